Source: an optimization exercise on an open RTL-to-GDS flow (aim: small area). Production flows keep margins and buffers that such runs may drop.
At most, simulation tests tie the RTL to the original design; equivalence was not proved.
The runs stand in the order in which they began. Some may have run side by side, so a run need not build on the results above it, and the first need not be the original design.
The series may have gaps, and a smaller design here may also do less where the tests do not look.
Function not checked in runs 1 to 4, 6, 7 and 14 to 16: the RTL went through the layout flow alone.

<file path="flow/config.mk">
export PLATFORM = sky130hd
export DESIGN_NAME = complex_sinusoid_ddfs
export DESIGN_NICKNAME = complex_sinusoid_ddfs
export VERILOG_FILES = /design/flow/design.v
export SDC_FILE = /design/flow/constraint.sdc
export NUM_CORES = 4
export LEC_CHECK = 0
export ABC_AREA = 1
export CAP_MARGIN = 20
export CELL_PAD_IN_SITES_DETAIL_PLACEMENT = 2
export CELL_PAD_IN_SITES_GLOBAL_PLACEMENT = 4
export CORE_MARGIN = 2
export CORE_UTILIZATION = 20
export PLACE_DENSITY = 0.25
export SLEW_MARGIN = 20
export SYNTH_MEMORY_MAX_BITS = 1048576
</file>
<file path="flow/constraint.sdc">
create_clock -name core_clock -period 10.0 [get_ports {i_clk}]
set_input_delay 2.0000 -clock core_clock [delete_from_list [all_inputs] [get_ports {i_clk}]]
set_output_delay 2.0000 -clock core_clock [all_outputs]
set_load 0.01 [all_outputs]
</file>
<file path="flow/design.v">
`timescale 1ns / 1ps
module complex_sinusoid_ddfs#(parameter ROM_DEPTH = 2048, ROM_WIDTH = 16)
(
        input wire                           i_clk,
        input wire                           i_rst,
        input wire        [31:0]             i_freq_control,  
        input wire        [1:0]              i_invert_out,
        output reg signed [ROM_WIDTH-1:0]    o_real,
        output reg signed [ROM_WIDTH-1:0]    o_imag
);
    reg signed [ROM_WIDTH-1:0] rom_memory [ROM_DEPTH-1:0];
    initial begin
        $readmemh("16x2048_sine_lut_quarter.mem", rom_memory);
    end
    reg  [31:0] accumulator;
    wire [10:0] lut_index_sin;
    wire [10:0] lut_index_cos;
    wire [12:0] index;
    wire [ROM_WIDTH-1:0] sin_out;
    wire [ROM_WIDTH-1:0] cos_out;
    wire [1:0] sin_quadrant;
    wire [1:0] cos_quadrant;
    assign sin_quadrant = (i_invert_out[0]) ?  (index[12:11] + 2'd2) : index[12:11];
    assign cos_quadrant = (i_invert_out[1]) ?  (index[12:11] + 2'd3) : (index[12:11] + 1'b1);
    assign index = accumulator[31:19];
    assign lut_index_sin = (sin_quadrant[0]) ? ((ROM_DEPTH-1) - index[10:0]) : index[10:0];
    assign lut_index_cos = (cos_quadrant[0]) ? ((ROM_DEPTH-1) - index[10:0]) : index[10:0];
    assign sin_out  =  (sin_quadrant[1]) ? -rom_memory[lut_index_sin] : rom_memory[lut_index_sin];
    assign cos_out  =  (cos_quadrant[1]) ? -rom_memory[lut_index_cos] : rom_memory[lut_index_cos];
    always@(posedge i_clk) begin
        if(i_rst)begin
            o_real <= 0;
            o_imag <= 0;
            accumulator <= 0;
        end         
        else begin
            accumulator <= accumulator + i_freq_control;
            o_real <= cos_out;
            o_imag <= sin_out;
        end
    end
endmodule
</file>
<file path="flow/16x2048_sine_lut_quarter.mem">
0
19
32
4B
64
7D
96
AF
C9
E2
FB
114
12D
146
15F
178
192
1AB
1C4
1DD
1F6
20F
228
242
25B
274
28D
2A6
2BF
2D8
2F1
30B
324
33D
356
36F
388
3A1
3BA
3D4
3ED
406
41F
438
451
46A
483
49C
4B6
4CF
4E8
501
51A
533
54C
565
57E
598
5B1
5CA
5E3
5FC
615
62E
647
660
67A
693
6AC
6C5
6DE
6F7
710
729
742
75B
774
78E
7A7
7C0
7D9
7F2
80B
824
83D
856
86F
888
8A1
8BB
8D4
8ED
906
91F
938
951
96A
983
99C
9B5
9CE
9E7
A00
A19
A32
A4C
A65
A7E
A97
AB0
AC9
AE2
AFB
B14
B2D
B46
B5F
B78
B91
BAA
BC3
BDC
BF5
C0E
C27
C40
C59
C72
C8B
CA4
CBD
CD6
CEF
D08
D21
D3A
D53
D6C
D85
D9E
DB7
DD0
DE9
E02
E1B
E34
E4D
E66
E7F
E98
EB1
ECA
EE3
EFC
F15
F2E
F47
F60
F79
F92
FAB
FC3
FDC
FF5
100E
1027
1040
1059
1072
108B
10A4
10BD
10D6
10EF
1107
1120
1139
1152
116B
1184
119D
11B6
11CF
11E8
1200
1219
1232
124B
1264
127D
1296
12AF
12C7
12E0
12F9
1312
132B
1344
135D
1375
138E
13A7
13C0
13D9
13F2
140A
1423
143C
1455
146E
1486
149F
14B8
14D1
14EA
1502
151B
1534
154D
1566
157E
1597
15B0
15C9
15E1
15FA
1613
162C
1644
165D
1676
168F
16A7
16C0
16D9
16F2
170A
1723
173C
1754
176D
1786
179F
17B7
17D0
17E9
1801
181A
1833
184B
1864
187D
1895
18AE
18C7
18DF
18F8
1911
1929
1942
195B
1973
198C
19A4
19BD
19D6
19EE
1A07
1A20
1A38
1A51
1A69
1A82
1A9B
1AB3
1ACC
1AE4
1AFD
1B15
1B2E
1B46
1B5F
1B78
1B90
1BA9
1BC1
1BDA
1BF2
1C0B
1C23
1C3C
1C54
1C6D
1C85
1C9E
1CB6
1CCF
1CE7
1D00
1D18
1D31
1D49
1D62
1D7A
1D93
1DAB
1DC3
1DDC
1DF4
1E0D
1E25
1E3E
1E56
1E6E
1E87
1E9F
1EB8
1ED0
1EE8
1F01
1F19
1F32
1F4A
1F62
1F7B
1F93
1FAB
1FC4
1FDC
1FF4
200D
2025
203D
2056
206E
2086
209F
20B7
20CF
20E8
2100
2118
2130
2149
2161
2179
2191
21AA
21C2
21DA
21F2
220B
2223
223B
2253
226C
2284
229C
22B4
22CC
22E4
22FD
2315
232D
2345
235D
2375
238E
23A6
23BE
23D6
23EE
2406
241E
2436
244F
2467
247F
2497
24AF
24C7
24DF
24F7
250F
2527
253F
2557
256F
2587
259F
25B7
25CF
25E7
25FF
2617
262F
2647
265F
2677
268F
26A7
26BF
26D7
26EF
2707
271F
2737
274F
2767
277F
2797
27AF
27C6
27DE
27F6
280E
2826
283E
2856
286D
2885
289D
28B5
28CD
28E5
28FC
2914
292C
2944
295C
2973
298B
29A3
29BB
29D2
29EA
2A02
2A1A
2A31
2A49
2A61
2A79
2A90
2AA8
2AC0
2AD7
2AEF
2B07
2B1E
2B36
2B4E
2B65
2B7D
2B95
2BAC
2BC4
2BDB
2BF3
2C0B
2C22
2C3A
2C51
2C69
2C81
2C98
2CB0
2CC7
2CDF
2CF6
2D0E
2D25
2D3D
2D54
2D6C
2D83
2D9B
2DB2
2DCA
2DE1
2DF9
2E10
2E28
2E3F
2E56
2E6E
2E85
2E9D
2EB4
2ECC
2EE3
2EFA
2F12
2F29
2F40
2F58
2F6F
2F86
2F9E
2FB5
2FCC
2FE4
2FFB
3012
302A
3041
3058
306F
3087
309E
30B5
30CC
30E4
30FB
3112
3129
3141
3158
316F
3186
319D
31B4
31CC
31E3
31FA
3211
3228
323F
3256
326D
3285
329C
32B3
32CA
32E1
32F8
330F
3326
333D
3354
336B
3382
3399
33B0
33C7
33DE
33F5
340C
3423
343A
3451
3468
347F
3496
34AD
34C3
34DA
34F1
3508
351F
3536
354D
3563
357A
3591
35A8
35BF
35D6
35EC
3603
361A
3631
3647
365E
3675
368C
36A2
36B9
36D0
36E7
36FD
3714
372B
3741
3758
376F
3785
379C
37B3
37C9
37E0
37F6
380D
3824
383A
3851
3867
387E
3894
38AB
38C2
38D8
38EF
3905
391C
3932
3949
395F
3975
398C
39A2
39B9
39CF
39E6
39FC
3A12
3A29
3A3F
3A56
3A6C
3A82
3A99
3AAF
3AC5
3ADC
3AF2
3B08
3B1F
3B35
3B4B
3B61
3B78
3B8E
3BA4
3BBA
3BD1
3BE7
3BFD
3C13
3C29
3C40
3C56
3C6C
3C82
3C98
3CAE
3CC4
3CDB
3CF1
3D07
3D1D
3D33
3D49
3D5F
3D75
3D8B
3DA1
3DB7
3DCD
3DE3
3DF9
3E0F
3E25
3E3B
3E51
3E67
3E7D
3E93
3EA9
3EBF
3ED5
3EEB
3F00
3F16
3F2C
3F42
3F58
3F6E
3F84
3F99
3FAF
3FC5
3FDB
3FF0
4006
401C
4032
4047
405D
4073
4089
409E
40B4
40CA
40DF
40F5
410B
4120
4136
414C
4161
4177
418C
41A2
41B8
41CD
41E3
41F8
420E
4223
4239
424E
4264
4279
428F
42A4
42BA
42CF
42E4
42FA
430F
4325
433A
4350
4365
437A
4390
43A5
43BA
43D0
43E5
43FA
440F
4425
443A
444F
4465
447A
448F
44A4
44B9
44CF
44E4
44F9
450E
4523
4538
454E
4563
4578
458D
45A2
45B7
45CC
45E1
45F6
460B
4620
4635
464A
465F
4674
4689
469E
46B3
46C8
46DD
46F2
4707
471C
4731
4746
475B
476F
4784
4799
47AE
47C3
47D8
47EC
4801
4816
482B
483F
4854
4869
487E
4892
48A7
48BC
48D0
48E5
48FA
490E
4923
4938
494C
4961
4975
498A
499E
49B3
49C8
49DC
49F1
4A05
4A1A
4A2E
4A43
4A57
4A6B
4A80
4A94
4AA9
4ABD
4AD2
4AE6
4AFA
4B0F
4B23
4B37
4B4C
4B60
4B74
4B89
4B9D
4BB1
4BC5
4BDA
4BEE
4C02
4C16
4C2B
4C3F
4C53
4C67
4C7B
4C8F
4CA4
4CB8
4CCC
4CE0
4CF4
4D08
4D1C
4D30
4D44
4D58
4D6C
4D80
4D94
4DA8
4DBC
4DD0
4DE4
4DF8
4E0C
4E20
4E34
4E48
4E5C
4E6F
4E83
4E97
4EAB
4EBF
4ED3
4EE6
4EFA
4F0E
4F22
4F35
4F49
4F5D
4F71
4F84
4F98
4FAC
4FBF
4FD3
4FE7
4FFA
500E
5021
5035
5049
505C
5070
5083
5097
50AA
50BE
50D1
50E5
50F8
510C
511F
5133
5146
5159
516D
5180
5194
51A7
51BA
51CE
51E1
51F4
5208
521B
522E
5241
5255
5268
527B
528E
52A2
52B5
52C8
52DB
52EE
5301
5314
5328
533B
534E
5361
5374
5387
539A
53AD
53C0
53D3
53E6
53F9
540C
541F
5432
5445
5458
546B
547D
5490
54A3
54B6
54C9
54DC
54EF
5501
5514
5527
553A
554C
555F
5572
5585
5597
55AA
55BD
55CF
55E2
55F4
5607
561A
562C
563F
5651
5664
5677
5689
569C
56AE
56C1
56D3
56E5
56F8
570A
571D
572F
5742
5754
5766
5779
578B
579D
57B0
57C2
57D4
57E7
57F9
580B
581D
582F
5842
5854
5866
5878
588A
589D
58AF
58C1
58D3
58E5
58F7
5909
591B
592D
593F
5951
5963
5975
5987
5999
59AB
59BD
59CF
59E1
59F3
5A05
5A16
5A28
5A3A
5A4C
5A5E
5A6F
5A81
5A93
5AA5
5AB7
5AC8
5ADA
5AEC
5AFD
5B0F
5B21
5B32
5B44
5B56
5B67
5B79
5B8A
5B9C
5BAD
5BBF
5BD0
5BE2
5BF3
5C05
5C16
5C28
5C39
5C4B
5C5C
5C6D
5C7F
5C90
5CA2
5CB3
5CC4
5CD6
5CE7
5CF8
5D09
5D1B
5D2C
5D3D
5D4E
5D5F
5D71
5D82
5D93
5DA4
5DB5
5DC6
5DD7
5DE9
5DFA
5E0B
5E1C
5E2D
5E3E
5E4F
5E60
5E71
5E82
5E93
5EA4
5EB4
5EC5
5ED6
5EE7
5EF8
5F09
5F1A
5F2A
5F3B
5F4C
5F5D
5F6E
5F7E
5F8F
5FA0
5FB0
5FC1
5FD2
5FE2
5FF3
6004
6014
6025
6036
6046
6057
6067
6078
6088
6099
60A9
60BA
60CA
60DB
60EB
60FB
610C
611C
612D
613D
614D
615E
616E
617E
618E
619F
61AF
61BF
61CF
61E0
61F0
6200
6210
6220
6230
6240
6251
6261
6271
6281
6291
62A1
62B1
62C1
62D1
62E1
62F1
6301
6311
6320
6330
6340
6350
6360
6370
6380
638F
639F
63AF
63BF
63CE
63DE
63EE
63FE
640D
641D
642D
643C
644C
645B
646B
647B
648A
649A
64A9
64B9
64C8
64D8
64E7
64F7
6506
6516
6525
6534
6544
6553
6562
6572
6581
6590
65A0
65AF
65BE
65CD
65DD
65EC
65FB
660A
6619
6629
6638
6647
6656
6665
6674
6683
6692
66A1
66B0
66BF
66CE
66DD
66EC
66FB
670A
6719
6728
6737
6745
6754
6763
6772
6781
6790
679E
67AD
67BC
67CA
67D9
67E8
67F7
6805
6814
6822
6831
6840
684E
685D
686B
687A
6888
6897
68A5
68B4
68C2
68D1
68DF
68ED
68FC
690A
6919
6927
6935
6944
6952
6960
696E
697D
698B
6999
69A7
69B5
69C4
69D2
69E0
69EE
69FC
6A0A
6A18
6A26
6A34
6A42
6A50
6A5E
6A6C
6A7A
6A88
6A96
6AA4
6AB2
6AC0
6ACE
6ADB
6AE9
6AF7
6B05
6B13
6B20
6B2E
6B3C
6B4A
6B57
6B65
6B73
6B80
6B8E
6B9C
6BA9
6BB7
6BC4
6BD2
6BDF
6BED
6BFA
6C08
6C15
6C23
6C30
6C3E
6C4B
6C58
6C66
6C73
6C81
6C8E
6C9B
6CA8
6CB6
6CC3
6CD0
6CDD
6CEB
6CF8
6D05
6D12
6D1F
6D2C
6D3A
6D47
6D54
6D61
6D6E
6D7B
6D88
6D95
6DA2
6DAF
6DBC
6DC9
6DD6
6DE3
6DEF
6DFC
6E09
6E16
6E23
6E30
6E3C
6E49
6E56
6E63
6E6F
6E7C
6E89
6E95
6EA2
6EAF
6EBB
6EC8
6ED4
6EE1
6EED
6EFA
6F07
6F13
6F1F
6F2C
6F38
6F45
6F51
6F5E
6F6A
6F76
6F83
6F8F
6F9B
6FA8
6FB4
6FC0
6FCC
6FD9
6FE5
6FF1
6FFD
7009
7016
7022
702E
703A
7046
7052
705E
706A
7076
7082
708E
709A
70A6
70B2
70BE
70CA
70D6
70E1
70ED
70F9
7105
7111
711C
7128
7134
7140
714B
7157
7163
716E
717A
7186
7191
719D
71A8
71B4
71BF
71CB
71D6
71E2
71ED
71F9
7204
7210
721B
7226
7232
723D
7248
7254
725F
726A
7276
7281
728C
7297
72A2
72AE
72B9
72C4
72CF
72DA
72E5
72F0
72FB
7306
7311
731C
7327
7332
733D
7348
7353
735E
7369
7374
737F
7389
7394
739F
73AA
73B5
73BF
73CA
73D5
73DF
73EA
73F5
73FF
740A
7415
741F
742A
7434
743F
7449
7454
745E
7469
7473
747E
7488
7492
749D
74A7
74B1
74BC
74C6
74D0
74DB
74E5
74EF
74F9
7503
750E
7518
7522
752C
7536
7540
754A
7554
755E
7568
7572
757C
7586
7590
759A
75A4
75AE
75B8
75C2
75CC
75D5
75DF
75E9
75F3
75FD
7606
7610
761A
7623
762D
7637
7640
764A
7653
765D
7667
7670
767A
7683
768D
7696
76A0
76A9
76B2
76BC
76C5
76CF
76D8
76E1
76EA
76F4
76FD
7706
7710
7719
7722
772B
7734
773D
7747
7750
7759
7762
776B
7774
777D
7786
778F
7798
77A1
77AA
77B3
77BC
77C4
77CD
77D6
77DF
77E8
77F1
77F9
7802
780B
7813
781C
7825
782E
7836
783F
7847
7850
7859
7861
786A
7872
787B
7883
788C
7894
789C
78A5
78AD
78B6
78BE
78C6
78CF
78D7
78DF
78E7
78F0
78F8
7900
7908
7910
7919
7921
7929
7931
7939
7941
7949
7951
7959
7961
7969
7971
7979
7981
7989
7991
7998
79A0
79A8
79B0
79B8
79BF
79C7
79CF
79D7
79DE
79E6
79EE
79F5
79FD
7A04
7A0C
7A14
7A1B
7A23
7A2A
7A32
7A39
7A41
7A48
7A4F
7A57
7A5E
7A66
7A6D
7A74
7A7C
7A83
7A8A
7A91
7A99
7AA0
7AA7
7AAE
7AB5
7ABC
7AC4
7ACB
7AD2
7AD9
7AE0
7AE7
7AEE
7AF5
7AFC
7B03
7B0A
7B11
7B18
7B1E
7B25
7B2C
7B33
7B3A
7B41
7B47
7B4E
7B55
7B5C
7B62
7B69
7B70
7B76
7B7D
7B83
7B8A
7B91
7B97
7B9E
7BA4
7BAB
7BB1
7BB8
7BBE
7BC4
7BCB
7BD1
7BD8
7BDE
7BE4
7BEB
7BF1
7BF7
7BFD
7C04
7C0A
7C10
7C16
7C1C
7C22
7C29
7C2F
7C35
7C3B
7C41
7C47
7C4D
7C53
7C59
7C5F
7C65
7C6B
7C70
7C76
7C7C
7C82
7C88
7C8E
7C93
7C99
7C9F
7CA5
7CAA
7CB0
7CB6
7CBB
7CC1
7CC7
7CCC
7CD2
7CD7
7CDD
7CE2
7CE8
7CED
7CF3
7CF8
7CFE
7D03
7D08
7D0E
7D13
7D18
7D1E
7D23
7D28
7D2E
7D33
7D38
7D3D
7D42
7D48
7D4D
7D52
7D57
7D5C
7D61
7D66
7D6B
7D70
7D75
7D7A
7D7F
7D84
7D89
7D8E
7D93
7D98
7D9C
7DA1
7DA6
7DAB
7DB0
7DB4
7DB9
7DBE
7DC2
7DC7
7DCC
7DD0
7DD5
7DDA
7DDE
7DE3
7DE7
7DEC
7DF0
7DF5
7DF9
7DFE
7E02
7E06
7E0B
7E0F
7E13
7E18
7E1C
7E20
7E25
7E29
7E2D
7E31
7E36
7E3A
7E3E
7E42
7E46
7E4A
7E4E
7E52
7E56
7E5A
7E5E
7E62
7E66
7E6A
7E6E
7E72
7E76
7E7A
7E7E
7E82
7E85
7E89
7E8D
7E91
7E94
7E98
7E9C
7EA0
7EA3
7EA7
7EAA
7EAE
7EB2
7EB5
7EB9
7EBC
7EC0
7EC3
7EC7
7ECA
7ECE
7ED1
7ED4
7ED8
7EDB
7EDE
7EE2
7EE5
7EE8
7EEC
7EEF
7EF2
7EF5
7EF8
7EFC
7EFF
7F02
7F05
7F08
7F0B
7F0E
7F11
7F14
7F17
7F1A
7F1D
7F20
7F23
7F26
7F29
7F2C
7F2E
7F31
7F34
7F37
7F3A
7F3C
7F3F
7F42
7F44
7F47
7F4A
7F4C
7F4F
7F52
7F54
7F57
7F59
7F5C
7F5E
7F61
7F63
7F66
7F68
7F6A
7F6D
7F6F
7F71
7F74
7F76
7F78
7F7B
7F7D
7F7F
7F81
7F84
7F86
7F88
7F8A
7F8C
7F8E
7F90
7F92
7F94
7F96
7F98
7F9A
7F9C
7F9E
7FA0
7FA2
7FA4
7FA6
7FA8
7FA9
7FAB
7FAD
7FAF
7FB0
7FB2
7FB4
7FB6
7FB7
7FB9
7FBB
7FBC
7FBE
7FBF
7FC1
7FC2
7FC4
7FC5
7FC7
7FC8
7FCA
7FCB
7FCD
7FCE
7FCF
7FD1
7FD2
7FD3
7FD5
7FD6
7FD7
7FD8
7FD9
7FDB
7FDC
7FDD
7FDE
7FDF
7FE0
7FE1
7FE2
7FE3
7FE4
7FE5
7FE6
7FE7
7FE8
7FE9
7FEA
7FEB
7FEC
7FED
7FEE
7FEE
7FEF
7FF0
7FF1
7FF1
7FF2
7FF3
7FF3
7FF4
7FF5
7FF5
7FF6
7FF6
7FF7
7FF7
7FF8
7FF8
7FF9
7FF9
7FFA
7FFA
7FFB
7FFB
7FFB
7FFC
7FFC
7FFC
7FFD
7FFD
7FFD
7FFD
7FFE
7FFE
7FFE
7FFE
7FFE
7FFE
7FFE
7FFE
7FFE
7FFE
</file>
<file path="flow/run.sh">
#!/bin/bash
# synth_recipe.tcl (not shown) runs the flow's synth.tcl, then flattens the netlist and writes it again
# the make line also repeats each setting of config.mk as NAME=value (left out here)
make -C /OpenROAD-flow-scripts/flow DESIGN_CONFIG=/design/flow/config.mk WORK_HOME=/design/flow/orfs CLKGATE_MAP_FILE= SYNTH_SCRIPT=/design/flow/synth_recipe.tcl finish
</file>
==> results of run 1 <==
==> worst max-delay path by stage <==
stage | start | endpoint | slack [ns]
finish | accumulator[30] | o_real[10] | 3.16
CTS | accumulator[30] | o_imag[12] | 3.45
global placement | accumulator[30] | o_real[14] | 3.23
global route | accumulator[30] | o_imag[12] | 3.03
floorplan | i_freq_control[0] | accumulator[26] | 5.58
detailed placement | accumulator[30] | o_imag[12] | 3.47
==> placed cells by master (no fill, tap or decap), types with 6 or more instances in the layout <==
cell type and n:
and2_1 7, a31oi_1 29, a21oi_1 459, o211ai_1 53
inv_1 316, nor2_1 497, nand3_1 847, nand2_2 45
nand2_4 15, o2111ai_1 6, diode_2 11, buf_4 133
o21a_1 17, nor3_1 31, a22oi_1 13, o21ai_1 86
nand2_1 3041, nand2_8 7, inv_2 23, o31ai_1 9
o21ai_0 371, dfxtp_1 63, nand3_2 22, nand4_1 110
ha_1 73, o221ai_1 9, clkbuf_16 9, buf_12 7
nor2_2 22, nand3b_1 8, o22ai_1 10, nor2_4 13
clkdlybuf4s50_1 67
==> sequential cells by signal, indices dropped and copies added, names as in the netlist <==
register,flops
accumulator,32
o_imag,16
o_real,16
==> area by class of cell <==
cell class / instances / area, um2 / share of cell area [%]
repair buffers: 208 / 1824 / 5.368
well taps: 2058 / 2575 / 7.578
flip-flops and latches: 64 / 1282 / 3.774
clock buffers: 10 / 239.0 / 0.7033
inverters: 350 / 1336 / 3.932
clock inverters: 6 / 42.54 / 0.1252
diodes: 11 / 27.53 / 0.08100
multi-input cells: 5852 / 26650 / 78.44
==> per-layer routing <==
metal  vias to the layer above  track usage [%]
li1                      21540                -
met1                     26570            57.30
met2                      3126            64.55
met3                       966            9.162
met4                        16            27.19
met5                         -                0
==> logic make-up after synthesis <==
group | count (synthesis)
XOR/XNOR | 9
AO/OA/AOI/OAI | 1092
buffers and inverters | 775
AND/OR/NAND/NOR | 4677
flip-flops | 64
adder cells (fa/ha/maj) | 74
==> per-stage QoR <==
step	std cells	worst slack, ns	util (%)	area, um2
3_5_place_dp	8532	3.471	21.58	33670
6_report	8559	3.157	21.78	33980
2_1_floorplan	6691	5.583	-	31390
5_1_grt	8551	3.028	21.77	33960
3_3_place_gp	8531	3.234	21.56	33640
4_1_cts	8548	3.449	21.76	33950
==> critical path, stage by stage (launching register included) <==
cell and delay (ns):
dfxtp_2 0.62, buf_4 0.41, inv_6 0.16, nand2_2 0.14, nand2_1 0.31, ha_1 0.44
inv_1 0.13, nand3_2 0.66, nand2_1 0.78, nand2_1 0.27, nand3_1 0.13, nand3_1 0.08
nor2_1 0.43, nor2_1 0.10, nand2_1 0.09, nand2_1 0.05, nand3_1 0.10, nand3_1 0.10
nand2_1 0.54, ha_1 0.28, nand3_1 0.15, nor3_2 0.33, a21oi_1 0.14, nand2_1 0.09
nand2_1 0.06, nor2_1 0.11
==> metrics.cfg, run 1 <==
[sta]
tightest_slew_ns=1.218
fin_hold_ws_ns=0.5541
hold_violations=0
fmax_mhz=146.1
fin_skew_ns=0.01283
setup_tns_ns=0
slew_violations=0
period_share_pct=68.43
maxSlewHeadroom_pct=18.62
final-setup-viol-count=0
period_minus_slack_ns=6.843
rsz0062_at_grt=false

[setup_path]
crit_path_end_kind=flip-flop
worstPathArrival_ns=7.17
r2r-start=accumulator[30]
cp_data_required_time_ns=10.33
r2r_end=o_real[10]
reg2reg_depth=25
worstSetupPathType=reg -> reg
crit_fanout=14
worst-r2r-setup-slack_ns=3.16
start_kind=flip-flop

[cts]
clk_path_buf_depth=2
cts-resized-gates=0
clock_latency_ns=0.40
cts_num_sinks=64
numCtsBuffers=9
clk_pin_slew_ns=0.07
clk_root_buffer_cell=clkbuf_16
cts_tree=done
ctsHtreeMaxLevel=3
cts_setup_buffers=0
hold_buffers=0

[floorplan]
die_h_um=400.2
start_util_pct=20.12
dieArea_um2=160100
die_x_um=400.2
rows=145
ioPinCount=68
core_um2=156000

[synthesis]
yosysMostFrequentCell=nand2_1
synth_top_family_by_area=simple AND/OR/NAND/NOR gates
netlist_instances=6691
synth_compound_area_share_pct=18.78
netlist_area_um2=31390
synth-main-ff-cell=dfxtp_1
yosysSeqAreaShare_pct=4.082
synthSimpleGateAreaFrac_pct=62.13
synth_edf_count=0
synthTopCellsByCount=nand2_1, nand3_1, nor2_1
ys_ff_latch=64
synthAdderAreaFrac_pct=2.974
yosysWarnings=1
yosys.area.top_type_share_pct=36.40
synthArstFlopShare_pct=0
ys_types=64
yosys-top-cells-area=nand2_1, nand3_1, a21oi_1
synth_mux_area_share_pct=0
yosysTopAreaCell=nand2_1
syn_area_per_cell_um2=4.691
synth_xor_xnor_area_share_pct=0.4185

[route]
dr_total_vias=52210
drt_iter0_markers=6484
top_layer=met5
drc=0
wl_met3_um=31970
ant_nets=0
wl_per_cell_um=42.04
first_pass_iters=6
finalWirelength_um=359900
wirelength_met1_um=151300
vias_per_cell=6.100
dr_wl_met2_um=149800

[flow_run]
maxCapViolCount=0

[finish]
areaGrowthSynthToFinish_pct=8.255
drive_gt1_share_pct=5.054
nFillCells=20320
fin_nets=6595

[global_route]
grt_pass1_vias=52590
gr-usage-all-layers_pct=43.61
antenna_found_initial=17
grt_pass1_wl_um=480600
grt_max_degree=115
grt_overflow_total=0

[worst_hold_path]
hold_path_end=accumulator[0]
hold_path_depth=3
hp-class=reg -> reg
hp-start=accumulator[0]

[run_status]
status=finished clean

[placement]
place_congestion=1.006
port_buffers=67
dp_hpwl_um=260600

Power of run 1 is left out: the tool's default activity adds up to more than one toggle a clock period on the data nets, which glitch-free logic cannot reach.
==> run 2, diff against run 1 <==
==> flow/design.v (replaced) <==
`timescale 1ns / 1ps
module complex_sinusoid_ddfs#(parameter ROM_DEPTH = 2048, ROM_WIDTH = 16)
(
        input wire                           i_clk,
        input wire                           i_rst,
        input wire        [31:0]             i_freq_control,
        input wire        [1:0]              i_invert_out,
        output reg signed [ROM_WIDTH-1:0]    o_real,
        output reg signed [ROM_WIDTH-1:0]    o_imag
);
    reg  [31:0] accumulator;
    wire [31:0] acc_sum;
    wire [31:0] acc_c;
    ddfs_fa u_acc0 (.a(accumulator[0]), .b(i_freq_control[0]), .c(1'b0), .s(acc_sum[0]), .co(acc_c[0]));
    ddfs_fa u_acc1 (.a(accumulator[1]), .b(i_freq_control[1]), .c(acc_c[0]), .s(acc_sum[1]), .co(acc_c[1]));
    ddfs_fa u_acc2 (.a(accumulator[2]), .b(i_freq_control[2]), .c(acc_c[1]), .s(acc_sum[2]), .co(acc_c[2]));
    ddfs_fa u_acc3 (.a(accumulator[3]), .b(i_freq_control[3]), .c(acc_c[2]), .s(acc_sum[3]), .co(acc_c[3]));
    ddfs_fa u_acc4 (.a(accumulator[4]), .b(i_freq_control[4]), .c(acc_c[3]), .s(acc_sum[4]), .co(acc_c[4]));
    ddfs_fa u_acc5 (.a(accumulator[5]), .b(i_freq_control[5]), .c(acc_c[4]), .s(acc_sum[5]), .co(acc_c[5]));
    ddfs_fa u_acc6 (.a(accumulator[6]), .b(i_freq_control[6]), .c(acc_c[5]), .s(acc_sum[6]), .co(acc_c[6]));
    ddfs_fa u_acc7 (.a(accumulator[7]), .b(i_freq_control[7]), .c(acc_c[6]), .s(acc_sum[7]), .co(acc_c[7]));
    ddfs_fa u_acc8 (.a(accumulator[8]), .b(i_freq_control[8]), .c(acc_c[7]), .s(acc_sum[8]), .co(acc_c[8]));
    ddfs_fa u_acc9 (.a(accumulator[9]), .b(i_freq_control[9]), .c(acc_c[8]), .s(acc_sum[9]), .co(acc_c[9]));
    ddfs_fa u_acc10 (.a(accumulator[10]), .b(i_freq_control[10]), .c(acc_c[9]), .s(acc_sum[10]), .co(acc_c[10]));
    ddfs_fa u_acc11 (.a(accumulator[11]), .b(i_freq_control[11]), .c(acc_c[10]), .s(acc_sum[11]), .co(acc_c[11]));
    ddfs_fa u_acc12 (.a(accumulator[12]), .b(i_freq_control[12]), .c(acc_c[11]), .s(acc_sum[12]), .co(acc_c[12]));
    ddfs_fa u_acc13 (.a(accumulator[13]), .b(i_freq_control[13]), .c(acc_c[12]), .s(acc_sum[13]), .co(acc_c[13]));
    ddfs_fa u_acc14 (.a(accumulator[14]), .b(i_freq_control[14]), .c(acc_c[13]), .s(acc_sum[14]), .co(acc_c[14]));
    ddfs_fa u_acc15 (.a(accumulator[15]), .b(i_freq_control[15]), .c(acc_c[14]), .s(acc_sum[15]), .co(acc_c[15]));
    ddfs_fa u_acc16 (.a(accumulator[16]), .b(i_freq_control[16]), .c(acc_c[15]), .s(acc_sum[16]), .co(acc_c[16]));
    ddfs_fa u_acc17 (.a(accumulator[17]), .b(i_freq_control[17]), .c(acc_c[16]), .s(acc_sum[17]), .co(acc_c[17]));
    ddfs_fa u_acc18 (.a(accumulator[18]), .b(i_freq_control[18]), .c(acc_c[17]), .s(acc_sum[18]), .co(acc_c[18]));
    ddfs_fa u_acc19 (.a(accumulator[19]), .b(i_freq_control[19]), .c(acc_c[18]), .s(acc_sum[19]), .co(acc_c[19]));
    ddfs_fa u_acc20 (.a(accumulator[20]), .b(i_freq_control[20]), .c(acc_c[19]), .s(acc_sum[20]), .co(acc_c[20]));
    ddfs_fa u_acc21 (.a(accumulator[21]), .b(i_freq_control[21]), .c(acc_c[20]), .s(acc_sum[21]), .co(acc_c[21]));
    ddfs_fa u_acc22 (.a(accumulator[22]), .b(i_freq_control[22]), .c(acc_c[21]), .s(acc_sum[22]), .co(acc_c[22]));
    ddfs_fa u_acc23 (.a(accumulator[23]), .b(i_freq_control[23]), .c(acc_c[22]), .s(acc_sum[23]), .co(acc_c[23]));
    ddfs_fa u_acc24 (.a(accumulator[24]), .b(i_freq_control[24]), .c(acc_c[23]), .s(acc_sum[24]), .co(acc_c[24]));
    ddfs_fa u_acc25 (.a(accumulator[25]), .b(i_freq_control[25]), .c(acc_c[24]), .s(acc_sum[25]), .co(acc_c[25]));
    ddfs_fa u_acc26 (.a(accumulator[26]), .b(i_freq_control[26]), .c(acc_c[25]), .s(acc_sum[26]), .co(acc_c[26]));
    ddfs_fa u_acc27 (.a(accumulator[27]), .b(i_freq_control[27]), .c(acc_c[26]), .s(acc_sum[27]), .co(acc_c[27]));
    ddfs_fa u_acc28 (.a(accumulator[28]), .b(i_freq_control[28]), .c(acc_c[27]), .s(acc_sum[28]), .co(acc_c[28]));
    ddfs_fa u_acc29 (.a(accumulator[29]), .b(i_freq_control[29]), .c(acc_c[28]), .s(acc_sum[29]), .co(acc_c[29]));
    ddfs_fa u_acc30 (.a(accumulator[30]), .b(i_freq_control[30]), .c(acc_c[29]), .s(acc_sum[30]), .co(acc_c[30]));
    ddfs_fa u_acc31 (.a(accumulator[31]), .b(i_freq_control[31]), .c(acc_c[30]), .s(acc_sum[31]), .co(acc_c[31]));
    wire [10:0] sin_addr = accumulator[29:19] ^ {11{accumulator[30]}};
    wire [10:0] cos_addr = ~sin_addr;
    wire [7:0]  g;                        
    ddfs_g u_g (.t(sin_addr[4:0]), .g(g));
    wire [19:0] s_c0n, c_c0n;
    wire [11:0] s_c1, c_c1;
    wire [4:0]  s_c2, c_c2;
    ddfs_rom u_rom_s (.s(sin_addr[10:5]), .c0n(s_c0n), .c1(s_c1), .c2(s_c2));
    ddfs_rom u_rom_c (.s(cos_addr[10:5]), .c0n(c_c0n), .c1(c_c1), .c2(c_c2));
    wire [14:0] sin_mag_n, cos_mag_n;    
    ddfs_poly u_poly_s (.c0n(s_c0n), .c1(s_c1), .c2(s_c2), .t(sin_addr[4:0]), .g(g), .v_n(sin_mag_n));
    ddfs_poly u_poly_c (.c0n(c_c0n), .c1(c_c1), .c2(c_c2), .t(cos_addr[4:0]), .g(g), .v_n(cos_mag_n));
    wire sin_neg = accumulator[31] ^ i_invert_out[0];
    wire cos_neg = accumulator[31] ^ accumulator[30] ^ i_invert_out[1];
    wire [15:0] sin_out = {sin_neg, sin_mag_n ^ {15{~sin_neg}}} + {15'd0, sin_neg};
    wire [15:0] cos_out = {cos_neg, cos_mag_n ^ {15{~cos_neg}}} + {15'd0, cos_neg};
    always @(posedge i_clk) begin
        if (i_rst) begin
            o_real <= 0;
            o_imag <= 0;
            accumulator <= 0;
        end else begin
            accumulator <= acc_sum;
            o_real <= cos_out;
            o_imag <= sin_out;
        end
    end
endmodule
module ddfs_rom(input [5:0] s, output reg [19:0] c0n, output reg [11:0] c1, output reg [4:0] c2);
  always @* begin
    case (s)
      6'd0: begin c0n = ~20'd0; c1 = 12'd3217; c2 = 5'd0; end
      6'd1: begin c0n = ~20'd25737; c1 = 12'd3214; c2 = 5'd0; end
      6'd2: begin c0n = ~20'd51453; c1 = 12'd3211; c2 = 5'd0; end
      6'd3: begin c0n = ~20'd77141; c1 = 12'd3205; c2 = 5'd0; end
      6'd4: begin c0n = ~20'd102752; c1 = 12'd3200; c2 = 5'd0; end
      6'd5: begin c0n = ~20'd128352; c1 = 12'd3188; c2 = 5'd2; end
      6'd6: begin c0n = ~20'd153854; c1 = 12'd3177; c2 = 5'd2; end
      6'd7: begin c0n = ~20'd179262; c1 = 12'd3163; c2 = 5'd3; end
      6'd8: begin c0n = ~20'd204559; c1 = 12'd3147; c2 = 5'd5; end
      6'd9: begin c0n = ~20'd229737; c1 = 12'd3130; c2 = 5'd4; end
      6'd10: begin c0n = ~20'd254777; c1 = 12'd3111; c2 = 5'd4; end
      6'd11: begin c0n = ~20'd279667; c1 = 12'd3090; c2 = 5'd3; end
      6'd12: begin c0n = ~20'd304379; c1 = 12'd3068; c2 = 5'd0; end
      6'd13: begin c0n = ~20'd328909; c1 = 12'd3043; c2 = 5'd5; end
      6'd14: begin c0n = ~20'd353241; c1 = 12'd3017; c2 = 5'd6; end
      6'd15: begin c0n = ~20'd377366; c1 = 12'd2987; c2 = 5'd7; end
      6'd16: begin c0n = ~20'd401267; c1 = 12'd2958; c2 = 5'd5; end
      6'd17: begin c0n = ~20'd424922; c1 = 12'd2924; c2 = 5'd7; end
      6'd18: begin c0n = ~20'd448314; c1 = 12'd2891; c2 = 5'd8; end
      6'd19: begin c0n = ~20'd471440; c1 = 12'd2856; c2 = 5'd8; end
      6'd20: begin c0n = ~20'd494296; c1 = 12'd2817; c2 = 5'd3; end
      6'd21: begin c0n = ~20'd516829; c1 = 12'd2780; c2 = 5'd8; end
      6'd22: begin c0n = ~20'd539054; c1 = 12'd2740; c2 = 5'd11; end
      6'd23: begin c0n = ~20'd560973; c1 = 12'd2698; c2 = 5'd8; end
      6'd24: begin c0n = ~20'd582543; c1 = 12'd2653; c2 = 5'd11; end
      6'd25: begin c0n = ~20'd603767; c1 = 12'd2607; c2 = 5'd10; end
      6'd26: begin c0n = ~20'd624621; c1 = 12'd2561; c2 = 5'd9; end
      6'd27: begin c0n = ~20'd645099; c1 = 12'd2513; c2 = 5'd10; end
      6'd28: begin c0n = ~20'd665186; c1 = 12'd2463; c2 = 5'd12; end
      6'd29: begin c0n = ~20'd684887; c1 = 12'd2411; c2 = 5'd11; end
      6'd30: begin c0n = ~20'd704157; c1 = 12'd2358; c2 = 5'd14; end
      6'd31: begin c0n = ~20'd723015; c1 = 12'd2303; c2 = 5'd14; end
      6'd32: begin c0n = ~20'd741437; c1 = 12'd2247; c2 = 5'd13; end
      6'd33: begin c0n = ~20'd759407; c1 = 12'd2190; c2 = 5'd14; end
      6'd34: begin c0n = ~20'd776924; c1 = 12'd2133; c2 = 5'd12; end
      6'd35: begin c0n = ~20'd793970; c1 = 12'd2072; c2 = 5'd14; end
      6'd36: begin c0n = ~20'd810534; c1 = 12'd2012; c2 = 5'd14; end
      6'd37: begin c0n = ~20'd826623; c1 = 12'd1949; c2 = 5'd13; end
      6'd38: begin c0n = ~20'd842196; c1 = 12'd1886; c2 = 5'd16; end
      6'd39: begin c0n = ~20'd857277; c1 = 12'd1821; c2 = 5'd15; end
      6'd40: begin c0n = ~20'd871838; c1 = 12'd1755; c2 = 5'd15; end
      6'd41: begin c0n = ~20'd885869; c1 = 12'd1689; c2 = 5'd15; end
      6'd42: begin c0n = ~20'd899369; c1 = 12'd1620; c2 = 5'd18; end
      6'd43: begin c0n = ~20'd912328; c1 = 12'd1555; c2 = 5'd13; end
      6'd44: begin c0n = ~20'd924735; c1 = 12'd1482; c2 = 5'd17; end
      6'd45: begin c0n = ~20'd936593; c1 = 12'd1412; c2 = 5'd14; end
      6'd46: begin c0n = ~20'd947879; c1 = 12'd1341; c2 = 5'd16; end
      6'd47: begin c0n = ~20'd958591; c1 = 12'd1269; c2 = 5'd17; end
      6'd48: begin c0n = ~20'd968728; c1 = 12'd1196; c2 = 5'd18; end
      6'd49: begin c0n = ~20'd978293; c1 = 12'd1122; c2 = 5'd16; end
      6'd50: begin c0n = ~20'd987256; c1 = 12'd1049; c2 = 5'd16; end
      6'd51: begin c0n = ~20'd995624; c1 = 12'd973; c2 = 5'd17; end
      6'd52: begin c0n = ~20'd1003402; c1 = 12'd897; c2 = 5'd16; end
      6'd53: begin c0n = ~20'd1010565; c1 = 12'd821; c2 = 5'd18; end
      6'd54: begin c0n = ~20'd1017148; c1 = 12'd742; c2 = 5'd14; end
      6'd55: begin c0n = ~20'd1023070; c1 = 12'd669; c2 = 5'd17; end
      6'd56: begin c0n = ~20'd1028398; c1 = 12'd590; c2 = 5'd19; end
      6'd57: begin c0n = ~20'd1033111; c1 = 12'd512; c2 = 5'd18; end
      6'd58: begin c0n = ~20'd1037199; c1 = 12'd434; c2 = 5'd18; end
      6'd59: begin c0n = ~20'd1040671; c1 = 12'd355; c2 = 5'd17; end
      6'd60: begin c0n = ~20'd1043498; c1 = 12'd278; c2 = 5'd18; end
      6'd61: begin c0n = ~20'd1045707; c1 = 12'd199; c2 = 5'd18; end
      6'd62: begin c0n = ~20'd1047282; c1 = 12'd120; c2 = 5'd19; end
      6'd63: begin c0n = ~20'd1048226; c1 = 12'd41; c2 = 5'd20; end
      default: begin c0n = {20{1'b1}}; c1 = 12'd0; c2 = 5'd0; end
    endcase
  end
endmodule
module ddfs_g(input [4:0] t, output reg [7:0] g);
  always @* begin
    case (t)
      5'd0: g = 8'd0;
      5'd1: g = 8'd30;
      5'd2: g = 8'd58;
      5'd3: g = 8'd84;
      5'd4: g = 8'd108;
      5'd5: g = 8'd130;
      5'd6: g = 8'd150;
      5'd7: g = 8'd168;
      5'd8: g = 8'd184;
      5'd9: g = 8'd198;
      5'd10: g = 8'd210;
      5'd11: g = 8'd220;
      5'd12: g = 8'd228;
      5'd13: g = 8'd234;
      5'd14: g = 8'd238;
      5'd15: g = 8'd240;
      5'd16: g = 8'd240;
      5'd17: g = 8'd238;
      5'd18: g = 8'd234;
      5'd19: g = 8'd228;
      5'd20: g = 8'd220;
      5'd21: g = 8'd210;
      5'd22: g = 8'd198;
      5'd23: g = 8'd184;
      5'd24: g = 8'd168;
      5'd25: g = 8'd150;
      5'd26: g = 8'd130;
      5'd27: g = 8'd108;
      5'd28: g = 8'd84;
      5'd29: g = 8'd58;
      5'd30: g = 8'd30;
      5'd31: g = 8'd0;
      default: g = 8'd0;
    endcase
  end
endmodule
module ddfs_poly(input [19:0] c0n, input [11:0] c1, input [4:0] c2, input [4:0] t, input [7:0] g, output [14:0] v_n);
  wire n1;
  wire n2;
  wire n3;
  wire n4;
  wire n5;
  wire n6;
  wire n7;
  wire n8;
  wire n9;
  wire n10;
  wire n11;
  wire n12;
  wire n13;
  wire n14;
  wire n15;
  wire n16;
  wire n17;
  wire n18;
  wire n19;
  wire n20;
  wire n21;
  wire n22;
  wire n23;
  wire n24;
  wire n25;
  wire n26;
  wire n27;
  wire n28;
  wire n29;
  wire n30;
  wire n31;
  wire n32;
  wire n33;
  wire n34;
  wire n35;
  wire n36;
  wire n37;
  wire n38;
  wire n39;
  wire n40;
  wire n41;
  wire n42;
  wire n43;
  wire n44;
  wire n45;
  wire n46;
  wire n47;
  wire n48;
  wire n49;
  wire n50;
  wire n51;
  wire n52;
  wire n53;
  wire n54;
  wire n55;
  wire n56;
  wire n57;
  wire n58;
  wire n59;
  wire n60;
  wire n61;
  wire n62;
  wire n63;
  wire n64;
  wire n65;
  wire n66;
  wire n67;
  wire n68;
  wire n69;
  wire n70;
  wire n71;
  wire n72;
  wire n73;
  wire n74;
  wire n75;
  wire n76;
  wire n77;
  wire n78;
  wire n79;
  wire n80;
  wire n81;
  wire n82;
  wire n83;
  wire n84;
  wire n85;
  wire n86;
  wire n87;
  wire n88;
  wire n89;
  wire n90;
  wire n91;
  wire n92;
  wire n93;
  wire n94;
  wire n95;
  wire n96;
  wire n97;
  wire n98;
  wire n99;
  wire n100;
  wire n101;
  wire n102;
  wire n103;
  wire n104;
  wire n105;
  wire n106;
  wire n107;
  wire n108;
  wire n109;
  wire n110;
  wire n111;
  wire n112;
  wire n113;
  wire n114;
  wire n115;
  wire n116;
  wire n117;
  wire n118;
  wire n119;
  wire n120;
  wire n121;
  wire n122;
  wire n123;
  wire n124;
  wire n125;
  wire n126;
  wire n127;
  wire n128;
  wire n129;
  wire n130;
  wire n131;
  wire n132;
  wire n133;
  wire n134;
  wire n135;
  wire n136;
  wire n137;
  wire n138;
  wire n139;
  wire n140;
  wire n141;
  wire n142;
  wire n143;
  wire n144;
  wire n145;
  wire n146;
  wire n147;
  wire n148;
  wire n149;
  wire n150;
  wire n151;
  wire n152;
  wire n153;
  wire n154;
  wire n155;
  wire n156;
  wire n157;
  wire n158;
  wire n159;
  wire n160;
  wire n161;
  wire n162;
  wire n163;
  wire n164;
  wire n165;
  wire n166;
  wire n167;
  wire n168;
  wire n169;
  wire n170;
  wire n171;
  wire n172;
  wire n173;
  wire n174;
  wire n175;
  wire n176;
  wire n177;
  wire n178;
  wire n179;
  wire n180;
  wire n181;
  wire n182;
  wire n183;
  wire n184;
  wire n185;
  wire n186;
  wire n187;
  wire n188;
  wire n189;
  wire n190;
  wire n191;
  wire n192;
  wire n193;
  wire n194;
  wire n195;
  wire n196;
  wire n197;
  wire n198;
  wire n199;
  wire n200;
  wire n201;
  wire n202;
  wire n203;
  wire n204;
  wire n205;
  wire n206;
  wire n207;
  wire n208;
  wire n209;
  wire n210;
  wire n211;
  wire n212;
  wire n213;
  wire n214;
  wire n215;
  wire n216;
  wire n217;
  wire n218;
  ddfs_han nha2 (.a(c0n[1]), .b(~(c1[3]&t[0])), .s(n1), .co(n2));
  ddfs_fa nfa4 (.a(c0n[2]), .b(~(c1[4]&t[0])), .c(~(c1[3]&t[1])), .s(n3), .co(n4));
  ddfs_han nha6 (.a(c0n[3]), .b(~(c1[5]&t[0])), .s(n5), .co(n6));
  ddfs_han nha8 (.a(~(c1[1]&t[0])), .b(~(c1[0]&t[1])), .s(n7), .co(n8));
  ddfs_fa nfa10 (.a(c0n[0]), .b(~(c1[2]&t[0])), .c(~(c1[1]&t[1])), .s(n9), .co(n10));
  ddfs_fa nfa12 (.a(~(c1[0]&t[2])), .b(~(c2[4]&g[2])), .c(~(c2[3]&g[3])), .s(n11), .co(n12));
  ddfs_fa nfa14 (.a(~(c1[2]&t[1])), .b(~(c1[1]&t[2])), .c(~(c1[0]&t[3])), .s(n13), .co(n14));
  ddfs_fa nfa16 (.a(~(c2[4]&g[3])), .b(~(c2[3]&g[4])), .c(~(c2[2]&g[5])), .s(n15), .co(n16));
  ddfs_han nha18 (.a(~(c2[1]&g[6])), .b(~(c2[0]&g[7])), .s(n17), .co(n18));
  ddfs_fa nfa20 (.a(~(c1[2]&t[2])), .b(~(c1[1]&t[3])), .c(~(c1[0]&t[4])), .s(n19), .co(n20));
  ddfs_fa nfa22 (.a(~(c2[4]&g[4])), .b(~(c2[3]&g[5])), .c(~(c2[2]&g[6])), .s(n21), .co(n22));
  ddfs_fa nfa24 (.a(~(c2[1]&g[7])), .b(n2), .c(n3), .s(n23), .co(n24));
  ddfs_fa nfa26 (.a(~(c1[4]&t[1])), .b(~(c1[3]&t[2])), .c(~(c1[2]&t[3])), .s(n25), .co(n26));
  ddfs_fa nfa28 (.a(~(c1[1]&t[4])), .b(~(c2[4]&g[5])), .c(~(c2[3]&g[6])), .s(n27), .co(n28));
  ddfs_fa nfa30 (.a(~(c2[2]&g[7])), .b(n4), .c(n5), .s(n29), .co(n30));
  ddfs_fa nfa32 (.a(c0n[4]), .b(~(c1[6]&t[0])), .c(~(c1[5]&t[1])), .s(n31), .co(n32));
  ddfs_fa nfa34 (.a(~(c1[4]&t[2])), .b(~(c1[3]&t[3])), .c(~(c1[2]&t[4])), .s(n33), .co(n34));
  ddfs_fa nfa36 (.a(~(c2[4]&g[6])), .b(~(c2[3]&g[7])), .c(n6), .s(n35), .co(n36));
  ddfs_fa nfa38 (.a(c0n[5]), .b(~(c1[7]&t[0])), .c(~(c1[6]&t[1])), .s(n37), .co(n38));
  ddfs_fa nfa40 (.a(~(c1[5]&t[2])), .b(~(c1[4]&t[3])), .c(~(c1[3]&t[4])), .s(n39), .co(n40));
  ddfs_fa nfa42 (.a(c0n[6]), .b(~(c1[8]&t[0])), .c(~(c1[7]&t[1])), .s(n41), .co(n42));
  ddfs_han nha44 (.a(c0n[7]), .b(~(c1[9]&t[0])), .s(n43), .co(n44));
  ddfs_han nha46 (.a(c0n[8]), .b(~(c1[10]&t[0])), .s(n45), .co(n46));
  ddfs_han nha48 (.a(c0n[9]), .b(~(c1[11]&t[0])), .s(n47), .co(n48));
  ddfs_fa nfa50 (.a(~(c1[0]&t[0])), .b(~(c2[4]&g[0])), .c(~(c2[3]&g[1])), .s(n49), .co(n50));
  ddfs_fa nfa52 (.a(~(c2[4]&g[1])), .b(~(c2[3]&g[2])), .c(~(c2[2]&g[3])), .s(n51), .co(n52));
  ddfs_han nha54 (.a(~(c2[1]&g[4])), .b(~(c2[0]&g[5])), .s(n53), .co(n54));
  ddfs_fa nfa56 (.a(~(c2[2]&g[4])), .b(~(c2[1]&g[5])), .c(~(c2[0]&g[6])), .s(n55), .co(n56));
  ddfs_fa nfa58 (.a(n8), .b(n9), .c(n11), .s(n57), .co(n58));
  ddfs_fa nfa60 (.a(n1), .b(n10), .c(n12), .s(n59), .co(n60));
  ddfs_fa nfa62 (.a(n13), .b(n15), .c(n17), .s(n61), .co(n62));
  ddfs_fa nfa64 (.a(n14), .b(n16), .c(n18), .s(n63), .co(n64));
  ddfs_fa nfa66 (.a(n19), .b(n21), .c(n23), .s(n65), .co(n66));
  ddfs_fa nfa68 (.a(n20), .b(n22), .c(n24), .s(n67), .co(n68));
  ddfs_fa nfa70 (.a(n25), .b(n27), .c(n29), .s(n69), .co(n70));
  ddfs_fa nfa72 (.a(n26), .b(n28), .c(n30), .s(n71), .co(n72));
  ddfs_fa nfa74 (.a(n31), .b(n33), .c(n35), .s(n73), .co(n74));
  ddfs_fa nfa76 (.a(~(c2[4]&g[7])), .b(n32), .c(n34), .s(n75), .co(n76));
  ddfs_fa nfa78 (.a(n36), .b(n37), .c(n39), .s(n77), .co(n78));
  ddfs_fa nfa80 (.a(~(c1[6]&t[2])), .b(~(c1[5]&t[3])), .c(~(c1[4]&t[4])), .s(n79), .co(n80));
  ddfs_fa nfa82 (.a(n38), .b(n40), .c(n41), .s(n81), .co(n82));
  ddfs_fa nfa84 (.a(~(c1[8]&t[1])), .b(~(c1[7]&t[2])), .c(~(c1[6]&t[3])), .s(n83), .co(n84));
  ddfs_fa nfa86 (.a(~(c1[5]&t[4])), .b(n42), .c(n43), .s(n85), .co(n86));
  ddfs_fa nfa88 (.a(~(c1[9]&t[1])), .b(~(c1[8]&t[2])), .c(~(c1[7]&t[3])), .s(n87), .co(n88));
  ddfs_fa nfa90 (.a(~(c1[6]&t[4])), .b(n44), .c(n45), .s(n89), .co(n90));
  ddfs_fa nfa92 (.a(~(c1[10]&t[1])), .b(~(c1[9]&t[2])), .c(~(c1[8]&t[3])), .s(n91), .co(n92));
  ddfs_fa nfa94 (.a(~(c1[7]&t[4])), .b(n46), .c(n47), .s(n93), .co(n94));
  ddfs_fa nfa96 (.a(c0n[10]), .b(~(c1[11]&t[1])), .c(~(c1[10]&t[2])), .s(n95), .co(n96));
  ddfs_fa nfa98 (.a(~(c1[9]&t[3])), .b(~(c1[8]&t[4])), .c(n48), .s(n97), .co(n98));
  ddfs_fa nfa100 (.a(c0n[11]), .b(~(c1[11]&t[2])), .c(~(c1[10]&t[3])), .s(n99), .co(n100));
  ddfs_han nha102 (.a(~(c2[3]&g[0])), .b(~(c2[2]&g[1])), .s(n101), .co(n102));
  ddfs_fa nfa104 (.a(~(c2[2]&g[2])), .b(~(c2[1]&g[3])), .c(~(c2[0]&g[4])), .s(n103), .co(n104));
  ddfs_fa nfa106 (.a(n7), .b(n50), .c(n51), .s(n105), .co(n106));
  ddfs_fa nfa108 (.a(n52), .b(n54), .c(n55), .s(n107), .co(n108));
  ddfs_fa nfa110 (.a(n56), .b(n58), .c(n59), .s(n109), .co(n110));
  ddfs_fa nfa112 (.a(n60), .b(n62), .c(n63), .s(n111), .co(n112));
  ddfs_fa nfa114 (.a(n64), .b(n66), .c(n67), .s(n113), .co(n114));
  ddfs_fa nfa116 (.a(n68), .b(n70), .c(n71), .s(n115), .co(n116));
  ddfs_fa nfa118 (.a(n72), .b(n74), .c(n75), .s(n117), .co(n118));
  ddfs_fa nfa120 (.a(n76), .b(n78), .c(n79), .s(n119), .co(n120));
  ddfs_fa nfa122 (.a(n80), .b(n82), .c(n83), .s(n121), .co(n122));
  ddfs_fa nfa124 (.a(n84), .b(n86), .c(n87), .s(n123), .co(n124));
  ddfs_fa nfa126 (.a(n88), .b(n90), .c(n91), .s(n125), .co(n126));
  ddfs_fa nfa128 (.a(n92), .b(n94), .c(n95), .s(n127), .co(n128));
  ddfs_fa nfa130 (.a(~(c1[9]&t[4])), .b(n96), .c(n98), .s(n129), .co(n130));
  ddfs_fa nfa132 (.a(c0n[12]), .b(~(c1[11]&t[3])), .c(~(c1[10]&t[4])), .s(n131), .co(n132));
  ddfs_han nha134 (.a(~(c2[2]&g[0])), .b(~(c2[1]&g[1])), .s(n133), .co(n134));
  ddfs_fa nfa136 (.a(~(c2[1]&g[2])), .b(~(c2[0]&g[3])), .c(n101), .s(n135), .co(n136));
  ddfs_fa nfa138 (.a(n49), .b(n102), .c(n103), .s(n137), .co(n138));
  ddfs_fa nfa140 (.a(n53), .b(n104), .c(n105), .s(n139), .co(n140));
  ddfs_fa nfa142 (.a(n57), .b(n106), .c(n107), .s(n141), .co(n142));
  ddfs_fa nfa144 (.a(n61), .b(n108), .c(n109), .s(n143), .co(n144));
  ddfs_fa nfa146 (.a(n65), .b(n110), .c(n111), .s(n145), .co(n146));
  ddfs_fa nfa148 (.a(n69), .b(n112), .c(n113), .s(n147), .co(n148));
  ddfs_fa nfa150 (.a(n73), .b(n114), .c(n115), .s(n149), .co(n150));
  ddfs_fa nfa152 (.a(n77), .b(n116), .c(n117), .s(n151), .co(n152));
  ddfs_fa nfa154 (.a(n81), .b(n118), .c(n119), .s(n153), .co(n154));
  ddfs_fa nfa156 (.a(n85), .b(n120), .c(n121), .s(n155), .co(n156));
  ddfs_fa nfa158 (.a(n89), .b(n122), .c(n123), .s(n157), .co(n158));
  ddfs_fa nfa160 (.a(n93), .b(n124), .c(n125), .s(n159), .co(n160));
  ddfs_fa nfa162 (.a(n97), .b(n126), .c(n127), .s(n161), .co(n162));
  ddfs_fa nfa164 (.a(n99), .b(n128), .c(n129), .s(n163), .co(n164));
  ddfs_fa nfa166 (.a(n100), .b(n130), .c(n131), .s(n165), .co(n166));
  ddfs_fa nfa168 (.a(c0n[13]), .b(~(c1[11]&t[4])), .c(n132), .s(n167), .co(n168));
  ddfs_han nha170 (.a(~(c2[1]&g[0])), .b(~(c2[0]&g[1])), .s(n169), .co(n170));
  ddfs_fa nfa172 (.a(~(c2[0]&g[2])), .b(n133), .c(n170), .s(n171), .co(n172));
  ddfs_fa nfa174 (.a(n134), .b(n135), .c(n172), .s(n173), .co(n174));
  ddfs_fa nfa176 (.a(n136), .b(n137), .c(n174), .s(n175), .co(n176));
  ddfs_fa nfa178 (.a(n138), .b(n139), .c(n176), .s(n177), .co(n178));
  ddfs_fa nfa180 (.a(n140), .b(n141), .c(n178), .s(n179), .co(n180));
  ddfs_fa nfa182 (.a(n142), .b(n143), .c(n180), .s(n181), .co(n182));
  ddfs_fa nfa184 (.a(n144), .b(n145), .c(n182), .s(n183), .co(n184));
  ddfs_fa nfa186 (.a(n146), .b(n147), .c(n184), .s(n185), .co(n186));
  ddfs_fa nfa188 (.a(n148), .b(n149), .c(n186), .s(n187), .co(n188));
  ddfs_fa nfa190 (.a(n150), .b(n151), .c(n188), .s(n189), .co(n190));
  ddfs_fa nfa192 (.a(n152), .b(n153), .c(n190), .s(n191), .co(n192));
  ddfs_fa nfa194 (.a(n154), .b(n155), .c(n192), .s(n193), .co(n194));
  ddfs_fa nfa196 (.a(n156), .b(n157), .c(n194), .s(n195), .co(n196));
  ddfs_fa nfa198 (.a(n158), .b(n159), .c(n196), .s(n197), .co(n198));
  ddfs_fa nfa200 (.a(n160), .b(n161), .c(n198), .s(n199), .co(n200));
  ddfs_fa nfa202 (.a(n162), .b(n163), .c(n200), .s(n201), .co(n202));
  ddfs_fa nfa204 (.a(n164), .b(n165), .c(n202), .s(n203), .co(n204));
  ddfs_fa nfa206 (.a(n166), .b(n167), .c(n204), .s(n205), .co(n206));
  ddfs_fa nfa208 (.a(c0n[14]), .b(n168), .c(n206), .s(n207), .co(n208));
  ddfs_han nha210 (.a(c0n[15]), .b(n208), .s(n209), .co(n210));
  ddfs_han nha212 (.a(c0n[16]), .b(n210), .s(n211), .co(n212));
  ddfs_han nha214 (.a(c0n[17]), .b(n212), .s(n213), .co(n214));
  ddfs_han nha216 (.a(c0n[18]), .b(n214), .s(n215), .co(n216));
  ddfs_han nha218 (.a(c0n[19]), .b(n216), .s(n217), .co(n218));
  assign v_n = {n217,n215,n213,n211,n209,n207,n205,n203,n201,n199,n197,n195,n193,n191,n189};
endmodule
module ddfs_fa(input a, input b, input c, output s, output co);
  assign {co, s} = a + b + c;
endmodule
module ddfs_ha(input a, input b, output s, output co);
  assign {co, s} = a + b;
endmodule
module ddfs_han(input a, input b, output s, output co);
  assign s  = ~(a ^ b);
  assign co = a | b;
endmodule
--- a/flow/config.mk
+++ b/flow/config.mk
@@ -13,4 +13,5 @@
 export CORE_UTILIZATION = 20
 export PLACE_DENSITY = 0.25
 export SLEW_MARGIN = 20
+export SYNTH_HIERARCHICAL = 1
 export SYNTH_MEMORY_MAX_BITS = 1048576
removed: flow/16x2048_sine_lut_quarter.mem
==> run 2 against run 1 <==
Compared with the run above:
- final cell count fell by 54%
- clock skew decreased by 0.0071 ns
- global-route usage down 21 points
- final area is 31% lower
- synthesized area shrank 51%
- fmax is 49% lower
- sequential share of layout area grew 1.7 points
- non-clock buffer count rose by 453
- now fails the layout checks on negative setup slack
- count of clock-buffer cells in the layout unchanged
==> metrics.cfg, run 2 <==
[synthesis]
netlist_instances=2358
netlist_area_um2=15430
syn_area_per_cell_um2=6.546
yosysWarnings=9

[finish]
max_flop_register=accumulator
nFillCells=9038
final_cells=3934
final_cell_mix=nand2_1, buf_4, nand3_1
reg_top3=accumulator x32, o_imag x16, o_real x16
drive_gt1_share_pct=34.76
largest_register_ffs=32
layout_commonest_cell=nand2_1
utilization_pct=30.60
areaGrowthSynthToFinish_pct=51.08
fin_nets=3228

[route]
drt_iter0_markers=753
finalWirelength_um=88640
vias_per_cell=4.491
dr_total_vias=17670
wl_per_cell_um=22.53
ant_nets=0
first_pass_iters=5
drc=0

[sta]
period_minus_slack_ns=13.35
period_share_pct=133.5
maxSlewHeadroom_pct=30.63
fmax_mhz=74.92
final.setup.worst_slack_ns=-3.347
hold_violations=0
rsz0062_at_grt=true
tightest_slew_ns=1.039
setup_tns_ns=-26.85
fin_skew_ns=0.005781
slew_violations=0
final-setup-viol-count=24

[setup_path]
worstSetupPathType=in -> reg
crit_family=adder cells
cp.buffers_inverters=2
crit_path_end_kind=flip-flop
cp_data_required_time_ns=10.28
r2r_end=accumulator[31]
start_kind=primary input
slowest_delay_ns=0.49
reg2reg_depth=34
endpoint=accumulator[31]
worst-r2r-setup-slack_ns=-1.96
crit_fanout=1
r2r-start=accumulator[0]
slowest_stage=fa_1
worstPathArrival_ns=13.63
crit_path_frequent_cell=fa_2
cp.depth=35
startpoint=i_freq_control[0]

[placement]
dp_hpwl_um=76210
place_congestion=0.8985
post-place-ws_ns=-4.069
placed_cells=3869
port_buffers=67

[global_route]
grt_max_degree=40
antenna_found_initial=1
grt_pass1_vias=20300
grt_pass1_wl_um=132700
gr-usage-all-layers_pct=22.63
grt_overflow_total=0

[floorplan]
die_x_um=281.8
dieArea_um2=79410
rows=101
core_um2=76200
start_util_pct=20.26
ioPinCount=68
die_h_um=281.8

[cts]
cts_num_sinks=64
clk_root_buffer_cell=clkbuf_16
numCtsBuffers=9
ctsHtreeMaxLevel=3
cts_tree=done
clk_pin_slew_ns=0.06
clock_latency_ns=0.34
clk_path_buf_depth=2

[worst_hold_path]
hp-class=reg -> reg
hp-start=accumulator[5]

[run_status]
status=complete, but fails checks
checkFailReasons=negative setup slack

[flow_run]
maxCapViolCount=0

-- run 2: worst min-delay path by stage --
stage	to	slack (ns)	depth (start not counted)
after global placement	accumulator[15]	0.66	3
after floorplan	accumulator[10]	0.64	3
after CTS	accumulator[5]	0.69	3
after global routing	accumulator[3]	0.73	3
after detailed placement	accumulator[5]	0.68	3
final	accumulator[5]	0.68	3
-- run 2: stage by stage --
stage	area [um2]	hold slack [ns]
2_1_floorplan	15980	0.6443
3_3_place_gp	21380	0.6613
3_5_place_dp	21380	0.6764
4_1_cts	22650	0.6908
5_1_grt	23320	0.7276
6_report	23320	0.6754
-- run 2: tightest hold or removal path, stage by stage, from the launching register on --
cell     delay [ns]
dfxtp_1        0.34
fa_2           0.20
inv_1          0.03
nor2_1         0.06
-- run 2: layout make-up --
cell class                 count  area, um2  area share [%]
sequential                    64       1286           5.516
clock inverter                 6      81.33          0.3488
multi-input combinational   1854      13570           58.20
inverter                     308       1239           5.312
antenna                        1      2.502         0.01073
timing repair buffer         661       5610           24.06
clock buffer                  10      239.0           1.025
tap                         1030       1289           5.527
-- run 2: what timing repair did --
| action | CTS | global route |
|---|---|---|
| resized for setup | 194 | 158 |
| cloned | 0 | 0 |
| endpoints found under the hold margin | 0 | 0 |
| setup buffers | 32 | 22 |
| endpoints found under the setup margin | 28 | 27 |
| hold buffers | 0 | 0 |
| pin swaps | 37 | 40 |
-- run 2: per-layer routing --
layer  part of all wire, %  global-route usage (%)
met1                    44                   28.21
met2                    53                   42.92
met3                   1.5                   1.152
met4                   2.0                   4.296
met5                     0                       0
Power of run 2 is left out for the same reason.
==> run 3, diff against run 2 <==
==> flow/config.mk (replaced) <==
export PLATFORM = sky130hd
export DESIGN_NAME = complex_sinusoid_ddfs
export DESIGN_NICKNAME = complex_sinusoid_ddfs
export VERILOG_FILES = /design/flow/design.v
export SDC_FILE = /design/flow/constraint.sdc
export NUM_CORES = 4
export LEC_CHECK = 0
export ABC_AREA = 1
export CAP_MARGIN = 20
export CORE_MARGIN = 2
export CORE_UTILIZATION = 40
export PLACE_DENSITY = 0.6
export SLEW_MARGIN = 20
export SYNTH_HIERARCHICAL = 1
==> run 3 against run 2 <==
Compared with the run above:
- still fails the layout checks on negative setup slack
- count of clock-buffer cells in the layout down 1
- clock skew increased by 0.0040 ns
- synthesized area stayed put
- critical path type unchanged
==> metrics.cfg, run 3 <==
[finish]
fin_nets=3144
antenna_cells=0
max_flop_register=accumulator
areaGrowthSynthToFinish_pct=38.40
final_cell_mix=nand2_1, buf_4, inv_1, nand3_1, nor2_1
utilization_pct=56.45
reg_top3=accumulator x32, o_imag x16, o_real x16
largest_register_ffs=32
final_cells=3330
layout_commonest_cell=nand2_1
drive_gt1_share_pct=29.55

[placement]
post-place-ws_ns=-3.961
place_congestion=1.032
dp_hpwl_um=55120
port_buffers=67
placed_cells=3285

[sta]
fin_skew_ns=0.009787
slew_violations=0
hold_violations=0
rsz0062_at_grt=true
fmax_mhz=75.57
final-setup-viol-count=23
final.setup.worst_slack_ns=-3.232
period_share_pct=132.3
period_minus_slack_ns=13.23
tightest_slew_ns=0.9548
maxSlewHeadroom_pct=36.27
setup_tns_ns=-25.30

[floorplan]
die_x_um=200.4
start_util_pct=40.79
rows=71
die_h_um=200.4
dieArea_um2=40170
core_um2=37840
ioPinCount=68

[cts]
cts_num_sinks=64
cts_tree=done
clk_root_buffer_cell=clkbuf_16
clk_pin_slew_ns=0.06
numCtsBuffers=9
hold_buffers=0
clk_path_buf_depth=2
clock_latency_ns=0.34
ctsHtreeMaxLevel=3

[synthesis]
yosysWarnings=9
netlist_instances=2358
netlist_area_um2=15430
syn_area_per_cell_um2=6.546

[setup_path]
slowest_delay_ns=0.44
crit_path_end_kind=flip-flop
worstSetupPathType=in -> reg
start_kind=primary input
worstPathArrival_ns=13.44
crit_path_frequent_cell=fa_2
slowest_stage=fa_1
cp_data_required_time_ns=10.21
crit_fanout=1

[run_status]
checkFailReasons=negative setup slack
status=complete, but fails checks

[route]
first_pass_iters=5
finalWirelength_um=66030
dr_total_vias=17370
drt_iter0_markers=1345
ant_nets=0
wl_per_cell_um=19.83
vias_per_cell=5.217
drc=0

[worst_hold_path]
hp-class=reg -> reg

[global_route]
antenna_found_initial=0
grt_overflow_total=0
grt_pass1_vias=17970
grt_pass1_wl_um=102600
grt_max_degree=40
gr-usage-all-layers_pct=33.08

[flow_run]
maxCapViolCount=0

==> run 3: worst max-delay path, delay by kind of cell <==
kind / cells / cell delay, ns
buffers and inverters: 2 / 0.16
adders and majority gates: 32 / 11.21
and+or+nand+nor: 1 / 0.03
==> run 3: path summary, 6_finish.rpt <==
kind | startpoint | endpoint | slack (ns) | depth (start not counted)
max reg2reg | accumulator[0] | accumulator[31] | -1.84 | 34
min | accumulator[6] | accumulator[6] | 0.68 | 3
min reg2reg | accumulator[6] | accumulator[6] | 0.68 | 3
max | i_freq_control[0] | accumulator[31] | -3.23 | 35
==> run 3: final cells by class <==
cell class / count / area, um2
fill: 3785 / 16480
multi-input combinational: 1854 / 13180
timing repair buffer: 577 / 4761
sequential: 64 / 1286
inverter: 308 / 1224
tap: 511 / 639.4
clock buffer: 9 / 225.2
clock inverter: 7 / 48.80
==> run 3: metal layers <==
metal  GRT usage (%)  share of wire [%]  vias up
met4           17.67                6.2        0
met5               0                  0        -
li1                -                  -     8148
met3           3.328                5.2      204
met1           41.25                 41     8330
met2           56.66                 48      689
==> run 3: stage by stage <==
| stage | hold WS (ns) | area (um2) |
|---|---|---|
| finish | 0.6799 | 21360 |
| detailed placement | 0.6603 | 20120 |
| global route | 0.7296 | 21360 |
| CTS | 0.6861 | 21070 |
| floorplan | 0.6443 | 15980 |
| global placement | 0.6620 | 20120 |
==> run 3: timing repair <==
item / in CTS / in global routing
resized for setup: 144 / 79
endpoints found under the setup margin: 26 / 27
setup buffers: 22 / 11
pin swaps: 41 / 24
Power of run 3 is left out for the same reason.
==> run 4, diff against run 3 <==
==> flow/design.v (replaced) <==
`timescale 1ns / 1ps
module complex_sinusoid_ddfs#(parameter ROM_DEPTH = 2048, ROM_WIDTH = 16)
(
        input wire                           i_clk,
        input wire                           i_rst,
        input wire        [31:0]             i_freq_control,
        input wire        [1:0]              i_invert_out,
        output reg signed [ROM_WIDTH-1:0]    o_real,
        output reg signed [ROM_WIDTH-1:0]    o_imag
);
    reg  [31:0] accumulator;
    wire [18:0] acc_lo, acc_lc;
    wire [12:0] acc_h0, acc_hc0, acc_h1, acc_hc1;
    ddfs_ha u_acc0 (.a(accumulator[0]), .b(i_freq_control[0]), .s(acc_lo[0]), .co(acc_lc[0]));
    ddfs_fa u_acc1 (.a(accumulator[1]), .b(i_freq_control[1]), .c(acc_lc[0]), .s(acc_lo[1]), .co(acc_lc[1]));
    ddfs_fa u_acc2 (.a(accumulator[2]), .b(i_freq_control[2]), .c(acc_lc[1]), .s(acc_lo[2]), .co(acc_lc[2]));
    ddfs_fa u_acc3 (.a(accumulator[3]), .b(i_freq_control[3]), .c(acc_lc[2]), .s(acc_lo[3]), .co(acc_lc[3]));
    ddfs_fa u_acc4 (.a(accumulator[4]), .b(i_freq_control[4]), .c(acc_lc[3]), .s(acc_lo[4]), .co(acc_lc[4]));
    ddfs_fa u_acc5 (.a(accumulator[5]), .b(i_freq_control[5]), .c(acc_lc[4]), .s(acc_lo[5]), .co(acc_lc[5]));
    ddfs_fa u_acc6 (.a(accumulator[6]), .b(i_freq_control[6]), .c(acc_lc[5]), .s(acc_lo[6]), .co(acc_lc[6]));
    ddfs_fa u_acc7 (.a(accumulator[7]), .b(i_freq_control[7]), .c(acc_lc[6]), .s(acc_lo[7]), .co(acc_lc[7]));
    ddfs_fa u_acc8 (.a(accumulator[8]), .b(i_freq_control[8]), .c(acc_lc[7]), .s(acc_lo[8]), .co(acc_lc[8]));
    ddfs_fa u_acc9 (.a(accumulator[9]), .b(i_freq_control[9]), .c(acc_lc[8]), .s(acc_lo[9]), .co(acc_lc[9]));
    ddfs_fa u_acc10 (.a(accumulator[10]), .b(i_freq_control[10]), .c(acc_lc[9]), .s(acc_lo[10]), .co(acc_lc[10]));
    ddfs_fa u_acc11 (.a(accumulator[11]), .b(i_freq_control[11]), .c(acc_lc[10]), .s(acc_lo[11]), .co(acc_lc[11]));
    ddfs_fa u_acc12 (.a(accumulator[12]), .b(i_freq_control[12]), .c(acc_lc[11]), .s(acc_lo[12]), .co(acc_lc[12]));
    ddfs_fa u_acc13 (.a(accumulator[13]), .b(i_freq_control[13]), .c(acc_lc[12]), .s(acc_lo[13]), .co(acc_lc[13]));
    ddfs_fa u_acc14 (.a(accumulator[14]), .b(i_freq_control[14]), .c(acc_lc[13]), .s(acc_lo[14]), .co(acc_lc[14]));
    ddfs_fa u_acc15 (.a(accumulator[15]), .b(i_freq_control[15]), .c(acc_lc[14]), .s(acc_lo[15]), .co(acc_lc[15]));
    ddfs_fa u_acc16 (.a(accumulator[16]), .b(i_freq_control[16]), .c(acc_lc[15]), .s(acc_lo[16]), .co(acc_lc[16]));
    ddfs_fa u_acc17 (.a(accumulator[17]), .b(i_freq_control[17]), .c(acc_lc[16]), .s(acc_lo[17]), .co(acc_lc[17]));
    ddfs_fa u_acc18 (.a(accumulator[18]), .b(i_freq_control[18]), .c(acc_lc[17]), .s(acc_lo[18]), .co(acc_lc[18]));
    ddfs_ha u_acc0_0 (.a(accumulator[19]), .b(i_freq_control[19]), .s(acc_h0[0]), .co(acc_hc0[0]));
    ddfs_han u_acc1_0 (.a(accumulator[19]), .b(i_freq_control[19]), .s(acc_h1[0]), .co(acc_hc1[0]));
    ddfs_fa u_acc0_1 (.a(accumulator[20]), .b(i_freq_control[20]), .c(acc_hc0[0]), .s(acc_h0[1]), .co(acc_hc0[1]));
    ddfs_fa u_acc1_1 (.a(accumulator[20]), .b(i_freq_control[20]), .c(acc_hc1[0]), .s(acc_h1[1]), .co(acc_hc1[1]));
    ddfs_fa u_acc0_2 (.a(accumulator[21]), .b(i_freq_control[21]), .c(acc_hc0[1]), .s(acc_h0[2]), .co(acc_hc0[2]));
    ddfs_fa u_acc1_2 (.a(accumulator[21]), .b(i_freq_control[21]), .c(acc_hc1[1]), .s(acc_h1[2]), .co(acc_hc1[2]));
    ddfs_fa u_acc0_3 (.a(accumulator[22]), .b(i_freq_control[22]), .c(acc_hc0[2]), .s(acc_h0[3]), .co(acc_hc0[3]));
    ddfs_fa u_acc1_3 (.a(accumulator[22]), .b(i_freq_control[22]), .c(acc_hc1[2]), .s(acc_h1[3]), .co(acc_hc1[3]));
    ddfs_fa u_acc0_4 (.a(accumulator[23]), .b(i_freq_control[23]), .c(acc_hc0[3]), .s(acc_h0[4]), .co(acc_hc0[4]));
    ddfs_fa u_acc1_4 (.a(accumulator[23]), .b(i_freq_control[23]), .c(acc_hc1[3]), .s(acc_h1[4]), .co(acc_hc1[4]));
    ddfs_fa u_acc0_5 (.a(accumulator[24]), .b(i_freq_control[24]), .c(acc_hc0[4]), .s(acc_h0[5]), .co(acc_hc0[5]));
    ddfs_fa u_acc1_5 (.a(accumulator[24]), .b(i_freq_control[24]), .c(acc_hc1[4]), .s(acc_h1[5]), .co(acc_hc1[5]));
    ddfs_fa u_acc0_6 (.a(accumulator[25]), .b(i_freq_control[25]), .c(acc_hc0[5]), .s(acc_h0[6]), .co(acc_hc0[6]));
    ddfs_fa u_acc1_6 (.a(accumulator[25]), .b(i_freq_control[25]), .c(acc_hc1[5]), .s(acc_h1[6]), .co(acc_hc1[6]));
    ddfs_fa u_acc0_7 (.a(accumulator[26]), .b(i_freq_control[26]), .c(acc_hc0[6]), .s(acc_h0[7]), .co(acc_hc0[7]));
    ddfs_fa u_acc1_7 (.a(accumulator[26]), .b(i_freq_control[26]), .c(acc_hc1[6]), .s(acc_h1[7]), .co(acc_hc1[7]));
    ddfs_fa u_acc0_8 (.a(accumulator[27]), .b(i_freq_control[27]), .c(acc_hc0[7]), .s(acc_h0[8]), .co(acc_hc0[8]));
    ddfs_fa u_acc1_8 (.a(accumulator[27]), .b(i_freq_control[27]), .c(acc_hc1[7]), .s(acc_h1[8]), .co(acc_hc1[8]));
    ddfs_fa u_acc0_9 (.a(accumulator[28]), .b(i_freq_control[28]), .c(acc_hc0[8]), .s(acc_h0[9]), .co(acc_hc0[9]));
    ddfs_fa u_acc1_9 (.a(accumulator[28]), .b(i_freq_control[28]), .c(acc_hc1[8]), .s(acc_h1[9]), .co(acc_hc1[9]));
    ddfs_fa u_acc0_10 (.a(accumulator[29]), .b(i_freq_control[29]), .c(acc_hc0[9]), .s(acc_h0[10]), .co(acc_hc0[10]));
    ddfs_fa u_acc1_10 (.a(accumulator[29]), .b(i_freq_control[29]), .c(acc_hc1[9]), .s(acc_h1[10]), .co(acc_hc1[10]));
    ddfs_fa u_acc0_11 (.a(accumulator[30]), .b(i_freq_control[30]), .c(acc_hc0[10]), .s(acc_h0[11]), .co(acc_hc0[11]));
    ddfs_fa u_acc1_11 (.a(accumulator[30]), .b(i_freq_control[30]), .c(acc_hc1[10]), .s(acc_h1[11]), .co(acc_hc1[11]));
    ddfs_fa u_acc0_12 (.a(accumulator[31]), .b(i_freq_control[31]), .c(acc_hc0[11]), .s(acc_h0[12]), .co(acc_hc0[12]));
    ddfs_fa u_acc1_12 (.a(accumulator[31]), .b(i_freq_control[31]), .c(acc_hc1[11]), .s(acc_h1[12]), .co(acc_hc1[12]));
    wire [31:0] acc_sum = {acc_lc[18] ? acc_h1 : acc_h0, acc_lo};
    wire [10:0] sin_addr = accumulator[29:19] ^ {11{accumulator[30]}};
    wire [10:0] cos_addr = ~sin_addr;
    wire [7:0]  g;                        
    ddfs_g u_g (.t(sin_addr[4:0]), .g(g));
    wire sin_neg = accumulator[31] ^ i_invert_out[0];
    wire cos_neg = accumulator[31] ^ accumulator[30] ^ i_invert_out[1];
    wire [19:0] s_c0n, c_c0n;
    wire [11:0] s_c1, c_c1;
    wire [4:0]  s_c2, c_c2;
    ddfs_rom u_rom_s (.s(sin_addr[10:5]), .c0n(s_c0n), .c1(s_c1), .c2(s_c2));
    ddfs_rom u_rom_c (.s(cos_addr[10:5]), .c0n(c_c0n), .c1(c_c1), .c2(c_c2));
    wire [14:0] sin_v_n, cos_v_n;
    ddfs_poly u_poly_s (.c0n(s_c0n), .c1(s_c1), .c2(s_c2), .t(sin_addr[4:0]), .g(g), .neg(sin_neg), .v_n(sin_v_n));
    ddfs_poly u_poly_c (.c0n(c_c0n), .c1(c_c1), .c2(c_c2), .t(cos_addr[4:0]), .g(g), .neg(cos_neg), .v_n(cos_v_n));
    wire [15:0] sin_out = {sin_neg & (|sin_addr), sin_v_n ^ {15{~sin_neg}}};
    wire [15:0] cos_out = {cos_neg & (|cos_addr), cos_v_n ^ {15{~cos_neg}}};
    always @(posedge i_clk) begin
        if (i_rst) begin
            o_real <= 0;
            o_imag <= 0;
            accumulator <= 0;
        end else begin
            accumulator <= acc_sum;
            o_real <= cos_out;
            o_imag <= sin_out;
        end
    end
endmodule
module ddfs_rom(input [5:0] s, output reg [19:0] c0n, output reg [11:0] c1, output reg [4:0] c2);
  always @* begin
    case (s)
      6'd0: begin c0n = ~20'd1048544; c1 = 12'd3217; end
      6'd1: begin c0n = ~20'd25705; c1 = 12'd3214; end
      6'd2: begin c0n = ~20'd51418; c1 = 12'd3211; end
      6'd3: begin c0n = ~20'd77115; c1 = 12'd3201; end
      6'd4: begin c0n = ~20'd102720; c1 = 12'd3200; end
      6'd5: begin c0n = ~20'd128320; c1 = 12'd3188; end
      6'd6: begin c0n = ~20'd153820; c1 = 12'd3176; end
      6'd7: begin c0n = ~20'd179224; c1 = 12'd3163; end
      6'd8: begin c0n = ~20'd204527; c1 = 12'd3147; end
      6'd9: begin c0n = ~20'd229702; c1 = 12'd3130; end
      6'd10: begin c0n = ~20'd254741; c1 = 12'd3111; end
      6'd11: begin c0n = ~20'd279628; c1 = 12'd3090; end
      6'd12: begin c0n = ~20'd304320; c1 = 12'd3070; end
      6'd13: begin c0n = ~20'd328873; c1 = 12'd3042; end
      6'd14: begin c0n = ~20'd353207; c1 = 12'd3016; end
      6'd15: begin c0n = ~20'd377331; c1 = 12'd2987; end
      6'd16: begin c0n = ~20'd401232; c1 = 12'd2955; end
      6'd17: begin c0n = ~20'd424883; c1 = 12'd2924; end
      6'd18: begin c0n = ~20'd448274; c1 = 12'd2892; end
      6'd19: begin c0n = ~20'd471404; c1 = 12'd2856; end
      6'd20: begin c0n = ~20'd494247; c1 = 12'd2819; end
      6'd21: begin c0n = ~20'd516796; c1 = 12'd2780; end
      6'd22: begin c0n = ~20'd539022; c1 = 12'd2740; end
      6'd23: begin c0n = ~20'd560939; c1 = 12'd2695; end
      6'd24: begin c0n = ~20'd582510; c1 = 12'd2653; end
      6'd25: begin c0n = ~20'd603728; c1 = 12'd2608; end
      6'd26: begin c0n = ~20'd624581; c1 = 12'd2561; end
      6'd27: begin c0n = ~20'd645067; c1 = 12'd2511; end
      6'd28: begin c0n = ~20'd665153; c1 = 12'd2462; end
      6'd29: begin c0n = ~20'd684839; c1 = 12'd2412; end
      6'd30: begin c0n = ~20'd704125; c1 = 12'd2358; end
      6'd31: begin c0n = ~20'd722982; c1 = 12'd2303; end
      6'd32: begin c0n = ~20'd741402; c1 = 12'd2247; end
      6'd33: begin c0n = ~20'd759374; c1 = 12'd2190; end
      6'd34: begin c0n = ~20'd776883; c1 = 12'd2133; end
      6'd35: begin c0n = ~20'd793935; c1 = 12'd2072; end
      6'd36: begin c0n = ~20'd810500; c1 = 12'd2011; end
      6'd37: begin c0n = ~20'd826582; c1 = 12'd1949; end
      6'd38: begin c0n = ~20'd842157; c1 = 12'd1886; end
      6'd39: begin c0n = ~20'd857236; c1 = 12'd1821; end
      6'd40: begin c0n = ~20'd871794; c1 = 12'd1756; end
      6'd41: begin c0n = ~20'd885831; c1 = 12'd1688; end
      6'd42: begin c0n = ~20'd899337; c1 = 12'd1620; end
      6'd43: begin c0n = ~20'd912288; c1 = 12'd1553; end
      6'd44: begin c0n = ~20'd924693; c1 = 12'd1483; end
      6'd45: begin c0n = ~20'd936549; c1 = 12'd1412; end
      6'd46: begin c0n = ~20'd947840; c1 = 12'd1341; end
      6'd47: begin c0n = ~20'd958555; c1 = 12'd1269; end
      6'd48: begin c0n = ~20'd968696; c1 = 12'd1196; end
      6'd49: begin c0n = ~20'd978254; c1 = 12'd1122; end
      6'd50: begin c0n = ~20'd987218; c1 = 12'd1049; end
      6'd51: begin c0n = ~20'd995589; c1 = 12'd973; end
      6'd52: begin c0n = ~20'd1003361; c1 = 12'd897; end
      6'd53: begin c0n = ~20'd1010531; c1 = 12'd821; end
      6'd54: begin c0n = ~20'd1017090; c1 = 12'd744; end
      6'd55: begin c0n = ~20'd1023030; c1 = 12'd669; end
      6'd56: begin c0n = ~20'd1028362; c1 = 12'd590; end
      6'd57: begin c0n = ~20'd1033071; c1 = 12'd512; end
      6'd58: begin c0n = ~20'd1037163; c1 = 12'd434; end
      6'd59: begin c0n = ~20'd1040622; c1 = 12'd357; end
      6'd60: begin c0n = ~20'd1043459; c1 = 12'd278; end
      6'd61: begin c0n = ~20'd1045669; c1 = 12'd199; end
      6'd62: begin c0n = ~20'd1047243; c1 = 12'd121; end
      6'd63: begin c0n = ~20'd1048193; c1 = 12'd41; end
      default: begin c0n = {20{1'b1}}; c1 = 12'd0; end
    endcase
    case (s[5:1])
      5'd0: c2 = 5'd0;
      5'd1: c2 = 5'd1;
      5'd2: c2 = 5'd2;
      5'd3: c2 = 5'd4;
      5'd4: c2 = 5'd5;
      5'd5: c2 = 5'd5;
      5'd6: c2 = 5'd8;
      5'd7: c2 = 5'd8;
      5'd8: c2 = 5'd9;
      5'd9: c2 = 5'd9;
      5'd10: c2 = 5'd9;
      5'd11: c2 = 5'd11;
      5'd12: c2 = 5'd11;
      5'd13: c2 = 5'd13;
      5'd14: c2 = 5'd14;
      5'd15: c2 = 5'd14;
      5'd16: c2 = 5'd14;
      5'd17: c2 = 5'd15;
      5'd18: c2 = 5'd16;
      5'd19: c2 = 5'd18;
      5'd20: c2 = 5'd18;
      5'd21: c2 = 5'd18;
      5'd22: c2 = 5'd19;
      5'd23: c2 = 5'd18;
      5'd24: c2 = 5'd18;
      5'd25: c2 = 5'd18;
      5'd26: c2 = 5'd19;
      5'd27: c2 = 5'd19;
      5'd28: c2 = 5'd21;
      5'd29: c2 = 5'd19;
      5'd30: c2 = 5'd20;
      5'd31: c2 = 5'd20;
      default: c2 = 5'd0;
    endcase
  end
endmodule
module ddfs_g(input [4:0] t, output reg [7:0] g);
  always @* begin
    case (t)
      5'd0: g = 8'd0;
      5'd1: g = 8'd30;
      5'd2: g = 8'd58;
      5'd3: g = 8'd84;
      5'd4: g = 8'd108;
      5'd5: g = 8'd130;
      5'd6: g = 8'd150;
      5'd7: g = 8'd168;
      5'd8: g = 8'd184;
      5'd9: g = 8'd198;
      5'd10: g = 8'd210;
      5'd11: g = 8'd220;
      5'd12: g = 8'd228;
      5'd13: g = 8'd234;
      5'd14: g = 8'd238;
      5'd15: g = 8'd240;
      5'd16: g = 8'd240;
      5'd17: g = 8'd238;
      5'd18: g = 8'd234;
      5'd19: g = 8'd228;
      5'd20: g = 8'd220;
      5'd21: g = 8'd210;
      5'd22: g = 8'd198;
      5'd23: g = 8'd184;
      5'd24: g = 8'd168;
      5'd25: g = 8'd150;
      5'd26: g = 8'd130;
      5'd27: g = 8'd108;
      5'd28: g = 8'd84;
      5'd29: g = 8'd58;
      5'd30: g = 8'd30;
      5'd31: g = 8'd0;
      default: g = 8'd0;
    endcase
  end
endmodule
module ddfs_poly(input [19:0] c0n, input [11:0] c1, input [4:0] c2, input [4:0] t, input [7:0] g, input neg, output [14:0] v_n);
  wire n1;
  wire n2;
  wire n3;
  wire n4;
  wire n5;
  wire n6;
  wire n7;
  wire n8;
  wire n9;
  wire n10;
  wire n11;
  wire n12;
  wire n13;
  wire n14;
  wire n15;
  wire n16;
  wire n17;
  wire n18;
  wire n19;
  wire n20;
  wire n21;
  wire n22;
  wire n23;
  wire n24;
  wire n25;
  wire n26;
  wire n27;
  wire n28;
  wire n29;
  wire n30;
  wire n31;
  wire n32;
  wire n33;
  wire n34;
  wire n35;
  wire n36;
  wire n37;
  wire n38;
  wire n39;
  wire n40;
  wire n41;
  wire n42;
  wire n43;
  wire n44;
  wire n45;
  wire n46;
  wire n47;
  wire n48;
  wire n49;
  wire n50;
  wire n51;
  wire n52;
  wire n53;
  wire n54;
  wire n55;
  wire n56;
  wire n57;
  wire n58;
  wire n59;
  wire n60;
  wire n61;
  wire n62;
  wire n63;
  wire n64;
  wire n65;
  wire n66;
  wire n67;
  wire n68;
  wire n69;
  wire n70;
  wire n71;
  wire n72;
  wire n73;
  wire n74;
  wire n75;
  wire n76;
  wire n77;
  wire n78;
  wire n79;
  wire n80;
  wire n81;
  wire n82;
  wire n83;
  wire n84;
  wire n85;
  wire n86;
  wire n87;
  wire n88;
  wire n89;
  wire n90;
  wire n91;
  wire n92;
  wire n93;
  wire n94;
  wire n95;
  wire n96;
  wire n97;
  wire n98;
  wire n99;
  wire n100;
  wire n101;
  wire n102;
  wire n103;
  wire n104;
  wire n105;
  wire n106;
  wire n107;
  wire n108;
  wire n109;
  wire n110;
  wire n111;
  wire n112;
  wire n113;
  wire n114;
  wire n115;
  wire n116;
  wire n117;
  wire n118;
  wire n119;
  wire n120;
  wire n121;
  wire n122;
  wire n123;
  wire n124;
  wire n125;
  wire n126;
  wire n127;
  wire n128;
  wire n129;
  wire n130;
  wire n131;
  wire n132;
  wire n133;
  wire n134;
  wire n135;
  wire n136;
  wire n137;
  wire n138;
  wire n139;
  wire n140;
  wire n141;
  wire n142;
  wire n143;
  wire n144;
  wire n145;
  wire n146;
  wire n147;
  wire n148;
  wire n149;
  wire n150;
  wire n151;
  wire n152;
  wire n153;
  wire n154;
  wire n155;
  wire n156;
  wire n157;
  wire n158;
  wire n159;
  wire n160;
  wire n161;
  wire n162;
  wire n163;
  wire n164;
  wire n165;
  wire n166;
  wire n167;
  wire n168;
  wire n169;
  wire n170;
  wire n171;
  wire n172;
  wire n173;
  wire n174;
  wire n175;
  wire n176;
  wire n177;
  wire n178;
  wire n179;
  wire n180;
  wire n181;
  wire n182;
  wire n183;
  wire n184;
  wire n185;
  wire n186;
  wire n187;
  wire n188;
  wire n189;
  wire n190;
  wire n191;
  wire n192;
  wire n193;
  wire n194;
  wire n195;
  wire n196;
  wire n197;
  wire n198;
  wire n199;
  wire n200;
  wire n201;
  wire n202;
  wire n203;
  wire n204;
  wire n205;
  wire n206;
  wire n207;
  wire n208;
  wire n209;
  wire n210;
  wire n211;
  wire n212;
  wire n213;
  wire n214;
  wire n215;
  wire n216;
  wire n217;
  ddfs_han nha2 (.a(c0n[1]), .b(~(c1[3]&t[0])), .s(n1), .co(n2));
  ddfs_fa nfa4 (.a(c0n[2]), .b(~(c1[4]&t[0])), .c(~(c1[3]&t[1])), .s(n3), .co(n4));
  ddfs_han nha6 (.a(c0n[3]), .b(~(c1[5]&t[0])), .s(n5), .co(n6));
  ddfs_han nha8 (.a(~(c1[1]&t[0])), .b(~(c1[0]&t[1])), .s(n7), .co(n8));
  ddfs_fa nfa10 (.a(c0n[0]), .b(~(c1[2]&t[0])), .c(~(c1[1]&t[1])), .s(n9), .co(n10));
  ddfs_fa nfa12 (.a(~(c1[0]&t[2])), .b(~(c2[4]&g[2])), .c(~(c2[3]&g[3])), .s(n11), .co(n12));
  ddfs_fa nfa14 (.a(~(c1[2]&t[1])), .b(~(c1[1]&t[2])), .c(~(c1[0]&t[3])), .s(n13), .co(n14));
  ddfs_fa nfa16 (.a(~(c2[4]&g[3])), .b(~(c2[3]&g[4])), .c(~(c2[2]&g[5])), .s(n15), .co(n16));
  ddfs_han nha18 (.a(~(c2[1]&g[6])), .b(~(c2[0]&g[7])), .s(n17), .co(n18));
  ddfs_fa nfa20 (.a(~(c1[2]&t[2])), .b(~(c1[1]&t[3])), .c(~(c1[0]&t[4])), .s(n19), .co(n20));
  ddfs_fa nfa22 (.a(~(c2[4]&g[4])), .b(~(c2[3]&g[5])), .c(~(c2[2]&g[6])), .s(n21), .co(n22));
  ddfs_fa nfa24 (.a(~(c2[1]&g[7])), .b(n2), .c(n3), .s(n23), .co(n24));
  ddfs_fa nfa26 (.a(~(c1[4]&t[1])), .b(~(c1[3]&t[2])), .c(~(c1[2]&t[3])), .s(n25), .co(n26));
  ddfs_fa nfa28 (.a(~(c1[1]&t[4])), .b(~(c2[4]&g[5])), .c(~(c2[3]&g[6])), .s(n27), .co(n28));
  ddfs_fa nfa30 (.a(~(c2[2]&g[7])), .b(n4), .c(n5), .s(n29), .co(n30));
  ddfs_fa nfa32 (.a(c0n[4]), .b(~(c1[6]&t[0])), .c(~(c1[5]&t[1])), .s(n31), .co(n32));
  ddfs_fa nfa34 (.a(~(c1[4]&t[2])), .b(~(c1[3]&t[3])), .c(~(c1[2]&t[4])), .s(n33), .co(n34));
  ddfs_fa nfa36 (.a(~(c2[4]&g[6])), .b(~(c2[3]&g[7])), .c(n6), .s(n35), .co(n36));
  ddfs_fa nfa38 (.a(c0n[5]), .b(~(c1[7]&t[0])), .c(~(c1[6]&t[1])), .s(n37), .co(n38));
  ddfs_fa nfa40 (.a(~(c1[5]&t[2])), .b(~(c1[4]&t[3])), .c(~(c1[3]&t[4])), .s(n39), .co(n40));
  ddfs_han nha42 (.a(~(c2[4]&g[7])), .b(neg), .s(n41), .co(n42));
  ddfs_fa nfa44 (.a(c0n[6]), .b(~(c1[8]&t[0])), .c(~(c1[7]&t[1])), .s(n43), .co(n44));
  ddfs_han nha46 (.a(~(c1[6]&t[2])), .b(~(c1[5]&t[3])), .s(n45), .co(n46));
  ddfs_fa nfa48 (.a(c0n[7]), .b(~(c1[9]&t[0])), .c(~(c1[8]&t[1])), .s(n47), .co(n48));
  ddfs_han nha50 (.a(c0n[8]), .b(~(c1[10]&t[0])), .s(n49), .co(n50));
  ddfs_han nha52 (.a(c0n[9]), .b(~(c1[11]&t[0])), .s(n51), .co(n52));
  ddfs_fa nfa54 (.a(~(c1[0]&t[0])), .b(~(c2[4]&g[0])), .c(~(c2[3]&g[1])), .s(n53), .co(n54));
  ddfs_fa nfa56 (.a(~(c2[4]&g[1])), .b(~(c2[3]&g[2])), .c(~(c2[2]&g[3])), .s(n55), .co(n56));
  ddfs_han nha58 (.a(~(c2[1]&g[4])), .b(~(c2[0]&g[5])), .s(n57), .co(n58));
  ddfs_fa nfa60 (.a(~(c2[2]&g[4])), .b(~(c2[1]&g[5])), .c(~(c2[0]&g[6])), .s(n59), .co(n60));
  ddfs_fa nfa62 (.a(n8), .b(n9), .c(n11), .s(n61), .co(n62));
  ddfs_fa nfa64 (.a(n1), .b(n10), .c(n12), .s(n63), .co(n64));
  ddfs_fa nfa66 (.a(n13), .b(n15), .c(n17), .s(n65), .co(n66));
  ddfs_fa nfa68 (.a(n14), .b(n16), .c(n18), .s(n67), .co(n68));
  ddfs_fa nfa70 (.a(n19), .b(n21), .c(n23), .s(n69), .co(n70));
  ddfs_fa nfa72 (.a(n20), .b(n22), .c(n24), .s(n71), .co(n72));
  ddfs_fa nfa74 (.a(n25), .b(n27), .c(n29), .s(n73), .co(n74));
  ddfs_fa nfa76 (.a(n26), .b(n28), .c(n30), .s(n75), .co(n76));
  ddfs_fa nfa78 (.a(n31), .b(n33), .c(n35), .s(n77), .co(n78));
  ddfs_fa nfa80 (.a(n32), .b(n34), .c(n36), .s(n79), .co(n80));
  ddfs_fa nfa82 (.a(n37), .b(n39), .c(n41), .s(n81), .co(n82));
  ddfs_fa nfa84 (.a(~(c1[4]&t[4])), .b(n38), .c(n40), .s(n83), .co(n84));
  ddfs_fa nfa86 (.a(n42), .b(n43), .c(n45), .s(n85), .co(n86));
  ddfs_fa nfa88 (.a(~(c1[7]&t[2])), .b(~(c1[6]&t[3])), .c(~(c1[5]&t[4])), .s(n87), .co(n88));
  ddfs_fa nfa90 (.a(n44), .b(n46), .c(n47), .s(n89), .co(n90));
  ddfs_fa nfa92 (.a(~(c1[9]&t[1])), .b(~(c1[8]&t[2])), .c(~(c1[7]&t[3])), .s(n91), .co(n92));
  ddfs_fa nfa94 (.a(~(c1[6]&t[4])), .b(n48), .c(n49), .s(n93), .co(n94));
  ddfs_fa nfa96 (.a(~(c1[10]&t[1])), .b(~(c1[9]&t[2])), .c(~(c1[8]&t[3])), .s(n95), .co(n96));
  ddfs_fa nfa98 (.a(~(c1[7]&t[4])), .b(n50), .c(n51), .s(n97), .co(n98));
  ddfs_fa nfa100 (.a(c0n[10]), .b(~(c1[11]&t[1])), .c(~(c1[10]&t[2])), .s(n99), .co(n100));
  ddfs_fa nfa102 (.a(~(c1[9]&t[3])), .b(~(c1[8]&t[4])), .c(n52), .s(n101), .co(n102));
  ddfs_fa nfa104 (.a(c0n[11]), .b(~(c1[11]&t[2])), .c(~(c1[10]&t[3])), .s(n103), .co(n104));
  ddfs_han nha106 (.a(~(c2[3]&g[0])), .b(~(c2[2]&g[1])), .s(n105), .co(n106));
  ddfs_fa nfa108 (.a(~(c2[2]&g[2])), .b(~(c2[1]&g[3])), .c(~(c2[0]&g[4])), .s(n107), .co(n108));
  ddfs_fa nfa110 (.a(n7), .b(n54), .c(n55), .s(n109), .co(n110));
  ddfs_fa nfa112 (.a(n56), .b(n58), .c(n59), .s(n111), .co(n112));
  ddfs_fa nfa114 (.a(n60), .b(n62), .c(n63), .s(n113), .co(n114));
  ddfs_fa nfa116 (.a(n64), .b(n66), .c(n67), .s(n115), .co(n116));
  ddfs_fa nfa118 (.a(n68), .b(n70), .c(n71), .s(n117), .co(n118));
  ddfs_fa nfa120 (.a(n72), .b(n74), .c(n75), .s(n119), .co(n120));
  ddfs_fa nfa122 (.a(n76), .b(n78), .c(n79), .s(n121), .co(n122));
  ddfs_fa nfa124 (.a(n80), .b(n82), .c(n83), .s(n123), .co(n124));
  ddfs_fa nfa126 (.a(n84), .b(n86), .c(n87), .s(n125), .co(n126));
  ddfs_fa nfa128 (.a(n88), .b(n90), .c(n91), .s(n127), .co(n128));
  ddfs_fa nfa130 (.a(n92), .b(n94), .c(n95), .s(n129), .co(n130));
  ddfs_fa nfa132 (.a(n96), .b(n98), .c(n99), .s(n131), .co(n132));
  ddfs_fa nfa134 (.a(~(c1[9]&t[4])), .b(n100), .c(n102), .s(n133), .co(n134));
  ddfs_fa nfa136 (.a(c0n[12]), .b(~(c1[11]&t[3])), .c(~(c1[10]&t[4])), .s(n135), .co(n136));
  ddfs_han nha138 (.a(~(c2[2]&g[0])), .b(~(c2[1]&g[1])), .s(n137), .co(n138));
  ddfs_fa nfa140 (.a(~(c2[1]&g[2])), .b(~(c2[0]&g[3])), .c(n105), .s(n139), .co(n140));
  ddfs_fa nfa142 (.a(n53), .b(n106), .c(n107), .s(n141), .co(n142));
  ddfs_fa nfa144 (.a(n57), .b(n108), .c(n109), .s(n143), .co(n144));
  ddfs_fa nfa146 (.a(n61), .b(n110), .c(n111), .s(n145), .co(n146));
  ddfs_fa nfa148 (.a(n65), .b(n112), .c(n113), .s(n147), .co(n148));
  ddfs_fa nfa150 (.a(n69), .b(n114), .c(n115), .s(n149), .co(n150));
  ddfs_fa nfa152 (.a(n73), .b(n116), .c(n117), .s(n151), .co(n152));
  ddfs_fa nfa154 (.a(n77), .b(n118), .c(n119), .s(n153), .co(n154));
  ddfs_fa nfa156 (.a(n81), .b(n120), .c(n121), .s(n155), .co(n156));
  ddfs_fa nfa158 (.a(n85), .b(n122), .c(n123), .s(n157), .co(n158));
  ddfs_fa nfa160 (.a(n89), .b(n124), .c(n125), .s(n159), .co(n160));
  ddfs_fa nfa162 (.a(n93), .b(n126), .c(n127), .s(n161), .co(n162));
  ddfs_fa nfa164 (.a(n97), .b(n128), .c(n129), .s(n163), .co(n164));
  ddfs_fa nfa166 (.a(n101), .b(n130), .c(n131), .s(n165), .co(n166));
  ddfs_fa nfa168 (.a(n103), .b(n132), .c(n133), .s(n167), .co(n168));
  ddfs_fa nfa170 (.a(n104), .b(n134), .c(n135), .s(n169), .co(n170));
  ddfs_fa nfa172 (.a(c0n[13]), .b(~(c1[11]&t[4])), .c(n136), .s(n171), .co(n172));
  ddfs_han nha174 (.a(~(c2[1]&g[0])), .b(~(c2[0]&g[1])), .s(n173), .co(n174));
  ddfs_fa nfa176 (.a(~(c2[0]&g[2])), .b(n137), .c(n174), .s(n175), .co(n176));
  ddfs_fa nfa178 (.a(n138), .b(n139), .c(n176), .s(n177), .co(n178));
  ddfs_fa nfa180 (.a(n140), .b(n141), .c(n178), .s(n179), .co(n180));
  ddfs_fa nfa182 (.a(n142), .b(n143), .c(n180), .s(n181), .co(n182));
  ddfs_fa nfa184 (.a(n144), .b(n145), .c(n182), .s(n183), .co(n184));
  ddfs_fa nfa186 (.a(n146), .b(n147), .c(n184), .s(n185), .co(n186));
  ddfs_fa nfa188 (.a(n148), .b(n149), .c(n186), .s(n187), .co(n188));
  ddfs_fa nfa190 (.a(n150), .b(n151), .c(n188), .s(n189), .co(n190));
  ddfs_fa nfa192 (.a(n152), .b(n153), .c(n190), .s(n191), .co(n192));
  ddfs_fa nfa194 (.a(n154), .b(n155), .c(n192), .s(n193), .co(n194));
  ddfs_fa nfa196 (.a(n156), .b(n157), .c(n194), .s(n195), .co(n196));
  ddfs_fa nfa198 (.a(n158), .b(n159), .c(n196), .s(n197), .co(n198));
  ddfs_fa nfa200 (.a(n160), .b(n161), .c(n198), .s(n199), .co(n200));
  ddfs_fa nfa202 (.a(n162), .b(n163), .c(n200), .s(n201), .co(n202));
  ddfs_fa nfa204 (.a(n164), .b(n165), .c(n202), .s(n203), .co(n204));
  ddfs_fa nfa206 (.a(n166), .b(n167), .c(n204), .s(n205), .co(n206));
  ddfs_fa nfa208 (.a(n168), .b(n169), .c(n206), .s(n207), .co(n208));
  ddfs_fa nfa210 (.a(n170), .b(n171), .c(n208), .s(n209), .co(n210));
  ddfs_fa nfa212 (.a(c0n[14]), .b(n172), .c(n210), .s(n211), .co(n212));
  assign n213 = c0n[15] ^ ~(n212);
  assign n214 = c0n[16] ^ ~(n212 | c0n[15]);
  assign n215 = c0n[17] ^ ~(n212 | c0n[15] | c0n[16]);
  assign n216 = c0n[18] ^ ~(n212 | c0n[15] | c0n[16] | c0n[17]);
  assign n217 = c0n[19] ^ ~(n212 | c0n[15] | c0n[16] | c0n[17] | c0n[18]);
  assign v_n = {n217,n216,n215,n214,n213,n211,n209,n207,n205,n203,n201,n199,n197,n195,n193};
endmodule
module ddfs_fa(input a, input b, input c, output s, output co);
  assign {co, s} = a + b + c;
endmodule
module ddfs_ha(input a, input b, output s, output co);
  assign {co, s} = a + b;
endmodule
module ddfs_han(input a, input b, output s, output co);
  assign s  = ~(a ^ b);
  assign co = a | b;
endmodule
==> run 4 against run 3 <==
Compared with the run above:
- still fails the layout checks on negative setup slack
- register-to-register slack improved by 1.7 ns
- final area is 5.9% lower
- non-clock buffer count is 65 lower
- die area decreased by 3.5%
- via count fell by 5.4%
- fmax increased by 30%
- first-iteration DRC count rose by 3.2%
- core utilization fell by 1.5 points
- final cell count decreased by 7.5%
- global-route usage is 1.4 points higher
- wire length rose by 1.1%
- critical path depth grew 10
==> metrics.cfg, run 4 <==
[route]
first_pass_iters=6
ant_nets=0
finalWirelength_um=66730
dr_total_vias=16430
wl_per_cell_um=21.67
drc=0
vias_per_cell=5.334
drt_iter0_markers=1388

[global_route]
grt_max_degree=45
antenna_found_initial=0
grt_overflow_total=0
grt_use_met1_pct=42.03
met3_usage_pct=3.525
gr-usage-all-layers_pct=34.51
grt-busiest-layer=met2
grt_pass1_vias=16990
use_met2_pct=58.60
grt_pass1_wl_um=100300

[floorplan]
rows=70
core_um2=36610
ioPinCount=68
start_util_pct=40.67
die_x_um=196.9
die_h_um=196.9
dieArea_um2=38790

[synthesis]
yosysWarnings=9
netlist_instances=2216
netlist_area_um2=14890
syn_area_per_cell_um2=6.720

[cts]
clk_root_buffer_cell=clkbuf_16
clk_pin_slew_ns=0.06
clock_latency_ns=0.34
cts_num_sinks=64
hold_buffers=0
cts_tree=done
numCtsBuffers=9
clk_path_buf_depth=2
ctsHtreeMaxLevel=3

[setup_path]
crit_path_end_kind=flip-flop
start_kind=flip-flop
worstPathArrival_ns=10.37
worst-r2r-setup-slack_ns=-0.15
crit_fanout=6
reg2reg_depth=45
worstSetupPathType=reg -> reg
slowest_delay_ns=0.43
cp_data_required_time_ns=10.21
slowest_stage=fa_1
r2r_end=o_imag[14]
r2r-start=accumulator[30]
crit_path_frequent_cell=fa_2

[sta]
maxSlewHeadroom_pct=36.60
fmax_mhz=98.48
rsz0062_at_grt=true
setup_tns_ns=-0.4409
hold_violations=0
fin_skew_ns=0.01201
slew_violations=0
tightest_slew_ns=0.9410
period_share_pct=101.5
final.setup.worst_slack_ns=-0.1542
final-setup-viol-count=4
period_minus_slack_ns=10.15

[finish]
final_area_um2=20110
nFillCells=3611
antenna_cells=0
largest_register_ffs=32
areaGrowthSynthToFinish_pct=35.06
max_flop_register=accumulator
drive_gt1_share_pct=25.54
reg_top3=accumulator x32, o_imag x16, o_real x16
final_cell_mix=nand2_1, buf_4, inv_1
utilization_pct=54.94
fin_nets=2952
layout_commonest_cell=nand2_1

[placement]
placed_cell_area_um2=18760
place_congestion=1.021
port_buffers=67
dp_hpwl_um=55000

[flow_run]
maxCapViolCount=0

[worst_hold_path]
hp-class=reg -> reg
hold_path_end=accumulator[0]
hp-start=accumulator[0]
hold_path_depth=3

[run_status]
status=complete, but fails checks
checkFailReasons=negative setup slack

==> run 4: what timing repair did <==
item,CTS,global route
gates cloned,1,3
setup buffers,9,36
endpoints found under the setup margin,8,23
gates resized for setup,33,162
pin swaps,8,36
==> run 4: worst max-delay path by stage <==
| stage | startpoint | end | cells past startpoint |
|---|---|---|---|
| 6_report | accumulator[30] | o_imag[14] | 45 |
| 3_3_place_gp | accumulator[30] | o_imag[14] | 45 |
| 4_1_cts | accumulator[30] | o_real[14] | 46 |
| 2_1_floorplan | accumulator[30] | o_real[14] | 49 |
| 3_5_place_dp | accumulator[30] | o_real[14] | 43 |
| 5_1_grt | accumulator[30] | o_imag[13] | 40 |
==> run 4: critical path: cells and delay by family, from the launching register on <==
| family | cells | cell delay (ns) |
|---|---|---|
| compound gates | 3 | 0.22 |
| xor+xnor | 1 | 0.22 |
| fa+ha+maj | 25 | 7.84 |
| buf+inv | 11 | 1.05 |
| flops | 1 | 0.36 |
| simple gates | 5 | 0.32 |
==> run 4: stage by stage <==
step                hold slack (ns)  instances  worst slack [ns]
floorplan                    0.5316       2216          -0.02425
global placement             0.5411       3016           -0.2494
detailed placement           0.5862       3016           -0.4327
CTS                          0.6001       3042           -0.2020
global route                 0.6581       3080           -0.4099
finish                       0.5894       3080           -0.1542
==> run 4: final cells by class <==
class / instances / area (um2) / area share, %
multi-input cells: 1722 / 12300 / 61.14
repair buffers: 512 / 4452 / 22.14
flip-flops and latches: 64 / 1290 / 6.414
inverters: 298 / 1159 / 5.761
well taps: 468 / 585.6 / 2.912
clock buffers: 10 / 239.0 / 1.188
clock inverters: 6 / 90.09 / 0.4479
==> run 4: metal layers <==
layer  routed length, um  part of all wire (%)  vias to the layer above
met4                4905                   7.4                        0
met3                3960                   5.9                      195
met5                   0                     0                        -
met1               25810                    39                     7949
met2               32060                    48                      722
li1                    -                     -                     7562
Power of run 4 is left out for the same reason.
==> run 5, diff against run 4 <==
--- a/flow/design.v
+++ b/flow/design.v
@@ -85,111 +85,613 @@
         end
     end
 endmodule
-module ddfs_rom(input [5:0] s, output reg [19:0] c0n, output reg [11:0] c1, output reg [4:0] c2);
-  always @* begin
-    case (s)
-      6'd0: begin c0n = ~20'd1048544; c1 = 12'd3217; end
-      6'd1: begin c0n = ~20'd25705; c1 = 12'd3214; end
-      6'd2: begin c0n = ~20'd51418; c1 = 12'd3211; end
-      6'd3: begin c0n = ~20'd77115; c1 = 12'd3201; end
-      6'd4: begin c0n = ~20'd102720; c1 = 12'd3200; end
-      6'd5: begin c0n = ~20'd128320; c1 = 12'd3188; end
-      6'd6: begin c0n = ~20'd153820; c1 = 12'd3176; end
-      6'd7: begin c0n = ~20'd179224; c1 = 12'd3163; end
-      6'd8: begin c0n = ~20'd204527; c1 = 12'd3147; end
-      6'd9: begin c0n = ~20'd229702; c1 = 12'd3130; end
-      6'd10: begin c0n = ~20'd254741; c1 = 12'd3111; end
-      6'd11: begin c0n = ~20'd279628; c1 = 12'd3090; end
-      6'd12: begin c0n = ~20'd304320; c1 = 12'd3070; end
-      6'd13: begin c0n = ~20'd328873; c1 = 12'd3042; end
-      6'd14: begin c0n = ~20'd353207; c1 = 12'd3016; end
-      6'd15: begin c0n = ~20'd377331; c1 = 12'd2987; end
-      6'd16: begin c0n = ~20'd401232; c1 = 12'd2955; end
-      6'd17: begin c0n = ~20'd424883; c1 = 12'd2924; end
-      6'd18: begin c0n = ~20'd448274; c1 = 12'd2892; end
-      6'd19: begin c0n = ~20'd471404; c1 = 12'd2856; end
-      6'd20: begin c0n = ~20'd494247; c1 = 12'd2819; end
-      6'd21: begin c0n = ~20'd516796; c1 = 12'd2780; end
-      6'd22: begin c0n = ~20'd539022; c1 = 12'd2740; end
-      6'd23: begin c0n = ~20'd560939; c1 = 12'd2695; end
-      6'd24: begin c0n = ~20'd582510; c1 = 12'd2653; end
-      6'd25: begin c0n = ~20'd603728; c1 = 12'd2608; end
-      6'd26: begin c0n = ~20'd624581; c1 = 12'd2561; end
-      6'd27: begin c0n = ~20'd645067; c1 = 12'd2511; end
-      6'd28: begin c0n = ~20'd665153; c1 = 12'd2462; end
-      6'd29: begin c0n = ~20'd684839; c1 = 12'd2412; end
-      6'd30: begin c0n = ~20'd704125; c1 = 12'd2358; end
-      6'd31: begin c0n = ~20'd722982; c1 = 12'd2303; end
-      6'd32: begin c0n = ~20'd741402; c1 = 12'd2247; end
-      6'd33: begin c0n = ~20'd759374; c1 = 12'd2190; end
-      6'd34: begin c0n = ~20'd776883; c1 = 12'd2133; end
-      6'd35: begin c0n = ~20'd793935; c1 = 12'd2072; end
-      6'd36: begin c0n = ~20'd810500; c1 = 12'd2011; end
-      6'd37: begin c0n = ~20'd826582; c1 = 12'd1949; end
-      6'd38: begin c0n = ~20'd842157; c1 = 12'd1886; end
-      6'd39: begin c0n = ~20'd857236; c1 = 12'd1821; end
-      6'd40: begin c0n = ~20'd871794; c1 = 12'd1756; end
-      6'd41: begin c0n = ~20'd885831; c1 = 12'd1688; end
-      6'd42: begin c0n = ~20'd899337; c1 = 12'd1620; end
-      6'd43: begin c0n = ~20'd912288; c1 = 12'd1553; end
-      6'd44: begin c0n = ~20'd924693; c1 = 12'd1483; end
-      6'd45: begin c0n = ~20'd936549; c1 = 12'd1412; end
-      6'd46: begin c0n = ~20'd947840; c1 = 12'd1341; end
-      6'd47: begin c0n = ~20'd958555; c1 = 12'd1269; end
-      6'd48: begin c0n = ~20'd968696; c1 = 12'd1196; end
-      6'd49: begin c0n = ~20'd978254; c1 = 12'd1122; end
-      6'd50: begin c0n = ~20'd987218; c1 = 12'd1049; end
-      6'd51: begin c0n = ~20'd995589; c1 = 12'd973; end
-      6'd52: begin c0n = ~20'd1003361; c1 = 12'd897; end
-      6'd53: begin c0n = ~20'd1010531; c1 = 12'd821; end
-      6'd54: begin c0n = ~20'd1017090; c1 = 12'd744; end
-      6'd55: begin c0n = ~20'd1023030; c1 = 12'd669; end
-      6'd56: begin c0n = ~20'd1028362; c1 = 12'd590; end
-      6'd57: begin c0n = ~20'd1033071; c1 = 12'd512; end
-      6'd58: begin c0n = ~20'd1037163; c1 = 12'd434; end
-      6'd59: begin c0n = ~20'd1040622; c1 = 12'd357; end
-      6'd60: begin c0n = ~20'd1043459; c1 = 12'd278; end
-      6'd61: begin c0n = ~20'd1045669; c1 = 12'd199; end
-      6'd62: begin c0n = ~20'd1047243; c1 = 12'd121; end
-      6'd63: begin c0n = ~20'd1048193; c1 = 12'd41; end
-      default: begin c0n = {20{1'b1}}; c1 = 12'd0; end
-    endcase
-    case (s[5:1])
-      5'd0: c2 = 5'd0;
-      5'd1: c2 = 5'd1;
-      5'd2: c2 = 5'd2;
-      5'd3: c2 = 5'd4;
-      5'd4: c2 = 5'd5;
-      5'd5: c2 = 5'd5;
-      5'd6: c2 = 5'd8;
-      5'd7: c2 = 5'd8;
-      5'd8: c2 = 5'd9;
-      5'd9: c2 = 5'd9;
-      5'd10: c2 = 5'd9;
-      5'd11: c2 = 5'd11;
-      5'd12: c2 = 5'd11;
-      5'd13: c2 = 5'd13;
-      5'd14: c2 = 5'd14;
-      5'd15: c2 = 5'd14;
-      5'd16: c2 = 5'd14;
-      5'd17: c2 = 5'd15;
-      5'd18: c2 = 5'd16;
-      5'd19: c2 = 5'd18;
-      5'd20: c2 = 5'd18;
-      5'd21: c2 = 5'd18;
-      5'd22: c2 = 5'd19;
-      5'd23: c2 = 5'd18;
-      5'd24: c2 = 5'd18;
-      5'd25: c2 = 5'd18;
-      5'd26: c2 = 5'd19;
-      5'd27: c2 = 5'd19;
-      5'd28: c2 = 5'd21;
-      5'd29: c2 = 5'd19;
-      5'd30: c2 = 5'd20;
-      5'd31: c2 = 5'd20;
-      default: c2 = 5'd0;
-    endcase
-  end
+module ddfs_rom(input [5:0] s, output [19:0] c0n, output [11:0] c1, output [4:0] c2);
+  wire new_n44, new_n45, new_n46, new_n47, new_n48, new_n49, new_n50,
+    new_n51, new_n52, new_n54, new_n55, new_n56, new_n57, new_n58, new_n59,
+    new_n60, new_n61, new_n62, new_n63, new_n64, new_n65, new_n66, new_n68,
+    new_n69, new_n70, new_n71, new_n72, new_n73, new_n74, new_n75, new_n76,
+    new_n77, new_n78, new_n79, new_n80, new_n81, new_n82, new_n83, new_n84,
+    new_n85, new_n86, new_n87, new_n88, new_n90, new_n91, new_n92, new_n93,
+    new_n94, new_n95, new_n96, new_n97, new_n98, new_n99, new_n100,
+    new_n101, new_n102, new_n103, new_n104, new_n105, new_n106, new_n107,
+    new_n108, new_n109, new_n110, new_n111, new_n112, new_n113, new_n114,
+    new_n115, new_n116, new_n117, new_n118, new_n119, new_n120, new_n121,
+    new_n123, new_n124, new_n125, new_n126, new_n127, new_n128, new_n129,
+    new_n130, new_n131, new_n132, new_n133, new_n134, new_n135, new_n136,
+    new_n137, new_n138, new_n139, new_n140, new_n141, new_n142, new_n143,
+    new_n144, new_n145, new_n146, new_n147, new_n148, new_n149, new_n150,
+    new_n152, new_n153, new_n154, new_n155, new_n156, new_n157, new_n158,
+    new_n159, new_n160, new_n161, new_n162, new_n163, new_n164, new_n165,
+    new_n166, new_n167, new_n168, new_n169, new_n170, new_n171, new_n172,
+    new_n174, new_n175, new_n176, new_n177, new_n178, new_n179, new_n180,
+    new_n181, new_n182, new_n183, new_n184, new_n185, new_n186, new_n187,
+    new_n188, new_n189, new_n190, new_n191, new_n192, new_n194, new_n195,
+    new_n196, new_n197, new_n198, new_n199, new_n200, new_n201, new_n202,
+    new_n203, new_n204, new_n205, new_n206, new_n207, new_n208, new_n209,
+    new_n210, new_n211, new_n212, new_n213, new_n215, new_n216, new_n217,
+    new_n218, new_n219, new_n220, new_n221, new_n222, new_n223, new_n224,
+    new_n225, new_n226, new_n227, new_n228, new_n229, new_n230, new_n231,
+    new_n232, new_n233, new_n235, new_n236, new_n237, new_n238, new_n239,
+    new_n240, new_n241, new_n242, new_n243, new_n244, new_n245, new_n246,
+    new_n247, new_n248, new_n249, new_n250, new_n251, new_n252, new_n253,
+    new_n254, new_n255, new_n256, new_n257, new_n258, new_n260, new_n261,
+    new_n262, new_n263, new_n264, new_n265, new_n266, new_n267, new_n268,
+    new_n269, new_n270, new_n271, new_n272, new_n273, new_n274, new_n275,
+    new_n276, new_n278, new_n279, new_n280, new_n281, new_n282, new_n283,
+    new_n284, new_n285, new_n286, new_n287, new_n288, new_n289, new_n290,
+    new_n291, new_n292, new_n293, new_n294, new_n296, new_n297, new_n298,
+    new_n299, new_n300, new_n301, new_n302, new_n303, new_n304, new_n305,
+    new_n306, new_n307, new_n308, new_n309, new_n310, new_n311, new_n313,
+    new_n314, new_n315, new_n316, new_n317, new_n318, new_n319, new_n320,
+    new_n321, new_n322, new_n323, new_n324, new_n325, new_n326, new_n327,
+    new_n328, new_n329, new_n331, new_n332, new_n333, new_n334, new_n335,
+    new_n336, new_n337, new_n338, new_n339, new_n340, new_n341, new_n342,
+    new_n343, new_n344, new_n345, new_n346, new_n347, new_n348, new_n350,
+    new_n351, new_n352, new_n353, new_n354, new_n355, new_n356, new_n357,
+    new_n358, new_n359, new_n360, new_n361, new_n362, new_n363, new_n365,
+    new_n366, new_n367, new_n368, new_n369, new_n370, new_n371, new_n372,
+    new_n373, new_n374, new_n375, new_n376, new_n377, new_n379, new_n380,
+    new_n381, new_n382, new_n383, new_n384, new_n385, new_n386, new_n387,
+    new_n388, new_n389, new_n390, new_n391, new_n393, new_n394, new_n395,
+    new_n396, new_n397, new_n398, new_n399, new_n400, new_n401, new_n402,
+    new_n403, new_n404, new_n405, new_n406, new_n408, new_n409, new_n410,
+    new_n411, new_n412, new_n413, new_n414, new_n415, new_n416, new_n417,
+    new_n418, new_n419, new_n420, new_n422, new_n424, new_n426, new_n428,
+    new_n429, new_n430, new_n431, new_n432, new_n433, new_n434, new_n435,
+    new_n437, new_n438, new_n439, new_n440, new_n441, new_n442, new_n443,
+    new_n444, new_n445, new_n446, new_n447, new_n449, new_n450, new_n451,
+    new_n452, new_n453, new_n454, new_n455, new_n456, new_n457, new_n458,
+    new_n459, new_n460, new_n461, new_n463, new_n464, new_n465, new_n466,
+    new_n467, new_n468, new_n469, new_n470, new_n471, new_n472, new_n473,
+    new_n474, new_n476, new_n477, new_n478, new_n479, new_n480, new_n481,
+    new_n482, new_n483, new_n484, new_n485, new_n486, new_n487, new_n488,
+    new_n489, new_n491, new_n492, new_n493, new_n494, new_n495, new_n496,
+    new_n497, new_n498, new_n499, new_n500, new_n501, new_n502, new_n503,
+    new_n504, new_n505, new_n507, new_n508, new_n509, new_n510, new_n511,
+    new_n512, new_n513, new_n514, new_n515, new_n516, new_n518, new_n519,
+    new_n520, new_n521, new_n522, new_n523, new_n524, new_n525, new_n526,
+    new_n527, new_n528, new_n530, new_n531, new_n532, new_n533, new_n534,
+    new_n535, new_n536, new_n537, new_n538, new_n539, new_n540, new_n541,
+    new_n542, new_n543, new_n545, new_n546, new_n547, new_n548, new_n549,
+    new_n550, new_n551, new_n552, new_n553, new_n554, new_n555, new_n556,
+    new_n557, new_n559, new_n560, new_n561, new_n562, new_n564, new_n565,
+    new_n566, new_n567, new_n568, new_n570, new_n571, new_n572, new_n573,
+    new_n574, new_n575, new_n576;
+  assign new_n44 = ~s[5] & ~s[4];
+  assign new_n45 = ~s[3] & ~s[1];
+  assign new_n46 = ~s[3] & ~s[2];
+  assign new_n47 = ~new_n45 & ~new_n46;
+  assign new_n48 = ~s[5] & ~new_n47;
+  assign new_n49 = ~new_n44 & ~new_n48;
+  assign new_n50 = ~s[2] & ~s[0];
+  assign new_n51 = new_n45 & new_n50;
+  assign new_n52 = ~s[4] & new_n51;
+  assign c0n[19] = ~new_n49 & ~new_n52;
+  assign new_n54 = ~s[2] & ~s[1];
+  assign new_n55 = s[3] & ~new_n54;
+  assign new_n56 = s[0] & new_n55;
+  assign new_n57 = s[3] & s[2];
+  assign new_n58 = ~s[0] & new_n57;
+  assign new_n59 = ~s[4] & ~new_n58;
+  assign new_n60 = ~new_n51 & new_n59;
+  assign new_n61 = ~new_n56 & new_n60;
+  assign new_n62 = ~new_n49 & ~new_n61;
+  assign new_n63 = s[1] & s[0];
+  assign new_n64 = new_n46 & ~new_n63;
+  assign new_n65 = ~s[4] & new_n64;
+  assign new_n66 = s[5] & ~new_n65;
+  assign c0n[18] = ~new_n62 & ~new_n66;
+  assign new_n68 = s[2] & s[1];
+  assign new_n69 = ~new_n54 & ~new_n68;
+  assign new_n70 = ~s[3] & new_n69;
+  assign new_n71 = ~s[0] & new_n70;
+  assign new_n72 = ~new_n46 & ~new_n57;
+  assign new_n73 = s[0] & ~new_n72;
+  assign new_n74 = ~s[4] & ~new_n73;
+  assign new_n75 = ~s[5] & new_n74;
+  assign new_n76 = s[3] & s[1];
+  assign new_n77 = ~new_n45 & ~new_n76;
+  assign new_n78 = s[0] & ~new_n77;
+  assign new_n79 = ~new_n58 & ~new_n78;
+  assign new_n80 = new_n75 & new_n79;
+  assign new_n81 = ~new_n71 & new_n80;
+  assign new_n82 = ~s[4] & ~new_n57;
+  assign new_n83 = ~new_n64 & new_n82;
+  assign new_n84 = s[5] & ~new_n83;
+  assign new_n85 = ~new_n45 & ~new_n57;
+  assign new_n86 = ~new_n46 & new_n85;
+  assign new_n87 = s[4] & ~new_n86;
+  assign new_n88 = ~new_n84 & ~new_n87;
+  assign c0n[17] = ~new_n81 & new_n88;
+  assign new_n90 = ~new_n54 & ~new_n76;
+  assign new_n91 = ~s[0] & ~new_n45;
+  assign new_n92 = new_n90 & new_n91;
+  assign new_n93 = s[3] & ~s[1];
+  assign new_n94 = ~new_n57 & ~new_n93;
+  assign new_n95 = s[0] & ~new_n70;
+  assign new_n96 = new_n94 & new_n95;
+  assign new_n97 = new_n44 & ~new_n96;
+  assign new_n98 = ~new_n92 & new_n97;
+  assign new_n99 = ~s[1] & ~new_n54;
+  assign new_n100 = s[3] & ~new_n99;
+  assign new_n101 = new_n95 & ~new_n100;
+  assign new_n102 = ~s[3] & s[1];
+  assign new_n103 = ~s[0] & new_n102;
+  assign new_n104 = ~s[2] & ~new_n76;
+  assign new_n105 = ~new_n57 & ~new_n104;
+  assign new_n106 = ~s[0] & ~new_n105;
+  assign new_n107 = ~new_n103 & ~new_n106;
+  assign new_n108 = ~s[5] & s[4];
+  assign new_n109 = new_n107 & new_n108;
+  assign new_n110 = ~new_n101 & new_n109;
+  assign new_n111 = ~new_n98 & ~new_n110;
+  assign new_n112 = ~s[1] & new_n46;
+  assign new_n113 = s[5] & s[4];
+  assign new_n114 = ~new_n112 & new_n113;
+  assign new_n115 = ~new_n57 & ~new_n70;
+  assign new_n116 = s[0] & ~new_n115;
+  assign new_n117 = s[2] & ~s[0];
+  assign new_n118 = ~s[4] & ~new_n117;
+  assign new_n119 = s[5] & new_n118;
+  assign new_n120 = ~new_n116 & new_n119;
+  assign new_n121 = ~new_n114 & ~new_n120;
+  assign c0n[16] = new_n111 & new_n121;
+  assign new_n123 = s[0] & ~new_n105;
+  assign new_n124 = ~s[0] & ~new_n70;
+  assign new_n125 = ~new_n100 & new_n124;
+  assign new_n126 = new_n108 & ~new_n125;
+  assign new_n127 = ~new_n123 & new_n126;
+  assign new_n128 = ~new_n70 & new_n113;
+  assign new_n129 = s[1] & ~s[0];
+  assign new_n130 = ~new_n57 & new_n129;
+  assign new_n131 = ~s[1] & s[0];
+  assign new_n132 = ~s[2] & new_n131;
+  assign new_n133 = ~new_n78 & ~new_n132;
+  assign new_n134 = ~new_n130 & new_n133;
+  assign new_n135 = s[5] & ~s[4];
+  assign new_n136 = ~new_n134 & new_n135;
+  assign new_n137 = s[3] & ~new_n69;
+  assign new_n138 = ~s[3] & s[2];
+  assign new_n139 = s[1] & new_n138;
+  assign new_n140 = ~s[0] & ~new_n139;
+  assign new_n141 = ~new_n137 & new_n140;
+  assign new_n142 = s[3] & new_n69;
+  assign new_n143 = s[3] & s[0];
+  assign new_n144 = s[2] & s[0];
+  assign new_n145 = ~new_n143 & ~new_n144;
+  assign new_n146 = ~new_n142 & ~new_n145;
+  assign new_n147 = ~new_n141 & ~new_n146;
+  assign new_n148 = new_n44 & ~new_n147;
+  assign new_n149 = ~new_n136 & ~new_n148;
+  assign new_n150 = ~new_n128 & new_n149;
+  assign c0n[15] = ~new_n127 & new_n150;
+  assign new_n152 = ~s[0] & ~new_n77;
+  assign new_n153 = ~new_n117 & ~new_n152;
+  assign new_n154 = s[0] & ~new_n142;
+  assign new_n155 = ~new_n45 & new_n154;
+  assign new_n156 = new_n153 & ~new_n155;
+  assign new_n157 = new_n108 & ~new_n156;
+  assign new_n158 = s[3] & ~s[0];
+  assign new_n159 = ~new_n68 & new_n158;
+  assign new_n160 = ~new_n54 & new_n159;
+  assign new_n161 = ~s[4] & ~new_n160;
+  assign new_n162 = ~new_n154 & new_n161;
+  assign new_n163 = new_n50 & new_n93;
+  assign new_n164 = s[4] & ~new_n102;
+  assign new_n165 = ~new_n163 & new_n164;
+  assign new_n166 = s[5] & ~new_n165;
+  assign new_n167 = ~new_n162 & new_n166;
+  assign new_n168 = ~new_n77 & ~new_n117;
+  assign new_n169 = ~s[4] & ~new_n129;
+  assign new_n170 = ~new_n168 & new_n169;
+  assign new_n171 = ~s[5] & new_n170;
+  assign new_n172 = ~new_n167 & ~new_n171;
+  assign c0n[14] = new_n157 | ~new_n172;
+  assign new_n174 = s[4] & ~new_n78;
+  assign new_n175 = ~new_n73 & new_n174;
+  assign new_n176 = ~s[4] & ~new_n76;
+  assign new_n177 = ~new_n175 & ~new_n176;
+  assign new_n178 = s[4] & ~new_n94;
+  assign new_n179 = ~s[0] & new_n178;
+  assign new_n180 = s[5] & ~new_n179;
+  assign new_n181 = ~new_n177 & new_n180;
+  assign new_n182 = ~new_n55 & ~new_n112;
+  assign new_n183 = ~s[0] & new_n182;
+  assign new_n184 = ~s[4] & ~new_n143;
+  assign new_n185 = ~new_n183 & new_n184;
+  assign new_n186 = ~new_n68 & ~new_n93;
+  assign new_n187 = ~s[0] & new_n186;
+  assign new_n188 = ~new_n46 & new_n63;
+  assign new_n189 = s[4] & ~new_n188;
+  assign new_n190 = ~new_n187 & new_n189;
+  assign new_n191 = ~new_n185 & ~new_n190;
+  assign new_n192 = ~s[5] & new_n191;
+  assign c0n[13] = new_n181 | new_n192;
+  assign new_n194 = ~new_n93 & new_n144;
+  assign new_n195 = ~new_n117 & ~new_n158;
+  assign new_n196 = ~new_n68 & ~new_n195;
+  assign new_n197 = s[4] & ~new_n196;
+  assign new_n198 = ~new_n194 & new_n197;
+  assign new_n199 = ~s[4] & new_n138;
+  assign new_n200 = ~s[1] & new_n50;
+  assign new_n201 = ~s[4] & new_n200;
+  assign new_n202 = ~s[5] & ~new_n201;
+  assign new_n203 = ~new_n199 & new_n202;
+  assign new_n204 = ~new_n198 & new_n203;
+  assign new_n205 = ~new_n163 & new_n184;
+  assign new_n206 = s[2] & ~new_n76;
+  assign new_n207 = new_n91 & ~new_n206;
+  assign new_n208 = ~new_n57 & ~new_n102;
+  assign new_n209 = s[0] & ~new_n208;
+  assign new_n210 = ~new_n207 & ~new_n209;
+  assign new_n211 = s[4] & ~new_n210;
+  assign new_n212 = s[5] & ~new_n211;
+  assign new_n213 = ~new_n205 & new_n212;
+  assign c0n[12] = new_n204 | new_n213;
+  assign new_n215 = ~s[4] & ~new_n102;
+  assign new_n216 = new_n45 & ~new_n144;
+  assign new_n217 = s[4] & ~new_n216;
+  assign new_n218 = ~new_n68 & new_n217;
+  assign new_n219 = ~new_n215 & ~new_n218;
+  assign new_n220 = new_n202 & ~new_n219;
+  assign new_n221 = new_n57 & new_n129;
+  assign new_n222 = ~new_n51 & ~new_n221;
+  assign new_n223 = s[0] & ~new_n69;
+  assign new_n224 = ~s[4] & ~new_n223;
+  assign new_n225 = new_n222 & new_n224;
+  assign new_n226 = ~new_n45 & ~new_n68;
+  assign new_n227 = s[4] & s[0];
+  assign new_n228 = ~new_n226 & new_n227;
+  assign new_n229 = ~new_n102 & new_n117;
+  assign new_n230 = s[4] & new_n229;
+  assign new_n231 = ~new_n228 & ~new_n230;
+  assign new_n232 = ~new_n225 & new_n231;
+  assign new_n233 = s[5] & new_n232;
+  assign c0n[11] = new_n220 | new_n233;
+  assign new_n235 = ~s[4] & ~new_n56;
+  assign new_n236 = ~s[1] & new_n138;
+  assign new_n237 = new_n94 & ~new_n236;
+  assign new_n238 = ~s[0] & new_n237;
+  assign new_n239 = new_n235 & ~new_n238;
+  assign new_n240 = ~s[3] & ~new_n69;
+  assign new_n241 = s[0] & ~new_n57;
+  assign new_n242 = ~new_n240 & new_n241;
+  assign new_n243 = s[4] & ~new_n242;
+  assign new_n244 = ~new_n207 & new_n243;
+  assign new_n245 = ~new_n239 & ~new_n244;
+  assign new_n246 = s[5] & ~new_n245;
+  assign new_n247 = s[0] & new_n86;
+  assign new_n248 = ~new_n46 & ~new_n55;
+  assign new_n249 = ~s[0] & ~new_n248;
+  assign new_n250 = s[4] & ~new_n249;
+  assign new_n251 = ~new_n247 & new_n250;
+  assign new_n252 = ~s[3] & new_n117;
+  assign new_n253 = ~new_n129 & ~new_n252;
+  assign new_n254 = ~new_n69 & new_n143;
+  assign new_n255 = new_n253 & ~new_n254;
+  assign new_n256 = ~s[4] & ~new_n255;
+  assign new_n257 = ~new_n251 & ~new_n256;
+  assign new_n258 = ~s[5] & new_n257;
+  assign c0n[10] = ~new_n246 & ~new_n258;
+  assign new_n260 = ~new_n71 & ~new_n221;
+  assign new_n261 = ~new_n131 & ~new_n241;
+  assign new_n262 = ~new_n182 & ~new_n261;
+  assign new_n263 = new_n135 & ~new_n262;
+  assign new_n264 = new_n260 & new_n263;
+  assign new_n265 = ~new_n137 & ~new_n236;
+  assign new_n266 = s[0] & ~new_n265;
+  assign new_n267 = new_n113 & ~new_n152;
+  assign new_n268 = ~new_n266 & new_n267;
+  assign new_n269 = ~s[0] & ~new_n90;
+  assign new_n270 = new_n44 & ~new_n269;
+  assign new_n271 = ~s[2] & new_n102;
+  assign new_n272 = ~new_n261 & ~new_n271;
+  assign new_n273 = new_n108 & ~new_n140;
+  assign new_n274 = ~new_n272 & new_n273;
+  assign new_n275 = ~new_n270 & ~new_n274;
+  assign new_n276 = ~new_n268 & new_n275;
+  assign c0n[9] = new_n264 | ~new_n276;
+  assign new_n278 = s[0] & ~new_n139;
+  assign new_n279 = ~new_n55 & new_n278;
+  assign new_n280 = ~new_n57 & ~new_n271;
+  assign new_n281 = ~s[0] & new_n280;
+  assign new_n282 = ~new_n279 & ~new_n281;
+  assign new_n283 = new_n113 & ~new_n282;
+  assign new_n284 = new_n108 & ~new_n266;
+  assign new_n285 = ~new_n229 & new_n284;
+  assign new_n286 = ~new_n283 & ~new_n285;
+  assign new_n287 = new_n72 & new_n91;
+  assign new_n288 = ~s[2] & new_n63;
+  assign new_n289 = ~new_n287 & ~new_n288;
+  assign new_n290 = new_n135 & ~new_n289;
+  assign new_n291 = new_n154 & ~new_n240;
+  assign new_n292 = ~new_n152 & ~new_n291;
+  assign new_n293 = new_n44 & ~new_n292;
+  assign new_n294 = ~new_n290 & ~new_n293;
+  assign c0n[8] = new_n286 & new_n294;
+  assign new_n296 = ~new_n68 & ~new_n102;
+  assign new_n297 = ~s[0] & new_n296;
+  assign new_n298 = ~new_n123 & ~new_n297;
+  assign new_n299 = new_n135 & ~new_n298;
+  assign new_n300 = new_n113 & new_n222;
+  assign new_n301 = ~new_n56 & new_n300;
+  assign new_n302 = ~new_n299 & ~new_n301;
+  assign new_n303 = s[0] & new_n57;
+  assign new_n304 = ~s[4] & ~new_n303;
+  assign new_n305 = ~s[5] & new_n304;
+  assign new_n306 = new_n107 & new_n305;
+  assign new_n307 = ~new_n57 & ~new_n77;
+  assign new_n308 = s[0] & ~new_n307;
+  assign new_n309 = ~new_n106 & ~new_n308;
+  assign new_n310 = new_n108 & ~new_n309;
+  assign new_n311 = ~new_n306 & ~new_n310;
+  assign c0n[7] = ~new_n302 | ~new_n311;
+  assign new_n313 = ~s[0] & ~new_n76;
+  assign new_n314 = ~s[4] & ~new_n313;
+  assign new_n315 = new_n133 & new_n314;
+  assign new_n316 = ~s[3] & new_n131;
+  assign new_n317 = ~new_n144 & ~new_n316;
+  assign new_n318 = ~new_n103 & ~new_n252;
+  assign new_n319 = new_n317 & new_n318;
+  assign new_n320 = s[4] & ~new_n319;
+  assign new_n321 = ~s[5] & ~new_n320;
+  assign new_n322 = ~new_n315 & new_n321;
+  assign new_n323 = new_n195 & ~new_n209;
+  assign new_n324 = s[4] & ~new_n323;
+  assign new_n325 = ~new_n152 & new_n324;
+  assign new_n326 = new_n74 & ~new_n131;
+  assign new_n327 = ~new_n163 & new_n326;
+  assign new_n328 = s[5] & ~new_n327;
+  assign new_n329 = ~new_n325 & new_n328;
+  assign c0n[6] = ~new_n322 & ~new_n329;
+  assign new_n331 = s[4] & ~new_n265;
+  assign new_n332 = ~s[4] & ~new_n69;
+  assign new_n333 = ~s[0] & ~new_n332;
+  assign new_n334 = ~new_n331 & new_n333;
+  assign new_n335 = ~s[2] & new_n143;
+  assign new_n336 = ~new_n199 & ~new_n335;
+  assign new_n337 = ~new_n334 & new_n336;
+  assign new_n338 = ~s[5] & ~new_n337;
+  assign new_n339 = new_n59 & ~new_n152;
+  assign new_n340 = ~new_n154 & new_n339;
+  assign new_n341 = ~s[0] & ~new_n307;
+  assign new_n342 = s[1] & new_n57;
+  assign new_n343 = ~new_n46 & ~new_n342;
+  assign new_n344 = s[0] & ~new_n343;
+  assign new_n345 = s[4] & ~new_n344;
+  assign new_n346 = ~new_n341 & new_n345;
+  assign new_n347 = s[5] & ~new_n346;
+  assign new_n348 = ~new_n340 & new_n347;
+  assign c0n[5] = new_n338 | new_n348;
+  assign new_n350 = ~new_n138 & new_n313;
+  assign new_n351 = ~new_n194 & ~new_n350;
+  assign new_n352 = new_n135 & ~new_n351;
+  assign new_n353 = new_n195 & ~new_n278;
+  assign new_n354 = new_n113 & new_n353;
+  assign new_n355 = ~new_n352 & ~new_n354;
+  assign new_n356 = s[0] & ~new_n296;
+  assign new_n357 = new_n169 & ~new_n356;
+  assign new_n358 = ~s[1] & new_n241;
+  assign new_n359 = ~s[0] & ~new_n343;
+  assign new_n360 = s[4] & ~new_n359;
+  assign new_n361 = ~new_n358 & new_n360;
+  assign new_n362 = ~new_n357 & ~new_n361;
+  assign new_n363 = ~s[5] & new_n362;
+  assign c0n[4] = new_n355 & ~new_n363;
+  assign new_n365 = new_n94 & new_n124;
+  assign new_n366 = ~new_n344 & ~new_n365;
+  assign new_n367 = new_n135 & ~new_n366;
+  assign new_n368 = ~s[5] & new_n339;
+  assign new_n369 = ~new_n266 & new_n368;
+  assign new_n370 = new_n108 & ~new_n303;
+  assign new_n371 = ~new_n132 & new_n370;
+  assign new_n372 = ~new_n141 & new_n371;
+  assign new_n373 = s[2] & ~new_n129;
+  assign new_n374 = new_n113 & ~new_n373;
+  assign new_n375 = ~new_n102 & new_n374;
+  assign new_n376 = ~new_n372 & ~new_n375;
+  assign new_n377 = ~new_n369 & new_n376;
+  assign c0n[3] = ~new_n367 & new_n377;
+  assign new_n379 = new_n44 & ~new_n373;
+  assign new_n380 = ~new_n46 & new_n379;
+  assign new_n381 = ~s[0] & new_n100;
+  assign new_n382 = ~new_n252 & ~new_n381;
+  assign new_n383 = ~new_n116 & new_n382;
+  assign new_n384 = new_n108 & ~new_n383;
+  assign new_n385 = s[5] & ~new_n50;
+  assign new_n386 = new_n176 & new_n385;
+  assign new_n387 = ~new_n77 & new_n144;
+  assign new_n388 = s[5] & new_n227;
+  assign new_n389 = ~new_n387 & new_n388;
+  assign new_n390 = ~new_n386 & ~new_n389;
+  assign new_n391 = ~new_n384 & new_n390;
+  assign c0n[2] = ~new_n380 & new_n391;
+  assign new_n393 = ~new_n137 & ~new_n271;
+  assign new_n394 = ~s[4] & ~new_n393;
+  assign new_n395 = new_n227 & new_n240;
+  assign new_n396 = ~new_n394 & ~new_n395;
+  assign new_n397 = ~s[5] & ~new_n396;
+  assign new_n398 = ~new_n104 & ~new_n387;
+  assign new_n399 = new_n135 & ~new_n398;
+  assign new_n400 = s[0] & new_n280;
+  assign new_n401 = ~new_n91 & ~new_n400;
+  assign new_n402 = new_n113 & ~new_n401;
+  assign new_n403 = ~new_n56 & ~new_n183;
+  assign new_n404 = new_n108 & ~new_n403;
+  assign new_n405 = ~new_n402 & ~new_n404;
+  assign new_n406 = ~new_n399 & new_n405;
+  assign c0n[1] = ~new_n397 & new_n406;
+  assign new_n408 = new_n96 & new_n113;
+  assign new_n409 = ~new_n103 & ~new_n200;
+  assign new_n410 = s[4] & ~new_n409;
+  assign new_n411 = ~new_n408 & ~new_n410;
+  assign new_n412 = new_n108 & new_n291;
+  assign new_n413 = ~new_n93 & new_n280;
+  assign new_n414 = s[0] & ~new_n413;
+  assign new_n415 = new_n91 & ~new_n137;
+  assign new_n416 = new_n135 & ~new_n415;
+  assign new_n417 = ~new_n414 & new_n416;
+  assign new_n418 = ~new_n412 & ~new_n417;
+  assign new_n419 = new_n75 & ~new_n381;
+  assign new_n420 = new_n418 & ~new_n419;
+  assign c0n[0] = ~new_n411 | ~new_n420;
+  assign new_n422 = ~s[4] & new_n46;
+  assign c2[4] = s[5] & ~new_n422;
+  assign new_n424 = new_n44 & ~new_n57;
+  assign c2[3] = ~c2[4] & ~new_n424;
+  assign new_n426 = s[4] & ~new_n64;
+  assign c1[10] = ~c2[3] & ~new_n426;
+  assign new_n428 = ~new_n56 & ~new_n58;
+  assign new_n429 = new_n108 & ~new_n428;
+  assign new_n430 = ~new_n424 & ~new_n429;
+  assign new_n431 = s[4] & new_n63;
+  assign new_n432 = s[5] & ~new_n431;
+  assign new_n433 = ~new_n72 & new_n432;
+  assign new_n434 = new_n76 & new_n113;
+  assign new_n435 = ~new_n433 & ~new_n434;
+  assign c1[9] = new_n430 & new_n435;
+  assign new_n437 = ~s[0] & new_n68;
+  assign new_n438 = new_n409 & ~new_n437;
+  assign new_n439 = ~s[1] & new_n143;
+  assign new_n440 = new_n438 & ~new_n439;
+  assign new_n441 = ~new_n223 & new_n440;
+  assign new_n442 = new_n113 & ~new_n441;
+  assign new_n443 = ~new_n424 & ~new_n442;
+  assign new_n444 = ~new_n146 & ~new_n287;
+  assign new_n445 = new_n108 & ~new_n444;
+  assign new_n446 = new_n119 & ~new_n206;
+  assign new_n447 = ~new_n445 & ~new_n446;
+  assign c1[8] = new_n443 & new_n447;
+  assign new_n449 = ~s[0] & ~new_n413;
+  assign new_n450 = new_n133 & ~new_n449;
+  assign new_n451 = new_n113 & ~new_n450;
+  assign new_n452 = ~new_n93 & ~new_n145;
+  assign new_n453 = s[4] & ~new_n452;
+  assign new_n454 = ~new_n125 & new_n453;
+  assign new_n455 = ~s[5] & new_n454;
+  assign new_n456 = ~s[0] & ~new_n86;
+  assign new_n457 = new_n75 & ~new_n456;
+  assign new_n458 = s[1] & new_n304;
+  assign new_n459 = s[5] & new_n458;
+  assign new_n460 = ~new_n457 & ~new_n459;
+  assign new_n461 = ~new_n455 & new_n460;
+  assign c1[7] = ~new_n451 & new_n461;
+  assign new_n463 = s[0] & ~new_n206;
+  assign new_n464 = new_n44 & ~new_n187;
+  assign new_n465 = ~new_n463 & new_n464;
+  assign new_n466 = new_n77 & new_n241;
+  assign new_n467 = new_n108 & ~new_n466;
+  assign new_n468 = new_n153 & new_n467;
+  assign new_n469 = ~new_n465 & ~new_n468;
+  assign new_n470 = ~new_n117 & new_n261;
+  assign new_n471 = new_n314 & ~new_n470;
+  assign new_n472 = s[4] & ~new_n147;
+  assign new_n473 = s[5] & ~new_n472;
+  assign new_n474 = ~new_n471 & new_n473;
+  assign c1[6] = ~new_n469 | new_n474;
+  assign new_n476 = s[4] & ~new_n123;
+  assign new_n477 = ~new_n437 & new_n476;
+  assign new_n478 = ~s[5] & new_n477;
+  assign new_n479 = ~s[0] & new_n240;
+  assign new_n480 = ~new_n76 & ~new_n316;
+  assign new_n481 = ~new_n479 & new_n480;
+  assign new_n482 = new_n113 & new_n481;
+  assign new_n483 = new_n135 & ~new_n342;
+  assign new_n484 = ~new_n482 & ~new_n483;
+  assign new_n485 = s[0] & new_n237;
+  assign new_n486 = new_n140 & ~new_n142;
+  assign new_n487 = ~new_n485 & ~new_n486;
+  assign new_n488 = new_n44 & ~new_n487;
+  assign new_n489 = new_n484 & ~new_n488;
+  assign c1[5] = ~new_n478 & new_n489;
+  assign new_n491 = new_n227 & ~new_n265;
+  assign new_n492 = ~s[1] & ~new_n72;
+  assign new_n493 = ~s[0] & ~new_n492;
+  assign new_n494 = new_n74 & ~new_n493;
+  assign new_n495 = s[4] & ~new_n186;
+  assign new_n496 = ~s[0] & new_n495;
+  assign new_n497 = ~s[5] & ~new_n496;
+  assign new_n498 = ~new_n494 & new_n497;
+  assign new_n499 = ~new_n491 & new_n498;
+  assign new_n500 = new_n138 & new_n227;
+  assign new_n501 = new_n135 & new_n492;
+  assign new_n502 = ~new_n45 & new_n249;
+  assign new_n503 = new_n113 & ~new_n502;
+  assign new_n504 = ~new_n501 & ~new_n503;
+  assign new_n505 = ~new_n500 & ~new_n504;
+  assign c1[4] = ~new_n499 & ~new_n505;
+  assign new_n507 = new_n50 & ~new_n93;
+  assign new_n508 = new_n235 & ~new_n507;
+  assign new_n509 = s[5] & new_n508;
+  assign new_n510 = new_n175 & ~new_n350;
+  assign new_n511 = new_n224 & ~new_n341;
+  assign new_n512 = ~s[5] & ~new_n511;
+  assign new_n513 = ~new_n510 & new_n512;
+  assign new_n514 = ~new_n356 & new_n438;
+  assign new_n515 = new_n113 & ~new_n514;
+  assign new_n516 = ~new_n513 & ~new_n515;
+  assign c1[3] = new_n509 | ~new_n516;
+  assign new_n518 = new_n161 & ~new_n316;
+  assign new_n519 = ~new_n144 & new_n174;
+  assign new_n520 = ~new_n341 & new_n519;
+  assign new_n521 = ~new_n518 & ~new_n520;
+  assign new_n522 = ~s[5] & ~new_n521;
+  assign new_n523 = ~new_n138 & new_n223;
+  assign new_n524 = new_n253 & ~new_n523;
+  assign new_n525 = new_n113 & ~new_n524;
+  assign new_n526 = new_n169 & new_n317;
+  assign new_n527 = new_n385 & new_n526;
+  assign new_n528 = ~new_n525 & ~new_n527;
+  assign c1[2] = ~new_n522 & new_n528;
+  assign new_n530 = ~s[0] & ~new_n85;
+  assign new_n531 = new_n189 & ~new_n530;
+  assign new_n532 = ~s[0] & new_n226;
+  assign new_n533 = new_n184 & ~new_n532;
+  assign new_n534 = ~new_n223 & new_n533;
+  assign new_n535 = ~new_n531 & ~new_n534;
+  assign new_n536 = ~s[5] & ~new_n535;
+  assign new_n537 = ~new_n72 & new_n131;
+  assign new_n538 = new_n113 & ~new_n159;
+  assign new_n539 = ~new_n537 & new_n538;
+  assign new_n540 = ~new_n76 & new_n117;
+  assign new_n541 = ~new_n112 & new_n135;
+  assign new_n542 = ~new_n540 & new_n541;
+  assign new_n543 = ~new_n539 & ~new_n542;
+  assign c1[1] = ~new_n536 & new_n543;
+  assign new_n545 = ~new_n63 & new_n113;
+  assign new_n546 = ~new_n144 & new_n545;
+  assign new_n547 = new_n260 & new_n546;
+  assign new_n548 = new_n135 & ~new_n452;
+  assign new_n549 = ~new_n456 & new_n548;
+  assign new_n550 = ~new_n547 & ~new_n549;
+  assign new_n551 = ~new_n144 & ~new_n208;
+  assign new_n552 = s[4] & ~new_n131;
+  assign new_n553 = ~new_n551 & new_n552;
+  assign new_n554 = s[0] & new_n296;
+  assign new_n555 = new_n118 & ~new_n554;
+  assign new_n556 = ~new_n553 & ~new_n555;
+  assign new_n557 = ~s[5] & new_n556;
+  assign c1[0] = new_n550 & ~new_n557;
+  assign new_n559 = ~new_n178 & c2[4];
+  assign new_n560 = ~new_n55 & new_n108;
+  assign new_n561 = new_n44 & ~new_n86;
+  assign new_n562 = ~new_n560 & ~new_n561;
+  assign c2[2] = ~new_n559 & new_n562;
+  assign new_n564 = ~s[4] & new_n236;
+  assign new_n565 = ~new_n178 & ~new_n564;
+  assign new_n566 = s[5] & ~new_n565;
+  assign new_n567 = ~new_n495 & ~new_n564;
+  assign new_n568 = ~s[5] & new_n567;
+  assign c2[1] = ~new_n566 & ~new_n568;
+  assign new_n570 = new_n100 & new_n135;
+  assign new_n571 = ~s[4] & new_n45;
+  assign new_n572 = ~s[5] & new_n57;
+  assign new_n573 = ~new_n571 & ~new_n572;
+  assign new_n574 = ~new_n72 & new_n113;
+  assign new_n575 = ~new_n199 & ~new_n574;
+  assign new_n576 = new_n573 & new_n575;
+  assign c2[0] = ~new_n570 & new_n576;
+  assign c1[11] = ~c2[4];
 endmodule
 module ddfs_g(input [4:0] t, output reg [7:0] g);
   always @* begin
@@ -448,6 +950,27 @@
   wire n215;
   wire n216;
   wire n217;
+  wire n218;
+  wire n219;
+  wire n220;
+  wire n221;
+  wire n222;
+  wire n223;
+  wire n224;
+  wire n225;
+  wire n226;
+  wire n227;
+  wire n228;
+  wire n229;
+  wire n230;
+  wire n231;
+  wire n232;
+  wire n233;
+  wire n234;
+  wire n235;
+  wire n236;
+  wire n237;
+  wire n238;
   ddfs_han nha2 (.a(c0n[1]), .b(~(c1[3]&t[0])), .s(n1), .co(n2));
   ddfs_fa nfa4 (.a(c0n[2]), .b(~(c1[4]&t[0])), .c(~(c1[3]&t[1])), .s(n3), .co(n4));
   ddfs_han nha6 (.a(c0n[3]), .b(~(c1[5]&t[0])), .s(n5), .co(n6));
@@ -534,32 +1057,63 @@
   ddfs_fa nfa168 (.a(n103), .b(n132), .c(n133), .s(n167), .co(n168));
   ddfs_fa nfa170 (.a(n104), .b(n134), .c(n135), .s(n169), .co(n170));
   ddfs_fa nfa172 (.a(c0n[13]), .b(~(c1[11]&t[4])), .c(n136), .s(n171), .co(n172));
-  ddfs_han nha174 (.a(~(c2[1]&g[0])), .b(~(c2[0]&g[1])), .s(n173), .co(n174));
-  ddfs_fa nfa176 (.a(~(c2[0]&g[2])), .b(n137), .c(n174), .s(n175), .co(n176));
-  ddfs_fa nfa178 (.a(n138), .b(n139), .c(n176), .s(n177), .co(n178));
-  ddfs_fa nfa180 (.a(n140), .b(n141), .c(n178), .s(n179), .co(n180));
-  ddfs_fa nfa182 (.a(n142), .b(n143), .c(n180), .s(n181), .co(n182));
-  ddfs_fa nfa184 (.a(n144), .b(n145), .c(n182), .s(n183), .co(n184));
-  ddfs_fa nfa186 (.a(n146), .b(n147), .c(n184), .s(n185), .co(n186));
-  ddfs_fa nfa188 (.a(n148), .b(n149), .c(n186), .s(n187), .co(n188));
-  ddfs_fa nfa190 (.a(n150), .b(n151), .c(n188), .s(n189), .co(n190));
-  ddfs_fa nfa192 (.a(n152), .b(n153), .c(n190), .s(n191), .co(n192));
-  ddfs_fa nfa194 (.a(n154), .b(n155), .c(n192), .s(n193), .co(n194));
-  ddfs_fa nfa196 (.a(n156), .b(n157), .c(n194), .s(n195), .co(n196));
-  ddfs_fa nfa198 (.a(n158), .b(n159), .c(n196), .s(n197), .co(n198));
-  ddfs_fa nfa200 (.a(n160), .b(n161), .c(n198), .s(n199), .co(n200));
-  ddfs_fa nfa202 (.a(n162), .b(n163), .c(n200), .s(n201), .co(n202));
-  ddfs_fa nfa204 (.a(n164), .b(n165), .c(n202), .s(n203), .co(n204));
-  ddfs_fa nfa206 (.a(n166), .b(n167), .c(n204), .s(n205), .co(n206));
-  ddfs_fa nfa208 (.a(n168), .b(n169), .c(n206), .s(n207), .co(n208));
-  ddfs_fa nfa210 (.a(n170), .b(n171), .c(n208), .s(n209), .co(n210));
-  ddfs_fa nfa212 (.a(c0n[14]), .b(n172), .c(n210), .s(n211), .co(n212));
-  assign n213 = c0n[15] ^ ~(n212);
-  assign n214 = c0n[16] ^ ~(n212 | c0n[15]);
-  assign n215 = c0n[17] ^ ~(n212 | c0n[15] | c0n[16]);
-  assign n216 = c0n[18] ^ ~(n212 | c0n[15] | c0n[16] | c0n[17]);
-  assign n217 = c0n[19] ^ ~(n212 | c0n[15] | c0n[16] | c0n[17] | c0n[18]);
-  assign v_n = {n217,n216,n215,n214,n213,n211,n209,n207,n205,n203,n201,n199,n197,n195,n193};
+  assign n173 = ~(~(c2[0]&g[0]));
+  assign n174 = ~(~(c2[1]&g[0]) | ~(c2[0]&g[1]));
+  assign n175 = ~(~(c2[1]&g[0]) & ~(c2[0]&g[1]));
+  assign n176 = ~(~(c2[0]&g[2]) | n137);
+  assign n177 = ~(~(c2[0]&g[2]) & n137);
+  assign n178 = ~(n138 | n139);
+  assign n179 = ~(n138 & n139);
+  assign n180 = ~(n140 | n141);
+  assign n181 = ~(n140 & n141);
+  assign n182 = ~(n142 | n143);
+  assign n183 = ~(n142 & n143);
+  assign n184 = ~(n144 | n145);
+  assign n185 = ~(n144 & n145);
+  assign n186 = ~(n146 | n147);
+  assign n187 = ~(n146 & n147);
+  assign n188 = ~(n148 | n149);
+  assign n189 = ~(n148 & n149);
+  assign n190 = ~(n150 | n151);
+  assign n191 = ~(n150 & n151);
+  assign n192 = ~(n152 | n153);
+  assign n193 = ~(n152 & n153);
+  assign n194 = n175 & n173;
+  assign n195 = n178 | (n179 & n176);
+  assign n196 = n179 & n177;
+  assign n197 = n182 | (n183 & n180);
+  assign n198 = n183 & n181;
+  assign n199 = n186 | (n187 & n184);
+  assign n200 = n187 & n185;
+  assign n201 = n190 | (n191 & n188);
+  assign n202 = n191 & n189;
+  assign n203 = n195 | (n196 & n174);
+  assign n204 = n196 & n194;
+  assign n205 = n199 | (n200 & n197);
+  assign n206 = n200 & n198;
+  assign n207 = n192 | (n193 & n201);
+  assign n208 = n193 & n202;
+  assign n209 = n205 | (n206 & n203);
+  assign n210 = n206 & n204;
+  assign n211 = n207 | (n208 & n209);
+  assign n212 = n208 & n210;
+  assign n213 = ~(n211);
+  ddfs_fa nfa215 (.a(n154), .b(n155), .c(n213), .s(n214), .co(n215));
+  ddfs_fa nfa217 (.a(n156), .b(n157), .c(n215), .s(n216), .co(n217));
+  ddfs_fa nfa219 (.a(n158), .b(n159), .c(n217), .s(n218), .co(n219));
+  ddfs_fa nfa221 (.a(n160), .b(n161), .c(n219), .s(n220), .co(n221));
+  ddfs_fa nfa223 (.a(n162), .b(n163), .c(n221), .s(n222), .co(n223));
+  ddfs_fa nfa225 (.a(n164), .b(n165), .c(n223), .s(n224), .co(n225));
+  ddfs_fa nfa227 (.a(n166), .b(n167), .c(n225), .s(n226), .co(n227));
+  ddfs_fa nfa229 (.a(n168), .b(n169), .c(n227), .s(n228), .co(n229));
+  ddfs_fa nfa231 (.a(n170), .b(n171), .c(n229), .s(n230), .co(n231));
+  ddfs_fa nfa233 (.a(c0n[14]), .b(n172), .c(n231), .s(n232), .co(n233));
+  assign n234 = c0n[15] ^ ~(n233);
+  assign n235 = c0n[16] ^ ~(n233 | c0n[15]);
+  assign n236 = c0n[17] ^ ~(n233 | c0n[15] | c0n[16]);
+  assign n237 = c0n[18] ^ ~(n233 | c0n[15] | c0n[16] | c0n[17]);
+  assign n238 = c0n[19] ^ ~(n233 | c0n[15] | c0n[16] | c0n[17] | c0n[18]);
+  assign v_n = {n238,n237,n236,n235,n234,n232,n230,n228,n226,n224,n222,n220,n218,n216,n214};
 endmodule
 module ddfs_fa(input a, input b, input c, output s, output co);
   assign {co, s} = a + b + c;
--- a/flow/config.mk
+++ b/flow/config.mk
@@ -9,6 +9,7 @@
 export CAP_MARGIN = 20
 export CORE_MARGIN = 2
 export CORE_UTILIZATION = 40
+export GPL_TIMING_DRIVEN = 0
 export PLACE_DENSITY = 0.6
 export SLEW_MARGIN = 20
 export SYNTH_HIERARCHICAL = 1
==> run 5 against run 4 <==
Compared with the run above:
- the run now finishes clean
- sequential cell count did not move
- die area down 7.3%
- clock skew fell by 0.0038 ns
- global-route usage fell by 2.2 points
- largest cell class unchanged
- non-clock buffer count down 264
- register-to-register slack better by 0.35 ns
- synthesized cell count shrank 7.5%
- highest routed layer unchanged
- critical endpoint unchanged
==> metrics.cfg, run 5 <==
[run_status]
status=finished clean

[placement]
dp_hpwl_um=45470
place_congestion=0.9932
port_buffers=67

[setup_path]
startpoint=accumulator[30]
worstPathArrival_ns=10.01
crit_path_frequent_cell=fa_2
crit_path_end_kind=flip-flop
worst-r2r-setup-slack_ns=0.20
crit_fanout=12
slowest_stage=fa_2
r2r-start=accumulator[30]
slowest_delay_ns=0.59
start_kind=flip-flop
reg2reg_depth=42
cp_data_required_time_ns=10.21
worstSetupPathType=reg -> reg
r2r_end=o_imag[14]

[global_route]
grt_pass1_vias=14700
grt_pass1_wl_um=87580
gr-usage-all-layers_pct=32.29
grt_max_degree=16
antenna_found_initial=0
grt_overflow_total=0

[worst_hold_path]
hold_path_end=accumulator[0]
hp-start=accumulator[0]
hold_path_depth=3
hp-class=reg -> reg

[synthesis]
yosysWarnings=8
synth_edf_count=0
yosysTopAreaCell=fa_1
netlist_area_um2=13770
yosys-top-cells-area=fa_1, nand2_1, dfxtp_1
synth-main-ff-cell=dfxtp_1
synthTopCellsByCount=nand2_1, inv_1, fa_1
yosys.area.top_type_share_pct=30.81
yosysMostFrequentCell=nand2_1
synthArstFlopShare_pct=0
netlist_instances=2049
syn_area_per_cell_um2=6.723
ys_ff_latch=64
yosysSeqAreaShare_pct=9.301
ys_types=39

[sta]
rsz0062_at_grt=true
slew_violations=0
maxSlewHeadroom_pct=30.40
final-setup-viol-count=0
fin_skew_ns=0.008211
fmax_mhz=102.0
period_share_pct=98.01
period_minus_slack_ns=9.801
hold_violations=0
tightest_slew_ns=1.038

[cts]
clock_latency_ns=0.33
numCtsBuffers=9
clk_pin_slew_ns=0.06
clk_root_buffer_cell=clkbuf_16
clk_path_buf_depth=2
cts_tree=done
cts_num_sinks=64
ctsHtreeMaxLevel=3

[route]
wl_per_cell_um=21.86
dr_total_vias=14730
drt_iter0_markers=1524
finalWirelength_um=57870
first_pass_iters=6
vias_per_cell=5.563
ant_nets=0
drc=0

[floorplan]
start_util_pct=40.87
ioPinCount=68
die_h_um=189.6
core_um2=33700
die_x_um=189.6
rows=67
dieArea_um2=35940

[finish]
reg_top3=accumulator x32, o_imag x16, o_real x16
layout_commonest_cell=nand2_1
final_cell_mix=nand2_1, inv_1, nor2_1
drive_gt1_share_pct=18.74
fin_nets=2510
largest_register_ffs=32
antenna_cells=0
areaGrowthSynthToFinish_pct=24.03
max_flop_register=accumulator
nFillCells=3395
utilization_pct=50.69

[flow_run]
maxCapViolCount=0

[run 5: cell families after synthesis]
| group | synth area share, % |
|---|---|
| AOI/OAI and AO/OA | 8.693 |
| adders and majority gates | 36.99 |
| DFF | 9.301 |
| and+or+nand+nor | 31.80 |
| buffers and inverters | 12.68 |
| other | 0.02722 |
| xor gates and xnor gates | 0.5087 |
[run 5: per-layer routing]
layer	track usage [%]	vias to the layer above	part of all wire [%]	routed length (um)
met1	46.16	7137	43	24950
li1	-	6621	-	-
met5	0	-	0	0
met4	13.51	0	4.5	2578
met3	4.187	147	9.0	5181
met2	49.28	820	43	25160
[run 5: how the worst max path moves through the flow]
stage	cells after the start	end	slack [ns]
after detailed placement	44	o_real[14]	-1.78
after global routing	42	o_real[14]	-0.12
after floorplan	43	o_imag[14]	0.08
after global placement	41	o_real[14]	-1.89
final	42	o_imag[14]	0.20
after CTS	43	o_real[14]	-0.001
[run 5: final cells by class]
type	count	area [um2]	area share, %
Timing Repair Buffer	137	1231	7.207
Clock buffer	10	239.0	1.399
Sequential cell	64	1286	7.529
Buffer	111	880.8	5.156
Clock inverter	6	43.79	0.2563
Tap cell	448	560.5	3.281
Timing Repair inverter	1	8.758	0.05127
Inverter	285	1152	6.745
Multi-Input combinational cell	1585	11680	68.38
[run 5: worst max-delay path: cells and delay by family, from the launching register on]
family	cells	cell delay (ns)
AO/OA/AOI/OAI	5	0.74
XOR/XNOR	1	0.14
adder cells (fa/ha/maj)	20	6.99
buffers and inverters	9	0.81
flip-flops	1	0.36
AND/OR/NAND/NOR	7	0.64
[run 5: what timing repair did]
action	4_1_cts	5_1_grt
pin swaps	19	47
gates cloned	0	3
endpoints found under the setup margin	26	23
buffers inserted	23	45
hold buffers	0	0
gates resized for setup	192	186
[run 5: stage by stage]
stage	instances	TNS, ns	area [um2]	hold WS, ns	worst slack (ns)
finish	2647	0	17080	0.5923	0.1990
CTS	2600	-0.001105	16080	0.5740	-0.001105
floorplan	2049	0	13770	0.5316	0.08444
detailed placement	2564	-25.58	15010	0.5586	-1.783
global route	2647	-0.3220	17080	0.6467	-0.1180
global placement	2564	-26.46	15010	0.5429	-1.893
[run 5: Yosys stat by module, one instance, submodules excluded]
module	flops+latches	times used
complex_sinusoid_ddfs	64	1
ddfs_fa	0	212
ddfs_g	0	1
ddfs_ha	0	2
ddfs_han	0	23
ddfs_poly	0	2
ddfs_rom	0	2
Power of run 5 is left out for the same reason.
==> run 6, diff against run 5 <==
--- a/flow/design.v
+++ b/flow/design.v
@@ -9,8 +9,8 @@
         output reg signed [ROM_WIDTH-1:0]    o_imag
 );
     reg  [31:0] accumulator;
-    wire [18:0] acc_lo, acc_lc;
-    wire [12:0] acc_h0, acc_hc0, acc_h1, acc_hc1;
+    wire [15:0] acc_lo, acc_lc;
+    wire [15:0] acc_h0, acc_hc0, acc_h1, acc_hc1;
     ddfs_ha u_acc0 (.a(accumulator[0]), .b(i_freq_control[0]), .s(acc_lo[0]), .co(acc_lc[0]));
     ddfs_fa u_acc1 (.a(accumulator[1]), .b(i_freq_control[1]), .c(acc_lc[0]), .s(acc_lo[1]), .co(acc_lc[1]));
     ddfs_fa u_acc2 (.a(accumulator[2]), .b(i_freq_control[2]), .c(acc_lc[1]), .s(acc_lo[2]), .co(acc_lc[2]));
@@ -27,36 +27,39 @@
     ddfs_fa u_acc13 (.a(accumulator[13]), .b(i_freq_control[13]), .c(acc_lc[12]), .s(acc_lo[13]), .co(acc_lc[13]));
     ddfs_fa u_acc14 (.a(accumulator[14]), .b(i_freq_control[14]), .c(acc_lc[13]), .s(acc_lo[14]), .co(acc_lc[14]));
     ddfs_fa u_acc15 (.a(accumulator[15]), .b(i_freq_control[15]), .c(acc_lc[14]), .s(acc_lo[15]), .co(acc_lc[15]));
-    ddfs_fa u_acc16 (.a(accumulator[16]), .b(i_freq_control[16]), .c(acc_lc[15]), .s(acc_lo[16]), .co(acc_lc[16]));
-    ddfs_fa u_acc17 (.a(accumulator[17]), .b(i_freq_control[17]), .c(acc_lc[16]), .s(acc_lo[17]), .co(acc_lc[17]));
-    ddfs_fa u_acc18 (.a(accumulator[18]), .b(i_freq_control[18]), .c(acc_lc[17]), .s(acc_lo[18]), .co(acc_lc[18]));
-    ddfs_ha u_acc0_0 (.a(accumulator[19]), .b(i_freq_control[19]), .s(acc_h0[0]), .co(acc_hc0[0]));
-    ddfs_han u_acc1_0 (.a(accumulator[19]), .b(i_freq_control[19]), .s(acc_h1[0]), .co(acc_hc1[0]));
-    ddfs_fa u_acc0_1 (.a(accumulator[20]), .b(i_freq_control[20]), .c(acc_hc0[0]), .s(acc_h0[1]), .co(acc_hc0[1]));
-    ddfs_fa u_acc1_1 (.a(accumulator[20]), .b(i_freq_control[20]), .c(acc_hc1[0]), .s(acc_h1[1]), .co(acc_hc1[1]));
-    ddfs_fa u_acc0_2 (.a(accumulator[21]), .b(i_freq_control[21]), .c(acc_hc0[1]), .s(acc_h0[2]), .co(acc_hc0[2]));
-    ddfs_fa u_acc1_2 (.a(accumulator[21]), .b(i_freq_control[21]), .c(acc_hc1[1]), .s(acc_h1[2]), .co(acc_hc1[2]));
-    ddfs_fa u_acc0_3 (.a(accumulator[22]), .b(i_freq_control[22]), .c(acc_hc0[2]), .s(acc_h0[3]), .co(acc_hc0[3]));
-    ddfs_fa u_acc1_3 (.a(accumulator[22]), .b(i_freq_control[22]), .c(acc_hc1[2]), .s(acc_h1[3]), .co(acc_hc1[3]));
-    ddfs_fa u_acc0_4 (.a(accumulator[23]), .b(i_freq_control[23]), .c(acc_hc0[3]), .s(acc_h0[4]), .co(acc_hc0[4]));
-    ddfs_fa u_acc1_4 (.a(accumulator[23]), .b(i_freq_control[23]), .c(acc_hc1[3]), .s(acc_h1[4]), .co(acc_hc1[4]));
-    ddfs_fa u_acc0_5 (.a(accumulator[24]), .b(i_freq_control[24]), .c(acc_hc0[4]), .s(acc_h0[5]), .co(acc_hc0[5]));
-    ddfs_fa u_acc1_5 (.a(accumulator[24]), .b(i_freq_control[24]), .c(acc_hc1[4]), .s(acc_h1[5]), .co(acc_hc1[5]));
-    ddfs_fa u_acc0_6 (.a(accumulator[25]), .b(i_freq_control[25]), .c(acc_hc0[5]), .s(acc_h0[6]), .co(acc_hc0[6]));
-    ddfs_fa u_acc1_6 (.a(accumulator[25]), .b(i_freq_control[25]), .c(acc_hc1[5]), .s(acc_h1[6]), .co(acc_hc1[6]));
-    ddfs_fa u_acc0_7 (.a(accumulator[26]), .b(i_freq_control[26]), .c(acc_hc0[6]), .s(acc_h0[7]), .co(acc_hc0[7]));
-    ddfs_fa u_acc1_7 (.a(accumulator[26]), .b(i_freq_control[26]), .c(acc_hc1[6]), .s(acc_h1[7]), .co(acc_hc1[7]));
-    ddfs_fa u_acc0_8 (.a(accumulator[27]), .b(i_freq_control[27]), .c(acc_hc0[7]), .s(acc_h0[8]), .co(acc_hc0[8]));
-    ddfs_fa u_acc1_8 (.a(accumulator[27]), .b(i_freq_control[27]), .c(acc_hc1[7]), .s(acc_h1[8]), .co(acc_hc1[8]));
-    ddfs_fa u_acc0_9 (.a(accumulator[28]), .b(i_freq_control[28]), .c(acc_hc0[8]), .s(acc_h0[9]), .co(acc_hc0[9]));
-    ddfs_fa u_acc1_9 (.a(accumulator[28]), .b(i_freq_control[28]), .c(acc_hc1[8]), .s(acc_h1[9]), .co(acc_hc1[9]));
-    ddfs_fa u_acc0_10 (.a(accumulator[29]), .b(i_freq_control[29]), .c(acc_hc0[9]), .s(acc_h0[10]), .co(acc_hc0[10]));
-    ddfs_fa u_acc1_10 (.a(accumulator[29]), .b(i_freq_control[29]), .c(acc_hc1[9]), .s(acc_h1[10]), .co(acc_hc1[10]));
-    ddfs_fa u_acc0_11 (.a(accumulator[30]), .b(i_freq_control[30]), .c(acc_hc0[10]), .s(acc_h0[11]), .co(acc_hc0[11]));
-    ddfs_fa u_acc1_11 (.a(accumulator[30]), .b(i_freq_control[30]), .c(acc_hc1[10]), .s(acc_h1[11]), .co(acc_hc1[11]));
-    ddfs_fa u_acc0_12 (.a(accumulator[31]), .b(i_freq_control[31]), .c(acc_hc0[11]), .s(acc_h0[12]), .co(acc_hc0[12]));
-    ddfs_fa u_acc1_12 (.a(accumulator[31]), .b(i_freq_control[31]), .c(acc_hc1[11]), .s(acc_h1[12]), .co(acc_hc1[12]));
-    wire [31:0] acc_sum = {acc_lc[18] ? acc_h1 : acc_h0, acc_lo};
+    ddfs_ha u_acc0_0 (.a(accumulator[16]), .b(i_freq_control[16]), .s(acc_h0[0]), .co(acc_hc0[0]));
+    ddfs_han u_acc1_0 (.a(accumulator[16]), .b(i_freq_control[16]), .s(acc_h1[0]), .co(acc_hc1[0]));
+    ddfs_fa u_acc0_1 (.a(accumulator[17]), .b(i_freq_control[17]), .c(acc_hc0[0]), .s(acc_h0[1]), .co(acc_hc0[1]));
+    ddfs_fa u_acc1_1 (.a(accumulator[17]), .b(i_freq_control[17]), .c(acc_hc1[0]), .s(acc_h1[1]), .co(acc_hc1[1]));
+    ddfs_fa u_acc0_2 (.a(accumulator[18]), .b(i_freq_control[18]), .c(acc_hc0[1]), .s(acc_h0[2]), .co(acc_hc0[2]));
+    ddfs_fa u_acc1_2 (.a(accumulator[18]), .b(i_freq_control[18]), .c(acc_hc1[1]), .s(acc_h1[2]), .co(acc_hc1[2]));
+    ddfs_fa u_acc0_3 (.a(accumulator[19]), .b(i_freq_control[19]), .c(acc_hc0[2]), .s(acc_h0[3]), .co(acc_hc0[3]));
+    ddfs_fa u_acc1_3 (.a(accumulator[19]), .b(i_freq_control[19]), .c(acc_hc1[2]), .s(acc_h1[3]), .co(acc_hc1[3]));
+    ddfs_fa u_acc0_4 (.a(accumulator[20]), .b(i_freq_control[20]), .c(acc_hc0[3]), .s(acc_h0[4]), .co(acc_hc0[4]));
+    ddfs_fa u_acc1_4 (.a(accumulator[20]), .b(i_freq_control[20]), .c(acc_hc1[3]), .s(acc_h1[4]), .co(acc_hc1[4]));
+    ddfs_fa u_acc0_5 (.a(accumulator[21]), .b(i_freq_control[21]), .c(acc_hc0[4]), .s(acc_h0[5]), .co(acc_hc0[5]));
+    ddfs_fa u_acc1_5 (.a(accumulator[21]), .b(i_freq_control[21]), .c(acc_hc1[4]), .s(acc_h1[5]), .co(acc_hc1[5]));
+    ddfs_fa u_acc0_6 (.a(accumulator[22]), .b(i_freq_control[22]), .c(acc_hc0[5]), .s(acc_h0[6]), .co(acc_hc0[6]));
+    ddfs_fa u_acc1_6 (.a(accumulator[22]), .b(i_freq_control[22]), .c(acc_hc1[5]), .s(acc_h1[6]), .co(acc_hc1[6]));
+    ddfs_fa u_acc0_7 (.a(accumulator[23]), .b(i_freq_control[23]), .c(acc_hc0[6]), .s(acc_h0[7]), .co(acc_hc0[7]));
+    ddfs_fa u_acc1_7 (.a(accumulator[23]), .b(i_freq_control[23]), .c(acc_hc1[6]), .s(acc_h1[7]), .co(acc_hc1[7]));
+    ddfs_fa u_acc0_8 (.a(accumulator[24]), .b(i_freq_control[24]), .c(acc_hc0[7]), .s(acc_h0[8]), .co(acc_hc0[8]));
+    ddfs_fa u_acc1_8 (.a(accumulator[24]), .b(i_freq_control[24]), .c(acc_hc1[7]), .s(acc_h1[8]), .co(acc_hc1[8]));
+    ddfs_fa u_acc0_9 (.a(accumulator[25]), .b(i_freq_control[25]), .c(acc_hc0[8]), .s(acc_h0[9]), .co(acc_hc0[9]));
+    ddfs_fa u_acc1_9 (.a(accumulator[25]), .b(i_freq_control[25]), .c(acc_hc1[8]), .s(acc_h1[9]), .co(acc_hc1[9]));
+    ddfs_fa u_acc0_10 (.a(accumulator[26]), .b(i_freq_control[26]), .c(acc_hc0[9]), .s(acc_h0[10]), .co(acc_hc0[10]));
+    ddfs_fa u_acc1_10 (.a(accumulator[26]), .b(i_freq_control[26]), .c(acc_hc1[9]), .s(acc_h1[10]), .co(acc_hc1[10]));
+    ddfs_fa u_acc0_11 (.a(accumulator[27]), .b(i_freq_control[27]), .c(acc_hc0[10]), .s(acc_h0[11]), .co(acc_hc0[11]));
+    ddfs_fa u_acc1_11 (.a(accumulator[27]), .b(i_freq_control[27]), .c(acc_hc1[10]), .s(acc_h1[11]), .co(acc_hc1[11]));
+    ddfs_fa u_acc0_12 (.a(accumulator[28]), .b(i_freq_control[28]), .c(acc_hc0[11]), .s(acc_h0[12]), .co(acc_hc0[12]));
+    ddfs_fa u_acc1_12 (.a(accumulator[28]), .b(i_freq_control[28]), .c(acc_hc1[11]), .s(acc_h1[12]), .co(acc_hc1[12]));
+    ddfs_fa u_acc0_13 (.a(accumulator[29]), .b(i_freq_control[29]), .c(acc_hc0[12]), .s(acc_h0[13]), .co(acc_hc0[13]));
+    ddfs_fa u_acc1_13 (.a(accumulator[29]), .b(i_freq_control[29]), .c(acc_hc1[12]), .s(acc_h1[13]), .co(acc_hc1[13]));
+    ddfs_fa u_acc0_14 (.a(accumulator[30]), .b(i_freq_control[30]), .c(acc_hc0[13]), .s(acc_h0[14]), .co(acc_hc0[14]));
+    ddfs_fa u_acc1_14 (.a(accumulator[30]), .b(i_freq_control[30]), .c(acc_hc1[13]), .s(acc_h1[14]), .co(acc_hc1[14]));
+    ddfs_fa u_acc0_15 (.a(accumulator[31]), .b(i_freq_control[31]), .c(acc_hc0[14]), .s(acc_h0[15]), .co(acc_hc0[15]));
+    ddfs_fa u_acc1_15 (.a(accumulator[31]), .b(i_freq_control[31]), .c(acc_hc1[14]), .s(acc_h1[15]), .co(acc_hc1[15]));
+    wire [31:0] acc_sum = {acc_lc[15] ? acc_h1 : acc_h0, acc_lo};
     wire [10:0] sin_addr = accumulator[29:19] ^ {11{accumulator[30]}};
     wire [10:0] cos_addr = ~sin_addr;
     wire [7:0]  g;                        
@@ -971,6 +974,51 @@
   wire n236;
   wire n237;
   wire n238;
+  wire n239;
+  wire n240;
+  wire n241;
+  wire n242;
+  wire n243;
+  wire n244;
+  wire n245;
+  wire n246;
+  wire n247;
+  wire n248;
+  wire n249;
+  wire n250;
+  wire n251;
+  wire n252;
+  wire n253;
+  wire n254;
+  wire n255;
+  wire n256;
+  wire n257;
+  wire n258;
+  wire n259;
+  wire n260;
+  wire n261;
+  wire n262;
+  wire n263;
+  wire n264;
+  wire n265;
+  wire n266;
+  wire n267;
+  wire n268;
+  wire n269;
+  wire n270;
+  wire n271;
+  wire n272;
+  wire n273;
+  wire n274;
+  wire n275;
+  wire n276;
+  wire n277;
+  wire n278;
+  wire n279;
+  wire n280;
+  wire n281;
+  wire n282;
+  wire n283;
   ddfs_han nha2 (.a(c0n[1]), .b(~(c1[3]&t[0])), .s(n1), .co(n2));
   ddfs_fa nfa4 (.a(c0n[2]), .b(~(c1[4]&t[0])), .c(~(c1[3]&t[1])), .s(n3), .co(n4));
   ddfs_han nha6 (.a(c0n[3]), .b(~(c1[5]&t[0])), .s(n5), .co(n6));
@@ -1097,23 +1145,68 @@
   assign n210 = n206 & n204;
   assign n211 = n207 | (n208 & n209);
   assign n212 = n208 & n210;
-  assign n213 = ~(n211);
-  ddfs_fa nfa215 (.a(n154), .b(n155), .c(n213), .s(n214), .co(n215));
-  ddfs_fa nfa217 (.a(n156), .b(n157), .c(n215), .s(n216), .co(n217));
-  ddfs_fa nfa219 (.a(n158), .b(n159), .c(n217), .s(n218), .co(n219));
-  ddfs_fa nfa221 (.a(n160), .b(n161), .c(n219), .s(n220), .co(n221));
-  ddfs_fa nfa223 (.a(n162), .b(n163), .c(n221), .s(n222), .co(n223));
-  ddfs_fa nfa225 (.a(n164), .b(n165), .c(n223), .s(n224), .co(n225));
-  ddfs_fa nfa227 (.a(n166), .b(n167), .c(n225), .s(n226), .co(n227));
-  ddfs_fa nfa229 (.a(n168), .b(n169), .c(n227), .s(n228), .co(n229));
-  ddfs_fa nfa231 (.a(n170), .b(n171), .c(n229), .s(n230), .co(n231));
-  ddfs_fa nfa233 (.a(c0n[14]), .b(n172), .c(n231), .s(n232), .co(n233));
-  assign n234 = c0n[15] ^ ~(n233);
-  assign n235 = c0n[16] ^ ~(n233 | c0n[15]);
-  assign n236 = c0n[17] ^ ~(n233 | c0n[15] | c0n[16]);
-  assign n237 = c0n[18] ^ ~(n233 | c0n[15] | c0n[16] | c0n[17]);
-  assign n238 = c0n[19] ^ ~(n233 | c0n[15] | c0n[16] | c0n[17] | c0n[18]);
-  assign v_n = {n238,n237,n236,n235,n234,n232,n230,n228,n226,n224,n222,n220,n218,n216,n214};
+  assign n213 = ~(n154 | n155);
+  assign n214 = ~(n154 & n155);
+  assign n215 = ~(n156 | n157);
+  assign n216 = ~(n156 & n157);
+  assign n217 = ~(n158 | n159);
+  assign n218 = ~(n158 & n159);
+  assign n219 = ~(n160 | n161);
+  assign n220 = ~(n160 & n161);
+  assign n221 = ~(n162 | n163);
+  assign n222 = ~(n162 & n163);
+  assign n223 = ~(n164 | n165);
+  assign n224 = ~(n164 & n165);
+  assign n225 = n215 | (n216 & n213);
+  assign n226 = n216 & n214;
+  assign n227 = n219 | (n220 & n217);
+  assign n228 = n220 & n218;
+  assign n229 = n223 | (n224 & n221);
+  assign n230 = n224 & n222;
+  assign n231 = n227 | (n228 & n225);
+  assign n232 = n228 & n226;
+  assign n233 = n229 | (n230 & n231);
+  assign n234 = n230 & n232;
+  assign n235 = n233 | (n234 & n211);
+  assign n236 = ~(n166 | n167);
+  assign n237 = ~(n166 & n167);
+  assign n238 = ~(n168 | n169);
+  assign n239 = ~(n168 & n169);
+  assign n240 = ~(n170 | n171);
+  assign n241 = ~(n170 & n171);
+  assign n242 = ~(c0n[14] | n172);
+  assign n243 = ~(c0n[14] & n172);
+  assign n244 = ~(c0n[15]);
+  assign n245 = ~(c0n[16]);
+  assign n246 = n238 | (n239 & n236);
+  assign n247 = n239 & n237;
+  assign n248 = n242 | (n243 & n240);
+  assign n249 = n243 & n241;
+  assign n250 = n245 & n244;
+  assign n251 = n248 | (n249 & n246);
+  assign n252 = n249 & n247;
+  assign n253 = 1'b0 | (n250 & n251);
+  assign n254 = n250 & n252;
+  assign n255 = n253 | (n254 & n235);
+  assign n256 = ~(n211);
+  ddfs_fa nfa258 (.a(n154), .b(n155), .c(n256), .s(n257), .co(n258));
+  ddfs_fa nfa260 (.a(n156), .b(n157), .c(n258), .s(n259), .co(n260));
+  ddfs_fa nfa262 (.a(n158), .b(n159), .c(n260), .s(n261), .co(n262));
+  ddfs_fa nfa264 (.a(n160), .b(n161), .c(n262), .s(n263), .co(n264));
+  ddfs_fa nfa266 (.a(n162), .b(n163), .c(n264), .s(n265), .co(n266));
+  ddfs_fa nfa268 (.a(n164), .b(n165), .c(n266), .s(n267), .co(n268));
+  assign n269 = ~(n235);
+  ddfs_fa nfa271 (.a(n166), .b(n167), .c(n269), .s(n270), .co(n271));
+  ddfs_fa nfa273 (.a(n168), .b(n169), .c(n271), .s(n272), .co(n273));
+  ddfs_fa nfa275 (.a(n170), .b(n171), .c(n273), .s(n274), .co(n275));
+  ddfs_fa nfa277 (.a(c0n[14]), .b(n172), .c(n275), .s(n276), .co(n277));
+  assign n278 = c0n[15] ^ ~(n277);
+  assign n279 = c0n[16] ^ ~(n277 | c0n[15]);
+  assign n280 = ~(n255);
+  assign n281 = c0n[17] ^ ~(n280);
+  assign n282 = c0n[18] ^ ~(n280 | c0n[17]);
+  assign n283 = c0n[19] ^ ~(n280 | c0n[17] | c0n[18]);
+  assign v_n = {n283,n282,n281,n279,n278,n276,n274,n272,n270,n267,n265,n263,n261,n259,n257};
 endmodule
 module ddfs_fa(input a, input b, input c, output s, output co);
   assign {co, s} = a + b + c;
==> run 6 against run 5 <==
Compared with the run above:
- final cell count grew 0.98%
- synthesized area is 2.9% higher
- register-to-register slack better by 0.18 ns
- largest cell class unchanged
==> metrics.cfg, run 6 <==
[run_status]
status=finished clean

[setup_path]
worstPathArrival_ns=9.84
worstSetupPathType=reg -> reg
worst-r2r-setup-slack_ns=0.38
r2r-start=accumulator[30]
slowest_delay_ns=0.90
r2r_end=o_real[5]
reg2reg_depth=35
slowest_stage=xnor2_1
start_kind=flip-flop
crit_path_end_kind=flip-flop
crit_path_frequent_cell=fa_1
crit_fanout=14
cp_data_required_time_ns=10.22

[route]
wl_per_cell_um=20.49
vias_per_cell=5.553
dr_total_vias=14840
finalWirelength_um=54780
ant_nets=0
first_pass_iters=5
drc=0
drt_iter0_markers=1599

[global_route]
antenna_found_initial=0
grt_pass1_wl_um=85010
grt_overflow_total=0
grt_max_degree=16
gr-usage-all-layers_pct=30.27
grt_pass1_vias=14810

[synthesis]
ys_ff_latch=64
synth_top_family_by_area=adder cells
synthTopCellsByCount=nand2_1, inv_1, nor2_1
yosysTopAreaCell=fa_1
yosysSeqAreaShare_pct=9.041
synthAdderAreaFrac_pct=36.20
ys_types=37
netlist_area_um2=14170
synthSimpleGateAreaFrac_pct=32.44
syn_area_per_cell_um2=6.634
synth_edf_count=0
synth_compound_area_share_pct=9.209
netlist_instances=2136
yosysMostFrequentCell=nand2_1
synth_xor_xnor_area_share_pct=0.6180
yosys.area.top_type_share_pct=30.37
synth_mux_area_share_pct=0
synthArstFlopShare_pct=0
synth-main-ff-cell=dfxtp_1
yosys-top-cells-area=fa_1, nand2_1, dfxtp_1
yosysWarnings=8

[worst_hold_path]
hold_path_depth=3
hold_path_end=accumulator[0]
hp-start=accumulator[0]
hp-class=reg -> reg

[finish]
largest_register_ffs=32
max_flop_register=accumulator
layout_commonest_cell=nand2_1
antenna_cells=0
areaGrowthSynthToFinish_pct=10.79
reg_top3=accumulator x32, o_imag x16, o_real x16
final_cell_mix=nand2_1, inv_1, nor2_1
drive_gt1_share_pct=5.951
fin_nets=2530

[sta]
tightest_slew_ns=1.119
slew_violations=0
fmax_mhz=104.0
rsz0062_at_grt=false
hold_violations=0
final-setup-viol-count=0
fin_skew_ns=0.006333
setup_tns_ns=0
maxSlewHeadroom_pct=24.84
period_minus_slack_ns=9.617
period_share_pct=96.17

[floorplan]
die_h_um=192.2
start_util_pct=40.82
rows=68
core_um2=34710
dieArea_um2=36950
ioPinCount=68
die_x_um=192.2

[placement]
port_buffers=66
place_congestion=1.056
dp_hpwl_um=44670

[cts]
clk_path_buf_depth=2
ctsHtreeMaxLevel=3
cts_tree=done
cts-resized-gates=0
cts_num_sinks=64
clock_latency_ns=0.33
numCtsBuffers=9
cts_setup_buffers=0
clk_root_buffer_cell=clkbuf_16
hold_buffers=0
clk_pin_slew_ns=0.06

[flow_run]
maxCapViolCount=0

run 6: metrics by stage:
| step | setup WS (ns) | util, % | hold slack, ns | instances | instance area, um2 |
|---|---|---|---|---|---|
| 6_report | 0.3827 | 45.23 | 0.5601 | 2673 | 15700 |
| 5_1_grt | 0.02154 | 45.23 | 0.6042 | 2673 | 15700 |
| 4_1_cts | 0.4440 | 45.21 | 0.5660 | 2673 | 15690 |
| 3_5_place_dp | 0.3714 | 44.37 | 0.5520 | 2657 | 15400 |
| 3_3_place_gp | 0.4132 | 44.37 | 0.5457 | 2657 | 15400 |
| 2_1_floorplan | 1.415 | - | 0.5316 | 2136 | 14170 |
run 6: worst max-delay path by stage:
stage	endpoint	slack (ns)	startpoint	cells past startpoint
floorplan	accumulator[21]	1.41	i_freq_control[0]	20
global placement	accumulator[28]	0.41	i_freq_control[0]	21
detailed placement	accumulator[30]	0.37	i_freq_control[0]	21
CTS	o_real[5]	0.44	accumulator[30]	36
global route	o_real[5]	0.02	accumulator[30]	34
finish	o_real[5]	0.38	accumulator[30]	35
run 6: critical path: cells and delay by family, from the launching register on:
family	cells	cell delay, ns
fa+ha+maj	12	5.32
simple gates	13	1.40
buf+inv	8	1.39
xor+xnor	1	0.90
flops	1	0.36
compound gates	1	0.11
run 6: metal layers:
metal	wire (um)	share of wire, %	global-route usage, %
met4	1997	3.6	10.72
met3	5343	9.8	5.975
met5	0	0	0
met2	23200	42	45.56
met1	24240	44	43.05
run 6: kinds of logic (layout without fill, tap and decap cells):
logic type,Yosys count,count (layout)
AND/OR/NAND/NOR,1134,1134
buffers and inverters,410,492
adder cells (fa/ha/maj),281,281
AO/OA/AOI/OAI,236,236
flip-flops,64,64
XOR/XNOR,10,10
other,1,1
run 6: area by class of cell:
cell class / instances / area [um2]
well taps: 455 / 569.3
multi-input cells: 1662 / 11120
repair buffers: 66 / 660.6
inverters: 294 / 1111
plain buffers: 116 / 663.1
clock buffers: 11 / 252.7
fillers: 3678 / 19010
clock inverters: 5 / 38.79
flip-flops and latches: 64 / 1281
run 6: per-module statistics from Yosys, one instance, submodules excluded:
module                 times used  cells inside  area, um2  flip-flops and latches
complex_sinusoid_ddfs           1           391       2649                      64
ddfs_g                          1            61      301.5                       0
ddfs_poly                       2           211      937.1                       0
ddfs_rom                        2           465       2192                       0
ddfs_ha                         2             1      12.51                       0
ddfs_han                       23             5      27.53                       0
ddfs_fa                       215             1      20.02                       0
Power of run 6 is left out for the same reason.
==> run 7, diff against run 6 <==
--- a/flow/config.mk
+++ b/flow/config.mk
@@ -9,6 +9,7 @@
 export CAP_MARGIN = 20
 export CORE_MARGIN = 2
 export CORE_UTILIZATION = 40
+export CTS_BUF_LIST = sky130_fd_sc_hd__clkbuf_4
 export GPL_TIMING_DRIVEN = 0
 export PLACE_DENSITY = 0.6
 export SLEW_MARGIN = 20
==> run 7 against run 6 <==
Compared with the run above:
- critical path depth rose by 1
- critical endpoint unchanged
- first-iteration DRC count rose by 3.9%
- largest cell class unchanged
- critical path type unchanged
- still clean
- sequential cell count did not move
- die area did not move
==> metrics.cfg, run 7 <==
[floorplan]
die_x_um=192.2
die_h_um=192.2
start_util_pct=40.82
core_um2=34710
dieArea_um2=36950
rows=68
ioPinCount=68

[cts]
numCtsBuffers=9
clock_latency_ns=0.41
clk_root_buffer_cell=clkbuf_4
clk_pin_slew_ns=0.12
cts_tree=done
clk_path_buf_depth=2
cts_setup_buffers=0
cts_num_sinks=64
ctsHtreeMaxLevel=3

[synthesis]
ys_ff_latch=64
synth-main-ff-cell=dfxtp_1
netlist_instances=2136
synthTopCellsByCount=nand2_1, inv_1, nor2_1
yosysSeqAreaShare_pct=9.041
yosys-top-cells-area=fa_1, nand2_1, dfxtp_1
yosys.area.top_type_share_pct=30.37
netlist_area_um2=14170
yosysTopAreaCell=fa_1
syn_area_per_cell_um2=6.634
synth_edf_count=0
yosysWarnings=8
synthArstFlopShare_pct=0
ys_types=37
yosysMostFrequentCell=nand2_1

[worst_hold_path]
hold_path_depth=3
hp-class=reg -> reg

[global_route]
grt_pass1_wl_um=84980
grt_pass1_vias=14800
antenna_found_initial=1
grt_overflow_total=0
gr-usage-all-layers_pct=30.23
grt_max_degree=16

[sta]
fin_skew_ns=0.01612
fmax_mhz=104.0
maxSlewHeadroom_pct=24.85
slew_violations=0
tightest_slew_ns=1.119
hold_violations=0
period_share_pct=96.17
final-setup-viol-count=0
setup_tns_ns=0
period_minus_slack_ns=9.617
rsz0062_at_grt=false

[setup_path]
crit_fanout=10
worstPathArrival_ns=9.95
reg2reg_depth=36
slowest_stage=fa_1
cp_data_required_time_ns=10.34
start_kind=flip-flop
slowest_delay_ns=0.57
cp.depth=36
crit_family=adder cells
worstSetupPathType=reg -> reg
crit_path_end_kind=flip-flop
cp.buffers_inverters=8

[placement]
place_congestion=1.056
port_buffers=66
placed_cells=2657
placed_cell_area_um2=15400
dp_hpwl_um=44670

[finish]
fin_nets=2530
reg_top3=accumulator x32, o_imag x16, o_real x16
utilization_pct=44.72
final_cell_mix=nand2_1, inv_1, nor2_1
largest_register_ffs=32
layout_commonest_cell=nand2_1
final_cells=2674
final_area_um2=15520
max_flop_register=accumulator
drive_gt1_share_pct=5.861
areaGrowthSynthToFinish_pct=9.553
nFillCells=3709

[route]
dr_total_vias=14840
drc=0
drt_iter0_markers=1662
first_pass_iters=6
ant_nets=0
vias_per_cell=5.550
wl_per_cell_um=20.47
finalWirelength_um=54740

[flow_run]
maxCapViolCount=0

[run_status]
status=finished clean

==> run 7: changes by cell type in the layout (fill, tap and decap cells not counted) <==
cell / before / now
diode_2: 0 / 1
clkbuf_16: 9 / 0
clkbuf_8: 2 / 0
clkbuf_4: 0 / 9
clkinv_1: 0 / 2
==> run 7: metrics by stage <==
| step | setup slack [ns] | hold WS [ns] |
|---|---|---|
| finish | 0.3834 | 0.5743 |
| detailed placement | 0.3714 | 0.5520 |
| floorplan | 1.415 | 0.5316 |
| global route | 0.002399 | 0.6212 |
| CTS | 0.4178 | 0.5823 |
| global placement | 0.4132 | 0.5457 |
==> run 7: worst reg2reg max path, delay by kind of cell (launching register included) <==
kind,cells,cell delay (ns)
adders and majority gates,12,5.47
and+or+nand+nor,15,1.95
buffers and inverters,8,1.60
DFF,1,0.44
AOI/OAI and AO/OA,1,0.11
==> run 7: path summary, 6_finish.rpt <==
check / end / start / slack, ns
worst max-delay path: o_real[5] / accumulator[30] / 0.38
worst min-delay path: accumulator[0] / accumulator[0] / 0.57
worst max register to register: o_real[5] / accumulator[30] / 0.38
worst min register to register: accumulator[0] / accumulator[0] / 0.57
==> run 7: final cells by class <==
cell class | count | area, um2 | area share (%)
diodes | 1 | 2.502 | 0.01612
plain buffers | 116 | 663.1 | 4.271
clock buffers | 9 | 67.56 | 0.4352
clock inverters | 7 | 46.29 | 0.2982
inverters | 294 | 1111 | 7.157
multi-input cells | 1662 | 11120 | 71.65
flip-flops and latches | 64 | 1281 | 8.253
well taps | 455 | 569.3 | 3.667
repair buffers | 66 | 660.6 | 4.255
==> run 7: Yosys stat by module, one instance, submodules excluded <==
| module | cell area [um2] | flops+latches | cells inside |
|---|---|---|---|
| ddfs_poly | 937.1 | 0 | 211 |
| ddfs_han | 27.53 | 0 | 5 |
| ddfs_g | 301.5 | 0 | 61 |
| ddfs_rom | 2192 | 0 | 465 |
| complex_sinusoid_ddfs | 2649 | 64 | 391 |
| ddfs_ha | 12.51 | 0 | 1 |
| ddfs_fa | 20.02 | 0 | 1 |
==> run 7: kinds of logic after synthesis <==
group,after synthesis,share of synthesized area [%]
compound gates,236,9.209
xor+xnor,10,0.6181
fa+ha+maj,281,36.20
buf+inv,410,12.47
flops,64,9.041
other cells,1,0.02646
simple gates,1134,32.44
==> run 7: layer usage <==
metal / up-vias / global-route usage, % / part of all wire [%]
li1: 6760 / - / -
met1: 7083 / 43.05 / 44
met2: 865 / 45.48 / 42
met3: 133 / 5.920 / 11
met4: 0 / 10.72 / 3.6
met5: - / 0 / 0
==> run 7: repair_timing <==
item	CTS	global route
endpoints found under the setup margin	0	2
hold endpoints to repair	0	0
hold buffers	0	0
resized for setup	0	2
Power of run 7 is left out for the same reason.
==> run 8, diff against run 7 <==
--- a/flow/design.v
+++ b/flow/design.v
@@ -9,60 +9,51 @@
         output reg signed [ROM_WIDTH-1:0]    o_imag
 );
     reg  [31:0] accumulator;
-    wire [15:0] acc_lo, acc_lc;
-    wire [15:0] acc_h0, acc_hc0, acc_h1, acc_hc1;
-    ddfs_ha u_acc0 (.a(accumulator[0]), .b(i_freq_control[0]), .s(acc_lo[0]), .co(acc_lc[0]));
-    ddfs_fa u_acc1 (.a(accumulator[1]), .b(i_freq_control[1]), .c(acc_lc[0]), .s(acc_lo[1]), .co(acc_lc[1]));
-    ddfs_fa u_acc2 (.a(accumulator[2]), .b(i_freq_control[2]), .c(acc_lc[1]), .s(acc_lo[2]), .co(acc_lc[2]));
-    ddfs_fa u_acc3 (.a(accumulator[3]), .b(i_freq_control[3]), .c(acc_lc[2]), .s(acc_lo[3]), .co(acc_lc[3]));
-    ddfs_fa u_acc4 (.a(accumulator[4]), .b(i_freq_control[4]), .c(acc_lc[3]), .s(acc_lo[4]), .co(acc_lc[4]));
-    ddfs_fa u_acc5 (.a(accumulator[5]), .b(i_freq_control[5]), .c(acc_lc[4]), .s(acc_lo[5]), .co(acc_lc[5]));
-    ddfs_fa u_acc6 (.a(accumulator[6]), .b(i_freq_control[6]), .c(acc_lc[5]), .s(acc_lo[6]), .co(acc_lc[6]));
-    ddfs_fa u_acc7 (.a(accumulator[7]), .b(i_freq_control[7]), .c(acc_lc[6]), .s(acc_lo[7]), .co(acc_lc[7]));
-    ddfs_fa u_acc8 (.a(accumulator[8]), .b(i_freq_control[8]), .c(acc_lc[7]), .s(acc_lo[8]), .co(acc_lc[8]));
-    ddfs_fa u_acc9 (.a(accumulator[9]), .b(i_freq_control[9]), .c(acc_lc[8]), .s(acc_lo[9]), .co(acc_lc[9]));
-    ddfs_fa u_acc10 (.a(accumulator[10]), .b(i_freq_control[10]), .c(acc_lc[9]), .s(acc_lo[10]), .co(acc_lc[10]));
-    ddfs_fa u_acc11 (.a(accumulator[11]), .b(i_freq_control[11]), .c(acc_lc[10]), .s(acc_lo[11]), .co(acc_lc[11]));
-    ddfs_fa u_acc12 (.a(accumulator[12]), .b(i_freq_control[12]), .c(acc_lc[11]), .s(acc_lo[12]), .co(acc_lc[12]));
-    ddfs_fa u_acc13 (.a(accumulator[13]), .b(i_freq_control[13]), .c(acc_lc[12]), .s(acc_lo[13]), .co(acc_lc[13]));
-    ddfs_fa u_acc14 (.a(accumulator[14]), .b(i_freq_control[14]), .c(acc_lc[13]), .s(acc_lo[14]), .co(acc_lc[14]));
-    ddfs_fa u_acc15 (.a(accumulator[15]), .b(i_freq_control[15]), .c(acc_lc[14]), .s(acc_lo[15]), .co(acc_lc[15]));
-    ddfs_ha u_acc0_0 (.a(accumulator[16]), .b(i_freq_control[16]), .s(acc_h0[0]), .co(acc_hc0[0]));
-    ddfs_han u_acc1_0 (.a(accumulator[16]), .b(i_freq_control[16]), .s(acc_h1[0]), .co(acc_hc1[0]));
-    ddfs_fa u_acc0_1 (.a(accumulator[17]), .b(i_freq_control[17]), .c(acc_hc0[0]), .s(acc_h0[1]), .co(acc_hc0[1]));
-    ddfs_fa u_acc1_1 (.a(accumulator[17]), .b(i_freq_control[17]), .c(acc_hc1[0]), .s(acc_h1[1]), .co(acc_hc1[1]));
-    ddfs_fa u_acc0_2 (.a(accumulator[18]), .b(i_freq_control[18]), .c(acc_hc0[1]), .s(acc_h0[2]), .co(acc_hc0[2]));
-    ddfs_fa u_acc1_2 (.a(accumulator[18]), .b(i_freq_control[18]), .c(acc_hc1[1]), .s(acc_h1[2]), .co(acc_hc1[2]));
-    ddfs_fa u_acc0_3 (.a(accumulator[19]), .b(i_freq_control[19]), .c(acc_hc0[2]), .s(acc_h0[3]), .co(acc_hc0[3]));
-    ddfs_fa u_acc1_3 (.a(accumulator[19]), .b(i_freq_control[19]), .c(acc_hc1[2]), .s(acc_h1[3]), .co(acc_hc1[3]));
-    ddfs_fa u_acc0_4 (.a(accumulator[20]), .b(i_freq_control[20]), .c(acc_hc0[3]), .s(acc_h0[4]), .co(acc_hc0[4]));
-    ddfs_fa u_acc1_4 (.a(accumulator[20]), .b(i_freq_control[20]), .c(acc_hc1[3]), .s(acc_h1[4]), .co(acc_hc1[4]));
-    ddfs_fa u_acc0_5 (.a(accumulator[21]), .b(i_freq_control[21]), .c(acc_hc0[4]), .s(acc_h0[5]), .co(acc_hc0[5]));
-    ddfs_fa u_acc1_5 (.a(accumulator[21]), .b(i_freq_control[21]), .c(acc_hc1[4]), .s(acc_h1[5]), .co(acc_hc1[5]));
-    ddfs_fa u_acc0_6 (.a(accumulator[22]), .b(i_freq_control[22]), .c(acc_hc0[5]), .s(acc_h0[6]), .co(acc_hc0[6]));
-    ddfs_fa u_acc1_6 (.a(accumulator[22]), .b(i_freq_control[22]), .c(acc_hc1[5]), .s(acc_h1[6]), .co(acc_hc1[6]));
-    ddfs_fa u_acc0_7 (.a(accumulator[23]), .b(i_freq_control[23]), .c(acc_hc0[6]), .s(acc_h0[7]), .co(acc_hc0[7]));
-    ddfs_fa u_acc1_7 (.a(accumulator[23]), .b(i_freq_control[23]), .c(acc_hc1[6]), .s(acc_h1[7]), .co(acc_hc1[7]));
-    ddfs_fa u_acc0_8 (.a(accumulator[24]), .b(i_freq_control[24]), .c(acc_hc0[7]), .s(acc_h0[8]), .co(acc_hc0[8]));
-    ddfs_fa u_acc1_8 (.a(accumulator[24]), .b(i_freq_control[24]), .c(acc_hc1[7]), .s(acc_h1[8]), .co(acc_hc1[8]));
-    ddfs_fa u_acc0_9 (.a(accumulator[25]), .b(i_freq_control[25]), .c(acc_hc0[8]), .s(acc_h0[9]), .co(acc_hc0[9]));
-    ddfs_fa u_acc1_9 (.a(accumulator[25]), .b(i_freq_control[25]), .c(acc_hc1[8]), .s(acc_h1[9]), .co(acc_hc1[9]));
-    ddfs_fa u_acc0_10 (.a(accumulator[26]), .b(i_freq_control[26]), .c(acc_hc0[9]), .s(acc_h0[10]), .co(acc_hc0[10]));
-    ddfs_fa u_acc1_10 (.a(accumulator[26]), .b(i_freq_control[26]), .c(acc_hc1[9]), .s(acc_h1[10]), .co(acc_hc1[10]));
-    ddfs_fa u_acc0_11 (.a(accumulator[27]), .b(i_freq_control[27]), .c(acc_hc0[10]), .s(acc_h0[11]), .co(acc_hc0[11]));
-    ddfs_fa u_acc1_11 (.a(accumulator[27]), .b(i_freq_control[27]), .c(acc_hc1[10]), .s(acc_h1[11]), .co(acc_hc1[11]));
-    ddfs_fa u_acc0_12 (.a(accumulator[28]), .b(i_freq_control[28]), .c(acc_hc0[11]), .s(acc_h0[12]), .co(acc_hc0[12]));
-    ddfs_fa u_acc1_12 (.a(accumulator[28]), .b(i_freq_control[28]), .c(acc_hc1[11]), .s(acc_h1[12]), .co(acc_hc1[12]));
-    ddfs_fa u_acc0_13 (.a(accumulator[29]), .b(i_freq_control[29]), .c(acc_hc0[12]), .s(acc_h0[13]), .co(acc_hc0[13]));
-    ddfs_fa u_acc1_13 (.a(accumulator[29]), .b(i_freq_control[29]), .c(acc_hc1[12]), .s(acc_h1[13]), .co(acc_hc1[13]));
-    ddfs_fa u_acc0_14 (.a(accumulator[30]), .b(i_freq_control[30]), .c(acc_hc0[13]), .s(acc_h0[14]), .co(acc_hc0[14]));
-    ddfs_fa u_acc1_14 (.a(accumulator[30]), .b(i_freq_control[30]), .c(acc_hc1[13]), .s(acc_h1[14]), .co(acc_hc1[14]));
-    ddfs_fa u_acc0_15 (.a(accumulator[31]), .b(i_freq_control[31]), .c(acc_hc0[14]), .s(acc_h0[15]), .co(acc_hc0[15]));
-    ddfs_fa u_acc1_15 (.a(accumulator[31]), .b(i_freq_control[31]), .c(acc_hc1[14]), .s(acc_h1[15]), .co(acc_hc1[15]));
-    wire [31:0] acc_sum = {acc_lc[15] ? acc_h1 : acc_h0, acc_lo};
+    wire [31:0] acc_s0, acc_c;
+    ddfs_ha u_acc0 (.a(accumulator[0]), .b(i_freq_control[0]), .s(acc_s0[0]), .co(acc_c[0]));
+    ddfs_fa u_acc1 (.a(accumulator[1]), .b(i_freq_control[1]), .c(acc_c[0]), .s(acc_s0[1]), .co(acc_c[1]));
+    ddfs_fa u_acc2 (.a(accumulator[2]), .b(i_freq_control[2]), .c(acc_c[1]), .s(acc_s0[2]), .co(acc_c[2]));
+    ddfs_fa u_acc3 (.a(accumulator[3]), .b(i_freq_control[3]), .c(acc_c[2]), .s(acc_s0[3]), .co(acc_c[3]));
+    ddfs_fa u_acc4 (.a(accumulator[4]), .b(i_freq_control[4]), .c(acc_c[3]), .s(acc_s0[4]), .co(acc_c[4]));
+    ddfs_fa u_acc5 (.a(accumulator[5]), .b(i_freq_control[5]), .c(acc_c[4]), .s(acc_s0[5]), .co(acc_c[5]));
+    ddfs_fa u_acc6 (.a(accumulator[6]), .b(i_freq_control[6]), .c(acc_c[5]), .s(acc_s0[6]), .co(acc_c[6]));
+    ddfs_fa u_acc7 (.a(accumulator[7]), .b(i_freq_control[7]), .c(acc_c[6]), .s(acc_s0[7]), .co(acc_c[7]));
+    ddfs_fa u_acc8 (.a(accumulator[8]), .b(i_freq_control[8]), .c(acc_c[7]), .s(acc_s0[8]), .co(acc_c[8]));
+    ddfs_fa u_acc9 (.a(accumulator[9]), .b(i_freq_control[9]), .c(acc_c[8]), .s(acc_s0[9]), .co(acc_c[9]));
+    ddfs_fa u_acc10 (.a(accumulator[10]), .b(i_freq_control[10]), .c(acc_c[9]), .s(acc_s0[10]), .co(acc_c[10]));
+    ddfs_fa u_acc11 (.a(accumulator[11]), .b(i_freq_control[11]), .c(acc_c[10]), .s(acc_s0[11]), .co(acc_c[11]));
+    ddfs_fa u_acc12 (.a(accumulator[12]), .b(i_freq_control[12]), .c(acc_c[11]), .s(acc_s0[12]), .co(acc_c[12]));
+    ddfs_fa u_acc13 (.a(accumulator[13]), .b(i_freq_control[13]), .c(acc_c[12]), .s(acc_s0[13]), .co(acc_c[13]));
+    ddfs_fa u_acc14 (.a(accumulator[14]), .b(i_freq_control[14]), .c(acc_c[13]), .s(acc_s0[14]), .co(acc_c[14]));
+    ddfs_fa u_acc15 (.a(accumulator[15]), .b(i_freq_control[15]), .c(acc_c[14]), .s(acc_s0[15]), .co(acc_c[15]));
+    ddfs_ha u_acc16 (.a(accumulator[16]), .b(i_freq_control[16]), .s(acc_s0[16]), .co(acc_c[16]));
+    ddfs_fa u_acc17 (.a(accumulator[17]), .b(i_freq_control[17]), .c(acc_c[16]), .s(acc_s0[17]), .co(acc_c[17]));
+    ddfs_fa u_acc18 (.a(accumulator[18]), .b(i_freq_control[18]), .c(acc_c[17]), .s(acc_s0[18]), .co(acc_c[18]));
+    ddfs_fa u_acc19 (.a(accumulator[19]), .b(i_freq_control[19]), .c(acc_c[18]), .s(acc_s0[19]), .co(acc_c[19]));
+    ddfs_fa u_acc20 (.a(accumulator[20]), .b(i_freq_control[20]), .c(acc_c[19]), .s(acc_s0[20]), .co(acc_c[20]));
+    ddfs_fa u_acc21 (.a(accumulator[21]), .b(i_freq_control[21]), .c(acc_c[20]), .s(acc_s0[21]), .co(acc_c[21]));
+    ddfs_fa u_acc22 (.a(accumulator[22]), .b(i_freq_control[22]), .c(acc_c[21]), .s(acc_s0[22]), .co(acc_c[22]));
+    ddfs_fa u_acc23 (.a(accumulator[23]), .b(i_freq_control[23]), .c(acc_c[22]), .s(acc_s0[23]), .co(acc_c[23]));
+    ddfs_fa u_acc24 (.a(accumulator[24]), .b(i_freq_control[24]), .c(acc_c[23]), .s(acc_s0[24]), .co(acc_c[24]));
+    ddfs_fa u_acc25 (.a(accumulator[25]), .b(i_freq_control[25]), .c(acc_c[24]), .s(acc_s0[25]), .co(acc_c[25]));
+    ddfs_fa u_acc26 (.a(accumulator[26]), .b(i_freq_control[26]), .c(acc_c[25]), .s(acc_s0[26]), .co(acc_c[26]));
+    ddfs_fa u_acc27 (.a(accumulator[27]), .b(i_freq_control[27]), .c(acc_c[26]), .s(acc_s0[27]), .co(acc_c[27]));
+    ddfs_fa u_acc28 (.a(accumulator[28]), .b(i_freq_control[28]), .c(acc_c[27]), .s(acc_s0[28]), .co(acc_c[28]));
+    ddfs_fa u_acc29 (.a(accumulator[29]), .b(i_freq_control[29]), .c(acc_c[28]), .s(acc_s0[29]), .co(acc_c[29]));
+    ddfs_fa u_acc30 (.a(accumulator[30]), .b(i_freq_control[30]), .c(acc_c[29]), .s(acc_s0[30]), .co(acc_c[30]));
+    ddfs_fa u_acc31 (.a(accumulator[31]), .b(i_freq_control[31]), .c(acc_c[30]), .s(acc_s0[31]), .co(acc_c[31]));
+    wire [31:16] acc_run;             
+    assign acc_run[16] = 1'b1;
+    genvar gi;
+    generate
+        for (gi = 16 + 1; gi < 32; gi = gi + 1) begin : g_run
+            assign acc_run[gi] = acc_run[gi-1] & acc_s0[gi-1];
+        end
+    endgenerate
+    wire [31:0] acc_sum = {acc_s0[31:16] ^ ({32-16{acc_c[15]}} & acc_run), acc_s0[15:0]};
     wire [10:0] sin_addr = accumulator[29:19] ^ {11{accumulator[30]}};
     wire [10:0] cos_addr = ~sin_addr;
-    wire [7:0]  g;                        
+    wire [7:0]  g;                     
     ddfs_g u_g (.t(sin_addr[4:0]), .g(g));
     wire sin_neg = accumulator[31] ^ i_invert_out[0];
     wire cos_neg = accumulator[31] ^ accumulator[30] ^ i_invert_out[1];
--- a/flow/config.mk
+++ b/flow/config.mk
@@ -9,7 +9,7 @@
 export CAP_MARGIN = 20
 export CORE_MARGIN = 2
 export CORE_UTILIZATION = 40
-export CTS_BUF_LIST = sky130_fd_sc_hd__clkbuf_4
+export CTS_BUF_LIST = sky130_fd_sc_hd__clkbuf_8
 export GPL_TIMING_DRIVEN = 0
 export PLACE_DENSITY = 0.6
 export SLEW_MARGIN = 20
==> run 8 against run 7 <==
Compared with the run above:
- synthesized cell count is 5.6% lower
- fmax is 1.0% lower
- core utilization is 0.58 points higher
- register-to-register slack worse by 0.10 ns
- critical path type unchanged
- worst setup slack worse by 0.10 ns
- sequential share of layout area is 0.18 points higher
- synthesized area is 3.7% lower
==> metrics.cfg, run 8 <==
[global_route]
grt_pass1_wl_um=85100
antenna_found_initial=0
gr-usage-all-layers_pct=31.60
grt_pass1_vias=14160
grt_max_degree=16
grt_overflow_total=0

[floorplan]
start_util_pct=40.68
dieArea_um2=35600
die_x_um=188.7
ioPinCount=68
core_um2=33530
rows=67
die_h_um=188.7

[setup_path]
worstPathArrival_ns=9.97
crit_family=adder cells
crit_fanout=10
worst-r2r-setup-slack_ns=0.28
cp_data_required_time_ns=10.25
crit_path_end_kind=flip-flop
cp.depth=35
startpoint=accumulator[30]
cp.buffers_inverters=9
reg2reg_depth=35
r2r-start=accumulator[30]
start_kind=flip-flop
slowest_delay_ns=0.57
crit_path_frequent_cell=fa_1
endpoint=o_imag[5]
r2r_end=o_imag[5]
slowest_stage=ha_1
worstSetupPathType=reg -> reg

[cts]
clock_latency_ns=0.38
numCtsBuffers=9
clk_root_buffer_cell=clkbuf_8
cts_tree=done
cts_num_sinks=64
clk_path_buf_depth=2
hold_buffers=0
clk_pin_slew_ns=0.09
ctsHtreeMaxLevel=3
cts-resized-gates=0
cts_setup_buffers=0

[route]
drt_iter0_markers=1521
finalWirelength_um=56000
first_pass_iters=5
dr_total_vias=14220
vias_per_cell=5.576
ant_nets=0
drc=0
wl_per_cell_um=21.95

[sta]
maxSlewHeadroom_pct=36.58
fin_skew_ns=0.01416
final-setup-viol-count=0
tightest_slew_ns=0.9445
slew_violations=0
rsz0062_at_grt=false
hold_violations=0
fmax_mhz=102.9
setup_tns_ns=0
final.setup.worst_slack_ns=0.2839
period_share_pct=97.16
period_minus_slack_ns=9.716

[finish]
seqCellArea_um2=1281
max_flop_register=accumulator
fin_nets=2400
reg_top3=accumulator x32, o_imag x16, o_real x16
largest_register_ffs=32
multi_input_area_um2=10710
drive_gt1_share_pct=6.752
antenna_cells=0
final_cell_mix=nand2_1, inv_1, fa_1
layout_commonest_cell=nand2_1
nFillCells=3594
areaGrowthSynthToFinish_pct=11.36

[placement]
dp_hpwl_um=44500
port_buffers=67
post-place-ws_ns=0.4643
place_congestion=1.065

[synthesis]
yosys-top-cells-area=fa_1, nand2_1, dfxtp_1
yosysTopAreaCell=fa_1
ys_types=39
synthArstFlopShare_pct=0
synth_compound_area_share_pct=10.52
ys_ff_latch=64
syn_area_per_cell_um2=6.763
netlist_instances=2017
synthAdderAreaFrac_pct=35.40
synth_top_family_by_area=adder cells
yosysWarnings=8
synthSimpleGateAreaFrac_pct=31.04
yosysMostFrequentCell=nand2_1
synth_edf_count=0
synth-main-ff-cell=dfxtp_1
synthTopCellsByCount=nand2_1, inv_1, fa_1
synth_mux_area_share_pct=0
yosys.area.top_type_share_pct=29.35
synth_xor_xnor_area_share_pct=1.220
yosysSeqAreaShare_pct=9.392
netlist_area_um2=13640

[worst_hold_path]
hold_path_depth=3
hp-class=reg -> reg

[flow_run]
maxCapViolCount=0

[run_status]
status=finished clean

[run 8: per-stage QoR]
| stage | area, um2 | util (%) | hold slack, ns | std cells |
|---|---|---|---|---|
| after global placement | 14870 | 44.35 | 0.5423 | 2532 |
| after global routing | 15190 | 45.31 | 0.6186 | 2551 |
| after detailed placement | 14930 | 44.54 | 0.5727 | 2535 |
| after floorplan | 13640 | - | 0.5316 | 2017 |
| final | 15190 | 45.31 | 0.5799 | 2551 |
| after CTS | 15180 | 45.28 | 0.5922 | 2551 |
[run 8: cell type report]
| cell class | count | share of cell area, % |
|---|---|---|
| multi-input combinational | 1557 | 70.47 |
| sequential | 64 | 8.434 |
| inverter | 287 | 7.091 |
| timing repair buffer | 70 | 4.637 |
| buffer | 109 | 4.044 |
| tap | 448 | 3.690 |
| clock inverter | 7 | 0.8236 |
| clock buffer | 9 | 0.8154 |
[run 8: worst min-delay path by stage]
stage / startpoint / slack, ns / endpoint
final: accumulator[0] / 0.58 / accumulator[0]
after global routing: accumulator[0] / 0.62 / accumulator[0]
after CTS: accumulator[0] / 0.59 / accumulator[0]
after detailed placement: accumulator[0] / 0.57 / accumulator[0]
after global placement: accumulator[0] / 0.54 / accumulator[0]
after floorplan: accumulator[0] / 0.53 / accumulator[0]
[run 8: metal layers]
metal  vias to the layer above  GRT usage [%]  share of wire, %
met3                       115          7.469                11
li1                       6461              -                 -
met1                      6865          45.17                44
met2                       783          46.88                42
met4                         0          10.37               3.2
met5                         -              0                 0
[run 8: cell families (layout without fill, tap and decap cells)]
logic type / after synthesis / in the layout
adder cells (fa/ha/maj): 266 / 266
AO/OA/AOI/OAI: 259 / 259
other: 1 / 1
flip-flops: 64 / 64
AND/OR/NAND/NOR: 1012 / 1012
XOR/XNOR: 19 / 19
buffers and inverters: 396 / 482
[run 8: Yosys stat by module (local to each module, per instance)]
module                 copies in the design  flops+latches  cells
ddfs_poly                                 2              0    211
complex_sinusoid_ddfs                     1             64    292
ddfs_g                                    1              0     61
ddfs_ha                                   2              0      1
ddfs_han                                 22              0      5
ddfs_rom                                  2              0    465
ddfs_fa                                 200              0      1
[run 8: worst register-to-register path: cells and delay by family (launching register included)]
kind / cells / cell delay [ns]
adders and majority gates: 12 / 5.42
buffers and inverters: 9 / 1.96
and+or+nand+nor: 10 / 1.16
DFF: 1 / 0.44
AOI/OAI and AO/OA: 3 / 0.37
xor gates and xnor gates: 1 / 0.24
Power of run 8 is left out for the same reason.
==> run 9, diff against run 8 <==
==> flow/flow/run.sh (new file) <==
#!/bin/bash
# Layout flow: the standard flow (standard.sh, the ORFS make targets up to
# finish) unchanged, except that the port buffers buffer_ports inserts are
# sky130_fd_sc_hd__buf_1 cells. make's full output goes to flow_make.log here;
# ORFS keeps each step's log under orfs/logs.
set -euo pipefail
bash standard.sh "BUFFER_PORTS_ARGS=-buffer_cell sky130_fd_sc_hd__buf_1" finish > flow_make.log 2>&1
==> flow/standard.sh (new file) <==
#!/bin/bash
# synth_recipe.tcl (not shown) runs the flow's synth.tcl, then flattens the netlist and writes it again
# the make line also repeats each setting of config.mk as NAME=value (left out here)
make -C /OpenROAD-flow-scripts/flow DESIGN_CONFIG=/design/flow/config.mk WORK_HOME=/design/flow/orfs CLKGATE_MAP_FILE= SYNTH_SCRIPT=/design/flow/synth_recipe.tcl "${@:-finish}"
removed: flow/run.sh
==> run 9 against run 8 <==
Compared with the run above:
- final cell count is essentially flat
- hold slack worse by 0.0016 ns
- register-to-register slack better by 0.10 ns
- critical endpoint unchanged
==> metrics.cfg, run 9 <==
[finish]
fin_nets=2398
nFillCells=3630
final_cell_mix=nand2_1, inv_1, fa_1
areaGrowthSynthToFinish_pct=7.961
layout_commonest_cell=nand2_1
antenna_cells=0
drive_gt1_share_pct=6.663
utilization_pct=43.92
largest_register_ffs=32
max_flop_register=accumulator
reg_top3=accumulator x32, o_imag x16, o_real x16
final_area_um2=14730

[route]
drt_iter0_markers=1455
vias_per_cell=5.502
first_pass_iters=6
ant_nets=0
finalWirelength_um=54000
drc=0
wl_per_cell_um=21.18
dr_total_vias=14020

[placement]
placed_cell_area_um2=14490
port_buffers=67
dp_hpwl_um=43430
place_congestion=1.062

[sta]
hold_violations=0
slew_violations=0
tightest_slew_ns=1.072
period_share_pct=96.16
period_minus_slack_ns=9.616
rsz0062_at_grt=false
final-setup-viol-count=0
maxSlewHeadroom_pct=27.99
setup_tns_ns=0
fmax_mhz=104.0
fin_skew_ns=0.01532

[synthesis]
yosysMostFrequentCell=nand2_1
yosysTopAreaCell=fa_1
ys_types=39
yosysSeqAreaShare_pct=9.392
yosys.area.top_type_share_pct=29.35
synthTopCellsByCount=nand2_1, inv_1, fa_1
yosysWarnings=8
netlist_area_um2=13640
yosys-top-cells-area=fa_1, nand2_1, dfxtp_1
ys_ff_latch=64
synthArstFlopShare_pct=0
syn_area_per_cell_um2=6.763
synth-main-ff-cell=dfxtp_1
netlist_instances=2017
synth_edf_count=0

[setup_path]
r2r_end=o_imag[5]
crit_path_frequent_cell=fa_1
endpoint=o_imag[5]
r2r-start=accumulator[30]
slowest_stage=xnor2_2
crit_path_end_kind=flip-flop
startpoint=accumulator[30]
worstPathArrival_ns=9.87
reg2reg_depth=36
cp_data_required_time_ns=10.25
crit_fanout=15
start_kind=flip-flop
worst-r2r-setup-slack_ns=0.38
slowest_delay_ns=0.70
worstSetupPathType=reg -> reg

[cts]
clk_path_buf_depth=2
hold_buffers=0
clk_root_buffer_cell=clkbuf_8
cts_num_sinks=64
cts_tree=done
ctsHtreeMaxLevel=3
clock_latency_ns=0.38
clk_pin_slew_ns=0.10
numCtsBuffers=9

[floorplan]
rows=67
ioPinCount=68
start_util_pct=40.68
die_h_um=188.7
dieArea_um2=35600
die_x_um=188.7
core_um2=33530

[global_route]
gr-usage-all-layers_pct=30.86
grt_pass1_wl_um=83370
antenna_found_initial=0
grt_overflow_total=0
grt_pass1_vias=14030
grt_max_degree=16

[worst_hold_path]
hp-class=reg -> reg
hp-start=accumulator[0]

[run_status]
status=finished clean

[flow_run]
maxCapViolCount=0

==> run 9: cell counts after synthesis <==
Identical to the previous run, type by type.
==> run 9: routing by layer <==
layer | track usage, % | vias to the layer above | wire length (um)
met2 | 46.42 | 661 | 22980
met4 | 11.03 | 0 | 1916
met3 | 5.699 | 121 | 4771
li1 | - | 6458 | -
met1 | 44.26 | 6784 | 24330
met5 | 0 | - | 0
==> run 9: area by class of cell <==
| class | instances | area (um2) | area share (%) |
|---|---|---|---|
| Tap cell | 448 | 560.5 | 3.806 |
| Timing Repair Buffer | 68 | 262.8 | 1.784 |
| Clock inverter | 7 | 102.6 | 0.6966 |
| Clock buffer | 9 | 123.9 | 0.8410 |
| Multi-Input combinational cell | 1557 | 10710 | 72.69 |
| Sequential cell | 64 | 1281 | 8.699 |
| Buffer | 109 | 614.3 | 4.171 |
| Inverter | 287 | 1077 | 7.315 |
==> run 9: worst min path at each step <==
stage | cells after the start | slack [ns] | end
after detailed placement | 3 | 0.56 | accumulator[0]
after global routing | 3 | 0.62 | accumulator[0]
after floorplan | 3 | 0.53 | accumulator[0]
final | 3 | 0.58 | accumulator[0]
after global placement | 3 | 0.54 | accumulator[0]
after CTS | 3 | 0.59 | accumulator[0]
==> run 9: metrics by stage <==
step | setup slack (ns) | cells | hold slack, ns
floorplan | 1.335 | 2017 | 0.5316
global placement | -0.2232 | 2532 | 0.5414
detailed placement | 0.4084 | 2533 | 0.5626
CTS | 0.3925 | 2549 | 0.5863
global route | 0.03239 | 2549 | 0.6226
finish | 0.3839 | 2549 | 0.5783
==> run 9: critical path, delay by kind of cell (launching register included) <==
kind                       cells  cell delay, ns
adders and majority gates     12            4.98
buffers and inverters         10            1.77
and+or+nand+nor               10            1.32
xor gates and xnor gates       1            0.70
DFF                            1            0.37
AOI/OAI and AO/OA              3            0.34
==> run 9: Yosys stat by module (local to each module, per instance), a selection <==
module / times used / cells inside / flops+latches
complex_sinusoid_ddfs: 1 / 292 / 64
ddfs_fa: 200 / 1 / 0
ddfs_g: 1 / 61 / 0
ddfs_ha: 2 / 1 / 0
ddfs_han: 22 / 5 / 0
ddfs_poly: 2 / 211 / 0
==> run 9: cells by family (layout without fill, tap and decap cells) <==
family	Yosys count	after routing	synth area share (%)
and+or+nand+nor	1012	1012	31.04
DFF	64	64	9.392
buffers and inverters	396	480	12.40
xor gates and xnor gates	19	19	1.220
other	1	1	0.02749
AOI/OAI and AO/OA	259	259	10.52
adders and majority gates	266	266	35.40
==> run 9: timing repair <==
action                     CTS  global route
gates resized for setup      0             1
setup buffers                0             0
setup endpoints to repair    0             1
Power of run 9 is left out for the same reason.
==> run 10, diff against run 9 <==
==> flow/flow/run.sh (replaced) <==
#!/bin/bash
# Layout flow: the standard flow (standard.sh, the ORFS make targets up to
# finish) with two changes:
#  - synthesis runs flow/synth.tcl, which sources synth_recipe.tcl unchanged but
#    maps the coefficient tables (module ddfs_rom) with flow/rom_abc.script;
#  - the port buffers are sky130_fd_sc_hd__buf_1 cells.
# make's full output goes to flow_make.log here; ORFS keeps each step's log
# under orfs/logs.
set -euo pipefail
export FLOW_SYNTH_TCL=$PWD/synth_recipe.tcl
export ROM_ABC_SCRIPT=$PWD/flow/rom_abc.script
bash standard.sh "SYNTH_SCRIPT=$PWD/flow/synth.tcl" "BUFFER_PORTS_ARGS=-buffer_cell sky130_fd_sc_hd__buf_1" finish > flow_make.log 2>&1
==> flow/flow/rom_abc.script (new file) <==
strash
dch
map -a
topo
stime -c
buffer -c
upsize -c
dnsize -c
==> flow/flow/synth.tcl (new file) <==
# The standard flow's own synthesis script (synth_recipe.tcl, sourced unchanged), except
# that ABC maps the coefficient tables (module ddfs_rom) with an
# area-oriented script; every other module is mapped as synth_recipe.tcl does.
proc abc {args} {
  set i [lsearch -exact $args -script]
  set rom_args $args
  lset rom_args [expr { $i + 1 }] $::env(ROM_ABC_SCRIPT)
  yosys abc {*}$rom_args ddfs_rom
  yosys abc {*}$args
}
source $::env(FLOW_SYNTH_TCL)
==> run 10 against run 9 <==
Compared with the run above:
- via count fell by 2.3%
- count of clock-buffer cells in the layout did not move
- hold slack got worse by 0.011 ns
- non-clock buffer count fell by 2
- worst setup slack got worse by 0.10 ns
- synthesized area fell by 2.6%
- core utilization rose by 0.51 points
- sequential share of layout area rose by 0.14 points
- register-to-register slack got worse by 0.10 ns
- fmax fell by 1.0%
- global-route usage rose by 1.3 points
==> metrics.cfg, run 10 <==
[setup_path]
slowest_delay_ns=0.57
r2r-start=accumulator[30]
worstSetupPathType=reg -> reg
crit_family=adder cells
cp.depth=32
cp.buffers_inverters=8
cp_data_required_time_ns=10.27
worstPathArrival_ns=9.98
crit_path_end_kind=flip-flop
reg2reg_depth=32
crit_fanout=13
crit_path_frequent_cell=fa_1
slowest_stage=fa_1
r2r_end=o_imag[5]
worst-r2r-setup-slack_ns=0.28
start_kind=flip-flop

[global_route]
grt_overflow_total=0
grt_max_degree=14
grt_pass1_wl_um=82090
gr-usage-all-layers_pct=32.21
grt_pass1_vias=13490
antenna_found_initial=0

[synthesis]
yosys.area.top_type_share_pct=30.13
synthArstFlopShare_pct=0
yosysTopAreaCell=fa_1
synth_edf_count=0
synth-main-ff-cell=dfxtp_1
syn_area_per_cell_um2=7.155
ys_ff_latch=64
synthTopCellsByCount=nand2_1, inv_1, nor2_1
netlist_area_um2=13290
yosysWarnings=8
yosysSeqAreaShare_pct=9.643
yosysMostFrequentCell=nand2_1
ys_types=52
netlist_instances=1857
yosys-top-cells-area=fa_1, nand2_1, dfxtp_1

[route]
wl_per_cell_um=22.91
vias_per_cell=5.737
first_pass_iters=6
dr_total_vias=13700
finalWirelength_um=54700
drt_iter0_markers=1563
drc=0
ant_nets=0

[flow_run]
maxCapViolCount=0

[sta]
period_share_pct=97.16
period_minus_slack_ns=9.716
final.setup.worst_slack_ns=0.2836
fin_skew_ns=0.02718
rsz0062_at_grt=true
final-setup-viol-count=0
maxSlewHeadroom_pct=23.92
hold_violations=0
fmax_mhz=102.9
slew_violations=0
setup_tns_ns=0
tightest_slew_ns=1.129

[finish]
nFillCells=3452
areaGrowthSynthToFinish_pct=9.078
fin_nets=2242
largest_register_ffs=32
drive_gt1_share_pct=8.380
reg_top3=accumulator x32, o_imag x16, o_real x16
final_cell_mix=nand2_1, inv_1, nor2_1
layout_commonest_cell=nand2_1
max_flop_register=accumulator

[worst_hold_path]
hold_path_depth=3
hp-class=reg -> reg
hold_path_end=accumulator[0]
hp-start=accumulator[0]

[floorplan]
dieArea_um2=34690
die_h_um=186.3
rows=66
start_util_pct=40.73
core_um2=32620
die_x_um=186.3
ioPinCount=68

[cts]
cts_num_sinks=64
ctsHtreeMaxLevel=3
clk_path_buf_depth=2
clock_latency_ns=0.43
numCtsBuffers=9
cts_setup_buffers=0
clk_pin_slew_ns=0.08
cts_tree=done
clk_root_buffer_cell=clkbuf_8

[placement]
place_congestion=1.062
port_buffers=67
post-place-ws_ns=0.1141
dp_hpwl_um=44550

[run_status]
status=finished clean

run 10: changes by cell type after synthesis, moves of 18 or more:
cell      previous run  this run
nand3_1            173        61
nor3_1               6        32
nor2_1             163       201
a21oi_1             87       131
o211ai_1            20         2
nand2_1            615       401
run 10: tightest hold or removal path, cell delays in order, from the launching register on:
cell	delay, ns
dfxtp_1	0.32
ha_1	0.12
inv_1	0.03
nor2_1	0.06
run 10: area by class of cell:
class	count	area [um2]	share of cell area [%]
antenna	1	2.502	0.01727
buffer	103	581.8	4.015
clock buffer	9	123.9	0.8547
clock inverter	7	102.6	0.7079
inverter	291	1096	7.563
multi-input combinational	1399	10460	72.17
sequential	64	1281	8.841
tap	442	553.0	3.816
timing repair buffer	72	291.5	2.012
run 10: modules after synthesis, one instance, submodules excluded:
module / area, um2 / cells
ddfs_poly: 937.1 / 211
ddfs_han: 27.53 / 5
complex_sinusoid_ddfs: 2447 / 292
ddfs_g: 301.5 / 61
ddfs_fa: 20.02 / 1
ddfs_ha: 12.51 / 1
ddfs_rom: 2014 / 385
run 10: kinds of logic (layout without fill, tap and decap cells):
group                    count (synthesis)  in the layout  share of synthesized area, %
AND/OR/NAND/NOR                        754            754                         23.92
buffers and inverters                  394            482                         12.60
AO/OA/AOI/OAI                          359            359                         16.21
adder cells (fa/ha/maj)                266            266                         36.35
flip-flops                              64             64                         9.643
XOR/XNOR                                19             19                         1.252
other                                    1              2                       0.02822
run 10: worst max-delay path by stage:
stage | to | from
final | o_imag[5] | accumulator[30]
after global routing | o_imag[5] | accumulator[30]
after CTS | o_imag[5] | accumulator[30]
after detailed placement | o_imag[5] | accumulator[30]
after global placement | o_imag[5] | accumulator[30]
after floorplan | accumulator[31] | i_freq_control[0]
run 10: layer usage:
metal | vias up | global-route usage (%) | part of all wire, %
met4 | 0 | 12.82 | 4.4
met1 | 6670 | 45.54 | 44
met5 | - | 0 | 0
met2 | 764 | 46.53 | 41
met3 | 158 | 8.645 | 11
li1 | 6109 | - | -
run 10: stage by stage:
| stage | area (um2) | hold slack, ns | utilization, % | cells |
|---|---|---|---|---|
| 6_report | 14490 | 0.5677 | 44.43 | 2388 |
| 2_1_floorplan | 13290 | 0.5316 | - | 1857 |
| 3_5_place_dp | 14180 | 0.5511 | 43.48 | 2371 |
| 3_3_place_gp | 14090 | 0.5417 | 43.20 | 2366 |
| 5_1_grt | 14490 | 0.6017 | 44.42 | 2387 |
| 4_1_cts | 14410 | 0.5726 | 44.17 | 2387 |
run 10: timing repair:
item                       CTS  global route
setup endpoints to repair    0             4
hold buffers                 0             0
gates resized for setup      0            10
Power of run 10 is left out for the same reason.
==> run 11, diff against run 10 <==
==> flow/flow/rom_abc.script (replaced) <==
strash
dch
map -a
==> run 11 against run 10 <==
Compared with the run above:
- die area is 2.1% lower
- synthesized cell count is 2.2% lower
- hold slack better by 0.0020 ns
- global-route usage is 2.3 points lower
- sequential share of layout area hardly changed
- wire length is 9.7% lower
- core utilization is 0.29 points higher
- sequential cell count stayed put
- clock skew is 0.012 ns lower
- critical path depth is 1 higher
- worst setup slack better by 0.019 ns
- register-to-register slack better by 0.02 ns
- critical path type unchanged
- highest routed layer unchanged
==> metrics.cfg, run 11 <==
[placement]
place_congestion=1.064
placed_cells=2340
post-place-ws_ns=-1.284
port_buffers=67
dp_hpwl_um=39060
placed_cell_area_um2=14030

[cts]
clk_pin_slew_ns=0.08
ctsHtreeMaxLevel=3
clk_root_buffer_cell=clkbuf_8
clk_path_buf_depth=2
numCtsBuffers=9
cts_num_sinks=64
clock_latency_ns=0.40
cts_tree=done

[sta]
maxSlewHeadroom_pct=25.51
period_minus_slack_ns=9.697
final-setup-viol-count=0
fin_skew_ns=0.01492
slew_violations=0
tightest_slew_ns=1.106
final.setup.worst_slack_ns=0.3027
period_share_pct=96.97
hold_violations=0
fmax_mhz=103.1

[finish]
final_area_um2=14440
final_cells=2364
multi_input_area_um2=10420
largest_register_ffs=32
final_cell_mix=nand2_1, nor2_1, fa_1
fin_nets=2218
layout_commonest_cell=nand2_1
nFillCells=3358
seqCellArea_um2=1281
reg_top3=accumulator x32, o_imag x16, o_real x16
areaGrowthSynthToFinish_pct=11.07
drive_gt1_share_pct=7.652
max_flop_register=accumulator

[worst_hold_path]
hold_path_depth=3
hp-start=accumulator[0]
hp-class=reg -> reg
hold_path_end=accumulator[0]

[synthesis]
netlist_area_um2=13000
ys_ff_latch=64
synthSimpleGateAreaFrac_pct=24.06
synthTopCellsByCount=nand2_1, nor2_1, fa_1
yosys-top-cells-area=fa_1, nand2_1, dfxtp_1
synth_compound_area_share_pct=16.41
synth_edf_count=0
yosysWarnings=8
synth_xor_xnor_area_share_pct=1.280
ys_types=48
synthAdderAreaFrac_pct=37.15
syn_area_per_cell_um2=7.155
yosysTopAreaCell=fa_1
synth-main-ff-cell=dfxtp_1
yosys.area.top_type_share_pct=30.80
synth_top_family_by_area=adder cells
synth_mux_area_share_pct=0
yosysSeqAreaShare_pct=9.855
yosysMostFrequentCell=nand2_1
netlist_instances=1817
synthArstFlopShare_pct=0

[route]
finalWirelength_um=49410
first_pass_iters=6
vias_per_cell=5.654
drt_iter0_markers=1229
drc=0
dr_total_vias=13370
wl_per_cell_um=20.90
ant_nets=0

[floorplan]
ioPinCount=68
die_x_um=184.3
die_h_um=184.3
core_um2=32290
dieArea_um2=33960
start_util_pct=40.27
rows=66

[flow_run]
maxCapViolCount=0

[setup_path]
crit_path_end_kind=flip-flop
r2r_end=o_imag[5]
slowest_stage=fa_1
worst-r2r-setup-slack_ns=0.30
worstPathArrival_ns=9.97
worstSetupPathType=reg -> reg
r2r-start=accumulator[30]
crit_path_frequent_cell=fa_1
slowest_delay_ns=0.57
reg2reg_depth=33
cp_data_required_time_ns=10.27
start_kind=flip-flop
crit_fanout=15

[global_route]
grt_use_met1_pct=35.77
gr-usage-all-layers_pct=29.91
grt-busiest-layer=met2
grt_max_degree=36
use_met2_pct=49.80
met3_usage_pct=4.841
antenna_found_initial=1
grt_pass1_vias=13350
grt_pass1_wl_um=76510
grt_overflow_total=0

[run_status]
status=finished clean

## run 11: what timing repair did
action                                  CTS  global route
hold buffers                              0             0
gates cloned                              0             1
endpoints found under the setup margin    9             7
hold endpoints to repair                  0             0
setup buffers                             0             5
resized for setup                        15            21
## run 11: critical path, delay by kind of cell, from the launching register on
kind	cells	cell delay [ns]
AND/OR/NAND/NOR	7	1.02
XOR/XNOR	1	0.24
flip-flops	1	0.49
adder cells (fa/ha/maj)	12	5.11
AO/OA/AOI/OAI	4	0.72
buffers and inverters	9	1.96
## run 11: kinds of logic (layout without fill, tap and decap cells)
group	count (synthesis)	count (layout)
adders and majority gates	266	266
and+or+nand+nor	754	754
other	1	2
DFF	64	64
buffers and inverters	354	458
xor gates and xnor gates	19	19
AOI/OAI and AO/OA	359	359
## run 11: stage by stage
step | hold slack [ns] | setup TNS (ns) | utilization, %
floorplan | 0.5316 | 0 | -
global placement | 0.5411 | -68.72 | 42.76
detailed placement | 0.5643 | -5.864 | 43.44
CTS | 0.5849 | 0 | 44.26
global route | 0.6367 | -0.006324 | 44.72
finish | 0.5696 | 0 | 44.72
## run 11: how the worst max path moves through the flow
stage | from | to | slack, ns | depth (start not counted)
6_report | accumulator[30] | o_imag[5] | 0.30 | 33
5_1_grt | accumulator[30] | o_imag[5] | -0.006 | 34
4_1_cts | accumulator[30] | o_real[5] | 0.007 | 30
3_5_place_dp | accumulator[30] | o_imag[5] | -1.28 | 36
2_1_floorplan | accumulator[30] | o_real[5] | 0.29 | 31
3_3_place_gp | accumulator[30] | o_real[5] | -3.56 | 31
## run 11: layout make-up
type	count	area share, %
clock buffer	10	0.9531
timing repair buffer	87	3.137
sequential	64	8.873
antenna	1	0.01733
clock inverter	6	0.6325
multi-input combinational	1399	72.13
buffer	63	2.539
tap	442	3.830
inverter	291	7.850
timing repair inverter	1	0.03466
## run 11: routing by layer
layer,vias to the layer above,routed length [um]
met5,-,0
met4,0,3709
met3,202,3885
met2,731,23050
met1,6355,18770
li1,6078,-
## run 11: Yosys stat by module, one instance, submodules excluded
module / times used / area (um2)
complex_sinusoid_ddfs: 1 / 2447
ddfs_fa: 200 / 20.02
ddfs_rom: 2 / 1872
ddfs_han: 22 / 27.53
ddfs_g: 1 / 301.5
ddfs_poly: 2 / 937.1
ddfs_ha: 2 / 12.51
Power of run 11 is left out for the same reason.
==> run 12, diff against run 11 <==
==> flow/flow/run.sh (replaced) <==
#!/bin/bash
# Layout flow: the standard flow (standard.sh, the ORFS make targets up to
# finish) with two changes:
#  - synthesis runs flow/synth.tcl, which sources synth_recipe.tcl unchanged but
#    has ABC map with flow/abc.script;
#  - the port buffers are sky130_fd_sc_hd__buf_1 cells.
# make's full output goes to flow_make.log here; ORFS keeps each step's log
# under orfs/logs.
set -euo pipefail
export FLOW_SYNTH_TCL=$PWD/synth_recipe.tcl
export CUSTOM_ABC_SCRIPT=$PWD/flow/abc.script
bash standard.sh "SYNTH_SCRIPT=$PWD/flow/synth.tcl" "BUFFER_PORTS_ARGS=-buffer_cell sky130_fd_sc_hd__buf_1" finish > flow_make.log 2>&1
==> flow/flow/abc.script (new file) <==
strash
dch
map -a
==> flow/flow/synth.tcl (replaced) <==
# The standard flow's own synthesis script (synth_recipe.tcl, sourced unchanged), except
# that ABC maps every module with flow/abc.script (area-oriented) instead of
# ORFS's abc_area.script.
proc abc {args} {
  set i [lsearch -exact $args -script]
  lset args [expr { $i + 1 }] $::env(CUSTOM_ABC_SCRIPT)
  yosys abc {*}$args
}
source $::env(FLOW_SYNTH_TCL)
removed: flow/flow/rom_abc.script
==> run 12 against run 11 <==
Compared with the run above:
- still clean
- die area is 3.3% lower
- sequential share of layout area is 0.22 points higher
- non-clock buffer count is 25 lower
- synthesized cell count is 7.2% lower
- global-route usage is 0.40 points higher
- fmax is 1.2% higher
- sequential cell count stayed put
- final cell count is 7.3% lower
- critical endpoint unchanged
==> metrics.cfg, run 12 <==
[synthesis]
yosysMostFrequentCell=nand2_1
yosysTopAreaCell=fa_1
synth_edf_count=0
yosys-top-cells-area=fa_1, nand2_1, dfxtp_1
yosysSeqAreaShare_pct=10.20
netlist_instances=1686
syn_area_per_cell_um2=7.453
yosys.area.top_type_share_pct=31.86
netlist_area_um2=12570
synthTopCellsByCount=nand2_1, clkinv_1, fa_1
ys_ff_latch=64
synth-main-ff-cell=dfxtp_1
synthArstFlopShare_pct=0
ys_types=42
yosysWarnings=8

[flow_run]
maxCapViolCount=0

[finish]
fin_nets=2092
seqCellArea_um2=1285
nFillCells=3215
utilization_pct=45.94
max_flop_register=accumulator
largest_register_ffs=32
layout_commonest_cell=nand2_1
antenna_cells=0
drive_gt1_share_pct=8.022
final_cell_mix=nand2_1, clkinv_1, fa_1
areaGrowthSynthToFinish_pct=12.41
multi_input_area_um2=10320
final_area_um2=14120
reg_top3=accumulator x32, o_imag x16, o_real x16

[global_route]
grt_pass1_vias=12660
grt_max_degree=37
grt_pass1_wl_um=75820
grt_overflow_total=0
gr-usage-all-layers_pct=30.31
antenna_found_initial=1

[route]
first_pass_iters=6
finalWirelength_um=49110
drt_iter0_markers=1702
dr_total_vias=12940
drc=0
vias_per_cell=5.904
ant_nets=0
wl_per_cell_um=22.42

[sta]
period_share_pct=95.85
tightest_slew_ns=1.133
period_minus_slack_ns=9.585
fin_hold_ws_ns=0.5935
fmax_mhz=104.3
fin_skew_ns=0.03188
final-setup-viol-count=0
hold_violations=0
slew_violations=0
maxSlewHeadroom_pct=23.70

[worst_hold_path]
hp-class=reg -> reg
hp-start=accumulator[0]

[cts]
clk_pin_slew_ns=0.08
clk_path_buf_depth=2
clk_root_buffer_cell=clkbuf_8
ctsHtreeMaxLevel=3
clock_latency_ns=0.41
cts_tree=done
cts_num_sinks=64
numCtsBuffers=9

[setup_path]
r2r-start=accumulator[30]
cp_data_required_time_ns=10.34
crit_fanout=31
worstSetupPathType=reg -> reg
startpoint=accumulator[30]
worst-r2r-setup-slack_ns=0.42
worstPathArrival_ns=9.93
crit_path_end_kind=flip-flop
start_kind=flip-flop

[floorplan]
start_util_pct=40.87
ioPinCount=68
core_um2=30750
die_h_um=181.2
dieArea_um2=32850
rows=64
die_x_um=181.2

[placement]
place_congestion=1.029
placed_cell_area_um2=13690
port_buffers=67
dp_hpwl_um=38590

[run_status]
status=finished clean

==> run 12: cell count changes after synthesis, sizes merged, moves of 4 or more <==
cell / delta
inv: -193
clkinv: +169
nand2: -67
o21ai: -38
clkbuf: -27
nor2: -23
nand3: -19
o21a: +17
o21bai: +15
nor3: +13
nand4: -6
o22ai: +5
a22oi: +4
buf: -4
==> run 12: per-stage QoR <==
stage	TNS (ns)	setup WS [ns]	cells
detailed placement	-5.352	-0.8901	2168
global route	-0.02023	-0.02023	2191
global placement	-77.06	-3.504	2149
finish	0	0.4154	2191
CTS	0	0.003202	2184
floorplan	0	0.03069	1686
==> run 12: cell type report <==
class                           count  area share [%]
Clock inverter                      6          0.4783
Clock buffer                       10          0.9744
Buffer                             32           1.674
Inverter                          267           7.379
Multi-Input combinational cell   1323           73.06
Sequential cell                    64           9.097
Tap cell                          396           3.508
Timing Repair Buffer               93           3.827
==> run 12: worst paths after layout <==
kind,end,depth (start not counted)
max,o_imag[5],25
min,accumulator[0],3
max reg2reg,o_imag[5],25
min reg2reg,accumulator[0],3
==> run 12: what timing repair did <==
item,CTS,global route
gates cloned,0,0
buffers inserted,0,6
hold buffers,0,0
setup endpoints to repair,11,15
resized for setup,14,32
==> run 12: critical path, stage by stage, from the launching register on <==
cell and delay, ns:
dfxtp_4 0.44, xnor2_4 0.54, clkinvlp_4 0.74, nor2_1 0.89, clkinv_1 0.57, nor3_1 0.29, a2111oi_0 0.12, buf_1 0.19
fa_1 0.56, fa_1 0.45, fa_1 0.40, fa_1 0.55, fa_1 0.45, a22oi_1 0.21, nand2_1 0.07, o21ai_0 0.07
a31oi_1 0.12, fa_1 0.43, fa_1 0.40, fa_1 0.40, fa_1 0.40, fa_1 0.39, fa_1 0.44, buf_4 0.14
a21oi_1 0.13, o21a_1 0.12
==> run 12: metal layers <==
metal	routed length, um	GRT usage, %	part of all wire [%]	vias to the layer above
li1	-	-	-	5810
met1	21460	43.76	44	6286
met2	20940	45.15	43	704
met3	5061	6.632	10	133
met4	1635	9.496	3.3	2
met5	13	0	0.026	-
==> run 12: modules after synthesis (local to each module, per instance) <==
module                 cells  cell area (um2)  times used  flip-flops and latches
ddfs_poly                175            833.3           2                       0
ddfs_han                   5            27.53          22                       0
ddfs_fa                    1            20.02         200                       0
ddfs_g                    40            249.0           1                       0
ddfs_rom                 365             1872           2                       0
complex_sinusoid_ddfs    254             2272           1                      64
ddfs_ha                    1            12.51           2                       0
==> run 12: cell families after synthesis <==
| family | after synthesis | share of synthesized area (%) |
|---|---|---|
| other | 1 | 0.02984 |
| xor gates and xnor gates | 22 | 1.533 |
| DFF | 64 | 10.20 |
| and+or+nand+nor | 655 | 21.01 |
| buffers and inverters | 299 | 9.858 |
| adders and majority gates | 268 | 38.59 |
| AOI/OAI and AO/OA | 377 | 18.78 |
Power of run 12 is left out for the same reason.
==> run 13, diff against run 12 <==
==> flow/flow/abc.script (replaced) <==
strash
dch
map -a
topo
stime -c
buffer -c
upsize -c
dnsize -c
==> run 13 against run 12 <==
Compared with the run above:
- wire length rose by 10%
- via count rose by 2.8%
- worst setup slack improved by 0.015 ns
- critical path type unchanged
- final area rose by 0.78%
- global-route usage rose by 2.3 points
- clock skew fell by 0.018 ns
- final cell count rose by 4.4%
- non-clock buffer count rose by 49
- synthesized area rose by 4.1%
- still clean on timing, DRC and antenna
- critical path depth rose by 6
- core utilization fell by 2.0 points
- critical endpoint unchanged
==> metrics.cfg, run 13 <==
[run_status]
status=finished clean

[setup_path]
crit_path_frequent_cell=fa_1
crit_path_end_kind=flip-flop
crit_fanout=10
slowest_delay_ns=0.84
cp_data_required_time_ns=10.34
worstSetupPathType=reg -> reg
worstPathArrival_ns=9.91
slowest_stage=xnor2_1
start_kind=flip-flop

[sta]
slew_violations=0
period_share_pct=95.70
maxSlewHeadroom_pct=26.71
period_minus_slack_ns=9.570
tightest_slew_ns=1.091
fmax_mhz=104.5
fin_skew_ns=0.01412
rsz0062_at_grt=false
setup_tns_ns=0
hold_violations=0
fin_hold_ws_ns=0.5677
final-setup-viol-count=0

[finish]
final_cell_mix=nand2_1, inv_1, fa_1
reg_top3=accumulator x32, o_imag x16, o_real x16
largest_register_ffs=32
seqCellArea_um2=1281
drive_gt1_share_pct=9.056
nFillCells=3432
multi_input_area_um2=10320
max_flop_register=accumulator
fin_nets=2141
areaGrowthSynthToFinish_pct=8.819
layout_commonest_cell=nand2_1
final_area_um2=14230

[route]
vias_per_cell=5.814
finalWirelength_um=54140
dr_total_vias=13300
ant_nets=0
drc=0
first_pass_iters=6
drt_iter0_markers=1332
wl_per_cell_um=23.67

[synthesis]
yosysWarnings=8
synth-main-ff-cell=dfxtp_1
synth_edf_count=0
synthTopCellsByCount=nand2_1, inv_1, fa_1
ys_types=59
netlist_area_um2=13080
netlist_instances=1758
yosys.area.top_type_share_pct=30.61
syn_area_per_cell_um2=7.441
yosysTopAreaCell=fa_1
synthArstFlopShare_pct=0
yosysSeqAreaShare_pct=9.794
yosys-top-cells-area=fa_1, dfxtp_1, nand2_1
ys_ff_latch=64
yosysMostFrequentCell=nand2_1

[floorplan]
ioPinCount=68
die_h_um=184.8
rows=66
die_x_um=184.8
start_util_pct=40.41
core_um2=32370
dieArea_um2=34170

[cts]
clock_latency_ns=0.39
cts_num_sinks=64
clk_root_buffer_cell=clkbuf_8
ctsHtreeMaxLevel=3
cts_setup_buffers=0
clk_path_buf_depth=2
cts-resized-gates=3
hold_buffers=0
numCtsBuffers=9
clk_pin_slew_ns=0.08
cts_tree=done

[global_route]
antenna_found_initial=1
grt_pass1_wl_um=82300
grt_overflow_total=0
grt_max_degree=14
gr-usage-all-layers_pct=32.63
grt_pass1_vias=13570

[worst_hold_path]
hp-class=reg -> reg

[placement]
place_congestion=1.084
port_buffers=66
dp_hpwl_um=43850
placed_cell_area_um2=13950

[flow_run]
maxCapViolCount=0

-- run 13: cell types whose count changed after synthesis, moves of 6 or more --
cell,previous run,this run
clkinv_1,267,2
inv_1,0,237
clkbuf_1,0,35
inv_2,0,28
buf_2,0,22
nor2_1,197,183
nand2_1,342,331
nand2_2,0,11
nor2_2,0,10
buf_4,31,37
-- run 13: area by class of cell --
| class | count | share of cell area (%) |
|---|---|---|
| diodes | 1 | 0.01758 |
| repair buffers | 70 | 1.943 |
| clock buffers | 9 | 0.8702 |
| flip-flops and latches | 64 | 9.001 |
| well taps | 442 | 3.885 |
| multi-input cells | 1323 | 72.52 |
| clock inverters | 7 | 0.5450 |
| inverters | 267 | 7.067 |
| plain buffers | 104 | 4.149 |
-- run 13: cell families (layout without fill, tap and decap cells) --
kind of cell | Yosys count | after routing | synth area share, %
AND/OR/NAND/NOR | 655 | 655 | 20.85
AO/OA/AOI/OAI | 377 | 377 | 18.63
buffers and inverters | 371 | 457 | 12.15
adder cells (fa/ha/maj) | 268 | 268 | 37.07
flip-flops | 64 | 64 | 9.794
XOR/XNOR | 22 | 22 | 1.473
other | 1 | 2 | 0.02867
-- run 13: path summary, 6_finish.rpt --
check                                startpoint        endpoint  slack, ns  depth (start not counted)
worst max-delay path            accumulator[30]       o_imag[5]       0.43                         31
worst min-delay path             accumulator[0]  accumulator[0]       0.57                          3
worst max register to register  accumulator[30]       o_imag[5]       0.43                         31
worst min register to register   accumulator[0]  accumulator[0]       0.57                          3
-- run 13: per-stage QoR --
step                      std cells  util [%]  setup slack, ns
final                          2287     43.97           0.4303
after global routing           2286     43.97          0.03478
after CTS                      2286     43.76           0.1385
after detailed placement       2270     43.09          -0.2046
after global placement         2266     42.88           -1.705
after floorplan                1758         -           0.6732
-- run 13: Yosys stat by module, one instance, submodules excluded --
module	flip-flops and latches	copies in the design	cells inside
complex_sinusoid_ddfs	64	1	268
ddfs_rom	0	2	385
ddfs_poly	0	2	184
ddfs_g	0	1	40
ddfs_han	0	22	5
ddfs_fa	0	200	1
ddfs_ha	0	2	1
-- run 13: routing by layer --
| metal | GRT usage [%] | wire [um] | vias to the layer above |
|---|---|---|---|
| li1 | - | - | 5867 |
| met3 | 9.477 | 5938 | 113 |
| met5 | 0 | 17 | - |
| met2 | 48.49 | 22940 | 764 |
| met4 | 10.13 | 1533 | 2 |
| met1 | 45.67 | 23710 | 6550 |
-- run 13: worst max-delay path: cells and delay by family, from the launching register on --
kind / cells / cell delay [ns]
AO/OA/AOI/OAI: 9 / 2.01
AND/OR/NAND/NOR: 5 / 0.64
adder cells (fa/ha/maj): 10 / 4.37
flip-flops: 1 / 0.39
buffers and inverters: 6 / 1.26
XOR/XNOR: 1 / 0.84
Power of run 13 is left out for the same reason.
==> run 14, diff against run 13 <==
--- a/flow/design.v
+++ b/flow/design.v
@@ -1010,15 +1010,15 @@
   wire n281;
   wire n282;
   wire n283;
-  ddfs_han nha2 (.a(c0n[1]), .b(~(c1[3]&t[0])), .s(n1), .co(n2));
+  ddfs_fa nha2 (.a(c0n[1]), .b(~(c1[3]&t[0])), .c(1'b1), .s(n1), .co(n2));
   ddfs_fa nfa4 (.a(c0n[2]), .b(~(c1[4]&t[0])), .c(~(c1[3]&t[1])), .s(n3), .co(n4));
-  ddfs_han nha6 (.a(c0n[3]), .b(~(c1[5]&t[0])), .s(n5), .co(n6));
-  ddfs_han nha8 (.a(~(c1[1]&t[0])), .b(~(c1[0]&t[1])), .s(n7), .co(n8));
+  ddfs_fa nha6 (.a(c0n[3]), .b(~(c1[5]&t[0])), .c(1'b1), .s(n5), .co(n6));
+  ddfs_fa nha8 (.a(~(c1[1]&t[0])), .b(~(c1[0]&t[1])), .c(1'b1), .s(n7), .co(n8));
   ddfs_fa nfa10 (.a(c0n[0]), .b(~(c1[2]&t[0])), .c(~(c1[1]&t[1])), .s(n9), .co(n10));
   ddfs_fa nfa12 (.a(~(c1[0]&t[2])), .b(~(c2[4]&g[2])), .c(~(c2[3]&g[3])), .s(n11), .co(n12));
   ddfs_fa nfa14 (.a(~(c1[2]&t[1])), .b(~(c1[1]&t[2])), .c(~(c1[0]&t[3])), .s(n13), .co(n14));
   ddfs_fa nfa16 (.a(~(c2[4]&g[3])), .b(~(c2[3]&g[4])), .c(~(c2[2]&g[5])), .s(n15), .co(n16));
-  ddfs_han nha18 (.a(~(c2[1]&g[6])), .b(~(c2[0]&g[7])), .s(n17), .co(n18));
+  ddfs_fa nha18 (.a(~(c2[1]&g[6])), .b(~(c2[0]&g[7])), .c(1'b1), .s(n17), .co(n18));
   ddfs_fa nfa20 (.a(~(c1[2]&t[2])), .b(~(c1[1]&t[3])), .c(~(c1[0]&t[4])), .s(n19), .co(n20));
   ddfs_fa nfa22 (.a(~(c2[4]&g[4])), .b(~(c2[3]&g[5])), .c(~(c2[2]&g[6])), .s(n21), .co(n22));
   ddfs_fa nfa24 (.a(~(c2[1]&g[7])), .b(n2), .c(n3), .s(n23), .co(n24));
@@ -1030,15 +1030,15 @@
   ddfs_fa nfa36 (.a(~(c2[4]&g[6])), .b(~(c2[3]&g[7])), .c(n6), .s(n35), .co(n36));
   ddfs_fa nfa38 (.a(c0n[5]), .b(~(c1[7]&t[0])), .c(~(c1[6]&t[1])), .s(n37), .co(n38));
   ddfs_fa nfa40 (.a(~(c1[5]&t[2])), .b(~(c1[4]&t[3])), .c(~(c1[3]&t[4])), .s(n39), .co(n40));
-  ddfs_han nha42 (.a(~(c2[4]&g[7])), .b(neg), .s(n41), .co(n42));
+  ddfs_fa nha42 (.a(~(c2[4]&g[7])), .b(neg), .c(1'b1), .s(n41), .co(n42));
   ddfs_fa nfa44 (.a(c0n[6]), .b(~(c1[8]&t[0])), .c(~(c1[7]&t[1])), .s(n43), .co(n44));
-  ddfs_han nha46 (.a(~(c1[6]&t[2])), .b(~(c1[5]&t[3])), .s(n45), .co(n46));
+  ddfs_fa nha46 (.a(~(c1[6]&t[2])), .b(~(c1[5]&t[3])), .c(1'b1), .s(n45), .co(n46));
   ddfs_fa nfa48 (.a(c0n[7]), .b(~(c1[9]&t[0])), .c(~(c1[8]&t[1])), .s(n47), .co(n48));
-  ddfs_han nha50 (.a(c0n[8]), .b(~(c1[10]&t[0])), .s(n49), .co(n50));
-  ddfs_han nha52 (.a(c0n[9]), .b(~(c1[11]&t[0])), .s(n51), .co(n52));
+  ddfs_fa nha50 (.a(c0n[8]), .b(~(c1[10]&t[0])), .c(1'b1), .s(n49), .co(n50));
+  ddfs_fa nha52 (.a(c0n[9]), .b(~(c1[11]&t[0])), .c(1'b1), .s(n51), .co(n52));
   ddfs_fa nfa54 (.a(~(c1[0]&t[0])), .b(~(c2[4]&g[0])), .c(~(c2[3]&g[1])), .s(n53), .co(n54));
   ddfs_fa nfa56 (.a(~(c2[4]&g[1])), .b(~(c2[3]&g[2])), .c(~(c2[2]&g[3])), .s(n55), .co(n56));
-  ddfs_han nha58 (.a(~(c2[1]&g[4])), .b(~(c2[0]&g[5])), .s(n57), .co(n58));
+  ddfs_fa nha58 (.a(~(c2[1]&g[4])), .b(~(c2[0]&g[5])), .c(1'b1), .s(n57), .co(n58));
   ddfs_fa nfa60 (.a(~(c2[2]&g[4])), .b(~(c2[1]&g[5])), .c(~(c2[0]&g[6])), .s(n59), .co(n60));
   ddfs_fa nfa62 (.a(n8), .b(n9), .c(n11), .s(n61), .co(n62));
   ddfs_fa nfa64 (.a(n1), .b(n10), .c(n12), .s(n63), .co(n64));
@@ -1062,7 +1062,7 @@
   ddfs_fa nfa100 (.a(c0n[10]), .b(~(c1[11]&t[1])), .c(~(c1[10]&t[2])), .s(n99), .co(n100));
   ddfs_fa nfa102 (.a(~(c1[9]&t[3])), .b(~(c1[8]&t[4])), .c(n52), .s(n101), .co(n102));
   ddfs_fa nfa104 (.a(c0n[11]), .b(~(c1[11]&t[2])), .c(~(c1[10]&t[3])), .s(n103), .co(n104));
-  ddfs_han nha106 (.a(~(c2[3]&g[0])), .b(~(c2[2]&g[1])), .s(n105), .co(n106));
+  ddfs_fa nha106 (.a(~(c2[3]&g[0])), .b(~(c2[2]&g[1])), .c(1'b1), .s(n105), .co(n106));
   ddfs_fa nfa108 (.a(~(c2[2]&g[2])), .b(~(c2[1]&g[3])), .c(~(c2[0]&g[4])), .s(n107), .co(n108));
   ddfs_fa nfa110 (.a(n7), .b(n54), .c(n55), .s(n109), .co(n110));
   ddfs_fa nfa112 (.a(n56), .b(n58), .c(n59), .s(n111), .co(n112));
@@ -1078,7 +1078,7 @@
   ddfs_fa nfa132 (.a(n96), .b(n98), .c(n99), .s(n131), .co(n132));
   ddfs_fa nfa134 (.a(~(c1[9]&t[4])), .b(n100), .c(n102), .s(n133), .co(n134));
   ddfs_fa nfa136 (.a(c0n[12]), .b(~(c1[11]&t[3])), .c(~(c1[10]&t[4])), .s(n135), .co(n136));
-  ddfs_han nha138 (.a(~(c2[2]&g[0])), .b(~(c2[1]&g[1])), .s(n137), .co(n138));
+  ddfs_fa nha138 (.a(~(c2[2]&g[0])), .b(~(c2[1]&g[1])), .c(1'b1), .s(n137), .co(n138));
   ddfs_fa nfa140 (.a(~(c2[1]&g[2])), .b(~(c2[0]&g[3])), .c(n105), .s(n139), .co(n140));
   ddfs_fa nfa142 (.a(n53), .b(n106), .c(n107), .s(n141), .co(n142));
   ddfs_fa nfa144 (.a(n57), .b(n108), .c(n109), .s(n143), .co(n144));
==> flow/flow/abc.script (replaced) <==
strash
dch
map -a
==> run 14 against run 13 <==
Compared with the run above:
- via count fell by 5.3%
- critical path type unchanged
- hold slack improved by 0.027 ns
- final cell count fell by 7.2%
- still clean
- final area fell by 1.4%
- synthesized area fell by 5.1%
- critical endpoint unchanged
- clock skew fell by 0.0017 ns
- largest cell class unchanged
- highest routed layer is now met4
- worst setup slack got worse by 0.15 ns
- non-clock buffer count fell by 53
- global-route usage fell by 3.1 points
==> metrics.cfg, run 14 <==
[run_status]
status=finished clean

[synthesis]
ys_ff_latch=64
yosys.area.top_type_share_pct=35.82
yosysTopAreaCell=fa_1
netlist_area_um2=12410
yosysMostFrequentCell=nand2_1
syn_area_per_cell_um2=7.755
netlist_instances=1600
yosys-top-cells-area=fa_1, nand2_1, dfxtp_1
synthTopCellsByCount=nand2_1, fa_1, nor2_1
synth_edf_count=0
synth-main-ff-cell=dfxtp_1
yosysSeqAreaShare_pct=10.33
synthArstFlopShare_pct=0
yosysWarnings=8
ys_types=42

[setup_path]
cp_data_required_time_ns=10.32
worstPathArrival_ns=10.04
crit_fanout=22
start_kind=flip-flop
crit_path_frequent_cell=fa_1
crit_path_end_kind=flip-flop
reg2reg_depth=26
slowest_delay_ns=0.76
worstSetupPathType=reg -> reg
slowest_stage=nor2_2

[sta]
hold_violations=0
maxSlewHeadroom_pct=24.46
period_minus_slack_ns=9.717
final-setup-viol-count=0
slew_violations=0
tightest_slew_ns=1.133
period_share_pct=97.17
rsz0062_at_grt=false
fmax_mhz=102.9
fin_skew_ns=0.01245

[floorplan]
die_h_um=180.1
rows=64
start_util_pct=40.56
die_x_um=180.1
core_um2=30590
ioPinCount=68
dieArea_um2=32450

[worst_hold_path]
hp-class=reg -> reg
hold_path_depth=3

[cts]
clk_path_buf_depth=2
numCtsBuffers=9
ctsHtreeMaxLevel=3
clk_pin_slew_ns=0.09
clock_latency_ns=0.37
cts_tree=done
clk_root_buffer_cell=clkbuf_8
cts_num_sinks=64

[route]
drc=0
vias_per_cell=5.933
drt_iter0_markers=1313
dr_total_vias=12590
finalWirelength_um=47720
first_pass_iters=6
wl_per_cell_um=22.49
ant_nets=0

[global_route]
grt_pass1_vias=12750
antenna_found_initial=0
grt_max_degree=41
gr-usage-all-layers_pct=29.49
grt_pass1_wl_um=74710
grt_overflow_total=0

[placement]
place_congestion=1.023
dp_hpwl_um=37680
port_buffers=67

[finish]
final_cell_mix=nand2_1, fa_1, nor2_1
reg_top3=accumulator x32, o_imag x16, o_real x16
largest_register_ffs=32
fin_nets=2023
utilization_pct=45.91
drive_gt1_share_pct=8.633
antenna_cells=0
nFillCells=3158
areaGrowthSynthToFinish_pct=13.17
layout_commonest_cell=nand2_1
max_flop_register=accumulator

[flow_run]
maxCapViolCount=0

==> run 14: cell types whose count changed after synthesis, sizes merged <==
cell,before,now
clkinv,2,179
inv,265,0
conb,1,3
fa,200,222
clkbuf,35,0
ha,66,44
buf,69,32
==> run 14: cell families after synthesis <==
family | Yosys count | share of synthesized area (%)
other cells | 3 | 0.09075
fa+ha+maj | 268 | 40.42
xor+xnor | 22 | 1.553
simple gates | 655 | 21.28
compound gates | 377 | 19.02
flops | 64 | 10.33
buf+inv | 211 | 7.321
==> run 14: per-module statistics from Yosys, one instance, submodules excluded <==
| module | cells inside | area [um2] |
|---|---|---|
| ddfs_fa | 1 | 20.02 |
| ddfs_poly | 176 | 837.1 |
| ddfs_g | 40 | 249.0 |
| ddfs_ha | 1 | 12.51 |
| complex_sinusoid_ddfs | 254 | 2272 |
| ddfs_rom | 365 | 1872 |
==> run 14: layer usage <==
layer	track usage [%]	routed length, um	share of wire (%)
met4	9.581	1552	3.3
met2	44.29	20650	43
met1	42.51	20690	43
met3	6.144	4824	10
met5	0	0	0
==> run 14: through the flow <==
stage	hold slack [ns]	cells	area [um2]	setup WS, ns	TNS (ns)
floorplan	0.5574	1620	12500	0.03069	0
global placement	0.5744	2083	13250	-3.797	-75.02
detailed placement	0.5791	2097	13560	-1.552	-11.74
CTS	0.6031	2113	13830	0.008638	0
global route	0.6691	2122	14040	0.02829	0
finish	0.5948	2122	14040	0.2826	0
==> run 14: final timing paths <==
check | to | startpoint | slack [ns]
max reg2reg | o_imag[5] | accumulator[30] | 0.28
min reg2reg | accumulator[0] | accumulator[0] | 0.59
max | o_imag[5] | accumulator[30] | 0.28
min | accumulator[0] | accumulator[0] | 0.59
==> run 14: timing repair <==
action | 4_1_cts | 5_1_grt
hold buffers | 0 | 0
pin swaps | 0 | 0
gates cloned | 0 | 1
setup endpoints to repair | 20 | 15
buffers inserted | 0 | 8
gates resized for setup | 22 | 34
==> run 14: layout make-up <==
class	count	area, um2	share of cell area [%]
repair inverters	1	5.005	0.03564
well taps	396	495.5	3.528
plain buffers	32	236.5	1.684
multi-input cells	1345	10610	75.55
repair buffers	89	490.5	3.493
clock inverters	7	76.32	0.5435
inverters	179	720.7	5.132
flip-flops and latches	64	1285	9.151
clock buffers	9	123.9	0.8821
==> run 14: worst max-delay path, delay by kind of cell, from the launching register on <==
family	cells	cell delay (ns)
adders and majority gates	11	4.79
and+or+nand+nor	3	1.03
AOI/OAI and AO/OA	7	1.30
buffers and inverters	4	1.80
xor gates and xnor gates	1	0.17
DFF	1	0.57
Power of run 14 is left out for the same reason.
==> run 15, diff against run 14 <==
==> flow/flow/run.sh (replaced) <==
#!/bin/bash
# Layout flow: the standard flow (standard.sh, the ORFS make targets up to
# finish) with these changes:
#  - synthesis runs flow/synth.tcl, which sources synth_recipe.tcl unchanged but
#    has ABC map with flow/abc.script (area-oriented);
#  - the port buffers are sky130_fd_sc_hd__buf_1 cells;
#  - clock tree synthesis uses clkbuf_8 buffers and no dummy loads.
# make's full output goes to flow_make.log here; ORFS keeps each step's log
# under orfs/logs.
set -euo pipefail
export FLOW_SYNTH_TCL=$PWD/synth_recipe.tcl
export CUSTOM_ABC_SCRIPT=$PWD/flow/abc.script
bash standard.sh "SYNTH_SCRIPT=$PWD/flow/synth.tcl" \
  "BUFFER_PORTS_ARGS=-buffer_cell sky130_fd_sc_hd__buf_1" \
  "CTS_ARGS=-sink_clustering_enable -repair_clock_nets -buf_list sky130_fd_sc_hd__clkbuf_8 -dont_use_dummy_load" \
  finish > flow_make.log 2>&1
==> flow/flow/abc.script (replaced) <==
strash
ifraig
dc2
dch -f
map -a
==> run 15 against run 14 <==
Compared with the run above:
- largest cell class unchanged
- highest routed layer is now met5
- count of clock-buffer cells in the layout did not move
- core utilization fell by 0.34 points
- sequential share of layout area increased by 0.14 points
- register-to-register slack gained 0.07 ns
==> metrics.cfg, run 15 <==
[run_status]
status=finished clean

[flow_run]
maxCapViolCount=0

[setup_path]
cp.buffers_inverters=5
crit_path_frequent_cell=fa_1
crit_family=adder cells
slowest_delay_ns=0.59
slowest_stage=nor2_2
crit_path_end_kind=flip-flop
cp_data_required_time_ns=10.18
start_kind=flip-flop
worstPathArrival_ns=9.83
worstSetupPathType=reg -> reg
reg2reg_depth=27
crit_fanout=26
r2r_end=o_imag[5]
worst-r2r-setup-slack_ns=0.35
r2r-start=accumulator[30]

[sta]
fin_skew_ns=0.02852
tightest_slew_ns=1.150
fmax_mhz=103.6
rsz0062_at_grt=true
hold_violations=0
slew_violations=0
maxSlewHeadroom_pct=23.35
period_share_pct=96.51
final-setup-viol-count=0
period_minus_slack_ns=9.651
final.setup.worst_slack_ns=0.3488

[global_route]
grt-busiest-layer=met1
grt_use_met1_pct=43.99
gr-usage-all-layers_pct=29.84
grt_pass1_vias=12310
grt_max_degree=45
antenna_found_initial=1
met3_usage_pct=6.722
grt_pass1_wl_um=72600
use_met2_pct=43.27
grt_overflow_total=0

[finish]
final_cell_mix=nand2_1, fa_1, nor2_1
largest_register_ffs=32
fin_nets=2002
nFillCells=3054
multi_input_area_um2=10450
reg_top3=accumulator x32, o_imag x16, o_real x16
drive_gt1_share_pct=8.068
antenna_cells=0
areaGrowthSynthToFinish_pct=12.79
layout_commonest_cell=nand2_1
max_flop_register=accumulator
seqCellArea_um2=1285
utilization_pct=45.57

[worst_hold_path]
hp-class=reg -> reg
hold_path_end=accumulator[0]
hp-start=accumulator[0]
hold_path_depth=3

[route]
drc=0
first_pass_iters=6
ant_nets=0
drt_iter0_markers=1381
dr_total_vias=12560
finalWirelength_um=46940
vias_per_cell=5.996
wl_per_cell_um=22.41

[floorplan]
die_x_um=179.1
core_um2=30350
ioPinCount=68
rows=64
die_h_um=179.1
start_util_pct=40.40
dieArea_um2=32070

[cts]
ctsHtreeMaxLevel=3
clk_path_buf_depth=2
clock_latency_ns=0.35
clk_pin_slew_ns=0.08
hold_buffers=0
numCtsBuffers=9
clk_root_buffer_cell=clkbuf_8
cts_num_sinks=64
cts_tree=done

[synthesis]
yosys.area.top_type_share_pct=36.24
yosysMostFrequentCell=nand2_1
syn_area_per_cell_um2=7.780
yosysWarnings=8
yosysSeqAreaShare_pct=10.45
synth_edf_count=0
yosysTopAreaCell=fa_1
netlist_area_um2=12260
netlist_instances=1576
synthTopCellsByCount=nand2_1, fa_1, clkinv_1
ys_types=37
ys_ff_latch=64
synthArstFlopShare_pct=0
synth-main-ff-cell=dfxtp_1
yosys-top-cells-area=fa_1, dfxtp_1, nand2_1

[placement]
dp_hpwl_um=36800
port_buffers=67
post-place-ws_ns=-1.126
place_congestion=1.041

[run 15: worst reg2reg max path: cells and delay by family (launching register included)]
kind,cells,cell delay (ns)
adder cells (fa/ha/maj),11,4.85
AND/OR/NAND/NOR,3,0.80
flip-flops,1,0.47
buffers and inverters,5,1.60
XOR/XNOR,1,0.39
AO/OA/AOI/OAI,7,1.40
[run 15: routing by layer]
layer  share of wire (%)  vias to the layer above
met4                 3.2                        2
met3                  11                      102
li1                    -                     5534
met1                  44                     6178
met5               0.026                        -
met2                  42                      739
[run 15: logic make-up after synthesis]
logic type               Yosys count  share of synthesized area, %
AND/OR/NAND/NOR                  590                         19.21
AO/OA/AOI/OAI                    427                         20.83
adder cells (fa/ha/maj)          266                         40.73
buffers and inverters            206                         7.255
flip-flops                        64                         10.45
XOR/XNOR                          20                         1.429
other                              3                       0.09183
[run 15: how the worst max path moves through the flow]
| stage | start | endpoint | slack [ns] | depth (start not counted) |
|---|---|---|---|---|
| finish | accumulator[30] | o_imag[5] | 0.35 | 27 |
| global route | accumulator[30] | o_real[5] | -0.02 | 27 |
| CTS | accumulator[30] | o_real[5] | 0.02 | 27 |
| detailed placement | accumulator[30] | o_real[5] | -1.13 | 26 |
| global placement | accumulator[30] | o_real[5] | -3.50 | 24 |
| floorplan | i_freq_control[0] | accumulator[30] | 0.16 | 42 |
[run 15: timing repair]
action	CTS	global route
buffers inserted	0	11
endpoints found under the setup margin	20	15
gates resized for setup	17	25
pin swaps	1	4
[run 15: stage by stage]
stage | instances | area (um2) | setup TNS [ns] | hold WS (ns)
3_3_place_gp | 2059 | 13100 | -68.03 | 0.5744
4_1_cts | 2082 | 13640 | 0 | 0.6157
5_1_grt | 2094 | 13830 | -0.02377 | 0.6529
3_5_place_dp | 2073 | 13480 | -8.055 | 0.5988
6_report | 2094 | 13830 | 0 | 0.6126
2_1_floorplan | 1596 | 12350 | 0 | 0.5574
[run 15: cell type report]
| class | instances | share of cell area, % |
|---|---|---|
| multi-input combinational | 1326 | 75.55 |
| sequential | 64 | 9.292 |
| inverter | 174 | 5.003 |
| timing repair buffer | 93 | 3.972 |
| tap | 396 | 3.583 |
| buffer | 32 | 1.710 |
| clock buffer | 9 | 0.8957 |
[run 15: modules after synthesis, one instance, submodules excluded]
module,cells inside,cell area (um2),copies in the design,flip-flops and latches
ddfs_poly,169,808.3,2,0
ddfs_ha,1,12.51,2,0
ddfs_g,42,250.2,1,0
ddfs_fa,1,20.02,222,0
ddfs_rom,358,1863,2,0
complex_sinusoid_ddfs,256,2200,1,64
Power of run 15 is left out for the same reason.
==> run 16, diff against run 15 <==
==> flow/flow/abc.script (replaced) <==
strash
dch
map -a
==> run 16 against run 15 <==
Compared with the run above:
- wire length increased by 1.0%
- via count rose by 0.37%
- critical path depth shrank 1
- critical path type unchanged
- largest cell class unchanged
==> metrics.cfg, run 16 <==
[run_status]
status=finished clean

[setup_path]
worstSetupPathType=reg -> reg
worstPathArrival_ns=10.00
cp_data_required_time_ns=10.30
crit_path_end_kind=flip-flop
crit_fanout=22
start_kind=flip-flop

[synthesis]
yosys-top-cells-area=fa_1, nand2_1, dfxtp_1
netlist_instances=1600
synth_edf_count=0
yosysMostFrequentCell=nand2_1
yosysWarnings=8
yosys.area.top_type_share_pct=35.82
yosysTopAreaCell=fa_1
ys_types=42
synthArstFlopShare_pct=0
netlist_area_um2=12410
syn_area_per_cell_um2=7.755
synthTopCellsByCount=nand2_1, fa_1, nor2_1
ys_ff_latch=64
yosysSeqAreaShare_pct=10.33
synth-main-ff-cell=dfxtp_1

[sta]
maxSlewHeadroom_pct=24.75
fin_skew_ns=0.02903
hold_violations=0
period_share_pct=96.96
tightest_slew_ns=1.129
fmax_mhz=103.1
period_minus_slack_ns=9.696
slew_violations=0
rsz0062_at_grt=true
final-setup-viol-count=0

[placement]
placed_cell_area_um2=13560
port_buffers=67
place_congestion=1.023
dp_hpwl_um=37680

[floorplan]
rows=64
dieArea_um2=32450
die_h_um=180.1
die_x_um=180.1
ioPinCount=68
start_util_pct=40.56
core_um2=30590

[route]
ant_nets=0
wl_per_cell_um=22.42
top_layer=met4
wirelength_met1_um=20870
wl_met3_um=4443
drc=0
finalWirelength_um=47410
first_pass_iters=6
dr_total_vias=12600
vias_per_cell=5.961
drt_iter0_markers=1236
dr_wl_met2_um=20650

[cts]
clk_path_buf_depth=2
ctsHtreeMaxLevel=3
clk_root_buffer_cell=clkbuf_8
hold_buffers=0
clk_pin_slew_ns=0.09
cts_tree=done
cts_num_sinks=64
clock_latency_ns=0.37
numCtsBuffers=9

[finish]
largest_register_ffs=32
reg_top3=accumulator x32, o_imag x16, o_real x16
max_flop_register=accumulator
drive_gt1_share_pct=8.265
multi_input_area_um2=10610
nFillCells=3175
seqCellArea_um2=1285
areaGrowthSynthToFinish_pct=12.46
layout_commonest_cell=nand2_1
antenna_cells=0
final_cell_mix=nand2_1, fa_1, nor2_1
final_area_um2=13950
fin_nets=2022

[global_route]
gr-usage-all-layers_pct=29.43
antenna_found_initial=0
grt_pass1_vias=12740
grt_overflow_total=0
grt_pass1_wl_um=74640
grt_max_degree=41

[worst_hold_path]
hp-class=reg -> reg

[flow_run]
maxCapViolCount=0

==> run 16: Yosys stat by module (local to each module, per instance) <==
| module | flip-flops and latches | cells | copies in the design | cell area, um2 |
|---|---|---|---|---|
| ddfs_poly | 0 | 176 | 2 | 837.1 |
| ddfs_g | 0 | 40 | 1 | 249.0 |
| ddfs_rom | 0 | 365 | 2 | 1872 |
| complex_sinusoid_ddfs | 64 | 254 | 1 | 2272 |
| ddfs_ha | 0 | 1 | 2 | 12.51 |
| ddfs_fa | 0 | 1 | 222 | 20.02 |
==> run 16: layout make-up <==
type / count / share of cell area [%]
Buffer: 32 / 1.695
Clock buffer: 9 / 0.8877
Inverter: 179 / 5.102
Multi-Input combinational cell: 1345 / 76.04
Sequential cell: 64 / 9.208
Tap cell: 396 / 3.551
Timing Repair Buffer: 89 / 3.515
==> run 16: timing repair <==
action	4_1_cts	5_1_grt
setup endpoints to repair	20	15
buffers inserted	0	8
resized for setup	23	32
==> run 16: critical path, cell delays in order, from the launching register on <==
cell,delay [ns]
dfxtp_4,0.57
xnor2_2,0.17
clkinv_1,0.50
clkinvlp_4,0.59
nor2_2,0.78
clkinv_1,0.54
o21ai_0,0.30
a32oi_1,0.24
nand2_1,0.20
fa_1,0.46
fa_1,0.39
fa_1,0.40
fa_1,0.57
fa_1,0.45
a22oi_1,0.23
nand2_1,0.07
o21ai_0,0.07
a31oi_1,0.15
fa_1,0.46
fa_1,0.39
fa_1,0.40
fa_1,0.39
fa_1,0.39
fa_1,0.48
buf_4,0.16
a21oi_1,0.13
o21a_1,0.13
==> run 16: path summary, 6_finish.rpt <==
path / from / end / cells past startpoint / slack (ns)
setup / recovery: accumulator[30] / o_imag[5] / 26 / 0.30
hold / removal: accumulator[0] / accumulator[0] / 3 / 0.59
setup reg to reg: accumulator[30] / o_imag[5] / 26 / 0.30
hold reg to reg: accumulator[0] / accumulator[0] / 3 / 0.59
==> run 16: layer usage <==
metal	vias up	track usage (%)
met5	-	0
li1	5606	-
met4	0	9.581
met2	657	44.34
met1	6225	42.25
met3	114	6.184
==> run 16: per-stage QoR <==
step                hold slack (ns)   TNS, ns  instances  setup WS (ns)  utilization [%]
floorplan                    0.5574         0       1620        0.03069                -
global placement             0.5744    -75.02       2083         -3.797            43.30
detailed placement           0.5791    -11.74       2097         -1.552            44.33
CTS                          0.6003         0       2106        0.02202            44.98
global route                 0.6654  -0.03579       2114       -0.03579            45.62
finish                       0.5912         0       2114         0.3035            45.62
==> run 16: cell families after synthesis <==
logic type,Yosys count,share of synthesized area [%]
XOR/XNOR,22,1.553
AND/OR/NAND/NOR,655,21.28
buffers and inverters,211,7.321
flip-flops,64,10.33
AO/OA/AOI/OAI,377,19.02
adder cells (fa/ha/maj),268,40.42
other,3,0.09075
Power of run 16 is left out for the same reason.
==> run 17, diff against run 16 <==
--- a/flow/design.v
+++ b/flow/design.v
@@ -990,214 +990,176 @@
   wire n261;
   wire n262;
   wire n263;
-  wire n264;
-  wire n265;
-  wire n266;
-  wire n267;
-  wire n268;
-  wire n269;
-  wire n270;
-  wire n271;
-  wire n272;
-  wire n273;
-  wire n274;
-  wire n275;
-  wire n276;
-  wire n277;
-  wire n278;
-  wire n279;
-  wire n280;
-  wire n281;
-  wire n282;
-  wire n283;
-  ddfs_fa nha2 (.a(c0n[1]), .b(~(c1[3]&t[0])), .c(1'b1), .s(n1), .co(n2));
+  ddfs_fa nfa2 (.a(c0n[1]), .b(~(c1[3]&t[0])), .c(~(c1[2]&t[1])), .s(n1), .co(n2));
   ddfs_fa nfa4 (.a(c0n[2]), .b(~(c1[4]&t[0])), .c(~(c1[3]&t[1])), .s(n3), .co(n4));
-  ddfs_fa nha6 (.a(c0n[3]), .b(~(c1[5]&t[0])), .c(1'b1), .s(n5), .co(n6));
-  ddfs_fa nha8 (.a(~(c1[1]&t[0])), .b(~(c1[0]&t[1])), .c(1'b1), .s(n7), .co(n8));
+  ddfs_fa nfa6 (.a(c0n[3]), .b(~(c1[5]&t[0])), .c(~(c1[4]&t[1])), .s(n5), .co(n6));
+  ddfs_fa nfa8 (.a(~(c1[1]&t[0])), .b(~(c1[0]&t[1])), .c(~(c2[4]&g[1])), .s(n7), .co(n8));
   ddfs_fa nfa10 (.a(c0n[0]), .b(~(c1[2]&t[0])), .c(~(c1[1]&t[1])), .s(n9), .co(n10));
   ddfs_fa nfa12 (.a(~(c1[0]&t[2])), .b(~(c2[4]&g[2])), .c(~(c2[3]&g[3])), .s(n11), .co(n12));
-  ddfs_fa nfa14 (.a(~(c1[2]&t[1])), .b(~(c1[1]&t[2])), .c(~(c1[0]&t[3])), .s(n13), .co(n14));
-  ddfs_fa nfa16 (.a(~(c2[4]&g[3])), .b(~(c2[3]&g[4])), .c(~(c2[2]&g[5])), .s(n15), .co(n16));
-  ddfs_fa nha18 (.a(~(c2[1]&g[6])), .b(~(c2[0]&g[7])), .c(1'b1), .s(n17), .co(n18));
-  ddfs_fa nfa20 (.a(~(c1[2]&t[2])), .b(~(c1[1]&t[3])), .c(~(c1[0]&t[4])), .s(n19), .co(n20));
-  ddfs_fa nfa22 (.a(~(c2[4]&g[4])), .b(~(c2[3]&g[5])), .c(~(c2[2]&g[6])), .s(n21), .co(n22));
-  ddfs_fa nfa24 (.a(~(c2[1]&g[7])), .b(n2), .c(n3), .s(n23), .co(n24));
-  ddfs_fa nfa26 (.a(~(c1[4]&t[1])), .b(~(c1[3]&t[2])), .c(~(c1[2]&t[3])), .s(n25), .co(n26));
-  ddfs_fa nfa28 (.a(~(c1[1]&t[4])), .b(~(c2[4]&g[5])), .c(~(c2[3]&g[6])), .s(n27), .co(n28));
-  ddfs_fa nfa30 (.a(~(c2[2]&g[7])), .b(n4), .c(n5), .s(n29), .co(n30));
-  ddfs_fa nfa32 (.a(c0n[4]), .b(~(c1[6]&t[0])), .c(~(c1[5]&t[1])), .s(n31), .co(n32));
-  ddfs_fa nfa34 (.a(~(c1[4]&t[2])), .b(~(c1[3]&t[3])), .c(~(c1[2]&t[4])), .s(n33), .co(n34));
-  ddfs_fa nfa36 (.a(~(c2[4]&g[6])), .b(~(c2[3]&g[7])), .c(n6), .s(n35), .co(n36));
-  ddfs_fa nfa38 (.a(c0n[5]), .b(~(c1[7]&t[0])), .c(~(c1[6]&t[1])), .s(n37), .co(n38));
-  ddfs_fa nfa40 (.a(~(c1[5]&t[2])), .b(~(c1[4]&t[3])), .c(~(c1[3]&t[4])), .s(n39), .co(n40));
-  ddfs_fa nha42 (.a(~(c2[4]&g[7])), .b(neg), .c(1'b1), .s(n41), .co(n42));
-  ddfs_fa nfa44 (.a(c0n[6]), .b(~(c1[8]&t[0])), .c(~(c1[7]&t[1])), .s(n43), .co(n44));
-  ddfs_fa nha46 (.a(~(c1[6]&t[2])), .b(~(c1[5]&t[3])), .c(1'b1), .s(n45), .co(n46));
-  ddfs_fa nfa48 (.a(c0n[7]), .b(~(c1[9]&t[0])), .c(~(c1[8]&t[1])), .s(n47), .co(n48));
-  ddfs_fa nha50 (.a(c0n[8]), .b(~(c1[10]&t[0])), .c(1'b1), .s(n49), .co(n50));
-  ddfs_fa nha52 (.a(c0n[9]), .b(~(c1[11]&t[0])), .c(1'b1), .s(n51), .co(n52));
-  ddfs_fa nfa54 (.a(~(c1[0]&t[0])), .b(~(c2[4]&g[0])), .c(~(c2[3]&g[1])), .s(n53), .co(n54));
-  ddfs_fa nfa56 (.a(~(c2[4]&g[1])), .b(~(c2[3]&g[2])), .c(~(c2[2]&g[3])), .s(n55), .co(n56));
-  ddfs_fa nha58 (.a(~(c2[1]&g[4])), .b(~(c2[0]&g[5])), .c(1'b1), .s(n57), .co(n58));
-  ddfs_fa nfa60 (.a(~(c2[2]&g[4])), .b(~(c2[1]&g[5])), .c(~(c2[0]&g[6])), .s(n59), .co(n60));
-  ddfs_fa nfa62 (.a(n8), .b(n9), .c(n11), .s(n61), .co(n62));
-  ddfs_fa nfa64 (.a(n1), .b(n10), .c(n12), .s(n63), .co(n64));
-  ddfs_fa nfa66 (.a(n13), .b(n15), .c(n17), .s(n65), .co(n66));
-  ddfs_fa nfa68 (.a(n14), .b(n16), .c(n18), .s(n67), .co(n68));
-  ddfs_fa nfa70 (.a(n19), .b(n21), .c(n23), .s(n69), .co(n70));
-  ddfs_fa nfa72 (.a(n20), .b(n22), .c(n24), .s(n71), .co(n72));
-  ddfs_fa nfa74 (.a(n25), .b(n27), .c(n29), .s(n73), .co(n74));
-  ddfs_fa nfa76 (.a(n26), .b(n28), .c(n30), .s(n75), .co(n76));
-  ddfs_fa nfa78 (.a(n31), .b(n33), .c(n35), .s(n77), .co(n78));
-  ddfs_fa nfa80 (.a(n32), .b(n34), .c(n36), .s(n79), .co(n80));
-  ddfs_fa nfa82 (.a(n37), .b(n39), .c(n41), .s(n81), .co(n82));
-  ddfs_fa nfa84 (.a(~(c1[4]&t[4])), .b(n38), .c(n40), .s(n83), .co(n84));
-  ddfs_fa nfa86 (.a(n42), .b(n43), .c(n45), .s(n85), .co(n86));
-  ddfs_fa nfa88 (.a(~(c1[7]&t[2])), .b(~(c1[6]&t[3])), .c(~(c1[5]&t[4])), .s(n87), .co(n88));
-  ddfs_fa nfa90 (.a(n44), .b(n46), .c(n47), .s(n89), .co(n90));
-  ddfs_fa nfa92 (.a(~(c1[9]&t[1])), .b(~(c1[8]&t[2])), .c(~(c1[7]&t[3])), .s(n91), .co(n92));
-  ddfs_fa nfa94 (.a(~(c1[6]&t[4])), .b(n48), .c(n49), .s(n93), .co(n94));
-  ddfs_fa nfa96 (.a(~(c1[10]&t[1])), .b(~(c1[9]&t[2])), .c(~(c1[8]&t[3])), .s(n95), .co(n96));
-  ddfs_fa nfa98 (.a(~(c1[7]&t[4])), .b(n50), .c(n51), .s(n97), .co(n98));
-  ddfs_fa nfa100 (.a(c0n[10]), .b(~(c1[11]&t[1])), .c(~(c1[10]&t[2])), .s(n99), .co(n100));
-  ddfs_fa nfa102 (.a(~(c1[9]&t[3])), .b(~(c1[8]&t[4])), .c(n52), .s(n101), .co(n102));
-  ddfs_fa nfa104 (.a(c0n[11]), .b(~(c1[11]&t[2])), .c(~(c1[10]&t[3])), .s(n103), .co(n104));
-  ddfs_fa nha106 (.a(~(c2[3]&g[0])), .b(~(c2[2]&g[1])), .c(1'b1), .s(n105), .co(n106));
-  ddfs_fa nfa108 (.a(~(c2[2]&g[2])), .b(~(c2[1]&g[3])), .c(~(c2[0]&g[4])), .s(n107), .co(n108));
-  ddfs_fa nfa110 (.a(n7), .b(n54), .c(n55), .s(n109), .co(n110));
-  ddfs_fa nfa112 (.a(n56), .b(n58), .c(n59), .s(n111), .co(n112));
-  ddfs_fa nfa114 (.a(n60), .b(n62), .c(n63), .s(n113), .co(n114));
-  ddfs_fa nfa116 (.a(n64), .b(n66), .c(n67), .s(n115), .co(n116));
-  ddfs_fa nfa118 (.a(n68), .b(n70), .c(n71), .s(n117), .co(n118));
-  ddfs_fa nfa120 (.a(n72), .b(n74), .c(n75), .s(n119), .co(n120));
-  ddfs_fa nfa122 (.a(n76), .b(n78), .c(n79), .s(n121), .co(n122));
-  ddfs_fa nfa124 (.a(n80), .b(n82), .c(n83), .s(n123), .co(n124));
-  ddfs_fa nfa126 (.a(n84), .b(n86), .c(n87), .s(n125), .co(n126));
-  ddfs_fa nfa128 (.a(n88), .b(n90), .c(n91), .s(n127), .co(n128));
-  ddfs_fa nfa130 (.a(n92), .b(n94), .c(n95), .s(n129), .co(n130));
-  ddfs_fa nfa132 (.a(n96), .b(n98), .c(n99), .s(n131), .co(n132));
-  ddfs_fa nfa134 (.a(~(c1[9]&t[4])), .b(n100), .c(n102), .s(n133), .co(n134));
-  ddfs_fa nfa136 (.a(c0n[12]), .b(~(c1[11]&t[3])), .c(~(c1[10]&t[4])), .s(n135), .co(n136));
-  ddfs_fa nha138 (.a(~(c2[2]&g[0])), .b(~(c2[1]&g[1])), .c(1'b1), .s(n137), .co(n138));
-  ddfs_fa nfa140 (.a(~(c2[1]&g[2])), .b(~(c2[0]&g[3])), .c(n105), .s(n139), .co(n140));
-  ddfs_fa nfa142 (.a(n53), .b(n106), .c(n107), .s(n141), .co(n142));
-  ddfs_fa nfa144 (.a(n57), .b(n108), .c(n109), .s(n143), .co(n144));
-  ddfs_fa nfa146 (.a(n61), .b(n110), .c(n111), .s(n145), .co(n146));
-  ddfs_fa nfa148 (.a(n65), .b(n112), .c(n113), .s(n147), .co(n148));
-  ddfs_fa nfa150 (.a(n69), .b(n114), .c(n115), .s(n149), .co(n150));
-  ddfs_fa nfa152 (.a(n73), .b(n116), .c(n117), .s(n151), .co(n152));
-  ddfs_fa nfa154 (.a(n77), .b(n118), .c(n119), .s(n153), .co(n154));
-  ddfs_fa nfa156 (.a(n81), .b(n120), .c(n121), .s(n155), .co(n156));
-  ddfs_fa nfa158 (.a(n85), .b(n122), .c(n123), .s(n157), .co(n158));
-  ddfs_fa nfa160 (.a(n89), .b(n124), .c(n125), .s(n159), .co(n160));
-  ddfs_fa nfa162 (.a(n93), .b(n126), .c(n127), .s(n161), .co(n162));
-  ddfs_fa nfa164 (.a(n97), .b(n128), .c(n129), .s(n163), .co(n164));
-  ddfs_fa nfa166 (.a(n101), .b(n130), .c(n131), .s(n165), .co(n166));
-  ddfs_fa nfa168 (.a(n103), .b(n132), .c(n133), .s(n167), .co(n168));
-  ddfs_fa nfa170 (.a(n104), .b(n134), .c(n135), .s(n169), .co(n170));
-  ddfs_fa nfa172 (.a(c0n[13]), .b(~(c1[11]&t[4])), .c(n136), .s(n171), .co(n172));
-  assign n173 = ~(~(c2[0]&g[0]));
-  assign n174 = ~(~(c2[1]&g[0]) | ~(c2[0]&g[1]));
-  assign n175 = ~(~(c2[1]&g[0]) & ~(c2[0]&g[1]));
-  assign n176 = ~(~(c2[0]&g[2]) | n137);
-  assign n177 = ~(~(c2[0]&g[2]) & n137);
-  assign n178 = ~(n138 | n139);
-  assign n179 = ~(n138 & n139);
-  assign n180 = ~(n140 | n141);
-  assign n181 = ~(n140 & n141);
-  assign n182 = ~(n142 | n143);
-  assign n183 = ~(n142 & n143);
-  assign n184 = ~(n144 | n145);
-  assign n185 = ~(n144 & n145);
-  assign n186 = ~(n146 | n147);
-  assign n187 = ~(n146 & n147);
-  assign n188 = ~(n148 | n149);
-  assign n189 = ~(n148 & n149);
-  assign n190 = ~(n150 | n151);
-  assign n191 = ~(n150 & n151);
-  assign n192 = ~(n152 | n153);
-  assign n193 = ~(n152 & n153);
-  assign n194 = n175 & n173;
-  assign n195 = n178 | (n179 & n176);
-  assign n196 = n179 & n177;
-  assign n197 = n182 | (n183 & n180);
-  assign n198 = n183 & n181;
-  assign n199 = n186 | (n187 & n184);
-  assign n200 = n187 & n185;
-  assign n201 = n190 | (n191 & n188);
-  assign n202 = n191 & n189;
-  assign n203 = n195 | (n196 & n174);
-  assign n204 = n196 & n194;
-  assign n205 = n199 | (n200 & n197);
-  assign n206 = n200 & n198;
-  assign n207 = n192 | (n193 & n201);
-  assign n208 = n193 & n202;
-  assign n209 = n205 | (n206 & n203);
-  assign n210 = n206 & n204;
-  assign n211 = n207 | (n208 & n209);
-  assign n212 = n208 & n210;
-  assign n213 = ~(n154 | n155);
-  assign n214 = ~(n154 & n155);
-  assign n215 = ~(n156 | n157);
-  assign n216 = ~(n156 & n157);
-  assign n217 = ~(n158 | n159);
-  assign n218 = ~(n158 & n159);
-  assign n219 = ~(n160 | n161);
-  assign n220 = ~(n160 & n161);
-  assign n221 = ~(n162 | n163);
-  assign n222 = ~(n162 & n163);
-  assign n223 = ~(n164 | n165);
-  assign n224 = ~(n164 & n165);
-  assign n225 = n215 | (n216 & n213);
-  assign n226 = n216 & n214;
-  assign n227 = n219 | (n220 & n217);
-  assign n228 = n220 & n218;
-  assign n229 = n223 | (n224 & n221);
-  assign n230 = n224 & n222;
-  assign n231 = n227 | (n228 & n225);
-  assign n232 = n228 & n226;
-  assign n233 = n229 | (n230 & n231);
+  ddfs_fa nfa14 (.a(~(c1[1]&t[2])), .b(~(c1[0]&t[3])), .c(~(c2[4]&g[3])), .s(n13), .co(n14));
+  ddfs_fa nfa16 (.a(~(c2[3]&g[4])), .b(~(c2[2]&g[5])), .c(~(c2[1]&g[6])), .s(n15), .co(n16));
+  ddfs_fa nfa18 (.a(~(c1[2]&t[2])), .b(~(c1[1]&t[3])), .c(~(c1[0]&t[4])), .s(n17), .co(n18));
+  ddfs_fa nfa20 (.a(~(c2[4]&g[4])), .b(~(c2[3]&g[5])), .c(~(c2[2]&g[6])), .s(n19), .co(n20));
+  ddfs_fa nfa22 (.a(~(c2[1]&g[7])), .b(n2), .c(n3), .s(n21), .co(n22));
+  ddfs_fa nfa24 (.a(~(c1[3]&t[2])), .b(~(c1[2]&t[3])), .c(~(c1[1]&t[4])), .s(n23), .co(n24));
+  ddfs_fa nfa26 (.a(~(c2[4]&g[5])), .b(~(c2[3]&g[6])), .c(~(c2[2]&g[7])), .s(n25), .co(n26));
+  ddfs_fa nfa28 (.a(n4), .b(n5), .c(n18), .s(n27), .co(n28));
+  ddfs_fa nfa30 (.a(c0n[4]), .b(~(c1[6]&t[0])), .c(~(c1[5]&t[1])), .s(n29), .co(n30));
+  ddfs_fa nfa32 (.a(~(c1[4]&t[2])), .b(~(c1[3]&t[3])), .c(~(c1[2]&t[4])), .s(n31), .co(n32));
+  ddfs_fa nfa34 (.a(~(c2[4]&g[6])), .b(~(c2[3]&g[7])), .c(n6), .s(n33), .co(n34));
+  ddfs_fa nfa36 (.a(c0n[5]), .b(~(c1[7]&t[0])), .c(~(c1[6]&t[1])), .s(n35), .co(n36));
+  ddfs_fa nfa38 (.a(~(c1[5]&t[2])), .b(~(c1[4]&t[3])), .c(~(c1[3]&t[4])), .s(n37), .co(n38));
+  ddfs_fa nfa40 (.a(~(c2[4]&g[7])), .b(neg), .c(n30), .s(n39), .co(n40));
+  ddfs_fa nfa42 (.a(c0n[6]), .b(~(c1[8]&t[0])), .c(~(c1[7]&t[1])), .s(n41), .co(n42));
+  ddfs_fa nfa44 (.a(~(c1[6]&t[2])), .b(~(c1[5]&t[3])), .c(~(c1[4]&t[4])), .s(n43), .co(n44));
+  ddfs_fa nfa46 (.a(c0n[7]), .b(~(c1[9]&t[0])), .c(~(c1[8]&t[1])), .s(n45), .co(n46));
+  ddfs_fa nfa48 (.a(c0n[8]), .b(~(c1[10]&t[0])), .c(~(c1[9]&t[1])), .s(n47), .co(n48));
+  ddfs_fa nfa50 (.a(c0n[9]), .b(~(c1[11]&t[0])), .c(~(c1[10]&t[1])), .s(n49), .co(n50));
+  ddfs_fa nfa52 (.a(~(c1[0]&t[0])), .b(~(c2[4]&g[0])), .c(~(c2[3]&g[1])), .s(n51), .co(n52));
+  ddfs_fa nfa54 (.a(~(c2[3]&g[2])), .b(~(c2[2]&g[3])), .c(~(c2[1]&g[4])), .s(n53), .co(n54));
+  ddfs_fa nfa56 (.a(~(c2[2]&g[4])), .b(~(c2[1]&g[5])), .c(~(c2[0]&g[6])), .s(n55), .co(n56));
+  ddfs_fa nfa58 (.a(n8), .b(n9), .c(n11), .s(n57), .co(n58));
+  ddfs_fa nfa60 (.a(~(c2[0]&g[7])), .b(n1), .c(n10), .s(n59), .co(n60));
+  ddfs_fa nfa62 (.a(n12), .b(n13), .c(n15), .s(n61), .co(n62));
+  ddfs_fa nfa64 (.a(n14), .b(n16), .c(n17), .s(n63), .co(n64));
+  ddfs_fa nfa66 (.a(n19), .b(n21), .c(n60), .s(n65), .co(n66));
+  ddfs_fa nfa68 (.a(n20), .b(n22), .c(n23), .s(n67), .co(n68));
+  ddfs_fa nfa70 (.a(n25), .b(n27), .c(n64), .s(n69), .co(n70));
+  ddfs_fa nfa72 (.a(n24), .b(n26), .c(n28), .s(n71), .co(n72));
+  ddfs_fa nfa74 (.a(n29), .b(n31), .c(n33), .s(n73), .co(n74));
+  ddfs_fa nfa76 (.a(n32), .b(n34), .c(n35), .s(n75), .co(n76));
+  ddfs_fa nfa78 (.a(n37), .b(n39), .c(n72), .s(n77), .co(n78));
+  ddfs_fa nfa80 (.a(n36), .b(n38), .c(n40), .s(n79), .co(n80));
+  ddfs_fa nfa82 (.a(n41), .b(n43), .c(n76), .s(n81), .co(n82));
+  ddfs_fa nfa84 (.a(~(c1[7]&t[2])), .b(~(c1[6]&t[3])), .c(~(c1[5]&t[4])), .s(n83), .co(n84));
+  ddfs_fa nfa86 (.a(n42), .b(n44), .c(n45), .s(n85), .co(n86));
+  ddfs_fa nfa88 (.a(~(c1[8]&t[2])), .b(~(c1[7]&t[3])), .c(~(c1[6]&t[4])), .s(n87), .co(n88));
+  ddfs_fa nfa90 (.a(n46), .b(n47), .c(n84), .s(n89), .co(n90));
+  ddfs_fa nfa92 (.a(~(c1[9]&t[2])), .b(~(c1[8]&t[3])), .c(~(c1[7]&t[4])), .s(n91), .co(n92));
+  ddfs_fa nfa94 (.a(n48), .b(n49), .c(n88), .s(n93), .co(n94));
+  ddfs_fa nfa96 (.a(c0n[10]), .b(~(c1[11]&t[1])), .c(~(c1[10]&t[2])), .s(n95), .co(n96));
+  ddfs_fa nfa98 (.a(~(c1[9]&t[3])), .b(~(c1[8]&t[4])), .c(n50), .s(n97), .co(n98));
+  ddfs_fa nfa100 (.a(c0n[11]), .b(~(c1[11]&t[2])), .c(~(c1[10]&t[3])), .s(n99), .co(n100));
+  ddfs_fa nfa102 (.a(~(c2[3]&g[0])), .b(~(c2[2]&g[1])), .c(~(c2[1]&g[2])), .s(n101), .co(n102));
+  ddfs_fa nfa104 (.a(~(c2[2]&g[2])), .b(~(c2[1]&g[3])), .c(~(c2[0]&g[4])), .s(n103), .co(n104));
+  ddfs_fa nfa106 (.a(~(c2[0]&g[5])), .b(n7), .c(n52), .s(n105), .co(n106));
+  ddfs_fa nfa108 (.a(n54), .b(n55), .c(n57), .s(n107), .co(n108));
+  ddfs_fa nfa110 (.a(n56), .b(n58), .c(n59), .s(n109), .co(n110));
+  ddfs_fa nfa112 (.a(n62), .b(n63), .c(n65), .s(n111), .co(n112));
+  ddfs_fa nfa114 (.a(n66), .b(n67), .c(n69), .s(n113), .co(n114));
+  ddfs_fa nfa116 (.a(n68), .b(n70), .c(n71), .s(n115), .co(n116));
+  ddfs_fa nfa118 (.a(n74), .b(n75), .c(n77), .s(n117), .co(n118));
+  ddfs_fa nfa120 (.a(n78), .b(n79), .c(n81), .s(n119), .co(n120));
+  ddfs_fa nfa122 (.a(n80), .b(n82), .c(n83), .s(n121), .co(n122));
+  ddfs_fa nfa124 (.a(n86), .b(n87), .c(n89), .s(n123), .co(n124));
+  ddfs_fa nfa126 (.a(n90), .b(n91), .c(n93), .s(n125), .co(n126));
+  ddfs_fa nfa128 (.a(n92), .b(n94), .c(n95), .s(n127), .co(n128));
+  ddfs_fa nfa130 (.a(~(c1[9]&t[4])), .b(n96), .c(n98), .s(n129), .co(n130));
+  ddfs_fa nfa132 (.a(c0n[12]), .b(~(c1[11]&t[3])), .c(~(c1[10]&t[4])), .s(n131), .co(n132));
+  ddfs_fa nfa134 (.a(~(c2[2]&g[0])), .b(~(c2[1]&g[1])), .c(~(c2[0]&g[2])), .s(n133), .co(n134));
+  ddfs_fa nfa136 (.a(~(c2[0]&g[3])), .b(n101), .c(n134), .s(n135), .co(n136));
+  ddfs_fa nfa138 (.a(n51), .b(n102), .c(n103), .s(n137), .co(n138));
+  ddfs_fa nfa140 (.a(n53), .b(n104), .c(n105), .s(n139), .co(n140));
+  ddfs_fa nfa142 (.a(n106), .b(n107), .c(n140), .s(n141), .co(n142));
+  ddfs_fa nfa144 (.a(n61), .b(n108), .c(n109), .s(n143), .co(n144));
+  ddfs_fa nfa146 (.a(n110), .b(n111), .c(n144), .s(n145), .co(n146));
+  ddfs_fa nfa148 (.a(n112), .b(n113), .c(n146), .s(n147), .co(n148));
+  ddfs_fa nfa150 (.a(n73), .b(n114), .c(n115), .s(n149), .co(n150));
+  ddfs_fa nfa152 (.a(n116), .b(n117), .c(n150), .s(n151), .co(n152));
+  ddfs_fa nfa154 (.a(n118), .b(n119), .c(n152), .s(n153), .co(n154));
+  ddfs_fa nfa156 (.a(n85), .b(n120), .c(n121), .s(n155), .co(n156));
+  ddfs_fa nfa158 (.a(n122), .b(n123), .c(n156), .s(n157), .co(n158));
+  ddfs_fa nfa160 (.a(n124), .b(n125), .c(n158), .s(n159), .co(n160));
+  ddfs_fa nfa162 (.a(n97), .b(n126), .c(n127), .s(n161), .co(n162));
+  ddfs_fa nfa164 (.a(n99), .b(n128), .c(n129), .s(n163), .co(n164));
+  ddfs_fa nfa166 (.a(n100), .b(n130), .c(n131), .s(n165), .co(n166));
+  ddfs_fa nfa168 (.a(c0n[13]), .b(~(c1[11]&t[4])), .c(n132), .s(n167), .co(n168));
+  assign n169 = ~(~(c2[0]&g[0]));
+  assign n170 = ~(~(c2[1]&g[0]) | ~(c2[0]&g[1]));
+  assign n171 = ~(~(c2[1]&g[0]) & ~(c2[0]&g[1]));
+  assign n172 = ~(n133);
+  assign n173 = ~(n135);
+  assign n174 = ~(n136 | n137);
+  assign n175 = ~(n136 & n137);
+  assign n176 = ~(n138 | n139);
+  assign n177 = ~(n138 & n139);
+  assign n178 = ~(n141);
+  assign n179 = ~(n142 | n143);
+  assign n180 = ~(n142 & n143);
+  assign n181 = ~(n145);
+  assign n182 = ~(n147);
+  assign n183 = ~(n148 | n149);
+  assign n184 = ~(n148 & n149);
+  assign n185 = n171 & n169;
+  assign n186 = n173 & n172;
+  assign n187 = n176 | (n177 & n174);
+  assign n188 = n177 & n175;
+  assign n189 = n180 & n178;
+  assign n190 = n182 & n181;
+  assign n191 = 1'b0 | (n186 & n170);
+  assign n192 = n186 & n185;
+  assign n193 = n179 | (n189 & n187);
+  assign n194 = n189 & n188;
+  assign n195 = n184 & n190;
+  assign n196 = n193 | (n194 & n191);
+  assign n197 = n194 & n192;
+  assign n198 = n183 | (n195 & n196);
+  assign n199 = n195 & n197;
+  assign n200 = ~(n151);
+  assign n201 = ~(n153);
+  assign n202 = ~(n154 | n155);
+  assign n203 = ~(n154 & n155);
+  assign n204 = ~(n157);
+  assign n205 = ~(n159);
+  assign n206 = ~(n160 | n161);
+  assign n207 = ~(n160 & n161);
+  assign n208 = n201 & n200;
+  assign n209 = 1'b0 | (n204 & n202);
+  assign n210 = n204 & n203;
+  assign n211 = n207 & n205;
+  assign n212 = n210 & n208;
+  assign n213 = n206 | (n211 & n209);
+  assign n214 = n211 & n212;
+  assign n215 = n213 | (n214 & n198);
+  assign n216 = ~(n162 | n163);
+  assign n217 = ~(n162 & n163);
+  assign n218 = ~(n164 | n165);
+  assign n219 = ~(n164 & n165);
+  assign n220 = ~(n166 | n167);
+  assign n221 = ~(n166 & n167);
+  assign n222 = ~(c0n[14] | n168);
+  assign n223 = ~(c0n[14] & n168);
+  assign n224 = ~(c0n[15]);
+  assign n225 = ~(c0n[16]);
+  assign n226 = n218 | (n219 & n216);
+  assign n227 = n219 & n217;
+  assign n228 = n222 | (n223 & n220);
+  assign n229 = n223 & n221;
+  assign n230 = n225 & n224;
+  assign n231 = n228 | (n229 & n226);
+  assign n232 = n229 & n227;
+  assign n233 = 1'b0 | (n230 & n231);
   assign n234 = n230 & n232;
-  assign n235 = n233 | (n234 & n211);
-  assign n236 = ~(n166 | n167);
-  assign n237 = ~(n166 & n167);
-  assign n238 = ~(n168 | n169);
-  assign n239 = ~(n168 & n169);
-  assign n240 = ~(n170 | n171);
-  assign n241 = ~(n170 & n171);
-  assign n242 = ~(c0n[14] | n172);
-  assign n243 = ~(c0n[14] & n172);
-  assign n244 = ~(c0n[15]);
-  assign n245 = ~(c0n[16]);
-  assign n246 = n238 | (n239 & n236);
-  assign n247 = n239 & n237;
-  assign n248 = n242 | (n243 & n240);
-  assign n249 = n243 & n241;
-  assign n250 = n245 & n244;
-  assign n251 = n248 | (n249 & n246);
-  assign n252 = n249 & n247;
-  assign n253 = 1'b0 | (n250 & n251);
-  assign n254 = n250 & n252;
-  assign n255 = n253 | (n254 & n235);
-  assign n256 = ~(n211);
-  ddfs_fa nfa258 (.a(n154), .b(n155), .c(n256), .s(n257), .co(n258));
-  ddfs_fa nfa260 (.a(n156), .b(n157), .c(n258), .s(n259), .co(n260));
-  ddfs_fa nfa262 (.a(n158), .b(n159), .c(n260), .s(n261), .co(n262));
-  ddfs_fa nfa264 (.a(n160), .b(n161), .c(n262), .s(n263), .co(n264));
-  ddfs_fa nfa266 (.a(n162), .b(n163), .c(n264), .s(n265), .co(n266));
-  ddfs_fa nfa268 (.a(n164), .b(n165), .c(n266), .s(n267), .co(n268));
-  assign n269 = ~(n235);
-  ddfs_fa nfa271 (.a(n166), .b(n167), .c(n269), .s(n270), .co(n271));
-  ddfs_fa nfa273 (.a(n168), .b(n169), .c(n271), .s(n272), .co(n273));
-  ddfs_fa nfa275 (.a(n170), .b(n171), .c(n273), .s(n274), .co(n275));
-  ddfs_fa nfa277 (.a(c0n[14]), .b(n172), .c(n275), .s(n276), .co(n277));
-  assign n278 = c0n[15] ^ ~(n277);
-  assign n279 = c0n[16] ^ ~(n277 | c0n[15]);
-  assign n280 = ~(n255);
-  assign n281 = c0n[17] ^ ~(n280);
-  assign n282 = c0n[18] ^ ~(n280 | c0n[17]);
-  assign n283 = c0n[19] ^ ~(n280 | c0n[17] | c0n[18]);
-  assign v_n = {n283,n282,n281,n279,n278,n276,n274,n272,n270,n267,n265,n263,n261,n259,n257};
+  assign n235 = n233 | (n234 & n215);
+  assign n236 = ~(n198);
+  ddfs_fa nha238 (.a(n151), .b(n236), .c(1'b1), .s(n237), .co(n238));
+  ddfs_fa nha240 (.a(n153), .b(n238), .c(1'b1), .s(n239), .co(n240));
+  ddfs_fa nfa242 (.a(n154), .b(n155), .c(n240), .s(n241), .co(n242));
+  ddfs_fa nha244 (.a(n157), .b(n242), .c(1'b1), .s(n243), .co(n244));
+  ddfs_fa nha246 (.a(n159), .b(n244), .c(1'b1), .s(n245), .co(n246));
+  ddfs_fa nfa248 (.a(n160), .b(n161), .c(n246), .s(n247), .co(n248));
+  assign n249 = ~(n215);
+  ddfs_fa nfa251 (.a(n162), .b(n163), .c(n249), .s(n250), .co(n251));
+  ddfs_fa nfa253 (.a(n164), .b(n165), .c(n251), .s(n252), .co(n253));
+  ddfs_fa nfa255 (.a(n166), .b(n167), .c(n253), .s(n254), .co(n255));
+  ddfs_fa nfa257 (.a(c0n[14]), .b(n168), .c(n255), .s(n256), .co(n257));
+  assign n258 = c0n[15] ^ ~(n257);
+  assign n259 = c0n[16] ^ ~(n257 | c0n[15]);
+  assign n260 = ~(n235);
+  assign n261 = c0n[17] ^ ~(n260);
+  assign n262 = c0n[18] ^ ~(n260 | c0n[17]);
+  assign n263 = c0n[19] ^ ~(n260 | c0n[17] | c0n[18]);
+  assign v_n = {n263,n262,n261,n259,n258,n256,n254,n252,n250,n247,n245,n243,n241,n239,n237};
 endmodule
 module ddfs_fa(input a, input b, input c, output s, output co);
   assign {co, s} = a + b + c;
==> flow/flow/abc.script (replaced) <==
strash
ifraig
dc2
dch -f
map -a
--- a/flow/config.mk
+++ b/flow/config.mk
@@ -8,9 +8,9 @@
 export ABC_AREA = 1
 export CAP_MARGIN = 20
 export CORE_MARGIN = 2
-export CORE_UTILIZATION = 40
+export CORE_UTILIZATION = 50
 export CTS_BUF_LIST = sky130_fd_sc_hd__clkbuf_8
 export GPL_TIMING_DRIVEN = 0
-export PLACE_DENSITY = 0.6
+export PLACE_DENSITY = 0.65
 export SLEW_MARGIN = 20
 export SYNTH_HIERARCHICAL = 1
==> run 17 against run 16 <==
Compared with the run above:
- still clean on timing, DRC and antenna
- first-iteration DRC count up 13%
- fmax down 0.67%
- critical path depth up 17
- core utilization up 12 points
- final cell count down 7.2%
- worst setup slack worse by 0.065 ns
- count of clock-buffer cells in the layout unchanged
- non-clock buffer count up 4
- sequential cell count unchanged
- sequential share of layout area up 0.24 points
- global-route usage up 7.4 points
- critical path type is now in -> reg
- largest cell class unchanged
- highest routed layer unchanged
==> metrics.cfg, run 17 <==
[run_status]
status=finished clean

[finish]
seqCellArea_um2=1285
utilization_pct=57.92
largest_register_ffs=32
max_flop_register=accumulator
final_cells=1961
antenna_cells=0
final_area_um2=13600
multi_input_area_um2=10340
drive_gt1_share_pct=10.05
fin_nets=1942
areaGrowthSynthToFinish_pct=13.42
nFillCells=2185
layout_commonest_cell=nand2_1
final_cell_mix=nand2_1, fa_1, nor2_1
reg_top3=accumulator x32, o_imag x16, o_real x16

[synthesis]
yosysSeqAreaShare_pct=10.69
yosys-top-cells-area=fa_1, dfxtp_1, nand2_1
synthArstFlopShare_pct=0
synth-main-ff-cell=dfxtp_1
yosysMostFrequentCell=nand2_1
yosysWarnings=8
synth_edf_count=0
ys_ff_latch=64
yosys.area.top_type_share_pct=36.41
netlist_instances=1534
synthTopCellsByCount=nand2_1, fa_1, nor2_1
yosysTopAreaCell=fa_1
netlist_area_um2=11990
ys_types=36
syn_area_per_cell_um2=7.814

[placement]
place_congestion=1.083
dp_hpwl_um=35670
port_buffers=67
placed_cells=1937
placed_cell_area_um2=13030

[setup_path]
crit_path_end_kind=flip-flop
worst-r2r-setup-slack_ns=0.32
slowest_stage=fa_1
worstSetupPathType=in -> reg
start_kind=primary input
crit_fanout=3
cp_data_required_time_ns=10.23
worstPathArrival_ns=9.99
slowest_delay_ns=0.40
crit_path_frequent_cell=nand2_1

[global_route]
grt_max_degree=45
grt_pass1_wl_um=72290
antenna_found_initial=0
grt_pass1_vias=12650
grt_overflow_total=0
gr-usage-all-layers_pct=36.85

[sta]
tightest_slew_ns=1.021
maxSlewHeadroom_pct=31.48
fin_hold_ws_ns=0.5960
final-setup-viol-count=0
period_minus_slack_ns=9.762
hold_violations=0
fin_skew_ns=0.02581
slew_violations=0
period_share_pct=97.62
fmax_mhz=102.4

[route]
ant_nets=0
vias_per_cell=6.364
drt_iter0_markers=1400
finalWirelength_um=46810
drc=0
dr_total_vias=12480
wl_per_cell_um=23.87
first_pass_iters=6

[cts]
clk_path_buf_depth=2
clock_latency_ns=0.35
clk_root_buffer_cell=clkbuf_8
clk_pin_slew_ns=0.08
numCtsBuffers=9
cts_tree=done
ctsHtreeMaxLevel=3
cts_num_sinks=64

[floorplan]
core_um2=23470
rows=56
dieArea_um2=25230
die_x_um=158.8
die_h_um=158.8
start_util_pct=51.07
ioPinCount=68

[worst_hold_path]
hp-class=reg -> reg

[flow_run]
maxCapViolCount=0

run 17: changes by cell type after synthesis, sizes merged, moves of 15 or more:
cell,before,now
o21ai,79,131
nor2,197,172
nor3,45,26
clkinv,179,164
o21a,17,2
o21bai,15,0
run 17: cells by family after synthesis:
group	after synthesis	synth area share (%)
AOI/OAI and AO/OA	405	20.20
xor gates and xnor gates	20	1.461
adders and majority gates	262	41.00
buffers and inverters	196	7.108
DFF	64	10.69
other	3	0.09394
and+or+nand+nor	584	19.45
run 17: final timing paths:
kind                                   startpoint              end  cells past startpoint
worst max-delay path            i_freq_control[0]  accumulator[31]                     43
worst min-delay path               accumulator[0]   accumulator[0]                      3
worst max register to register    accumulator[30]        o_real[5]                     26
worst min register to register     accumulator[0]   accumulator[0]                      3
run 17: critical path: cells and delay by family:
| kind | cells | cell delay, ns |
|---|---|---|
| adder cells (fa/ha/maj) | 16 | 5.76 |
| AND/OR/NAND/NOR | 13 | 1.05 |
| buffers and inverters | 12 | 0.91 |
| AO/OA/AOI/OAI | 2 | 0.28 |
run 17: cell type report:
cell class              count  share of cell area, %
multi-input cells        1280                  76.03
flip-flops and latches     64                  9.452
inverters                 164                  4.896
repair buffers             93                  4.040
well taps                 319                  2.936
plain buffers              32                  1.739
clock buffers               9                 0.9111
run 17: timing repair:
item | in CTS | in global routing
resized for setup | 36 | 60
buffers inserted | 4 | 10
endpoints found under the setup margin | 27 | 14
hold buffers | 0 | 0
pin swaps | 1 | 4
run 17: per-module statistics from Yosys, one instance, submodules excluded:
module | times used | cells
ddfs_ha | 2 | 1
ddfs_fa | 218 | 1
ddfs_rom | 2 | 358
ddfs_poly | 2 | 150
ddfs_g | 1 | 42
complex_sinusoid_ddfs | 1 | 256
run 17: stage by stage:
stage               setup slack [ns]  TNS [ns]
finish                        0.2381         0
global route                -0.08033   -0.1314
CTS                          0.03835         0
detailed placement            -1.374    -17.35
global placement              -3.733    -74.77
floorplan                    0.05189         0
run 17: per-layer routing:
layer	vias up	wire [um]	track usage [%]	part of all wire, %
li1	5372	-	-	-
met1	6111	18870	49.84	40
met2	839	20560	56.75	44
met3	157	5602	10.74	12
met4	0	1777	12.68	3.8
met5	-	0	0	0
Power of run 17 is left out for the same reason.
==> run 18, diff against run 17 <==
--- a/flow/config.mk
+++ b/flow/config.mk
@@ -8,9 +8,9 @@
 export ABC_AREA = 1
 export CAP_MARGIN = 20
 export CORE_MARGIN = 2
-export CORE_UTILIZATION = 50
+export CORE_UTILIZATION = 40
 export CTS_BUF_LIST = sky130_fd_sc_hd__clkbuf_8
 export GPL_TIMING_DRIVEN = 0
-export PLACE_DENSITY = 0.65
+export PLACE_DENSITY = 0.6
 export SLEW_MARGIN = 20
 export SYNTH_HIERARCHICAL = 1
==> run 18 against run 17 <==
Compared with the run above:
- still clean on timing, DRC and antenna
- clock skew grew 0.0035 ns
- register-to-register slack got worse by 0.05 ns
- via count shrank 2.7%
- final cell count up 3.7%
- count of clock-buffer cells in the layout stayed put
- first-iteration DRC count is 0.86% higher
- die area increased by 24%
- global-route usage decreased by 8.3 points
- non-clock buffer count up 2
- final area about the same
==> metrics.cfg, run 18 <==
[run_status]
status=finished clean

[route]
vias_per_cell=5.971
finalWirelength_um=43990
dr_total_vias=12150
wl_per_cell_um=21.63
ant_nets=0
drt_iter0_markers=1412
first_pass_iters=6
drc=0

[synthesis]
synthArstFlopShare_pct=0
yosysMostFrequentCell=nand2_1
yosysTopAreaCell=fa_1
synth_mux_area_share_pct=0
syn_area_per_cell_um2=7.814
synth-main-ff-cell=dfxtp_1
ys_types=36
synthTopCellsByCount=nand2_1, fa_1, nor2_1
synth_edf_count=0
yosys.area.top_type_share_pct=36.41
yosysWarnings=8
ys_ff_latch=64
synth_top_family_by_area=adder cells
yosys-top-cells-area=fa_1, dfxtp_1, nand2_1
synth_xor_xnor_area_share_pct=1.461
netlist_area_um2=11990
netlist_instances=1534
yosysSeqAreaShare_pct=10.69
synthAdderAreaFrac_pct=41.00
synthSimpleGateAreaFrac_pct=19.45
synth_compound_area_share_pct=20.20

[setup_path]
slowest_stage=fa_1
worstPathArrival_ns=9.95
slowest_delay_ns=0.54
worstSetupPathType=reg -> reg
crit_path_end_kind=flip-flop
crit_path_frequent_cell=fa_1
start_kind=flip-flop
worst-r2r-setup-slack_ns=0.27
crit_fanout=16
cp_data_required_time_ns=10.22

[floorplan]
dieArea_um2=31370
rows=63
ioPinCount=68
start_util_pct=40.55
die_h_um=177.1
die_x_um=177.1
core_um2=29560

[worst_hold_path]
hp-class=reg -> reg

[finish]
seqCellArea_um2=1285
fin_nets=1944
utilization_pct=45.96
multi_input_area_um2=10260
layout_commonest_cell=nand2_1
final_cell_mix=nand2_1, fa_1, nor2_1
drive_gt1_share_pct=10.22
max_flop_register=accumulator
nFillCells=2990
antenna_cells=0
areaGrowthSynthToFinish_pct=13.34
largest_register_ffs=32
reg_top3=accumulator x32, o_imag x16, o_real x16

[global_route]
grt_max_degree=45
grt_pass1_vias=11930
antenna_found_initial=0
grt_overflow_total=0
grt_pass1_wl_um=68560
gr-usage-all-layers_pct=28.58

[cts]
cts_num_sinks=64
numCtsBuffers=9
clk_pin_slew_ns=0.08
clk_root_buffer_cell=clkbuf_8
cts_tree=done
clk_path_buf_depth=2
clock_latency_ns=0.37
ctsHtreeMaxLevel=3

[sta]
slew_violations=0
tightest_slew_ns=1.102
hold_violations=0
maxSlewHeadroom_pct=25.77
fin_hold_ws_ns=0.5904
period_share_pct=97.28
final-setup-viol-count=0
fin_skew_ns=0.02932
fmax_mhz=102.8
period_minus_slack_ns=9.728

[flow_run]
maxCapViolCount=0

[placement]
dp_hpwl_um=34580
port_buffers=67
place_congestion=1.020

[run 18: cell types whose count changed in the layout (fill, tap and decap cells not counted), moves of 4 or more]
cell / change
buf_2: +4
buf_8: +4
fa_1: -4
fa_2: +4
inv_4: -6
nor2_1: +4
[run 18: Yosys stat by module, one instance, submodules excluded]
| module | cell area [um2] | times used | cells inside |
|---|---|---|---|
| ddfs_fa | 20.02 | 218 | 1 |
| ddfs_poly | 710.7 | 2 | 150 |
| complex_sinusoid_ddfs | 2200 | 1 | 256 |
| ddfs_rom | 1863 | 2 | 358 |
| ddfs_ha | 12.51 | 2 | 1 |
| ddfs_g | 250.2 | 1 | 42 |
[run 18: area by class of cell]
class                      count  share of cell area, %
multi-input combinational   1280                  75.51
timing repair buffer          95                  3.840
sequential                    64                  9.458
tap                          390                  3.592
buffer                        32                  1.741
clock buffer                   9                 0.9118
inverter                     164                  4.946
[run 18: kinds of logic (layout without fill, tap and decap cells)]
| kind of cell | Yosys count | after routing |
|---|---|---|
| AOI/OAI and AO/OA | 405 | 405 |
| xor gates and xnor gates | 20 | 20 |
| adders and majority gates | 262 | 262 |
| buffers and inverters | 196 | 300 |
| DFF | 64 | 64 |
| other | 3 | 9 |
| and+or+nand+nor | 584 | 584 |
[run 18: through the flow]
| step | TNS (ns) | setup WS [ns] | area [um2] | instances |
|---|---|---|---|---|
| final | 0 | 0.2720 | 13590 | 2034 |
| after global routing | -0.04143 | -0.02961 | 13590 | 2034 |
| after CTS | 0 | 0.0003428 | 13360 | 2027 |
| after detailed placement | -15.55 | -1.488 | 13110 | 2013 |
| after global placement | -76.56 | -3.995 | 12760 | 1997 |
| after floorplan | 0 | 0.05189 | 12020 | 1540 |
[run 18: worst max-delay path, delay by kind of cell, from the launching register on]
family / cells / cell delay (ns)
adder cells (fa/ha/maj): 13 / 5.19
AO/OA/AOI/OAI: 9 / 2.05
buffers and inverters: 4 / 0.78
AND/OR/NAND/NOR: 2 / 0.63
flip-flops: 1 / 0.49
XOR/XNOR: 2 / 0.40
[run 18: per-layer routing]
metal  GRT usage [%]  vias to the layer above  routed length, um
li1                -                     5378                  -
met5               0                        -                  0
met4           12.50                        0               1942
met3           4.532                      141               4496
met2           43.71                      751              19340
met1           39.97                     5875              18210
[run 18: worst paths after layout]
check                                     start        endpoint  depth (start not counted)
worst max register to register  accumulator[30]      o_imag[11]                         30
worst min-delay path             accumulator[0]  accumulator[0]                          3
worst max-delay path            accumulator[30]      o_imag[11]                         30
worst min register to register   accumulator[0]  accumulator[0]                          3
[run 18: what timing repair did]
item / in CTS / in global routing
buffers inserted: 5 / 7
pin swaps: 3 / 4
resized for setup: 34 / 49
setup endpoints to repair: 24 / 14
hold buffers: 0 / 0
Power of run 18 is left out for the same reason.
==> run 19, diff against run 18 <==
--- a/flow/config.mk
+++ b/flow/config.mk
@@ -6,11 +6,11 @@
 export NUM_CORES = 4
 export LEC_CHECK = 0
 export ABC_AREA = 1
-export CAP_MARGIN = 20
+export CAP_MARGIN = 5
 export CORE_MARGIN = 2
 export CORE_UTILIZATION = 40
 export CTS_BUF_LIST = sky130_fd_sc_hd__clkbuf_8
 export GPL_TIMING_DRIVEN = 0
 export PLACE_DENSITY = 0.6
-export SLEW_MARGIN = 20
+export SLEW_MARGIN = 5
 export SYNTH_HIERARCHICAL = 1
==> run 19 against run 18 <==
Compared with the run above:
- still clean on timing, DRC and antenna
- wire length rose by 0.71%
- sequential share of layout area barely moved
- fmax rose by 0.95%
- core utilization barely moved
- highest routed layer unchanged
==> metrics.cfg, run 19 <==
[synthesis]
syn_area_per_cell_um2=7.814
yosysSeqAreaShare_pct=10.69
ys_types=36
yosys-top-cells-area=fa_1, dfxtp_1, nand2_1
yosysMostFrequentCell=nand2_1
netlist_area_um2=11990
netlist_instances=1534
synth-main-ff-cell=dfxtp_1
yosys.area.top_type_share_pct=36.41
ys_ff_latch=64
synthArstFlopShare_pct=0
yosysWarnings=8
yosysTopAreaCell=fa_1
synth_edf_count=0
synthTopCellsByCount=nand2_1, fa_1, nor2_1

[cts]
clock_latency_ns=0.36
hold_buffers=0
clk_path_buf_depth=2
numCtsBuffers=9
clk_root_buffer_cell=clkbuf_8
cts_num_sinks=64
ctsHtreeMaxLevel=3
clk_pin_slew_ns=0.07
cts_tree=done

[floorplan]
start_util_pct=40.55
core_um2=29560
rows=63
die_x_um=177.1
ioPinCount=68
die_h_um=177.1
dieArea_um2=31370

[setup_path]
reg2reg_depth=29
cp.buffers_inverters=7
r2r-start=accumulator[30]
worstPathArrival_ns=9.85
crit_family=adder cells
cp_data_required_time_ns=10.22
slowest_delay_ns=0.56
worstSetupPathType=reg -> reg
worst-r2r-setup-slack_ns=0.36
crit_path_end_kind=flip-flop
slowest_stage=a311oi_1
crit_path_frequent_cell=fa_1
crit_fanout=38
r2r_end=o_imag[11]
start_kind=flip-flop

[finish]
max_flop_register=accumulator
drive_gt1_share_pct=9.585
nFillCells=3016
seqCellArea_um2=1285
final_cell_mix=nand2_1, fa_1, nor2_1
largest_register_ffs=32
fin_nets=1938
layout_commonest_cell=nand2_1
reg_top3=accumulator x32, o_imag x16, o_real x16
areaGrowthSynthToFinish_pct=13.37
antenna_cells=0
multi_input_area_um2=10270

[route]
drc=0
wl_per_cell_um=21.84
dr_total_vias=12200
vias_per_cell=6.017
ant_nets=0
first_pass_iters=6
drt_iter0_markers=1390
finalWirelength_um=44300

[sta]
period_share_pct=96.36
hold_violations=0
fin_skew_ns=0.02395
setup_tns_ns=0
slew_violations=0
period_minus_slack_ns=9.636
fmax_mhz=103.8
final-setup-viol-count=0
tightest_slew_ns=1.349
maxSlewHeadroom_pct=10.07

[global_route]
antenna_found_initial=0
grt_pass1_wl_um=68350
grt_max_degree=45
gr-usage-all-layers_pct=28.56
grt_pass1_vias=11900
grt_overflow_total=0

[flow_run]
maxCapViolCount=0

[worst_hold_path]
hp-class=reg -> reg
hold_path_end=accumulator[0]
hp-start=accumulator[0]
hold_path_depth=3

[placement]
place_congestion=1.020
port_buffers=67
dp_hpwl_um=34670

[run_status]
status=finished clean

==> run 19: cell counts after synthesis <==
No cell type changed its count.
==> run 19: worst max-delay path by stage <==
stage,start,endpoint,slack [ns],depth (start not counted)
3_3_place_gp,accumulator[30],o_real[11],-3.99,28
2_1_floorplan,accumulator[30],o_real[11],0.05,28
6_report,accumulator[30],o_imag[11],0.36,29
4_1_cts,accumulator[30],o_real[11],0.01,30
3_5_place_dp,accumulator[30],o_real[11],-1.87,30
5_1_grt,accumulator[30],o_imag[11],-0.008,30
==> run 19: repair_timing <==
action / 4_1_cts / 5_1_grt
endpoints found under the hold margin: 0 / 0
setup endpoints to repair: 28 / 14
gates resized for setup: 43 / 50
setup buffers: 0 / 9
cloned: 0 / 0
pin swaps: 0 / 7
==> run 19: final cells by class <==
cell class	instances	area share, %
Multi-Input combinational cell	1280	75.61
Sequential cell	64	9.456
Inverter	164	4.954
Timing Repair Buffer	89	3.738
Tap cell	390	3.591
Buffer	32	1.740
Clock buffer	9	0.9115
==> run 19: per-module statistics from Yosys, one instance, submodules excluded <==
module | area (um2) | flip-flops and latches | cells inside | times used
ddfs_ha | 12.51 | 0 | 1 | 2
ddfs_g | 250.2 | 0 | 42 | 1
ddfs_fa | 20.02 | 0 | 1 | 218
ddfs_poly | 710.7 | 0 | 150 | 2
complex_sinusoid_ddfs | 2200 | 64 | 256 | 1
ddfs_rom | 1863 | 0 | 358 | 2
==> run 19: cell families (layout without fill, tap and decap cells) <==
group / Yosys count / count (layout) / share of synthesized area [%]
simple gates: 584 / 584 / 19.45
compound gates: 405 / 405 / 20.20
fa+ha+maj: 262 / 262 / 41.00
buf+inv: 196 / 294 / 7.108
flops: 64 / 64 / 10.69
xor+xnor: 20 / 20 / 1.461
other cells: 3 / 9 / 0.09394
==> run 19: per-stage QoR <==
step                setup slack, ns  cells  area [um2]  hold slack, ns  util, %
global route              -0.007560   2028       13590          0.6774    45.97
detailed placement           -1.873   2009       13070          0.5804    44.22
floorplan                   0.05189   1540       12020          0.5574        -
finish                       0.3639   2028       13590          0.5925    45.97
global placement             -3.995   1997       12760          0.5804    43.18
CTS                         0.01474   2018       13340          0.6000    45.13
==> run 19: worst register-to-register path, delay by kind of cell (launching register included) <==
family / cells / cell delay [ns]
xor+xnor: 2 / 0.37
flops: 1 / 0.51
fa+ha+maj: 12 / 4.89
buf+inv: 7 / 1.51
compound gates: 6 / 1.56
simple gates: 2 / 0.65
==> run 19: metal layers <==
metal	track usage (%)	vias to the layer above	wire length, um
met5	0	-	0
met4	12.91	0	2101
met3	5.369	159	4442
met2	43.77	765	19200
met1	39.16	5929	18550
li1	-	5350	-
Power of run 19 is left out for the same reason.
==> run 20, diff against run 19 <==
--- a/flow/flow/run.sh
+++ b/flow/flow/run.sh
@@ -4,7 +4,9 @@
 #  - synthesis runs flow/synth.tcl, which sources synth_recipe.tcl unchanged but
 #    has ABC map with flow/abc.script (area-oriented);
 #  - the port buffers are sky130_fd_sc_hd__buf_1 cells;
-#  - clock tree synthesis uses clkbuf_8 buffers and no dummy loads.
+#  - clock tree synthesis uses clkbuf_8 buffers and no dummy loads;
+#  - after global routing, gates off the critical paths are downsized
+#    (RECOVER_POWER, repair_timing -recover_power).
 # make's full output goes to flow_make.log here; ORFS keeps each step's log
 # under orfs/logs.
 set -euo pipefail
@@ -13,4 +15,5 @@
 bash standard.sh "SYNTH_SCRIPT=$PWD/flow/synth.tcl" \
   "BUFFER_PORTS_ARGS=-buffer_cell sky130_fd_sc_hd__buf_1" \
   "CTS_ARGS=-sink_clustering_enable -repair_clock_nets -buf_list sky130_fd_sc_hd__clkbuf_8 -dont_use_dummy_load" \
+  "RECOVER_POWER=100" \
   finish > flow_make.log 2>&1
--- a/flow/config.mk
+++ b/flow/config.mk
@@ -6,11 +6,11 @@
 export NUM_CORES = 4
 export LEC_CHECK = 0
 export ABC_AREA = 1
-export CAP_MARGIN = 5
+export CAP_MARGIN = 20
 export CORE_MARGIN = 2
 export CORE_UTILIZATION = 40
 export CTS_BUF_LIST = sky130_fd_sc_hd__clkbuf_8
 export GPL_TIMING_DRIVEN = 0
 export PLACE_DENSITY = 0.6
-export SLEW_MARGIN = 5
+export SLEW_MARGIN = 20
 export SYNTH_HIERARCHICAL = 1
==> run 20 against run 19 <==
Compared with the run above:
- largest cell class unchanged
- core utilization about the same
- die area did not move
- wire length down 0.67%
- critical path depth is 1 higher
- sequential cell count unchanged
- global-route usage hardly changed
- hold slack worse by 0.0021 ns
- still clean
- fmax shrank 0.99%
- first-iteration DRC count grew 1.6%
- critical endpoint unchanged
- via count decreased by 0.32%
- synthesized area unchanged
==> metrics.cfg, run 20 <==
[finish]
max_flop_register=accumulator
antenna_cells=0
largest_register_ffs=32
final_cells=2034
reg_top3=accumulator x32, o_imag x16, o_real x16
drive_gt1_share_pct=10.16
layout_commonest_cell=nand2_1
seqCellArea_um2=1285
areaGrowthSynthToFinish_pct=13.33
final_area_um2=13580
final_cell_mix=nand2_1, fa_1, nor2_1
multi_input_area_um2=10260
nFillCells=2990
fin_nets=1944

[synthesis]
netlist_instances=1534
ys_types=36
synth-main-ff-cell=dfxtp_1
yosys.area.top_type_share_pct=36.41
yosysMostFrequentCell=nand2_1
ys_ff_latch=64
yosysSeqAreaShare_pct=10.69
yosys-top-cells-area=fa_1, dfxtp_1, nand2_1
synthTopCellsByCount=nand2_1, fa_1, nor2_1
synth_edf_count=0
yosysTopAreaCell=fa_1
yosysWarnings=8
synthArstFlopShare_pct=0
syn_area_per_cell_um2=7.814
netlist_area_um2=11990

[run_status]
status=finished clean

[placement]
port_buffers=67
placed_cells=2013
placed_cell_area_um2=13110
place_congestion=1.020
dp_hpwl_um=34580

[floorplan]
dieArea_um2=31370
rows=63
ioPinCount=68
core_um2=29560
die_h_um=177.1
die_x_um=177.1
start_util_pct=40.55

[cts]
clk_pin_slew_ns=0.08
cts_tree=done
hold_buffers=0
clk_root_buffer_cell=clkbuf_8
numCtsBuffers=9
clk_path_buf_depth=2
cts_num_sinks=64
ctsHtreeMaxLevel=3
clock_latency_ns=0.37

[sta]
tightest_slew_ns=1.152
final-setup-viol-count=0
hold_violations=0
period_share_pct=97.32
period_minus_slack_ns=9.732
slew_violations=0
fin_skew_ns=0.02932
maxSlewHeadroom_pct=23.22
fin_hold_ws_ns=0.5904
fmax_mhz=102.8

[global_route]
antenna_found_initial=0
grt_pass1_wl_um=68560
grt_overflow_total=0
grt_max_degree=45
grt_pass1_vias=11930
gr-usage-all-layers_pct=28.58

[setup_path]
crit_family=adder cells
slowest_stage=fa_1
worstSetupPathType=reg -> reg
crit_path_end_kind=flip-flop
crit_path_frequent_cell=fa_1
slowest_delay_ns=0.54
crit_fanout=16
cp_data_required_time_ns=10.22
worstPathArrival_ns=9.95
start_kind=flip-flop
cp.buffers_inverters=4

[worst_hold_path]
hp-class=reg -> reg

[flow_run]
maxCapViolCount=0

[route]
drt_iter0_markers=1412
first_pass_iters=6
dr_total_vias=12160
wl_per_cell_um=21.64
ant_nets=0
drc=0
finalWirelength_um=44010
vias_per_cell=5.980

==> run 20: Yosys stat by module, one instance, submodules excluded <==
module	flops+latches	copies in the design	cells	area (um2)
ddfs_fa	0	218	1	20.02
ddfs_g	0	1	42	250.2
complex_sinusoid_ddfs	64	1	256	2200
ddfs_poly	0	2	150	710.7
ddfs_ha	0	2	1	12.51
ddfs_rom	0	2	358	1863
==> run 20: cell type report <==
class / instances / area share [%]
Buffer: 32 / 1.741
Clock buffer: 9 / 0.9119
Inverter: 164 / 4.946
Multi-Input combinational cell: 1280 / 75.52
Sequential cell: 64 / 9.459
Tap cell: 390 / 3.592
Timing Repair Buffer: 95 / 3.832
==> run 20: tightest hold or removal path: cells and delay by family, from the launching register on <==
family / cells / cell delay, ns
flip-flops: 1 / 0.31
adder cells (fa/ha/maj): 1 / 0.13
AND/OR/NAND/NOR: 1 / 0.07
buffers and inverters: 1 / 0.05
==> run 20: through the flow <==
stage	setup slack, ns	TNS (ns)	util [%]
finish	0.2678	0	45.96
detailed placement	-1.488	-15.55	44.36
floorplan	0.05189	0	-
global placement	-3.995	-76.56	43.18
CTS	0.0003428	0	45.21
global route	-0.03053	-0.04259	45.96
==> run 20: repair_timing <==
action | in CTS | in global routing
setup endpoints to repair | 24 | 14
buffers inserted | 5 | 7
endpoints found under the hold margin | 0 | 0
pin swaps | 3 | 4
gates resized for setup | 34 | 49
==> run 20: path summary, 6_finish.rpt <==
| path | start | endpoint | slack (ns) | cells past startpoint |
|---|---|---|---|---|
| max | accumulator[30] | o_imag[11] | 0.27 | 30 |
| min | accumulator[0] | accumulator[0] | 0.59 | 3 |
| max reg2reg | accumulator[30] | o_imag[11] | 0.27 | 30 |
| min reg2reg | accumulator[0] | accumulator[0] | 0.59 | 3 |
==> run 20: cells by family after synthesis <==
kind of cell	count (synthesis)	synth area share, %
AND/OR/NAND/NOR	584	19.45
other	3	0.09394
adder cells (fa/ha/maj)	262	41.00
XOR/XNOR	20	1.461
buffers and inverters	196	7.108
flip-flops	64	10.69
AO/OA/AOI/OAI	405	20.20
==> run 20: layer usage <==
metal / track usage [%] / vias to the layer above / share of wire, %
li1: - / 5378 / -
met1: 39.97 / 5885 / 42
met2: 43.71 / 752 / 44
met3: 4.532 / 149 / 10
met4: 12.50 / 0 / 4.5
met5: 0 / - / 0
Power of run 20 is left out for the same reason.
==> run 21, diff against run 20 <==
--- a/flow/design.v
+++ b/flow/design.v
@@ -9,39 +9,40 @@
         output reg signed [ROM_WIDTH-1:0]    o_imag
 );
     reg  [31:0] accumulator;
+    wire [31:0] phase = {accumulator[31:30], accumulator[29:19] ^ {11{accumulator[30]}}, accumulator[18:0]};
     wire [31:0] acc_s0, acc_c;
-    ddfs_ha u_acc0 (.a(accumulator[0]), .b(i_freq_control[0]), .s(acc_s0[0]), .co(acc_c[0]));
-    ddfs_fa u_acc1 (.a(accumulator[1]), .b(i_freq_control[1]), .c(acc_c[0]), .s(acc_s0[1]), .co(acc_c[1]));
-    ddfs_fa u_acc2 (.a(accumulator[2]), .b(i_freq_control[2]), .c(acc_c[1]), .s(acc_s0[2]), .co(acc_c[2]));
-    ddfs_fa u_acc3 (.a(accumulator[3]), .b(i_freq_control[3]), .c(acc_c[2]), .s(acc_s0[3]), .co(acc_c[3]));
-    ddfs_fa u_acc4 (.a(accumulator[4]), .b(i_freq_control[4]), .c(acc_c[3]), .s(acc_s0[4]), .co(acc_c[4]));
-    ddfs_fa u_acc5 (.a(accumulator[5]), .b(i_freq_control[5]), .c(acc_c[4]), .s(acc_s0[5]), .co(acc_c[5]));
-    ddfs_fa u_acc6 (.a(accumulator[6]), .b(i_freq_control[6]), .c(acc_c[5]), .s(acc_s0[6]), .co(acc_c[6]));
-    ddfs_fa u_acc7 (.a(accumulator[7]), .b(i_freq_control[7]), .c(acc_c[6]), .s(acc_s0[7]), .co(acc_c[7]));
-    ddfs_fa u_acc8 (.a(accumulator[8]), .b(i_freq_control[8]), .c(acc_c[7]), .s(acc_s0[8]), .co(acc_c[8]));
-    ddfs_fa u_acc9 (.a(accumulator[9]), .b(i_freq_control[9]), .c(acc_c[8]), .s(acc_s0[9]), .co(acc_c[9]));
-    ddfs_fa u_acc10 (.a(accumulator[10]), .b(i_freq_control[10]), .c(acc_c[9]), .s(acc_s0[10]), .co(acc_c[10]));
-    ddfs_fa u_acc11 (.a(accumulator[11]), .b(i_freq_control[11]), .c(acc_c[10]), .s(acc_s0[11]), .co(acc_c[11]));
-    ddfs_fa u_acc12 (.a(accumulator[12]), .b(i_freq_control[12]), .c(acc_c[11]), .s(acc_s0[12]), .co(acc_c[12]));
-    ddfs_fa u_acc13 (.a(accumulator[13]), .b(i_freq_control[13]), .c(acc_c[12]), .s(acc_s0[13]), .co(acc_c[13]));
-    ddfs_fa u_acc14 (.a(accumulator[14]), .b(i_freq_control[14]), .c(acc_c[13]), .s(acc_s0[14]), .co(acc_c[14]));
-    ddfs_fa u_acc15 (.a(accumulator[15]), .b(i_freq_control[15]), .c(acc_c[14]), .s(acc_s0[15]), .co(acc_c[15]));
-    ddfs_ha u_acc16 (.a(accumulator[16]), .b(i_freq_control[16]), .s(acc_s0[16]), .co(acc_c[16]));
-    ddfs_fa u_acc17 (.a(accumulator[17]), .b(i_freq_control[17]), .c(acc_c[16]), .s(acc_s0[17]), .co(acc_c[17]));
-    ddfs_fa u_acc18 (.a(accumulator[18]), .b(i_freq_control[18]), .c(acc_c[17]), .s(acc_s0[18]), .co(acc_c[18]));
-    ddfs_fa u_acc19 (.a(accumulator[19]), .b(i_freq_control[19]), .c(acc_c[18]), .s(acc_s0[19]), .co(acc_c[19]));
-    ddfs_fa u_acc20 (.a(accumulator[20]), .b(i_freq_control[20]), .c(acc_c[19]), .s(acc_s0[20]), .co(acc_c[20]));
-    ddfs_fa u_acc21 (.a(accumulator[21]), .b(i_freq_control[21]), .c(acc_c[20]), .s(acc_s0[21]), .co(acc_c[21]));
-    ddfs_fa u_acc22 (.a(accumulator[22]), .b(i_freq_control[22]), .c(acc_c[21]), .s(acc_s0[22]), .co(acc_c[22]));
-    ddfs_fa u_acc23 (.a(accumulator[23]), .b(i_freq_control[23]), .c(acc_c[22]), .s(acc_s0[23]), .co(acc_c[23]));
-    ddfs_fa u_acc24 (.a(accumulator[24]), .b(i_freq_control[24]), .c(acc_c[23]), .s(acc_s0[24]), .co(acc_c[24]));
-    ddfs_fa u_acc25 (.a(accumulator[25]), .b(i_freq_control[25]), .c(acc_c[24]), .s(acc_s0[25]), .co(acc_c[25]));
-    ddfs_fa u_acc26 (.a(accumulator[26]), .b(i_freq_control[26]), .c(acc_c[25]), .s(acc_s0[26]), .co(acc_c[26]));
-    ddfs_fa u_acc27 (.a(accumulator[27]), .b(i_freq_control[27]), .c(acc_c[26]), .s(acc_s0[27]), .co(acc_c[27]));
-    ddfs_fa u_acc28 (.a(accumulator[28]), .b(i_freq_control[28]), .c(acc_c[27]), .s(acc_s0[28]), .co(acc_c[28]));
-    ddfs_fa u_acc29 (.a(accumulator[29]), .b(i_freq_control[29]), .c(acc_c[28]), .s(acc_s0[29]), .co(acc_c[29]));
-    ddfs_fa u_acc30 (.a(accumulator[30]), .b(i_freq_control[30]), .c(acc_c[29]), .s(acc_s0[30]), .co(acc_c[30]));
-    ddfs_fa u_acc31 (.a(accumulator[31]), .b(i_freq_control[31]), .c(acc_c[30]), .s(acc_s0[31]), .co(acc_c[31]));
+    ddfs_ha u_acc0 (.a(phase[0]), .b(i_freq_control[0]), .s(acc_s0[0]), .co(acc_c[0]));
+    ddfs_fa u_acc1 (.a(phase[1]), .b(i_freq_control[1]), .c(acc_c[0]), .s(acc_s0[1]), .co(acc_c[1]));
+    ddfs_fa u_acc2 (.a(phase[2]), .b(i_freq_control[2]), .c(acc_c[1]), .s(acc_s0[2]), .co(acc_c[2]));
+    ddfs_fa u_acc3 (.a(phase[3]), .b(i_freq_control[3]), .c(acc_c[2]), .s(acc_s0[3]), .co(acc_c[3]));
+    ddfs_fa u_acc4 (.a(phase[4]), .b(i_freq_control[4]), .c(acc_c[3]), .s(acc_s0[4]), .co(acc_c[4]));
+    ddfs_fa u_acc5 (.a(phase[5]), .b(i_freq_control[5]), .c(acc_c[4]), .s(acc_s0[5]), .co(acc_c[5]));
+    ddfs_fa u_acc6 (.a(phase[6]), .b(i_freq_control[6]), .c(acc_c[5]), .s(acc_s0[6]), .co(acc_c[6]));
+    ddfs_fa u_acc7 (.a(phase[7]), .b(i_freq_control[7]), .c(acc_c[6]), .s(acc_s0[7]), .co(acc_c[7]));
+    ddfs_fa u_acc8 (.a(phase[8]), .b(i_freq_control[8]), .c(acc_c[7]), .s(acc_s0[8]), .co(acc_c[8]));
+    ddfs_fa u_acc9 (.a(phase[9]), .b(i_freq_control[9]), .c(acc_c[8]), .s(acc_s0[9]), .co(acc_c[9]));
+    ddfs_fa u_acc10 (.a(phase[10]), .b(i_freq_control[10]), .c(acc_c[9]), .s(acc_s0[10]), .co(acc_c[10]));
+    ddfs_fa u_acc11 (.a(phase[11]), .b(i_freq_control[11]), .c(acc_c[10]), .s(acc_s0[11]), .co(acc_c[11]));
+    ddfs_fa u_acc12 (.a(phase[12]), .b(i_freq_control[12]), .c(acc_c[11]), .s(acc_s0[12]), .co(acc_c[12]));
+    ddfs_fa u_acc13 (.a(phase[13]), .b(i_freq_control[13]), .c(acc_c[12]), .s(acc_s0[13]), .co(acc_c[13]));
+    ddfs_fa u_acc14 (.a(phase[14]), .b(i_freq_control[14]), .c(acc_c[13]), .s(acc_s0[14]), .co(acc_c[14]));
+    ddfs_fa u_acc15 (.a(phase[15]), .b(i_freq_control[15]), .c(acc_c[14]), .s(acc_s0[15]), .co(acc_c[15]));
+    ddfs_ha u_acc16 (.a(phase[16]), .b(i_freq_control[16]), .s(acc_s0[16]), .co(acc_c[16]));
+    ddfs_fa u_acc17 (.a(phase[17]), .b(i_freq_control[17]), .c(acc_c[16]), .s(acc_s0[17]), .co(acc_c[17]));
+    ddfs_fa u_acc18 (.a(phase[18]), .b(i_freq_control[18]), .c(acc_c[17]), .s(acc_s0[18]), .co(acc_c[18]));
+    ddfs_fa u_acc19 (.a(phase[19]), .b(i_freq_control[19]), .c(acc_c[18]), .s(acc_s0[19]), .co(acc_c[19]));
+    ddfs_fa u_acc20 (.a(phase[20]), .b(i_freq_control[20]), .c(acc_c[19]), .s(acc_s0[20]), .co(acc_c[20]));
+    ddfs_fa u_acc21 (.a(phase[21]), .b(i_freq_control[21]), .c(acc_c[20]), .s(acc_s0[21]), .co(acc_c[21]));
+    ddfs_fa u_acc22 (.a(phase[22]), .b(i_freq_control[22]), .c(acc_c[21]), .s(acc_s0[22]), .co(acc_c[22]));
+    ddfs_fa u_acc23 (.a(phase[23]), .b(i_freq_control[23]), .c(acc_c[22]), .s(acc_s0[23]), .co(acc_c[23]));
+    ddfs_fa u_acc24 (.a(phase[24]), .b(i_freq_control[24]), .c(acc_c[23]), .s(acc_s0[24]), .co(acc_c[24]));
+    ddfs_fa u_acc25 (.a(phase[25]), .b(i_freq_control[25]), .c(acc_c[24]), .s(acc_s0[25]), .co(acc_c[25]));
+    ddfs_fa u_acc26 (.a(phase[26]), .b(i_freq_control[26]), .c(acc_c[25]), .s(acc_s0[26]), .co(acc_c[26]));
+    ddfs_fa u_acc27 (.a(phase[27]), .b(i_freq_control[27]), .c(acc_c[26]), .s(acc_s0[27]), .co(acc_c[27]));
+    ddfs_fa u_acc28 (.a(phase[28]), .b(i_freq_control[28]), .c(acc_c[27]), .s(acc_s0[28]), .co(acc_c[28]));
+    ddfs_fa u_acc29 (.a(phase[29]), .b(i_freq_control[29]), .c(acc_c[28]), .s(acc_s0[29]), .co(acc_c[29]));
+    ddfs_fa u_acc30 (.a(phase[30]), .b(i_freq_control[30]), .c(acc_c[29]), .s(acc_s0[30]), .co(acc_c[30]));
+    ddfs_fa u_acc31 (.a(phase[31]), .b(i_freq_control[31]), .c(acc_c[30]), .s(acc_s0[31]), .co(acc_c[31]));
     wire [31:16] acc_run;             
     assign acc_run[16] = 1'b1;
     genvar gi;
@@ -51,7 +52,7 @@
         end
     endgenerate
     wire [31:0] acc_sum = {acc_s0[31:16] ^ ({32-16{acc_c[15]}} & acc_run), acc_s0[15:0]};
-    wire [10:0] sin_addr = accumulator[29:19] ^ {11{accumulator[30]}};
+    wire [10:0] sin_addr = accumulator[29:19];
     wire [10:0] cos_addr = ~sin_addr;
     wire [7:0]  g;                     
     ddfs_g u_g (.t(sin_addr[4:0]), .g(g));
@@ -73,7 +74,7 @@
             o_imag <= 0;
             accumulator <= 0;
         end else begin
-            accumulator <= acc_sum;
+            accumulator <= {acc_sum[31:30], acc_sum[29:19] ^ {11{acc_sum[30]}}, acc_sum[18:0]};
             o_real <= cos_out;
             o_imag <= sin_out;
         end
==> flow/flow/run.sh (replaced) <==
#!/bin/bash
# Layout flow: the standard flow (standard.sh, the ORFS make targets up to
# finish) with these changes:
#  - synthesis runs flow/synth.tcl, which sources synth_recipe.tcl unchanged but
#    has ABC map with flow/abc.script (area-oriented);
#  - the port buffers are sky130_fd_sc_hd__buf_1 cells;
#  - clock tree synthesis uses clkbuf_8 buffers and no dummy loads.
# make's full output goes to flow_make.log here; ORFS keeps each step's log
# under orfs/logs.
set -euo pipefail
export FLOW_SYNTH_TCL=$PWD/synth_recipe.tcl
export CUSTOM_ABC_SCRIPT=$PWD/flow/abc.script
bash standard.sh "SYNTH_SCRIPT=$PWD/flow/synth.tcl" \
  "BUFFER_PORTS_ARGS=-buffer_cell sky130_fd_sc_hd__buf_1" \
  "CTS_ARGS=-sink_clustering_enable -repair_clock_nets -buf_list sky130_fd_sc_hd__clkbuf_8 -dont_use_dummy_load" \
  finish > flow_make.log 2>&1
==> run 21 against run 20 <==
Compared with the run above:
- still clean on timing, DRC and antenna
- die area increased by 0.70%
- non-clock buffer count decreased by 19
- core utilization decreased by 1.4 points
- critical path depth decreased by 3
- synthesized cell count increased by 1.0%
- via count decreased by 0.49%
- worst setup slack improved by 0.065 ns
- global-route usage decreased by 0.50 points
- fmax increased by 0.67%
- final area decreased by 2.6%
- sequential cell count unchanged
- critical endpoint unchanged
- highest routed layer unchanged
==> metrics.cfg, run 21 <==
[run_status]
status=finished clean

[synthesis]
syn_area_per_cell_um2=7.788
synthArstFlopShare_pct=0
synth-main-ff-cell=dfxtp_1
yosysTopAreaCell=fa_1
yosys-top-cells-area=fa_1, dfxtp_1, nand2_1
yosysMostFrequentCell=nand2_1
netlist_instances=1550
yosysSeqAreaShare_pct=10.61
yosys.area.top_type_share_pct=36.15
synthTopCellsByCount=nand2_1, fa_1, nor2_1
yosysWarnings=8
netlist_area_um2=12070
ys_types=38
ys_ff_latch=64
synth_edf_count=0

[sta]
fin_skew_ns=0.03116
rsz0062_at_grt=false
tightest_slew_ns=1.211
hold_violations=0
period_minus_slack_ns=9.668
slew_violations=0
setup_tns_ns=0
period_share_pct=96.68
final.setup.worst_slack_ns=0.3324
fin_hold_ws_ns=0.5930
maxSlewHeadroom_pct=19.30
fmax_mhz=103.4
final-setup-viol-count=0

[setup_path]
endpoint=o_imag[11]
cp.buffers_inverters=5
crit_path_end_kind=flip-flop
slowest_stage=dfxtp_2
crit_fanout=23
crit_family=adder cells
worstPathArrival_ns=9.88
r2r_end=o_imag[11]
start_kind=flip-flop
slowest_delay_ns=0.76
worstSetupPathType=reg -> reg
cp.depth=27
cp_data_required_time_ns=10.21
reg2reg_depth=27
crit_path_frequent_cell=fa_1
r2r-start=accumulator[29]
startpoint=accumulator[29]
worst-r2r-setup-slack_ns=0.33

[route]
drt_iter0_markers=1571
first_pass_iters=6
dr_total_vias=12100
vias_per_cell=5.957
finalWirelength_um=43940
drc=0
ant_nets=0
wl_per_cell_um=21.62

[floorplan]
rows=63
ioPinCount=68
die_x_um=177.7
core_um2=29720
die_h_um=177.7
start_util_pct=40.62
dieArea_um2=31580

[finish]
final_cell_mix=nand2_1, fa_1, nor2_1
largest_register_ffs=32
antenna_cells=0
fin_nets=1942
layout_commonest_cell=nand2_1
utilization_pct=44.52
drive_gt1_share_pct=6.516
max_flop_register=accumulator
areaGrowthSynthToFinish_pct=9.608
reg_top3=accumulator x32, o_imag x16, o_real x16

[global_route]
grt_max_degree=44
gr-usage-all-layers_pct=28.08
grt_overflow_total=0
antenna_found_initial=1
grt_pass1_wl_um=67880
grt_pass1_vias=11870

[flow_run]
maxCapViolCount=0

[cts]
hold_buffers=0
clk_root_buffer_cell=clkbuf_8
cts_num_sinks=64
cts_setup_buffers=0
ctsHtreeMaxLevel=3
cts_tree=done
clk_pin_slew_ns=0.06
numCtsBuffers=9
clock_latency_ns=0.35
clk_path_buf_depth=2

[placement]
port_buffers=67
dp_hpwl_um=34040
post-place-ws_ns=-0.7779
place_congestion=1.069

[worst_hold_path]
hp-class=reg -> reg

==> run 21: per-module statistics from Yosys (local to each module, per instance) <==
module | cells | flops+latches | area, um2 | times used
complex_sinusoid_ddfs | 272 | 64 | 2292 | 1
ddfs_ha | 1 | 0 | 12.51 | 2
ddfs_g | 42 | 0 | 250.2 | 1
ddfs_poly | 150 | 0 | 706.9 | 2
ddfs_rom | 358 | 0 | 1863 | 2
ddfs_fa | 1 | 0 | 20.02 | 218
==> run 21: worst register-to-register path, delay by kind of cell, from the launching register on <==
kind / cells / cell delay [ns]
flip-flops: 1 / 0.76
AO/OA/AOI/OAI: 7 / 1.64
adder cells (fa/ha/maj): 12 / 4.90
buffers and inverters: 5 / 1.57
AND/OR/NAND/NOR: 2 / 0.61
XOR/XNOR: 1 / 0.06
==> run 21: how the worst min path moves through the flow <==
stage                               from              to  slack (ns)  cells after the start
final                     accumulator[0]  accumulator[0]        0.59                      3
after global routing      accumulator[0]  accumulator[0]        0.69                      3
after CTS                 accumulator[0]  accumulator[0]        0.60                      3
after detailed placement  accumulator[0]  accumulator[0]        0.58                      3
after global placement    accumulator[0]  accumulator[0]        0.57                      3
after floorplan           accumulator[0]  accumulator[0]        0.56                      3
==> run 21: stage by stage <==
stage / cells / cell area [um2]
floorplan: 1556 / 12090
global placement: 2013 / 12830
detailed placement: 2020 / 12950
CTS: 2029 / 13100
global route: 2032 / 13230
finish: 2032 / 13230
==> run 21: layout make-up <==
| cell class | instances | area [um2] |
|---|---|---|
| plain buffers | 32 | 236.5 |
| clock buffers | 9 | 123.9 |
| fillers | 3017 | 16490 |
| inverters | 163 | 656.9 |
| multi-input cells | 1297 | 10090 |
| flip-flops and latches | 64 | 1291 |
| well taps | 390 | 488.0 |
| repair buffers | 76 | 340.3 |
| repair inverters | 1 | 5.005 |
==> run 21: layer usage <==
metal  GRT usage, %  up-vias  share of wire, %
met3          5.013      153                10
met1          39.79     5777                43
li1               -     5426                 -
met2          42.38      748                43
met4          11.27        0               4.0
met5              0        -                 0
==> run 21: cell families (layout without fill, tap and decap cells) <==
family	Yosys count	after routing	synth area share, %
AND/OR/NAND/NOR	587	587	19.44
AO/OA/AOI/OAI	417	417	20.51
adder cells (fa/ha/maj)	262	262	40.71
buffers and inverters	195	281	7.027
flip-flops	64	64	10.61
XOR/XNOR	22	22	1.596
other	3	9	0.09328
==> run 21: timing repair <==
item                                   4_1_cts  5_1_grt
setup endpoints to repair                   21       19
pin swaps                                    0        1
resized for setup                           16       34
endpoints found under the hold margin        0        0
cloned                                       0        1
Power of run 21 is left out for the same reason.
==> run 22, diff against run 21 <==
--- a/flow/design.v
+++ b/flow/design.v
@@ -51,7 +51,11 @@
             assign acc_run[gi] = acc_run[gi-1] & acc_s0[gi-1];
         end
     endgenerate
-    wire [31:0] acc_sum = {acc_s0[31:16] ^ ({32-16{acc_c[15]}} & acc_run), acc_s0[15:0]};
+    wire        acc_cy = acc_c[15];
+    wire [31:0] acc_sum = {acc_s0[31:16] ^ ({32-16{acc_cy}} & acc_run), acc_s0[15:0]};
+    wire [10:0] enc_x = acc_s0[29:19] ^ {11{acc_s0[30]}};
+    wire [10:0] enc_r = acc_run[29:19] ^ {11{acc_run[30]}};
+    wire [31:0] acc_next = {acc_sum[31:30], enc_x ^ ({11{acc_cy}} & enc_r), acc_sum[18:0]};
     wire [10:0] sin_addr = accumulator[29:19];
     wire [10:0] cos_addr = ~sin_addr;
     wire [7:0]  g;                     
@@ -74,7 +78,7 @@
             o_imag <= 0;
             accumulator <= 0;
         end else begin
-            accumulator <= {acc_sum[31:30], acc_sum[29:19] ^ {11{acc_sum[30]}}, acc_sum[18:0]};
+            accumulator <= acc_next;
             o_real <= cos_out;
             o_imag <= sin_out;
         end
@@ -990,7 +994,6 @@
   wire n260;
   wire n261;
   wire n262;
-  wire n263;
   ddfs_fa nfa2 (.a(c0n[1]), .b(~(c1[3]&t[0])), .c(~(c1[2]&t[1])), .s(n1), .co(n2));
   ddfs_fa nfa4 (.a(c0n[2]), .b(~(c1[4]&t[0])), .c(~(c1[3]&t[1])), .s(n3), .co(n4));
   ddfs_fa nfa6 (.a(c0n[3]), .b(~(c1[5]&t[0])), .c(~(c1[4]&t[1])), .s(n5), .co(n6));
@@ -1111,56 +1114,56 @@
   assign n202 = ~(n154 | n155);
   assign n203 = ~(n154 & n155);
   assign n204 = ~(n157);
-  assign n205 = ~(n159);
-  assign n206 = ~(n160 | n161);
-  assign n207 = ~(n160 & n161);
-  assign n208 = n201 & n200;
-  assign n209 = 1'b0 | (n204 & n202);
-  assign n210 = n204 & n203;
-  assign n211 = n207 & n205;
-  assign n212 = n210 & n208;
-  assign n213 = n206 | (n211 & n209);
-  assign n214 = n211 & n212;
-  assign n215 = n213 | (n214 & n198);
-  assign n216 = ~(n162 | n163);
-  assign n217 = ~(n162 & n163);
-  assign n218 = ~(n164 | n165);
-  assign n219 = ~(n164 & n165);
-  assign n220 = ~(n166 | n167);
-  assign n221 = ~(n166 & n167);
-  assign n222 = ~(c0n[14] | n168);
-  assign n223 = ~(c0n[14] & n168);
-  assign n224 = ~(c0n[15]);
-  assign n225 = ~(c0n[16]);
-  assign n226 = n218 | (n219 & n216);
-  assign n227 = n219 & n217;
-  assign n228 = n222 | (n223 & n220);
-  assign n229 = n223 & n221;
-  assign n230 = n225 & n224;
-  assign n231 = n228 | (n229 & n226);
-  assign n232 = n229 & n227;
-  assign n233 = 1'b0 | (n230 & n231);
-  assign n234 = n230 & n232;
-  assign n235 = n233 | (n234 & n215);
-  assign n236 = ~(n198);
-  ddfs_fa nha238 (.a(n151), .b(n236), .c(1'b1), .s(n237), .co(n238));
-  ddfs_fa nha240 (.a(n153), .b(n238), .c(1'b1), .s(n239), .co(n240));
-  ddfs_fa nfa242 (.a(n154), .b(n155), .c(n240), .s(n241), .co(n242));
-  ddfs_fa nha244 (.a(n157), .b(n242), .c(1'b1), .s(n243), .co(n244));
-  ddfs_fa nha246 (.a(n159), .b(n244), .c(1'b1), .s(n245), .co(n246));
-  ddfs_fa nfa248 (.a(n160), .b(n161), .c(n246), .s(n247), .co(n248));
-  assign n249 = ~(n215);
-  ddfs_fa nfa251 (.a(n162), .b(n163), .c(n249), .s(n250), .co(n251));
-  ddfs_fa nfa253 (.a(n164), .b(n165), .c(n251), .s(n252), .co(n253));
-  ddfs_fa nfa255 (.a(n166), .b(n167), .c(n253), .s(n254), .co(n255));
-  ddfs_fa nfa257 (.a(c0n[14]), .b(n168), .c(n255), .s(n256), .co(n257));
-  assign n258 = c0n[15] ^ ~(n257);
-  assign n259 = c0n[16] ^ ~(n257 | c0n[15]);
-  assign n260 = ~(n235);
-  assign n261 = c0n[17] ^ ~(n260);
-  assign n262 = c0n[18] ^ ~(n260 | c0n[17]);
-  assign n263 = c0n[19] ^ ~(n260 | c0n[17] | c0n[18]);
-  assign v_n = {n263,n262,n261,n259,n258,n256,n254,n252,n250,n247,n245,n243,n241,n239,n237};
+  assign n205 = n201 & n200;
+  assign n206 = 1'b0 | (n204 & n202);
+  assign n207 = n204 & n203;
+  assign n208 = n207 & n205;
+  assign n209 = n206 | (n208 & n198);
+  assign n210 = ~(n159);
+  assign n211 = ~(n160 | n161);
+  assign n212 = ~(n160 & n161);
+  assign n213 = ~(n162 | n163);
+  assign n214 = ~(n162 & n163);
+  assign n215 = ~(n164 | n165);
+  assign n216 = ~(n164 & n165);
+  assign n217 = n212 & n210;
+  assign n218 = n215 | (n216 & n213);
+  assign n219 = n216 & n214;
+  assign n220 = n218 | (n219 & n211);
+  assign n221 = n219 & n217;
+  assign n222 = n220 | (n221 & n209);
+  assign n223 = ~(n166 | n167);
+  assign n224 = ~(n166 & n167);
+  assign n225 = ~(c0n[14] | n168);
+  assign n226 = ~(c0n[14] & n168);
+  assign n227 = ~(c0n[15]);
+  assign n228 = ~(c0n[16]);
+  assign n229 = n225 | (n226 & n223);
+  assign n230 = n226 & n224;
+  assign n231 = n228 & n227;
+  assign n232 = 1'b0 | (n231 & n229);
+  assign n233 = n231 & n230;
+  assign n234 = n232 | (n233 & n222);
+  assign n235 = ~(n198);
+  ddfs_fa nha237 (.a(n151), .b(n235), .c(1'b1), .s(n236), .co(n237));
+  ddfs_fa nha239 (.a(n153), .b(n237), .c(1'b1), .s(n238), .co(n239));
+  ddfs_fa nfa241 (.a(n154), .b(n155), .c(n239), .s(n240), .co(n241));
+  assign n242 = n157 ^ ~(n241);
+  assign n243 = ~(n209);
+  ddfs_fa nha245 (.a(n159), .b(n243), .c(1'b1), .s(n244), .co(n245));
+  ddfs_fa nfa247 (.a(n160), .b(n161), .c(n245), .s(n246), .co(n247));
+  ddfs_fa nfa249 (.a(n162), .b(n163), .c(n247), .s(n248), .co(n249));
+  ddfs_fa nfa251 (.a(n164), .b(n165), .c(n249), .s(n250), .co(n251));
+  assign n252 = ~(n222);
+  ddfs_fa nfa254 (.a(n166), .b(n167), .c(n252), .s(n253), .co(n254));
+  ddfs_fa nfa256 (.a(c0n[14]), .b(n168), .c(n254), .s(n255), .co(n256));
+  assign n257 = c0n[15] ^ ~(n256);
+  assign n258 = c0n[16] ^ ~(n256 | c0n[15]);
+  assign n259 = ~(n234);
+  assign n260 = c0n[17] ^ ~(n259);
+  assign n261 = c0n[18] ^ ~(n259 | c0n[17]);
+  assign n262 = c0n[19] ^ ~(n259 | c0n[17] | c0n[18]);
+  assign v_n = {n262,n261,n260,n258,n257,n255,n253,n250,n248,n246,n244,n242,n240,n238,n236};
 endmodule
 module ddfs_fa(input a, input b, input c, output s, output co);
   assign {co, s} = a + b + c;
==> run 22 against run 21 <==
Compared with the run above:
- non-clock buffer count grew 5
- count of clock-buffer cells in the layout unchanged
- synthesized cell count grew 0.19%
- fmax is 1.2% higher
- wire length is 1.1% lower
- worst setup slack gained 0.12 ns
- die area increased by 0.43%
- sequential cell count stayed put
- final area increased by 0.11%
- first-iteration DRC count increased by 0.32%
- highest routed layer is now met5
==> metrics.cfg, run 22 <==
[global_route]
grt_overflow_total=0
gr-usage-all-layers_pct=28.07
grt_pass1_wl_um=68890
antenna_found_initial=1
grt_pass1_vias=12190
grt_max_degree=39

[synthesis]
ys_ff_latch=64
netlist_instances=1553
syn_area_per_cell_um2=7.807
ys_types=37
yosysSeqAreaShare_pct=10.57
yosys.area.top_type_share_pct=35.67
yosysTopAreaCell=fa_1
netlist_area_um2=12120
synth_edf_count=0
synthArstFlopShare_pct=0
yosys-top-cells-area=fa_1, dfxtp_1, nand2_1
yosysMostFrequentCell=nand2_1
yosysWarnings=8
synth-main-ff-cell=dfxtp_1
synthTopCellsByCount=nand2_1, fa_1, nor2_1

[route]
vias_per_cell=6.028
ant_nets=0
wl_per_cell_um=21.34
dr_total_vias=12280
first_pass_iters=5
finalWirelength_um=43480
drc=0
drt_iter0_markers=1576

[worst_hold_path]
hp-class=reg -> reg
hold_path_depth=3
hp-start=accumulator[0]
hold_path_end=accumulator[0]

[placement]
placed_cell_area_um2=12960
place_congestion=1.051
port_buffers=67
dp_hpwl_um=33460

[finish]
nFillCells=3080
drive_gt1_share_pct=6.375
antenna_cells=0
seqCellArea_um2=1289
fin_nets=1945
final_cell_mix=nand2_1, fa_1, nor2_1
final_area_um2=13250
max_flop_register=accumulator
largest_register_ffs=32
multi_input_area_um2=10100
areaGrowthSynthToFinish_pct=9.257
layout_commonest_cell=nand2_1
utilization_pct=44.57
reg_top3=accumulator x32, o_imag x16, o_real x16

[sta]
final-setup-viol-count=0
maxSlewHeadroom_pct=19.73
period_share_pct=95.52
rsz0062_at_grt=false
hold_violations=0
fin_skew_ns=0.02139
fmax_mhz=104.7
period_minus_slack_ns=9.552
tightest_slew_ns=1.196
fin_hold_ws_ns=0.5810
slew_violations=0
setup_tns_ns=0

[floorplan]
die_x_um=178.1
rows=63
ioPinCount=68
dieArea_um2=31720
core_um2=29720
start_util_pct=40.80
die_h_um=178.1

[setup_path]
start_kind=flip-flop
reg2reg_depth=29
slowest_stage=dfxtp_2
r2r_end=o_imag[14]
crit_fanout=18
worst-r2r-setup-slack_ns=0.45
crit_path_end_kind=flip-flop
slowest_delay_ns=0.72
r2r-start=accumulator[25]
crit_path_frequent_cell=fa_1
worstSetupPathType=reg -> reg
worstPathArrival_ns=9.81
cp_data_required_time_ns=10.26

[cts]
ctsHtreeMaxLevel=3
clk_root_buffer_cell=clkbuf_8
hold_buffers=0
cts_num_sinks=64
clock_latency_ns=0.35
numCtsBuffers=9
cts_tree=done
clk_pin_slew_ns=0.05
clk_path_buf_depth=2

[run_status]
status=finished clean

[flow_run]
maxCapViolCount=0

==> run 22: how the worst max path moves through the flow <==
stage,from,to,slack [ns]
final,accumulator[25],o_imag[14],0.45
after global routing,accumulator[29],o_real[14],0.02
after CTS,accumulator[24],o_real[11],0.004
after detailed placement,accumulator[25],o_real[11],-0.43
after global placement,accumulator[28],o_real[11],-1.92
after floorplan,accumulator[28],o_real[7],1.10
==> run 22: what timing repair did <==
| item | CTS | global route |
|---|---|---|
| buffers inserted | 0 | 4 |
| resized for setup | 12 | 21 |
| setup endpoints to repair | 15 | 15 |
==> run 22: kinds of logic (layout without fill, tap and decap cells) <==
family                     after synthesis  in the layout  synth area share [%]
and+or+nand+nor                        592            592                 19.60
adders and majority gates              260            260                 40.21
buffers and inverters                  195            285                 6.997
AOI/OAI and AO/OA                      405            405                 20.08
other                                    3              7               0.09287
xor gates and xnor gates                34             34                 2.456
DFF                                     64             64                 10.57
==> run 22: Yosys stat by module, one instance, submodules excluded <==
module                 cell area, um2  cells  copies in the design  flip-flops and latches
ddfs_g                          250.2     42                     1                       0
ddfs_fa                         20.02      1                   216                       0
ddfs_poly                       721.9    152                     2                       0
ddfs_ha                         12.51      1                     2                       0
complex_sinusoid_ddfs            2355    273                     1                      64
ddfs_rom                         1863    358                     2                       0
==> run 22: area by class of cell <==
type,instances,share of cell area [%]
multi-input combinational,1298,76.26
sequential,64,9.729
inverter,163,4.940
tap,390,3.684
timing repair buffer,81,2.664
buffer,32,1.785
clock buffer,9,0.9351
==> run 22: routing by layer <==
layer	global-route usage [%]	wire [um]	part of all wire (%)
met2	41.86	18530	43
met1	40.41	18720	43
met4	9.597	1698	3.9
met3	5.733	4511	10
met5	0	13	0.030
==> run 22: worst max-delay path: cells and delay by family, from the launching register on <==
family / cells / cell delay, ns
buffers and inverters: 3 / 0.80
xor gates and xnor gates: 1 / 0.18
DFF: 1 / 0.72
adders and majority gates: 10 / 4.23
AOI/OAI and AO/OA: 10 / 2.41
and+or+nand+nor: 5 / 1.15
==> run 22: through the flow <==
step / worst slack [ns] / std cells
global route: 0.02037 / 2037
finish: 0.4483 / 2037
CTS: 0.003832 / 2030
floorplan: 1.099 / 1557
detailed placement: -0.4267 / 2021
global placement: -1.921 / 2014
Power of run 22 is left out for the same reason.
==> run 23, diff against run 22 <==
==> flow/run.sh (new file) <==
#!/bin/bash
# synth_recipe.tcl (not shown) runs the flow's synth.tcl, then flattens the netlist and writes it again
# the make line also repeats each setting of config.mk as NAME=value (left out here)
make -C /OpenROAD-flow-scripts/flow DESIGN_CONFIG=/design/flow/config.mk WORK_HOME=/design/flow/orfs CLKGATE_MAP_FILE= SYNTH_SCRIPT=/design/flow/synth_recipe.tcl finish
removed: flow/flow/run.sh
removed: flow/flow/abc.script
removed: flow/flow/synth.tcl
removed: flow/standard.sh
==> run 23 against run 22 <==
Compared with the run above:
- via count grew 14%
- critical path depth up 1
- final area grew 12%
- count of clock-buffer cells in the layout up 1
- critical path type unchanged
- worst setup slack improved by 0.13 ns
- hold slack worse by 0.017 ns
==> metrics.cfg, run 23 <==
[run_status]
status=finished clean

[finish]
final_cells=2449
max_flop_register=accumulator
largest_register_ffs=32
areaGrowthSynthToFinish_pct=10.81
final_cell_mix=nand2_1, fa_1, inv_1
reg_top3=accumulator x32, o_imag x16, o_real x16
drive_gt1_share_pct=6.378
fin_nets=2298
multi_input_area_um2=10760
antenna_cells=0
seqCellArea_um2=1281
nFillCells=3468
layout_commonest_cell=nand2_1

[setup_path]
reg2reg_depth=30
crit_fanout=12
slowest_delay_ns=0.84
r2r-start=accumulator[26]
crit_path_frequent_cell=fa_1
slowest_stage=dfxtp_1
r2r_end=o_imag[7]
cp_data_required_time_ns=10.24
start_kind=flip-flop
worstSetupPathType=reg -> reg
worstPathArrival_ns=9.66
crit_path_end_kind=flip-flop
worst-r2r-setup-slack_ns=0.58

[global_route]
gr-usage-all-layers_pct=31.28
grt_pass1_vias=14150
antenna_found_initial=0
grt_max_degree=16
met3_usage_pct=4.972
grt-busiest-layer=met2
use_met2_pct=50.96
grt_use_met1_pct=40.66
grt_pass1_wl_um=83960
grt_overflow_total=0

[synthesis]
yosys-top-cells-area=fa_1, nand2_1, dfxtp_1
synth-main-ff-cell=dfxtp_1
ys_ff_latch=64
yosysSeqAreaShare_pct=9.576
synth_edf_count=0
synthTopCellsByCount=nand2_1, fa_1, inv_1
syn_area_per_cell_um2=6.972
synthArstFlopShare_pct=0
yosys.area.top_type_share_pct=32.32
yosysWarnings=8
yosysMostFrequentCell=nand2_1
ys_types=43
netlist_instances=1919
yosysTopAreaCell=fa_1
netlist_area_um2=13380

[floorplan]
die_h_um=186.9
core_um2=32700
ioPinCount=68
dieArea_um2=34930
die_x_um=186.9
rows=66
start_util_pct=40.91

[cts]
clock_latency_ns=0.37
hold_buffers=0
clk_pin_slew_ns=0.07
ctsHtreeMaxLevel=3
clk_root_buffer_cell=clkbuf_8
cts-resized-gates=0
numCtsBuffers=9
clk_path_buf_depth=2
cts_num_sinks=64
cts_setup_buffers=0
cts_tree=done

[sta]
fmax_mhz=106.1
final-setup-viol-count=0
maxSlewHeadroom_pct=45.28
setup_tns_ns=0
period_share_pct=94.22
slew_violations=0
period_minus_slack_ns=9.422
rsz0062_at_grt=false
tightest_slew_ns=0.8208
fin_skew_ns=0.01230
hold_violations=0

[placement]
placed_cells=2432
dp_hpwl_um=42760
place_congestion=1.020
port_buffers=67

[route]
drt_iter0_markers=1870
wl_per_cell_um=21.95
drc=0
first_pass_iters=6
ant_nets=0
vias_per_cell=5.708
finalWirelength_um=53760
dr_total_vias=13980

[worst_hold_path]
hp-start=accumulator[0]
hp-class=reg -> reg
hold_path_depth=3
hold_path_end=accumulator[0]

[flow_run]
maxCapViolCount=0

-- run 23: changes by cell type after synthesis, moves of 29 or more --
| cell | before | now |
|---|---|---|
| a21oi_1 | 148 | 94 |
| nand3_1 | 29 | 175 |
| clkinv_1 | 163 | 5 |
| buf_2 | 0 | 30 |
| nand2_1 | 324 | 599 |
| inv_1 | 0 | 180 |
| clkbuf_1 | 0 | 34 |
| nor3_1 | 38 | 9 |
-- run 23: final cells by class --
type / instances / area share [%]
Inverter: 199 / 5.038
Timing Repair Buffer: 68 / 4.557
Clock buffer: 10 / 0.9283
Buffer: 110 / 4.152
Sequential cell: 64 / 8.642
Clock inverter: 6 / 0.4051
Tap cell: 442 / 3.730
Multi-Input combinational cell: 1550 / 72.55
-- run 23: kinds of logic after synthesis --
family	share of synthesized area (%)
AND/OR/NAND/NOR	31.20
buffers and inverters	10.18
adder cells (fa/ha/maj)	36.44
AO/OA/AOI/OAI	10.49
flip-flops	9.576
XOR/XNOR	2.029
other	0.08416
-- run 23: worst max path at each step --
stage                            startpoint         endpoint  slack (ns)  depth (start not counted)
after CTS                   accumulator[26]        o_imag[7]        0.79                         29
after global routing        accumulator[26]        o_imag[7]        0.33                         30
after floorplan           i_freq_control[0]  accumulator[31]        1.44                         22
after global placement    i_freq_control[0]  accumulator[31]        0.59                         23
final                       accumulator[26]        o_imag[7]        0.58                         30
after detailed placement  i_freq_control[0]  accumulator[31]        0.54                         23
-- run 23: worst max-delay path: cells and delay by family, from the launching register on --
| kind | cells | cell delay (ns) |
|---|---|---|
| compound gates | 3 | 0.31 |
| buf+inv | 6 | 1.19 |
| flops | 1 | 0.84 |
| simple gates | 9 | 1.35 |
| fa+ha+maj | 12 | 5.58 |
-- run 23: through the flow --
stage	worst slack, ns	cell area (um2)	utilization [%]	hold slack [ns]
2_1_floorplan	1.442	13390	-	0.5316
3_3_place_gp	0.5948	14620	44.70	0.5428
3_5_place_dp	0.5424	14620	44.72	0.5469
4_1_cts	0.7928	14820	45.32	0.5676
5_1_grt	0.3269	14830	45.34	0.6079
6_report	0.5780	14830	45.34	0.5643
-- run 23: modules after synthesis (local to each module, per instance) --
module	copies in the design	flops+latches
complex_sinusoid_ddfs	1	64
ddfs_fa	216	0
ddfs_g	1	0
ddfs_ha	2	0
ddfs_poly	2	0
ddfs_rom	2	0
-- run 23: layer usage --
metal  vias to the layer above  part of all wire, %
met3                       199                  8.3
li1                       6244                    -
met2                       828                   46
met5                         -                    0
met1                      6709                   40
met4                         0                  5.8
Power of run 23 is left out for the same reason.
==> run 24, diff against run 23 <==
==> flow/flow/run.sh (new file) <==
#!/bin/bash
# Layout flow: the standard flow (standard.sh, the ORFS make targets up to
# finish) with these changes:
#  - synthesis runs flow/synth.tcl, which sources synth_recipe.tcl unchanged but
#    has ABC map with flow/abc.script (area-oriented);
#  - the port buffers are sky130_fd_sc_hd__buf_1 cells;
#  - clock tree synthesis uses clkbuf_8 buffers and no dummy loads.
# make's full output goes to flow_make.log here; ORFS keeps each step's log
# under orfs/logs.
set -euo pipefail
export FLOW_SYNTH_TCL=$PWD/synth_recipe.tcl
export CUSTOM_ABC_SCRIPT=$PWD/flow/abc.script
bash standard.sh "SYNTH_SCRIPT=$PWD/flow/synth.tcl" \
  "BUFFER_PORTS_ARGS=-buffer_cell sky130_fd_sc_hd__buf_1" \
  "CTS_ARGS=-sink_clustering_enable -repair_clock_nets -buf_list sky130_fd_sc_hd__clkbuf_8 -dont_use_dummy_load" \
  finish > flow_make.log 2>&1
==> flow/flow/abc.script (new file) <==
strash
dch
map -a
==> flow/flow/synth.tcl (new file) <==
# The standard flow's own synthesis script (synth_recipe.tcl, sourced unchanged), except
# that ABC maps every module with flow/abc.script (area-oriented) instead of
# ORFS's abc_area.script.
proc abc {args} {
  set i [lsearch -exact $args -script]
  lset args [expr { $i + 1 }] $::env(CUSTOM_ABC_SCRIPT)
  yosys abc {*}$args
}
source $::env(FLOW_SYNTH_TCL)
==> flow/standard.sh (new file) <==
#!/bin/bash
# synth_recipe.tcl (not shown) runs the flow's synth.tcl, then flattens the netlist and writes it again
# the make line also repeats each setting of config.mk as NAME=value (left out here)
make -C /OpenROAD-flow-scripts/flow DESIGN_CONFIG=/design/flow/config.mk WORK_HOME=/design/flow/orfs CLKGATE_MAP_FILE= SYNTH_SCRIPT=/design/flow/synth_recipe.tcl "${@:-finish}"
removed: flow/run.sh
==> run 24 against run 23 <==
Compared with the run above:
- synthesized cell count down 18%
- highest routed layer unchanged
- final area fell by 9.5%
- critical endpoint unchanged
- non-clock buffer count is 63 lower
- still clean
- worst setup slack worse by 0.21 ns
- via count fell by 12%
- fmax down 2.2%
- hold slack better by 0.069 ns
- first-iteration DRC count down 9.5%
- critical path type unchanged
- global-route usage down 3.3 points
==> metrics.cfg, run 24 <==
[run_status]
status=finished clean

[sta]
final-setup-viol-count=0
period_share_pct=96.33
maxSlewHeadroom_pct=26.74
hold_violations=0
rsz0062_at_grt=false
slew_violations=0
tightest_slew_ns=1.099
fin_hold_ws_ns=0.6331
period_minus_slack_ns=9.633
fmax_mhz=103.8
fin_skew_ns=0.02842

[finish]
areaGrowthSynthToFinish_pct=9.615
reg_top3=accumulator x32, o_imag x16, o_real x16
final_cells=2068
largest_register_ffs=32
drive_gt1_share_pct=6.041
fin_nets=1970
max_flop_register=accumulator
antenna_cells=0
final_cell_mix=nand2_1, fa_1, nor2_1
layout_commonest_cell=nand2_1

[setup_path]
worst-r2r-setup-slack_ns=0.37
r2r-start=accumulator[26]
slowest_delay_ns=0.64
crit_path_end_kind=flip-flop
worstPathArrival_ns=9.92
cp_data_required_time_ns=10.29
crit_path_frequent_cell=fa_1
worstSetupPathType=reg -> reg
start_kind=flip-flop
startpoint=accumulator[26]
slowest_stage=dfxtp_2
r2r_end=o_imag[7]
crit_fanout=18
endpoint=o_imag[7]
reg2reg_depth=28

[cts]
ctsHtreeMaxLevel=3
clk_pin_slew_ns=0.07
hold_buffers=0
cts_num_sinks=64
numCtsBuffers=9
clock_latency_ns=0.35
clk_path_buf_depth=2
clk_root_buffer_cell=clkbuf_8
cts_tree=done

[floorplan]
start_util_pct=40.35
ioPinCount=68
dieArea_um2=32030
die_h_um=179.0
core_um2=30350
rows=64
die_x_um=179.0

[flow_run]
maxCapViolCount=0

[worst_hold_path]
hp-class=reg -> reg

[route]
drt_iter0_markers=1692
first_pass_iters=6
dr_total_vias=12300
ant_nets=0
wl_per_cell_um=21.17
vias_per_cell=5.949
finalWirelength_um=43780
drc=0

[synthesis]
synth_xor_xnor_area_share_pct=2.646
synthArstFlopShare_pct=0
synth_compound_area_share_pct=19.19
yosys.area.top_type_share_pct=35.31
syn_area_per_cell_um2=7.770
netlist_instances=1576
yosysSeqAreaShare_pct=10.46
yosysWarnings=8
synth_mux_area_share_pct=0
netlist_area_um2=12250
synthAdderAreaFrac_pct=39.81
synth_edf_count=0
ys_ff_latch=64
synthTopCellsByCount=nand2_1, fa_1, nor2_1
yosys-top-cells-area=fa_1, dfxtp_1, nand2_1
synth_top_family_by_area=adder cells
synthSimpleGateAreaFrac_pct=20.63
ys_types=41
yosysTopAreaCell=fa_1
yosysMostFrequentCell=nand2_1
synth-main-ff-cell=dfxtp_1

[placement]
port_buffers=67
dp_hpwl_um=33980
placed_cells=2053
place_congestion=1.082

[global_route]
antenna_found_initial=0
grt-busiest-layer=met2
grt_use_met1_pct=36.94
grt_pass1_wl_um=68910
grt_pass1_vias=12360
gr-usage-all-layers_pct=27.98
grt_max_degree=38
met3_usage_pct=4.750
use_met2_pct=45.14
grt_overflow_total=0

## run 24: cell types whose count changed in the layout (fill, tap and decap cells not counted), sizes merged, moves of 35 or more
cell           delta
nand3           -131
nand2           -284
clkdlybuf4s50    -67
inv             -194
clkinv          +152
a21oi            +48
clkbuf           -35
buf              +38
## run 24: worst min path at each step
stage | from | end | slack [ns] | depth (start not counted)
after global placement | accumulator[0] | accumulator[0] | 0.58 | 3
after floorplan | accumulator[0] | accumulator[0] | 0.56 | 3
after global routing | accumulator[31] | o_imag[15] | 0.67 | 2
after CTS | accumulator[31] | o_imag[15] | 0.65 | 2
after detailed placement | accumulator[0] | accumulator[0] | 0.65 | 3
final | accumulator[31] | o_imag[15] | 0.63 | 2
## run 24: what timing repair did
item                                   4_1_cts  5_1_grt
pin swaps                                    0        0
setup buffers                                0        6
resized for setup                           12       19
endpoints found under the hold margin        0        0
gates cloned                                 0        0
setup endpoints to repair                   14        9
## run 24: through the flow
step	instance area (um2)	worst slack, ns	setup TNS, ns	util (%)
3_3_place_gp	13010	-2.284	-37.68	42.86
5_1_grt	13420	0.07438	0	44.23
2_1_floorplan	12260	0.7921	0	-
6_report	13420	0.3675	0	44.23
3_5_place_dp	13150	-0.6887	-2.823	43.33
4_1_cts	13300	0.08990	0	43.81
## run 24: layout make-up
type | count | area, um2
Sequential cell | 64 | 1289
Multi-Input combinational cell | 1313 | 10180
Clock buffer | 9 | 123.9
Inverter | 171 | 688.2
Fill cell | 3074 | 16930
Tap cell | 396 | 495.5
Timing Repair Buffer | 83 | 406.6
Buffer | 32 | 236.5
## run 24: cells by family after synthesis
| kind of cell | Yosys count |
|---|---|
| simple gates | 627 |
| compound gates | 382 |
| fa+ha+maj | 260 |
| buf+inv | 203 |
| flops | 64 |
| xor+xnor | 37 |
| other cells | 3 |
## run 24: critical path: cells and delay by family (launching register included)
kind                     cells  cell delay (ns)
flip-flops                   1             0.64
buffers and inverters        5             1.23
AND/OR/NAND/NOR              5             0.93
adder cells (fa/ha/maj)     12             5.35
AO/OA/AOI/OAI                6             1.41
## run 24: modules after synthesis (local to each module, per instance)
module                 area (um2)  times used  cells  flops+latches
complex_sinusoid_ddfs        2422           1    276             64
ddfs_fa                     20.02         216      1              0
ddfs_g                      249.0           1     40              0
ddfs_ha                     12.51           2      1              0
ddfs_poly                   740.7           2    156              0
ddfs_rom                     1872           2    365              0
## run 24: metal layers
layer / part of all wire, % / wire, um
met4: 4.5 / 1957
met1: 40 / 17530
met5: 0 / 0
met2: 47 / 20450
met3: 8.8 / 3842
Power of run 24 is left out for the same reason.
==> run 25, diff against run 24 <==
==> flow/design.v (replaced) <==
`timescale 1ns / 1ps
module complex_sinusoid_ddfs#(parameter ROM_DEPTH = 2048, ROM_WIDTH = 16)
(
        input wire                           i_clk,
        input wire                           i_rst,
        input wire        [31:0]             i_freq_control,
        input wire        [1:0]              i_invert_out,
        output reg signed [ROM_WIDTH-1:0]    o_real,
        output reg signed [ROM_WIDTH-1:0]    o_imag
);
    reg  [31:0] accumulator;
    wire [31:0] phase = {accumulator[31:30], accumulator[29:19] ^ {11{accumulator[30]}}, accumulator[18:0]};
    wire [31:0] acc_s0, acc_c;
    ddfs_ha u_acc0 (.a(phase[0]), .b(i_freq_control[0]), .s(acc_s0[0]), .co(acc_c[0]));
    ddfs_fa u_acc1 (.a(phase[1]), .b(i_freq_control[1]), .c(acc_c[0]), .s(acc_s0[1]), .co(acc_c[1]));
    ddfs_fa u_acc2 (.a(phase[2]), .b(i_freq_control[2]), .c(acc_c[1]), .s(acc_s0[2]), .co(acc_c[2]));
    ddfs_fa u_acc3 (.a(phase[3]), .b(i_freq_control[3]), .c(acc_c[2]), .s(acc_s0[3]), .co(acc_c[3]));
    ddfs_fa u_acc4 (.a(phase[4]), .b(i_freq_control[4]), .c(acc_c[3]), .s(acc_s0[4]), .co(acc_c[4]));
    ddfs_fa u_acc5 (.a(phase[5]), .b(i_freq_control[5]), .c(acc_c[4]), .s(acc_s0[5]), .co(acc_c[5]));
    ddfs_fa u_acc6 (.a(phase[6]), .b(i_freq_control[6]), .c(acc_c[5]), .s(acc_s0[6]), .co(acc_c[6]));
    ddfs_fa u_acc7 (.a(phase[7]), .b(i_freq_control[7]), .c(acc_c[6]), .s(acc_s0[7]), .co(acc_c[7]));
    ddfs_fa u_acc8 (.a(phase[8]), .b(i_freq_control[8]), .c(acc_c[7]), .s(acc_s0[8]), .co(acc_c[8]));
    ddfs_fa u_acc9 (.a(phase[9]), .b(i_freq_control[9]), .c(acc_c[8]), .s(acc_s0[9]), .co(acc_c[9]));
    ddfs_fa u_acc10 (.a(phase[10]), .b(i_freq_control[10]), .c(acc_c[9]), .s(acc_s0[10]), .co(acc_c[10]));
    ddfs_fa u_acc11 (.a(phase[11]), .b(i_freq_control[11]), .c(acc_c[10]), .s(acc_s0[11]), .co(acc_c[11]));
    ddfs_fa u_acc12 (.a(phase[12]), .b(i_freq_control[12]), .c(acc_c[11]), .s(acc_s0[12]), .co(acc_c[12]));
    ddfs_fa u_acc13 (.a(phase[13]), .b(i_freq_control[13]), .c(acc_c[12]), .s(acc_s0[13]), .co(acc_c[13]));
    ddfs_fa u_acc14 (.a(phase[14]), .b(i_freq_control[14]), .c(acc_c[13]), .s(acc_s0[14]), .co(acc_c[14]));
    ddfs_fa u_acc15 (.a(phase[15]), .b(i_freq_control[15]), .c(acc_c[14]), .s(acc_s0[15]), .co(acc_c[15]));
    ddfs_ha u_acc16 (.a(phase[16]), .b(i_freq_control[16]), .s(acc_s0[16]), .co(acc_c[16]));
    ddfs_fa u_acc17 (.a(phase[17]), .b(i_freq_control[17]), .c(acc_c[16]), .s(acc_s0[17]), .co(acc_c[17]));
    ddfs_fa u_acc18 (.a(phase[18]), .b(i_freq_control[18]), .c(acc_c[17]), .s(acc_s0[18]), .co(acc_c[18]));
    ddfs_fa u_acc19 (.a(phase[19]), .b(i_freq_control[19]), .c(acc_c[18]), .s(acc_s0[19]), .co(acc_c[19]));
    ddfs_fa u_acc20 (.a(phase[20]), .b(i_freq_control[20]), .c(acc_c[19]), .s(acc_s0[20]), .co(acc_c[20]));
    ddfs_fa u_acc21 (.a(phase[21]), .b(i_freq_control[21]), .c(acc_c[20]), .s(acc_s0[21]), .co(acc_c[21]));
    ddfs_fa u_acc22 (.a(phase[22]), .b(i_freq_control[22]), .c(acc_c[21]), .s(acc_s0[22]), .co(acc_c[22]));
    ddfs_fa u_acc23 (.a(phase[23]), .b(i_freq_control[23]), .c(acc_c[22]), .s(acc_s0[23]), .co(acc_c[23]));
    ddfs_fa u_acc24 (.a(phase[24]), .b(i_freq_control[24]), .c(acc_c[23]), .s(acc_s0[24]), .co(acc_c[24]));
    ddfs_fa u_acc25 (.a(phase[25]), .b(i_freq_control[25]), .c(acc_c[24]), .s(acc_s0[25]), .co(acc_c[25]));
    ddfs_fa u_acc26 (.a(phase[26]), .b(i_freq_control[26]), .c(acc_c[25]), .s(acc_s0[26]), .co(acc_c[26]));
    ddfs_fa u_acc27 (.a(phase[27]), .b(i_freq_control[27]), .c(acc_c[26]), .s(acc_s0[27]), .co(acc_c[27]));
    ddfs_fa u_acc28 (.a(phase[28]), .b(i_freq_control[28]), .c(acc_c[27]), .s(acc_s0[28]), .co(acc_c[28]));
    ddfs_fa u_acc29 (.a(phase[29]), .b(i_freq_control[29]), .c(acc_c[28]), .s(acc_s0[29]), .co(acc_c[29]));
    ddfs_fa u_acc30 (.a(phase[30]), .b(i_freq_control[30]), .c(acc_c[29]), .s(acc_s0[30]), .co(acc_c[30]));
    ddfs_fa u_acc31 (.a(phase[31]), .b(i_freq_control[31]), .c(acc_c[30]), .s(acc_s0[31]), .co(acc_c[31]));
    wire [31:16] acc_run;             
    assign acc_run[16] = 1'b1;
    genvar gi;
    generate
        for (gi = 16 + 1; gi < 32; gi = gi + 1) begin : g_run
            assign acc_run[gi] = acc_run[gi-1] & acc_s0[gi-1];
        end
    endgenerate
    wire        acc_cy = acc_c[15];
    wire [31:0] acc_sum = {acc_s0[31:16] ^ ({32-16{acc_cy}} & acc_run), acc_s0[15:0]};
    wire [10:0] enc_x = acc_s0[29:19] ^ {11{acc_s0[30]}};
    wire [10:0] enc_r = acc_run[29:19] ^ {11{acc_run[30]}};
    wire [31:0] acc_next = {acc_sum[31:30], enc_x ^ ({11{acc_cy}} & enc_r), acc_sum[18:0]};
    wire [10:0] sin_addr = accumulator[29:19];
    wire [10:0] cos_addr = ~sin_addr;
    wire [7:0]  g;                     
    ddfs_g u_g (.t(sin_addr[4:0]), .g(g));
    wire sin_neg = accumulator[31] ^ i_invert_out[0];
    wire cos_neg = accumulator[31] ^ accumulator[30] ^ i_invert_out[1];
    wire [19:0] s_c0n, c_c0n;
    wire [11:0] s_c1, c_c1;
    wire [4:0]  s_c2, c_c2;
    ddfs_rom u_rom_s (.s(sin_addr[10:5]), .c0n(s_c0n), .c1(s_c1), .c2(s_c2));
    ddfs_rom u_rom_c (.s(cos_addr[10:5]), .c0n(c_c0n), .c1(c_c1), .c2(c_c2));
    wire [14:0] sin_v_n, cos_v_n;
    ddfs_poly u_poly_s (.c0n(s_c0n), .c1(s_c1), .c2(s_c2), .t(sin_addr[4:0]), .g(g), .neg(sin_neg), .v_n(sin_v_n));
    ddfs_poly u_poly_c (.c0n(c_c0n), .c1(c_c1), .c2(c_c2), .t(cos_addr[4:0]), .g(g), .neg(cos_neg), .v_n(cos_v_n));
    wire [15:0] sin_out = {sin_neg & (|sin_addr), sin_v_n ^ {15{~sin_neg}}};
    wire [15:0] cos_out = {cos_neg & (|cos_addr), cos_v_n ^ {15{~cos_neg}}};
    always @(posedge i_clk) begin
        if (i_rst) begin
            o_real <= 0;
            o_imag <= 0;
            accumulator <= 0;
        end else begin
            accumulator <= acc_next;
            o_real <= cos_out;
            o_imag <= sin_out;
        end
    end
endmodule
module ddfs_rom(input [5:0] s, output [19:0] c0n, output [11:0] c1, output [4:0] c2);
  wire new_n44, new_n45, new_n46, new_n47, new_n48, new_n49, new_n50,
    new_n51, new_n52, new_n53, new_n54, new_n55, new_n56, new_n57, new_n59,
    new_n60, new_n61, new_n62, new_n63, new_n64, new_n65, new_n66, new_n67,
    new_n68, new_n69, new_n70, new_n71, new_n73, new_n74, new_n76, new_n77,
    new_n78, new_n79, new_n80, new_n81, new_n82, new_n83, new_n84, new_n85,
    new_n86, new_n87, new_n88, new_n89, new_n90, new_n91, new_n92, new_n93,
    new_n94, new_n95, new_n96, new_n97, new_n98, new_n99, new_n101,
    new_n102, new_n103, new_n104, new_n105, new_n106, new_n107, new_n108,
    new_n109, new_n110, new_n111, new_n112, new_n113, new_n114, new_n115,
    new_n116, new_n117, new_n118, new_n119, new_n120, new_n121, new_n122,
    new_n123, new_n124, new_n125, new_n126, new_n127, new_n128, new_n129,
    new_n130, new_n131, new_n133, new_n134, new_n135, new_n136, new_n137,
    new_n138, new_n139, new_n140, new_n141, new_n142, new_n143, new_n144,
    new_n145, new_n146, new_n147, new_n148, new_n149, new_n150, new_n151,
    new_n152, new_n153, new_n154, new_n155, new_n156, new_n157, new_n158,
    new_n159, new_n160, new_n161, new_n162, new_n163, new_n165, new_n166,
    new_n167, new_n168, new_n169, new_n170, new_n171, new_n172, new_n173,
    new_n174, new_n175, new_n176, new_n177, new_n178, new_n179, new_n180,
    new_n181, new_n182, new_n184, new_n185, new_n186, new_n187, new_n188,
    new_n189, new_n190, new_n191, new_n192, new_n193, new_n194, new_n195,
    new_n196, new_n197, new_n198, new_n199, new_n200, new_n202, new_n203,
    new_n204, new_n205, new_n206, new_n207, new_n208, new_n209, new_n210,
    new_n211, new_n212, new_n213, new_n214, new_n215, new_n216, new_n217,
    new_n219, new_n220, new_n221, new_n222, new_n223, new_n224, new_n225,
    new_n226, new_n227, new_n228, new_n229, new_n230, new_n231, new_n232,
    new_n233, new_n234, new_n235, new_n236, new_n237, new_n238, new_n240,
    new_n241, new_n242, new_n243, new_n244, new_n245, new_n246, new_n247,
    new_n248, new_n249, new_n250, new_n251, new_n252, new_n253, new_n254,
    new_n255, new_n257, new_n258, new_n259, new_n260, new_n261, new_n262,
    new_n263, new_n264, new_n265, new_n266, new_n267, new_n268, new_n269,
    new_n270, new_n271, new_n272, new_n273, new_n274, new_n275, new_n276,
    new_n278, new_n279, new_n280, new_n281, new_n282, new_n283, new_n284,
    new_n285, new_n286, new_n287, new_n288, new_n289, new_n290, new_n291,
    new_n292, new_n293, new_n295, new_n296, new_n297, new_n298, new_n299,
    new_n300, new_n301, new_n302, new_n303, new_n304, new_n305, new_n306,
    new_n307, new_n308, new_n309, new_n311, new_n312, new_n313, new_n314,
    new_n315, new_n316, new_n317, new_n318, new_n319, new_n320, new_n321,
    new_n322, new_n323, new_n324, new_n325, new_n326, new_n327, new_n329,
    new_n330, new_n331, new_n332, new_n333, new_n334, new_n335, new_n336,
    new_n337, new_n338, new_n339, new_n340, new_n341, new_n343, new_n344,
    new_n345, new_n346, new_n347, new_n348, new_n349, new_n350, new_n351,
    new_n352, new_n353, new_n354, new_n355, new_n356, new_n357, new_n358,
    new_n359, new_n360, new_n361, new_n363, new_n364, new_n365, new_n366,
    new_n367, new_n368, new_n369, new_n370, new_n371, new_n372, new_n373,
    new_n374, new_n375, new_n376, new_n377, new_n378, new_n379, new_n380,
    new_n382, new_n383, new_n384, new_n385, new_n386, new_n387, new_n388,
    new_n389, new_n390, new_n391, new_n392, new_n393, new_n395, new_n396,
    new_n397, new_n398, new_n399, new_n400, new_n401, new_n402, new_n403,
    new_n404, new_n405, new_n406, new_n407, new_n408, new_n409, new_n411,
    new_n412, new_n413, new_n414, new_n415, new_n416, new_n417, new_n418,
    new_n419, new_n420, new_n421, new_n422, new_n423, new_n424, new_n425,
    new_n427, new_n428, new_n429, new_n430, new_n431, new_n432, new_n433,
    new_n435, new_n436, new_n437, new_n438, new_n439, new_n440, new_n441,
    new_n442, new_n443, new_n445, new_n446, new_n447, new_n448, new_n449,
    new_n450, new_n451, new_n452, new_n453, new_n454, new_n455, new_n456,
    new_n457, new_n459, new_n460, new_n461, new_n462, new_n463, new_n464,
    new_n465, new_n466, new_n467, new_n468, new_n469, new_n470, new_n471,
    new_n472, new_n473, new_n475, new_n476, new_n477, new_n478, new_n479,
    new_n480, new_n481, new_n482, new_n483, new_n484, new_n485, new_n486,
    new_n487, new_n488, new_n489, new_n490, new_n492, new_n493, new_n494,
    new_n495, new_n496, new_n497, new_n498, new_n499, new_n500, new_n502,
    new_n503, new_n504, new_n505, new_n506, new_n507, new_n508, new_n509,
    new_n510, new_n511, new_n512, new_n513, new_n514, new_n515, new_n516,
    new_n518, new_n519, new_n520, new_n521, new_n522, new_n523, new_n524,
    new_n525, new_n526, new_n527, new_n528, new_n529, new_n530, new_n531,
    new_n532, new_n533, new_n534, new_n536, new_n537, new_n538, new_n539,
    new_n540, new_n541, new_n542, new_n543, new_n544, new_n545, new_n546,
    new_n547, new_n548, new_n549, new_n551, new_n552, new_n553, new_n554,
    new_n555, new_n556, new_n557, new_n558, new_n559, new_n560, new_n561,
    new_n562, new_n563, new_n564, new_n565, new_n566, new_n568, new_n569,
    new_n570, new_n571, new_n572, new_n573, new_n574, new_n575, new_n576,
    new_n577, new_n578, new_n579, new_n582, new_n583, new_n584, new_n585,
    new_n587, new_n588, new_n589, new_n590, new_n591, new_n592, new_n593,
    new_n595, new_n596, new_n597, new_n598, new_n599, new_n600, new_n601;
  assign new_n44 = s[4] & s[3];
  assign new_n45 = ~s[2] & ~s[1];
  assign new_n46 = ~s[4] & ~new_n45;
  assign new_n47 = s[2] & s[1];
  assign new_n48 = s[4] & ~new_n47;
  assign new_n49 = ~new_n46 & ~new_n48;
  assign new_n50 = ~s[0] & ~new_n49;
  assign new_n51 = s[4] & s[2];
  assign new_n52 = s[0] & ~new_n51;
  assign new_n53 = ~s[1] & s[0];
  assign new_n54 = ~new_n52 & ~new_n53;
  assign new_n55 = ~s[3] & new_n54;
  assign new_n56 = ~new_n50 & new_n55;
  assign new_n57 = ~s[5] & ~new_n56;
  assign c0n[19] = ~new_n44 & new_n57;
  assign new_n59 = ~s[2] & ~s[0];
  assign new_n60 = ~s[1] & new_n59;
  assign new_n61 = ~new_n48 & ~new_n60;
  assign new_n62 = ~s[3] & new_n61;
  assign new_n63 = s[1] & s[0];
  assign new_n64 = ~s[4] & new_n63;
  assign new_n65 = ~s[4] & s[2];
  assign new_n66 = s[3] & ~new_n65;
  assign new_n67 = ~new_n64 & new_n66;
  assign new_n68 = ~s[5] & ~new_n67;
  assign new_n69 = ~new_n62 & new_n68;
  assign new_n70 = ~s[4] & ~s[2];
  assign new_n71 = ~s[3] & new_n70;
  assign c2[4] = s[5] & ~new_n71;
  assign new_n73 = s[5] & new_n63;
  assign new_n74 = ~c2[4] & ~new_n73;
  assign c0n[18] = ~new_n69 & new_n74;
  assign new_n76 = ~new_n45 & ~new_n47;
  assign new_n77 = ~s[4] & ~new_n76;
  assign new_n78 = ~s[0] & ~new_n48;
  assign new_n79 = ~new_n77 & new_n78;
  assign new_n80 = s[4] & ~s[2];
  assign new_n81 = ~s[4] & s[0];
  assign new_n82 = ~new_n63 & ~new_n81;
  assign new_n83 = ~new_n80 & ~new_n82;
  assign new_n84 = ~s[3] & ~new_n83;
  assign new_n85 = s[1] & new_n65;
  assign new_n86 = ~s[3] & new_n85;
  assign new_n87 = ~new_n84 & ~new_n86;
  assign new_n88 = ~new_n79 & ~new_n87;
  assign new_n89 = ~new_n51 & ~new_n70;
  assign new_n90 = s[3] & ~new_n64;
  assign new_n91 = ~new_n89 & new_n90;
  assign new_n92 = ~s[5] & ~new_n91;
  assign new_n93 = ~new_n88 & new_n92;
  assign new_n94 = ~s[3] & ~new_n64;
  assign new_n95 = ~new_n65 & new_n94;
  assign new_n96 = s[3] & s[2];
  assign new_n97 = ~new_n44 & ~new_n96;
  assign new_n98 = ~new_n95 & new_n97;
  assign new_n99 = s[5] & new_n98;
  assign c0n[17] = new_n93 | new_n99;
  assign new_n101 = s[4] & s[1];
  assign new_n102 = new_n52 & ~new_n77;
  assign new_n103 = ~new_n101 & new_n102;
  assign new_n104 = ~s[0] & ~new_n101;
  assign new_n105 = ~new_n70 & new_n104;
  assign new_n106 = ~new_n51 & new_n105;
  assign new_n107 = ~new_n103 & ~new_n106;
  assign new_n108 = ~s[3] & new_n107;
  assign new_n109 = s[5] & ~new_n66;
  assign new_n110 = ~new_n108 & new_n109;
  assign new_n111 = s[2] & ~s[1];
  assign new_n112 = s[2] & s[0];
  assign new_n113 = ~new_n53 & ~new_n112;
  assign new_n114 = ~new_n111 & ~new_n113;
  assign new_n115 = ~s[4] & ~s[1];
  assign new_n116 = ~s[0] & ~new_n115;
  assign new_n117 = ~new_n111 & new_n116;
  assign new_n118 = ~s[3] & ~new_n117;
  assign new_n119 = ~new_n114 & new_n118;
  assign new_n120 = ~s[2] & s[1];
  assign new_n121 = s[4] & ~new_n120;
  assign new_n122 = ~new_n111 & ~new_n121;
  assign new_n123 = ~s[0] & ~new_n122;
  assign new_n124 = ~s[4] & ~new_n120;
  assign new_n125 = s[0] & ~new_n124;
  assign new_n126 = ~new_n80 & ~new_n101;
  assign new_n127 = new_n125 & new_n126;
  assign new_n128 = s[3] & ~new_n127;
  assign new_n129 = ~new_n123 & new_n128;
  assign new_n130 = ~new_n119 & ~new_n129;
  assign new_n131 = ~s[5] & new_n130;
  assign c0n[16] = new_n110 | new_n131;
  assign new_n133 = ~new_n111 & new_n121;
  assign new_n134 = ~new_n115 & ~new_n133;
  assign new_n135 = s[0] & ~new_n134;
  assign new_n136 = ~s[4] & s[1];
  assign new_n137 = ~new_n133 & ~new_n136;
  assign new_n138 = ~s[0] & ~new_n137;
  assign new_n139 = ~s[3] & ~new_n138;
  assign new_n140 = ~new_n135 & new_n139;
  assign new_n141 = s[3] & ~s[0];
  assign new_n142 = new_n124 & new_n141;
  assign new_n143 = s[5] & ~new_n96;
  assign new_n144 = s[5] & ~new_n115;
  assign new_n145 = ~new_n143 & ~new_n144;
  assign new_n146 = ~new_n142 & ~new_n145;
  assign new_n147 = ~new_n140 & new_n146;
  assign new_n148 = ~new_n80 & new_n104;
  assign new_n149 = new_n46 & ~new_n47;
  assign new_n150 = s[3] & ~new_n149;
  assign new_n151 = new_n148 & new_n150;
  assign new_n152 = s[4] & ~new_n113;
  assign new_n153 = new_n76 & new_n81;
  assign new_n154 = ~new_n152 & ~new_n153;
  assign new_n155 = s[3] & ~new_n154;
  assign new_n156 = ~s[3] & ~new_n112;
  assign new_n157 = ~s[1] & new_n80;
  assign new_n158 = ~s[0] & ~new_n47;
  assign new_n159 = ~new_n157 & new_n158;
  assign new_n160 = new_n156 & ~new_n159;
  assign new_n161 = ~new_n155 & ~new_n160;
  assign new_n162 = ~new_n151 & new_n161;
  assign new_n163 = ~s[5] & new_n162;
  assign c0n[15] = ~new_n147 & ~new_n163;
  assign new_n165 = ~new_n76 & new_n81;
  assign new_n166 = ~s[4] & ~s[0];
  assign new_n167 = ~new_n60 & ~new_n166;
  assign new_n168 = ~new_n77 & ~new_n167;
  assign new_n169 = s[3] & ~new_n168;
  assign new_n170 = ~new_n165 & new_n169;
  assign new_n171 = ~s[3] & ~new_n101;
  assign new_n172 = ~new_n81 & new_n171;
  assign new_n173 = s[5] & ~new_n172;
  assign new_n174 = ~new_n170 & new_n173;
  assign new_n175 = ~s[3] & ~new_n63;
  assign new_n176 = ~new_n123 & new_n175;
  assign new_n177 = ~s[0] & ~new_n136;
  assign new_n178 = ~new_n157 & new_n177;
  assign new_n179 = s[3] & ~new_n178;
  assign new_n180 = ~new_n135 & new_n179;
  assign new_n181 = ~new_n176 & ~new_n180;
  assign new_n182 = ~s[5] & new_n181;
  assign c0n[14] = new_n174 | new_n182;
  assign new_n184 = ~new_n101 & ~new_n115;
  assign new_n185 = new_n59 & ~new_n184;
  assign new_n186 = new_n82 & ~new_n185;
  assign new_n187 = s[3] & ~new_n186;
  assign new_n188 = ~s[0] & new_n49;
  assign new_n189 = new_n55 & ~new_n188;
  assign new_n190 = ~new_n187 & ~new_n189;
  assign new_n191 = ~s[5] & ~new_n190;
  assign new_n192 = s[1] & new_n80;
  assign new_n193 = new_n116 & ~new_n192;
  assign new_n194 = s[0] & new_n51;
  assign new_n195 = ~new_n63 & ~new_n194;
  assign new_n196 = ~new_n193 & new_n195;
  assign new_n197 = s[3] & ~new_n196;
  assign new_n198 = s[0] & new_n84;
  assign new_n199 = s[5] & ~new_n198;
  assign new_n200 = ~new_n197 & new_n199;
  assign c0n[13] = new_n191 | new_n200;
  assign new_n202 = s[3] & ~new_n50;
  assign new_n203 = ~new_n83 & new_n202;
  assign new_n204 = ~new_n124 & new_n148;
  assign new_n205 = s[0] & ~new_n65;
  assign new_n206 = ~new_n80 & new_n205;
  assign new_n207 = ~new_n204 & ~new_n206;
  assign new_n208 = ~s[3] & new_n207;
  assign new_n209 = ~new_n203 & ~new_n208;
  assign new_n210 = ~s[5] & ~new_n209;
  assign new_n211 = new_n121 & new_n175;
  assign new_n212 = ~s[1] & ~s[0];
  assign new_n213 = ~new_n89 & new_n212;
  assign new_n214 = ~new_n52 & ~new_n213;
  assign new_n215 = s[3] & ~new_n214;
  assign new_n216 = s[5] & ~new_n215;
  assign new_n217 = ~new_n211 & new_n216;
  assign c0n[12] = ~new_n210 & ~new_n217;
  assign new_n219 = new_n54 & new_n202;
  assign new_n220 = ~s[0] & ~new_n89;
  assign new_n221 = ~new_n101 & new_n116;
  assign new_n222 = s[0] & ~new_n137;
  assign new_n223 = ~new_n221 & ~new_n222;
  assign new_n224 = ~new_n220 & new_n223;
  assign new_n225 = ~s[3] & ~new_n224;
  assign new_n226 = ~new_n219 & ~new_n225;
  assign new_n227 = ~s[5] & ~new_n226;
  assign new_n228 = ~new_n77 & new_n83;
  assign new_n229 = ~s[1] & new_n166;
  assign new_n230 = s[3] & ~new_n229;
  assign new_n231 = ~new_n220 & new_n230;
  assign new_n232 = ~new_n228 & new_n231;
  assign new_n233 = ~s[0] & ~new_n45;
  assign new_n234 = ~new_n101 & new_n233;
  assign new_n235 = new_n154 & ~new_n234;
  assign new_n236 = ~s[3] & new_n235;
  assign new_n237 = s[5] & ~new_n236;
  assign new_n238 = ~new_n232 & new_n237;
  assign c0n[11] = ~new_n227 & ~new_n238;
  assign new_n240 = s[4] & new_n76;
  assign new_n241 = s[0] & ~new_n240;
  assign new_n242 = ~s[3] & ~new_n241;
  assign new_n243 = ~new_n123 & new_n242;
  assign new_n244 = s[2] & ~s[0];
  assign new_n245 = ~new_n101 & new_n244;
  assign new_n246 = ~new_n89 & ~new_n113;
  assign new_n247 = new_n230 & ~new_n246;
  assign new_n248 = ~new_n245 & new_n247;
  assign new_n249 = s[5] & ~new_n248;
  assign new_n250 = ~new_n243 & new_n249;
  assign new_n251 = ~s[2] & new_n177;
  assign new_n252 = new_n84 & ~new_n251;
  assign new_n253 = ~new_n102 & new_n179;
  assign new_n254 = ~new_n252 & ~new_n253;
  assign new_n255 = ~s[5] & new_n254;
  assign c0n[10] = ~new_n250 & ~new_n255;
  assign new_n257 = ~new_n133 & ~new_n149;
  assign new_n258 = s[3] & ~new_n257;
  assign new_n259 = ~s[1] & ~new_n89;
  assign new_n260 = ~s[3] & new_n259;
  assign new_n261 = s[0] & ~new_n260;
  assign new_n262 = ~new_n258 & new_n261;
  assign new_n263 = ~new_n77 & new_n171;
  assign new_n264 = s[1] & ~new_n97;
  assign new_n265 = ~new_n263 & ~new_n264;
  assign new_n266 = ~s[0] & new_n265;
  assign new_n267 = s[5] & ~new_n266;
  assign new_n268 = ~new_n262 & new_n267;
  assign new_n269 = ~s[3] & ~new_n152;
  assign new_n270 = ~s[0] & ~new_n46;
  assign new_n271 = ~new_n47 & new_n270;
  assign new_n272 = new_n269 & ~new_n271;
  assign new_n273 = s[3] & ~new_n116;
  assign new_n274 = new_n61 & new_n273;
  assign new_n275 = ~new_n272 & ~new_n274;
  assign new_n276 = ~s[5] & new_n275;
  assign c0n[9] = ~new_n268 & ~new_n276;
  assign new_n278 = ~new_n51 & new_n116;
  assign new_n279 = ~new_n141 & ~new_n258;
  assign new_n280 = ~new_n278 & ~new_n279;
  assign new_n281 = ~new_n80 & new_n171;
  assign new_n282 = ~new_n229 & new_n281;
  assign new_n283 = ~new_n153 & new_n282;
  assign new_n284 = ~s[5] & ~new_n283;
  assign new_n285 = ~new_n280 & new_n284;
  assign new_n286 = ~new_n54 & ~new_n124;
  assign new_n287 = new_n116 & ~new_n120;
  assign new_n288 = ~s[3] & ~new_n287;
  assign new_n289 = ~new_n286 & new_n288;
  assign new_n290 = s[0] & ~new_n184;
  assign new_n291 = s[3] & new_n290;
  assign new_n292 = new_n143 & ~new_n291;
  assign new_n293 = ~new_n289 & new_n292;
  assign c0n[8] = ~new_n285 & ~new_n293;
  assign new_n295 = ~new_n51 & ~new_n113;
  assign new_n296 = s[3] & ~new_n158;
  assign new_n297 = ~new_n295 & new_n296;
  assign new_n298 = ~new_n178 & ~new_n205;
  assign new_n299 = ~s[3] & new_n298;
  assign new_n300 = ~new_n297 & ~new_n299;
  assign new_n301 = s[5] & ~new_n300;
  assign new_n302 = new_n70 & ~new_n212;
  assign new_n303 = ~new_n121 & ~new_n302;
  assign new_n304 = s[3] & ~new_n303;
  assign new_n305 = new_n82 & ~new_n177;
  assign new_n306 = ~s[3] & ~new_n220;
  assign new_n307 = ~new_n305 & new_n306;
  assign new_n308 = ~new_n304 & ~new_n307;
  assign new_n309 = ~s[5] & new_n308;
  assign c0n[7] = ~new_n301 & ~new_n309;
  assign new_n311 = ~new_n112 & ~new_n136;
  assign new_n312 = new_n90 & ~new_n311;
  assign new_n313 = new_n52 & ~new_n184;
  assign new_n314 = new_n167 & ~new_n313;
  assign new_n315 = ~s[3] & new_n314;
  assign new_n316 = ~new_n312 & ~new_n315;
  assign new_n317 = ~s[5] & ~new_n316;
  assign new_n318 = ~new_n71 & ~new_n175;
  assign new_n319 = ~new_n78 & ~new_n318;
  assign new_n320 = ~s[2] & new_n115;
  assign new_n321 = new_n104 & ~new_n320;
  assign new_n322 = s[0] & ~new_n45;
  assign new_n323 = ~new_n89 & new_n322;
  assign new_n324 = s[3] & ~new_n323;
  assign new_n325 = ~new_n321 & new_n324;
  assign new_n326 = s[5] & ~new_n325;
  assign new_n327 = ~new_n319 & new_n326;
  assign c0n[6] = new_n317 | new_n327;
  assign new_n329 = s[2] & ~new_n212;
  assign new_n330 = ~new_n60 & ~new_n329;
  assign new_n331 = s[3] & ~new_n330;
  assign new_n332 = ~new_n65 & new_n118;
  assign new_n333 = ~new_n331 & ~new_n332;
  assign new_n334 = ~s[5] & ~new_n333;
  assign new_n335 = ~s[3] & ~new_n194;
  assign new_n336 = ~new_n221 & new_n335;
  assign new_n337 = ~new_n54 & ~new_n77;
  assign new_n338 = s[3] & ~new_n185;
  assign new_n339 = ~new_n337 & new_n338;
  assign new_n340 = s[5] & ~new_n339;
  assign new_n341 = ~new_n336 & new_n340;
  assign c0n[5] = ~new_n334 & ~new_n341;
  assign new_n343 = new_n63 & new_n89;
  assign new_n344 = new_n230 & ~new_n343;
  assign new_n345 = ~s[3] & ~new_n59;
  assign new_n346 = s[4] & ~s[1];
  assign new_n347 = new_n112 & ~new_n346;
  assign new_n348 = new_n345 & ~new_n347;
  assign new_n349 = ~new_n344 & ~new_n348;
  assign new_n350 = s[5] & ~new_n349;
  assign new_n351 = ~new_n59 & ~new_n184;
  assign new_n352 = ~s[3] & ~new_n212;
  assign new_n353 = ~new_n351 & new_n352;
  assign new_n354 = ~new_n85 & ~new_n157;
  assign new_n355 = s[0] & new_n354;
  assign new_n356 = s[4] & new_n59;
  assign new_n357 = s[3] & ~new_n212;
  assign new_n358 = ~new_n356 & new_n357;
  assign new_n359 = ~new_n355 & new_n358;
  assign new_n360 = ~new_n353 & ~new_n359;
  assign new_n361 = ~s[5] & new_n360;
  assign c0n[4] = new_n350 | new_n361;
  assign new_n363 = ~s[0] & ~new_n133;
  assign new_n364 = ~new_n320 & new_n363;
  assign new_n365 = s[0] & ~new_n149;
  assign new_n366 = ~new_n364 & ~new_n365;
  assign new_n367 = s[3] & ~new_n366;
  assign new_n368 = new_n137 & new_n205;
  assign new_n369 = new_n139 & ~new_n368;
  assign new_n370 = ~s[5] & ~new_n369;
  assign new_n371 = ~new_n367 & new_n370;
  assign new_n372 = ~new_n229 & ~new_n245;
  assign new_n373 = ~new_n355 & new_n372;
  assign new_n374 = s[3] & ~new_n373;
  assign new_n375 = ~new_n65 & new_n241;
  assign new_n376 = ~s[3] & ~new_n375;
  assign new_n377 = ~new_n76 & new_n104;
  assign new_n378 = new_n376 & ~new_n377;
  assign new_n379 = s[5] & ~new_n378;
  assign new_n380 = ~new_n374 & new_n379;
  assign c0n[3] = ~new_n371 & ~new_n380;
  assign new_n382 = s[0] & new_n47;
  assign new_n383 = new_n288 & ~new_n382;
  assign new_n384 = ~s[0] & ~new_n111;
  assign new_n385 = s[3] & ~new_n125;
  assign new_n386 = ~new_n384 & new_n385;
  assign new_n387 = ~new_n383 & ~new_n386;
  assign new_n388 = ~s[5] & ~new_n387;
  assign new_n389 = ~new_n60 & ~new_n63;
  assign new_n390 = new_n273 & new_n389;
  assign new_n391 = ~new_n270 & new_n335;
  assign new_n392 = s[5] & ~new_n391;
  assign new_n393 = ~new_n390 & new_n392;
  assign c0n[2] = new_n388 | new_n393;
  assign new_n395 = ~new_n85 & new_n233;
  assign new_n396 = s[3] & ~new_n103;
  assign new_n397 = ~new_n395 & new_n396;
  assign new_n398 = ~s[0] & new_n65;
  assign new_n399 = ~new_n60 & ~new_n398;
  assign new_n400 = ~new_n81 & new_n175;
  assign new_n401 = ~new_n86 & ~new_n400;
  assign new_n402 = new_n399 & ~new_n401;
  assign new_n403 = ~s[5] & ~new_n402;
  assign new_n404 = ~new_n397 & new_n403;
  assign new_n405 = new_n150 & ~new_n166;
  assign new_n406 = ~new_n194 & new_n405;
  assign new_n407 = ~new_n105 & ~new_n318;
  assign new_n408 = ~new_n406 & ~new_n407;
  assign new_n409 = s[5] & new_n408;
  assign c0n[1] = new_n404 | new_n409;
  assign new_n411 = ~s[1] & ~new_n65;
  assign new_n412 = new_n345 & new_n411;
  assign new_n413 = ~new_n111 & new_n205;
  assign new_n414 = s[3] & ~new_n106;
  assign new_n415 = ~new_n413 & new_n414;
  assign new_n416 = ~new_n412 & ~new_n415;
  assign new_n417 = ~s[5] & ~new_n416;
  assign new_n418 = s[3] & new_n113;
  assign new_n419 = ~new_n395 & new_n418;
  assign new_n420 = s[1] & new_n205;
  assign new_n421 = new_n184 & new_n244;
  assign new_n422 = ~new_n420 & ~new_n421;
  assign new_n423 = ~s[3] & new_n422;
  assign new_n424 = s[5] & ~new_n423;
  assign new_n425 = ~new_n419 & new_n424;
  assign c0n[0] = ~new_n417 & ~new_n425;
  assign new_n427 = ~s[5] & ~new_n96;
  assign new_n428 = ~s[4] & new_n427;
  assign new_n429 = s[4] & new_n63;
  assign new_n430 = new_n89 & ~new_n429;
  assign new_n431 = ~s[3] & ~new_n430;
  assign new_n432 = s[5] & ~new_n44;
  assign new_n433 = ~new_n431 & new_n432;
  assign c1[10] = new_n428 | new_n433;
  assign new_n435 = ~s[3] & ~new_n429;
  assign new_n436 = ~s[2] & new_n435;
  assign new_n437 = ~new_n45 & ~new_n97;
  assign new_n438 = ~new_n436 & ~new_n437;
  assign new_n439 = s[5] & ~new_n438;
  assign new_n440 = s[3] & new_n430;
  assign new_n441 = s[4] & ~s[3];
  assign new_n442 = ~new_n440 & ~new_n441;
  assign new_n443 = ~s[5] & new_n442;
  assign c1[9] = ~new_n439 & ~new_n443;
  assign new_n445 = ~new_n65 & new_n384;
  assign new_n446 = new_n376 & ~new_n445;
  assign new_n447 = ~new_n70 & new_n141;
  assign new_n448 = ~new_n133 & new_n447;
  assign new_n449 = new_n89 & new_n291;
  assign new_n450 = ~new_n448 & ~new_n449;
  assign new_n451 = s[5] & new_n450;
  assign new_n452 = ~new_n446 & new_n451;
  assign new_n453 = new_n48 & new_n156;
  assign new_n454 = s[3] & ~new_n59;
  assign new_n455 = ~new_n375 & new_n454;
  assign new_n456 = ~new_n453 & ~new_n455;
  assign new_n457 = ~s[5] & new_n456;
  assign c1[8] = ~new_n452 & ~new_n457;
  assign new_n459 = ~s[4] & ~new_n47;
  assign new_n460 = ~new_n133 & ~new_n459;
  assign new_n461 = ~s[0] & ~new_n460;
  assign new_n462 = ~new_n206 & ~new_n461;
  assign new_n463 = ~s[3] & ~new_n462;
  assign new_n464 = ~new_n101 & new_n205;
  assign new_n465 = s[3] & ~new_n445;
  assign new_n466 = ~new_n464 & new_n465;
  assign new_n467 = ~new_n463 & ~new_n466;
  assign new_n468 = ~s[5] & ~new_n467;
  assign new_n469 = ~new_n115 & new_n413;
  assign new_n470 = ~new_n193 & ~new_n469;
  assign new_n471 = s[3] & ~new_n470;
  assign new_n472 = s[5] & ~new_n471;
  assign new_n473 = ~new_n353 & new_n472;
  assign c1[7] = new_n468 | new_n473;
  assign new_n475 = s[0] & new_n460;
  assign new_n476 = s[3] & ~new_n475;
  assign new_n477 = ~new_n461 & new_n476;
  assign new_n478 = s[0] & new_n80;
  assign new_n479 = ~new_n78 & ~new_n478;
  assign new_n480 = ~s[3] & new_n479;
  assign new_n481 = ~new_n477 & ~new_n480;
  assign new_n482 = s[5] & ~new_n481;
  assign new_n483 = ~new_n136 & new_n322;
  assign new_n484 = new_n399 & ~new_n483;
  assign new_n485 = s[3] & ~new_n484;
  assign new_n486 = new_n205 & ~new_n346;
  assign new_n487 = ~new_n220 & ~new_n486;
  assign new_n488 = new_n352 & new_n487;
  assign new_n489 = ~new_n485 & ~new_n488;
  assign new_n490 = ~s[5] & new_n489;
  assign c1[6] = ~new_n482 & ~new_n490;
  assign new_n492 = ~new_n79 & new_n418;
  assign new_n493 = ~new_n64 & ~new_n158;
  assign new_n494 = ~new_n206 & new_n493;
  assign new_n495 = ~s[3] & ~new_n494;
  assign new_n496 = ~new_n492 & ~new_n495;
  assign new_n497 = ~s[5] & ~new_n496;
  assign new_n498 = ~new_n363 & new_n400;
  assign new_n499 = s[5] & ~new_n498;
  assign new_n500 = ~new_n264 & new_n499;
  assign c1[5] = ~new_n497 & ~new_n500;
  assign new_n502 = ~new_n51 & new_n233;
  assign new_n503 = ~new_n64 & new_n156;
  assign new_n504 = ~new_n502 & new_n503;
  assign new_n505 = s[3] & new_n89;
  assign new_n506 = ~s[1] & new_n505;
  assign new_n507 = s[0] & new_n44;
  assign new_n508 = ~new_n506 & ~new_n507;
  assign new_n509 = ~new_n504 & new_n508;
  assign new_n510 = s[5] & ~new_n509;
  assign new_n511 = ~new_n123 & ~new_n486;
  assign new_n512 = s[3] & ~new_n511;
  assign new_n513 = ~s[3] & ~new_n50;
  assign new_n514 = ~new_n413 & new_n513;
  assign new_n515 = ~new_n512 & ~new_n514;
  assign new_n516 = ~s[5] & new_n515;
  assign c1[4] = ~new_n510 & ~new_n516;
  assign new_n518 = new_n244 & ~new_n346;
  assign new_n519 = ~new_n356 & ~new_n518;
  assign new_n520 = new_n82 & new_n519;
  assign new_n521 = s[5] & new_n520;
  assign new_n522 = ~s[5] & ~new_n278;
  assign new_n523 = ~new_n365 & new_n522;
  assign new_n524 = ~s[3] & ~new_n523;
  assign new_n525 = ~new_n521 & new_n524;
  assign new_n526 = s[0] & ~new_n49;
  assign new_n527 = new_n76 & new_n116;
  assign new_n528 = ~new_n526 & ~new_n527;
  assign new_n529 = s[5] & ~new_n528;
  assign new_n530 = ~new_n382 & ~new_n398;
  assign new_n531 = ~new_n411 & new_n530;
  assign new_n532 = ~s[5] & new_n531;
  assign new_n533 = s[3] & ~new_n532;
  assign new_n534 = ~new_n529 & new_n533;
  assign c1[3] = new_n525 | new_n534;
  assign new_n536 = ~new_n184 & new_n233;
  assign new_n537 = ~new_n375 & ~new_n536;
  assign new_n538 = s[3] & ~new_n537;
  assign new_n539 = ~new_n101 & new_n384;
  assign new_n540 = new_n156 & ~new_n290;
  assign new_n541 = ~new_n539 & new_n540;
  assign new_n542 = ~new_n538 & ~new_n541;
  assign new_n543 = s[5] & ~new_n542;
  assign new_n544 = ~new_n148 & new_n435;
  assign new_n545 = s[3] & new_n121;
  assign new_n546 = ~s[5] & ~new_n545;
  assign new_n547 = new_n141 & new_n149;
  assign new_n548 = new_n546 & ~new_n547;
  assign new_n549 = ~new_n544 & new_n548;
  assign c1[2] = ~new_n543 & ~new_n549;
  assign new_n551 = ~new_n80 & new_n413;
  assign new_n552 = ~s[3] & ~new_n551;
  assign new_n553 = ~new_n204 & new_n552;
  assign new_n554 = ~new_n116 & ~new_n240;
  assign new_n555 = s[3] & ~new_n220;
  assign new_n556 = ~new_n554 & new_n555;
  assign new_n557 = ~new_n553 & ~new_n556;
  assign new_n558 = ~s[5] & ~new_n557;
  assign new_n559 = ~new_n111 & ~new_n356;
  assign new_n560 = ~new_n44 & ~new_n141;
  assign new_n561 = ~new_n559 & ~new_n560;
  assign new_n562 = ~s[0] & ~new_n124;
  assign new_n563 = ~new_n322 & ~new_n562;
  assign new_n564 = ~s[3] & new_n563;
  assign new_n565 = s[5] & ~new_n564;
  assign new_n566 = ~new_n561 & new_n565;
  assign c1[1] = ~new_n558 & ~new_n566;
  assign new_n568 = ~new_n64 & ~new_n194;
  assign new_n569 = ~new_n518 & new_n568;
  assign new_n570 = s[3] & ~new_n569;
  assign new_n571 = ~new_n138 & new_n376;
  assign new_n572 = ~new_n570 & ~new_n571;
  assign new_n573 = s[5] & ~new_n572;
  assign new_n574 = ~new_n114 & new_n454;
  assign new_n575 = s[0] & ~new_n192;
  assign new_n576 = new_n519 & ~new_n575;
  assign new_n577 = ~s[3] & ~new_n576;
  assign new_n578 = ~new_n574 & ~new_n577;
  assign new_n579 = ~s[5] & new_n578;
  assign c1[0] = new_n573 | new_n579;
  assign c2[3] = ~c2[4] & ~new_n428;
  assign new_n582 = c2[4] & ~new_n545;
  assign new_n583 = new_n66 & ~new_n157;
  assign new_n584 = ~new_n86 & ~new_n583;
  assign new_n585 = ~s[5] & new_n584;
  assign c2[2] = ~new_n582 & ~new_n585;
  assign new_n587 = ~s[4] & new_n111;
  assign new_n588 = ~s[3] & new_n587;
  assign new_n589 = ~new_n545 & ~new_n588;
  assign new_n590 = s[5] & ~new_n589;
  assign new_n591 = s[2] & ~new_n184;
  assign new_n592 = ~s[3] & new_n591;
  assign new_n593 = new_n546 & ~new_n592;
  assign c2[1] = ~new_n590 & ~new_n593;
  assign new_n595 = s[5] & new_n80;
  assign new_n596 = ~new_n124 & ~new_n595;
  assign new_n597 = ~s[3] & ~new_n596;
  assign new_n598 = new_n89 & ~new_n136;
  assign new_n599 = s[3] & ~new_n598;
  assign new_n600 = s[5] & ~new_n599;
  assign new_n601 = ~new_n427 & ~new_n600;
  assign c2[0] = ~new_n597 & ~new_n601;
  assign c1[11] = ~c2[4];
endmodule
module ddfs_g(input [4:0] t, output reg [7:0] g);
  always @* begin
    case (t)
      5'd0: g = 8'd0;
      5'd1: g = 8'd30;
      5'd2: g = 8'd58;
      5'd3: g = 8'd84;
      5'd4: g = 8'd108;
      5'd5: g = 8'd130;
      5'd6: g = 8'd150;
      5'd7: g = 8'd168;
      5'd8: g = 8'd184;
      5'd9: g = 8'd198;
      5'd10: g = 8'd210;
      5'd11: g = 8'd220;
      5'd12: g = 8'd228;
      5'd13: g = 8'd234;
      5'd14: g = 8'd238;
      5'd15: g = 8'd240;
      5'd16: g = 8'd240;
      5'd17: g = 8'd238;
      5'd18: g = 8'd234;
      5'd19: g = 8'd228;
      5'd20: g = 8'd220;
      5'd21: g = 8'd210;
      5'd22: g = 8'd198;
      5'd23: g = 8'd184;
      5'd24: g = 8'd168;
      5'd25: g = 8'd150;
      5'd26: g = 8'd130;
      5'd27: g = 8'd108;
      5'd28: g = 8'd84;
      5'd29: g = 8'd58;
      5'd30: g = 8'd30;
      5'd31: g = 8'd0;
      default: g = 8'd0;
    endcase
  end
endmodule
module ddfs_poly(input [19:0] c0n, input [11:0] c1, input [4:0] c2, input [4:0] t, input [7:0] g, input neg, output [14:0] v_n);
  wire n1;
  wire n2;
  wire n3;
  wire n4;
  wire n5;
  wire n6;
  wire n7;
  wire n8;
  wire n9;
  wire n10;
  wire n11;
  wire n12;
  wire n13;
  wire n14;
  wire n15;
  wire n16;
  wire n17;
  wire n18;
  wire n19;
  wire n20;
  wire n21;
  wire n22;
  wire n23;
  wire n24;
  wire n25;
  wire n26;
  wire n27;
  wire n28;
  wire n29;
  wire n30;
  wire n31;
  wire n32;
  wire n33;
  wire n34;
  wire n35;
  wire n36;
  wire n37;
  wire n38;
  wire n39;
  wire n40;
  wire n41;
  wire n42;
  wire n43;
  wire n44;
  wire n45;
  wire n46;
  wire n47;
  wire n48;
  wire n49;
  wire n50;
  wire n51;
  wire n52;
  wire n53;
  wire n54;
  wire n55;
  wire n56;
  wire n57;
  wire n58;
  wire n59;
  wire n60;
  wire n61;
  wire n62;
  wire n63;
  wire n64;
  wire n65;
  wire n66;
  wire n67;
  wire n68;
  wire n69;
  wire n70;
  wire n71;
  wire n72;
  wire n73;
  wire n74;
  wire n75;
  wire n76;
  wire n77;
  wire n78;
  wire n79;
  wire n80;
  wire n81;
  wire n82;
  wire n83;
  wire n84;
  wire n85;
  wire n86;
  wire n87;
  wire n88;
  wire n89;
  wire n90;
  wire n91;
  wire n92;
  wire n93;
  wire n94;
  wire n95;
  wire n96;
  wire n97;
  wire n98;
  wire n99;
  wire n100;
  wire n101;
  wire n102;
  wire n103;
  wire n104;
  wire n105;
  wire n106;
  wire n107;
  wire n108;
  wire n109;
  wire n110;
  wire n111;
  wire n112;
  wire n113;
  wire n114;
  wire n115;
  wire n116;
  wire n117;
  wire n118;
  wire n119;
  wire n120;
  wire n121;
  wire n122;
  wire n123;
  wire n124;
  wire n125;
  wire n126;
  wire n127;
  wire n128;
  wire n129;
  wire n130;
  wire n131;
  wire n132;
  wire n133;
  wire n134;
  wire n135;
  wire n136;
  wire n137;
  wire n138;
  wire n139;
  wire n140;
  wire n141;
  wire n142;
  wire n143;
  wire n144;
  wire n145;
  wire n146;
  wire n147;
  wire n148;
  wire n149;
  wire n150;
  wire n151;
  wire n152;
  wire n153;
  wire n154;
  wire n155;
  wire n156;
  wire n157;
  wire n158;
  wire n159;
  wire n160;
  wire n161;
  wire n162;
  wire n163;
  wire n164;
  wire n165;
  wire n166;
  wire n167;
  wire n168;
  wire n169;
  wire n170;
  wire n171;
  wire n172;
  wire n173;
  wire n174;
  wire n175;
  wire n176;
  wire n177;
  wire n178;
  wire n179;
  wire n180;
  wire n181;
  wire n182;
  wire n183;
  wire n184;
  wire n185;
  wire n186;
  wire n187;
  wire n188;
  wire n189;
  wire n190;
  wire n191;
  wire n192;
  wire n193;
  wire n194;
  wire n195;
  wire n196;
  wire n197;
  wire n198;
  wire n199;
  wire n200;
  wire n201;
  wire n202;
  wire n203;
  wire n204;
  wire n205;
  wire n206;
  wire n207;
  wire n208;
  wire n209;
  wire n210;
  wire n211;
  wire n212;
  wire n213;
  wire n214;
  wire n215;
  wire n216;
  wire n217;
  wire n218;
  wire n219;
  wire n220;
  wire n221;
  wire n222;
  wire n223;
  wire n224;
  wire n225;
  wire n226;
  wire n227;
  wire n228;
  wire n229;
  wire n230;
  wire n231;
  wire n232;
  wire n233;
  wire n234;
  wire n235;
  wire n236;
  wire n237;
  wire n238;
  wire n239;
  wire n240;
  wire n241;
  wire n242;
  wire n243;
  wire n244;
  wire n245;
  wire n246;
  wire n247;
  wire n248;
  wire n249;
  wire n250;
  wire n251;
  wire n252;
  ddfs_fa nfa2 (.a(c0n[1]), .b(~(c1[3]&t[0])), .c(~(c1[2]&t[1])), .s(n1), .co(n2));
  ddfs_fa nfa4 (.a(c0n[2]), .b(~(c1[4]&t[0])), .c(~(c1[3]&t[1])), .s(n3), .co(n4));
  ddfs_fa nfa6 (.a(c0n[3]), .b(~(c1[5]&t[0])), .c(~(c1[4]&t[1])), .s(n5), .co(n6));
  ddfs_fa nfa8 (.a(~(c1[1]&t[0])), .b(~(c1[0]&t[1])), .c(~(c2[4]&g[1])), .s(n7), .co(n8));
  ddfs_fa nfa10 (.a(c0n[0]), .b(~(c1[2]&t[0])), .c(~(c1[1]&t[1])), .s(n9), .co(n10));
  ddfs_fa nfa12 (.a(~(c1[0]&t[2])), .b(~(c2[4]&g[2])), .c(~(c2[3]&g[3])), .s(n11), .co(n12));
  ddfs_fa nfa14 (.a(~(c1[1]&t[2])), .b(~(c1[0]&t[3])), .c(~(c2[4]&g[3])), .s(n13), .co(n14));
  ddfs_fa nfa16 (.a(~(c2[3]&g[4])), .b(~(c2[2]&g[5])), .c(~(c2[1]&g[6])), .s(n15), .co(n16));
  ddfs_fa nfa18 (.a(~(c1[2]&t[2])), .b(~(c1[1]&t[3])), .c(~(c1[0]&t[4])), .s(n17), .co(n18));
  ddfs_fa nfa20 (.a(~(c2[4]&g[4])), .b(~(c2[3]&g[5])), .c(~(c2[2]&g[6])), .s(n19), .co(n20));
  ddfs_fa nfa22 (.a(~(c2[1]&g[7])), .b(n2), .c(n3), .s(n21), .co(n22));
  ddfs_fa nfa24 (.a(~(c1[3]&t[2])), .b(~(c1[2]&t[3])), .c(~(c1[1]&t[4])), .s(n23), .co(n24));
  ddfs_fa nfa26 (.a(~(c2[4]&g[5])), .b(~(c2[3]&g[6])), .c(~(c2[2]&g[7])), .s(n25), .co(n26));
  ddfs_fa nfa28 (.a(n4), .b(n5), .c(n18), .s(n27), .co(n28));
  ddfs_fa nfa30 (.a(c0n[4]), .b(~(c1[6]&t[0])), .c(~(c1[5]&t[1])), .s(n29), .co(n30));
  ddfs_fa nfa32 (.a(~(c1[4]&t[2])), .b(~(c1[3]&t[3])), .c(~(c1[2]&t[4])), .s(n31), .co(n32));
  ddfs_fa nfa34 (.a(~(c2[4]&g[6])), .b(~(c2[3]&g[7])), .c(n6), .s(n33), .co(n34));
  ddfs_fa nfa36 (.a(c0n[5]), .b(~(c1[7]&t[0])), .c(~(c1[6]&t[1])), .s(n35), .co(n36));
  ddfs_fa nfa38 (.a(~(c1[5]&t[2])), .b(~(c1[4]&t[3])), .c(~(c1[3]&t[4])), .s(n37), .co(n38));
  ddfs_fa nfa40 (.a(~(c2[4]&g[7])), .b(neg), .c(n30), .s(n39), .co(n40));
  ddfs_fa nfa42 (.a(c0n[6]), .b(~(c1[8]&t[0])), .c(~(c1[7]&t[1])), .s(n41), .co(n42));
  ddfs_fa nfa44 (.a(~(c1[6]&t[2])), .b(~(c1[5]&t[3])), .c(~(c1[4]&t[4])), .s(n43), .co(n44));
  ddfs_fa nfa46 (.a(c0n[7]), .b(~(c1[9]&t[0])), .c(~(c1[8]&t[1])), .s(n45), .co(n46));
  ddfs_fa nfa48 (.a(c0n[8]), .b(~(c1[10]&t[0])), .c(~(c1[9]&t[1])), .s(n47), .co(n48));
  ddfs_fa nfa50 (.a(c0n[9]), .b(~(c1[11]&t[0])), .c(~(c1[10]&t[1])), .s(n49), .co(n50));
  ddfs_fa nfa52 (.a(~(c1[0]&t[0])), .b(~(c2[4]&g[0])), .c(~(c2[3]&g[1])), .s(n51), .co(n52));
  ddfs_fa nfa54 (.a(~(c2[3]&g[2])), .b(~(c2[2]&g[3])), .c(~(c2[1]&g[4])), .s(n53), .co(n54));
  ddfs_fa nfa56 (.a(~(c2[2]&g[4])), .b(~(c2[1]&g[5])), .c(~(c2[0]&g[6])), .s(n55), .co(n56));
  ddfs_fa nfa58 (.a(n8), .b(n9), .c(n11), .s(n57), .co(n58));
  ddfs_fa nfa60 (.a(~(c2[0]&g[7])), .b(n1), .c(n10), .s(n59), .co(n60));
  ddfs_fa nfa62 (.a(n12), .b(n13), .c(n15), .s(n61), .co(n62));
  ddfs_fa nfa64 (.a(n14), .b(n16), .c(n17), .s(n63), .co(n64));
  ddfs_fa nfa66 (.a(n19), .b(n21), .c(n60), .s(n65), .co(n66));
  ddfs_fa nfa68 (.a(n20), .b(n22), .c(n23), .s(n67), .co(n68));
  ddfs_fa nfa70 (.a(n25), .b(n27), .c(n64), .s(n69), .co(n70));
  ddfs_fa nfa72 (.a(n24), .b(n26), .c(n28), .s(n71), .co(n72));
  ddfs_fa nfa74 (.a(n29), .b(n31), .c(n33), .s(n73), .co(n74));
  ddfs_fa nfa76 (.a(n32), .b(n34), .c(n35), .s(n75), .co(n76));
  ddfs_fa nfa78 (.a(n37), .b(n39), .c(n72), .s(n77), .co(n78));
  ddfs_fa nfa80 (.a(n36), .b(n38), .c(n40), .s(n79), .co(n80));
  ddfs_fa nfa82 (.a(n41), .b(n43), .c(n76), .s(n81), .co(n82));
  ddfs_fa nfa84 (.a(~(c1[7]&t[2])), .b(~(c1[6]&t[3])), .c(~(c1[5]&t[4])), .s(n83), .co(n84));
  ddfs_fa nfa86 (.a(n42), .b(n44), .c(n45), .s(n85), .co(n86));
  ddfs_fa nfa88 (.a(~(c1[8]&t[2])), .b(~(c1[7]&t[3])), .c(~(c1[6]&t[4])), .s(n87), .co(n88));
  ddfs_fa nfa90 (.a(n46), .b(n47), .c(n84), .s(n89), .co(n90));
  ddfs_fa nfa92 (.a(~(c1[9]&t[2])), .b(~(c1[8]&t[3])), .c(~(c1[7]&t[4])), .s(n91), .co(n92));
  ddfs_fa nfa94 (.a(n48), .b(n49), .c(n88), .s(n93), .co(n94));
  ddfs_fa nfa96 (.a(c0n[10]), .b(~(c1[11]&t[1])), .c(~(c1[10]&t[2])), .s(n95), .co(n96));
  ddfs_fa nfa98 (.a(~(c1[9]&t[3])), .b(~(c1[8]&t[4])), .c(n50), .s(n97), .co(n98));
  ddfs_fa nfa100 (.a(c0n[11]), .b(~(c1[11]&t[2])), .c(~(c1[10]&t[3])), .s(n99), .co(n100));
  ddfs_fa nfa102 (.a(~(c2[3]&g[0])), .b(~(c2[2]&g[1])), .c(~(c2[1]&g[2])), .s(n101), .co(n102));
  ddfs_fa nfa104 (.a(~(c2[2]&g[2])), .b(~(c2[1]&g[3])), .c(~(c2[0]&g[4])), .s(n103), .co(n104));
  ddfs_fa nfa106 (.a(~(c2[0]&g[5])), .b(n7), .c(n52), .s(n105), .co(n106));
  ddfs_fa nfa108 (.a(n54), .b(n55), .c(n57), .s(n107), .co(n108));
  ddfs_fa nfa110 (.a(n56), .b(n58), .c(n59), .s(n109), .co(n110));
  ddfs_fa nfa112 (.a(n62), .b(n63), .c(n65), .s(n111), .co(n112));
  ddfs_fa nfa114 (.a(n66), .b(n67), .c(n69), .s(n113), .co(n114));
  ddfs_fa nfa116 (.a(n68), .b(n70), .c(n71), .s(n115), .co(n116));
  ddfs_fa nfa118 (.a(n74), .b(n75), .c(n77), .s(n117), .co(n118));
  ddfs_fa nfa120 (.a(n78), .b(n79), .c(n81), .s(n119), .co(n120));
  ddfs_fa nfa122 (.a(n80), .b(n82), .c(n83), .s(n121), .co(n122));
  ddfs_fa nfa124 (.a(n86), .b(n87), .c(n89), .s(n123), .co(n124));
  ddfs_fa nfa126 (.a(n90), .b(n91), .c(n93), .s(n125), .co(n126));
  ddfs_fa nfa128 (.a(n92), .b(n94), .c(n95), .s(n127), .co(n128));
  ddfs_fa nfa130 (.a(~(c1[9]&t[4])), .b(n96), .c(n98), .s(n129), .co(n130));
  ddfs_fa nfa132 (.a(c0n[12]), .b(~(c1[11]&t[3])), .c(~(c1[10]&t[4])), .s(n131), .co(n132));
  ddfs_fa nfa134 (.a(n51), .b(n102), .c(n103), .s(n133), .co(n134));
  ddfs_fa nfa136 (.a(n53), .b(n104), .c(n105), .s(n135), .co(n136));
  ddfs_fa nfa138 (.a(n106), .b(n107), .c(n136), .s(n137), .co(n138));
  ddfs_fa nfa140 (.a(n61), .b(n108), .c(n109), .s(n139), .co(n140));
  ddfs_fa nfa142 (.a(n110), .b(n111), .c(n140), .s(n141), .co(n142));
  ddfs_fa nfa144 (.a(n112), .b(n113), .c(n142), .s(n143), .co(n144));
  ddfs_fa nfa146 (.a(n73), .b(n114), .c(n115), .s(n145), .co(n146));
  ddfs_fa nfa148 (.a(n116), .b(n117), .c(n146), .s(n147), .co(n148));
  ddfs_fa nfa150 (.a(n118), .b(n119), .c(n148), .s(n149), .co(n150));
  ddfs_fa nfa152 (.a(n85), .b(n120), .c(n121), .s(n151), .co(n152));
  ddfs_fa nfa154 (.a(n122), .b(n123), .c(n152), .s(n153), .co(n154));
  ddfs_fa nfa156 (.a(n124), .b(n125), .c(n154), .s(n155), .co(n156));
  ddfs_fa nfa158 (.a(n97), .b(n126), .c(n127), .s(n157), .co(n158));
  ddfs_fa nfa160 (.a(n99), .b(n128), .c(n129), .s(n159), .co(n160));
  ddfs_fa nfa162 (.a(n100), .b(n130), .c(n131), .s(n161), .co(n162));
  ddfs_fa nfa164 (.a(c0n[13]), .b(~(c1[11]&t[4])), .c(n132), .s(n163), .co(n164));
  assign n165 = ~(~(c2[0]&g[3]) | n101);
  assign n166 = ~(~(c2[0]&g[3]) & n101);
  assign n167 = ~(n133);
  assign n168 = ~(n134 | n135);
  assign n169 = ~(n134 & n135);
  assign n170 = ~(n137);
  assign n171 = ~(n138 | n139);
  assign n172 = ~(n138 & n139);
  assign n173 = ~(n141);
  assign n174 = ~(n143);
  assign n175 = ~(n144 | n145);
  assign n176 = ~(n144 & n145);
  assign n177 = 1'b0 | (n167 & n165);
  assign n178 = n167 & n166;
  assign n179 = 1'b0 | (n170 & n168);
  assign n180 = n170 & n169;
  assign n181 = 1'b0 | (n173 & n171);
  assign n182 = n173 & n172;
  assign n183 = n176 & n174;
  assign n184 = n179 | (n180 & n177);
  assign n185 = n180 & n178;
  assign n186 = n175 | (n183 & n181);
  assign n187 = n183 & n182;
  assign n188 = n186 | (n187 & n184);
  assign n189 = n187 & n185;
  assign n190 = ~(n147);
  assign n191 = ~(n149);
  assign n192 = ~(n150 | n151);
  assign n193 = ~(n150 & n151);
  assign n194 = ~(n153);
  assign n195 = n191 & n190;
  assign n196 = 1'b0 | (n194 & n192);
  assign n197 = n194 & n193;
  assign n198 = n197 & n195;
  assign n199 = n196 | (n198 & n188);
  assign n200 = ~(n155);
  assign n201 = ~(n156 | n157);
  assign n202 = ~(n156 & n157);
  assign n203 = ~(n158 | n159);
  assign n204 = ~(n158 & n159);
  assign n205 = ~(n160 | n161);
  assign n206 = ~(n160 & n161);
  assign n207 = n202 & n200;
  assign n208 = n205 | (n206 & n203);
  assign n209 = n206 & n204;
  assign n210 = n208 | (n209 & n201);
  assign n211 = n209 & n207;
  assign n212 = n210 | (n211 & n199);
  assign n213 = ~(n162 | n163);
  assign n214 = ~(n162 & n163);
  assign n215 = ~(c0n[14] | n164);
  assign n216 = ~(c0n[14] & n164);
  assign n217 = ~(c0n[15]);
  assign n218 = ~(c0n[16]);
  assign n219 = n215 | (n216 & n213);
  assign n220 = n216 & n214;
  assign n221 = n218 & n217;
  assign n222 = 1'b0 | (n221 & n219);
  assign n223 = n221 & n220;
  assign n224 = n222 | (n223 & n212);
  assign n225 = ~(n188);
  ddfs_fa nha227 (.a(n147), .b(n225), .c(1'b1), .s(n226), .co(n227));
  ddfs_fa nha229 (.a(n149), .b(n227), .c(1'b1), .s(n228), .co(n229));
  ddfs_fa nfa231 (.a(n150), .b(n151), .c(n229), .s(n230), .co(n231));
  assign n232 = n153 ^ ~(n231);
  assign n233 = ~(n199);
  ddfs_fa nha235 (.a(n155), .b(n233), .c(1'b1), .s(n234), .co(n235));
  ddfs_fa nfa237 (.a(n156), .b(n157), .c(n235), .s(n236), .co(n237));
  ddfs_fa nfa239 (.a(n158), .b(n159), .c(n237), .s(n238), .co(n239));
  ddfs_fa nfa241 (.a(n160), .b(n161), .c(n239), .s(n240), .co(n241));
  assign n242 = ~(n212);
  ddfs_fa nfa244 (.a(n162), .b(n163), .c(n242), .s(n243), .co(n244));
  ddfs_fa nfa246 (.a(c0n[14]), .b(n164), .c(n244), .s(n245), .co(n246));
  assign n247 = c0n[15] ^ ~(n246);
  assign n248 = c0n[16] ^ ~(n246 | c0n[15]);
  assign n249 = ~(n224);
  assign n250 = c0n[17] ^ ~(n249);
  assign n251 = c0n[18] ^ ~(n249 | c0n[17]);
  assign n252 = c0n[19] ^ ~(n249 | c0n[17] | c0n[18]);
  assign v_n = {n252,n251,n250,n248,n247,n245,n243,n240,n238,n236,n234,n232,n230,n228,n226};
endmodule
module ddfs_fa(input a, input b, input c, output s, output co);
  assign {co, s} = a + b + c;
endmodule
module ddfs_ha(input a, input b, output s, output co);
  assign {co, s} = a + b;
endmodule
module ddfs_han(input a, input b, output s, output co);
  assign s  = ~(a ^ b);
  assign co = a | b;
endmodule
==> flow/flow/abc.script (replaced) <==
strash
ifraig
dc2
dch -f
map -a
==> run 25 against run 24 <==
Compared with the run above:
- still clean
- first-iteration DRC count fell by 8.5%
- clock skew grew 0.011 ns
- sequential cell count stayed put
- register-to-register slack worse by 0.06 ns
- synthesized cell count down 1.3%
- global-route usage grew 1.7 points
- worst setup slack worse by 0.057 ns
- wire length is 4.9% higher
- final cell count decreased by 1.7%
- hold slack got worse by 0.029 ns
- critical path depth shrank 2
- non-clock buffer count is 9 lower
- largest cell class unchanged
==> metrics.cfg, run 25 <==
[run_status]
status=finished clean

[setup_path]
crit_path_end_kind=flip-flop
crit_fanout=19
worstSetupPathType=reg -> reg
cp_data_required_time_ns=10.20
worstPathArrival_ns=9.89
start_kind=flip-flop

[placement]
post-place-ws_ns=-0.7273
place_congestion=0.9890
dp_hpwl_um=35580
port_buffers=67

[synthesis]
yosysMostFrequentCell=nand2_1
syn_area_per_cell_um2=7.745
yosys.area.top_type_share_pct=35.57
synth_edf_count=0
synthTopCellsByCount=nand2_1, fa_1, nor2_1
yosys-top-cells-area=fa_1, dfxtp_1, nand2_1
ys_ff_latch=64
yosysWarnings=8
synth-main-ff-cell=dfxtp_1
netlist_instances=1555
netlist_area_um2=12040
yosysSeqAreaShare_pct=10.64
synthArstFlopShare_pct=0
yosysTopAreaCell=fa_1
ys_types=40

[sta]
final.setup.worst_slack_ns=0.3108
period_share_pct=96.89
fin_skew_ns=0.03988
final-setup-viol-count=0
maxSlewHeadroom_pct=25.98
rsz0062_at_grt=false
hold_violations=0
fmax_mhz=103.2
slew_violations=0
tightest_slew_ns=1.099
setup_tns_ns=0
period_minus_slack_ns=9.689

[floorplan]
start_util_pct=40.64
dieArea_um2=31510
die_x_um=177.5
ioPinCount=68
die_h_um=177.5
core_um2=29640
rows=63

[cts]
ctsHtreeMaxLevel=3
cts_num_sinks=64
hold_buffers=0
clk_path_buf_depth=2
cts_tree=done
clock_latency_ns=0.35
clk_pin_slew_ns=0.07
numCtsBuffers=9
clk_root_buffer_cell=clkbuf_8

[route]
ant_nets=0
finalWirelength_um=45930
drc=0
drt_iter0_markers=1549
vias_per_cell=5.989
wl_per_cell_um=22.59
dr_total_vias=12180
first_pass_iters=8

[finish]
final_cell_mix=nand2_1, fa_1, nor2_1
max_flop_register=accumulator
nFillCells=3099
drive_gt1_share_pct=5.542
layout_commonest_cell=nand2_1
fin_nets=1932
largest_register_ffs=32
areaGrowthSynthToFinish_pct=9.027
utilization_pct=44.31
reg_top3=accumulator x32, o_imag x16, o_real x16

[worst_hold_path]
hp-class=reg -> reg

[global_route]
grt_max_degree=64
grt_overflow_total=0
antenna_found_initial=1
grt_pass1_wl_um=71090
gr-usage-all-layers_pct=29.64
grt_pass1_vias=12250

[flow_run]
maxCapViolCount=0

[run 25: cell types whose count changed after synthesis, moves of 15 or more]
cell / delta
o21ai_0: +27
o21a_1: -15
nand3_1: -24
a31oi_1: +19
clkinv_1: -16
[run 25: logic make-up (layout without fill, tap and decap cells)]
group	Yosys count	in the layout	share of synthesized area [%]
other cells	3	8	0.09349
xor+xnor	34	34	2.473
flops	64	64	10.64
fa+ha+maj	252	252	39.52
simple gates	590	590	19.37
compound gates	425	425	21.11
buf+inv	187	270	6.794
[run 25: worst max-delay path, stage by stage, from the launching register on]
cell,delay [ns]
dfxtp_2,0.50
clkinv_2,0.36
clkinvlp_4,0.42
ha_1,0.49
nor2_1,0.50
nand2_1,0.37
o21ai_0,0.26
a21oi_1,0.09
a21oi_1,0.61
nand2_1,0.17
fa_1,0.49
fa_1,0.48
fa_1,0.40
fa_1,0.50
fa_1,0.43
fa_1,0.40
fa_1,0.49
a211o_2,0.32
o22ai_1,0.19
nand2_1,0.11
fa_1,0.41
fa_1,0.38
fa_1,0.39
fa_1,0.43
buf_4,0.14
o21ai_0,0.14
a21oi_1,0.06
[run 25: what timing repair did]
item | in CTS | in global routing
gates resized for setup | 6 | 17
setup buffers | 0 | 4
setup endpoints to repair | 17 | 15
[run 25: metal layers]
layer / wire [um] / GRT usage (%) / share of wire [%]
met5: 0 / 0 / 0
met4: 1752 / 10.69 / 3.8
met3: 4794 / 6.662 / 10
met2: 20180 / 46.03 / 44
met1: 19200 / 40.50 / 42
[run 25: per-module statistics from Yosys (local to each module, per instance)]
module / cells inside / flip-flops and latches / copies in the design
ddfs_g: 42 / 0 / 1
ddfs_rom: 365 / 0 / 2
complex_sinusoid_ddfs: 273 / 64 / 1
ddfs_ha: 1 / 0 / 2
ddfs_fa: 1 / 0 / 212
ddfs_poly: 148 / 0 / 2
[run 25: area by class of cell]
type | count | area, um2 | area share (%)
inverters | 155 | 610.6 | 4.650
repair buffers | 74 | 337.8 | 2.573
multi-input cells | 1308 | 10040 | 76.46
plain buffers | 32 | 236.5 | 1.801
well taps | 390 | 488.0 | 3.716
flip-flops and latches | 64 | 1292 | 9.843
clock buffers | 9 | 123.9 | 0.9433
diodes | 1 | 2.502 | 0.01906
[run 25: worst paths after layout]
path                    from             end  slack, ns  cells after the start
max          accumulator[28]       o_real[7]       0.31                     26
min           accumulator[0]  accumulator[0]       0.60                      3
max reg2reg  accumulator[28]       o_real[7]       0.31                     26
min reg2reg   accumulator[0]  accumulator[0]       0.60                      3
[run 25: metrics by stage]
| step | instance area, um2 | instances | hold slack (ns) |
|---|---|---|---|
| final | 13130 | 2033 | 0.6044 |
| after global routing | 13130 | 2032 | 0.6560 |
| after CTS | 13020 | 2028 | 0.6108 |
| after detailed placement | 12880 | 2019 | 0.5918 |
| after global placement | 12800 | 2016 | 0.5702 |
| after floorplan | 12060 | 1559 | 0.5574 |
Power of run 25 is left out for the same reason.

-- separate check: timing with driven ports --
The flow's constraints put no driver on any port. The routed layouts listed below were extracted and timed again, unchanged, in two steps. Step 1 (the two cells are an assumption about what drives the block):
set clk [get_ports {i_clk}]
set_driving_cell -lib_cell sky130_fd_sc_hd__clkbuf_16 $clk
set_driving_cell -lib_cell sky130_fd_sc_hd__buf_2 [delete_from_list [all_inputs] $clk]
Step 2 moves the port delays by t, midway between the first and last clock arrival at a register: inputs arrive t later, outputs are due t later. That takes back most of the time a late clock gives input paths. a / b / c = ideal / step 1 / step 2; a / b = the first two.
run | t (ns) | setup WS [ns] | latest minus earliest clock arrival (ns)
run 1 | 0.461 | 3.157 / 3.157 / 3.157 | 0.015 / 0.015
run 2 | 0.385 | -3.347 / -3.339 / -3.724 | 0.006 / 0.005
run 3 | 0.377 | -3.232 / -3.221 / -3.598 | 0.010 / 0.010
run 4 | 0.374 | -0.154 / -0.154 / -0.154 | 0.012 / 0.012
run 5 | 0.365 | 0.199 / 0.199 / -0.089 | 0.009 / 0.009
run 6 | 0.361 | 0.383 / 0.383 / 0.383 | 0.007 / 0.006
run 7 | 0.435 | 0.383 / 0.383 / 0.383 | 0.017 / 0.017
run 8 | 0.412 | 0.284 / 0.284 / 0.284 | 0.015 / 0.014
run 9 | 0.418 | 0.384 / 0.384 / 0.384 | 0.017 / 0.016
run 10 | 0.454 | 0.284 / 0.284 / 0.284 | 0.033 / 0.033
run 11 | 0.445 | 0.303 / 0.303 / 0.303 | 0.014 / 0.015
run 12 | 0.447 | 0.415 / 0.415 / 0.103 | 0.032 / 0.032
run 13 | 0.427 | 0.430 / 0.430 / 0.146 | 0.014 / 0.015
run 14 | 0.396 | 0.283 / 0.283 / 0.142 | 0.013 / 0.013
run 15 | 0.367 | 0.349 / 0.349 / 0.145 | 0.029 / 0.029
run 16 | 0.383 | 0.304 / 0.304 / 0.145 | 0.029 / 0.029
run 17 | 0.379 | 0.238 / 0.257 / -0.122 | 0.026 / 0.026
run 18 | 0.391 | 0.272 / 0.272 / 0.122 | 0.030 / 0.030
run 19 | 0.386 | 0.364 / 0.364 / 0.098 | 0.024 / 0.024
run 20 | 0.391 | 0.268 / 0.268 / 0.121 | 0.029 / 0.030
run 21 | 0.379 | 0.332 / 0.332 / 0.012 | 0.031 / 0.032
run 22 | 0.379 | 0.448 / 0.448 / 0.448 | 0.022 / 0.022
run 23 | 0.408 | 0.578 / 0.578 / 0.532 | 0.014 / 0.014
run 24 | 0.379 | 0.367 / 0.367 / 0.367 | 0.032 / 0.031
run 25 | 0.365 | 0.311 / 0.311 / 0.311 | 0.040 / 0.040
Met with ideal ports but missed after step 2: setup timing in run 5 and run 17. The setup slack of run 2, which loses most, moves by +0.008 ns with the drivers and by -0.377 ns with both steps.
